What follows belongs to an exercise in optimizing a design on an open flow for small area and a short achievable clock period; a production flow would make more cautious choices. RTL that was checked went through simulation tests only; none was proved equivalent to the original. Runs are listed by start time; runs that overlapped did not see each other's results, and the first one shown may already differ from the original design. Some runs may be left out. An edit can pass the tests and still lose a function that they never use. Function not checked in runs 2 to 13 and 16: the RTL went through the layout flow alone. Power is estimated from default activity; no workload was simulated.

===== design/flow/design.v =====
module EntryBox(Ai, Bi, Pi, Gi);
  input Ai, Bi;
  output Pi, Gi;
  wire Pi, Gi;
  xor(Pi, Ai, Bi);
  and(Gi, Ai, Bi);
endmodule
module GenerateBox(Pi, Gi, Gki, G);
  input Pi, Gi, Gki;
  output G;
  wire G;
  wire w1, w2;
  and(w1, Pi, Gki);
  or(G, w1, Gi);
endmodule
module PropagateBox(Pi, Gi, Pki, Gki, P, G);
  input Pi, Gi, Pki, Gki;
  output P, G;
  wire P, G;
  and(P, Pi, Pki);  
  GenerateBox gbox(.Pi(Pi), .Gi(Gi), .Gki(Gki), .G(G));
endmodule
module SumBlock(Pi, Gki, Si);
  input Pi, Gki;
  output Si;
  wire Si;
  xor(Si, Pi, Gki);
endmodule
`timescale 1ns / 1ns
module KoggeStoneAdder8bit(A, B, Ci, S, Co);
  input Ci;
  input [7:0] A, B;
  output [7:0] S;
  output Co;
  wire [7:0] S;
  wire Co;
  wire P00, P01, P02, P03, P04, P05, P06, P07;
  wire G00, G01, G02, G03, G04, G05, G06, G07;
  wire P11, P12, P13, P14, P15, P16, P17;
  wire G10, G11, G12, G13, G14, G15, G16, G17;
  wire P23, P24, P25, P26, P27;
  wire G21, G22, G23, G24, G25, G26, G27;
  wire P37;
  wire G33, G34, G35, G36;
  EntryBox E0(.Ai(A[0]), .Bi(B[0]), .Pi(P00), .Gi(G00));
  EntryBox E1(.Ai(A[1]), .Bi(B[1]), .Pi(P01), .Gi(G01));
  EntryBox E2(.Ai(A[2]), .Bi(B[2]), .Pi(P02), .Gi(G02));
  EntryBox E3(.Ai(A[3]), .Bi(B[3]), .Pi(P03), .Gi(G03));
  EntryBox E4(.Ai(A[4]), .Bi(B[4]), .Pi(P04), .Gi(G04));
  EntryBox E5(.Ai(A[5]), .Bi(B[5]), .Pi(P05), .Gi(G05));
  EntryBox E6(.Ai(A[6]), .Bi(B[6]), .Pi(P06), .Gi(G06));
  EntryBox E7(.Ai(A[7]), .Bi(B[7]), .Pi(P07), .Gi(G07));
  GenerateBox  GB10 (.Pi(P00), .Gi(G00), .Gki(Ci),  .G(G10));
  PropagateBox PB11 (.Pi(P01), .Gi(G01), .Pki(P00), .Gki(G00), .P(P11), .G(G11));
  PropagateBox PB12 (.Pi(P02), .Gi(G02), .Pki(P01), .Gki(G01), .P(P12), .G(G12));
  PropagateBox PB13 (.Pi(P03), .Gi(G03), .Pki(P02), .Gki(G02), .P(P13), .G(G13));
  PropagateBox PB14 (.Pi(P04), .Gi(G04), .Pki(P03), .Gki(G03), .P(P14), .G(G14));
  PropagateBox PB15 (.Pi(P05), .Gi(G05), .Pki(P04), .Gki(G04), .P(P15), .G(G15));
  PropagateBox PB16 (.Pi(P06), .Gi(G06), .Pki(P05), .Gki(G05), .P(P16), .G(G16));
  PropagateBox PB17 (.Pi(P07), .Gi(G07), .Pki(P06), .Gki(G06), .P(P17), .G(G17));
  GenerateBox  GB21 (.Pi(P11), .Gi(G11), .Gki(Ci),  .G(G21));
  GenerateBox  GB22 (.Pi(P12), .Gi(G12), .Gki(G10), .G(G22));
  PropagateBox PB23 (.Pi(P13), .Gi(G13), .Pki(P11), .Gki(G11), .P(P23), .G(G23));
  PropagateBox PB24 (.Pi(P14), .Gi(G14), .Pki(P12), .Gki(G12), .P(P24), .G(G24));
  PropagateBox PB25 (.Pi(P15), .Gi(G15), .Pki(P13), .Gki(G13), .P(P25), .G(G25));
  PropagateBox PB26 (.Pi(P16), .Gi(G16), .Pki(P14), .Gki(G14), .P(P26), .G(G26));
  PropagateBox PB27 (.Pi(P17), .Gi(G17), .Pki(P15), .Gki(G15), .P(P27), .G(G27));
  GenerateBox  GB33 (.Pi(P23), .Gi(G23), .Gki(Ci),  .G(G33));
  GenerateBox  GB34 (.Pi(P24), .Gi(G24), .Gki(G10), .G(G34));
  GenerateBox  GB35 (.Pi(P25), .Gi(G25), .Gki(G21), .G(G35));
  GenerateBox  GB36 (.Pi(P26), .Gi(G26), .Gki(G22), .G(G36));
  PropagateBox PB37 (.Pi(P27), .Gi(G27), .Pki(P23), .Gki(G23), .P(P37), .G(G37));
  GenerateBox  GB47 (.Pi(P37), .Gi(G37), .Gki(Ci), .G(Co)); 
  SumBlock S0(.Pi(P00), .Gki(Ci),  .Si(S[0]));
  SumBlock S1(.Pi(P01), .Gki(G10), .Si(S[1]));
  SumBlock S2(.Pi(P02), .Gki(G21), .Si(S[2]));
  SumBlock S3(.Pi(P03), .Gki(G22), .Si(S[3]));
  SumBlock S4(.Pi(P04), .Gki(G33), .Si(S[4]));
  SumBlock S5(.Pi(P05), .Gki(G34), .Si(S[5]));
  SumBlock S6(.Pi(P06), .Gki(G35), .Si(S[6]));
  SumBlock S7(.Pi(P07), .Gki(G36), .Si(S[7]));
endmodule
`timescale 1ns / 1ns
module KSA_24bit(Ci, A, B, S, Co);
	input Ci;						 
	input [23:0] A, B;			 
	output wire [23:0] S;		 
	output wire Co;				 
	wire W1, W2;
	KoggeStoneAdder8bit KSA0(.A(A[7:0]),   .B(B[7:0]),   .Ci(Ci), .S(S[7:0]),   .Co(W1));
	KoggeStoneAdder8bit KSA1(.A(A[15:8]),  .B(B[15:8]),  .Ci(W1), .S(S[15:8]),  .Co(W2));
	KoggeStoneAdder8bit KSA2(.A(A[23:16]), .B(B[23:16]), .Ci(W2), .S(S[23:16]), .Co(Co));
endmodule
`timescale 1ns / 1ps
module FSA(clk, rst, Multiplicand, Multiplier, Result);
	input clk, rst;
	input [11:0] Multiplicand;
	input [11:0] Multiplier;
	output reg [23:0] Result;
	wire [23:0] W0, W1, W2, W3, W4, W5, W6, W7, W8, W9, W10, W11, W12;
	wire [11:0] WAND0, WAND1, WAND2, WAND3, WAND4, WAND5, WAND6, WAND7, WAND8, WAND9, WAND10, WAND11;
	and(WAND0[0], Multiplicand[0], Multiplier[0]);
	and(WAND0[1], Multiplicand[1], Multiplier[0]);
	and(WAND0[2], Multiplicand[2], Multiplier[0]);
	and(WAND0[3], Multiplicand[3], Multiplier[0]);
	and(WAND0[4], Multiplicand[4], Multiplier[0]);
	and(WAND0[5], Multiplicand[5], Multiplier[0]);
	and(WAND0[6], Multiplicand[6], Multiplier[0]);
	and(WAND0[7], Multiplicand[7], Multiplier[0]);
	and(WAND0[8], Multiplicand[8], Multiplier[0]);
	and(WAND0[9], Multiplicand[9], Multiplier[0]);
	and(WAND0[10], Multiplicand[10], Multiplier[0]);
	and(WAND0[11], Multiplicand[11], ~Multiplier[0]);
	and(WAND1[0], Multiplicand[0], Multiplier[1]);
	and(WAND1[1], Multiplicand[1], Multiplier[1]);
	and(WAND1[2], Multiplicand[2], Multiplier[1]);
	and(WAND1[3], Multiplicand[3], Multiplier[1]);
	and(WAND1[4], Multiplicand[4], Multiplier[1]);
	and(WAND1[5], Multiplicand[5], Multiplier[1]);
	and(WAND1[6], Multiplicand[6], Multiplier[1]);
	and(WAND1[7], Multiplicand[7], Multiplier[1]);
	and(WAND1[8], Multiplicand[8], Multiplier[1]);
	and(WAND1[9], Multiplicand[9], Multiplier[1]);
	and(WAND1[10], Multiplicand[10], Multiplier[1]);
	and(WAND1[11], Multiplicand[11], ~Multiplier[1]);
	and(WAND2[0], Multiplicand[0], Multiplier[2]);
	and(WAND2[1], Multiplicand[1], Multiplier[2]);
	and(WAND2[2], Multiplicand[2], Multiplier[2]);
	and(WAND2[3], Multiplicand[3], Multiplier[2]);
	and(WAND2[4], Multiplicand[4], Multiplier[2]);
	and(WAND2[5], Multiplicand[5], Multiplier[2]);
	and(WAND2[6], Multiplicand[6], Multiplier[2]);
	and(WAND2[7], Multiplicand[7], Multiplier[2]);
	and(WAND2[8], Multiplicand[8], Multiplier[2]);
	and(WAND2[9], Multiplicand[9], Multiplier[2]);
	and(WAND2[10], Multiplicand[10], Multiplier[2]);
	and(WAND2[11], Multiplicand[11], ~Multiplier[2]);
	and(WAND3[0], Multiplicand[0], Multiplier[3]);
	and(WAND3[1], Multiplicand[1], Multiplier[3]);
	and(WAND3[2], Multiplicand[2], Multiplier[3]);
	and(WAND3[3], Multiplicand[3], Multiplier[3]);
	and(WAND3[4], Multiplicand[4], Multiplier[3]);
	and(WAND3[5], Multiplicand[5], Multiplier[3]);
	and(WAND3[6], Multiplicand[6], Multiplier[3]);
	and(WAND3[7], Multiplicand[7], Multiplier[3]);
	and(WAND3[8], Multiplicand[8], Multiplier[3]);
	and(WAND3[9], Multiplicand[9], Multiplier[3]);
	and(WAND3[10], Multiplicand[10], Multiplier[3]);
	and(WAND3[11], Multiplicand[11], ~Multiplier[3]);
	and(WAND4[0], Multiplicand[0], Multiplier[4]);
	and(WAND4[1], Multiplicand[1], Multiplier[4]);
	and(WAND4[2], Multiplicand[2], Multiplier[4]);
	and(WAND4[3], Multiplicand[3], Multiplier[4]);
	and(WAND4[4], Multiplicand[4], Multiplier[4]);
	and(WAND4[5], Multiplicand[5], Multiplier[4]);
	and(WAND4[6], Multiplicand[6], Multiplier[4]);
	and(WAND4[7], Multiplicand[7], Multiplier[4]);
	and(WAND4[8], Multiplicand[8], Multiplier[4]);
	and(WAND4[9], Multiplicand[9], Multiplier[4]);
	and(WAND4[10], Multiplicand[10], Multiplier[4]);
	and(WAND4[11], Multiplicand[11], ~Multiplier[4]);
	and(WAND5[0], Multiplicand[0], Multiplier[5]);
	and(WAND5[1], Multiplicand[1], Multiplier[5]);
	and(WAND5[2], Multiplicand[2], Multiplier[5]);
	and(WAND5[3], Multiplicand[3], Multiplier[5]);
	and(WAND5[4], Multiplicand[4], Multiplier[5]);
	and(WAND5[5], Multiplicand[5], Multiplier[5]);
	and(WAND5[6], Multiplicand[6], Multiplier[5]);
	and(WAND5[7], Multiplicand[7], Multiplier[5]);
	and(WAND5[8], Multiplicand[8], Multiplier[5]);
	and(WAND5[9], Multiplicand[9], Multiplier[5]);
	and(WAND5[10], Multiplicand[10], Multiplier[5]);
	and(WAND5[11], Multiplicand[11], ~Multiplier[5]);
	and(WAND6[0], Multiplicand[0], Multiplier[6]);
	and(WAND6[1], Multiplicand[1], Multiplier[6]);
	and(WAND6[2], Multiplicand[2], Multiplier[6]);
	and(WAND6[3], Multiplicand[3], Multiplier[6]);
	and(WAND6[4], Multiplicand[4], Multiplier[6]);
	and(WAND6[5], Multiplicand[5], Multiplier[6]);
	and(WAND6[6], Multiplicand[6], Multiplier[6]);
	and(WAND6[7], Multiplicand[7], Multiplier[6]);
	and(WAND6[8], Multiplicand[8], Multiplier[6]);
	and(WAND6[9], Multiplicand[9], Multiplier[6]);
	and(WAND6[10], Multiplicand[10], Multiplier[6]);
	and(WAND6[11], Multiplicand[11], ~Multiplier[6]);
	and(WAND7[0], Multiplicand[0], Multiplier[7]);
	and(WAND7[1], Multiplicand[1], Multiplier[7]);
	and(WAND7[2], Multiplicand[2], Multiplier[7]);
	and(WAND7[3], Multiplicand[3], Multiplier[7]);
	and(WAND7[4], Multiplicand[4], Multiplier[7]);
	and(WAND7[5], Multiplicand[5], Multiplier[7]);
	and(WAND7[6], Multiplicand[6], Multiplier[7]);
	and(WAND7[7], Multiplicand[7], Multiplier[7]);
	and(WAND7[8], Multiplicand[8], Multiplier[7]);
	and(WAND7[9], Multiplicand[9], Multiplier[7]);
	and(WAND7[10], Multiplicand[10], Multiplier[7]);
	and(WAND7[11], Multiplicand[11], ~Multiplier[7]);
	and(WAND8[0], Multiplicand[0], Multiplier[8]);
	and(WAND8[1], Multiplicand[1], Multiplier[8]);
	and(WAND8[2], Multiplicand[2], Multiplier[8]);
	and(WAND8[3], Multiplicand[3], Multiplier[8]);
	and(WAND8[4], Multiplicand[4], Multiplier[8]);
	and(WAND8[5], Multiplicand[5], Multiplier[8]);
	and(WAND8[6], Multiplicand[6], Multiplier[8]);
	and(WAND8[7], Multiplicand[7], Multiplier[8]);
	and(WAND8[8], Multiplicand[8], Multiplier[8]);
	and(WAND8[9], Multiplicand[9], Multiplier[8]);
	and(WAND8[10], Multiplicand[10], Multiplier[8]);
	and(WAND8[11], Multiplicand[11], ~Multiplier[8]);
	and(WAND9[0], Multiplicand[0], Multiplier[9]);
	and(WAND9[1], Multiplicand[1], Multiplier[9]);
	and(WAND9[2], Multiplicand[2], Multiplier[9]);
	and(WAND9[3], Multiplicand[3], Multiplier[9]);
	and(WAND9[4], Multiplicand[4], Multiplier[9]);
	and(WAND9[5], Multiplicand[5], Multiplier[9]);
	and(WAND9[6], Multiplicand[6], Multiplier[9]);
	and(WAND9[7], Multiplicand[7], Multiplier[9]);
	and(WAND9[8], Multiplicand[8], Multiplier[9]);
	and(WAND9[9], Multiplicand[9], Multiplier[9]);
	and(WAND9[10], Multiplicand[10], Multiplier[9]);
	and(WAND9[11], Multiplicand[11], ~Multiplier[9]);
	and(WAND10[0], Multiplicand[0], Multiplier[10]);
	and(WAND10[1], Multiplicand[1], Multiplier[10]);
	and(WAND10[2], Multiplicand[2], Multiplier[10]);
	and(WAND10[3], Multiplicand[3], Multiplier[10]);
	and(WAND10[4], Multiplicand[4], Multiplier[10]);
	and(WAND10[5], Multiplicand[5], Multiplier[10]);
	and(WAND10[6], Multiplicand[6], Multiplier[10]);
	and(WAND10[7], Multiplicand[7], Multiplier[10]);
	and(WAND10[8], Multiplicand[8], Multiplier[10]);
	and(WAND10[9], Multiplicand[9], Multiplier[10]);
	and(WAND10[10], Multiplicand[10], Multiplier[10]);
	and(WAND10[11], Multiplicand[11], ~Multiplier[10]);
	and(WAND11[0], ~Multiplicand[0], Multiplier[11]);
	and(WAND11[1], ~Multiplicand[1], Multiplier[11]);
	and(WAND11[2], ~Multiplicand[2], Multiplier[11]);
	and(WAND11[3], ~Multiplicand[3], Multiplier[11]);
	and(WAND11[4], ~Multiplicand[4], Multiplier[11]);
	and(WAND11[5], ~Multiplicand[5], Multiplier[11]);
	and(WAND11[6], ~Multiplicand[6], Multiplier[11]);
	and(WAND11[7], ~Multiplicand[7], Multiplier[11]);
	and(WAND11[8], ~Multiplicand[8], Multiplier[11]);
	and(WAND11[9], ~Multiplicand[9], Multiplier[11]);
	and(WAND11[10], ~Multiplicand[10], Multiplier[11]);
	and(WAND11[11], Multiplicand[11], Multiplier[11]);
  KSA_24bit KSA0(.Ci(1'b0), .A({12'b0, WAND0}), .B({11'b0, WAND1, 1'b0}), .S(W0), .Co());
  KSA_24bit KSA1(.Ci(1'b0), .A({10'b0, WAND2, 2'b0}), .B({9'b0, WAND3, 3'b0}), .S(W1), .Co());
  KSA_24bit KSA2(.Ci(1'b0), .A({8'b0, WAND4, 4'b0}), .B({7'b0, WAND5, 5'b0}), .S(W2), .Co());
  KSA_24bit KSA3(.Ci(1'b0), .A({6'b0, WAND6, 6'b0}), .B({5'b0, WAND7, 7'b0}), .S(W3), .Co());
  KSA_24bit KSA4(.Ci(1'b0), .A({4'b0, WAND8, 8'b0}), .B({3'b0, WAND9, 9'b0}), .S(W4), .Co());
  KSA_24bit KSA5(.Ci(1'b0), .A({2'b0, WAND10, 10'b0}), .B({1'b0, WAND11, 11'b0}), .S(W5), .Co());
  KSA_24bit KSA6(.Ci(1'b0), .A({1'b0, ~Multiplier[11], 10'b0, Multiplier[11], 11'b0}), .B({1'b1, ~Multiplicand[11], 10'b0, Multiplicand[11], 11'b0}), .S(W6), .Co());
  KSA_24bit KSA7(.Ci(1'b0), .A(W0), .B(W1), .S(W7), .Co());
  KSA_24bit KSA8(.Ci(1'b0), .A(W2), .B(W3), .S(W8), .Co());
  KSA_24bit KSA9(.Ci(1'b0), .A(W4), .B(W5), .S(W9), .Co());
  KSA_24bit KSA10(.Ci(1'b0), .A(W7), .B(W8), .S(W10), .Co());
  KSA_24bit KSA11(.Ci(1'b0), .A(W6), .B(W9), .S(W11), .Co());
  KSA_24bit KSA12(.Ci(1'b0), .A(W10), .B(W11), .S(W12), .Co());
	always @(posedge clk) begin
		if(rst == 1'b1) begin			
			Result[23:0] <= 1'b0;
		end else begin
			Result[23:0] <= W12[23:0];
		end
	end
endmodule

===== design/flow/run.sh =====
#!/bin/bash
# synth_recipe.tcl (not shown) runs the flow's synth.tcl, then flattens the netlist and writes it again
# the make line also repeats each setting of config.mk as NAME=value (left out here)
make -C /OpenROAD-flow-scripts/flow DESIGN_CONFIG=/design/flow/config.mk WORK_HOME=/design/flow/orfs CLKGATE_MAP_FILE= SYNTH_SCRIPT=/design/flow/synth_recipe.tcl finish

===== design/flow/config.mk =====
export PLATFORM = sky130hd
export DESIGN_NAME = FSA
export DESIGN_NICKNAME = FSA
export VERILOG_FILES = /design/flow/design.v
export SDC_FILE = /design/flow/constraint.sdc
export NUM_CORES = 4
export LEC_CHECK = 0
export CAP_MARGIN = 20
export CORE_MARGIN = 2
export CORE_UTILIZATION = 40
export SLEW_MARGIN = 20

===== design/flow/constraint.sdc =====
create_clock -name core_clock -period 10.0 [get_ports {clk}]
set_input_delay 2.0000 -clock core_clock [delete_from_list [all_inputs] [get_ports {clk}]]
set_output_delay 2.0000 -clock core_clock [all_outputs]
set_load 0.01 [all_outputs]

==> impl_metrics.env, run 1 <==
export IMPL_drt_pass1_iter_count=4
export IMPL_top_register="Result"
export IMPL_ys_ff_latch=24
export IMPL_grt_total_usage=0.176
export IMPL_cts_buffer_depth=2
export IMPL_fmax_mhz=111
export IMPL_routedWlPerCell_um=13.3
export IMPL_core_sq_mm=0.0173
export IMPL_start_util=0.410
export IMPL_worstMarginPinSlew_ps=626
export IMPL_dieArea_sq_mm=0.0188
export IMPL_power_share_switching=0.472
export IMPL_drtAntennaViolNets=0
export IMPL_syn_area_per_cell_sq_um=7.62
export IMPL_crit_type="in2reg"
export IMPL_die_x_um=137
export IMPL_rsz0062_at_grt="no"
export IMPL_reg_top3="Result: 24 flops"
export IMPL_clkTransAtPathRegs_ps=50
export IMPL_clock_tree_root_cell="clkbuf_16"
export IMPL_ys_flop_type="dfxtp_1"
export IMPL_timing_hold_ws_ps=2500
export IMPL_portBuffers=49
export IMPL_vias=5992
export IMPL_peakVddDrop_mv=0.268
export IMPL_grt_use_met3=0.00185
export IMPL_synth_fp_nets=1117
export IMPL_cp_required_ps=10190
export IMPL_diodes=0
export IMPL_yosysWarnings=2
export IMPL_crit_end="Result[23]"
export IMPL_post_cts_buffers=0
export IMPL_cp_arrival_ps=9220
export IMPL_synth_area_sq_mm=0.00709
export IMPL_leakage_nw=3.91
export IMPL_period_minus_slack_ps=9040
export IMPL_grt_max_degree=26
export IMPL_place_congestion=0.855
export IMPL_hold_class="in2reg"
export IMPL_p_seq_frac=0.089
export IMPL_drt_iter0_drc=184
export IMPL_chipHeight_um=137
export IMPL_grt_antenna_before_repair=0
export IMPL_fin_crit_sh=0.904
export IMPL_relSlewSlack=0.578
export IMPL_synth_distinct_cells=56
export IMPL_maxCapViolations=0
export IMPL_rows=48
export IMPL_setup_viol=0
export IMPL_use_met2=0.284
export IMPL_synth_edf_count=0
export IMPL_ios=50
export IMPL_power_density_mw_per_mm2=208
export IMPL_crit_fanout=12
export IMPL_final_layout_size_suffix_gt1_frac=0.0208
export IMPL_grt_first_pass_wirelength_um=26600
export IMPL_async_flop_share=0
export IMPL_ys_seq_area_frac=0.0677
export IMPL_min_from="rst"
export IMPL_critPathMaxStageDelay_ps=610
export IMPL_hold_violations=0
export IMPL_cts_tree="done"
export IMPL_slew_violations=0
export IMPL_cts_htree_levels=1
export IMPL_largest_reg_flops=24
export IMPL_whs_path_depth=3
export IMPL_use_met1=0.260
export IMPL_area_growth_syn_to_layout_pct=11.1
export IMPL_drc=0
export IMPL_final_nets=1148
export IMPL_synth_cells=931
export IMPL_clkPwrFrac=0.050
export IMPL_vias_per_cell=5.06
export IMPL_grt_ovfl_total=0
export IMPL_p_int_mw=0.866
export IMPL_drt_total_wl_um=15800
export IMPL_critPathLaunch="Multiplicand[2]"
export IMPL_cp_slowest_cell="clkdlybuf4s50_1"
export IMPL_outcome="complete, no violations"
export IMPL_combPwrFrac=0.860
export IMPL_totalNegativeSetupSlack_ps=0
export IMPL_crit_top_cell="a21oi_1"
export IMPL_dp_hpwl_um=13700
export IMPL_grt_pass1_vias=5638
export IMPL_busiest_layer="met2"
export IMPL_worstSetupStartpointType="input pin"
export IMPL_worstSetupEndpointType="register"
export IMPL_netSwitchingPower_mw=0.774
export IMPL_cts_buffers=3
export IMPL_clock_sinks=24
[area by class of cell]
class                      count  area, sq um
tap                          225          282
sequential                    24          480
inverter                      79          297
multi-input combinational    800         6220
timing repair buffer          54          528
clock buffer                   3         75.1
fill                        1789         9420
[metal layers]
layer	share of wire	routed length, um	vias to the layer above
met2	0.42	6630	67
met1	0.55	8610	2706
met4	0.014	217	0
met5	0	0	-
met3	0.021	330	10
li1	-	-	3209
[worst min path at each step]
stage / endpoint / slack, ps
2_1_floorplan: Result[1] / 2070
3_3_place_gp: Result[0] / 2730
3_5_place_dp: Result[10] / 2730
4_1_cts: Result[5] / 2490
5_1_grt: Result[5] / 2510
6_report: Result[5] / 2500
[cells in the final DEF, fill, tap and decap left out, types with 5 or more instances in the layout]
cell and count:
or3_1 7, o21ai_0 22, a21oi_1 59, a21o_1 33, xor2_1 32, o21ai_1 10, inv_1 79, ha_1 135
clkdlybuf4s50_1 49, nor3_1 25, nand3_1 13, o21bai_1 18, and3_1 5, nand2b_1 13, and2_1 114, dfxtp_1 24
buf_4 5, nor2_1 96, nand2_1 34, nor2b_1 23, xnor2_1 79, a211oi_1 5, fa_1 25
[timing repair]
action | 4_1_cts | 5_1_grt
hold buffers | 0 | 0
endpoints found under the setup margin | 0 | 1
resized for setup | 0 | 1
[synth_stat cells, types with 3 or more instances]
cell type,number,area (sq um)
inv_1,79,297
or3_1,7,43.8
nand3_1,13,65.1
a211oi_1,5,37.5
xnor2_1,79,692
a21boi_1,3,22.5
o21a_1,4,30.0
xor2_1,32,280
o41a_1,3,33.8
and3_1,5,31.3
nor2b_1,23,144
ha_1,135,1690
o21ai_0,22,110
nand2_1,34,128
clkbuf_1,27,101
a21oi_1,59,295
nor4_1,3,18.8
nand2b_1,13,81.3
o21ai_1,10,50.1
fa_1,25,500
and2_1,114,713
dfxtp_1,24,480
nor3_1,25,125
o21bai_1,18,135
a21o_1,33,248
o41ai_1,3,26.3
nor2_1,96,360
[power groups by stage]
| stage | clock network, mW | registers (mW) | logic [mW] |
|---|---|---|---|
| 5_1_grt | 0.0887 | 0.150 | 1.63 |
| 2_1_floorplan | 0 | 0.168 | 1.11 |
| 6_report | 0.0823 | 0.147 | 1.41 |
| 4_1_cts | 0.0860 | 0.148 | 1.42 |
| 3_5_place_dp | 0 | 0.150 | 1.41 |
| 3_3_place_gp | 0 | 0.149 | 1.41 |
[cell families after synthesis]
family	synth area share
multiplexers	0.00494
other	0.000529
flip-flops	0.0677
buffers and inverters	0.0566
AO/OA/AOI/OAI	0.172
AND/OR/NAND/NOR	0.253
XOR/XNOR	0.137
adder cells (fa/ha/maj)	0.309
[critical path, delay by kind of cell]
kind	cells	cell delay (ps)
muxes	2	370
and+or+nand+nor	7	1250
AOI/OAI and AO/OA	16	2450
xor gates and xnor gates	3	380
adders and majority gates	6	2150
buffers and inverters	1	610
[per-stage QoR]
stage                     instance area [sq um]  setup WS, ps  power, mW  std cells  utilization
after global routing                       7880           207       1.87       1185        0.456
after floorplan                            7090          1720       1.28        931            -
after detailed placement                   7800           519       1.56       1182        0.451
after global placement                     7800           688       1.55       1182        0.451
after CTS                                  7870           746       1.66       1185        0.455
final                                      7880           962       1.64       1185        0.456
==> run 2, diff against run 1 <==
==> design/flow/design.v (replaced) <==
module FSA(clk, rst, Multiplicand, Multiplier, Result);
  input clk, rst;
  input [11:0] Multiplicand;
  input [11:0] Multiplier;
  output reg [23:0] Result;
  wire one1;
  wire two2;
  wire neg3;
  wire pp4;
  wire pp5;
  wire pp6;
  wire pp7;
  wire pp8;
  wire pp9;
  wire pp10;
  wire pp11;
  wire pp12;
  wire pp13;
  wire pp14;
  wire pp15;
  wire pp16;
  wire one17;
  wire two18;
  wire neg19;
  wire pp20;
  wire pp21;
  wire pp22;
  wire pp23;
  wire pp24;
  wire pp25;
  wire pp26;
  wire pp27;
  wire pp28;
  wire pp29;
  wire pp30;
  wire pp31;
  wire pp32;
  wire one33;
  wire two34;
  wire neg35;
  wire pp36;
  wire pp37;
  wire pp38;
  wire pp39;
  wire pp40;
  wire pp41;
  wire pp42;
  wire pp43;
  wire pp44;
  wire pp45;
  wire pp46;
  wire pp47;
  wire pp48;
  wire one49;
  wire two50;
  wire neg51;
  wire pp52;
  wire pp53;
  wire pp54;
  wire pp55;
  wire pp56;
  wire pp57;
  wire pp58;
  wire pp59;
  wire pp60;
  wire pp61;
  wire pp62;
  wire pp63;
  wire pp64;
  wire one65;
  wire two66;
  wire neg67;
  wire pp68;
  wire pp69;
  wire pp70;
  wire pp71;
  wire pp72;
  wire pp73;
  wire pp74;
  wire pp75;
  wire pp76;
  wire pp77;
  wire pp78;
  wire pp79;
  wire pp80;
  wire one81;
  wire two82;
  wire neg83;
  wire pp84;
  wire pp85;
  wire pp86;
  wire pp87;
  wire pp88;
  wire pp89;
  wire pp90;
  wire pp91;
  wire pp92;
  wire pp93;
  wire pp94;
  wire pp95;
  wire pp96;
  wire s97;
  wire c98;
  wire s99;
  wire c100;
  wire s101;
  wire c102;
  wire s103;
  wire c104;
  wire s105;
  wire c106;
  wire s107;
  wire c108;
  wire s109;
  wire c110;
  wire s111;
  wire c112;
  wire s113;
  wire c114;
  wire s115;
  wire c116;
  wire s117;
  wire c118;
  wire s119;
  wire c120;
  wire s121;
  wire c122;
  wire s123;
  wire c124;
  wire s125;
  wire c126;
  wire s127;
  wire c128;
  wire s129;
  wire c130;
  wire s131;
  wire c132;
  wire s133;
  wire c134;
  wire s135;
  wire c136;
  wire s137;
  wire c138;
  wire s139;
  wire c140;
  wire s141;
  wire c142;
  wire s143;
  wire c144;
  wire s145;
  wire c146;
  wire s147;
  wire c148;
  wire s149;
  wire c150;
  wire s151;
  wire c152;
  wire s153;
  wire c154;
  wire s155;
  wire c156;
  wire s157;
  wire c158;
  wire s159;
  wire c160;
  wire s161;
  wire c162;
  wire s163;
  wire c164;
  wire s165;
  wire c166;
  wire s167;
  wire c168;
  wire s169;
  wire c170;
  wire s171;
  wire c172;
  wire s173;
  wire c174;
  wire s175;
  wire c176;
  wire s177;
  wire c178;
  wire s179;
  wire c180;
  wire s181;
  wire c182;
  wire s183;
  wire c184;
  wire s185;
  wire c186;
  wire s187;
  wire c188;
  wire s189;
  wire c190;
  wire s191;
  wire c192;
  wire s193;
  wire c194;
  wire s195;
  wire c196;
  wire s197;
  wire c198;
  wire s199;
  wire c200;
  wire s201;
  wire c202;
  wire s203;
  wire c204;
  wire s205;
  wire c206;
  wire s207;
  wire c208;
  wire s209;
  wire c210;
  wire s211;
  wire c212;
  wire s213;
  wire c214;
  wire s215;
  wire c216;
  wire g217;
  wire p218;
  wire g219;
  wire p220;
  wire g221;
  wire p222;
  wire g223;
  wire p224;
  wire g225;
  wire p226;
  wire g227;
  wire p228;
  wire g229;
  wire p230;
  wire g231;
  wire p232;
  wire g233;
  wire p234;
  wire g235;
  wire p236;
  wire g237;
  wire p238;
  wire g239;
  wire p240;
  wire g241;
  wire p242;
  wire g243;
  wire p244;
  wire g245;
  wire p246;
  wire g247;
  wire p248;
  wire g249;
  wire p250;
  wire g251;
  wire p252;
  wire g253;
  wire p254;
  wire g255;
  wire p256;
  wire g257;
  wire p258;
  wire g259;
  wire p260;
  wire g261;
  wire p262;
  wire g263;
  wire p264;
  wire G265;
  wire P266;
  wire G267;
  wire P268;
  wire G269;
  wire P270;
  wire G271;
  wire P272;
  wire G273;
  wire P274;
  wire G275;
  wire P276;
  wire G277;
  wire P278;
  wire G279;
  wire P280;
  wire G281;
  wire P282;
  wire G283;
  wire P284;
  wire G285;
  wire P286;
  wire G287;
  wire P288;
  wire G289;
  wire P290;
  wire G291;
  wire P292;
  wire G293;
  wire P294;
  wire G295;
  wire P296;
  wire G297;
  wire P298;
  wire G299;
  wire P300;
  wire G301;
  wire P302;
  wire G303;
  wire P304;
  wire G305;
  wire P306;
  wire G307;
  wire P308;
  wire G309;
  wire P310;
  wire G311;
  wire P312;
  wire G313;
  wire P314;
  wire G315;
  wire P316;
  wire G317;
  wire P318;
  wire G319;
  wire P320;
  wire G321;
  wire P322;
  wire G323;
  wire P324;
  wire G325;
  wire P326;
  wire G327;
  wire P328;
  wire G329;
  wire P330;
  wire G331;
  wire P332;
  wire G333;
  wire P334;
  wire G335;
  wire P336;
  wire G337;
  wire P338;
  wire G339;
  wire P340;
  wire G341;
  wire P342;
  wire G343;
  wire P344;
  wire G345;
  wire P346;
  wire G347;
  wire P348;
  wire G349;
  wire P350;
  wire G351;
  wire P352;
  wire G353;
  wire P354;
  wire G355;
  wire P356;
  wire G357;
  wire P358;
  wire G359;
  wire P360;
  wire G361;
  wire P362;
  wire G363;
  wire P364;
  wire G365;
  wire P366;
  wire G367;
  wire P368;
  wire fs369;
  wire fs370;
  wire fs371;
  wire fs372;
  wire fs373;
  wire fs374;
  wire fs375;
  wire fs376;
  wire fs377;
  wire fs378;
  wire fs379;
  wire fs380;
  wire fs381;
  wire fs382;
  wire fs383;
  wire fs384;
  wire fs385;
  wire fs386;
  wire fs387;
  wire fs388;
  wire fs389;
  wire fs390;
  wire fs391;
  wire fs392;
  assign one1 = Multiplier[0] ^ 1'b0;
  assign two2 = (Multiplier[1] & ~Multiplier[0] & ~1'b0) | (~Multiplier[1] & Multiplier[0] & 1'b0);
  assign neg3 = Multiplier[1];
  assign pp4 = ((one1 & Multiplicand[0]) | (two2 & 1'b0)) ^ neg3;
  assign pp5 = ((one1 & Multiplicand[1]) | (two2 & Multiplicand[0])) ^ neg3;
  assign pp6 = ((one1 & Multiplicand[2]) | (two2 & Multiplicand[1])) ^ neg3;
  assign pp7 = ((one1 & Multiplicand[3]) | (two2 & Multiplicand[2])) ^ neg3;
  assign pp8 = ((one1 & Multiplicand[4]) | (two2 & Multiplicand[3])) ^ neg3;
  assign pp9 = ((one1 & Multiplicand[5]) | (two2 & Multiplicand[4])) ^ neg3;
  assign pp10 = ((one1 & Multiplicand[6]) | (two2 & Multiplicand[5])) ^ neg3;
  assign pp11 = ((one1 & Multiplicand[7]) | (two2 & Multiplicand[6])) ^ neg3;
  assign pp12 = ((one1 & Multiplicand[8]) | (two2 & Multiplicand[7])) ^ neg3;
  assign pp13 = ((one1 & Multiplicand[9]) | (two2 & Multiplicand[8])) ^ neg3;
  assign pp14 = ((one1 & Multiplicand[10]) | (two2 & Multiplicand[9])) ^ neg3;
  assign pp15 = ((one1 & Multiplicand[11]) | (two2 & Multiplicand[10])) ^ neg3;
  assign pp16 = ~(((one1 & Multiplicand[11]) | (two2 & Multiplicand[11])) ^ neg3);
  assign one17 = Multiplier[2] ^ Multiplier[1];
  assign two18 = (Multiplier[3] & ~Multiplier[2] & ~Multiplier[1]) | (~Multiplier[3] & Multiplier[2] & Multiplier[1]);
  assign neg19 = Multiplier[3];
  assign pp20 = ((one17 & Multiplicand[0]) | (two18 & 1'b0)) ^ neg19;
  assign pp21 = ((one17 & Multiplicand[1]) | (two18 & Multiplicand[0])) ^ neg19;
  assign pp22 = ((one17 & Multiplicand[2]) | (two18 & Multiplicand[1])) ^ neg19;
  assign pp23 = ((one17 & Multiplicand[3]) | (two18 & Multiplicand[2])) ^ neg19;
  assign pp24 = ((one17 & Multiplicand[4]) | (two18 & Multiplicand[3])) ^ neg19;
  assign pp25 = ((one17 & Multiplicand[5]) | (two18 & Multiplicand[4])) ^ neg19;
  assign pp26 = ((one17 & Multiplicand[6]) | (two18 & Multiplicand[5])) ^ neg19;
  assign pp27 = ((one17 & Multiplicand[7]) | (two18 & Multiplicand[6])) ^ neg19;
  assign pp28 = ((one17 & Multiplicand[8]) | (two18 & Multiplicand[7])) ^ neg19;
  assign pp29 = ((one17 & Multiplicand[9]) | (two18 & Multiplicand[8])) ^ neg19;
  assign pp30 = ((one17 & Multiplicand[10]) | (two18 & Multiplicand[9])) ^ neg19;
  assign pp31 = ((one17 & Multiplicand[11]) | (two18 & Multiplicand[10])) ^ neg19;
  assign pp32 = ~(((one17 & Multiplicand[11]) | (two18 & Multiplicand[11])) ^ neg19);
  assign one33 = Multiplier[4] ^ Multiplier[3];
  assign two34 = (Multiplier[5] & ~Multiplier[4] & ~Multiplier[3]) | (~Multiplier[5] & Multiplier[4] & Multiplier[3]);
  assign neg35 = Multiplier[5];
  assign pp36 = ((one33 & Multiplicand[0]) | (two34 & 1'b0)) ^ neg35;
  assign pp37 = ((one33 & Multiplicand[1]) | (two34 & Multiplicand[0])) ^ neg35;
  assign pp38 = ((one33 & Multiplicand[2]) | (two34 & Multiplicand[1])) ^ neg35;
  assign pp39 = ((one33 & Multiplicand[3]) | (two34 & Multiplicand[2])) ^ neg35;
  assign pp40 = ((one33 & Multiplicand[4]) | (two34 & Multiplicand[3])) ^ neg35;
  assign pp41 = ((one33 & Multiplicand[5]) | (two34 & Multiplicand[4])) ^ neg35;
  assign pp42 = ((one33 & Multiplicand[6]) | (two34 & Multiplicand[5])) ^ neg35;
  assign pp43 = ((one33 & Multiplicand[7]) | (two34 & Multiplicand[6])) ^ neg35;
  assign pp44 = ((one33 & Multiplicand[8]) | (two34 & Multiplicand[7])) ^ neg35;
  assign pp45 = ((one33 & Multiplicand[9]) | (two34 & Multiplicand[8])) ^ neg35;
  assign pp46 = ((one33 & Multiplicand[10]) | (two34 & Multiplicand[9])) ^ neg35;
  assign pp47 = ((one33 & Multiplicand[11]) | (two34 & Multiplicand[10])) ^ neg35;
  assign pp48 = ~(((one33 & Multiplicand[11]) | (two34 & Multiplicand[11])) ^ neg35);
  assign one49 = Multiplier[6] ^ Multiplier[5];
  assign two50 = (Multiplier[7] & ~Multiplier[6] & ~Multiplier[5]) | (~Multiplier[7] & Multiplier[6] & Multiplier[5]);
  assign neg51 = Multiplier[7];
  assign pp52 = ((one49 & Multiplicand[0]) | (two50 & 1'b0)) ^ neg51;
  assign pp53 = ((one49 & Multiplicand[1]) | (two50 & Multiplicand[0])) ^ neg51;
  assign pp54 = ((one49 & Multiplicand[2]) | (two50 & Multiplicand[1])) ^ neg51;
  assign pp55 = ((one49 & Multiplicand[3]) | (two50 & Multiplicand[2])) ^ neg51;
  assign pp56 = ((one49 & Multiplicand[4]) | (two50 & Multiplicand[3])) ^ neg51;
  assign pp57 = ((one49 & Multiplicand[5]) | (two50 & Multiplicand[4])) ^ neg51;
  assign pp58 = ((one49 & Multiplicand[6]) | (two50 & Multiplicand[5])) ^ neg51;
  assign pp59 = ((one49 & Multiplicand[7]) | (two50 & Multiplicand[6])) ^ neg51;
  assign pp60 = ((one49 & Multiplicand[8]) | (two50 & Multiplicand[7])) ^ neg51;
  assign pp61 = ((one49 & Multiplicand[9]) | (two50 & Multiplicand[8])) ^ neg51;
  assign pp62 = ((one49 & Multiplicand[10]) | (two50 & Multiplicand[9])) ^ neg51;
  assign pp63 = ((one49 & Multiplicand[11]) | (two50 & Multiplicand[10])) ^ neg51;
  assign pp64 = ~(((one49 & Multiplicand[11]) | (two50 & Multiplicand[11])) ^ neg51);
  assign one65 = Multiplier[8] ^ Multiplier[7];
  assign two66 = (Multiplier[9] & ~Multiplier[8] & ~Multiplier[7]) | (~Multiplier[9] & Multiplier[8] & Multiplier[7]);
  assign neg67 = Multiplier[9];
  assign pp68 = ((one65 & Multiplicand[0]) | (two66 & 1'b0)) ^ neg67;
  assign pp69 = ((one65 & Multiplicand[1]) | (two66 & Multiplicand[0])) ^ neg67;
  assign pp70 = ((one65 & Multiplicand[2]) | (two66 & Multiplicand[1])) ^ neg67;
  assign pp71 = ((one65 & Multiplicand[3]) | (two66 & Multiplicand[2])) ^ neg67;
  assign pp72 = ((one65 & Multiplicand[4]) | (two66 & Multiplicand[3])) ^ neg67;
  assign pp73 = ((one65 & Multiplicand[5]) | (two66 & Multiplicand[4])) ^ neg67;
  assign pp74 = ((one65 & Multiplicand[6]) | (two66 & Multiplicand[5])) ^ neg67;
  assign pp75 = ((one65 & Multiplicand[7]) | (two66 & Multiplicand[6])) ^ neg67;
  assign pp76 = ((one65 & Multiplicand[8]) | (two66 & Multiplicand[7])) ^ neg67;
  assign pp77 = ((one65 & Multiplicand[9]) | (two66 & Multiplicand[8])) ^ neg67;
  assign pp78 = ((one65 & Multiplicand[10]) | (two66 & Multiplicand[9])) ^ neg67;
  assign pp79 = ((one65 & Multiplicand[11]) | (two66 & Multiplicand[10])) ^ neg67;
  assign pp80 = ~(((one65 & Multiplicand[11]) | (two66 & Multiplicand[11])) ^ neg67);
  assign one81 = Multiplier[10] ^ Multiplier[9];
  assign two82 = (Multiplier[11] & ~Multiplier[10] & ~Multiplier[9]) | (~Multiplier[11] & Multiplier[10] & Multiplier[9]);
  assign neg83 = Multiplier[11];
  assign pp84 = ((one81 & Multiplicand[0]) | (two82 & 1'b0)) ^ neg83;
  assign pp85 = ((one81 & Multiplicand[1]) | (two82 & Multiplicand[0])) ^ neg83;
  assign pp86 = ((one81 & Multiplicand[2]) | (two82 & Multiplicand[1])) ^ neg83;
  assign pp87 = ((one81 & Multiplicand[3]) | (two82 & Multiplicand[2])) ^ neg83;
  assign pp88 = ((one81 & Multiplicand[4]) | (two82 & Multiplicand[3])) ^ neg83;
  assign pp89 = ((one81 & Multiplicand[5]) | (two82 & Multiplicand[4])) ^ neg83;
  assign pp90 = ((one81 & Multiplicand[6]) | (two82 & Multiplicand[5])) ^ neg83;
  assign pp91 = ((one81 & Multiplicand[7]) | (two82 & Multiplicand[6])) ^ neg83;
  assign pp92 = ((one81 & Multiplicand[8]) | (two82 & Multiplicand[7])) ^ neg83;
  assign pp93 = ((one81 & Multiplicand[9]) | (two82 & Multiplicand[8])) ^ neg83;
  assign pp94 = ((one81 & Multiplicand[10]) | (two82 & Multiplicand[9])) ^ neg83;
  assign pp95 = ((one81 & Multiplicand[11]) | (two82 & Multiplicand[10])) ^ neg83;
  assign pp96 = ~(((one81 & Multiplicand[11]) | (two82 & Multiplicand[11])) ^ neg83);
  assign s97 = neg19 ^ pp6;
  assign c98 = neg19 & pp6;
  assign s99 = pp7 ^ pp21;
  assign c100 = pp7 & pp21;
  assign s101 = neg35 ^ pp8 ^ pp22;
  assign c102 = (neg35 & pp8) | (neg35 & pp22) | (pp8 & pp22);
  assign s103 = pp36 ^ c100;
  assign c104 = pp36 & c100;
  assign s105 = pp9 ^ pp23 ^ pp37;
  assign c106 = (pp9 & pp23) | (pp9 & pp37) | (pp23 & pp37);
  assign s107 = c102 ^ c104;
  assign c108 = c102 & c104;
  assign s109 = neg51 ^ pp10 ^ pp24;
  assign c110 = (neg51 & pp10) | (neg51 & pp24) | (pp10 & pp24);
  assign s111 = pp38 ^ pp52 ^ c106;
  assign c112 = (pp38 & pp52) | (pp38 & c106) | (pp52 & c106);
  assign s113 = s109 ^ c108;
  assign c114 = s109 & c108;
  assign s115 = pp11 ^ pp25 ^ pp39;
  assign c116 = (pp11 & pp25) | (pp11 & pp39) | (pp25 & pp39);
  assign s117 = pp53 ^ c110 ^ s115;
  assign c118 = (pp53 & c110) | (pp53 & s115) | (c110 & s115);
  assign s119 = c112 ^ c114;
  assign c120 = c112 & c114;
  assign s121 = neg67 ^ pp12 ^ pp26;
  assign c122 = (neg67 & pp12) | (neg67 & pp26) | (pp12 & pp26);
  assign s123 = pp40 ^ pp54 ^ pp68;
  assign c124 = (pp40 & pp54) | (pp40 & pp68) | (pp54 & pp68);
  assign s125 = c116 ^ s121 ^ s123;
  assign c126 = (c116 & s121) | (c116 & s123) | (s121 & s123);
  assign s127 = c118 ^ s125;
  assign c128 = c118 & s125;
  assign s129 = pp13 ^ pp27 ^ pp41;
  assign c130 = (pp13 & pp27) | (pp13 & pp41) | (pp27 & pp41);
  assign s131 = pp55 ^ pp69 ^ c122;
  assign c132 = (pp55 & pp69) | (pp55 & c122) | (pp69 & c122);
  assign s133 = c124 ^ s129 ^ c126;
  assign c134 = (c124 & s129) | (c124 & c126) | (s129 & c126);
  assign s135 = s131 ^ c128;
  assign c136 = s131 & c128;
  assign s137 = neg83 ^ pp14 ^ pp28;
  assign c138 = (neg83 & pp14) | (neg83 & pp28) | (pp14 & pp28);
  assign s139 = pp42 ^ pp56 ^ pp70;
  assign c140 = (pp42 & pp56) | (pp42 & pp70) | (pp56 & pp70);
  assign s141 = pp84 ^ c130 ^ s137;
  assign c142 = (pp84 & c130) | (pp84 & s137) | (c130 & s137);
  assign s143 = s139 ^ c132 ^ s141;
  assign c144 = (s139 & c132) | (s139 & s141) | (c132 & s141);
  assign s145 = c134 ^ c136;
  assign c146 = c134 & c136;
  assign s147 = pp15 ^ pp29 ^ pp43;
  assign c148 = (pp15 & pp29) | (pp15 & pp43) | (pp29 & pp43);
  assign s149 = pp57 ^ pp71 ^ pp85;
  assign c150 = (pp57 & pp71) | (pp57 & pp85) | (pp71 & pp85);
  assign s151 = c138 ^ c140 ^ s147;
  assign c152 = (c138 & c140) | (c138 & s147) | (c140 & s147);
  assign s153 = s149 ^ c142 ^ s151;
  assign c154 = (s149 & c142) | (s149 & s151) | (c142 & s151);
  assign s155 = c144 ^ s153;
  assign c156 = c144 & s153;
  assign s157 = 1'b1 ^ pp16 ^ pp30;
  assign c158 = (1'b1 & pp16) | (1'b1 & pp30) | (pp16 & pp30);
  assign s159 = pp44 ^ pp58 ^ pp72;
  assign c160 = (pp44 & pp58) | (pp44 & pp72) | (pp58 & pp72);
  assign s161 = pp86 ^ c148 ^ c150;
  assign c162 = (pp86 & c148) | (pp86 & c150) | (c148 & c150);
  assign s163 = s157 ^ s159 ^ c152;
  assign c164 = (s157 & s159) | (s157 & c152) | (s159 & c152);
  assign s165 = s161 ^ c154 ^ s163;
  assign c166 = (s161 & c154) | (s161 & s163) | (c154 & s163);
  assign s167 = 1'b1 ^ pp31 ^ pp45;
  assign c168 = (1'b1 & pp31) | (1'b1 & pp45) | (pp31 & pp45);
  assign s169 = pp59 ^ pp73 ^ pp87;
  assign c170 = (pp59 & pp73) | (pp59 & pp87) | (pp73 & pp87);
  assign s171 = c158 ^ c160 ^ s167;
  assign c172 = (c158 & c160) | (c158 & s167) | (c160 & s167);
  assign s173 = s169 ^ c162 ^ s171;
  assign c174 = (s169 & c162) | (s169 & s171) | (c162 & s171);
  assign s175 = c164 ^ s173;
  assign c176 = c164 & s173;
  assign s177 = pp32 ^ pp46 ^ pp60;
  assign c178 = (pp32 & pp46) | (pp32 & pp60) | (pp46 & pp60);
  assign s179 = pp74 ^ pp88 ^ c168;
  assign c180 = (pp74 & pp88) | (pp74 & c168) | (pp88 & c168);
  assign s181 = c170 ^ s177 ^ c172;
  assign c182 = (c170 & s177) | (c170 & c172) | (s177 & c172);
  assign s183 = s179 ^ c174 ^ s181;
  assign c184 = (s179 & c174) | (s179 & s181) | (c174 & s181);
  assign s185 = 1'b1 ^ pp47 ^ pp61;
  assign c186 = (1'b1 & pp47) | (1'b1 & pp61) | (pp47 & pp61);
  assign s187 = pp75 ^ pp89 ^ c178;
  assign c188 = (pp75 & pp89) | (pp75 & c178) | (pp89 & c178);
  assign s189 = s185 ^ c180 ^ s187;
  assign c190 = (s185 & c180) | (s185 & s187) | (c180 & s187);
  assign s191 = c182 ^ s189;
  assign c192 = c182 & s189;
  assign s193 = pp48 ^ pp62 ^ pp76;
  assign c194 = (pp48 & pp62) | (pp48 & pp76) | (pp62 & pp76);
  assign s195 = pp90 ^ c186 ^ s193;
  assign c196 = (pp90 & c186) | (pp90 & s193) | (c186 & s193);
  assign s197 = c188 ^ s195 ^ c190;
  assign c198 = (c188 & s195) | (c188 & c190) | (s195 & c190);
  assign s199 = 1'b1 ^ pp63 ^ pp77;
  assign c200 = (1'b1 & pp63) | (1'b1 & pp77) | (pp63 & pp77);
  assign s201 = pp91 ^ c194 ^ s199;
  assign c202 = (pp91 & c194) | (pp91 & s199) | (c194 & s199);
  assign s203 = c196 ^ s201;
  assign c204 = c196 & s201;
  assign s205 = pp64 ^ pp78 ^ pp92;
  assign c206 = (pp64 & pp78) | (pp64 & pp92) | (pp78 & pp92);
  assign s207 = c200 ^ s205 ^ c202;
  assign c208 = (c200 & s205) | (c200 & c202) | (s205 & c202);
  assign s209 = 1'b1 ^ pp79 ^ pp93;
  assign c210 = (1'b1 & pp79) | (1'b1 & pp93) | (pp79 & pp93);
  assign s211 = c206 ^ s209;
  assign c212 = c206 & s209;
  assign s213 = pp80 ^ pp94 ^ c210;
  assign c214 = (pp80 & pp94) | (pp80 & c210) | (pp94 & c210);
  assign s215 = 1'b1 ^ pp95;
  assign c216 = 1'b1 & pp95;
  assign g217 = neg3 & pp4;
  assign p218 = neg3 ^ pp4;
  assign g219 = pp5 & 1'b0;
  assign p220 = pp5 ^ 1'b0;
  assign g221 = pp20 & s97;
  assign p222 = pp20 ^ s97;
  assign g223 = c98 & s99;
  assign p224 = c98 ^ s99;
  assign g225 = s101 & s103;
  assign p226 = s101 ^ s103;
  assign g227 = s105 & s107;
  assign p228 = s105 ^ s107;
  assign g229 = s111 & s113;
  assign p230 = s111 ^ s113;
  assign g231 = s117 & s119;
  assign p232 = s117 ^ s119;
  assign g233 = c120 & s127;
  assign p234 = c120 ^ s127;
  assign g235 = s133 & s135;
  assign p236 = s133 ^ s135;
  assign g237 = s143 & s145;
  assign p238 = s143 ^ s145;
  assign g239 = c146 & s155;
  assign p240 = c146 ^ s155;
  assign g241 = c156 & s165;
  assign p242 = c156 ^ s165;
  assign g243 = s175 & c166;
  assign p244 = s175 ^ c166;
  assign g245 = c176 & s183;
  assign p246 = c176 ^ s183;
  assign g247 = s191 & c184;
  assign p248 = s191 ^ c184;
  assign g249 = c192 & s197;
  assign p250 = c192 ^ s197;
  assign g251 = s203 & c198;
  assign p252 = s203 ^ c198;
  assign g253 = c204 & s207;
  assign p254 = c204 ^ s207;
  assign g255 = s211 & c208;
  assign p256 = s211 ^ c208;
  assign g257 = c212 & s213;
  assign p258 = c212 ^ s213;
  assign g259 = s215 & c214;
  assign p260 = s215 ^ c214;
  assign g261 = pp96 & c216;
  assign p262 = pp96 ^ c216;
  assign g263 = 1'b1 & 1'b0;
  assign p264 = 1'b1 ^ 1'b0;
  assign G265 = g219 | (p220 & g217);
  assign P266 = p220 & p218;
  assign G267 = g223 | (p224 & g221);
  assign P268 = p224 & p222;
  assign G269 = g227 | (p228 & g225);
  assign P270 = p228 & p226;
  assign G271 = g231 | (p232 & g229);
  assign P272 = p232 & p230;
  assign G273 = g235 | (p236 & g233);
  assign P274 = p236 & p234;
  assign G275 = g239 | (p240 & g237);
  assign P276 = p240 & p238;
  assign G277 = g243 | (p244 & g241);
  assign P278 = p244 & p242;
  assign G279 = g247 | (p248 & g245);
  assign P280 = p248 & p246;
  assign G281 = g251 | (p252 & g249);
  assign P282 = p252 & p250;
  assign G283 = g255 | (p256 & g253);
  assign P284 = p256 & p254;
  assign G285 = g259 | (p260 & g257);
  assign P286 = p260 & p258;
  assign G287 = g263 | (p264 & g261);
  assign P288 = p264 & p262;
  assign G289 = g221 | (p222 & G265);
  assign P290 = p222 & P266;
  assign G291 = G267 | (P268 & G265);
  assign P292 = P268 & P266;
  assign G293 = g229 | (p230 & G269);
  assign P294 = p230 & P270;
  assign G295 = G271 | (P272 & G269);
  assign P296 = P272 & P270;
  assign G297 = g237 | (p238 & G273);
  assign P298 = p238 & P274;
  assign G299 = G275 | (P276 & G273);
  assign P300 = P276 & P274;
  assign G301 = g245 | (p246 & G277);
  assign P302 = p246 & P278;
  assign G303 = G279 | (P280 & G277);
  assign P304 = P280 & P278;
  assign G305 = g253 | (p254 & G281);
  assign P306 = p254 & P282;
  assign G307 = G283 | (P284 & G281);
  assign P308 = P284 & P282;
  assign G309 = g261 | (p262 & G285);
  assign P310 = p262 & P286;
  assign G311 = G287 | (P288 & G285);
  assign P312 = P288 & P286;
  assign G313 = g225 | (p226 & G291);
  assign P314 = p226 & P292;
  assign G315 = G269 | (P270 & G291);
  assign P316 = P270 & P292;
  assign G317 = G293 | (P294 & G291);
  assign P318 = P294 & P292;
  assign G319 = G295 | (P296 & G291);
  assign P320 = P296 & P292;
  assign G321 = g241 | (p242 & G299);
  assign P322 = p242 & P300;
  assign G323 = G277 | (P278 & G299);
  assign P324 = P278 & P300;
  assign G325 = G301 | (P302 & G299);
  assign P326 = P302 & P300;
  assign G327 = G303 | (P304 & G299);
  assign P328 = P304 & P300;
  assign G329 = g257 | (p258 & G307);
  assign P330 = p258 & P308;
  assign G331 = G285 | (P286 & G307);
  assign P332 = P286 & P308;
  assign G333 = G309 | (P310 & G307);
  assign P334 = P310 & P308;
  assign G335 = G311 | (P312 & G307);
  assign P336 = P312 & P308;
  assign G337 = g233 | (p234 & G319);
  assign P338 = p234 & P320;
  assign G339 = G273 | (P274 & G319);
  assign P340 = P274 & P320;
  assign G341 = G297 | (P298 & G319);
  assign P342 = P298 & P320;
  assign G343 = G299 | (P300 & G319);
  assign P344 = P300 & P320;
  assign G345 = G321 | (P322 & G319);
  assign P346 = P322 & P320;
  assign G347 = G323 | (P324 & G319);
  assign P348 = P324 & P320;
  assign G349 = G325 | (P326 & G319);
  assign P350 = P326 & P320;
  assign G351 = G327 | (P328 & G319);
  assign P352 = P328 & P320;
  assign G353 = g249 | (p250 & G351);
  assign P354 = p250 & P352;
  assign G355 = G281 | (P282 & G351);
  assign P356 = P282 & P352;
  assign G357 = G305 | (P306 & G351);
  assign P358 = P306 & P352;
  assign G359 = G307 | (P308 & G351);
  assign P360 = P308 & P352;
  assign G361 = G329 | (P330 & G351);
  assign P362 = P330 & P352;
  assign G363 = G331 | (P332 & G351);
  assign P364 = P332 & P352;
  assign G365 = G333 | (P334 & G351);
  assign P366 = P334 & P352;
  assign G367 = G335 | (P336 & G351);
  assign P368 = P336 & P352;
  assign fs369 = p218;
  assign fs370 = p220 ^ g217;
  assign fs371 = p222 ^ G265;
  assign fs372 = p224 ^ G289;
  assign fs373 = p226 ^ G291;
  assign fs374 = p228 ^ G313;
  assign fs375 = p230 ^ G315;
  assign fs376 = p232 ^ G317;
  assign fs377 = p234 ^ G319;
  assign fs378 = p236 ^ G337;
  assign fs379 = p238 ^ G339;
  assign fs380 = p240 ^ G341;
  assign fs381 = p242 ^ G343;
  assign fs382 = p244 ^ G345;
  assign fs383 = p246 ^ G347;
  assign fs384 = p248 ^ G349;
  assign fs385 = p250 ^ G351;
  assign fs386 = p252 ^ G353;
  assign fs387 = p254 ^ G355;
  assign fs388 = p256 ^ G357;
  assign fs389 = p258 ^ G359;
  assign fs390 = p260 ^ G361;
  assign fs391 = p262 ^ G363;
  assign fs392 = p264 ^ G365;
  wire [23:0] prod = {fs392, fs391, fs390, fs389, fs388, fs387, fs386, fs385, fs384, fs383, fs382, fs381, fs380, fs379, fs378, fs377, fs376, fs375, fs374, fs373, fs372, fs371, fs370, fs369};
  always @(posedge clk) begin
    if (rst)
      Result <= 24'd0;
    else
      Result <= prod;
  end
endmodule
==> run 2 against run 1 <==
  * Cell area is 23% lower
  * Sequential cell count unchanged
  * Total power fell by 18%
  * Sequential power hardly changed
  * Global-route usage increased by 3.2 points
  * Final cell count down 23%
  * Routed wire length decreased by 4.4%
  * Critical path depth is 16 lower
  * Critical path type unchanged
  * Critical endpoint unchanged
  * Largest cell class unchanged
==> impl_metrics.env, run 2 <==
export IMPL_synth_cells=763
export IMPL_routedWlPerCell_um=16.4
export IMPL_reg_top3="Result: 24 flops"
export IMPL_path_buf_inv=4
export IMPL_final_layout_size_suffix_gt1_frac=0.0270
export IMPL_crit_fanout=20
export IMPL_largest_reg_flops=24
export IMPL_mostFrequentLayoutCells="79 x nand2_1, 69 x inv_1, 66 x a21oi_1, 56 x nor2_1, 48 x clkdlybuf4s50_1"
export IMPL_clock_tree_root_cell="clkbuf_16"
export IMPL_yosysWarnings=1
export IMPL_worstMarginPinSlew_ps=1140
export IMPL_crit_top_cell="fa_1"
export IMPL_grt_pass1_vias=4876
export IMPL_synth_distinct_cells=53
export IMPL_cts_buffer_depth=2
export IMPL_grt_total_usage=0.208
export IMPL_clkTransAtPathRegs_ps=60
export IMPL_vias_per_cell=5.82
export IMPL_start_util=0.414
export IMPL_min_from="Multiplier[1]"
export IMPL_async_flop_share=0
export IMPL_mostFrequentLayoutCell="nand2_1"
export IMPL_ys_ff_latch=24
export IMPL_layout_setup_ws_ps=2040
export IMPL_drc=0
export IMPL_worstSetupEndpointType="register"
export IMPL_core_sq_mm=0.0133
export IMPL_ys_flop_type="dfxtp_1"
export IMPL_dp_hpwl_um=10900
export IMPL_power_density_mw_per_mm2=222
export IMPL_post_cts_buffers=0
export IMPL_crit_chain="clkdlybuf4s50_1 > inv_1 > nor2_1 > a22oi_1 > o22ai_1 > a21oi_1 > fa_1 > fa_1 > inv_1 > fa_1 > fa_1 > inv_1 > ha_1 > and3_4 > and2_4 > a221oi_4 > a21boi_2 > o311a_1 > a2111oi_4"
export IMPL_relSlewSlack=0.236
export IMPL_syn_area_per_cell_sq_um=7.24
export IMPL_leakage_nw=2.50
export IMPL_ctsHoldBuffers=0
export IMPL_whs_endpoint="Result[0]"
export IMPL_totalNegativeSetupSlack_ps=0
export IMPL_synth_top_cell_by_area="fa_1"
export IMPL_cp_slowest_cell="clkdlybuf4s50_1"
export IMPL_vias=5341
export IMPL_final_nets=856
export IMPL_dieArea_sq_mm=0.0148
export IMPL_synth_common_cells="79 x nand2_1, 69 x inv_1, 68 x clkbuf_1"
export IMPL_whs_path_depth=4
export IMPL_portBuffers=49
export IMPL_rows=42
export IMPL_p_total_mw=1.34
export IMPL_drt_iter0_drc=554
export IMPL_netlist_top_cells_area="fa_1 16%, ha_1 9.5%, dfxtp_1 8.7%, a21oi_1 6.0%, nand2_1 5.4%"
export IMPL_ios=50
export IMPL_worstSetupStartpointType="input pin"
export IMPL_drtAntennaViolNets=0
export IMPL_synth_area_sq_mm=0.00552
export IMPL_seq_area_sq_um=480
export IMPL_fin_crit_sh=0.796
export IMPL_critPathMaxStageDelay_ps=960
export IMPL_chipHeight_um=121
export IMPL_cts_htree_levels=1
export IMPL_peakVddDrop_mv=0.140
export IMPL_place_ws_ps=1850
export IMPL_final_core_util=0.454
export IMPL_grt_antenna_before_repair=0
export IMPL_hold_class="in2reg"
export IMPL_drt_pass1_iter_count=5
export IMPL_period_minus_slack_ps=7960
export IMPL_multi_input_area_sq_mm=0.00447
export IMPL_cts_resized_gates=0
export IMPL_nFillCells=1353
export IMPL_timing_hold_ws_ps=2690
export IMPL_fmax_mhz=126
export IMPL_drt_total_wl_um=15100
export IMPL_maxCapViolations=0
export IMPL_setup_viol=0
export IMPL_grt_max_degree=57
export IMPL_rsz0062_at_grt="no"
export IMPL_synth_top_area_frac=0.160
export IMPL_synth_most_common_cell="nand2_1"
export IMPL_cp_required_ps=10150
export IMPL_place_congestion=0.888
export IMPL_cp_arrival_ps=8110
export IMPL_cpLargestDelayFamily="adder cells"
export IMPL_clock_sinks=24
export IMPL_crit_type="in2reg"
export IMPL_die_x_um=121
export IMPL_outcome="complete, no violations"
export IMPL_area_growth_syn_to_layout_pct=9.63
export IMPL_synth_edf_count=0
export IMPL_grt_ovfl_total=0
export IMPL_diodes=0
export IMPL_top_register="Result"
export IMPL_slew_violations=0
export IMPL_cts_buffers=3
export IMPL_cts_tree="done"
export IMPL_synth_fp_nets=875
export IMPL_grt_first_pass_wirelength_um=24700
export IMPL_ys_seq_area_frac=0.0870
export IMPL_hold_violations=0
run 2: power breakdown:
part / total [mW] / internal [mW] / switching (mW)
Clock: 0.0839 / 0.0529 / 0.0310
Sequential: 0.147 / 0.138 / 0.00830
Combinational: 1.11 / 0.501 / 0.609
Total: 1.34 / 0.693 / 0.649
run 2: worst min-delay path: cells and delay by family:
kind,cells,cell delay (ps)
buffers and inverters,2,650
xor gates and xnor gates,1,200
and+or+nand+nor,1,50
run 2: cells by family (layout without fill, tap and decap cells):
family / Yosys count / count (layout) / synth area share
adders and majority gates: 112 / 112 / 0.302
AOI/OAI and AO/OA: 234 / 234 / 0.283
and+or+nand+nor: 209 / 209 / 0.169
muxes: 12 / 12 / 0.0220
buffers and inverters: 151 / 130 / 0.104
xor gates and xnor gates: 21 / 21 / 0.0333
DFF: 24 / 24 / 0.0870
run 2: layout make-up:
| class | count | area share |
|---|---|---|
| Clock buffer | 3 | 0.0124 |
| Tap cell | 176 | 0.0364 |
| Timing Repair Buffer | 57 | 0.0901 |
| Inverter | 70 | 0.0434 |
| Sequential cell | 24 | 0.0794 |
| Multi-Input combinational cell | 588 | 0.738 |
run 2: through the flow:
stage / instances / cell area [sq um]
floorplan: 763 / 5520
global placement: 915 / 5980
detailed placement: 915 / 5980
CTS: 918 / 6050
global route: 918 / 6050
finish: 918 / 6050
run 2: how the worst max path moves through the flow:
stage / from / depth (start not counted) / endpoint / slack (ps)
finish: Multiplier[4] / 19 / Result[23] / 2040
global route: Multiplier[4] / 19 / Result[23] / 1660
CTS: Multiplier[4] / 19 / Result[23] / 2110
detailed placement: Multiplier[4] / 19 / Result[23] / 1850
global placement: Multiplier[4] / 19 / Result[23] / 1960
floorplan: Multiplier[5] / 18 / Result[23] / 3280
run 2: metal layers:
layer  global-route usage  wire [um]  up-vias
li1                     -          -     2630
met1                0.306       7270     2488
met2                0.323       6580      195
met3               0.0127        917       28
met4               0.0682        335        0
met5                    0          0        -
==> run 3, diff against run 2 <==
==> design/flow/design.v (replaced) <==
module FSA(clk, rst, Multiplicand, Multiplier, Result);
  input clk, rst;
  input [11:0] Multiplicand;
  input [11:0] Multiplier;
  output reg [23:0] Result;
  wire pp1;
  wire pp2;
  wire pp3;
  wire pp4;
  wire pp5;
  wire pp6;
  wire pp7;
  wire pp8;
  wire pp9;
  wire pp10;
  wire pp11;
  wire pp12;
  wire pp13;
  wire pp14;
  wire pp15;
  wire pp16;
  wire pp17;
  wire pp18;
  wire pp19;
  wire pp20;
  wire pp21;
  wire pp22;
  wire pp23;
  wire pp24;
  wire pp25;
  wire pp26;
  wire pp27;
  wire pp28;
  wire pp29;
  wire pp30;
  wire pp31;
  wire pp32;
  wire pp33;
  wire pp34;
  wire pp35;
  wire pp36;
  wire pp37;
  wire pp38;
  wire pp39;
  wire pp40;
  wire pp41;
  wire pp42;
  wire pp43;
  wire pp44;
  wire pp45;
  wire pp46;
  wire pp47;
  wire pp48;
  wire pp49;
  wire pp50;
  wire pp51;
  wire pp52;
  wire pp53;
  wire pp54;
  wire pp55;
  wire pp56;
  wire pp57;
  wire pp58;
  wire pp59;
  wire pp60;
  wire pp61;
  wire pp62;
  wire pp63;
  wire pp64;
  wire pp65;
  wire pp66;
  wire pp67;
  wire pp68;
  wire pp69;
  wire pp70;
  wire pp71;
  wire pp72;
  wire pp73;
  wire pp74;
  wire pp75;
  wire pp76;
  wire pp77;
  wire pp78;
  wire pp79;
  wire pp80;
  wire pp81;
  wire pp82;
  wire pp83;
  wire pp84;
  wire pp85;
  wire pp86;
  wire pp87;
  wire pp88;
  wire pp89;
  wire pp90;
  wire pp91;
  wire pp92;
  wire pp93;
  wire pp94;
  wire pp95;
  wire pp96;
  wire pp97;
  wire pp98;
  wire pp99;
  wire pp100;
  wire pp101;
  wire pp102;
  wire pp103;
  wire pp104;
  wire pp105;
  wire pp106;
  wire pp107;
  wire pp108;
  wire pp109;
  wire pp110;
  wire pp111;
  wire pp112;
  wire pp113;
  wire pp114;
  wire pp115;
  wire pp116;
  wire pp117;
  wire pp118;
  wire pp119;
  wire pp120;
  wire pp121;
  wire pp122;
  wire pp123;
  wire pp124;
  wire pp125;
  wire pp126;
  wire pp127;
  wire pp128;
  wire pp129;
  wire pp130;
  wire pp131;
  wire pp132;
  wire pp133;
  wire pp134;
  wire pp135;
  wire pp136;
  wire pp137;
  wire pp138;
  wire pp139;
  wire pp140;
  wire pp141;
  wire pp142;
  wire pp143;
  wire pp144;
  wire s145;
  wire c146;
  wire s147;
  wire c148;
  wire s149;
  wire c150;
  wire s151;
  wire c152;
  wire s153;
  wire c154;
  wire s155;
  wire c156;
  wire s157;
  wire c158;
  wire s159;
  wire c160;
  wire s161;
  wire c162;
  wire s163;
  wire c164;
  wire s165;
  wire c166;
  wire s167;
  wire c168;
  wire s169;
  wire c170;
  wire s171;
  wire c172;
  wire s173;
  wire c174;
  wire s175;
  wire c176;
  wire s177;
  wire c178;
  wire s179;
  wire c180;
  wire s181;
  wire c182;
  wire s183;
  wire c184;
  wire s185;
  wire c186;
  wire s187;
  wire c188;
  wire s189;
  wire c190;
  wire s191;
  wire c192;
  wire s193;
  wire c194;
  wire s195;
  wire c196;
  wire s197;
  wire c198;
  wire s199;
  wire c200;
  wire s201;
  wire c202;
  wire s203;
  wire c204;
  wire s205;
  wire c206;
  wire s207;
  wire c208;
  wire s209;
  wire c210;
  wire s211;
  wire c212;
  wire s213;
  wire c214;
  wire s215;
  wire c216;
  wire s217;
  wire c218;
  wire s219;
  wire c220;
  wire s221;
  wire c222;
  wire s223;
  wire c224;
  wire s225;
  wire c226;
  wire s227;
  wire c228;
  wire s229;
  wire c230;
  wire s231;
  wire c232;
  wire s233;
  wire c234;
  wire s235;
  wire c236;
  wire s237;
  wire c238;
  wire s239;
  wire c240;
  wire s241;
  wire c242;
  wire s243;
  wire c244;
  wire s245;
  wire c246;
  wire s247;
  wire c248;
  wire s249;
  wire c250;
  wire s251;
  wire c252;
  wire s253;
  wire c254;
  wire s255;
  wire c256;
  wire s257;
  wire c258;
  wire s259;
  wire c260;
  wire s261;
  wire c262;
  wire s263;
  wire c264;
  wire s265;
  wire c266;
  wire s267;
  wire c268;
  wire s269;
  wire c270;
  wire s271;
  wire c272;
  wire s273;
  wire c274;
  wire s275;
  wire c276;
  wire s277;
  wire c278;
  wire s279;
  wire c280;
  wire s281;
  wire c282;
  wire s283;
  wire c284;
  wire s285;
  wire c286;
  wire s287;
  wire c288;
  wire s289;
  wire c290;
  wire s291;
  wire c292;
  wire s293;
  wire c294;
  wire s295;
  wire c296;
  wire s297;
  wire c298;
  wire s299;
  wire c300;
  wire s301;
  wire c302;
  wire s303;
  wire c304;
  wire s305;
  wire c306;
  wire s307;
  wire c308;
  wire s309;
  wire c310;
  wire s311;
  wire c312;
  wire s313;
  wire c314;
  wire s315;
  wire c316;
  wire s317;
  wire c318;
  wire s319;
  wire c320;
  wire s321;
  wire c322;
  wire s323;
  wire c324;
  wire s325;
  wire c326;
  wire s327;
  wire c328;
  wire s329;
  wire c330;
  wire s331;
  wire c332;
  wire s333;
  wire c334;
  wire s335;
  wire c336;
  wire s337;
  wire c338;
  wire s339;
  wire c340;
  wire s341;
  wire c342;
  wire s343;
  wire c344;
  wire s345;
  wire c346;
  wire s347;
  wire c348;
  wire s349;
  wire c350;
  wire s351;
  wire c352;
  wire s353;
  wire c354;
  wire s355;
  wire c356;
  wire s357;
  wire c358;
  wire s359;
  wire c360;
  wire s361;
  wire c362;
  wire s363;
  wire c364;
  wire g365;
  wire p366;
  wire g367;
  wire p368;
  wire g369;
  wire p370;
  wire g371;
  wire p372;
  wire g373;
  wire p374;
  wire g375;
  wire p376;
  wire g377;
  wire p378;
  wire g379;
  wire p380;
  wire g381;
  wire p382;
  wire g383;
  wire p384;
  wire g385;
  wire p386;
  wire g387;
  wire p388;
  wire g389;
  wire p390;
  wire g391;
  wire p392;
  wire g393;
  wire p394;
  wire g395;
  wire p396;
  wire g397;
  wire p398;
  wire g399;
  wire p400;
  wire g401;
  wire p402;
  wire g403;
  wire p404;
  wire g405;
  wire p406;
  wire g407;
  wire p408;
  wire g409;
  wire p410;
  wire G411;
  wire P412;
  wire G413;
  wire P414;
  wire G415;
  wire P416;
  wire G417;
  wire P418;
  wire G419;
  wire P420;
  wire G421;
  wire P422;
  wire G423;
  wire P424;
  wire G425;
  wire P426;
  wire G427;
  wire P428;
  wire G429;
  wire P430;
  wire G431;
  wire P432;
  wire G433;
  wire P434;
  wire G435;
  wire P436;
  wire G437;
  wire P438;
  wire G439;
  wire P440;
  wire G441;
  wire P442;
  wire G443;
  wire P444;
  wire G445;
  wire P446;
  wire G447;
  wire P448;
  wire G449;
  wire P450;
  wire G451;
  wire P452;
  wire G453;
  wire P454;
  wire G455;
  wire P456;
  wire G457;
  wire P458;
  wire G459;
  wire P460;
  wire G461;
  wire P462;
  wire G463;
  wire P464;
  wire G465;
  wire P466;
  wire G467;
  wire P468;
  wire G469;
  wire P470;
  wire G471;
  wire P472;
  wire G473;
  wire P474;
  wire G475;
  wire P476;
  wire G477;
  wire P478;
  wire G479;
  wire P480;
  wire G481;
  wire P482;
  wire G483;
  wire P484;
  wire G485;
  wire P486;
  wire G487;
  wire P488;
  wire G489;
  wire P490;
  wire G491;
  wire P492;
  wire G493;
  wire P494;
  wire G495;
  wire P496;
  wire G497;
  wire P498;
  wire G499;
  wire P500;
  wire G501;
  wire P502;
  wire G503;
  wire P504;
  wire G505;
  wire P506;
  wire fs507;
  wire fs508;
  wire fs509;
  wire fs510;
  wire fs511;
  wire fs512;
  wire fs513;
  wire fs514;
  wire fs515;
  wire fs516;
  wire fs517;
  wire fs518;
  wire fs519;
  wire fs520;
  wire fs521;
  wire fs522;
  wire fs523;
  wire fs524;
  wire fs525;
  wire fs526;
  wire fs527;
  wire fs528;
  wire fs529;
  assign pp1 = Multiplicand[0] & Multiplier[0];
  assign pp2 = Multiplicand[0] & Multiplier[1];
  assign pp3 = Multiplicand[0] & Multiplier[2];
  assign pp4 = Multiplicand[0] & Multiplier[3];
  assign pp5 = Multiplicand[0] & Multiplier[4];
  assign pp6 = Multiplicand[0] & Multiplier[5];
  assign pp7 = Multiplicand[0] & Multiplier[6];
  assign pp8 = Multiplicand[0] & Multiplier[7];
  assign pp9 = Multiplicand[0] & Multiplier[8];
  assign pp10 = Multiplicand[0] & Multiplier[9];
  assign pp11 = Multiplicand[0] & Multiplier[10];
  assign pp12 = ~(Multiplicand[0] & Multiplier[11]);
  assign pp13 = Multiplicand[1] & Multiplier[0];
  assign pp14 = Multiplicand[1] & Multiplier[1];
  assign pp15 = Multiplicand[1] & Multiplier[2];
  assign pp16 = Multiplicand[1] & Multiplier[3];
  assign pp17 = Multiplicand[1] & Multiplier[4];
  assign pp18 = Multiplicand[1] & Multiplier[5];
  assign pp19 = Multiplicand[1] & Multiplier[6];
  assign pp20 = Multiplicand[1] & Multiplier[7];
  assign pp21 = Multiplicand[1] & Multiplier[8];
  assign pp22 = Multiplicand[1] & Multiplier[9];
  assign pp23 = Multiplicand[1] & Multiplier[10];
  assign pp24 = ~(Multiplicand[1] & Multiplier[11]);
  assign pp25 = Multiplicand[2] & Multiplier[0];
  assign pp26 = Multiplicand[2] & Multiplier[1];
  assign pp27 = Multiplicand[2] & Multiplier[2];
  assign pp28 = Multiplicand[2] & Multiplier[3];
  assign pp29 = Multiplicand[2] & Multiplier[4];
  assign pp30 = Multiplicand[2] & Multiplier[5];
  assign pp31 = Multiplicand[2] & Multiplier[6];
  assign pp32 = Multiplicand[2] & Multiplier[7];
  assign pp33 = Multiplicand[2] & Multiplier[8];
  assign pp34 = Multiplicand[2] & Multiplier[9];
  assign pp35 = Multiplicand[2] & Multiplier[10];
  assign pp36 = ~(Multiplicand[2] & Multiplier[11]);
  assign pp37 = Multiplicand[3] & Multiplier[0];
  assign pp38 = Multiplicand[3] & Multiplier[1];
  assign pp39 = Multiplicand[3] & Multiplier[2];
  assign pp40 = Multiplicand[3] & Multiplier[3];
  assign pp41 = Multiplicand[3] & Multiplier[4];
  assign pp42 = Multiplicand[3] & Multiplier[5];
  assign pp43 = Multiplicand[3] & Multiplier[6];
  assign pp44 = Multiplicand[3] & Multiplier[7];
  assign pp45 = Multiplicand[3] & Multiplier[8];
  assign pp46 = Multiplicand[3] & Multiplier[9];
  assign pp47 = Multiplicand[3] & Multiplier[10];
  assign pp48 = ~(Multiplicand[3] & Multiplier[11]);
  assign pp49 = Multiplicand[4] & Multiplier[0];
  assign pp50 = Multiplicand[4] & Multiplier[1];
  assign pp51 = Multiplicand[4] & Multiplier[2];
  assign pp52 = Multiplicand[4] & Multiplier[3];
  assign pp53 = Multiplicand[4] & Multiplier[4];
  assign pp54 = Multiplicand[4] & Multiplier[5];
  assign pp55 = Multiplicand[4] & Multiplier[6];
  assign pp56 = Multiplicand[4] & Multiplier[7];
  assign pp57 = Multiplicand[4] & Multiplier[8];
  assign pp58 = Multiplicand[4] & Multiplier[9];
  assign pp59 = Multiplicand[4] & Multiplier[10];
  assign pp60 = ~(Multiplicand[4] & Multiplier[11]);
  assign pp61 = Multiplicand[5] & Multiplier[0];
  assign pp62 = Multiplicand[5] & Multiplier[1];
  assign pp63 = Multiplicand[5] & Multiplier[2];
  assign pp64 = Multiplicand[5] & Multiplier[3];
  assign pp65 = Multiplicand[5] & Multiplier[4];
  assign pp66 = Multiplicand[5] & Multiplier[5];
  assign pp67 = Multiplicand[5] & Multiplier[6];
  assign pp68 = Multiplicand[5] & Multiplier[7];
  assign pp69 = Multiplicand[5] & Multiplier[8];
  assign pp70 = Multiplicand[5] & Multiplier[9];
  assign pp71 = Multiplicand[5] & Multiplier[10];
  assign pp72 = ~(Multiplicand[5] & Multiplier[11]);
  assign pp73 = Multiplicand[6] & Multiplier[0];
  assign pp74 = Multiplicand[6] & Multiplier[1];
  assign pp75 = Multiplicand[6] & Multiplier[2];
  assign pp76 = Multiplicand[6] & Multiplier[3];
  assign pp77 = Multiplicand[6] & Multiplier[4];
  assign pp78 = Multiplicand[6] & Multiplier[5];
  assign pp79 = Multiplicand[6] & Multiplier[6];
  assign pp80 = Multiplicand[6] & Multiplier[7];
  assign pp81 = Multiplicand[6] & Multiplier[8];
  assign pp82 = Multiplicand[6] & Multiplier[9];
  assign pp83 = Multiplicand[6] & Multiplier[10];
  assign pp84 = ~(Multiplicand[6] & Multiplier[11]);
  assign pp85 = Multiplicand[7] & Multiplier[0];
  assign pp86 = Multiplicand[7] & Multiplier[1];
  assign pp87 = Multiplicand[7] & Multiplier[2];
  assign pp88 = Multiplicand[7] & Multiplier[3];
  assign pp89 = Multiplicand[7] & Multiplier[4];
  assign pp90 = Multiplicand[7] & Multiplier[5];
  assign pp91 = Multiplicand[7] & Multiplier[6];
  assign pp92 = Multiplicand[7] & Multiplier[7];
  assign pp93 = Multiplicand[7] & Multiplier[8];
  assign pp94 = Multiplicand[7] & Multiplier[9];
  assign pp95 = Multiplicand[7] & Multiplier[10];
  assign pp96 = ~(Multiplicand[7] & Multiplier[11]);
  assign pp97 = Multiplicand[8] & Multiplier[0];
  assign pp98 = Multiplicand[8] & Multiplier[1];
  assign pp99 = Multiplicand[8] & Multiplier[2];
  assign pp100 = Multiplicand[8] & Multiplier[3];
  assign pp101 = Multiplicand[8] & Multiplier[4];
  assign pp102 = Multiplicand[8] & Multiplier[5];
  assign pp103 = Multiplicand[8] & Multiplier[6];
  assign pp104 = Multiplicand[8] & Multiplier[7];
  assign pp105 = Multiplicand[8] & Multiplier[8];
  assign pp106 = Multiplicand[8] & Multiplier[9];
  assign pp107 = Multiplicand[8] & Multiplier[10];
  assign pp108 = ~(Multiplicand[8] & Multiplier[11]);
  assign pp109 = Multiplicand[9] & Multiplier[0];
  assign pp110 = Multiplicand[9] & Multiplier[1];
  assign pp111 = Multiplicand[9] & Multiplier[2];
  assign pp112 = Multiplicand[9] & Multiplier[3];
  assign pp113 = Multiplicand[9] & Multiplier[4];
  assign pp114 = Multiplicand[9] & Multiplier[5];
  assign pp115 = Multiplicand[9] & Multiplier[6];
  assign pp116 = Multiplicand[9] & Multiplier[7];
  assign pp117 = Multiplicand[9] & Multiplier[8];
  assign pp118 = Multiplicand[9] & Multiplier[9];
  assign pp119 = Multiplicand[9] & Multiplier[10];
  assign pp120 = ~(Multiplicand[9] & Multiplier[11]);
  assign pp121 = Multiplicand[10] & Multiplier[0];
  assign pp122 = Multiplicand[10] & Multiplier[1];
  assign pp123 = Multiplicand[10] & Multiplier[2];
  assign pp124 = Multiplicand[10] & Multiplier[3];
  assign pp125 = Multiplicand[10] & Multiplier[4];
  assign pp126 = Multiplicand[10] & Multiplier[5];
  assign pp127 = Multiplicand[10] & Multiplier[6];
  assign pp128 = Multiplicand[10] & Multiplier[7];
  assign pp129 = Multiplicand[10] & Multiplier[8];
  assign pp130 = Multiplicand[10] & Multiplier[9];
  assign pp131 = Multiplicand[10] & Multiplier[10];
  assign pp132 = ~(Multiplicand[10] & Multiplier[11]);
  assign pp133 = ~(Multiplicand[11] & Multiplier[0]);
  assign pp134 = ~(Multiplicand[11] & Multiplier[1]);
  assign pp135 = ~(Multiplicand[11] & Multiplier[2]);
  assign pp136 = ~(Multiplicand[11] & Multiplier[3]);
  assign pp137 = ~(Multiplicand[11] & Multiplier[4]);
  assign pp138 = ~(Multiplicand[11] & Multiplier[5]);
  assign pp139 = ~(Multiplicand[11] & Multiplier[6]);
  assign pp140 = ~(Multiplicand[11] & Multiplier[7]);
  assign pp141 = ~(Multiplicand[11] & Multiplier[8]);
  assign pp142 = ~(Multiplicand[11] & Multiplier[9]);
  assign pp143 = ~(Multiplicand[11] & Multiplier[10]);
  assign pp144 = Multiplicand[11] & Multiplier[11];
  assign s145 = pp3 ^ pp14;
  assign c146 = pp3 & pp14;
  assign s147 = pp4 ^ pp15 ^ pp26;
  assign c148 = (pp4 & pp15) | (pp4 & pp26) | (pp15 & pp26);
  assign s149 = pp37 ^ c146;
  assign c150 = pp37 & c146;
  assign s151 = pp5 ^ pp16 ^ pp27;
  assign c152 = (pp5 & pp16) | (pp5 & pp27) | (pp16 & pp27);
  assign s153 = pp38 ^ pp49 ^ c148;
  assign c154 = (pp38 & pp49) | (pp38 & c148) | (pp49 & c148);
  assign s155 = c150 ^ s151;
  assign c156 = c150 & s151;
  assign s157 = pp6 ^ pp17 ^ pp28;
  assign c158 = (pp6 & pp17) | (pp6 & pp28) | (pp17 & pp28);
  assign s159 = pp39 ^ pp50 ^ pp61;
  assign c160 = (pp39 & pp50) | (pp39 & pp61) | (pp50 & pp61);
  assign s161 = c152 ^ s157 ^ s159;
  assign c162 = (c152 & s157) | (c152 & s159) | (s157 & s159);
  assign s163 = c156 ^ c154;
  assign c164 = c156 & c154;
  assign s165 = pp7 ^ pp18 ^ pp29;
  assign c166 = (pp7 & pp18) | (pp7 & pp29) | (pp18 & pp29);
  assign s167 = pp40 ^ pp51 ^ pp62;
  assign c168 = (pp40 & pp51) | (pp40 & pp62) | (pp51 & pp62);
  assign s169 = pp73 ^ c158 ^ c160;
  assign c170 = (pp73 & c158) | (pp73 & c160) | (c158 & c160);
  assign s171 = s165 ^ s167 ^ c162;
  assign c172 = (s165 & s167) | (s165 & c162) | (s167 & c162);
  assign s173 = s169 ^ c164;
  assign c174 = s169 & c164;
  assign s175 = pp8 ^ pp19 ^ pp30;
  assign c176 = (pp8 & pp19) | (pp8 & pp30) | (pp19 & pp30);
  assign s177 = pp41 ^ pp52 ^ pp63;
  assign c178 = (pp41 & pp52) | (pp41 & pp63) | (pp52 & pp63);
  assign s179 = pp74 ^ pp85 ^ c166;
  assign c180 = (pp74 & pp85) | (pp74 & c166) | (pp85 & c166);
  assign s181 = c168 ^ s175 ^ s177;
  assign c182 = (c168 & s175) | (c168 & s177) | (s175 & s177);
  assign s183 = c170 ^ s179 ^ s181;
  assign c184 = (c170 & s179) | (c170 & s181) | (s179 & s181);
  assign s185 = c172 ^ c174;
  assign c186 = c172 & c174;
  assign s187 = pp9 ^ pp20 ^ pp31;
  assign c188 = (pp9 & pp20) | (pp9 & pp31) | (pp20 & pp31);
  assign s189 = pp42 ^ pp53 ^ pp64;
  assign c190 = (pp42 & pp53) | (pp42 & pp64) | (pp53 & pp64);
  assign s191 = pp75 ^ pp86 ^ pp97;
  assign c192 = (pp75 & pp86) | (pp75 & pp97) | (pp86 & pp97);
  assign s193 = c176 ^ c178 ^ s187;
  assign c194 = (c176 & c178) | (c176 & s187) | (c178 & s187);
  assign s195 = s189 ^ s191 ^ c180;
  assign c196 = (s189 & s191) | (s189 & c180) | (s191 & c180);
  assign s197 = c182 ^ s193 ^ s195;
  assign c198 = (c182 & s193) | (c182 & s195) | (s193 & s195);
  assign s199 = c184 ^ c186;
  assign c200 = c184 & c186;
  assign s201 = pp10 ^ pp21 ^ pp32;
  assign c202 = (pp10 & pp21) | (pp10 & pp32) | (pp21 & pp32);
  assign s203 = pp43 ^ pp54 ^ pp65;
  assign c204 = (pp43 & pp54) | (pp43 & pp65) | (pp54 & pp65);
  assign s205 = pp76 ^ pp87 ^ pp98;
  assign c206 = (pp76 & pp87) | (pp76 & pp98) | (pp87 & pp98);
  assign s207 = pp109 ^ c188 ^ c190;
  assign c208 = (pp109 & c188) | (pp109 & c190) | (c188 & c190);
  assign s209 = c192 ^ s201 ^ s203;
  assign c210 = (c192 & s201) | (c192 & s203) | (s201 & s203);
  assign s211 = s205 ^ c194 ^ s207;
  assign c212 = (s205 & c194) | (s205 & s207) | (c194 & s207);
  assign s213 = s209 ^ c196 ^ s211;
  assign c214 = (s209 & c196) | (s209 & s211) | (c196 & s211);
  assign s215 = c198 ^ c200;
  assign c216 = c198 & c200;
  assign s217 = pp11 ^ pp22 ^ pp33;
  assign c218 = (pp11 & pp22) | (pp11 & pp33) | (pp22 & pp33);
  assign s219 = pp44 ^ pp55 ^ pp66;
  assign c220 = (pp44 & pp55) | (pp44 & pp66) | (pp55 & pp66);
  assign s221 = pp77 ^ pp88 ^ pp99;
  assign c222 = (pp77 & pp88) | (pp77 & pp99) | (pp88 & pp99);
  assign s223 = pp110 ^ pp121 ^ c202;
  assign c224 = (pp110 & pp121) | (pp110 & c202) | (pp121 & c202);
  assign s225 = c204 ^ c206 ^ s217;
  assign c226 = (c204 & c206) | (c204 & s217) | (c206 & s217);
  assign s227 = s219 ^ s221 ^ c208;
  assign c228 = (s219 & s221) | (s219 & c208) | (s221 & c208);
  assign s229 = c210 ^ s223 ^ s225;
  assign c230 = (c210 & s223) | (c210 & s225) | (s223 & s225);
  assign s231 = c212 ^ s227 ^ s229;
  assign c232 = (c212 & s227) | (c212 & s229) | (s227 & s229);
  assign s233 = c214 ^ s231;
  assign c234 = c214 & s231;
  assign s235 = pp12 ^ pp23 ^ pp34;
  assign c236 = (pp12 & pp23) | (pp12 & pp34) | (pp23 & pp34);
  assign s237 = pp45 ^ pp56 ^ pp67;
  assign c238 = (pp45 & pp56) | (pp45 & pp67) | (pp56 & pp67);
  assign s239 = pp78 ^ pp89 ^ pp100;
  assign c240 = (pp78 & pp89) | (pp78 & pp100) | (pp89 & pp100);
  assign s241 = pp111 ^ pp122 ^ pp133;
  assign c242 = (pp111 & pp122) | (pp111 & pp133) | (pp122 & pp133);
  assign s243 = c218 ^ c220 ^ c222;
  assign c244 = (c218 & c220) | (c218 & c222) | (c220 & c222);
  assign s245 = s235 ^ s237 ^ s239;
  assign c246 = (s235 & s237) | (s235 & s239) | (s237 & s239);
  assign s247 = s241 ^ c224 ^ c226;
  assign c248 = (s241 & c224) | (s241 & c226) | (c224 & c226);
  assign s249 = s243 ^ s245 ^ c228;
  assign c250 = (s243 & s245) | (s243 & c228) | (s245 & c228);
  assign s251 = c230 ^ s247 ^ s249;
  assign c252 = (c230 & s247) | (c230 & s249) | (s247 & s249);
  assign s253 = c232 ^ c234;
  assign c254 = c232 & c234;
  assign s255 = 1'b1 ^ pp24 ^ pp35;
  assign c256 = (1'b1 & pp24) | (1'b1 & pp35) | (pp24 & pp35);
  assign s257 = pp46 ^ pp57 ^ pp68;
  assign c258 = (pp46 & pp57) | (pp46 & pp68) | (pp57 & pp68);
  assign s259 = pp79 ^ pp90 ^ pp101;
  assign c260 = (pp79 & pp90) | (pp79 & pp101) | (pp90 & pp101);
  assign s261 = pp112 ^ pp123 ^ pp134;
  assign c262 = (pp112 & pp123) | (pp112 & pp134) | (pp123 & pp134);
  assign s263 = c236 ^ c238 ^ c240;
  assign c264 = (c236 & c238) | (c236 & c240) | (c238 & c240);
  assign s265 = c242 ^ s255 ^ s257;
  assign c266 = (c242 & s255) | (c242 & s257) | (s255 & s257);
  assign s267 = s259 ^ s261 ^ c244;
  assign c268 = (s259 & s261) | (s259 & c244) | (s261 & c244);
  assign s269 = c246 ^ s263 ^ s265;
  assign c270 = (c246 & s263) | (c246 & s265) | (s263 & s265);
  assign s271 = c248 ^ s267 ^ s269;
  assign c272 = (c248 & s267) | (c248 & s269) | (s267 & s269);
  assign s273 = c250 ^ s271 ^ c252;
  assign c274 = (c250 & s271) | (c250 & c252) | (s271 & c252);
  assign s275 = pp36 ^ pp47 ^ pp58;
  assign c276 = (pp36 & pp47) | (pp36 & pp58) | (pp47 & pp58);
  assign s277 = pp69 ^ pp80 ^ pp91;
  assign c278 = (pp69 & pp80) | (pp69 & pp91) | (pp80 & pp91);
  assign s279 = pp102 ^ pp113 ^ pp124;
  assign c280 = (pp102 & pp113) | (pp102 & pp124) | (pp113 & pp124);
  assign s281 = pp135 ^ c256 ^ c258;
  assign c282 = (pp135 & c256) | (pp135 & c258) | (c256 & c258);
  assign s283 = c260 ^ c262 ^ s275;
  assign c284 = (c260 & c262) | (c260 & s275) | (c262 & s275);
  assign s285 = s277 ^ s279 ^ c264;
  assign c286 = (s277 & s279) | (s277 & c264) | (s279 & c264);
  assign s287 = c266 ^ s281 ^ s283;
  assign c288 = (c266 & s281) | (c266 & s283) | (s281 & s283);
  assign s289 = c268 ^ s285 ^ c270;
  assign c290 = (c268 & s285) | (c268 & c270) | (s285 & c270);
  assign s291 = s287 ^ c272 ^ s289;
  assign c292 = (s287 & c272) | (s287 & s289) | (c272 & s289);
  assign s293 = pp48 ^ pp59 ^ pp70;
  assign c294 = (pp48 & pp59) | (pp48 & pp70) | (pp59 & pp70);
  assign s295 = pp81 ^ pp92 ^ pp103;
  assign c296 = (pp81 & pp92) | (pp81 & pp103) | (pp92 & pp103);
  assign s297 = pp114 ^ pp125 ^ pp136;
  assign c298 = (pp114 & pp125) | (pp114 & pp136) | (pp125 & pp136);
  assign s299 = c276 ^ c278 ^ c280;
  assign c300 = (c276 & c278) | (c276 & c280) | (c278 & c280);
  assign s301 = s293 ^ s295 ^ s297;
  assign c302 = (s293 & s295) | (s293 & s297) | (s295 & s297);
  assign s303 = c282 ^ c284 ^ s299;
  assign c304 = (c282 & c284) | (c282 & s299) | (c284 & s299);
  assign s305 = s301 ^ c286 ^ c288;
  assign c306 = (s301 & c286) | (s301 & c288) | (c286 & c288);
  assign s307 = s303 ^ c290 ^ s305;
  assign c308 = (s303 & c290) | (s303 & s305) | (c290 & s305);
  assign s309 = pp60 ^ pp71 ^ pp82;
  assign c310 = (pp60 & pp71) | (pp60 & pp82) | (pp71 & pp82);
  assign s311 = pp93 ^ pp104 ^ pp115;
  assign c312 = (pp93 & pp104) | (pp93 & pp115) | (pp104 & pp115);
  assign s313 = pp126 ^ pp137 ^ c294;
  assign c314 = (pp126 & pp137) | (pp126 & c294) | (pp137 & c294);
  assign s315 = c296 ^ c298 ^ s309;
  assign c316 = (c296 & c298) | (c296 & s309) | (c298 & s309);
  assign s317 = s311 ^ c300 ^ c302;
  assign c318 = (s311 & c300) | (s311 & c302) | (c300 & c302);
  assign s319 = s313 ^ s315 ^ c304;
  assign c320 = (s313 & s315) | (s313 & c304) | (s315 & c304);
  assign s321 = s317 ^ c306 ^ s319;
  assign c322 = (s317 & c306) | (s317 & s319) | (c306 & s319);
  assign s323 = pp72 ^ pp83 ^ pp94;
  assign c324 = (pp72 & pp83) | (pp72 & pp94) | (pp83 & pp94);
  assign s325 = pp105 ^ pp116 ^ pp127;
  assign c326 = (pp105 & pp116) | (pp105 & pp127) | (pp116 & pp127);
  assign s327 = pp138 ^ c310 ^ c312;
  assign c328 = (pp138 & c310) | (pp138 & c312) | (c310 & c312);
  assign s329 = s323 ^ s325 ^ c314;
  assign c330 = (s323 & s325) | (s323 & c314) | (s325 & c314);
  assign s331 = c316 ^ s327 ^ c318;
  assign c332 = (c316 & s327) | (c316 & c318) | (s327 & c318);
  assign s333 = s329 ^ c320 ^ s331;
  assign c334 = (s329 & c320) | (s329 & s331) | (c320 & s331);
  assign s335 = pp84 ^ pp95 ^ pp106;
  assign c336 = (pp84 & pp95) | (pp84 & pp106) | (pp95 & pp106);
  assign s337 = pp117 ^ pp128 ^ pp139;
  assign c338 = (pp117 & pp128) | (pp117 & pp139) | (pp128 & pp139);
  assign s339 = c324 ^ c326 ^ s335;
  assign c340 = (c324 & c326) | (c324 & s335) | (c326 & s335);
  assign s341 = s337 ^ c328 ^ s339;
  assign c342 = (s337 & c328) | (s337 & s339) | (c328 & s339);
  assign s343 = c330 ^ s341 ^ c332;
  assign c344 = (c330 & s341) | (c330 & c332) | (s341 & c332);
  assign s345 = pp96 ^ pp107 ^ pp118;
  assign c346 = (pp96 & pp107) | (pp96 & pp118) | (pp107 & pp118);
  assign s347 = pp129 ^ pp140 ^ c336;
  assign c348 = (pp129 & pp140) | (pp129 & c336) | (pp140 & c336);
  assign s349 = c338 ^ s345 ^ c340;
  assign c350 = (c338 & s345) | (c338 & c340) | (s345 & c340);
  assign s351 = s347 ^ c342 ^ s349;
  assign c352 = (s347 & c342) | (s347 & s349) | (c342 & s349);
  assign s353 = pp108 ^ pp119 ^ pp130;
  assign c354 = (pp108 & pp119) | (pp108 & pp130) | (pp119 & pp130);
  assign s355 = pp141 ^ c346 ^ s353;
  assign c356 = (pp141 & c346) | (pp141 & s353) | (c346 & s353);
  assign s357 = c348 ^ s355 ^ c350;
  assign c358 = (c348 & s355) | (c348 & c350) | (s355 & c350);
  assign s359 = pp120 ^ pp131 ^ pp142;
  assign c360 = (pp120 & pp131) | (pp120 & pp142) | (pp131 & pp142);
  assign s361 = c354 ^ s359 ^ c356;
  assign c362 = (c354 & s359) | (c354 & c356) | (s359 & c356);
  assign s363 = pp132 ^ pp143 ^ c360;
  assign c364 = (pp132 & pp143) | (pp132 & c360) | (pp143 & c360);
  assign g365 = pp2 & pp13;
  assign p366 = pp2 ^ pp13;
  assign g367 = pp25 & s145;
  assign p368 = pp25 ^ s145;
  assign g369 = s147 & s149;
  assign p370 = s147 ^ s149;
  assign g371 = s155 & s153;
  assign p372 = s155 ^ s153;
  assign g373 = s161 & s163;
  assign p374 = s161 ^ s163;
  assign g375 = s171 & s173;
  assign p376 = s171 ^ s173;
  assign g377 = s183 & s185;
  assign p378 = s183 ^ s185;
  assign g379 = s197 & s199;
  assign p380 = s197 ^ s199;
  assign g381 = s213 & s215;
  assign p382 = s213 ^ s215;
  assign g383 = c216 & s233;
  assign p384 = c216 ^ s233;
  assign g385 = s251 & s253;
  assign p386 = s251 ^ s253;
  assign g387 = c254 & s273;
  assign p388 = c254 ^ s273;
  assign g389 = s291 & c274;
  assign p390 = s291 ^ c274;
  assign g391 = c292 & s307;
  assign p392 = c292 ^ s307;
  assign g393 = s321 & c308;
  assign p394 = s321 ^ c308;
  assign g395 = c322 & s333;
  assign p396 = c322 ^ s333;
  assign g397 = c334 & s343;
  assign p398 = c334 ^ s343;
  assign g399 = s351 & c344;
  assign p400 = s351 ^ c344;
  assign g401 = c352 & s357;
  assign p402 = c352 ^ s357;
  assign g403 = s361 & c358;
  assign p404 = s361 ^ c358;
  assign g405 = s363 & c362;
  assign p406 = s363 ^ c362;
  assign g407 = pp144 & c364;
  assign p408 = pp144 ^ c364;
  assign g409 = 1'b1 & 1'b0;
  assign p410 = 1'b1 ^ 1'b0;
  assign G411 = g367 | (p368 & g365);
  assign P412 = p368 & p366;
  assign G413 = g371 | (p372 & g369);
  assign P414 = p372 & p370;
  assign G415 = g375 | (p376 & g373);
  assign P416 = p376 & p374;
  assign G417 = g379 | (p380 & g377);
  assign P418 = p380 & p378;
  assign G419 = g383 | (p384 & g381);
  assign P420 = p384 & p382;
  assign G421 = g387 | (p388 & g385);
  assign P422 = p388 & p386;
  assign G423 = g391 | (p392 & g389);
  assign P424 = p392 & p390;
  assign G425 = g395 | (p396 & g393);
  assign P426 = p396 & p394;
  assign G427 = g399 | (p400 & g397);
  assign P428 = p400 & p398;
  assign G429 = g403 | (p404 & g401);
  assign P430 = p404 & p402;
  assign G431 = g407 | (p408 & g405);
  assign P432 = p408 & p406;
  assign G433 = g369 | (p370 & G411);
  assign P434 = p370 & P412;
  assign G435 = G413 | (P414 & G411);
  assign P436 = P414 & P412;
  assign G437 = g377 | (p378 & G415);
  assign P438 = p378 & P416;
  assign G439 = G417 | (P418 & G415);
  assign P440 = P418 & P416;
  assign G441 = g385 | (p386 & G419);
  assign P442 = p386 & P420;
  assign G443 = G421 | (P422 & G419);
  assign P444 = P422 & P420;
  assign G445 = g393 | (p394 & G423);
  assign P446 = p394 & P424;
  assign G447 = G425 | (P426 & G423);
  assign P448 = P426 & P424;
  assign G449 = g401 | (p402 & G427);
  assign P450 = p402 & P428;
  assign G451 = G429 | (P430 & G427);
  assign P452 = P430 & P428;
  assign G453 = g409 | (p410 & G431);
  assign P454 = p410 & P432;
  assign G455 = g373 | (p374 & G435);
  assign P456 = p374 & P436;
  assign G457 = G415 | (P416 & G435);
  assign P458 = P416 & P436;
  assign G459 = G437 | (P438 & G435);
  assign P460 = P438 & P436;
  assign G461 = G439 | (P440 & G435);
  assign P462 = P440 & P436;
  assign G463 = g389 | (p390 & G443);
  assign P464 = p390 & P444;
  assign G465 = G423 | (P424 & G443);
  assign P466 = P424 & P444;
  assign G467 = G445 | (P446 & G443);
  assign P468 = P446 & P444;
  assign G469 = G447 | (P448 & G443);
  assign P470 = P448 & P444;
  assign G471 = g405 | (p406 & G451);
  assign P472 = p406 & P452;
  assign G473 = G431 | (P432 & G451);
  assign P474 = P432 & P452;
  assign G475 = G453 | (P454 & G451);
  assign P476 = P454 & P452;
  assign G477 = g381 | (p382 & G461);
  assign P478 = p382 & P462;
  assign G479 = G419 | (P420 & G461);
  assign P480 = P420 & P462;
  assign G481 = G441 | (P442 & G461);
  assign P482 = P442 & P462;
  assign G483 = G443 | (P444 & G461);
  assign P484 = P444 & P462;
  assign G485 = G463 | (P464 & G461);
  assign P486 = P464 & P462;
  assign G487 = G465 | (P466 & G461);
  assign P488 = P466 & P462;
  assign G489 = G467 | (P468 & G461);
  assign P490 = P468 & P462;
  assign G491 = G469 | (P470 & G461);
  assign P492 = P470 & P462;
  assign G493 = g397 | (p398 & G491);
  assign P494 = p398 & P492;
  assign G495 = G427 | (P428 & G491);
  assign P496 = P428 & P492;
  assign G497 = G449 | (P450 & G491);
  assign P498 = P450 & P492;
  assign G499 = G451 | (P452 & G491);
  assign P500 = P452 & P492;
  assign G501 = G471 | (P472 & G491);
  assign P502 = P472 & P492;
  assign G503 = G473 | (P474 & G491);
  assign P504 = P474 & P492;
  assign G505 = G475 | (P476 & G491);
  assign P506 = P476 & P492;
  assign fs507 = p366;
  assign fs508 = p368 ^ g365;
  assign fs509 = p370 ^ G411;
  assign fs510 = p372 ^ G433;
  assign fs511 = p374 ^ G435;
  assign fs512 = p376 ^ G455;
  assign fs513 = p378 ^ G457;
  assign fs514 = p380 ^ G459;
  assign fs515 = p382 ^ G461;
  assign fs516 = p384 ^ G477;
  assign fs517 = p386 ^ G479;
  assign fs518 = p388 ^ G481;
  assign fs519 = p390 ^ G483;
  assign fs520 = p392 ^ G485;
  assign fs521 = p394 ^ G487;
  assign fs522 = p396 ^ G489;
  assign fs523 = p398 ^ G491;
  assign fs524 = p400 ^ G493;
  assign fs525 = p402 ^ G495;
  assign fs526 = p404 ^ G497;
  assign fs527 = p406 ^ G499;
  assign fs528 = p408 ^ G501;
  assign fs529 = p410 ^ G503;
  wire [23:0] prod = {fs529, fs528, fs527, fs526, fs525, fs524, fs523, fs522, fs521, fs520, fs519, fs518, fs517, fs516, fs515, fs514, fs513, fs512, fs511, fs510, fs509, fs508, fs507, pp1};
  always @(posedge clk) begin
    if (rst)
      Result <= 24'd0;
    else
      Result <= prod;
  end
endmodule
==> run 3 against run 2 <==
  * Still clean on timing, DRC and antenna
  * Worst setup slack improved by 490 ps
  * Critical path depth increased by 1
  * Hold slack got worse by 150 ps
  * Clock-buffer cell count increased by 1
  * Non-clock buffer count decreased by 7
  * Largest power group unchanged
  * Highest routed layer unchanged
==> impl_metrics.env, run 3 <==
export IMPL_outcome="complete, no violations"
export IMPL_ys_seq_area_frac=0.0955
export IMPL_crit_fanout=12
export IMPL_grt_ovfl_total=0
export IMPL_hold_violations=0
export IMPL_cts_buffers=3
export IMPL_core_sq_mm=0.0122
export IMPL_drtAntennaViolNets=0
export IMPL_fin_crit_sh=0.747
export IMPL_synth_fp_nets=717
export IMPL_portBuffers=49
export IMPL_chipHeight_um=116
export IMPL_area_growth_syn_to_layout_pct=13.4
export IMPL_final_core_util=0.469
export IMPL_routedWlPerCell_um=15.0
export IMPL_netlist_top_cells_area="fa_1 41%, and2_1 11%, dfxtp_1 9.5%, ha_1 8.0%, inv_1 7.9%"
export IMPL_final_nets=742
export IMPL_syn_area_per_cell_sq_um=9.07
export IMPL_crit_top_cell="fa_1"
export IMPL_drc=0
export IMPL_dp_hpwl_um=9030
export IMPL_clock_sinks=24
export IMPL_worstMarginPinSlew_ps=550
export IMPL_grt_total_usage=0.190
export IMPL_synth_top_area_frac=0.414
export IMPL_synth_distinct_cells=45
export IMPL_cts_buffer_depth=2
export IMPL_relSlewSlack=0.632
export IMPL_worstSetupEndpointType="register"
export IMPL_grt_first_pass_wirelength_um=19900
export IMPL_drt_pass1_iter_count=4
export IMPL_slew_violations=0
export IMPL_yosysWarnings=1
export IMPL_final_cells=747
export IMPL_peakVddDrop_mv=0.204
export IMPL_maxCapViolations=0
export IMPL_mostFrequentLayoutCell="inv_1"
export IMPL_whs_path_depth=3
export IMPL_seq_area_sq_um=480
export IMPL_place_congestion=0.844
export IMPL_final_area_sq_mm=0.00571
export IMPL_totalNegativeSetupSlack_ps=0
export IMPL_clkTransAtPathRegs_ps=60
export IMPL_min_from="rst"
export IMPL_whs_endpoint="Result[6]"
export IMPL_ys_flop_type="dfxtp_1"
export IMPL_hold_class="in2reg"
export IMPL_synth_cells=555
export IMPL_ios=50
export IMPL_synth_top_cell_by_area="fa_1"
export IMPL_largest_reg_flops=24
export IMPL_critPathMaxStageDelay_ps=660
export IMPL_timing_hold_ws_ps=2540
export IMPL_ctsHoldBuffers=0
export IMPL_fmax_mhz=134
export IMPL_start_util=0.414
export IMPL_vias=3746
export IMPL_drt_total_wl_um=11200
export IMPL_ys_ff_latch=24
export IMPL_crit_type="in2reg"
export IMPL_cts_resized_gates=0
export IMPL_synth_most_common_cell="inv_1"
export IMPL_clock_tree_root_cell="clkbuf_16"
export IMPL_vias_per_cell=5.01
export IMPL_rsz0062_at_grt="no"
export IMPL_rows=40
export IMPL_cts_htree_levels=1
export IMPL_diodes=0
export IMPL_grt_antenna_before_repair=0
export IMPL_drt_iter0_drc=190
export IMPL_nFillCells=1190
export IMPL_crit_chain="clkdlybuf4s50_1 > and2_1 > fa_1 > inv_1 > fa_1 > inv_1 > fa_1 > fa_1 > inv_1 > fa_1 > inv_1 > ha_1 > a21oi_4 > o211ai_2 > or2_1 > o21ai_0 > nand2b_1 > fa_1 > xnor2_1 > nor2_1"
export IMPL_multi_input_area_sq_mm=0.00403
export IMPL_worstSetupStartpointType="input pin"
export IMPL_cp_arrival_ps=7610
export IMPL_final_layout_size_suffix_gt1_frac=0.0225
export IMPL_top_register="Result"
export IMPL_period_minus_slack_ps=7470
export IMPL_dp_cells=743
export IMPL_async_flop_share=0
export IMPL_reg_top3="Result: 24 flops"
export IMPL_dieArea_sq_mm=0.0135
export IMPL_grt_pass1_vias=4206
export IMPL_setup_viol=0
export IMPL_synth_edf_count=0
export IMPL_power_density_mw_per_mm2=253
export IMPL_cts_tree="done"
export IMPL_synth_area_sq_mm=0.00503
export IMPL_synth_common_cells="106 x inv_1, 104 x fa_1, 91 x and2_1"
export IMPL_grt_max_degree=35
export IMPL_mostFrequentLayoutCells="106 x inv_1, 104 x fa_1, 91 x and2_1, 58 x nand2_1, 49 x clkdlybuf4s50_1"
export IMPL_cp_required_ps=10130
export IMPL_cp_slowest_cell="clkdlybuf4s50_1"
export IMPL_post_cts_buffers=0
export IMPL_leakage_nw=2.70
export IMPL_dpl_cell_area_sq_mm=0.00562
export IMPL_die_x_um=116
## run 3: cell count changes in the layout (fill, tap and decap cells not counted), sizes merged, moves of 15 or more
cell | before | now
and2 | 6 | 91
fa | 44 | 104
a21oi | 66 | 8
nor2 | 57 | 19
inv | 69 | 106
o21ai | 40 | 3
o22ai | 30 | 1
maj3 | 26 | 0
a22oi | 25 | 0
nand2 | 79 | 58
a221oi | 18 | 0
nand3 | 20 | 5
## run 3: how the worst max path moves through the flow
| stage | start | end | slack (ps) | cells past startpoint |
|---|---|---|---|---|
| global route | Multiplier[7] | Result[18] | 2140 | 20 |
| floorplan | Multiplicand[5] | Result[18] | 3100 | 21 |
| global placement | Multiplier[7] | Result[18] | 2310 | 20 |
| finish | Multiplier[7] | Result[18] | 2530 | 20 |
| CTS | Multiplicand[3] | Result[18] | 2510 | 19 |
| detailed placement | Multiplicand[3] | Result[18] | 2240 | 19 |
## run 3: final cells by class
cell class	instances	share of cell area
multi-input combinational	395	0.706
timing repair buffer	50	0.0872
sequential	24	0.0842
inverter	106	0.0697
tap	168	0.0368
clock buffer	4	0.0156
## run 3: kinds of logic (layout without fill, tap and decap cells)
kind of cell | after synthesis | in the layout | share of synthesized area
xor+xnor | 5 | 5 | 0.00870
compound gates | 40 | 40 | 0.0646
flops | 24 | 24 | 0.0955
fa+ha+maj | 136 | 136 | 0.493
buf+inv | 136 | 160 | 0.103
mux | 6 | 6 | 0.0134
simple gates | 208 | 208 | 0.221
## run 3: report_power, final
group,internal (mW),total (mW),switching (mW)
logic,0.556,1.21,0.652
clock network,0.0610,0.0916,0.0306
registers,0.138,0.146,0.00822
total,0.754,1.45,0.691
## run 3: critical path, delay by kind of cell
kind                       cells  cell delay (ps)
AOI/OAI and AO/OA              3              500
and+or+nand+nor                4              790
buffers and inverters          5              850
xor gates and xnor gates       1              160
adders and majority gates      7             3290
## run 3: metrics by stage
stage	setup WS (ps)	power [mW]
floorplan	3100	1.10
global placement	2310	1.35
detailed placement	2240	1.37
CTS	2510	1.47
global route	2140	1.66
finish	2530	1.45
## run 3: routing by layer
metal,GRT usage,share of wire,wire [um],vias up
li1,-,-,-,1710
met1,0.232,0.40,4470,1909
met2,0.353,0.53,5890,102
met3,0.0208,0.042,471,25
met4,0.0556,0.031,342,0
met5,0,0,0,-
==> run 4, diff against run 3 <==
==> design/flow/design.v (replaced) <==
module FSA(clk, rst, Multiplicand, Multiplier, Result);
  input clk, rst;
  input [11:0] Multiplicand;
  input [11:0] Multiplier;
  output reg [23:0] Result;
  wire pp1;
  wire pp2;
  wire pp3;
  wire pp4;
  wire pp5;
  wire pp6;
  wire pp7;
  wire pp8;
  wire pp9;
  wire pp10;
  wire pp11;
  wire pp12;
  wire pp13;
  wire pp14;
  wire pp15;
  wire pp16;
  wire pp17;
  wire pp18;
  wire pp19;
  wire pp20;
  wire pp21;
  wire pp22;
  wire pp23;
  wire pp24;
  wire pp25;
  wire pp26;
  wire pp27;
  wire pp28;
  wire pp29;
  wire pp30;
  wire pp31;
  wire pp32;
  wire pp33;
  wire pp34;
  wire pp35;
  wire pp36;
  wire pp37;
  wire pp38;
  wire pp39;
  wire pp40;
  wire pp41;
  wire pp42;
  wire pp43;
  wire pp44;
  wire pp45;
  wire pp46;
  wire pp47;
  wire pp48;
  wire pp49;
  wire pp50;
  wire pp51;
  wire pp52;
  wire pp53;
  wire pp54;
  wire pp55;
  wire pp56;
  wire pp57;
  wire pp58;
  wire pp59;
  wire pp60;
  wire pp61;
  wire pp62;
  wire pp63;
  wire pp64;
  wire pp65;
  wire pp66;
  wire pp67;
  wire pp68;
  wire pp69;
  wire pp70;
  wire pp71;
  wire pp72;
  wire pp73;
  wire pp74;
  wire pp75;
  wire pp76;
  wire pp77;
  wire pp78;
  wire pp79;
  wire pp80;
  wire pp81;
  wire pp82;
  wire pp83;
  wire pp84;
  wire pp85;
  wire pp86;
  wire pp87;
  wire pp88;
  wire pp89;
  wire pp90;
  wire pp91;
  wire pp92;
  wire pp93;
  wire pp94;
  wire pp95;
  wire pp96;
  wire pp97;
  wire pp98;
  wire pp99;
  wire pp100;
  wire pp101;
  wire pp102;
  wire pp103;
  wire pp104;
  wire pp105;
  wire pp106;
  wire pp107;
  wire pp108;
  wire pp109;
  wire pp110;
  wire pp111;
  wire pp112;
  wire pp113;
  wire pp114;
  wire pp115;
  wire pp116;
  wire pp117;
  wire pp118;
  wire pp119;
  wire pp120;
  wire pp121;
  wire pp122;
  wire pp123;
  wire pp124;
  wire pp125;
  wire pp126;
  wire pp127;
  wire pp128;
  wire pp129;
  wire pp130;
  wire pp131;
  wire pp132;
  wire pp133;
  wire pp134;
  wire pp135;
  wire pp136;
  wire pp137;
  wire pp138;
  wire pp139;
  wire pp140;
  wire pp141;
  wire pp142;
  wire pp143;
  wire pp144;
  wire s145;
  wire c146;
  wire s147;
  wire c148;
  wire s149;
  wire c150;
  wire s151;
  wire c152;
  wire s153;
  wire c154;
  wire s155;
  wire c156;
  wire s157;
  wire c158;
  wire s159;
  wire c160;
  wire s161;
  wire c162;
  wire s163;
  wire c164;
  wire s165;
  wire c166;
  wire s167;
  wire c168;
  wire s169;
  wire c170;
  wire s171;
  wire c172;
  wire s173;
  wire c174;
  wire s175;
  wire c176;
  wire s177;
  wire c178;
  wire s179;
  wire c180;
  wire s181;
  wire c182;
  wire s183;
  wire c184;
  wire s185;
  wire c186;
  wire s187;
  wire c188;
  wire s189;
  wire c190;
  wire s191;
  wire c192;
  wire s193;
  wire c194;
  wire s195;
  wire c196;
  wire s197;
  wire c198;
  wire s199;
  wire c200;
  wire s201;
  wire c202;
  wire s203;
  wire c204;
  wire s205;
  wire c206;
  wire s207;
  wire c208;
  wire s209;
  wire c210;
  wire s211;
  wire c212;
  wire s213;
  wire c214;
  wire s215;
  wire c216;
  wire s217;
  wire c218;
  wire s219;
  wire c220;
  wire s221;
  wire c222;
  wire s223;
  wire c224;
  wire s225;
  wire c226;
  wire s227;
  wire c228;
  wire s229;
  wire c230;
  wire s231;
  wire c232;
  wire s233;
  wire c234;
  wire s235;
  wire c236;
  wire s237;
  wire c238;
  wire s239;
  wire c240;
  wire s241;
  wire c242;
  wire s243;
  wire c244;
  wire s245;
  wire c246;
  wire s247;
  wire c248;
  wire s249;
  wire c250;
  wire s251;
  wire c252;
  wire s253;
  wire c254;
  wire s255;
  wire c256;
  wire s257;
  wire c258;
  wire s259;
  wire c260;
  wire s261;
  wire c262;
  wire s263;
  wire c264;
  wire s265;
  wire c266;
  wire s267;
  wire c268;
  wire s269;
  wire c270;
  wire s271;
  wire c272;
  wire s273;
  wire c274;
  wire s275;
  wire c276;
  wire s277;
  wire c278;
  wire s279;
  wire c280;
  wire s281;
  wire c282;
  wire s283;
  wire c284;
  wire s285;
  wire c286;
  wire s287;
  wire c288;
  wire s289;
  wire c290;
  wire s291;
  wire c292;
  wire s293;
  wire c294;
  wire s295;
  wire c296;
  wire s297;
  wire c298;
  wire s299;
  wire c300;
  wire s301;
  wire c302;
  wire s303;
  wire c304;
  wire s305;
  wire c306;
  wire s307;
  wire c308;
  wire s309;
  wire c310;
  wire s311;
  wire c312;
  wire s313;
  wire c314;
  wire s315;
  wire c316;
  wire s317;
  wire c318;
  wire s319;
  wire c320;
  wire s321;
  wire c322;
  wire s323;
  wire c324;
  wire s325;
  wire c326;
  wire s327;
  wire c328;
  wire s329;
  wire c330;
  wire s331;
  wire c332;
  wire s333;
  wire c334;
  wire s335;
  wire c336;
  wire s337;
  wire c338;
  wire s339;
  wire c340;
  wire s341;
  wire c342;
  wire s343;
  wire c344;
  wire s345;
  wire c346;
  wire s347;
  wire c348;
  wire s349;
  wire c350;
  wire s351;
  wire c352;
  wire s353;
  wire c354;
  wire s355;
  wire c356;
  wire s357;
  wire c358;
  wire s359;
  wire c360;
  wire s361;
  wire c362;
  wire s363;
  wire c364;
  wire g365;
  wire p366;
  wire g367;
  wire p368;
  wire g369;
  wire p370;
  wire g371;
  wire p372;
  wire g373;
  wire p374;
  wire g375;
  wire p376;
  wire g377;
  wire p378;
  wire g379;
  wire p380;
  wire g381;
  wire p382;
  wire g383;
  wire p384;
  wire g385;
  wire p386;
  wire g387;
  wire p388;
  wire g389;
  wire p390;
  wire g391;
  wire p392;
  wire g393;
  wire p394;
  wire g395;
  wire p396;
  wire g397;
  wire p398;
  wire g399;
  wire p400;
  wire g401;
  wire p402;
  wire g403;
  wire p404;
  wire g405;
  wire p406;
  wire g407;
  wire p408;
  wire g409;
  wire p410;
  wire G411;
  wire P412;
  wire G413;
  wire P414;
  wire G415;
  wire P416;
  wire G417;
  wire P418;
  wire G419;
  wire P420;
  wire G421;
  wire P422;
  wire G423;
  wire P424;
  wire G425;
  wire P426;
  wire G427;
  wire P428;
  wire G429;
  wire P430;
  wire G431;
  wire P432;
  wire G433;
  wire P434;
  wire G435;
  wire P436;
  wire G437;
  wire P438;
  wire G439;
  wire P440;
  wire G441;
  wire P442;
  wire G443;
  wire P444;
  wire G445;
  wire P446;
  wire G447;
  wire P448;
  wire G449;
  wire P450;
  wire G451;
  wire P452;
  wire G453;
  wire P454;
  wire G455;
  wire P456;
  wire G457;
  wire P458;
  wire G459;
  wire P460;
  wire G461;
  wire P462;
  wire G463;
  wire P464;
  wire G465;
  wire P466;
  wire G467;
  wire P468;
  wire G469;
  wire P470;
  wire G471;
  wire P472;
  wire G473;
  wire P474;
  wire G475;
  wire P476;
  wire G477;
  wire P478;
  wire G479;
  wire P480;
  wire G481;
  wire P482;
  wire G483;
  wire P484;
  wire G485;
  wire P486;
  wire G487;
  wire P488;
  wire G489;
  wire P490;
  wire G491;
  wire P492;
  wire G493;
  wire P494;
  wire G495;
  wire P496;
  wire G497;
  wire P498;
  wire G499;
  wire P500;
  wire G501;
  wire P502;
  wire G503;
  wire P504;
  wire G505;
  wire P506;
  wire fs507;
  wire fs508;
  wire fs509;
  wire fs510;
  wire fs511;
  wire fs512;
  wire fs513;
  wire fs514;
  wire fs515;
  wire fs516;
  wire fs517;
  wire fs518;
  wire fs519;
  wire fs520;
  wire fs521;
  wire fs522;
  wire fs523;
  wire fs524;
  wire fs525;
  wire fs526;
  wire fs527;
  wire fs528;
  wire fs529;
  assign pp1 = ~(Multiplicand[0] & Multiplier[0]);
  assign pp2 = ~(Multiplicand[0] & Multiplier[1]);
  assign pp3 = ~(Multiplicand[0] & Multiplier[2]);
  assign pp4 = ~(Multiplicand[0] & Multiplier[3]);
  assign pp5 = ~(Multiplicand[0] & Multiplier[4]);
  assign pp6 = ~(Multiplicand[0] & Multiplier[5]);
  assign pp7 = ~(Multiplicand[0] & Multiplier[6]);
  assign pp8 = ~(Multiplicand[0] & Multiplier[7]);
  assign pp9 = ~(Multiplicand[0] & Multiplier[8]);
  assign pp10 = ~(Multiplicand[0] & Multiplier[9]);
  assign pp11 = ~(Multiplicand[0] & Multiplier[10]);
  assign pp12 = ~(~(Multiplicand[0] & Multiplier[11]));
  assign pp13 = ~(Multiplicand[1] & Multiplier[0]);
  assign pp14 = ~(Multiplicand[1] & Multiplier[1]);
  assign pp15 = ~(Multiplicand[1] & Multiplier[2]);
  assign pp16 = ~(Multiplicand[1] & Multiplier[3]);
  assign pp17 = ~(Multiplicand[1] & Multiplier[4]);
  assign pp18 = ~(Multiplicand[1] & Multiplier[5]);
  assign pp19 = ~(Multiplicand[1] & Multiplier[6]);
  assign pp20 = ~(Multiplicand[1] & Multiplier[7]);
  assign pp21 = ~(Multiplicand[1] & Multiplier[8]);
  assign pp22 = ~(Multiplicand[1] & Multiplier[9]);
  assign pp23 = ~(Multiplicand[1] & Multiplier[10]);
  assign pp24 = ~(~(Multiplicand[1] & Multiplier[11]));
  assign pp25 = ~(Multiplicand[2] & Multiplier[0]);
  assign pp26 = ~(Multiplicand[2] & Multiplier[1]);
  assign pp27 = ~(Multiplicand[2] & Multiplier[2]);
  assign pp28 = ~(Multiplicand[2] & Multiplier[3]);
  assign pp29 = ~(Multiplicand[2] & Multiplier[4]);
  assign pp30 = ~(Multiplicand[2] & Multiplier[5]);
  assign pp31 = ~(Multiplicand[2] & Multiplier[6]);
  assign pp32 = ~(Multiplicand[2] & Multiplier[7]);
  assign pp33 = ~(Multiplicand[2] & Multiplier[8]);
  assign pp34 = ~(Multiplicand[2] & Multiplier[9]);
  assign pp35 = ~(Multiplicand[2] & Multiplier[10]);
  assign pp36 = ~(~(Multiplicand[2] & Multiplier[11]));
  assign pp37 = ~(Multiplicand[3] & Multiplier[0]);
  assign pp38 = ~(Multiplicand[3] & Multiplier[1]);
  assign pp39 = ~(Multiplicand[3] & Multiplier[2]);
  assign pp40 = ~(Multiplicand[3] & Multiplier[3]);
  assign pp41 = ~(Multiplicand[3] & Multiplier[4]);
  assign pp42 = ~(Multiplicand[3] & Multiplier[5]);
  assign pp43 = ~(Multiplicand[3] & Multiplier[6]);
  assign pp44 = ~(Multiplicand[3] & Multiplier[7]);
  assign pp45 = ~(Multiplicand[3] & Multiplier[8]);
  assign pp46 = ~(Multiplicand[3] & Multiplier[9]);
  assign pp47 = ~(Multiplicand[3] & Multiplier[10]);
  assign pp48 = ~(~(Multiplicand[3] & Multiplier[11]));
  assign pp49 = ~(Multiplicand[4] & Multiplier[0]);
  assign pp50 = ~(Multiplicand[4] & Multiplier[1]);
  assign pp51 = ~(Multiplicand[4] & Multiplier[2]);
  assign pp52 = ~(Multiplicand[4] & Multiplier[3]);
  assign pp53 = ~(Multiplicand[4] & Multiplier[4]);
  assign pp54 = ~(Multiplicand[4] & Multiplier[5]);
  assign pp55 = ~(Multiplicand[4] & Multiplier[6]);
  assign pp56 = ~(Multiplicand[4] & Multiplier[7]);
  assign pp57 = ~(Multiplicand[4] & Multiplier[8]);
  assign pp58 = ~(Multiplicand[4] & Multiplier[9]);
  assign pp59 = ~(Multiplicand[4] & Multiplier[10]);
  assign pp60 = ~(~(Multiplicand[4] & Multiplier[11]));
  assign pp61 = ~(Multiplicand[5] & Multiplier[0]);
  assign pp62 = ~(Multiplicand[5] & Multiplier[1]);
  assign pp63 = ~(Multiplicand[5] & Multiplier[2]);
  assign pp64 = ~(Multiplicand[5] & Multiplier[3]);
  assign pp65 = ~(Multiplicand[5] & Multiplier[4]);
  assign pp66 = ~(Multiplicand[5] & Multiplier[5]);
  assign pp67 = ~(Multiplicand[5] & Multiplier[6]);
  assign pp68 = ~(Multiplicand[5] & Multiplier[7]);
  assign pp69 = ~(Multiplicand[5] & Multiplier[8]);
  assign pp70 = ~(Multiplicand[5] & Multiplier[9]);
  assign pp71 = ~(Multiplicand[5] & Multiplier[10]);
  assign pp72 = ~(~(Multiplicand[5] & Multiplier[11]));
  assign pp73 = ~(Multiplicand[6] & Multiplier[0]);
  assign pp74 = ~(Multiplicand[6] & Multiplier[1]);
  assign pp75 = ~(Multiplicand[6] & Multiplier[2]);
  assign pp76 = ~(Multiplicand[6] & Multiplier[3]);
  assign pp77 = ~(Multiplicand[6] & Multiplier[4]);
  assign pp78 = ~(Multiplicand[6] & Multiplier[5]);
  assign pp79 = ~(Multiplicand[6] & Multiplier[6]);
  assign pp80 = ~(Multiplicand[6] & Multiplier[7]);
  assign pp81 = ~(Multiplicand[6] & Multiplier[8]);
  assign pp82 = ~(Multiplicand[6] & Multiplier[9]);
  assign pp83 = ~(Multiplicand[6] & Multiplier[10]);
  assign pp84 = ~(~(Multiplicand[6] & Multiplier[11]));
  assign pp85 = ~(Multiplicand[7] & Multiplier[0]);
  assign pp86 = ~(Multiplicand[7] & Multiplier[1]);
  assign pp87 = ~(Multiplicand[7] & Multiplier[2]);
  assign pp88 = ~(Multiplicand[7] & Multiplier[3]);
  assign pp89 = ~(Multiplicand[7] & Multiplier[4]);
  assign pp90 = ~(Multiplicand[7] & Multiplier[5]);
  assign pp91 = ~(Multiplicand[7] & Multiplier[6]);
  assign pp92 = ~(Multiplicand[7] & Multiplier[7]);
  assign pp93 = ~(Multiplicand[7] & Multiplier[8]);
  assign pp94 = ~(Multiplicand[7] & Multiplier[9]);
  assign pp95 = ~(Multiplicand[7] & Multiplier[10]);
  assign pp96 = ~(~(Multiplicand[7] & Multiplier[11]));
  assign pp97 = ~(Multiplicand[8] & Multiplier[0]);
  assign pp98 = ~(Multiplicand[8] & Multiplier[1]);
  assign pp99 = ~(Multiplicand[8] & Multiplier[2]);
  assign pp100 = ~(Multiplicand[8] & Multiplier[3]);
  assign pp101 = ~(Multiplicand[8] & Multiplier[4]);
  assign pp102 = ~(Multiplicand[8] & Multiplier[5]);
  assign pp103 = ~(Multiplicand[8] & Multiplier[6]);
  assign pp104 = ~(Multiplicand[8] & Multiplier[7]);
  assign pp105 = ~(Multiplicand[8] & Multiplier[8]);
  assign pp106 = ~(Multiplicand[8] & Multiplier[9]);
  assign pp107 = ~(Multiplicand[8] & Multiplier[10]);
  assign pp108 = ~(~(Multiplicand[8] & Multiplier[11]));
  assign pp109 = ~(Multiplicand[9] & Multiplier[0]);
  assign pp110 = ~(Multiplicand[9] & Multiplier[1]);
  assign pp111 = ~(Multiplicand[9] & Multiplier[2]);
  assign pp112 = ~(Multiplicand[9] & Multiplier[3]);
  assign pp113 = ~(Multiplicand[9] & Multiplier[4]);
  assign pp114 = ~(Multiplicand[9] & Multiplier[5]);
  assign pp115 = ~(Multiplicand[9] & Multiplier[6]);
  assign pp116 = ~(Multiplicand[9] & Multiplier[7]);
  assign pp117 = ~(Multiplicand[9] & Multiplier[8]);
  assign pp118 = ~(Multiplicand[9] & Multiplier[9]);
  assign pp119 = ~(Multiplicand[9] & Multiplier[10]);
  assign pp120 = ~(~(Multiplicand[9] & Multiplier[11]));
  assign pp121 = ~(Multiplicand[10] & Multiplier[0]);
  assign pp122 = ~(Multiplicand[10] & Multiplier[1]);
  assign pp123 = ~(Multiplicand[10] & Multiplier[2]);
  assign pp124 = ~(Multiplicand[10] & Multiplier[3]);
  assign pp125 = ~(Multiplicand[10] & Multiplier[4]);
  assign pp126 = ~(Multiplicand[10] & Multiplier[5]);
  assign pp127 = ~(Multiplicand[10] & Multiplier[6]);
  assign pp128 = ~(Multiplicand[10] & Multiplier[7]);
  assign pp129 = ~(Multiplicand[10] & Multiplier[8]);
  assign pp130 = ~(Multiplicand[10] & Multiplier[9]);
  assign pp131 = ~(Multiplicand[10] & Multiplier[10]);
  assign pp132 = ~(~(Multiplicand[10] & Multiplier[11]));
  assign pp133 = ~(~(Multiplicand[11] & Multiplier[0]));
  assign pp134 = ~(~(Multiplicand[11] & Multiplier[1]));
  assign pp135 = ~(~(Multiplicand[11] & Multiplier[2]));
  assign pp136 = ~(~(Multiplicand[11] & Multiplier[3]));
  assign pp137 = ~(~(Multiplicand[11] & Multiplier[4]));
  assign pp138 = ~(~(Multiplicand[11] & Multiplier[5]));
  assign pp139 = ~(~(Multiplicand[11] & Multiplier[6]));
  assign pp140 = ~(~(Multiplicand[11] & Multiplier[7]));
  assign pp141 = ~(~(Multiplicand[11] & Multiplier[8]));
  assign pp142 = ~(~(Multiplicand[11] & Multiplier[9]));
  assign pp143 = ~(~(Multiplicand[11] & Multiplier[10]));
  assign pp144 = ~(Multiplicand[11] & Multiplier[11]);
  IHA us145 (.an(pp3), .bn(pp14), .sn(s145), .con(c146));
  FA us147 (.a(pp4), .b(pp15), .c(pp26), .s(s147), .co(c148));
  IHA us149 (.an(pp37), .bn(c146), .sn(s149), .con(c150));
  FA us151 (.a(pp5), .b(pp16), .c(pp27), .s(s151), .co(c152));
  FA us153 (.a(pp38), .b(pp49), .c(c148), .s(s153), .co(c154));
  IHA us155 (.an(c150), .bn(s151), .sn(s155), .con(c156));
  FA us157 (.a(pp6), .b(pp17), .c(pp28), .s(s157), .co(c158));
  FA us159 (.a(pp39), .b(pp50), .c(pp61), .s(s159), .co(c160));
  FA us161 (.a(c152), .b(s157), .c(s159), .s(s161), .co(c162));
  IHA us163 (.an(c156), .bn(c154), .sn(s163), .con(c164));
  FA us165 (.a(pp7), .b(pp18), .c(pp29), .s(s165), .co(c166));
  FA us167 (.a(pp40), .b(pp51), .c(pp62), .s(s167), .co(c168));
  FA us169 (.a(pp73), .b(c158), .c(c160), .s(s169), .co(c170));
  FA us171 (.a(s165), .b(s167), .c(c162), .s(s171), .co(c172));
  IHA us173 (.an(s169), .bn(c164), .sn(s173), .con(c174));
  FA us175 (.a(pp8), .b(pp19), .c(pp30), .s(s175), .co(c176));
  FA us177 (.a(pp41), .b(pp52), .c(pp63), .s(s177), .co(c178));
  FA us179 (.a(pp74), .b(pp85), .c(c166), .s(s179), .co(c180));
  FA us181 (.a(c168), .b(s175), .c(s177), .s(s181), .co(c182));
  FA us183 (.a(c170), .b(s179), .c(s181), .s(s183), .co(c184));
  IHA us185 (.an(c174), .bn(c172), .sn(s185), .con(c186));
  FA us187 (.a(pp9), .b(pp20), .c(pp31), .s(s187), .co(c188));
  FA us189 (.a(pp42), .b(pp53), .c(pp64), .s(s189), .co(c190));
  FA us191 (.a(pp75), .b(pp86), .c(pp97), .s(s191), .co(c192));
  FA us193 (.a(c176), .b(c178), .c(s187), .s(s193), .co(c194));
  FA us195 (.a(s189), .b(s191), .c(c180), .s(s195), .co(c196));
  FA us197 (.a(c182), .b(s193), .c(s195), .s(s197), .co(c198));
  IHA us199 (.an(c184), .bn(c186), .sn(s199), .con(c200));
  FA us201 (.a(pp10), .b(pp21), .c(pp32), .s(s201), .co(c202));
  FA us203 (.a(pp43), .b(pp54), .c(pp65), .s(s203), .co(c204));
  FA us205 (.a(pp76), .b(pp87), .c(pp98), .s(s205), .co(c206));
  FA us207 (.a(pp109), .b(c188), .c(c190), .s(s207), .co(c208));
  FA us209 (.a(c192), .b(s201), .c(s203), .s(s209), .co(c210));
  FA us211 (.a(s205), .b(c194), .c(s207), .s(s211), .co(c212));
  FA us213 (.a(s209), .b(c196), .c(s211), .s(s213), .co(c214));
  IHA us215 (.an(c200), .bn(c198), .sn(s215), .con(c216));
  FA us217 (.a(pp11), .b(pp22), .c(pp33), .s(s217), .co(c218));
  FA us219 (.a(pp44), .b(pp55), .c(pp66), .s(s219), .co(c220));
  FA us221 (.a(pp77), .b(pp88), .c(pp99), .s(s221), .co(c222));
  FA us223 (.a(pp110), .b(pp121), .c(c202), .s(s223), .co(c224));
  FA us225 (.a(c204), .b(c206), .c(s217), .s(s225), .co(c226));
  FA us227 (.a(s219), .b(s221), .c(c208), .s(s227), .co(c228));
  FA us229 (.a(c210), .b(s223), .c(s225), .s(s229), .co(c230));
  FA us231 (.a(c212), .b(s227), .c(s229), .s(s231), .co(c232));
  IHA us233 (.an(c214), .bn(s231), .sn(s233), .con(c234));
  FA us235 (.a(pp12), .b(pp23), .c(pp34), .s(s235), .co(c236));
  FA us237 (.a(pp45), .b(pp56), .c(pp67), .s(s237), .co(c238));
  FA us239 (.a(pp78), .b(pp89), .c(pp100), .s(s239), .co(c240));
  FA us241 (.a(pp111), .b(pp122), .c(pp133), .s(s241), .co(c242));
  FA us243 (.a(c218), .b(c220), .c(c222), .s(s243), .co(c244));
  FA us245 (.a(s235), .b(s237), .c(s239), .s(s245), .co(c246));
  FA us247 (.a(s241), .b(c224), .c(c226), .s(s247), .co(c248));
  FA us249 (.a(s243), .b(s245), .c(c228), .s(s249), .co(c250));
  FA us251 (.a(s247), .b(c230), .c(s249), .s(s251), .co(c252));
  IHA us253 (.an(c232), .bn(c234), .sn(s253), .con(c254));
  HA us255 (.a(pp24), .b(pp35), .s(s255), .co(c256));
  FA us257 (.a(pp46), .b(pp57), .c(pp68), .s(s257), .co(c258));
  FA us259 (.a(pp79), .b(pp90), .c(pp101), .s(s259), .co(c260));
  FA us261 (.a(pp112), .b(pp123), .c(pp134), .s(s261), .co(c262));
  FA us263 (.a(s255), .b(c236), .c(c238), .s(s263), .co(c264));
  FA us265 (.a(c240), .b(c242), .c(s257), .s(s265), .co(c266));
  FA us267 (.a(s259), .b(s261), .c(c244), .s(s267), .co(c268));
  FA us269 (.a(c246), .b(s263), .c(s265), .s(s269), .co(c270));
  FA us271 (.a(c248), .b(s267), .c(s269), .s(s271), .co(c272));
  FA us273 (.a(c250), .b(s271), .c(c252), .s(s273), .co(c274));
  FA us275 (.a(pp36), .b(pp47), .c(pp58), .s(s275), .co(c276));
  FA us277 (.a(pp69), .b(pp80), .c(pp91), .s(s277), .co(c278));
  FA us279 (.a(pp102), .b(pp113), .c(pp124), .s(s279), .co(c280));
  FA us281 (.a(pp135), .b(c256), .c(c258), .s(s281), .co(c282));
  FA us283 (.a(c260), .b(c262), .c(s275), .s(s283), .co(c284));
  FA us285 (.a(s277), .b(s279), .c(c264), .s(s285), .co(c286));
  FA us287 (.a(c266), .b(s281), .c(s283), .s(s287), .co(c288));
  FA us289 (.a(c268), .b(s285), .c(c270), .s(s289), .co(c290));
  FA us291 (.a(s287), .b(c272), .c(s289), .s(s291), .co(c292));
  FA us293 (.a(pp48), .b(pp59), .c(pp70), .s(s293), .co(c294));
  FA us295 (.a(pp81), .b(pp92), .c(pp103), .s(s295), .co(c296));
  FA us297 (.a(pp114), .b(pp125), .c(pp136), .s(s297), .co(c298));
  FA us299 (.a(c276), .b(c278), .c(c280), .s(s299), .co(c300));
  FA us301 (.a(s293), .b(s295), .c(s297), .s(s301), .co(c302));
  FA us303 (.a(c282), .b(c284), .c(s299), .s(s303), .co(c304));
  FA us305 (.a(s301), .b(c286), .c(s303), .s(s305), .co(c306));
  FA us307 (.a(c288), .b(c290), .c(s305), .s(s307), .co(c308));
  FA us309 (.a(pp60), .b(pp71), .c(pp82), .s(s309), .co(c310));
  FA us311 (.a(pp93), .b(pp104), .c(pp115), .s(s311), .co(c312));
  FA us313 (.a(pp126), .b(pp137), .c(c294), .s(s313), .co(c314));
  FA us315 (.a(c296), .b(c298), .c(s309), .s(s315), .co(c316));
  FA us317 (.a(s311), .b(c300), .c(c302), .s(s317), .co(c318));
  FA us319 (.a(s313), .b(s315), .c(c304), .s(s319), .co(c320));
  FA us321 (.a(s317), .b(s319), .c(c306), .s(s321), .co(c322));
  FA us323 (.a(pp72), .b(pp83), .c(pp94), .s(s323), .co(c324));
  FA us325 (.a(pp105), .b(pp116), .c(pp127), .s(s325), .co(c326));
  FA us327 (.a(pp138), .b(c310), .c(c312), .s(s327), .co(c328));
  FA us329 (.a(s323), .b(s325), .c(c314), .s(s329), .co(c330));
  FA us331 (.a(c316), .b(s327), .c(c318), .s(s331), .co(c332));
  FA us333 (.a(s329), .b(c320), .c(s331), .s(s333), .co(c334));
  FA us335 (.a(pp84), .b(pp95), .c(pp106), .s(s335), .co(c336));
  FA us337 (.a(pp117), .b(pp128), .c(pp139), .s(s337), .co(c338));
  FA us339 (.a(c324), .b(c326), .c(s335), .s(s339), .co(c340));
  FA us341 (.a(s337), .b(c328), .c(s339), .s(s341), .co(c342));
  FA us343 (.a(c330), .b(s341), .c(c332), .s(s343), .co(c344));
  FA us345 (.a(pp96), .b(pp107), .c(pp118), .s(s345), .co(c346));
  FA us347 (.a(pp129), .b(pp140), .c(c336), .s(s347), .co(c348));
  FA us349 (.a(c338), .b(s345), .c(c340), .s(s349), .co(c350));
  FA us351 (.a(s347), .b(s349), .c(c342), .s(s351), .co(c352));
  FA us353 (.a(pp108), .b(pp119), .c(pp130), .s(s353), .co(c354));
  FA us355 (.a(pp141), .b(c346), .c(s353), .s(s355), .co(c356));
  FA us357 (.a(c348), .b(s355), .c(c350), .s(s357), .co(c358));
  FA us359 (.a(pp120), .b(pp131), .c(pp142), .s(s359), .co(c360));
  FA us361 (.a(c354), .b(s359), .c(c356), .s(s361), .co(c362));
  FA us363 (.a(pp132), .b(pp143), .c(c360), .s(s363), .co(c364));
  assign g365 = ~pp2 & ~pp13;
  assign p366 = ~pp2 ^ ~pp13;
  assign g367 = ~pp25 & ~s145;
  assign p368 = ~pp25 ^ ~s145;
  assign g369 = ~s147 & ~s149;
  assign p370 = ~s147 ^ ~s149;
  assign g371 = ~s155 & ~s153;
  assign p372 = ~s155 ^ ~s153;
  assign g373 = ~s161 & ~s163;
  assign p374 = ~s161 ^ ~s163;
  assign g375 = ~s173 & ~s171;
  assign p376 = ~s173 ^ ~s171;
  assign g377 = ~s183 & ~s185;
  assign p378 = ~s183 ^ ~s185;
  assign g379 = ~s199 & ~s197;
  assign p380 = ~s199 ^ ~s197;
  assign g381 = ~s213 & ~s215;
  assign p382 = ~s213 ^ ~s215;
  assign g383 = ~c216 & ~s233;
  assign p384 = ~c216 ^ ~s233;
  assign g385 = ~s251 & ~s253;
  assign p386 = ~s251 ^ ~s253;
  assign g387 = ~c254 & ~s273;
  assign p388 = ~c254 ^ ~s273;
  assign g389 = ~s291 & ~c274;
  assign p390 = ~s291 ^ ~c274;
  assign g391 = ~c292 & ~s307;
  assign p392 = ~c292 ^ ~s307;
  assign g393 = ~c308 & ~s321;
  assign p394 = ~c308 ^ ~s321;
  assign g395 = ~c322 & ~s333;
  assign p396 = ~c322 ^ ~s333;
  assign g397 = ~c334 & ~s343;
  assign p398 = ~c334 ^ ~s343;
  assign g399 = ~s351 & ~c344;
  assign p400 = ~s351 ^ ~c344;
  assign g401 = ~s357 & ~c352;
  assign p402 = ~s357 ^ ~c352;
  assign g403 = ~s361 & ~c358;
  assign p404 = ~s361 ^ ~c358;
  assign g405 = ~s363 & ~c362;
  assign p406 = ~s363 ^ ~c362;
  assign g407 = ~pp144 & ~c364;
  assign p408 = ~pp144 ^ ~c364;
  assign g409 = 1'b1 & 1'b0;
  assign p410 = 1'b1 ^ 1'b0;
  assign G411 = g367 | (p368 & g365);
  assign P412 = p368 & p366;
  assign G413 = g371 | (p372 & g369);
  assign P414 = p372 & p370;
  assign G415 = g375 | (p376 & g373);
  assign P416 = p376 & p374;
  assign G417 = g379 | (p380 & g377);
  assign P418 = p380 & p378;
  assign G419 = g383 | (p384 & g381);
  assign P420 = p384 & p382;
  assign G421 = g387 | (p388 & g385);
  assign P422 = p388 & p386;
  assign G423 = g391 | (p392 & g389);
  assign P424 = p392 & p390;
  assign G425 = g395 | (p396 & g393);
  assign P426 = p396 & p394;
  assign G427 = g399 | (p400 & g397);
  assign P428 = p400 & p398;
  assign G429 = g403 | (p404 & g401);
  assign P430 = p404 & p402;
  assign G431 = g407 | (p408 & g405);
  assign P432 = p408 & p406;
  assign G433 = g369 | (p370 & G411);
  assign P434 = p370 & P412;
  assign G435 = G413 | (P414 & G411);
  assign P436 = P414 & P412;
  assign G437 = g377 | (p378 & G415);
  assign P438 = p378 & P416;
  assign G439 = G417 | (P418 & G415);
  assign P440 = P418 & P416;
  assign G441 = g385 | (p386 & G419);
  assign P442 = p386 & P420;
  assign G443 = G421 | (P422 & G419);
  assign P444 = P422 & P420;
  assign G445 = g393 | (p394 & G423);
  assign P446 = p394 & P424;
  assign G447 = G425 | (P426 & G423);
  assign P448 = P426 & P424;
  assign G449 = g401 | (p402 & G427);
  assign P450 = p402 & P428;
  assign G451 = G429 | (P430 & G427);
  assign P452 = P430 & P428;
  assign G453 = g409 | (p410 & G431);
  assign P454 = p410 & P432;
  assign G455 = g373 | (p374 & G435);
  assign P456 = p374 & P436;
  assign G457 = G415 | (P416 & G435);
  assign P458 = P416 & P436;
  assign G459 = G437 | (P438 & G435);
  assign P460 = P438 & P436;
  assign G461 = G439 | (P440 & G435);
  assign P462 = P440 & P436;
  assign G463 = g389 | (p390 & G443);
  assign P464 = p390 & P444;
  assign G465 = G423 | (P424 & G443);
  assign P466 = P424 & P444;
  assign G467 = G445 | (P446 & G443);
  assign P468 = P446 & P444;
  assign G469 = G447 | (P448 & G443);
  assign P470 = P448 & P444;
  assign G471 = g405 | (p406 & G451);
  assign P472 = p406 & P452;
  assign G473 = G431 | (P432 & G451);
  assign P474 = P432 & P452;
  assign G475 = G453 | (P454 & G451);
  assign P476 = P454 & P452;
  assign G477 = g381 | (p382 & G461);
  assign P478 = p382 & P462;
  assign G479 = G419 | (P420 & G461);
  assign P480 = P420 & P462;
  assign G481 = G441 | (P442 & G461);
  assign P482 = P442 & P462;
  assign G483 = G443 | (P444 & G461);
  assign P484 = P444 & P462;
  assign G485 = G463 | (P464 & G461);
  assign P486 = P464 & P462;
  assign G487 = G465 | (P466 & G461);
  assign P488 = P466 & P462;
  assign G489 = G467 | (P468 & G461);
  assign P490 = P468 & P462;
  assign G491 = G469 | (P470 & G461);
  assign P492 = P470 & P462;
  assign G493 = g397 | (p398 & G491);
  assign P494 = p398 & P492;
  assign G495 = G427 | (P428 & G491);
  assign P496 = P428 & P492;
  assign G497 = G449 | (P450 & G491);
  assign P498 = P450 & P492;
  assign G499 = G451 | (P452 & G491);
  assign P500 = P452 & P492;
  assign G501 = G471 | (P472 & G491);
  assign P502 = P472 & P492;
  assign G503 = G473 | (P474 & G491);
  assign P504 = P474 & P492;
  assign G505 = G475 | (P476 & G491);
  assign P506 = P476 & P492;
  assign fs507 = p366;
  assign fs508 = p368 ^ g365;
  assign fs509 = p370 ^ G411;
  assign fs510 = p372 ^ G433;
  assign fs511 = p374 ^ G435;
  assign fs512 = p376 ^ G455;
  assign fs513 = p378 ^ G457;
  assign fs514 = p380 ^ G459;
  assign fs515 = p382 ^ G461;
  assign fs516 = p384 ^ G477;
  assign fs517 = p386 ^ G479;
  assign fs518 = p388 ^ G481;
  assign fs519 = p390 ^ G483;
  assign fs520 = p392 ^ G485;
  assign fs521 = p394 ^ G487;
  assign fs522 = p396 ^ G489;
  assign fs523 = p398 ^ G491;
  assign fs524 = p400 ^ G493;
  assign fs525 = p402 ^ G495;
  assign fs526 = p404 ^ G497;
  assign fs527 = p406 ^ G499;
  assign fs528 = p408 ^ G501;
  assign fs529 = p410 ^ G503;
  wire [23:0] prod = {fs529, fs528, fs527, fs526, fs525, fs524, fs523, fs522, fs521, fs520, fs519, fs518, fs517, fs516, fs515, fs514, fs513, fs512, fs511, fs510, fs509, fs508, fs507, ~pp1};
  always @(posedge clk) begin
    if (rst)
      Result <= 24'd0;
    else
      Result <= prod;
  end
endmodule
module FA(a, b, c, s, co);
  input a, b, c;
  output s, co;
  assign s = a ^ b ^ c;
  assign co = (a & b) | (a & c) | (b & c);
endmodule
module HA(a, b, s, co);
  input a, b;
  output s, co;
  assign s = a ^ b;
  assign co = a & b;
endmodule
module IHA(an, bn, sn, con);
  input an, bn;
  output sn, con;
  assign sn = ~(an ^ bn);
  assign con = an | bn;
endmodule
--- a/design/flow/config.mk
+++ b/design/flow/config.mk
@@ -10,2 +10,3 @@
 export CORE_UTILIZATION = 40
 export SLEW_MARGIN = 20
+export SYNTH_HIERARCHICAL = 1
==> run 4 against run 3 <==
  * Still clean on timing, DRC and antenna
  * Worst setup slack improved by 250 ps
  * Via count decreased by 6.7%
  * Sequential share of layout area increased by 0.63 points
  * Clock-buffer cell count decreased by 1
  * Total power increased by 3.3%
  * Final cell count decreased by 8.0%
  * Global-route usage increased by 0.20 points
  * Critical endpoint unchanged
  * Largest power group unchanged
==> impl_metrics.env, run 4 <==
export IMPL_final_nets=707
export IMPL_crit_chain="clkdlybuf4s50_1 > nand2_1 > fa_1 > fa_1 > fa_1 > fa_1 > fa_1 > fa_1 > inv_1 > ha_1 > nor2_1 > nor2_1 > nand4_1 > o211ai_2 > inv_2 > fa_1 > xor2_1 > nor2_1"
export IMPL_mostFrequentLayoutCell="nand2_1"
export IMPL_routedWlPerCell_um=16.3
export IMPL_place_congestion=0.887
export IMPL_drtAntennaViolNets=0
export IMPL_clkTransAtPathRegs_ps=60
export IMPL_grt_total_usage=0.192
export IMPL_synth_top_cell_by_area="fa_1"
export IMPL_clock_tree_root_cell="clkbuf_16"
export IMPL_synth_edf_count=0
export IMPL_grt_pass1_vias=3883
export IMPL_cts_buffer_depth=2
export IMPL_crit_top_cell="fa_1"
export IMPL_ys_ff_latch=24
export IMPL_worstMarginPinSlew_ps=1010
export IMPL_syn_area_per_cell_sq_um=8.97
export IMPL_synth_cells=518
export IMPL_power_density_mw_per_mm2=281
export IMPL_yosysWarnings=7
export IMPL_synth_distinct_cells=43
export IMPL_diodes=0
export IMPL_clock_sinks=24
export IMPL_slew_violations=0
export IMPL_synth_most_common_cell="nand2_1"
export IMPL_synth_area_sq_mm=0.00464
export IMPL_final_layout_size_suffix_gt1_frac=0.0239
export IMPL_drt_iter0_drc=170
export IMPL_setup_viol=0
export IMPL_synth_fp_nets=680
export IMPL_cts_resized_gates=0
export IMPL_dp_hpwl_um=9020
export IMPL_largest_reg_flops=24
export IMPL_leakage_nw=2.38
export IMPL_worstSetupEndpointType="register"
export IMPL_outcome="complete, no violations"
export IMPL_fmax_mhz=138
export IMPL_peakVddDrop_mv=0.234
export IMPL_rsz0062_at_grt="no"
export IMPL_critPathMaxStageDelay_ps=880
export IMPL_rows=39
export IMPL_path_buf_inv=3
export IMPL_totalNegativeSetupSlack_ps=0
export IMPL_chipHeight_um=112
export IMPL_core_sq_mm=0.0114
export IMPL_top_register="Result"
export IMPL_reg_top3="Result: 24 flops"
export IMPL_ys_seq_area_frac=0.103
export IMPL_relSlewSlack=0.327
export IMPL_ctsHoldBuffers=0
export IMPL_crit_type="in2reg"
export IMPL_grt_ovfl_total=0
export IMPL_portBuffers=49
export IMPL_cp_arrival_ps=7330
export IMPL_dieArea_sq_mm=0.0125
export IMPL_post_cts_buffers=0
export IMPL_p_total_mw=1.49
export IMPL_hold_class="in2reg"
export IMPL_period_minus_slack_ps=7220
export IMPL_cts_buffers=3
export IMPL_area_growth_syn_to_layout_pct=14.3
export IMPL_async_flop_share=0
export IMPL_synth_common_cells="124 x nand2_1, 104 x fa_1, 84 x inv_1"
export IMPL_timing_hold_ws_ps=2740
export IMPL_cpLargestDelayFamily="adder cells"
export IMPL_cp_slowest_cell="clkdlybuf4s50_1"
export IMPL_ys_flop_type="dfxtp_1"
export IMPL_nFillCells=1091
export IMPL_cp_required_ps=10110
export IMPL_vias=3496
export IMPL_die_x_um=112
export IMPL_place_ws_ps=2580
export IMPL_mostFrequentLayoutCells="124 x nand2_1, 104 x fa_1, 84 x inv_1, 49 x clkdlybuf4s50_1, 32 x ha_1"
export IMPL_cts_htree_levels=1
export IMPL_worstSetupStartpointType="input pin"
export IMPL_drt_total_wl_um=11200
export IMPL_synth_top_area_frac=0.448
export IMPL_grt_antenna_before_repair=0
export IMPL_grt_max_degree=32
export IMPL_cts_tree="done"
export IMPL_hold_violations=0
export IMPL_grt_first_pass_wirelength_um=19100
export IMPL_netlist_top_cells_area="fa_1 45%, dfxtp_1 10%, nand2_1 10%, ha_1 8.6%, inv_1 6.8%"
export IMPL_drc=0
export IMPL_vias_per_cell=5.09
export IMPL_crit_fanout=12
export IMPL_maxCapViolations=0
export IMPL_final_core_util=0.467
export IMPL_ios=50
export IMPL_layout_setup_ws_ps=2780
export IMPL_drt_pass1_iter_count=4
export IMPL_fin_crit_sh=0.722
export IMPL_start_util=0.408
## run 4: tightest hold or removal path: cells and delay by family
family	cells	cell delay, ps
buf+inv	1	680
simple gates	2	260
## run 4: cell families (layout without fill, tap and decap cells)
kind of cell	count (synthesis)	after routing	share of synthesized area
mux	1	1	0.00242
flops	24	24	0.103
buf+inv	112	138	0.0927
xor+xnor	11	11	0.0207
fa+ha+maj	136	136	0.534
compound gates	32	32	0.0482
simple gates	202	202	0.198
## run 4: modules after synthesis, one instance, submodules excluded
module / cells inside / flip-flops and latches
FSA: 368 / 24
IHA: 5 / 0
FA: 1 / 0
HA: 1 / 0
## run 4: cell type report
cell class                 instances  area, sq um  share of cell area
multi-input combinational        382         3730               0.703
clock inverter                     1         30.0             0.00566
tap                              143          179              0.0337
sequential                        24          480              0.0905
clock buffer                       3         75.1              0.0141
timing repair buffer              49          490              0.0924
inverter                          85          319              0.0601
## run 4: routing by layer
| metal | share of wire | routed length [um] | track usage |
|---|---|---|---|
| met3 | 0.054 | 599 | 0.0229 |
| met4 | 0.014 | 153 | 0.0247 |
| met2 | 0.53 | 5960 | 0.362 |
| met1 | 0.40 | 4480 | 0.241 |
| met5 | 0 | 0 | 0 |
## run 4: worst paths after layout
path       startpoint  depth (start not counted)  slack, ps          to
min   Multiplicand[0]                          3       2740   Result[0]
max     Multiplier[8]                         18       2780  Result[18]
## run 4: power by group
group / total, mW / internal, mW / switching [mW]
Sequential: 0.147 / 0.139 / 0.00810
Combinational: 1.24 / 0.568 / 0.669
Clock: 0.110 / 0.0794 / 0.0307
Total: 1.49 / 0.786 / 0.708
## run 4: metrics by stage
stage	cells	area (sq um)
final	687	5310
after global routing	687	5310
after CTS	687	5310
after detailed placement	683	5200
after global placement	683	5200
after floorplan	518	4640
==> run 5, diff against run 4 <==
==> design/flow/design.v (replaced) <==
module FSA(clk, rst, Multiplicand, Multiplier, Result);
  input clk, rst;
  input [11:0] Multiplicand;
  input [11:0] Multiplier;
  output reg [23:0] Result;
  wire pp1;
  wire pp2;
  wire pp3;
  wire pp4;
  wire pp5;
  wire pp6;
  wire pp7;
  wire pp8;
  wire pp9;
  wire pp10;
  wire pp11;
  wire pp12;
  wire pp13;
  wire pp14;
  wire pp15;
  wire pp16;
  wire pp17;
  wire pp18;
  wire pp19;
  wire pp20;
  wire pp21;
  wire pp22;
  wire pp23;
  wire pp24;
  wire pp25;
  wire pp26;
  wire pp27;
  wire pp28;
  wire pp29;
  wire pp30;
  wire pp31;
  wire pp32;
  wire pp33;
  wire pp34;
  wire pp35;
  wire pp36;
  wire pp37;
  wire pp38;
  wire pp39;
  wire pp40;
  wire pp41;
  wire pp42;
  wire pp43;
  wire pp44;
  wire pp45;
  wire pp46;
  wire pp47;
  wire pp48;
  wire pp49;
  wire pp50;
  wire pp51;
  wire pp52;
  wire pp53;
  wire pp54;
  wire pp55;
  wire pp56;
  wire pp57;
  wire pp58;
  wire pp59;
  wire pp60;
  wire pp61;
  wire pp62;
  wire pp63;
  wire pp64;
  wire pp65;
  wire pp66;
  wire pp67;
  wire pp68;
  wire pp69;
  wire pp70;
  wire pp71;
  wire pp72;
  wire pp73;
  wire pp74;
  wire pp75;
  wire pp76;
  wire pp77;
  wire pp78;
  wire pp79;
  wire pp80;
  wire pp81;
  wire pp82;
  wire pp83;
  wire pp84;
  wire pp85;
  wire pp86;
  wire pp87;
  wire pp88;
  wire pp89;
  wire pp90;
  wire pp91;
  wire pp92;
  wire pp93;
  wire pp94;
  wire pp95;
  wire pp96;
  wire pp97;
  wire pp98;
  wire pp99;
  wire pp100;
  wire pp101;
  wire pp102;
  wire pp103;
  wire pp104;
  wire pp105;
  wire pp106;
  wire pp107;
  wire pp108;
  wire pp109;
  wire pp110;
  wire pp111;
  wire pp112;
  wire pp113;
  wire pp114;
  wire pp115;
  wire pp116;
  wire pp117;
  wire pp118;
  wire pp119;
  wire pp120;
  wire pp121;
  wire pp122;
  wire pp123;
  wire pp124;
  wire pp125;
  wire pp126;
  wire pp127;
  wire pp128;
  wire pp129;
  wire pp130;
  wire pp131;
  wire pp132;
  wire pp133;
  wire pp134;
  wire pp135;
  wire pp136;
  wire pp137;
  wire pp138;
  wire pp139;
  wire pp140;
  wire pp141;
  wire pp142;
  wire pp143;
  wire pp144;
  wire s145;
  wire c146;
  wire s147;
  wire c148;
  wire s149;
  wire c150;
  wire s151;
  wire c152;
  wire s153;
  wire c154;
  wire s155;
  wire c156;
  wire s157;
  wire c158;
  wire s159;
  wire c160;
  wire s161;
  wire c162;
  wire s163;
  wire c164;
  wire s165;
  wire c166;
  wire s167;
  wire c168;
  wire s169;
  wire c170;
  wire s171;
  wire c172;
  wire s173;
  wire c174;
  wire s175;
  wire c176;
  wire s177;
  wire c178;
  wire s179;
  wire c180;
  wire s181;
  wire c182;
  wire s183;
  wire c184;
  wire s185;
  wire c186;
  wire s187;
  wire c188;
  wire s189;
  wire c190;
  wire s191;
  wire c192;
  wire s193;
  wire c194;
  wire s195;
  wire c196;
  wire s197;
  wire c198;
  wire s199;
  wire c200;
  wire s201;
  wire c202;
  wire s203;
  wire c204;
  wire s205;
  wire c206;
  wire s207;
  wire c208;
  wire s209;
  wire c210;
  wire s211;
  wire c212;
  wire s213;
  wire c214;
  wire s215;
  wire c216;
  wire s217;
  wire c218;
  wire s219;
  wire c220;
  wire s221;
  wire c222;
  wire s223;
  wire c224;
  wire s225;
  wire c226;
  wire s227;
  wire c228;
  wire s229;
  wire c230;
  wire s231;
  wire c232;
  wire s233;
  wire c234;
  wire s235;
  wire c236;
  wire s237;
  wire c238;
  wire s239;
  wire c240;
  wire s241;
  wire c242;
  wire s243;
  wire c244;
  wire s245;
  wire c246;
  wire s247;
  wire c248;
  wire s249;
  wire c250;
  wire s251;
  wire c252;
  wire s253;
  wire c254;
  wire n255;
  wire n256;
  wire s257;
  wire c258;
  wire s259;
  wire c260;
  wire s261;
  wire c262;
  wire s263;
  wire c264;
  wire n265;
  wire s266;
  wire c267;
  wire s268;
  wire c269;
  wire s270;
  wire c271;
  wire s272;
  wire c273;
  wire s274;
  wire c275;
  wire s276;
  wire c277;
  wire s278;
  wire c279;
  wire s280;
  wire c281;
  wire s282;
  wire c283;
  wire n284;
  wire s285;
  wire c286;
  wire s287;
  wire c288;
  wire s289;
  wire c290;
  wire s291;
  wire c292;
  wire s293;
  wire c294;
  wire s295;
  wire c296;
  wire s297;
  wire c298;
  wire s299;
  wire c300;
  wire s301;
  wire c302;
  wire s303;
  wire c304;
  wire s305;
  wire c306;
  wire s307;
  wire c308;
  wire s309;
  wire c310;
  wire s311;
  wire c312;
  wire s313;
  wire c314;
  wire s315;
  wire c316;
  wire s317;
  wire c318;
  wire s319;
  wire c320;
  wire s321;
  wire c322;
  wire s323;
  wire c324;
  wire s325;
  wire c326;
  wire s327;
  wire c328;
  wire s329;
  wire c330;
  wire s331;
  wire c332;
  wire s333;
  wire c334;
  wire s335;
  wire c336;
  wire s337;
  wire c338;
  wire s339;
  wire c340;
  wire s341;
  wire c342;
  wire s343;
  wire c344;
  wire s345;
  wire c346;
  wire s347;
  wire c348;
  wire s349;
  wire c350;
  wire s351;
  wire c352;
  wire s353;
  wire c354;
  wire s355;
  wire c356;
  wire s357;
  wire c358;
  wire s359;
  wire c360;
  wire s361;
  wire c362;
  wire s363;
  wire c364;
  wire s365;
  wire c366;
  wire s367;
  wire c368;
  wire g369;
  wire p370;
  wire g371;
  wire p372;
  wire g373;
  wire p374;
  wire g375;
  wire p376;
  wire g377;
  wire p378;
  wire g379;
  wire p380;
  wire g381;
  wire p382;
  wire g383;
  wire p384;
  wire g385;
  wire p386;
  wire g387;
  wire p388;
  wire g389;
  wire p390;
  wire g391;
  wire p392;
  wire g393;
  wire p394;
  wire g395;
  wire p396;
  wire g397;
  wire p398;
  wire g399;
  wire p400;
  wire g401;
  wire p402;
  wire g403;
  wire p404;
  wire g405;
  wire p406;
  wire g407;
  wire p408;
  wire g409;
  wire p410;
  wire g411;
  wire p412;
  wire g413;
  wire p414;
  wire G415;
  wire P416;
  wire G417;
  wire P418;
  wire G419;
  wire P420;
  wire G421;
  wire P422;
  wire G423;
  wire P424;
  wire G425;
  wire P426;
  wire G427;
  wire P428;
  wire G429;
  wire P430;
  wire G431;
  wire P432;
  wire G433;
  wire P434;
  wire G435;
  wire P436;
  wire G437;
  wire P438;
  wire G439;
  wire P440;
  wire G441;
  wire P442;
  wire G443;
  wire P444;
  wire G445;
  wire P446;
  wire G447;
  wire P448;
  wire G449;
  wire P450;
  wire G451;
  wire P452;
  wire G453;
  wire P454;
  wire G455;
  wire P456;
  wire G457;
  wire P458;
  wire G459;
  wire P460;
  wire G461;
  wire P462;
  wire G463;
  wire P464;
  wire G465;
  wire P466;
  wire G467;
  wire P468;
  wire G469;
  wire P470;
  wire G471;
  wire P472;
  wire G473;
  wire P474;
  wire G475;
  wire P476;
  wire G477;
  wire P478;
  wire G479;
  wire P480;
  wire G481;
  wire P482;
  wire G483;
  wire P484;
  wire G485;
  wire P486;
  wire G487;
  wire P488;
  wire G489;
  wire P490;
  wire G491;
  wire P492;
  wire G493;
  wire P494;
  wire G495;
  wire P496;
  wire G497;
  wire P498;
  wire G499;
  wire P500;
  wire G501;
  wire P502;
  wire G503;
  wire P504;
  wire G505;
  wire P506;
  wire G507;
  wire P508;
  wire G509;
  wire P510;
  wire fs511;
  wire fs512;
  wire fs513;
  wire fs514;
  wire fs515;
  wire fs516;
  wire fs517;
  wire fs518;
  wire fs519;
  wire fs520;
  wire fs521;
  wire fs522;
  wire fs523;
  wire fs524;
  wire fs525;
  wire fs526;
  wire fs527;
  wire fs528;
  wire fs529;
  wire fs530;
  wire fs531;
  wire fs532;
  wire fs533;
  assign pp1 = Multiplicand[0] & Multiplier[0];
  assign pp2 = Multiplicand[0] & Multiplier[1];
  assign pp3 = Multiplicand[0] & Multiplier[2];
  assign pp4 = Multiplicand[0] & Multiplier[3];
  assign pp5 = Multiplicand[0] & Multiplier[4];
  assign pp6 = Multiplicand[0] & Multiplier[5];
  assign pp7 = Multiplicand[0] & Multiplier[6];
  assign pp8 = Multiplicand[0] & Multiplier[7];
  assign pp9 = Multiplicand[0] & Multiplier[8];
  assign pp10 = Multiplicand[0] & Multiplier[9];
  assign pp11 = Multiplicand[0] & Multiplier[10];
  assign pp12 = ~(Multiplicand[0] & Multiplier[11]);
  assign pp13 = Multiplicand[1] & Multiplier[0];
  assign pp14 = Multiplicand[1] & Multiplier[1];
  assign pp15 = Multiplicand[1] & Multiplier[2];
  assign pp16 = Multiplicand[1] & Multiplier[3];
  assign pp17 = Multiplicand[1] & Multiplier[4];
  assign pp18 = Multiplicand[1] & Multiplier[5];
  assign pp19 = Multiplicand[1] & Multiplier[6];
  assign pp20 = Multiplicand[1] & Multiplier[7];
  assign pp21 = Multiplicand[1] & Multiplier[8];
  assign pp22 = Multiplicand[1] & Multiplier[9];
  assign pp23 = Multiplicand[1] & Multiplier[10];
  assign pp24 = ~(Multiplicand[1] & Multiplier[11]);
  assign pp25 = Multiplicand[2] & Multiplier[0];
  assign pp26 = Multiplicand[2] & Multiplier[1];
  assign pp27 = Multiplicand[2] & Multiplier[2];
  assign pp28 = Multiplicand[2] & Multiplier[3];
  assign pp29 = Multiplicand[2] & Multiplier[4];
  assign pp30 = Multiplicand[2] & Multiplier[5];
  assign pp31 = Multiplicand[2] & Multiplier[6];
  assign pp32 = Multiplicand[2] & Multiplier[7];
  assign pp33 = Multiplicand[2] & Multiplier[8];
  assign pp34 = Multiplicand[2] & Multiplier[9];
  assign pp35 = Multiplicand[2] & Multiplier[10];
  assign pp36 = ~(Multiplicand[2] & Multiplier[11]);
  assign pp37 = Multiplicand[3] & Multiplier[0];
  assign pp38 = Multiplicand[3] & Multiplier[1];
  assign pp39 = Multiplicand[3] & Multiplier[2];
  assign pp40 = Multiplicand[3] & Multiplier[3];
  assign pp41 = Multiplicand[3] & Multiplier[4];
  assign pp42 = Multiplicand[3] & Multiplier[5];
  assign pp43 = Multiplicand[3] & Multiplier[6];
  assign pp44 = Multiplicand[3] & Multiplier[7];
  assign pp45 = Multiplicand[3] & Multiplier[8];
  assign pp46 = Multiplicand[3] & Multiplier[9];
  assign pp47 = Multiplicand[3] & Multiplier[10];
  assign pp48 = ~(Multiplicand[3] & Multiplier[11]);
  assign pp49 = Multiplicand[4] & Multiplier[0];
  assign pp50 = Multiplicand[4] & Multiplier[1];
  assign pp51 = Multiplicand[4] & Multiplier[2];
  assign pp52 = Multiplicand[4] & Multiplier[3];
  assign pp53 = Multiplicand[4] & Multiplier[4];
  assign pp54 = Multiplicand[4] & Multiplier[5];
  assign pp55 = Multiplicand[4] & Multiplier[6];
  assign pp56 = Multiplicand[4] & Multiplier[7];
  assign pp57 = Multiplicand[4] & Multiplier[8];
  assign pp58 = Multiplicand[4] & Multiplier[9];
  assign pp59 = Multiplicand[4] & Multiplier[10];
  assign pp60 = ~(Multiplicand[4] & Multiplier[11]);
  assign pp61 = Multiplicand[5] & Multiplier[0];
  assign pp62 = Multiplicand[5] & Multiplier[1];
  assign pp63 = Multiplicand[5] & Multiplier[2];
  assign pp64 = Multiplicand[5] & Multiplier[3];
  assign pp65 = Multiplicand[5] & Multiplier[4];
  assign pp66 = Multiplicand[5] & Multiplier[5];
  assign pp67 = Multiplicand[5] & Multiplier[6];
  assign pp68 = Multiplicand[5] & Multiplier[7];
  assign pp69 = Multiplicand[5] & Multiplier[8];
  assign pp70 = Multiplicand[5] & Multiplier[9];
  assign pp71 = Multiplicand[5] & Multiplier[10];
  assign pp72 = ~(Multiplicand[5] & Multiplier[11]);
  assign pp73 = Multiplicand[6] & Multiplier[0];
  assign pp74 = Multiplicand[6] & Multiplier[1];
  assign pp75 = Multiplicand[6] & Multiplier[2];
  assign pp76 = Multiplicand[6] & Multiplier[3];
  assign pp77 = Multiplicand[6] & Multiplier[4];
  assign pp78 = Multiplicand[6] & Multiplier[5];
  assign pp79 = Multiplicand[6] & Multiplier[6];
  assign pp80 = Multiplicand[6] & Multiplier[7];
  assign pp81 = Multiplicand[6] & Multiplier[8];
  assign pp82 = Multiplicand[6] & Multiplier[9];
  assign pp83 = Multiplicand[6] & Multiplier[10];
  assign pp84 = ~(Multiplicand[6] & Multiplier[11]);
  assign pp85 = Multiplicand[7] & Multiplier[0];
  assign pp86 = Multiplicand[7] & Multiplier[1];
  assign pp87 = Multiplicand[7] & Multiplier[2];
  assign pp88 = Multiplicand[7] & Multiplier[3];
  assign pp89 = Multiplicand[7] & Multiplier[4];
  assign pp90 = Multiplicand[7] & Multiplier[5];
  assign pp91 = Multiplicand[7] & Multiplier[6];
  assign pp92 = Multiplicand[7] & Multiplier[7];
  assign pp93 = Multiplicand[7] & Multiplier[8];
  assign pp94 = Multiplicand[7] & Multiplier[9];
  assign pp95 = Multiplicand[7] & Multiplier[10];
  assign pp96 = ~(Multiplicand[7] & Multiplier[11]);
  assign pp97 = Multiplicand[8] & Multiplier[0];
  assign pp98 = Multiplicand[8] & Multiplier[1];
  assign pp99 = Multiplicand[8] & Multiplier[2];
  assign pp100 = Multiplicand[8] & Multiplier[3];
  assign pp101 = Multiplicand[8] & Multiplier[4];
  assign pp102 = Multiplicand[8] & Multiplier[5];
  assign pp103 = Multiplicand[8] & Multiplier[6];
  assign pp104 = Multiplicand[8] & Multiplier[7];
  assign pp105 = Multiplicand[8] & Multiplier[8];
  assign pp106 = Multiplicand[8] & Multiplier[9];
  assign pp107 = Multiplicand[8] & Multiplier[10];
  assign pp108 = ~(Multiplicand[8] & Multiplier[11]);
  assign pp109 = Multiplicand[9] & Multiplier[0];
  assign pp110 = Multiplicand[9] & Multiplier[1];
  assign pp111 = Multiplicand[9] & Multiplier[2];
  assign pp112 = Multiplicand[9] & Multiplier[3];
  assign pp113 = Multiplicand[9] & Multiplier[4];
  assign pp114 = Multiplicand[9] & Multiplier[5];
  assign pp115 = Multiplicand[9] & Multiplier[6];
  assign pp116 = Multiplicand[9] & Multiplier[7];
  assign pp117 = Multiplicand[9] & Multiplier[8];
  assign pp118 = Multiplicand[9] & Multiplier[9];
  assign pp119 = Multiplicand[9] & Multiplier[10];
  assign pp120 = ~(Multiplicand[9] & Multiplier[11]);
  assign pp121 = Multiplicand[10] & Multiplier[0];
  assign pp122 = Multiplicand[10] & Multiplier[1];
  assign pp123 = Multiplicand[10] & Multiplier[2];
  assign pp124 = Multiplicand[10] & Multiplier[3];
  assign pp125 = Multiplicand[10] & Multiplier[4];
  assign pp126 = Multiplicand[10] & Multiplier[5];
  assign pp127 = Multiplicand[10] & Multiplier[6];
  assign pp128 = Multiplicand[10] & Multiplier[7];
  assign pp129 = Multiplicand[10] & Multiplier[8];
  assign pp130 = Multiplicand[10] & Multiplier[9];
  assign pp131 = Multiplicand[10] & Multiplier[10];
  assign pp132 = ~(Multiplicand[10] & Multiplier[11]);
  assign pp133 = ~(Multiplicand[11] & Multiplier[0]);
  assign pp134 = ~(Multiplicand[11] & Multiplier[1]);
  assign pp135 = ~(Multiplicand[11] & Multiplier[2]);
  assign pp136 = ~(Multiplicand[11] & Multiplier[3]);
  assign pp137 = ~(Multiplicand[11] & Multiplier[4]);
  assign pp138 = ~(Multiplicand[11] & Multiplier[5]);
  assign pp139 = ~(Multiplicand[11] & Multiplier[6]);
  assign pp140 = ~(Multiplicand[11] & Multiplier[7]);
  assign pp141 = ~(Multiplicand[11] & Multiplier[8]);
  assign pp142 = ~(Multiplicand[11] & Multiplier[9]);
  assign pp143 = ~(Multiplicand[11] & Multiplier[10]);
  assign pp144 = Multiplicand[11] & Multiplier[11];
  HA us145 (.a(pp3), .b(pp14), .s(s145), .co(c146));
  FA us147 (.a(pp4), .b(pp15), .c(pp26), .s(s147), .co(c148));
  HA us149 (.a(pp37), .b(c146), .s(s149), .co(c150));
  FA us151 (.a(pp5), .b(pp16), .c(pp27), .s(s151), .co(c152));
  FA us153 (.a(pp38), .b(pp49), .c(c148), .s(s153), .co(c154));
  HA us155 (.a(c150), .b(s151), .s(s155), .co(c156));
  FA us157 (.a(pp6), .b(pp17), .c(pp28), .s(s157), .co(c158));
  FA us159 (.a(pp39), .b(pp50), .c(pp61), .s(s159), .co(c160));
  FA us161 (.a(c152), .b(s157), .c(s159), .s(s161), .co(c162));
  HA us163 (.a(c156), .b(c154), .s(s163), .co(c164));
  FA us165 (.a(pp7), .b(pp18), .c(pp29), .s(s165), .co(c166));
  FA us167 (.a(pp40), .b(pp51), .c(pp62), .s(s167), .co(c168));
  FA us169 (.a(pp73), .b(c158), .c(c160), .s(s169), .co(c170));
  FA us171 (.a(s165), .b(s167), .c(c162), .s(s171), .co(c172));
  HA us173 (.a(s169), .b(c164), .s(s173), .co(c174));
  FA us175 (.a(pp8), .b(pp19), .c(pp30), .s(s175), .co(c176));
  FA us177 (.a(pp41), .b(pp52), .c(pp63), .s(s177), .co(c178));
  FA us179 (.a(pp74), .b(pp85), .c(c166), .s(s179), .co(c180));
  FA us181 (.a(c168), .b(s175), .c(s177), .s(s181), .co(c182));
  FA us183 (.a(c170), .b(s179), .c(s181), .s(s183), .co(c184));
  HA us185 (.a(c174), .b(c172), .s(s185), .co(c186));
  FA us187 (.a(pp9), .b(pp20), .c(pp31), .s(s187), .co(c188));
  FA us189 (.a(pp42), .b(pp53), .c(pp64), .s(s189), .co(c190));
  FA us191 (.a(pp75), .b(pp86), .c(pp97), .s(s191), .co(c192));
  FA us193 (.a(c176), .b(c178), .c(s187), .s(s193), .co(c194));
  FA us195 (.a(s189), .b(s191), .c(c180), .s(s195), .co(c196));
  FA us197 (.a(c182), .b(s193), .c(s195), .s(s197), .co(c198));
  HA us199 (.a(c184), .b(c186), .s(s199), .co(c200));
  FA us201 (.a(pp10), .b(pp21), .c(pp32), .s(s201), .co(c202));
  FA us203 (.a(pp43), .b(pp54), .c(pp65), .s(s203), .co(c204));
  FA us205 (.a(pp76), .b(pp87), .c(pp98), .s(s205), .co(c206));
  FA us207 (.a(pp109), .b(c188), .c(c190), .s(s207), .co(c208));
  FA us209 (.a(c192), .b(s201), .c(s203), .s(s209), .co(c210));
  FA us211 (.a(s205), .b(c194), .c(s207), .s(s211), .co(c212));
  FA us213 (.a(s209), .b(c196), .c(s211), .s(s213), .co(c214));
  HA us215 (.a(c200), .b(c198), .s(s215), .co(c216));
  FA us217 (.a(pp11), .b(pp22), .c(pp33), .s(s217), .co(c218));
  FA us219 (.a(pp44), .b(pp55), .c(pp66), .s(s219), .co(c220));
  FA us221 (.a(pp77), .b(pp88), .c(pp99), .s(s221), .co(c222));
  FA us223 (.a(pp110), .b(pp121), .c(c202), .s(s223), .co(c224));
  FA us225 (.a(c204), .b(c206), .c(s217), .s(s225), .co(c226));
  FA us227 (.a(s219), .b(s221), .c(c208), .s(s227), .co(c228));
  FA us229 (.a(c210), .b(s223), .c(s225), .s(s229), .co(c230));
  FA us231 (.a(c212), .b(s227), .c(s229), .s(s231), .co(c232));
  HA us233 (.a(c214), .b(s231), .s(s233), .co(c234));
  FA us235 (.a(pp12), .b(pp23), .c(pp34), .s(s235), .co(c236));
  FA us237 (.a(pp45), .b(pp56), .c(pp67), .s(s237), .co(c238));
  FA us239 (.a(pp78), .b(pp89), .c(pp100), .s(s239), .co(c240));
  FA us241 (.a(pp111), .b(pp122), .c(pp133), .s(s241), .co(c242));
  FA us243 (.a(c218), .b(c220), .c(c222), .s(s243), .co(c244));
  FA us245 (.a(s235), .b(s237), .c(s239), .s(s245), .co(c246));
  FA us247 (.a(s241), .b(c224), .c(c226), .s(s247), .co(c248));
  FA us249 (.a(s243), .b(s245), .c(c228), .s(s249), .co(c250));
  FA us251 (.a(s247), .b(c230), .c(s249), .s(s251), .co(c252));
  HA us253 (.a(c232), .b(c234), .s(s253), .co(c254));
  assign n255 = ~pp24;
  assign n256 = ~pp35;
  HA us257 (.a(n255), .b(n256), .s(s257), .co(c258));
  FA us259 (.a(pp46), .b(pp57), .c(pp68), .s(s259), .co(c260));
  FA us261 (.a(pp79), .b(pp90), .c(pp101), .s(s261), .co(c262));
  FA us263 (.a(pp112), .b(pp123), .c(pp134), .s(s263), .co(c264));
  assign n265 = ~s257;
  FA us266 (.a(n265), .b(c236), .c(c238), .s(s266), .co(c267));
  FA us268 (.a(c240), .b(c242), .c(s259), .s(s268), .co(c269));
  FA us270 (.a(s261), .b(s263), .c(c244), .s(s270), .co(c271));
  FA us272 (.a(c246), .b(s266), .c(s268), .s(s272), .co(c273));
  FA us274 (.a(c248), .b(s270), .c(s272), .s(s274), .co(c275));
  FA us276 (.a(c250), .b(s274), .c(c252), .s(s276), .co(c277));
  FA us278 (.a(pp36), .b(pp47), .c(pp58), .s(s278), .co(c279));
  FA us280 (.a(pp69), .b(pp80), .c(pp91), .s(s280), .co(c281));
  FA us282 (.a(pp102), .b(pp113), .c(pp124), .s(s282), .co(c283));
  assign n284 = ~c258;
  FA us285 (.a(pp135), .b(n284), .c(c260), .s(s285), .co(c286));
  FA us287 (.a(c262), .b(c264), .c(s278), .s(s287), .co(c288));
  FA us289 (.a(s280), .b(s282), .c(c267), .s(s289), .co(c290));
  FA us291 (.a(c269), .b(s285), .c(s287), .s(s291), .co(c292));
  FA us293 (.a(c271), .b(s289), .c(c273), .s(s293), .co(c294));
  FA us295 (.a(s291), .b(c275), .c(s293), .s(s295), .co(c296));
  FA us297 (.a(pp48), .b(pp59), .c(pp70), .s(s297), .co(c298));
  FA us299 (.a(pp81), .b(pp92), .c(pp103), .s(s299), .co(c300));
  FA us301 (.a(pp114), .b(pp125), .c(pp136), .s(s301), .co(c302));
  FA us303 (.a(c279), .b(c281), .c(c283), .s(s303), .co(c304));
  FA us305 (.a(s297), .b(s299), .c(s301), .s(s305), .co(c306));
  FA us307 (.a(c286), .b(c288), .c(s303), .s(s307), .co(c308));
  FA us309 (.a(s305), .b(c290), .c(s307), .s(s309), .co(c310));
  FA us311 (.a(c292), .b(c294), .c(s309), .s(s311), .co(c312));
  FA us313 (.a(pp60), .b(pp71), .c(pp82), .s(s313), .co(c314));
  FA us315 (.a(pp93), .b(pp104), .c(pp115), .s(s315), .co(c316));
  FA us317 (.a(pp126), .b(pp137), .c(c298), .s(s317), .co(c318));
  FA us319 (.a(c300), .b(c302), .c(s313), .s(s319), .co(c320));
  FA us321 (.a(s315), .b(c304), .c(c306), .s(s321), .co(c322));
  FA us323 (.a(s317), .b(s319), .c(c308), .s(s323), .co(c324));
  FA us325 (.a(s321), .b(s323), .c(c310), .s(s325), .co(c326));
  FA us327 (.a(pp72), .b(pp83), .c(pp94), .s(s327), .co(c328));
  FA us329 (.a(pp105), .b(pp116), .c(pp127), .s(s329), .co(c330));
  FA us331 (.a(pp138), .b(c314), .c(c316), .s(s331), .co(c332));
  FA us333 (.a(s327), .b(s329), .c(c318), .s(s333), .co(c334));
  FA us335 (.a(c320), .b(s331), .c(c322), .s(s335), .co(c336));
  FA us337 (.a(s333), .b(c324), .c(s335), .s(s337), .co(c338));
  FA us339 (.a(pp84), .b(pp95), .c(pp106), .s(s339), .co(c340));
  FA us341 (.a(pp117), .b(pp128), .c(pp139), .s(s341), .co(c342));
  FA us343 (.a(c328), .b(c330), .c(s339), .s(s343), .co(c344));
  FA us345 (.a(s341), .b(c332), .c(s343), .s(s345), .co(c346));
  FA us347 (.a(c334), .b(s345), .c(c336), .s(s347), .co(c348));
  FA us349 (.a(pp96), .b(pp107), .c(pp118), .s(s349), .co(c350));
  FA us351 (.a(pp129), .b(pp140), .c(c340), .s(s351), .co(c352));
  FA us353 (.a(c342), .b(s349), .c(c344), .s(s353), .co(c354));
  FA us355 (.a(s351), .b(s353), .c(c346), .s(s355), .co(c356));
  FA us357 (.a(pp108), .b(pp119), .c(pp130), .s(s357), .co(c358));
  FA us359 (.a(pp141), .b(c350), .c(s357), .s(s359), .co(c360));
  FA us361 (.a(c352), .b(s359), .c(c354), .s(s361), .co(c362));
  FA us363 (.a(pp120), .b(pp131), .c(pp142), .s(s363), .co(c364));
  FA us365 (.a(c358), .b(s363), .c(c360), .s(s365), .co(c366));
  FA us367 (.a(pp132), .b(pp143), .c(c364), .s(s367), .co(c368));
  assign g369 = pp2 & pp13;
  assign p370 = pp2 ^ pp13;
  assign g371 = pp25 & s145;
  assign p372 = pp25 ^ s145;
  assign g373 = s147 & s149;
  assign p374 = s147 ^ s149;
  assign g375 = s155 & s153;
  assign p376 = s155 ^ s153;
  assign g377 = s161 & s163;
  assign p378 = s161 ^ s163;
  assign g379 = s173 & s171;
  assign p380 = s173 ^ s171;
  assign g381 = s183 & s185;
  assign p382 = s183 ^ s185;
  assign g383 = s199 & s197;
  assign p384 = s199 ^ s197;
  assign g385 = s213 & s215;
  assign p386 = s213 ^ s215;
  assign g387 = c216 & s233;
  assign p388 = c216 ^ s233;
  assign g389 = s251 & s253;
  assign p390 = s251 ^ s253;
  assign g391 = c254 & s276;
  assign p392 = c254 ^ s276;
  assign g393 = s295 & c277;
  assign p394 = s295 ^ c277;
  assign g395 = c296 & s311;
  assign p396 = c296 ^ s311;
  assign g397 = c312 & s325;
  assign p398 = c312 ^ s325;
  assign g399 = c326 & s337;
  assign p400 = c326 ^ s337;
  assign g401 = c338 & s347;
  assign p402 = c338 ^ s347;
  assign g403 = s355 & c348;
  assign p404 = s355 ^ c348;
  assign g405 = s361 & c356;
  assign p406 = s361 ^ c356;
  assign g407 = s365 & c362;
  assign p408 = s365 ^ c362;
  assign g409 = s367 & c366;
  assign p410 = s367 ^ c366;
  assign g411 = pp144 & c368;
  assign p412 = pp144 ^ c368;
  assign g413 = 1'b1 & 1'b0;
  assign p414 = 1'b1 ^ 1'b0;
  assign G415 = g371 | (p372 & g369);
  assign P416 = p372 & p370;
  assign G417 = g375 | (p376 & g373);
  assign P418 = p376 & p374;
  assign G419 = g379 | (p380 & g377);
  assign P420 = p380 & p378;
  assign G421 = g383 | (p384 & g381);
  assign P422 = p384 & p382;
  assign G423 = g387 | (p388 & g385);
  assign P424 = p388 & p386;
  assign G425 = g391 | (p392 & g389);
  assign P426 = p392 & p390;
  assign G427 = g395 | (p396 & g393);
  assign P428 = p396 & p394;
  assign G429 = g399 | (p400 & g397);
  assign P430 = p400 & p398;
  assign G431 = g403 | (p404 & g401);
  assign P432 = p404 & p402;
  assign G433 = g407 | (p408 & g405);
  assign P434 = p408 & p406;
  assign G435 = g411 | (p412 & g409);
  assign P436 = p412 & p410;
  assign G437 = g373 | (p374 & G415);
  assign P438 = p374 & P416;
  assign G439 = G417 | (P418 & G415);
  assign P440 = P418 & P416;
  assign G441 = g381 | (p382 & G419);
  assign P442 = p382 & P420;
  assign G443 = G421 | (P422 & G419);
  assign P444 = P422 & P420;
  assign G445 = g389 | (p390 & G423);
  assign P446 = p390 & P424;
  assign G447 = G425 | (P426 & G423);
  assign P448 = P426 & P424;
  assign G449 = g397 | (p398 & G427);
  assign P450 = p398 & P428;
  assign G451 = G429 | (P430 & G427);
  assign P452 = P430 & P428;
  assign G453 = g405 | (p406 & G431);
  assign P454 = p406 & P432;
  assign G455 = G433 | (P434 & G431);
  assign P456 = P434 & P432;
  assign G457 = g413 | (p414 & G435);
  assign P458 = p414 & P436;
  assign G459 = g377 | (p378 & G439);
  assign P460 = p378 & P440;
  assign G461 = G419 | (P420 & G439);
  assign P462 = P420 & P440;
  assign G463 = G441 | (P442 & G439);
  assign P464 = P442 & P440;
  assign G465 = G443 | (P444 & G439);
  assign P466 = P444 & P440;
  assign G467 = g393 | (p394 & G447);
  assign P468 = p394 & P448;
  assign G469 = G427 | (P428 & G447);
  assign P470 = P428 & P448;
  assign G471 = G449 | (P450 & G447);
  assign P472 = P450 & P448;
  assign G473 = G451 | (P452 & G447);
  assign P474 = P452 & P448;
  assign G475 = g409 | (p410 & G455);
  assign P476 = p410 & P456;
  assign G477 = G435 | (P436 & G455);
  assign P478 = P436 & P456;
  assign G479 = G457 | (P458 & G455);
  assign P480 = P458 & P456;
  assign G481 = g385 | (p386 & G465);
  assign P482 = p386 & P466;
  assign G483 = G423 | (P424 & G465);
  assign P484 = P424 & P466;
  assign G485 = G445 | (P446 & G465);
  assign P486 = P446 & P466;
  assign G487 = G447 | (P448 & G465);
  assign P488 = P448 & P466;
  assign G489 = G467 | (P468 & G465);
  assign P490 = P468 & P466;
  assign G491 = G469 | (P470 & G465);
  assign P492 = P470 & P466;
  assign G493 = G471 | (P472 & G465);
  assign P494 = P472 & P466;
  assign G495 = G473 | (P474 & G465);
  assign P496 = P474 & P466;
  assign G497 = g401 | (p402 & G495);
  assign P498 = p402 & P496;
  assign G499 = G431 | (P432 & G495);
  assign P500 = P432 & P496;
  assign G501 = G453 | (P454 & G495);
  assign P502 = P454 & P496;
  assign G503 = G455 | (P456 & G495);
  assign P504 = P456 & P496;
  assign G505 = G475 | (P476 & G495);
  assign P506 = P476 & P496;
  assign G507 = G477 | (P478 & G495);
  assign P508 = P478 & P496;
  assign G509 = G479 | (P480 & G495);
  assign P510 = P480 & P496;
  assign fs511 = p370;
  assign fs512 = p372 ^ g369;
  assign fs513 = p374 ^ G415;
  assign fs514 = p376 ^ G437;
  assign fs515 = p378 ^ G439;
  assign fs516 = p380 ^ G459;
  assign fs517 = p382 ^ G461;
  assign fs518 = p384 ^ G463;
  assign fs519 = p386 ^ G465;
  assign fs520 = p388 ^ G481;
  assign fs521 = p390 ^ G483;
  assign fs522 = p392 ^ G485;
  assign fs523 = p394 ^ G487;
  assign fs524 = p396 ^ G489;
  assign fs525 = p398 ^ G491;
  assign fs526 = p400 ^ G493;
  assign fs527 = p402 ^ G495;
  assign fs528 = p404 ^ G497;
  assign fs529 = p406 ^ G499;
  assign fs530 = p408 ^ G501;
  assign fs531 = p410 ^ G503;
  assign fs532 = p412 ^ G505;
  assign fs533 = p414 ^ G507;
  wire [23:0] prod = {fs533, fs532, fs531, fs530, fs529, fs528, fs527, fs526, fs525, fs524, fs523, fs522, fs521, fs520, fs519, fs518, fs517, fs516, fs515, fs514, fs513, fs512, fs511, pp1};
  always @(posedge clk) begin
    if (rst)
      Result <= 24'd0;
    else
      Result <= prod;
  end
endmodule
module FA(a, b, c, s, co);
  input a, b, c;
  output s, co;
  assign s = a ^ b ^ c;
  assign co = (a & b) | (a & c) | (b & c);
endmodule
module HA(a, b, s, co);
  input a, b;
  output s, co;
  assign s = a ^ b;
  assign co = a & b;
endmodule
module IHA(an, bn, sn, con);
  input an, bn;
  output sn, con;
  assign sn = ~(an ^ bn);
  assign con = an | bn;
endmodule
==> run 5 against run 4 <==
  * Still clean
  * Critical path depth shrank 3
  * Maximum frequency is 1.8% higher
  * Final cell count down 11%
  * Synthesized cell count is 15% lower
  * Clock power about the same
  * Die area down 0.91%
  * Worst setup slack gained 130 ps
==> impl_metrics.env, run 5 <==
export IMPL_cts_buffers=3
export IMPL_synth_most_common_cell="and2_1"
export IMPL_cts_buffer_depth=2
export IMPL_clkTransAtPathRegs_ps=60
export IMPL_cp_required_ps=10170
export IMPL_netlist_top_cells_area="fa_1 45%, and2_1 17%, dfxtp_1 10%, ha_1 8.7%, nand2_1 2.3%"
export IMPL_synth_common_cells="122 x and2_1, 104 x fa_1, 32 x ha_1"
export IMPL_largest_reg_flops=24
export IMPL_setup_viol=0
export IMPL_final_nets=628
export IMPL_synth_top_cell_by_area="fa_1"
export IMPL_nFillCells=1094
export IMPL_area_growth_syn_to_layout_pct=14.5
export IMPL_drt_pass1_iter_count=4
export IMPL_wl_met3_um=335
export IMPL_grt_first_pass_wirelength_um=18000
export IMPL_period_minus_slack_ps=7090
export IMPL_worstMarginPinSlew_ps=959
export IMPL_chipHeight_um=111
export IMPL_crit_fanout=12
export IMPL_wl_met2_um=5520
export IMPL_ios=50
export IMPL_synth_top_area_frac=0.453
export IMPL_dp_hpwl_um=8760
export IMPL_fmax_mhz=141
export IMPL_start_util=0.406
export IMPL_clock_sinks=24
export IMPL_drt_total_wl_um=10400
export IMPL_vias=3157
export IMPL_m1WireLength_um=4440
export IMPL_reg_top3="Result: 24 flops"
export IMPL_portBuffers=49
export IMPL_grt_antenna_before_repair=0
export IMPL_ys_ff_latch=24
export IMPL_mostFrequentLayoutCell="and2_1"
export IMPL_crit_type="in2reg"
export IMPL_synth_edf_count=0
export IMPL_ys_flop_type="dfxtp_1"
export IMPL_leakage_nw=2.24
export IMPL_die_x_um=111
export IMPL_synth_fp_nets=602
export IMPL_slew_violations=0
export IMPL_grt_max_degree=29
export IMPL_relSlewSlack=0.359
export IMPL_power_density_mw_per_mm2=272
export IMPL_cp_arrival_ps=7260
export IMPL_p_total_mw=1.43
export IMPL_hold_class="in2reg"
export IMPL_cts_resized_gates=0
export IMPL_syn_area_per_cell_sq_um=10.5
export IMPL_post_cts_buffers=0
export IMPL_rows=39
export IMPL_highest_layer="met4"
export IMPL_top_register="Result"
export IMPL_final_layout_size_suffix_gt1_frac=0.0237
export IMPL_grt_ovfl_total=0
export IMPL_totalNegativeSetupSlack_ps=0
export IMPL_synth_cells=440
export IMPL_grt_pass1_vias=3590
export IMPL_worstSetupStartpointType="input pin"
export IMPL_ys_seq_area_frac=0.104
export IMPL_synth_area_sq_mm=0.00460
export IMPL_vias_per_cell=5.19
export IMPL_place_congestion=0.868
export IMPL_drc=0
export IMPL_async_flop_share=0
export IMPL_routedWlPerCell_um=17.1
export IMPL_yosysWarnings=7
export IMPL_diodes=0
export IMPL_cts_tree="done"
export IMPL_drtAntennaViolNets=0
export IMPL_hold_violations=0
export IMPL_worstSetupEndpointType="register"
export IMPL_fin_crit_sh=0.709
export IMPL_dieArea_sq_mm=0.0124
export IMPL_maxCapViolations=0
export IMPL_mostFrequentLayoutCells="122 x and2_1, 104 x fa_1, 49 x clkdlybuf4s50_1, 32 x ha_1, 28 x nand2_1"
export IMPL_synth_distinct_cells=41
export IMPL_drt_iter0_drc=95
export IMPL_rsz0062_at_grt="no"
export IMPL_cts_htree_levels=1
export IMPL_ctsHoldBuffers=0
export IMPL_grt_total_usage=0.182
export IMPL_outcome="complete, no violations"
export IMPL_clock_tree_root_cell="clkbuf_16"
export IMPL_peakVddDrop_mv=0.213
export IMPL_core_sq_mm=0.0113
==> run 5: cell count changes after synthesis, moves of 2 or more <==
cell,previous run,this run
a31oi_1,0,2
and2_1,26,122
and2_2,2,0
inv_1,84,10
nand2_1,124,28
nor2_1,19,21
nor3_1,7,0
nor3b_1,0,3
nor4b_1,4,1
o21a_1,2,0
o21ai_1,1,3
or4_1,2,0
==> run 5: cell type report <==
type | instances | area, sq um | share of cell area
sequential | 24 | 480 | 0.0912
inverter | 10 | 37.5 | 0.00712
clock inverter | 1 | 30.0 | 0.00570
timing repair buffer | 49 | 490 | 0.0931
multi-input combinational | 378 | 3980 | 0.755
clock buffer | 3 | 75.1 | 0.0142
tap | 143 | 179 | 0.0340
==> run 5: per-stage QoR <==
stage | setup slack (ps) | hold WS [ps] | utilization | instance area [sq um] | instances
final | 2910 | 2620 | 0.466 | 5270 | 608
after global routing | 2700 | 2690 | 0.466 | 5270 | 608
after CTS | 2910 | 2640 | 0.466 | 5270 | 608
after detailed placement | 2670 | 2740 | 0.456 | 5160 | 604
after global placement | 2720 | 2740 | 0.456 | 5160 | 604
after floorplan | 3500 | 2280 | - | 4600 | 440
==> run 5: per-module statistics from Yosys, one instance, submodules excluded <==
module  cells inside  cell area [sq um]
FA                 1               20.0
FSA              330               2480
HA                 1               12.5
==> run 5: cells by family (layout without fill, tap and decap cells) <==
family          after synthesis  after routing  share of synthesized area
flops                        24             24                      0.104
compound gates               38             38                     0.0639
buf+inv                      38             63                     0.0310
xor+xnor                     12             12                     0.0228
mux                           2              2                    0.00544
simple gates                190            190                      0.233
fa+ha+maj                   136            136                      0.540
==> run 5: worst max-delay path: stages <==
cell and delay, ps:
clkdlybuf4s50_1 710, and2_1 310, fa_1 420, fa_1 410
fa_1 380, fa_1 470, fa_1 390, fa_1 440
ha_1 340, a21o_1 200, a311oi_2 310, o31ai_4 160
a21oi_1 200, fa_1 430, nor2_1 100
==> run 5: final timing paths <==
kind                        start          to  slack [ps]  cells past startpoint
setup / recovery    Multiplier[7]  Result[17]        2910                     15
hold / removal    Multiplicand[0]   Result[0]        2620                      3
==> run 5: metal layers <==
| layer | global-route usage | vias to the layer above |
|---|---|---|
| li1 | - | 1442 |
| met2 | 0.340 | 71 |
| met5 | 0 | - |
| met1 | 0.232 | 1636 |
| met3 | 0.0213 | 8 |
| met4 | 0.0247 | 0 |
==> run 5: where the power goes <==
| group | total [mW] | leakage (nW) | internal (mW) | switching (mW) |
|---|---|---|---|---|
| Combinational | 1.17 | 1.99 | 0.554 | 0.620 |
| Clock | 0.112 | 0.0511 | 0.0795 | 0.0324 |
| Sequential | 0.147 | 0.200 | 0.138 | 0.00877 |
==> run 6, diff against run 5 <==
--- a/design/flow/config.mk
+++ b/design/flow/config.mk
@@ -9,4 +9,5 @@
 export CORE_MARGIN = 2
 export CORE_UTILIZATION = 40
+export SETUP_SLACK_MARGIN = 3
 export SLEW_MARGIN = 20
 export SYNTH_HIERARCHICAL = 1
==> run 6 against run 5 <==
  * Global-route usage did not move
  * Clock power barely moved
  * Clock-buffer cell count did not move
  * Still clean
  * Critical path type unchanged
  * Total power rose by 0.13%
  * Highest routed layer unchanged
  * Sequential share of layout area fell by 0.060 points
  * Worst setup slack improved by 370 ps
  * Largest power group unchanged
  * Critical endpoint unchanged
==> impl_metrics.env, run 6 <==
export IMPL_crit_fanout=12
export IMPL_worstSetupStartpointType="input pin"
export IMPL_rsz0062_at_grt="no"
export IMPL_largest_reg_flops=24
export IMPL_mostFrequentLayoutCells="122 x and2_1, 104 x fa_1, 32 x ha_1, 28 x nand2_1, 25 x clkdlybuf4s50_1"
export IMPL_ys_flop_type="dfxtp_1"
export IMPL_clkTransAtPathRegs_ps=60
export IMPL_synth_adder_area_share=0.540
export IMPL_outcome="complete, no violations"
export IMPL_crit_type="in2reg"
export IMPL_async_flop_share=0
export IMPL_wl_met3_um=352
export IMPL_hold_violations=0
export IMPL_period_minus_slack_ps=6730
export IMPL_maxCapViolations=0
export IMPL_drt_pass1_iter_count=4
export IMPL_syn_area_per_cell_sq_um=10.5
export IMPL_die_x_um=111
export IMPL_ys_ff_latch=24
export IMPL_min_from="Multiplicand[0]"
export IMPL_final_area_sq_mm=0.00531
export IMPL_grt_antenna_before_repair=0
export IMPL_synth_xor_area_frac=0.0228
export IMPL_vias_per_cell=5.18
export IMPL_grt_pass1_vias=3590
export IMPL_synth_compound_area_frac=0.0639
export IMPL_drtAntennaViolNets=0
export IMPL_synth_distinct_cells=41
export IMPL_fin_crit_sh=0.673
export IMPL_vias=3149
export IMPL_synth_top_cell_by_area="fa_1"
export IMPL_totalNegativeSetupSlack_ps=0
export IMPL_peakVddDrop_mv=0.214
export IMPL_cts_buffers=3
export IMPL_ctsHoldBuffers=0
export IMPL_routedWlPerCell_um=17.2
export IMPL_synth_simple_area_share=0.233
export IMPL_mostFrequentLayoutCell="and2_1"
export IMPL_final_layout_size_suffix_gt1_frac=0.0280
export IMPL_chipHeight_um=111
export IMPL_fmax_mhz=149
export IMPL_synth_common_cells="122 x and2_1, 104 x fa_1, 32 x ha_1"
export IMPL_start_util=0.406
export IMPL_clock_tree_root_cell="clkbuf_16"
export IMPL_rows=39
export IMPL_cts_tree="done"
export IMPL_cts_buffer_depth=2
export IMPL_grt_ovfl_total=0
export IMPL_cp_required_ps=10170
export IMPL_leakage_nw=2.40
export IMPL_drt_total_wl_um=10500
export IMPL_yosysWarnings=7
export IMPL_grt_total_usage=0.182
export IMPL_dpl_cell_area_sq_mm=0.00516
export IMPL_grt_max_degree=29
export IMPL_whs_path_depth=3
export IMPL_ios=50
export IMPL_synth_top_area_frac=0.453
export IMPL_final_nets=628
export IMPL_diodes=0
export IMPL_core_sq_mm=0.0113
export IMPL_post_cts_buffers=0
export IMPL_whs_endpoint="Result[0]"
export IMPL_worstMarginPinSlew_ps=963
export IMPL_setup_viol=0
export IMPL_synth_area_sq_mm=0.00460
export IMPL_slew_violations=0
export IMPL_highest_layer="met4"
export IMPL_grt_first_pass_wirelength_um=18000
export IMPL_synth_fp_nets=602
export IMPL_wl_met2_um=5550
export IMPL_synth_cells=440
export IMPL_ys_seq_area_frac=0.104
export IMPL_synth_edf_count=0
export IMPL_portBuffers=49
export IMPL_dp_hpwl_um=8760
export IMPL_hold_class="in2reg"
export IMPL_relSlewSlack=0.356
export IMPL_synthMuxAreaShare=0.00544
export IMPL_clock_sinks=24
export IMPL_area_growth_syn_to_layout_pct=15.3
export IMPL_top_register="Result"
export IMPL_cts_htree_levels=1
export IMPL_worstSetupEndpointType="register"
export IMPL_dieArea_sq_mm=0.0124
export IMPL_place_congestion=0.868
export IMPL_drc=0
export IMPL_synth_top_family_by_area="adder cells"
export IMPL_cp_arrival_ps=6900
export IMPL_netlist_top_cells_area="fa_1 45%, and2_1 17%, dfxtp_1 10%, ha_1 8.7%, nand2_1 2.3%"
export IMPL_reg_top3="Result: 24 flops"
export IMPL_power_density_mw_per_mm2=270
export IMPL_m1WireLength_um=4450
export IMPL_drt_iter0_drc=98
export IMPL_synth_most_common_cell="and2_1"
run 6: cell counts after synthesis:
No cell type changed its count.
run 6: worst max-delay path by stage:
stage	startpoint	end	slack (ps)	cells after the start
floorplan	Multiplicand[0]	Result[17]	3500	15
global placement	Multiplicand[3]	Result[17]	2720	15
detailed placement	Multiplier[7]	Result[17]	2670	15
CTS	Multiplier[4]	Result[17]	3000	15
global route	Multiplicand[2]	Result[17]	3020	15
finish	Multiplicand[2]	Result[17]	3280	15
run 6: cell type report:
type / count / area [sq um]
Tap cell: 143 / 179
Inverter: 10 / 37.5
Fill cell: 1090 / 6020
Sequential cell: 24 / 480
Clock inverter: 1 / 30.0
Clock buffer: 3 / 75.1
Multi-Input combinational cell: 378 / 3980
Timing Repair Buffer: 49 / 522
run 6: modules after synthesis, one instance, submodules excluded:
module	cells	copies in the design	flops+latches	area, sq um
FSA	330	1	24	2480
FA	1	99	0	20.0
HA	1	11	0	12.5
run 6: critical path: stages:
cell and delay (ps):
clkdlybuf4s15_1 390, and2_1 290, fa_1 390, fa_1 410, fa_1 380, fa_1 470
fa_1 390, fa_1 440, ha_1 340, a21o_1 200, a311oi_2 310, o31ai_4 160
a21oi_1 200, fa_1 430, nor2_1 100
run 6: cell families after synthesis:
family,Yosys count
AND/OR/NAND/NOR,190
adder cells (fa/ha/maj),136
AO/OA/AOI/OAI,38
buffers and inverters,38
flip-flops,24
XOR/XNOR,12
multiplexers,2
run 6: repair_timing:
item,in CTS,in global routing
endpoints found under the setup margin,4,9
gates cloned,0,0
hold endpoints to repair,0,0
gates resized for setup,7,21
run 6: through the flow:
step | setup WS, ps | power, mW | std cells | hold slack, ps | utilization
2_1_floorplan | 3500 | 1.05 | 440 | 2280 | -
3_3_place_gp | 2720 | 1.32 | 604 | 2740 | 0.456
3_5_place_dp | 2670 | 1.34 | 604 | 2740 | 0.456
4_1_cts | 3000 | 1.46 | 608 | 2640 | 0.465
5_1_grt | 3020 | 1.61 | 608 | 2270 | 0.469
6_report | 3280 | 1.43 | 608 | 2220 | 0.469
run 6: per-layer routing:
layer  vias to the layer above  track usage
met5                         -            0
met4                         0       0.0247
met3                         8       0.0213
met2                        71        0.340
met1                      1628        0.232
li1                       1442            -
run 6: report_power, final:
group,total [mW],internal (mW),switching (mW)
Sequential,0.147,0.138,0.00877
Clock,0.112,0.0795,0.0323
Combinational,1.18,0.554,0.621
Total,1.43,0.772,0.662
==> run 7, diff against run 6 <==
--- a/design/flow/config.mk
+++ b/design/flow/config.mk
@@ -9,5 +9,5 @@
 export CORE_MARGIN = 2
 export CORE_UTILIZATION = 40
-export SETUP_SLACK_MARGIN = 3
+export SETUP_SLACK_MARGIN = 4.5
 export SLEW_MARGIN = 20
 export SYNTH_HIERARCHICAL = 1
==> run 7 against run 6 <==
  * Still clean on timing, DRC and antenna
  * Sequential share of layout area fell by 0.90 points
  * Core utilization rose by 5.2 points
  * Worst setup slack improved by 590 ps
  * Final cell count rose by 3.1%
  * Global-route usage rose by 1.5 points
  * Total power rose by 43%
  * Non-clock buffer count rose by 20
  * Clock-buffer cell count did not move
  * Highest routed layer unchanged
==> impl_metrics.env, run 7 <==
export IMPL_hold_class="in2reg"
export IMPL_whs_path_depth=3
export IMPL_synth_area_sq_mm=0.00460
export IMPL_critPathMaxStageDelay_ps=560
export IMPL_grt_first_pass_wirelength_um=19300
export IMPL_crit_type="in2reg"
export IMPL_cp_arrival_ps=6310
export IMPL_peakVddDrop_mv=0.230
export IMPL_routedWlPerCell_um=18.4
export IMPL_ios=50
export IMPL_cts_htree_levels=1
export IMPL_largest_reg_flops=24
export IMPL_vias_per_cell=5.21
export IMPL_final_core_util=0.520
export IMPL_diodes=0
export IMPL_final_nets=648
export IMPL_clkPwrFrac=0.041
export IMPL_leakage_nw=2.44
export IMPL_crit_chain="buf_12 > buf_6 > and2_4 > fa_2 > fa_2 > fa_1 > fa_2 > fa_1 > ha_4 > a21o_1 > a311oi_4 > o31ai_4 > a21oi_2 > fa_2 > nor2_1"
export IMPL_vias=3265
export IMPL_totalNegativeSetupSlack_ps=0
export IMPL_dieArea_sq_mm=0.0124
export IMPL_slew_violations=0
export IMPL_portBuffers=49
export IMPL_core_sq_mm=0.0113
export IMPL_cp_slowest_cell="fa_1"
export IMPL_grt_ovfl_total=0
export IMPL_reg_top3="Result: 24 flops"
export IMPL_grt_antenna_before_repair=0
export IMPL_cpLargestDelayFamily="adder cells"
export IMPL_synth_fp_nets=602
export IMPL_drc=0
export IMPL_die_x_um=111
export IMPL_chipHeight_um=111
export IMPL_maxCapViolations=0
export IMPL_relSlewSlack=0.363
export IMPL_clock_tree_root_cell="clkbuf_16"
export IMPL_path_buf_inv=2
export IMPL_rsz0062_at_grt="yes"
export IMPL_grt_max_degree=29
export IMPL_outcome="complete, no violations"
export IMPL_dpl_cell_area_sq_mm=0.00529
export IMPL_synth_edf_count=0
export IMPL_drtAntennaViolNets=0
export IMPL_crit_top_cell="fa_2"
export IMPL_drt_pass1_iter_count=4
export IMPL_syn_area_per_cell_sq_um=10.5
export IMPL_worstSetupEndpointType="register"
export IMPL_cts_buffers=3
export IMPL_drt_iter0_drc=97
export IMPL_synth_cells=440
export IMPL_worstMarginPinSlew_ps=952
export IMPL_final_cells=627
export IMPL_synth_top_area_frac=0.453
export IMPL_grt_total_usage=0.197
export IMPL_drt_total_wl_um=11500
export IMPL_ys_ff_latch=24
export IMPL_netlist_top_cells_area="fa_1 45%, and2_1 17%, dfxtp_1 10%, ha_1 8.7%, nand2_1 2.3%"
export IMPL_mostFrequentLayoutCell="and2_1"
export IMPL_setup_viol=0
export IMPL_ys_seq_area_frac=0.104
export IMPL_fin_crit_sh=0.613
export IMPL_p_seq_frac=0.071
export IMPL_fmax_mhz=163
export IMPL_clock_sinks=24
export IMPL_netSwitchingPower_mw=0.921
export IMPL_start_util=0.406
export IMPL_ys_flop_type="dfxtp_1"
export IMPL_combPwrFrac=0.888
export IMPL_grt_pass1_vias=3748
export IMPL_synth_distinct_cells=41
export IMPL_cp_depth=15
export IMPL_yosysWarnings=7
export IMPL_cts_buffer_depth=2
export IMPL_top_register="Result"
export IMPL_cts_tree="done"
export IMPL_period_minus_slack_ps=6130
export IMPL_dp_cells=604
export IMPL_crit_fanout=5
export IMPL_worstSetupStartpointType="input pin"
export IMPL_power_share_switching=0.448
export IMPL_final_area_sq_mm=0.00589
export IMPL_area_growth_syn_to_layout_pct=28.1
export IMPL_mostFrequentLayoutCells="102 x and2_1, 79 x fa_1, 27 x nand2_1, 25 x fa_2, 25 x clkdlybuf4s50_1"
export IMPL_dp_hpwl_um=8840
export IMPL_synth_most_common_cell="and2_1"
export IMPL_async_flop_share=0
export IMPL_cp_required_ps=10170
export IMPL_timing_hold_ws_ps=2020
export IMPL_synth_common_cells="122 x and2_1, 104 x fa_1, 32 x ha_1"
export IMPL_place_congestion=0.858
export IMPL_ctsHoldBuffers=0
export IMPL_rows=39
export IMPL_p_int_mw=1.14
export IMPL_synth_top_cell_by_area="fa_1"
export IMPL_hold_violations=0
export IMPL_clkTransAtPathRegs_ps=60
export IMPL_power_density_mw_per_mm2=349
export IMPL_final_layout_size_suffix_gt1_frac=0.273
run 7: cell types whose count changed in the layout (fill, tap and decap cells not counted), moves of 10 or more:
cell	delta
ha_1	-11
dlymetal6s2s_1	-17
buf_6	+16
fa_1	-25
buf_4	+18
and2_1	-20
fa_2	+25
ha_4	+10
and2_4	+20
run 7: modules after synthesis, one instance, submodules excluded:
module  cell area, sq um  cells inside
FSA                 2480           330
FA                  20.0             1
HA                  12.5             1
run 7: power by group through the flow:
stage | logic (mW) | registers (mW) | clock network, mW
after floorplan | 0.992 | 0.166 | 0
after global placement | 1.29 | 0.149 | 0
after detailed placement | 1.31 | 0.150 | 0
after CTS | 1.56 | 0.148 | 0.0865
after global routing | 1.99 | 0.150 | 0.0899
final | 1.83 | 0.147 | 0.0833
run 7: final timing paths:
| kind | end | start | slack [ps] |
|---|---|---|---|
| setup / recovery | Result[17] | Multiplier[4] | 3870 |
| hold / removal | Result[0] | Multiplicand[0] | 2020 |
run 7: layout make-up:
type	instances	area, sq um
clock buffers	3	75.1
fillers	1034	5430
inverters	10	37.5
multi-input cells	378	4410
flip-flops and latches	24	480
well taps	143	179
repair buffers	69	706
run 7: worst min-delay path: stages:
cell,delay (ps)
buf_6,130
nand2_1,70
nor2_1,30
run 7: cell families (layout without fill, tap and decap cells):
family,Yosys count,count (layout),share of synthesized area
XOR/XNOR,12,12,0.0228
multiplexers,2,2,0.00544
adder cells (fa/ha/maj),136,136,0.540
AO/OA/AOI/OAI,38,38,0.0639
buffers and inverters,38,82,0.0310
flip-flops,24,24,0.104
AND/OR/NAND/NOR,190,190,0.233
run 7: timing repair:
item	in CTS	in global routing
setup buffers	8	11
gates cloned	0	1
pin swaps	26	28
setup endpoints to repair	15	15
resized for setup	179	59
run 7: metrics by stage:
stage	total power [mW]	worst slack [ps]
floorplan	1.16	3730
global placement	1.44	2850
detailed placement	1.46	2840
CTS	1.79	3800
global route	2.23	3730
finish	2.06	3870
run 7: layer usage:
layer / vias up / routed length (um) / GRT usage
li1: 1484 / - / -
met1: 1714 / 4650 / 0.243
met2: 57 / 6460 / 0.381
met3: 10 / 280 / 0.0186
met4: 0 / 125 / 0.0239
met5: - / 0 / 0
==> run 8, diff against run 7 <==
==> design/flow/design.v (replaced) <==
module FSA(clk, rst, Multiplicand, Multiplier, Result);
  input clk, rst;
  input [11:0] Multiplicand;
  input [11:0] Multiplier;
  output reg [23:0] Result;
  wire w1;
  wire w2;
  wire w3;
  wire w4;
  wire w5;
  wire w6;
  wire w7;
  wire w8;
  wire w9;
  wire w10;
  wire w11;
  wire w12;
  wire w13;
  wire w14;
  wire w15;
  wire w16;
  wire w17;
  wire w18;
  wire w19;
  wire w20;
  wire w21;
  wire w22;
  wire w23;
  wire w24;
  wire w25;
  wire w26;
  wire w27;
  wire w28;
  wire w29;
  wire w30;
  wire w31;
  wire w32;
  wire w33;
  wire w34;
  wire w35;
  wire w36;
  wire w37;
  wire w38;
  wire w39;
  wire w40;
  wire w41;
  wire w42;
  wire w43;
  wire w44;
  wire w45;
  wire w46;
  wire w47;
  wire w48;
  wire w49;
  wire w50;
  wire w51;
  wire w52;
  wire w53;
  wire w54;
  wire w55;
  wire w56;
  wire w57;
  wire w58;
  wire w59;
  wire w60;
  wire w61;
  wire w62;
  wire w63;
  wire w64;
  wire w65;
  wire w66;
  wire w67;
  wire w68;
  wire w69;
  wire w70;
  wire w71;
  wire w72;
  wire w73;
  wire w74;
  wire w75;
  wire w76;
  wire w77;
  wire w78;
  wire w79;
  wire w80;
  wire w81;
  wire w82;
  wire w83;
  wire w84;
  wire w85;
  wire w86;
  wire w87;
  wire w88;
  wire w89;
  wire w90;
  wire w91;
  wire w92;
  wire w93;
  wire w94;
  wire w95;
  wire w96;
  wire w97;
  wire w98;
  wire w99;
  wire w100;
  wire w101;
  wire w102;
  wire w103;
  wire w104;
  wire w105;
  wire w106;
  wire w107;
  wire w108;
  wire w109;
  wire w110;
  wire w111;
  wire w112;
  wire w113;
  wire w114;
  wire w115;
  wire w116;
  wire w117;
  wire w118;
  wire w119;
  wire w120;
  wire w121;
  wire w122;
  wire w123;
  wire w124;
  wire w125;
  wire w126;
  wire w127;
  wire w128;
  wire w129;
  wire w130;
  wire w131;
  wire w132;
  wire w133;
  wire w134;
  wire w135;
  wire w136;
  wire w137;
  wire w138;
  wire w139;
  wire w140;
  wire w141;
  wire w142;
  wire w143;
  wire w144;
  wire w145;
  wire w146;
  wire w147;
  wire w148;
  wire w149;
  wire w150;
  wire w151;
  wire w152;
  wire w153;
  wire w154;
  wire w155;
  wire w156;
  wire w157;
  wire w158;
  wire w159;
  wire w160;
  wire w161;
  wire w162;
  wire w163;
  wire w164;
  wire w165;
  wire w166;
  wire w167;
  wire w168;
  wire w169;
  wire w170;
  wire w171;
  wire w172;
  wire w173;
  wire w174;
  wire w175;
  wire w176;
  wire w177;
  wire w178;
  wire w179;
  wire w180;
  wire w181;
  wire w182;
  wire w183;
  wire w184;
  wire w185;
  wire w186;
  wire w187;
  wire w188;
  wire w189;
  wire w190;
  wire w191;
  wire w192;
  wire w193;
  wire w194;
  wire w195;
  wire w196;
  wire w197;
  wire w198;
  wire w199;
  wire w200;
  wire w201;
  wire w202;
  wire w203;
  wire w204;
  wire w205;
  wire w206;
  wire w207;
  wire w208;
  wire w209;
  wire w210;
  wire w211;
  wire w212;
  wire w213;
  wire w214;
  wire w215;
  wire w216;
  wire w217;
  wire w218;
  wire w219;
  wire w220;
  wire w221;
  wire w222;
  wire w223;
  wire w224;
  wire w225;
  wire w226;
  wire w227;
  wire w228;
  wire w229;
  wire w230;
  wire w231;
  wire w232;
  wire w233;
  wire w234;
  wire w235;
  wire w236;
  wire w237;
  wire w238;
  wire w239;
  wire w240;
  wire w241;
  wire w242;
  wire w243;
  wire w244;
  wire w245;
  wire w246;
  wire w247;
  wire w248;
  wire w249;
  wire w250;
  wire w251;
  wire w252;
  wire w253;
  wire w254;
  wire w255;
  wire w256;
  wire w257;
  wire w258;
  wire w259;
  wire w260;
  wire w261;
  wire w262;
  wire w263;
  wire w264;
  wire w265;
  wire w266;
  wire w267;
  wire w268;
  wire w269;
  wire w270;
  wire w271;
  wire w272;
  wire w273;
  wire w274;
  wire w275;
  wire w276;
  wire w277;
  wire w278;
  wire w279;
  wire w280;
  wire w281;
  wire w282;
  wire w283;
  wire w284;
  wire w285;
  wire w286;
  wire w287;
  wire w288;
  wire w289;
  wire w290;
  wire w291;
  wire w292;
  wire w293;
  wire w294;
  wire w295;
  wire w296;
  wire w297;
  wire w298;
  wire w299;
  wire w300;
  wire w301;
  wire w302;
  wire w303;
  wire w304;
  wire w305;
  wire w306;
  wire w307;
  wire w308;
  wire w309;
  wire w310;
  wire w311;
  wire w312;
  wire w313;
  wire w314;
  wire w315;
  wire w316;
  wire w317;
  wire w318;
  wire w319;
  wire w320;
  wire w321;
  wire w322;
  wire w323;
  wire w324;
  wire w325;
  wire w326;
  wire w327;
  wire w328;
  wire w329;
  wire w330;
  wire w331;
  wire w332;
  wire w333;
  wire w334;
  wire w335;
  wire w336;
  wire w337;
  wire w338;
  wire w339;
  wire w340;
  wire w341;
  wire w342;
  wire w343;
  wire w344;
  wire w345;
  wire w346;
  wire w347;
  wire w348;
  wire w349;
  wire w350;
  wire w351;
  wire w352;
  wire w353;
  wire w354;
  wire w355;
  wire w356;
  wire w357;
  wire w358;
  wire w359;
  wire w360;
  wire w361;
  wire w362;
  wire w363;
  wire w364;
  wire w365;
  wire w366;
  wire w367;
  wire w368;
  wire w369;
  wire w370;
  wire w371;
  wire w372;
  wire w373;
  wire w374;
  wire w375;
  wire w376;
  wire w377;
  wire w378;
  wire w379;
  wire w380;
  wire w381;
  wire w382;
  wire w383;
  wire w384;
  wire w385;
  wire w386;
  wire w387;
  wire w388;
  wire w389;
  wire w390;
  wire w391;
  wire w392;
  wire w393;
  wire w394;
  wire w395;
  wire w396;
  wire w397;
  wire w398;
  wire w399;
  wire w400;
  wire w401;
  wire w402;
  wire w403;
  wire w404;
  wire w405;
  wire w406;
  wire w407;
  wire w408;
  wire w409;
  wire w410;
  wire w411;
  wire w412;
  wire w413;
  wire w414;
  wire w415;
  wire w416;
  wire w417;
  wire w418;
  wire w419;
  wire w420;
  wire w421;
  wire w422;
  wire w423;
  wire w424;
  wire w425;
  wire w426;
  wire w427;
  wire w428;
  wire w429;
  wire w430;
  wire w431;
  wire w432;
  wire w433;
  wire w434;
  wire w435;
  wire w436;
  wire w437;
  wire w438;
  wire w439;
  wire w440;
  wire w441;
  wire w442;
  wire w443;
  wire w444;
  wire w445;
  wire w446;
  wire w447;
  wire w448;
  wire w449;
  wire w450;
  wire w451;
  wire w452;
  wire w453;
  wire w454;
  wire w455;
  wire w456;
  wire w457;
  wire w458;
  wire w459;
  wire w460;
  wire w461;
  wire w462;
  wire w463;
  wire w464;
  wire w465;
  wire w466;
  wire w467;
  wire w468;
  wire w469;
  wire w470;
  wire w471;
  wire w472;
  wire w473;
  wire w474;
  wire w475;
  wire w476;
  wire w477;
  wire w478;
  wire w479;
  wire w480;
  wire w481;
  wire w482;
  wire w483;
  wire w484;
  wire w485;
  wire w486;
  wire w487;
  wire w488;
  wire w489;
  wire w490;
  wire w491;
  wire w492;
  wire w493;
  wire w494;
  wire w495;
  wire w496;
  wire w497;
  wire w498;
  wire w499;
  wire w500;
  wire w501;
  wire w502;
  wire w503;
  wire w504;
  wire w505;
  wire w506;
  wire w507;
  wire w508;
  wire w509;
  wire w510;
  wire w511;
  wire w512;
  wire w513;
  wire w514;
  wire w515;
  ND2 u1 (Multiplicand[0], Multiplier[0], w1);
  ND2 u2 (Multiplicand[0], Multiplier[1], w2);
  ND2 u3 (Multiplicand[0], Multiplier[2], w3);
  ND2 u4 (Multiplicand[0], Multiplier[3], w4);
  ND2 u5 (Multiplicand[0], Multiplier[4], w5);
  ND2 u6 (Multiplicand[0], Multiplier[5], w6);
  ND2 u7 (Multiplicand[0], Multiplier[6], w7);
  ND2 u8 (Multiplicand[0], Multiplier[7], w8);
  ND2 u9 (Multiplicand[0], Multiplier[8], w9);
  ND2 u10 (Multiplicand[0], Multiplier[9], w10);
  ND2 u11 (Multiplicand[0], Multiplier[10], w11);
  AN2 u12 (Multiplicand[0], Multiplier[11], w12);
  ND2 u13 (Multiplicand[1], Multiplier[0], w13);
  ND2 u14 (Multiplicand[1], Multiplier[1], w14);
  ND2 u15 (Multiplicand[1], Multiplier[2], w15);
  ND2 u16 (Multiplicand[1], Multiplier[3], w16);
  ND2 u17 (Multiplicand[1], Multiplier[4], w17);
  ND2 u18 (Multiplicand[1], Multiplier[5], w18);
  ND2 u19 (Multiplicand[1], Multiplier[6], w19);
  ND2 u20 (Multiplicand[1], Multiplier[7], w20);
  ND2 u21 (Multiplicand[1], Multiplier[8], w21);
  ND2 u22 (Multiplicand[1], Multiplier[9], w22);
  ND2 u23 (Multiplicand[1], Multiplier[10], w23);
  AN2 u24 (Multiplicand[1], Multiplier[11], w24);
  ND2 u25 (Multiplicand[2], Multiplier[0], w25);
  ND2 u26 (Multiplicand[2], Multiplier[1], w26);
  ND2 u27 (Multiplicand[2], Multiplier[2], w27);
  ND2 u28 (Multiplicand[2], Multiplier[3], w28);
  ND2 u29 (Multiplicand[2], Multiplier[4], w29);
  ND2 u30 (Multiplicand[2], Multiplier[5], w30);
  ND2 u31 (Multiplicand[2], Multiplier[6], w31);
  ND2 u32 (Multiplicand[2], Multiplier[7], w32);
  ND2 u33 (Multiplicand[2], Multiplier[8], w33);
  ND2 u34 (Multiplicand[2], Multiplier[9], w34);
  ND2 u35 (Multiplicand[2], Multiplier[10], w35);
  AN2 u36 (Multiplicand[2], Multiplier[11], w36);
  ND2 u37 (Multiplicand[3], Multiplier[0], w37);
  ND2 u38 (Multiplicand[3], Multiplier[1], w38);
  ND2 u39 (Multiplicand[3], Multiplier[2], w39);
  ND2 u40 (Multiplicand[3], Multiplier[3], w40);
  ND2 u41 (Multiplicand[3], Multiplier[4], w41);
  ND2 u42 (Multiplicand[3], Multiplier[5], w42);
  ND2 u43 (Multiplicand[3], Multiplier[6], w43);
  ND2 u44 (Multiplicand[3], Multiplier[7], w44);
  ND2 u45 (Multiplicand[3], Multiplier[8], w45);
  ND2 u46 (Multiplicand[3], Multiplier[9], w46);
  ND2 u47 (Multiplicand[3], Multiplier[10], w47);
  AN2 u48 (Multiplicand[3], Multiplier[11], w48);
  ND2 u49 (Multiplicand[4], Multiplier[0], w49);
  ND2 u50 (Multiplicand[4], Multiplier[1], w50);
  ND2 u51 (Multiplicand[4], Multiplier[2], w51);
  ND2 u52 (Multiplicand[4], Multiplier[3], w52);
  ND2 u53 (Multiplicand[4], Multiplier[4], w53);
  ND2 u54 (Multiplicand[4], Multiplier[5], w54);
  ND2 u55 (Multiplicand[4], Multiplier[6], w55);
  ND2 u56 (Multiplicand[4], Multiplier[7], w56);
  ND2 u57 (Multiplicand[4], Multiplier[8], w57);
  ND2 u58 (Multiplicand[4], Multiplier[9], w58);
  ND2 u59 (Multiplicand[4], Multiplier[10], w59);
  AN2 u60 (Multiplicand[4], Multiplier[11], w60);
  ND2 u61 (Multiplicand[5], Multiplier[0], w61);
  ND2 u62 (Multiplicand[5], Multiplier[1], w62);
  ND2 u63 (Multiplicand[5], Multiplier[2], w63);
  ND2 u64 (Multiplicand[5], Multiplier[3], w64);
  ND2 u65 (Multiplicand[5], Multiplier[4], w65);
  ND2 u66 (Multiplicand[5], Multiplier[5], w66);
  ND2 u67 (Multiplicand[5], Multiplier[6], w67);
  ND2 u68 (Multiplicand[5], Multiplier[7], w68);
  ND2 u69 (Multiplicand[5], Multiplier[8], w69);
  ND2 u70 (Multiplicand[5], Multiplier[9], w70);
  ND2 u71 (Multiplicand[5], Multiplier[10], w71);
  AN2 u72 (Multiplicand[5], Multiplier[11], w72);
  ND2 u73 (Multiplicand[6], Multiplier[0], w73);
  ND2 u74 (Multiplicand[6], Multiplier[1], w74);
  ND2 u75 (Multiplicand[6], Multiplier[2], w75);
  ND2 u76 (Multiplicand[6], Multiplier[3], w76);
  ND2 u77 (Multiplicand[6], Multiplier[4], w77);
  ND2 u78 (Multiplicand[6], Multiplier[5], w78);
  ND2 u79 (Multiplicand[6], Multiplier[6], w79);
  ND2 u80 (Multiplicand[6], Multiplier[7], w80);
  ND2 u81 (Multiplicand[6], Multiplier[8], w81);
  ND2 u82 (Multiplicand[6], Multiplier[9], w82);
  ND2 u83 (Multiplicand[6], Multiplier[10], w83);
  AN2 u84 (Multiplicand[6], Multiplier[11], w84);
  ND2 u85 (Multiplicand[7], Multiplier[0], w85);
  ND2 u86 (Multiplicand[7], Multiplier[1], w86);
  ND2 u87 (Multiplicand[7], Multiplier[2], w87);
  ND2 u88 (Multiplicand[7], Multiplier[3], w88);
  ND2 u89 (Multiplicand[7], Multiplier[4], w89);
  ND2 u90 (Multiplicand[7], Multiplier[5], w90);
  ND2 u91 (Multiplicand[7], Multiplier[6], w91);
  ND2 u92 (Multiplicand[7], Multiplier[7], w92);
  ND2 u93 (Multiplicand[7], Multiplier[8], w93);
  ND2 u94 (Multiplicand[7], Multiplier[9], w94);
  ND2 u95 (Multiplicand[7], Multiplier[10], w95);
  AN2 u96 (Multiplicand[7], Multiplier[11], w96);
  ND2 u97 (Multiplicand[8], Multiplier[0], w97);
  ND2 u98 (Multiplicand[8], Multiplier[1], w98);
  ND2 u99 (Multiplicand[8], Multiplier[2], w99);
  ND2 u100 (Multiplicand[8], Multiplier[3], w100);
  ND2 u101 (Multiplicand[8], Multiplier[4], w101);
  ND2 u102 (Multiplicand[8], Multiplier[5], w102);
  ND2 u103 (Multiplicand[8], Multiplier[6], w103);
  ND2 u104 (Multiplicand[8], Multiplier[7], w104);
  ND2 u105 (Multiplicand[8], Multiplier[8], w105);
  ND2 u106 (Multiplicand[8], Multiplier[9], w106);
  ND2 u107 (Multiplicand[8], Multiplier[10], w107);
  AN2 u108 (Multiplicand[8], Multiplier[11], w108);
  ND2 u109 (Multiplicand[9], Multiplier[0], w109);
  ND2 u110 (Multiplicand[9], Multiplier[1], w110);
  ND2 u111 (Multiplicand[9], Multiplier[2], w111);
  ND2 u112 (Multiplicand[9], Multiplier[3], w112);
  ND2 u113 (Multiplicand[9], Multiplier[4], w113);
  ND2 u114 (Multiplicand[9], Multiplier[5], w114);
  ND2 u115 (Multiplicand[9], Multiplier[6], w115);
  ND2 u116 (Multiplicand[9], Multiplier[7], w116);
  ND2 u117 (Multiplicand[9], Multiplier[8], w117);
  ND2 u118 (Multiplicand[9], Multiplier[9], w118);
  ND2 u119 (Multiplicand[9], Multiplier[10], w119);
  AN2 u120 (Multiplicand[9], Multiplier[11], w120);
  ND2 u121 (Multiplicand[10], Multiplier[0], w121);
  ND2 u122 (Multiplicand[10], Multiplier[1], w122);
  ND2 u123 (Multiplicand[10], Multiplier[2], w123);
  ND2 u124 (Multiplicand[10], Multiplier[3], w124);
  ND2 u125 (Multiplicand[10], Multiplier[4], w125);
  ND2 u126 (Multiplicand[10], Multiplier[5], w126);
  ND2 u127 (Multiplicand[10], Multiplier[6], w127);
  ND2 u128 (Multiplicand[10], Multiplier[7], w128);
  ND2 u129 (Multiplicand[10], Multiplier[8], w129);
  ND2 u130 (Multiplicand[10], Multiplier[9], w130);
  ND2 u131 (Multiplicand[10], Multiplier[10], w131);
  AN2 u132 (Multiplicand[10], Multiplier[11], w132);
  AN2 u133 (Multiplicand[11], Multiplier[0], w133);
  AN2 u134 (Multiplicand[11], Multiplier[1], w134);
  AN2 u135 (Multiplicand[11], Multiplier[2], w135);
  AN2 u136 (Multiplicand[11], Multiplier[3], w136);
  AN2 u137 (Multiplicand[11], Multiplier[4], w137);
  AN2 u138 (Multiplicand[11], Multiplier[5], w138);
  AN2 u139 (Multiplicand[11], Multiplier[6], w139);
  AN2 u140 (Multiplicand[11], Multiplier[7], w140);
  AN2 u141 (Multiplicand[11], Multiplier[8], w141);
  AN2 u142 (Multiplicand[11], Multiplier[9], w142);
  AN2 u143 (Multiplicand[11], Multiplier[10], w143);
  ND2 u144 (Multiplicand[11], Multiplier[11], w144);
  XNOR2 u145 (w3, w14, w145);
  OR2 u146 (w3, w14, w146);
  FA u148 (w4, w15, w26, w147, w148);
  XNOR2 u149 (w37, w146, w149);
  OR2 u150 (w37, w146, w150);
  FA u152 (w5, w16, w27, w151, w152);
  FA u154 (w38, w49, w148, w153, w154);
  XNOR2 u155 (w150, w151, w155);
  OR2 u156 (w150, w151, w156);
  FA u158 (w6, w17, w28, w157, w158);
  FA u160 (w39, w50, w61, w159, w160);
  FA u162 (w152, w157, w159, w161, w162);
  XNOR2 u163 (w156, w154, w163);
  OR2 u164 (w156, w154, w164);
  FA u166 (w7, w18, w29, w165, w166);
  FA u168 (w40, w51, w62, w167, w168);
  FA u170 (w73, w158, w160, w169, w170);
  FA u172 (w165, w167, w162, w171, w172);
  XNOR2 u173 (w169, w164, w173);
  OR2 u174 (w169, w164, w174);
  FA u176 (w8, w19, w30, w175, w176);
  FA u178 (w41, w52, w63, w177, w178);
  FA u180 (w74, w85, w166, w179, w180);
  FA u182 (w168, w175, w177, w181, w182);
  FA u184 (w170, w179, w181, w183, w184);
  XNOR2 u185 (w174, w172, w185);
  OR2 u186 (w174, w172, w186);
  FA u188 (w9, w20, w31, w187, w188);
  FA u190 (w42, w53, w64, w189, w190);
  FA u192 (w75, w86, w97, w191, w192);
  FA u194 (w176, w178, w187, w193, w194);
  FA u196 (w189, w191, w180, w195, w196);
  FA u198 (w182, w193, w195, w197, w198);
  XNOR2 u199 (w184, w186, w199);
  OR2 u200 (w184, w186, w200);
  FA u202 (w10, w21, w32, w201, w202);
  FA u204 (w43, w54, w65, w203, w204);
  FA u206 (w76, w87, w98, w205, w206);
  FA u208 (w109, w188, w190, w207, w208);
  FA u210 (w192, w201, w203, w209, w210);
  FA u212 (w205, w194, w207, w211, w212);
  FA u214 (w209, w196, w211, w213, w214);
  XNOR2 u215 (w200, w198, w215);
  OR2 u216 (w200, w198, w216);
  FA u218 (w11, w22, w33, w217, w218);
  FA u220 (w44, w55, w66, w219, w220);
  FA u222 (w77, w88, w99, w221, w222);
  FA u224 (w110, w121, w202, w223, w224);
  FA u226 (w204, w206, w217, w225, w226);
  FA u228 (w219, w221, w208, w227, w228);
  FA u230 (w210, w223, w225, w229, w230);
  FA u232 (w212, w227, w229, w231, w232);
  XNOR2 u233 (w214, w231, w233);
  OR2 u234 (w214, w231, w234);
  FA u236 (w23, w34, w45, w235, w236);
  FA u238 (w56, w67, w78, w237, w238);
  FA u240 (w89, w100, w111, w239, w240);
  FA u242 (w122, w12, w133, w241, w242);
  FA u244 (w218, w220, w222, w243, w244);
  FA u246 (w235, w237, w239, w245, w246);
  FA u248 (w241, w224, w226, w247, w248);
  FA u250 (w243, w245, w228, w249, w250);
  FA u252 (w247, w230, w249, w251, w252);
  XNOR2 u253 (w232, w234, w253);
  OR2 u254 (w232, w234, w254);
  HA u256 (w35, w46, w255, w256);
  FA u258 (w57, w68, w79, w257, w258);
  FA u260 (w90, w101, w112, w259, w260);
  FA u262 (w123, w24, w134, w261, w262);
  FA u264 (w255, w236, w238, w263, w264);
  FA u266 (w240, w257, w259, w265, w266);
  FA u268 (w242, w261, w244, w267, w268);
  FA u270 (w246, w263, w265, w269, w270);
  FA u272 (w248, w267, w269, w271, w272);
  FA u274 (w250, w271, w252, w273, w274);
  FA u276 (w47, w58, w69, w275, w276);
  FA u278 (w80, w91, w102, w277, w278);
  FA u280 (w113, w124, w36, w279, w280);
  FA u282 (w135, w256, w258, w281, w282);
  FA u284 (w260, w275, w277, w283, w284);
  FA u286 (w262, w279, w264, w285, w286);
  FA u288 (w266, w281, w283, w287, w288);
  FA u290 (w268, w285, w270, w289, w290);
  FA u292 (w287, w272, w289, w291, w292);
  FA u294 (w59, w70, w81, w293, w294);
  FA u296 (w92, w103, w114, w295, w296);
  FA u298 (w125, w48, w136, w297, w298);
  FA u300 (w276, w278, w293, w299, w300);
  FA u302 (w295, w280, w297, w301, w302);
  FA u304 (w282, w284, w299, w303, w304);
  FA u306 (w301, w286, w288, w305, w306);
  FA u308 (w303, w290, w305, w307, w308);
  FA u310 (w71, w82, w93, w309, w310);
  FA u312 (w104, w115, w126, w311, w312);
  FA u314 (w60, w137, w294, w313, w314);
  FA u316 (w296, w309, w311, w315, w316);
  FA u318 (w298, w300, w313, w317, w318);
  FA u320 (w315, w302, w317, w319, w320);
  FA u322 (w304, w306, w319, w321, w322);
  FA u324 (w83, w94, w105, w323, w324);
  FA u326 (w116, w127, w72, w325, w326);
  FA u328 (w138, w310, w312, w327, w328);
  FA u330 (w323, w325, w314, w329, w330);
  FA u332 (w316, w327, w318, w331, w332);
  FA u334 (w329, w331, w320, w333, w334);
  FA u336 (w95, w106, w117, w335, w336);
  FA u338 (w128, w84, w139, w337, w338);
  FA u340 (w324, w335, w326, w339, w340);
  FA u342 (w337, w328, w339, w341, w342);
  FA u344 (w330, w341, w332, w343, w344);
  FA u346 (w107, w118, w129, w345, w346);
  FA u348 (w96, w140, w336, w347, w348);
  FA u350 (w345, w338, w347, w349, w350);
  FA u352 (w340, w349, w342, w351, w352);
  FA u354 (w119, w130, w108, w353, w354);
  FA u356 (w141, w346, w353, w355, w356);
  FA u358 (w348, w355, w350, w357, w358);
  FA u360 (w131, w120, w142, w359, w360);
  FA u362 (w354, w359, w356, w361, w362);
  FA u364 (w132, w143, w360, w363, w364);
  NR2 u365 (w2, w13, w365);
  XOR2 u366 (w2, w13, w366);
  NR2 u367 (w25, w145, w367);
  XOR2 u368 (w25, w145, w368);
  NR2 u369 (w147, w149, w369);
  XOR2 u370 (w147, w149, w370);
  NR2 u371 (w153, w155, w371);
  XOR2 u372 (w153, w155, w372);
  NR2 u373 (w161, w163, w373);
  XOR2 u374 (w161, w163, w374);
  NR2 u375 (w171, w173, w375);
  XOR2 u376 (w171, w173, w376);
  NR2 u377 (w183, w185, w377);
  XOR2 u378 (w183, w185, w378);
  NR2 u379 (w197, w199, w379);
  XOR2 u380 (w197, w199, w380);
  NR2 u381 (w213, w215, w381);
  XOR2 u382 (w213, w215, w382);
  NR2 u383 (w216, w233, w383);
  XOR2 u384 (w216, w233, w384);
  NR2 u385 (w251, w253, w385);
  XOR2 u386 (w251, w253, w386);
  NR2 u387 (w254, w273, w387);
  XOR2 u388 (w254, w273, w388);
  NR2 u389 (w274, w291, w389);
  XOR2 u390 (w274, w291, w390);
  NR2 u391 (w292, w307, w391);
  XOR2 u392 (w292, w307, w392);
  NR2 u393 (w308, w321, w393);
  XOR2 u394 (w308, w321, w394);
  NR2 u395 (w322, w333, w395);
  XOR2 u396 (w322, w333, w396);
  NR2 u397 (w334, w343, w397);
  XOR2 u398 (w334, w343, w398);
  NR2 u399 (w344, w351, w399);
  XOR2 u400 (w344, w351, w400);
  NR2 u401 (w352, w357, w401);
  XOR2 u402 (w352, w357, w402);
  NR2 u403 (w358, w361, w403);
  XOR2 u404 (w358, w361, w404);
  NR2 u405 (w362, w363, w405);
  XOR2 u406 (w362, w363, w406);
  NR2 u407 (w144, w364, w407);
  XOR2 u408 (w144, w364, w408);
  AOI21 u409 (w368, w365, w367, w409);
  AOI21 u410 (w372, w369, w371, w410);
  ND2 u411 (w372, w370, w411);
  AOI21 u412 (w376, w373, w375, w412);
  ND2 u413 (w376, w374, w413);
  AOI21 u414 (w380, w377, w379, w414);
  ND2 u415 (w380, w378, w415);
  AOI21 u416 (w384, w381, w383, w416);
  ND2 u417 (w384, w382, w417);
  AOI21 u418 (w388, w385, w387, w418);
  ND2 u419 (w388, w386, w419);
  AOI21 u420 (w392, w389, w391, w420);
  ND2 u421 (w392, w390, w421);
  AOI21 u422 (w396, w393, w395, w422);
  ND2 u423 (w396, w394, w423);
  AOI21 u424 (w400, w397, w399, w424);
  ND2 u425 (w400, w398, w425);
  AOI21 u426 (w404, w401, w403, w426);
  ND2 u427 (w404, w402, w427);
  AOI21 u428 (w408, w405, w407, w428);
  ND2 u429 (w408, w406, w429);
  INV u430 (w409, w430);
  AOI21 u431 (w370, w430, w369, w431);
  OAI21 u432 (w411, w409, w410, w432);
  INV u433 (w412, w433);
  AOI21 u434 (w378, w433, w377, w434);
  INV u435 (w413, w435);
  ND2 u436 (w378, w435, w436);
  OAI21 u437 (w415, w412, w414, w437);
  NR2 u438 (w415, w413, w438);
  INV u439 (w416, w439);
  AOI21 u440 (w386, w439, w385, w440);
  INV u441 (w417, w441);
  ND2 u442 (w386, w441, w442);
  OAI21 u443 (w419, w416, w418, w443);
  NR2 u444 (w419, w417, w444);
  INV u445 (w420, w445);
  AOI21 u446 (w394, w445, w393, w446);
  INV u447 (w421, w447);
  ND2 u448 (w394, w447, w448);
  OAI21 u449 (w423, w420, w422, w449);
  NR2 u450 (w423, w421, w450);
  INV u451 (w424, w451);
  AOI21 u452 (w402, w451, w401, w452);
  INV u453 (w425, w453);
  ND2 u454 (w402, w453, w454);
  OAI21 u455 (w427, w424, w426, w455);
  NR2 u456 (w427, w425, w456);
  AOI21 u457 (w374, w432, w373, w457);
  INV u458 (w432, w458);
  OAI21 u459 (w413, w458, w412, w459);
  OAI21 u460 (w436, w458, w434, w460);
  AOI21 u461 (w438, w432, w437, w461);
  AOI21 u462 (w390, w443, w389, w462);
  ND2 u463 (w390, w444, w463);
  INV u464 (w443, w464);
  OAI21 u465 (w421, w464, w420, w465);
  INV u466 (w444, w466);
  NR2 u467 (w421, w466, w467);
  OAI21 u468 (w448, w464, w446, w468);
  NR2 u469 (w448, w466, w469);
  AOI21 u470 (w450, w443, w449, w470);
  ND2 u471 (w450, w444, w471);
  AOI21 u472 (w406, w455, w405, w472);
  ND2 u473 (w406, w456, w473);
  INV u474 (w455, w474);
  OAI21 u475 (w429, w474, w428, w475);
  INV u476 (w456, w476);
  NR2 u477 (w429, w476, w477);
  INV u478 (w461, w478);
  AOI21 u479 (w382, w478, w381, w479);
  OAI21 u480 (w417, w461, w416, w480);
  OAI21 u481 (w442, w461, w440, w481);
  AOI21 u482 (w444, w478, w443, w482);
  OAI21 u483 (w463, w461, w462, w483);
  AOI21 u484 (w467, w478, w465, w484);
  AOI21 u485 (w469, w478, w468, w485);
  OAI21 u486 (w471, w461, w470, w486);
  AOI21 u487 (w398, w486, w397, w487);
  INV u488 (w486, w488);
  OAI21 u489 (w425, w488, w424, w489);
  OAI21 u490 (w454, w488, w452, w490);
  AOI21 u491 (w456, w486, w455, w491);
  OAI21 u492 (w473, w488, w472, w492);
  AOI21 u493 (w477, w486, w475, w493);
  XNOR2 u494 (w368, w365, w494);
  XOR2 u495 (w370, w409, w495);
  XOR2 u496 (w372, w431, w496);
  XNOR2 u497 (w374, w432, w497);
  XOR2 u498 (w376, w457, w498);
  XNOR2 u499 (w378, w459, w499);
  XNOR2 u500 (w380, w460, w500);
  XOR2 u501 (w382, w461, w501);
  XOR2 u502 (w384, w479, w502);
  XNOR2 u503 (w386, w480, w503);
  XNOR2 u504 (w388, w481, w504);
  XOR2 u505 (w390, w482, w505);
  XNOR2 u506 (w392, w483, w506);
  XOR2 u507 (w394, w484, w507);
  XOR2 u508 (w396, w485, w508);
  XNOR2 u509 (w398, w486, w509);
  XOR2 u510 (w400, w487, w510);
  XNOR2 u511 (w402, w489, w511);
  XNOR2 u512 (w404, w490, w512);
  XOR2 u513 (w406, w491, w513);
  XNOR2 u514 (w408, w492, w514);
  INV u515 (w493, w515);
  wire [23:0] prodn = {w515, w514, w513, w512, w511, w510, w509, w508, w507, w506, w505, w504, w503, w502, w501, w500, w499, w498, w497, w496, w495, w494, ~w366, w1};
  always @(posedge clk) begin
    if (rst)
      Result <= 24'd0;
    else
      Result <= ~prodn;
  end
endmodule
module AN2(a, b, y);
  input a, b;
  output y;
  assign y = a & b;
endmodule
module AOI21(a1, a2, b, y);
  input a1, a2, b;
  output y;
  assign y = ~((a1 & a2) | b);
endmodule
module INV(a, y);
  input a;
  output y;
  assign y = ~a;
endmodule
module ND2(a, b, y);
  input a, b;
  output y;
  assign y = ~(a & b);
endmodule
module NR2(a, b, y);
  input a, b;
  output y;
  assign y = ~(a | b);
endmodule
module OAI21(a1, a2, b, y);
  input a1, a2, b;
  output y;
  assign y = ~((a1 | a2) & b);
endmodule
module OR2(a, b, y);
  input a, b;
  output y;
  assign y = a | b;
endmodule
module XNOR2(a, b, y);
  input a, b;
  output y;
  assign y = ~(a ^ b);
endmodule
module XOR2(a, b, y);
  input a, b;
  output y;
  assign y = a ^ b;
endmodule
module FA(a, b, c, s, co);
  input a, b, c;
  output s, co;
  assign s = a ^ b ^ c;
  assign co = (a & b) | (a & c) | (b & c);
endmodule
module HA(a, b, s, co);
  input a, b;
  output s, co;
  assign s = a ^ b;
  assign co = a & b;
endmodule
--- a/design/flow/config.mk
+++ b/design/flow/config.mk
@@ -9,5 +9,5 @@
 export CORE_MARGIN = 2
 export CORE_UTILIZATION = 40
-export SETUP_SLACK_MARGIN = 4.5
+export SETUP_SLACK_MARGIN = 3
 export SLEW_MARGIN = 20
 export SYNTH_HIERARCHICAL = 1
==> run 8 against run 7 <==
  * Clock-buffer cell count is the same
  * Hold slack gained 140 ps
  * Non-clock buffer count shrank 20
==> impl_metrics.env, run 8 <==
export IMPL_dp_cells=648
export IMPL_start_util=0.413
export IMPL_final_cells=652
export IMPL_rows=37
export IMPL_crit_fanout=12
export IMPL_top_register="Result"
export IMPL_synth_common_cells="139 x nand2_1, 99 x fa_1, 52 x nor2_1"
export IMPL_worstMarginPinSlew_ps=795
export IMPL_synth_most_common_cell="nand2_1"
export IMPL_grt_pass1_vias=3778
export IMPL_die_x_um=107
export IMPL_drtAntennaViolNets=0
export IMPL_ios=50
export IMPL_synth_top_cell_by_area="fa_1"
export IMPL_critPathMaxStageDelay_ps=530
export IMPL_netSwitchingPower_mw=0.768
export IMPL_netlist_top_cells_area="fa_1 46%, nand2_1 12%, dfxtp_1 11%, xor2_1 6.5%, a21oi_2 5.7%"
export IMPL_hold_class="in2reg"
export IMPL_seq_area_sq_um=480
export IMPL_vias=3303
export IMPL_p_int_mw=0.726
export IMPL_nFillCells=1011
export IMPL_largest_reg_flops=24
export IMPL_core_sq_mm=0.0104
export IMPL_crit_type="in2reg"
export IMPL_path_buf_inv=2
export IMPL_rsz0062_at_grt="no"
export IMPL_leakage_nw=1.87
export IMPL_worstSetupEndpointType="register"
export IMPL_ys_ff_latch=24
export IMPL_maxCapViolations=0
export IMPL_clkTransAtPathRegs_ps=80
export IMPL_final_nets=643
export IMPL_chipHeight_um=107
export IMPL_synth_top_area_frac=0.463
export IMPL_cpLargestDelayFamily="adder cells"
export IMPL_synth_distinct_cells=14
export IMPL_relSlewSlack=0.469
export IMPL_diodes=0
export IMPL_final_area_sq_mm=0.00493
export IMPL_clkPwrFrac=0.056
export IMPL_cts_htree_levels=1
export IMPL_drt_pass1_iter_count=6
export IMPL_clock_sinks=24
export IMPL_cp_required_ps=10130
export IMPL_drt_iter0_drc=79
export IMPL_mostFrequentLayoutCells="139 x nand2_1, 99 x fa_1, 52 x nor2_1, 32 x xor2_1"
export IMPL_peakVddDrop_mv=0.212
export IMPL_yosysWarnings=7
export IMPL_dpl_cell_area_sq_mm=0.00492
export IMPL_area_growth_syn_to_layout_pct=15.3
export IMPL_worstSetupStartpointType="input pin"
export IMPL_routedWlPerCell_um=15.4
export IMPL_outcome="complete, no violations"
export IMPL_power_density_mw_per_mm2=303
export IMPL_dieArea_sq_mm=0.0115
export IMPL_final_core_util=0.476
export IMPL_grt_antenna_before_repair=0
export IMPL_crit_chain="dlymetal6s2s_1 > nand2_1 > fa_1 > fa_1 > fa_1 > fa_1 > fa_1 > fa_1 > xor2_1 > nand2_1 > nor2_1 > nand2_1 > o21ai_2 > inv_1 > o21ai_1 > xnor2_1 > nor2_1"
export IMPL_place_congestion=0.828
export IMPL_grt_total_usage=0.190
export IMPL_period_minus_slack_ps=6560
export IMPL_p_seq_frac=0.097
export IMPL_ctsHoldBuffers=0
export IMPL_hold_violations=0
export IMPL_dp_hpwl_um=8090
export IMPL_combPwrFrac=0.847
export IMPL_synth_cells=465
export IMPL_vias_per_cell=5.07
export IMPL_grt_ovfl_total=0
export IMPL_grt_max_degree=25
export IMPL_clock_tree_root_cell="clkbuf_8"
export IMPL_grt_first_pass_wirelength_um=17100
export IMPL_crit_top_cell="fa_1"
export IMPL_cts_tree="done"
export IMPL_power_share_switching=0.514
export IMPL_fmax_mhz=152
export IMPL_final_layout_size_suffix_gt1_frac=0.0930
export IMPL_synth_area_sq_mm=0.00428
export IMPL_syn_area_per_cell_sq_um=9.20
export IMPL_setup_viol=0
export IMPL_synth_edf_count=0
export IMPL_ys_seq_area_frac=0.112
export IMPL_fin_crit_sh=0.656
export IMPL_cp_arrival_ps=6690
export IMPL_drc=0
export IMPL_totalNegativeSetupSlack_ps=0
export IMPL_multi_input_area_sq_mm=0.00372
export IMPL_slew_violations=0
export IMPL_cp_slowest_cell="fa_1"
export IMPL_cts_buffer_depth=2
export IMPL_reg_top3="Result: 24 flops"
export IMPL_ys_flop_type="dfxtp_1"
export IMPL_portBuffers=49
export IMPL_mostFrequentLayoutCell="nand2_1"
export IMPL_layout_setup_ws_ps=3440
export IMPL_async_flop_share=0
export IMPL_drt_total_wl_um=10000
export IMPL_synth_fp_nets=591
export IMPL_place_ws_ps=2440
export IMPL_cts_buffers=3
[run 8: cell types whose count changed in the layout (fill, tap and decap cells not counted), moves of 25 or more]
cell     previous run  this run
fa_2               25         0
xor2_1              3        32
and2_1            102        22
a21oi_2             3        28
nand2_1            27       139
nor2_1             19        52
[run 8: cell type report]
cell class / instances / area share
multi-input combinational: 422 / 0.753
sequential: 24 / 0.0974
timing repair buffer: 49 / 0.0873
tap: 136 / 0.0345
inverter: 17 / 0.0129
clock buffer: 3 / 0.00837
clock inverter: 1 / 0.00609
[run 8: logic make-up (layout without fill, tap and decap cells)]
group / count (synthesis) / in the layout / share of synthesized area
adder cells (fa/ha/maj): 100 / 100 / 0.466
XOR/XNOR: 53 / 53 / 0.108
AND/OR/NAND/NOR: 224 / 224 / 0.216
buffers and inverters: 19 / 70 / 0.0202
AO/OA/AOI/OAI: 45 / 45 / 0.0772
flip-flops: 24 / 24 / 0.112
[run 8: what timing repair did]
item                                    4_1_cts  5_1_grt
gates cloned                                  0        0
endpoints found under the setup margin        5        9
setup buffers                                 0        0
gates resized for setup                      16       36
[run 8: path summary, 6_finish.rpt]
| check | to | slack, ps | startpoint | depth (start not counted) |
|---|---|---|---|---|
| setup / recovery | Result[22] | 3440 | Multiplier[3] | 17 |
| hold / removal | Result[0] | 2160 | Multiplicand[0] | 3 |
[run 8: modules after synthesis (local to each module, per instance), a selection]
module | area, sq um | flip-flops and latches | copies in the design
INV | 3.75 | 0 | 17
ND2 | 3.75 | 0 | 139
XNOR2 | 8.76 | 0 | 21
FSA | 596 | 24 | 1
HA | 12.5 | 0 | 1
NR2 | 3.75 | 0 | 29
AN2 | 6.26 | 0 | 22
OAI21 | 5.00 | 0 | 17
OR2 | 6.26 | 0 | 10
AOI21 | 8.76 | 0 | 28
FA | 20.0 | 0 | 99
[run 8: metrics by stage]
stage / power (mW) / hold slack (ps)
after floorplan: 1.14 / 2070
after global placement: 1.40 / 2740
after detailed placement: 1.42 / 2740
after CTS: 1.51 / 2380
after global routing: 1.68 / 2180
final: 1.49 / 2160
[run 8: power by group through the flow]
| stage | clock (mW) | sequential, mW | combinational [mW] |
|---|---|---|---|
| detailed placement | 0 | 0.149 | 1.27 |
| CTS | 0.0862 | 0.146 | 1.28 |
| global route | 0.0904 | 0.148 | 1.44 |
| floorplan | 0 | 0.167 | 0.970 |
| finish | 0.0831 | 0.145 | 1.27 |
| global placement | 0 | 0.149 | 1.26 |
[run 8: metal layers]
| metal | track usage | vias up | wire length (um) |
|---|---|---|---|
| li1 | - | 1529 | - |
| met4 | 0.0522 | 0 | 285 |
| met3 | 0.0248 | 18 | 370 |
| met2 | 0.366 | 77 | 5460 |
| met1 | 0.218 | 1679 | 3920 |
| met5 | 0 | - | 0 |
==> run 9, diff against run 8 <==
--- a/design/flow/design.v
+++ b/design/flow/design.v
@@ -490,33 +490,4 @@
   wire w485;
   wire w486;
-  wire w487;
-  wire w488;
-  wire w489;
-  wire w490;
-  wire w491;
-  wire w492;
-  wire w493;
-  wire w494;
-  wire w495;
-  wire w496;
-  wire w497;
-  wire w498;
-  wire w499;
-  wire w500;
-  wire w501;
-  wire w502;
-  wire w503;
-  wire w504;
-  wire w505;
-  wire w506;
-  wire w507;
-  wire w508;
-  wire w509;
-  wire w510;
-  wire w511;
-  wire w512;
-  wire w513;
-  wire w514;
-  wire w515;
   ND2 u1 (Multiplicand[0], Multiplier[0], w1);
   ND2 u2 (Multiplicand[0], Multiplier[1], w2);
@@ -848,91 +819,62 @@
   AOI21 u428 (w408, w405, w407, w428);
   ND2 u429 (w408, w406, w429);
-  INV u430 (w409, w430);
-  AOI21 u431 (w370, w430, w369, w431);
-  OAI21 u432 (w411, w409, w410, w432);
-  INV u433 (w412, w433);
-  AOI21 u434 (w378, w433, w377, w434);
-  INV u435 (w413, w435);
-  ND2 u436 (w378, w435, w436);
-  OAI21 u437 (w415, w412, w414, w437);
-  NR2 u438 (w415, w413, w438);
-  INV u439 (w416, w439);
-  AOI21 u440 (w386, w439, w385, w440);
-  INV u441 (w417, w441);
-  ND2 u442 (w386, w441, w442);
-  OAI21 u443 (w419, w416, w418, w443);
-  NR2 u444 (w419, w417, w444);
-  INV u445 (w420, w445);
-  AOI21 u446 (w394, w445, w393, w446);
-  INV u447 (w421, w447);
-  ND2 u448 (w394, w447, w448);
-  OAI21 u449 (w423, w420, w422, w449);
-  NR2 u450 (w423, w421, w450);
-  INV u451 (w424, w451);
-  AOI21 u452 (w402, w451, w401, w452);
-  INV u453 (w425, w453);
-  ND2 u454 (w402, w453, w454);
-  OAI21 u455 (w427, w424, w426, w455);
-  NR2 u456 (w427, w425, w456);
-  AOI21 u457 (w374, w432, w373, w457);
-  INV u458 (w432, w458);
-  OAI21 u459 (w413, w458, w412, w459);
-  OAI21 u460 (w436, w458, w434, w460);
-  AOI21 u461 (w438, w432, w437, w461);
-  AOI21 u462 (w390, w443, w389, w462);
-  ND2 u463 (w390, w444, w463);
-  INV u464 (w443, w464);
-  OAI21 u465 (w421, w464, w420, w465);
-  INV u466 (w444, w466);
-  NR2 u467 (w421, w466, w467);
-  OAI21 u468 (w448, w464, w446, w468);
-  NR2 u469 (w448, w466, w469);
-  AOI21 u470 (w450, w443, w449, w470);
-  ND2 u471 (w450, w444, w471);
-  AOI21 u472 (w406, w455, w405, w472);
-  ND2 u473 (w406, w456, w473);
-  INV u474 (w455, w474);
-  OAI21 u475 (w429, w474, w428, w475);
-  INV u476 (w456, w476);
-  NR2 u477 (w429, w476, w477);
-  INV u478 (w461, w478);
-  AOI21 u479 (w382, w478, w381, w479);
-  OAI21 u480 (w417, w461, w416, w480);
-  OAI21 u481 (w442, w461, w440, w481);
-  AOI21 u482 (w444, w478, w443, w482);
-  OAI21 u483 (w463, w461, w462, w483);
-  AOI21 u484 (w467, w478, w465, w484);
-  AOI21 u485 (w469, w478, w468, w485);
-  OAI21 u486 (w471, w461, w470, w486);
-  AOI21 u487 (w398, w486, w397, w487);
-  INV u488 (w486, w488);
-  OAI21 u489 (w425, w488, w424, w489);
-  OAI21 u490 (w454, w488, w452, w490);
-  AOI21 u491 (w456, w486, w455, w491);
-  OAI21 u492 (w473, w488, w472, w492);
-  AOI21 u493 (w477, w486, w475, w493);
-  XNOR2 u494 (w368, w365, w494);
-  XOR2 u495 (w370, w409, w495);
-  XOR2 u496 (w372, w431, w496);
-  XNOR2 u497 (w374, w432, w497);
-  XOR2 u498 (w376, w457, w498);
-  XNOR2 u499 (w378, w459, w499);
-  XNOR2 u500 (w380, w460, w500);
-  XOR2 u501 (w382, w461, w501);
-  XOR2 u502 (w384, w479, w502);
-  XNOR2 u503 (w386, w480, w503);
-  XNOR2 u504 (w388, w481, w504);
-  XOR2 u505 (w390, w482, w505);
-  XNOR2 u506 (w392, w483, w506);
-  XOR2 u507 (w394, w484, w507);
-  XOR2 u508 (w396, w485, w508);
-  XNOR2 u509 (w398, w486, w509);
-  XOR2 u510 (w400, w487, w510);
-  XNOR2 u511 (w402, w489, w511);
-  XNOR2 u512 (w404, w490, w512);
-  XOR2 u513 (w406, w491, w513);
-  XNOR2 u514 (w408, w492, w514);
-  INV u515 (w493, w515);
-  wire [23:0] prodn = {w515, w514, w513, w512, w511, w510, w509, w508, w507, w506, w505, w504, w503, w502, w501, w500, w499, w498, w497, w496, w495, w494, ~w366, w1};
+  OAI21 u430 (w411, w409, w410, w430);
+  OAI21 u431 (w415, w412, w414, w431);
+  NR2 u432 (w415, w413, w432);
+  OAI21 u433 (w419, w416, w418, w433);
+  NR2 u434 (w419, w417, w434);
+  OAI21 u435 (w423, w420, w422, w435);
+  NR2 u436 (w423, w421, w436);
+  OAI21 u437 (w427, w424, w426, w437);
+  NR2 u438 (w427, w425, w438);
+  AOI21 u439 (w432, w430, w431, w439);
+  AOI21 u440 (w436, w433, w435, w440);
+  ND2 u441 (w436, w434, w441);
+  OAI21 u442 (w441, w439, w440, w442);
+  INV u443 (w439, w443);
+  AOI21 u444 (w434, w443, w433, w444);
+  AOI21 u445 (w438, w442, w437, w445);
+  INV u446 (w430, w446);
+  OAI21 u447 (w413, w446, w412, w447);
+  OAI21 u448 (w417, w439, w416, w448);
+  OAI21 u449 (w421, w444, w420, w449);
+  INV u450 (w442, w450);
+  OAI21 u451 (w425, w450, w424, w451);
+  OAI21 u452 (w429, w445, w428, w452);
+  INV u453 (w409, w453);
+  AOI21 u454 (w370, w453, w369, w454);
+  AOI21 u455 (w374, w430, w373, w455);
+  AOI21 u456 (w378, w447, w377, w456);
+  AOI21 u457 (w382, w443, w381, w457);
+  AOI21 u458 (w386, w448, w385, w458);
+  INV u459 (w444, w459);
+  AOI21 u460 (w390, w459, w389, w460);
+  AOI21 u461 (w394, w449, w393, w461);
+  AOI21 u462 (w398, w442, w397, w462);
+  AOI21 u463 (w402, w451, w401, w463);
+  INV u464 (w445, w464);
+  AOI21 u465 (w406, w464, w405, w465);
+  XNOR2 u466 (w368, w365, w466);
+  XOR2 u467 (w370, w409, w467);
+  XOR2 u468 (w372, w454, w468);
+  XNOR2 u469 (w374, w430, w469);
+  XOR2 u470 (w376, w455, w470);
+  XNOR2 u471 (w378, w447, w471);
+  XOR2 u472 (w380, w456, w472);
+  XOR2 u473 (w382, w439, w473);
+  XOR2 u474 (w384, w457, w474);
+  XNOR2 u475 (w386, w448, w475);
+  XOR2 u476 (w388, w458, w476);
+  XOR2 u477 (w390, w444, w477);
+  XOR2 u478 (w392, w460, w478);
+  XNOR2 u479 (w394, w449, w479);
+  XOR2 u480 (w396, w461, w480);
+  XNOR2 u481 (w398, w442, w481);
+  XOR2 u482 (w400, w462, w482);
+  XNOR2 u483 (w402, w451, w483);
+  XOR2 u484 (w404, w463, w484);
+  XOR2 u485 (w406, w445, w485);
+  XOR2 u486 (w408, w465, w486);
+  wire [23:0] prodn = {w452, w486, w485, w484, w483, w482, w481, w480, w479, w478, w477, w476, w475, w474, w473, w472, w471, w470, w469, w468, w467, w466, ~w366, w1};
   always @(posedge clk) begin
     if (rst)
==> run 9 against run 8 <==
  * Total power decreased by 9.0%
  * Worst setup slack worse by 130 ps
  * Routed wire length fell by 1.2%
  * Largest cell class unchanged
  * Maximum frequency decreased by 1.9%
  * Sequential power about the same
  * Critical endpoint is now Result[20]
  * Cell area is 2.6% lower
  * Hold slack improved by 4.6 ps
==> impl_metrics.env, run 9 <==
export IMPL_ios=50
export IMPL_grt_total_usage=0.193
export IMPL_reg_top3="Result: 24 flops"
export IMPL_crit_chain="clkdlybuf4s15_1 > nand2_1 > fa_1 > fa_1 > fa_1 > fa_1 > fa_1 > xor2_1 > nand2_1 > nor2_1 > nand2_1 > o21ai_2 > inv_1 > o21ai_1 > a21oi_2 > xor2_1 > nor2_1"
export IMPL_final_area_sq_mm=0.00480
export IMPL_synth_most_common_cell="nand2_1"
export IMPL_yosysWarnings=7
export IMPL_area_growth_syn_to_layout_pct=15.8
export IMPL_final_nets=614
export IMPL_vias_per_cell=5.10
export IMPL_core_sq_mm=0.0102
export IMPL_clkTransAtPathRegs_ps=80
export IMPL_ys_seq_area_frac=0.116
export IMPL_layout_setup_ws_ps=3310
export IMPL_rows=37
export IMPL_worstSetupEndpointType="register"
export IMPL_dieArea_sq_mm=0.0112
export IMPL_grt_max_degree=25
export IMPL_totalNegativeSetupSlack_ps=0
export IMPL_leakage_nw=1.80
export IMPL_cp_slowest_cell="fa_1"
export IMPL_crit_top_cell="fa_1"
export IMPL_drt_iter0_drc=119
export IMPL_synth_area_sq_mm=0.00415
export IMPL_relSlewSlack=0.466
export IMPL_dp_hpwl_um=8110
export IMPL_ctsHoldBuffers=0
export IMPL_synth_top_cell_by_area="fa_1"
export IMPL_crit_type="in2reg"
export IMPL_cp_required_ps=10120
export IMPL_hold_violations=0
export IMPL_synth_cells=436
export IMPL_power_density_mw_per_mm2=283
export IMPL_drc=0
export IMPL_cts_htree_levels=1
export IMPL_cp_arrival_ps=6810
export IMPL_grt_antenna_before_repair=0
export IMPL_period_minus_slack_ps=6690
export IMPL_crit_fanout=12
export IMPL_syn_area_per_cell_sq_um=9.51
export IMPL_top_register="Result"
export IMPL_cpLargestDelayFamily="adder cells"
export IMPL_drt_total_wl_um=9920
export IMPL_outcome="complete, no violations"
export IMPL_fmax_mhz=150
export IMPL_synth_top_area_frac=0.478
export IMPL_final_core_util=0.472
export IMPL_seq_area_sq_um=480
export IMPL_portBuffers=49
export IMPL_cts_buffer_depth=2
export IMPL_drt_pass1_iter_count=8
export IMPL_cts_tree="done"
export IMPL_async_flop_share=0
export IMPL_vias=3177
export IMPL_dp_cells=619
export IMPL_clock_sinks=24
export IMPL_nFillCells=1006
export IMPL_worstSetupStartpointType="input pin"
export IMPL_maxCapViolations=0
export IMPL_mostFrequentLayoutCell="nand2_1"
export IMPL_cp_depth=17
export IMPL_diodes=0
export IMPL_timing_hold_ws_ps=2160
export IMPL_grt_first_pass_wirelength_um=17000
export IMPL_path_buf_inv=2
export IMPL_slew_violations=0
export IMPL_final_layout_size_suffix_gt1_frac=0.0862
export IMPL_ys_flop_type="dfxtp_1"
export IMPL_fin_crit_sh=0.669
export IMPL_routedWlPerCell_um=15.9
export IMPL_critPathLaunch="Multiplicand[6]"
export IMPL_multi_input_area_sq_mm=0.00363
export IMPL_final_cells=623
export IMPL_drtAntennaViolNets=0
export IMPL_synth_common_cells="133 x nand2_1, 99 x fa_1, 49 x nor2_1"
export IMPL_die_x_um=106
export IMPL_synth_edf_count=0
export IMPL_clock_tree_root_cell="clkbuf_8"
export IMPL_chipHeight_um=106
export IMPL_p_total_mw=1.36
export IMPL_hold_class="in2reg"
export IMPL_critPathMaxStageDelay_ps=550
export IMPL_place_ws_ps=2530
export IMPL_synth_fp_nets=562
export IMPL_crit_end="Result[20]"
export IMPL_netlist_top_cells_area="fa_1 48%, nand2_1 12%, dfxtp_1 12%, xor2_1 7.6%, a21oi_2 5.3%"
export IMPL_dpl_cell_area_sq_mm=0.00479
export IMPL_peakVddDrop_mv=0.223
export IMPL_synth_distinct_cells=14
export IMPL_largest_reg_flops=24
export IMPL_worstMarginPinSlew_ps=799
export IMPL_mostFrequentLayoutCells="133 x nand2_1, 99 x fa_1, 49 x nor2_1, 36 x xor2_1, 28 x clkdlybuf4s50_1"
export IMPL_place_congestion=0.815
export IMPL_start_util=0.407
export IMPL_ys_ff_latch=24
export IMPL_setup_viol=0
export IMPL_grt_pass1_vias=3662
export IMPL_rsz0062_at_grt="no"
export IMPL_grt_ovfl_total=0
export IMPL_cts_buffers=3
export IMPL_post_cts_buffers=0
[run 9: where the power goes]
group | total [mW] | internal [mW] | switching (mW)
Sequential | 0.146 | 0.138 | 0.00748
Clock | 0.0631 | 0.0350 | 0.0281
Combinational | 1.15 | 0.496 | 0.656
[run 9: Yosys stat by module, one instance, submodules excluded]
module  copies in the design  cell area (sq um)
AN2                       22               6.26
NR2                       26               3.75
HA                         1               12.5
XOR2                      36               8.76
OAI21                     11               5.00
ND2                      133               3.75
OR2                       10               6.26
FA                        99               20.0
INV                        6               3.75
XNOR2                     17               8.76
AOI21                     25               8.76
FSA                        1                596
[run 9: final cells by class]
type | count | share of cell area
Timing Repair Buffer | 49 | 0.0937
Multi-Input combinational cell | 404 | 0.755
Sequential cell | 24 | 0.100
Clock buffer | 4 | 0.0115
Tap cell | 136 | 0.0354
Inverter | 6 | 0.00469
[run 9: repair_timing]
item,in CTS,in global routing
pin swaps,0,0
endpoints found under the setup margin,3,5
gates resized for setup,14,33
[run 9: cell families after synthesis]
kind of cell,count (synthesis),synth area share
adders and majority gates,100,0.481
buffers and inverters,8,0.0109
xor gates and xnor gates,53,0.112
and+or+nand+nor,215,0.214
DFF,24,0.116
AOI/OAI and AO/OA,36,0.0661
[run 9: how the worst min path moves through the flow]
stage                 end  cells past startpoint            start
6_report        Result[0]                      3  Multiplicand[0]
5_1_grt         Result[0]                      3  Multiplicand[0]
4_1_cts         Result[0]                      3  Multiplicand[0]
3_5_place_dp   Result[15]                      1       Result[15]
3_3_place_gp    Result[8]                      1        Result[8]
2_1_floorplan  Result[21]                      1              rst
[run 9: per-layer routing]
metal	GRT usage	share of wire	vias to the layer above
met2	0.376	0.55	89
met4	0.0667	0.037	0
met1	0.215	0.38	1623
li1	-	-	1443
met3	0.0204	0.033	22
met5	0	0	-
==> run 10, diff against run 9 <==
==> design/flow/design.v: back to that of run 8 <==
==> design/flow/flow/run.sh (new file) <==
#!/bin/bash
# Own layout flow: the standard layout (standard.sh), except that the
# port buffers are small buffers instead of the resizer's default choice.
# Each tool's output goes to a log of its own here (make.log holds the ORFS
# make run, with its per-step logs under orfs/logs).
set -euo pipefail
BUF=${PORT_BUF:-sky130_fd_sc_hd__buf_1}
bash standard.sh "BUFFER_PORTS_ARGS=-buffer_cell $BUF" finish > make.log 2>&1
==> design/flow/standard.sh (new file) <==
#!/bin/bash
# synth_recipe.tcl (not shown) runs the flow's synth.tcl, then flattens the netlist and writes it again
# the make line also repeats each setting of config.mk as NAME=value (left out here)
make -C /OpenROAD-flow-scripts/flow DESIGN_CONFIG=/design/flow/config.mk WORK_HOME=/design/flow/orfs CLKGATE_MAP_FILE= SYNTH_SCRIPT=/design/flow/synth_recipe.tcl "${@:-finish}"
removed: design/flow/run.sh
==> run 10 against run 9 <==
  * Sequential power hardly changed
  * Clock-buffer cell count stayed put
  * Critical path depth is 1 lower
  * Critical path type unchanged
  * Critical endpoint unchanged
==> impl_metrics.env, run 10 <==
export IMPL_netlist_top_cells_area="fa_1 46%, nand2_1 12%, dfxtp_1 11%, xor2_1 6.5%, a21oi_2 5.7%"
export IMPL_p_int_mw=0.665
export IMPL_diodes=0
export IMPL_clock_tree_root_cell="clkbuf_8"
export IMPL_power_share_switching=0.532
export IMPL_critPathMaxStageDelay_ps=560
export IMPL_post_cts_buffers=0
export IMPL_area_growth_syn_to_layout_pct=9.65
export IMPL_synth_fp_nets=591
export IMPL_slew_violations=0
export IMPL_rows=37
export IMPL_relSlewSlack=0.374
export IMPL_cts_buffers=3
export IMPL_synth_cells=465
export IMPL_ys_flop_type="dfxtp_1"
export IMPL_ios=50
export IMPL_synth_top_cell_by_area="fa_1"
export IMPL_vias=3309
export IMPL_yosysWarnings=7
export IMPL_netSwitchingPower_mw=0.755
export IMPL_layout_setup_ws_ps=3330
export IMPL_drtAntennaViolNets=0
export IMPL_cts_resized_gates=1
export IMPL_hold_violations=0
export IMPL_dp_cells=648
export IMPL_chipHeight_um=107
export IMPL_synth_distinct_cells=14
export IMPL_synth_common_cells="139 x nand2_1, 99 x fa_1, 52 x nor2_1"
export IMPL_synth_area_sq_mm=0.00428
export IMPL_hold_class="in2reg"
export IMPL_cts_buffer_depth=2
export IMPL_path_buf_inv=2
export IMPL_vias_per_cell=5.08
export IMPL_cp_arrival_ps=6780
export IMPL_drc=0
export IMPL_reg_top3="Result: 24 flops"
export IMPL_worstSetupEndpointType="register"
export IMPL_final_nets=643
export IMPL_grt_total_usage=0.188
export IMPL_clkTransAtPathRegs_ps=80
export IMPL_cts_tree="done"
export IMPL_grt_ovfl_total=0
export IMPL_start_util=0.413
export IMPL_fin_crit_sh=0.667
export IMPL_outcome="complete, no violations"
export IMPL_final_layout_size_suffix_gt1_frac=0.0988
export IMPL_ys_seq_area_frac=0.112
export IMPL_ctsHoldBuffers=0
export IMPL_async_flop_share=0
export IMPL_place_ws_ps=2720
export IMPL_rsz0062_at_grt="no"
export IMPL_clock_sinks=24
export IMPL_worstSetupStartpointType="input pin"
export IMPL_mostFrequentLayoutCell="nand2_1"
export IMPL_ys_ff_latch=24
export IMPL_dieArea_sq_mm=0.0115
export IMPL_totalNegativeSetupSlack_ps=0
export IMPL_clkPwrFrac=0.045
export IMPL_drt_iter0_drc=156
export IMPL_crit_fanout=12
export IMPL_routedWlPerCell_um=15.2
export IMPL_worstMarginPinSlew_ps=938
export IMPL_crit_chain="buf_1 > nand2_1 > fa_1 > fa_1 > fa_1 > fa_1 > fa_1 > xor2_1 > nand2_1 > nor2_1 > nand2_1 > o21ai_2 > inv_1 > o21ai_1 > xnor2_1 > nor2_1"
export IMPL_combPwrFrac=0.852
export IMPL_peakVddDrop_mv=0.225
export IMPL_top_register="Result"
export IMPL_grt_max_degree=25
export IMPL_final_cells=652
export IMPL_drt_pass1_iter_count=4
export IMPL_crit_type="in2reg"
export IMPL_syn_area_per_cell_sq_um=9.20
export IMPL_nFillCells=1040
export IMPL_power_density_mw_per_mm2=303
export IMPL_grt_pass1_vias=3698
export IMPL_portBuffers=49
export IMPL_fmax_mhz=150
export IMPL_dp_hpwl_um=8120
export IMPL_cts_htree_levels=1
export IMPL_die_x_um=107
export IMPL_maxCapViolations=0
export IMPL_cp_slowest_cell="fa_1"
export IMPL_largest_reg_flops=24
export IMPL_place_congestion=0.860
export IMPL_cpLargestDelayFamily="adder cells"
export IMPL_core_sq_mm=0.0104
export IMPL_timing_hold_ws_ps=2130
export IMPL_synth_edf_count=0
export IMPL_leakage_nw=1.73
export IMPL_mostFrequentLayoutCells="139 x nand2_1, 99 x fa_1, 52 x nor2_1, 32 x xor2_1, 31 x buf_1"
export IMPL_period_minus_slack_ps=6670
export IMPL_drt_total_wl_um=9940
export IMPL_p_seq_frac=0.103
export IMPL_setup_viol=0
export IMPL_crit_top_cell="fa_1"
export IMPL_synth_top_area_frac=0.463
export IMPL_grt_first_pass_wirelength_um=17000
export IMPL_cp_required_ps=10120
export IMPL_synth_most_common_cell="nand2_1"
export IMPL_grt_antenna_before_repair=0
## run 10: cell types whose count changed after synthesis, sizes merged, moves of 4 or more
cell   change
xor2       -4
xnor2      +4
nand2      +6
inv       +11
o21ai      +6
## run 10: layout make-up
class,instances,area (sq um),area share
multi-input combinational,422,3720,0.792
sequential,24,480,0.102
timing repair buffer,49,206,0.0440
tap,136,170,0.0363
inverter,17,63.8,0.0136
clock buffer,4,55.1,0.0117
## run 10: cell families (layout without fill, tap and decap cells)
family	count (synthesis)	in the layout	share of synthesized area
adders and majority gates	100	100	0.466
buffers and inverters	19	70	0.0202
DFF	24	24	0.112
xor gates and xnor gates	53	53	0.108
and+or+nand+nor	224	224	0.216
AOI/OAI and AO/OA	45	45	0.0772
## run 10: modules after synthesis (local to each module, per instance), excerpt
module,flops+latches,copies in the design,cells,area [sq um]
OAI21,0,17,1,5.00
FSA,24,1,50,596
NR2,0,29,1,3.75
FA,0,99,1,20.0
XNOR2,0,21,1,8.76
ND2,0,139,1,3.75
## run 10: per-layer routing
metal	track usage	up-vias	wire length, um
li1	-	1527	-
met1	0.208	1665	3810
met2	0.369	97	5500
met3	0.0254	20	369
met4	0.0531	0	263
met5	0	-	0
## run 10: metrics by stage
| stage | util | power, mW | instance area, sq um |
|---|---|---|---|
| 2_1_floorplan | - | 1.14 | 4280 |
| 3_3_place_gp | 0.445 | 1.36 | 4610 |
| 3_5_place_dp | 0.445 | 1.37 | 4610 |
| 4_1_cts | 0.450 | 1.44 | 4670 |
| 5_1_grt | 0.452 | 1.60 | 4690 |
| 6_report | 0.452 | 1.42 | 4690 |
## run 10: power groups by stage
stage	Clock [mW]	Combinational, mW	Sequential [mW]
floorplan	0	0.970	0.167
global placement	0	1.21	0.149
detailed placement	0	1.22	0.150
CTS	0.0666	1.23	0.148
global route	0.0698	1.38	0.150
finish	0.0633	1.21	0.147
## run 10: worst min-delay path, stage by stage
cell and delay [ps]:
buf_2 190, nand2_1 110, nor2_1 40
## run 10: worst paths after layout
path | startpoint | to | slack, ps | depth (start not counted)
max | Multiplicand[9] | Result[20] | 3330 | 16
min | Multiplicand[0] | Result[0] | 2130 | 3
==> run 11, diff against run 10 <==
--- a/design/flow/config.mk
+++ b/design/flow/config.mk
@@ -9,5 +9,5 @@
 export CORE_MARGIN = 2
 export CORE_UTILIZATION = 40
-export SETUP_SLACK_MARGIN = 3
+export SETUP_SLACK_MARGIN = 4
 export SLEW_MARGIN = 20
 export SYNTH_HIERARCHICAL = 1
==> run 11 against run 10 <==
  * Still clean
  * Core utilization increased by 6.2 points
  * Global-route usage increased by 0.97 points
  * Hold slack got worse by 110 ps
  * Routed wire length increased by 7.4%
  * First-iteration DRC count decreased by 17%
  * Synthesized area unchanged
  * Critical path type unchanged
  * Highest routed layer unchanged
==> impl_metrics.env, run 11 <==
export IMPL_power_density_mw_per_mm2=337
export IMPL_relSlewSlack=0.361
export IMPL_drt_total_wl_um=10700
export IMPL_place_congestion=0.829
export IMPL_leakage_nw=2.00
export IMPL_cp_required_ps=10120
export IMPL_grt_total_usage=0.197
export IMPL_async_flop_share=0
export IMPL_core_sq_mm=0.0104
export IMPL_cp_slowest_cell="fa_1"
export IMPL_setup_viol=0
export IMPL_crit_fanout=10
export IMPL_final_layout_size_suffix_gt1_frac=0.214
export IMPL_drt_iter0_drc=130
export IMPL_crit_chain="buf_12 > nand2_2 > fa_1 > fa_1 > fa_1 > fa_1 > fa_2 > xor2_2 > a21oi_2 > o21ai_4 > a21oi_4 > o21ai_4 > buf_6 > a21oi_2 > xor2_1 > nor2_1"
export IMPL_grt_ovfl_total=0
export IMPL_cpLargestDelayFamily="adder cells"
export IMPL_mostFrequentLayoutCell="nand2_1"
export IMPL_wl_met2_um=6000
export IMPL_grt_antenna_before_repair=0
export IMPL_drc=0
export IMPL_final_nets=670
export IMPL_crit_top_cell="fa_1"
export IMPL_rows=37
export IMPL_synth_distinct_cells=14
export IMPL_synth_top_area_frac=0.463
export IMPL_place_ws_ps=3010
export IMPL_ctsHoldBuffers=0
export IMPL_dp_cells=648
export IMPL_synth_fp_nets=591
export IMPL_nFillCells=960
export IMPL_vias_per_cell=5.07
export IMPL_path_buf_inv=2
export IMPL_fmax_mhz=170
export IMPL_ys_ff_latch=24
export IMPL_drtAntennaViolNets=0
export IMPL_cts_buffer_depth=2
export IMPL_dp_hpwl_um=8170
export IMPL_ys_flop_type="dfxtp_1"
export IMPL_cts_tree="done"
export IMPL_top_register="Result"
export IMPL_outcome="complete, no violations"
export IMPL_worstMarginPinSlew_ps=958
export IMPL_fin_crit_sh=0.590
export IMPL_crit_type="in2reg"
export IMPL_critPathMaxStageDelay_ps=580
export IMPL_grt_first_pass_wirelength_um=17800
export IMPL_synth_edf_count=0
export IMPL_period_minus_slack_ps=5900
export IMPL_drt_pass1_iter_count=4
export IMPL_seq_area_sq_um=480
export IMPL_rsz0062_at_grt="yes"
export IMPL_multi_input_area_sq_mm=0.00389
export IMPL_routedWlPerCell_um=15.7
export IMPL_ios=50
export IMPL_layout_setup_ws_ps=4100
export IMPL_synth_area_sq_mm=0.00428
export IMPL_netlist_top_cells_area="fa_1 46%, nand2_1 12%, dfxtp_1 11%, xor2_1 6.5%, a21oi_2 5.7%"
export IMPL_largest_reg_flops=24
export IMPL_final_cells=679
export IMPL_clock_tree_root_cell="clkbuf_8"
export IMPL_synth_most_common_cell="nand2_1"
export IMPL_slew_violations=0
export IMPL_hold_class="in2reg"
export IMPL_highest_layer="met4"
export IMPL_worstSetupEndpointType="register"
export IMPL_die_x_um=107
export IMPL_synth_common_cells="139 x nand2_1, 99 x fa_1, 52 x nor2_1"
export IMPL_reg_top3="Result: 24 flops"
export IMPL_chipHeight_um=107
export IMPL_start_util=0.413
export IMPL_peakVddDrop_mv=0.240
export IMPL_clkTransAtPathRegs_ps=80
export IMPL_syn_area_per_cell_sq_um=9.20
export IMPL_cp_arrival_ps=6020
export IMPL_hold_violations=0
export IMPL_yosysWarnings=7
export IMPL_m1WireLength_um=3960
export IMPL_diodes=0
export IMPL_grt_pass1_vias=3848
export IMPL_cts_htree_levels=1
export IMPL_grt_max_degree=25
export IMPL_clock_sinks=24
export IMPL_worstSetupStartpointType="input pin"
export IMPL_synth_cells=465
export IMPL_area_growth_syn_to_layout_pct=24.7
export IMPL_ys_seq_area_frac=0.112
export IMPL_wl_met3_um=473
export IMPL_mostFrequentLayoutCells="131 x nand2_1, 90 x fa_1, 50 x nor2_1, 27 x buf_1"
export IMPL_synth_top_cell_by_area="fa_1"
export IMPL_maxCapViolations=0
export IMPL_totalNegativeSetupSlack_ps=0
export IMPL_vias=3445
export IMPL_portBuffers=49
export IMPL_cts_buffers=3
export IMPL_dieArea_sq_mm=0.0115
run 11: cell counts after synthesis:
Identical to the previous run, type by type.
run 11: tightest hold or removal path, cell delays in order:
cell	delay, ps
buf_6	130
nand2_1	70
nor2_1	40
run 11: cell families (layout without fill, tap and decap cells):
kind of cell               after synthesis  count (layout)  share of synthesized area
xor gates and xnor gates                53              53                      0.108
adders and majority gates              100             100                      0.466
buffers and inverters                   19              97                     0.0202
and+or+nand+nor                        224             224                      0.216
AOI/OAI and AO/OA                       45              45                     0.0772
DFF                                     24              24                      0.112
run 11: final cells by class:
| type | count | area share |
|---|---|---|
| tap | 136 | 0.0319 |
| inverter | 17 | 0.0120 |
| timing repair buffer | 76 | 0.127 |
| clock buffer | 4 | 0.0103 |
| multi-input combinational | 422 | 0.729 |
| sequential | 24 | 0.0900 |
run 11: report_power, final:
group	internal (mW)	total, mW	switching [mW]
clock	0.0351	0.0641	0.0290
sequential	0.138	0.146	0.00759
combinational	0.703	1.59	0.885
total	0.876	1.80	0.922
run 11: worst paths after layout:
path                        start  cells past startpoint          to  slack [ps]
setup / recovery  Multiplicand[8]                     16  Result[18]        4100
hold / removal    Multiplicand[0]                      3   Result[0]        2020
run 11: metrics by stage:
stage	hold WS [ps]	total power, mW	utilization	instance area [sq um]
after CTS	2020	1.63	0.470	4880
final	2020	1.80	0.515	5340
after detailed placement	2390	1.41	0.447	4640
after global placement	2390	1.39	0.447	4640
after floorplan	2070	1.17	-	4300
after global routing	2020	1.98	0.515	5340
run 11: timing repair:
item / in CTS / in global routing
resized for setup: 54 / 73
endpoints found under the setup margin: 11 / 9
gates cloned: 0 / 1
buffers inserted: 5 / 21
pin swaps: 9 / 22
run 11: metal layers:
layer	vias to the layer above	global-route usage
met2	100	0.390
met1	1748	0.222
met3	20	0.0260
li1	1577	-
met4	0	0.0458
met5	-	0
run 11: per-module statistics from Yosys, one instance, submodules excluded:
module,times used,flops+latches
FA,99,0
AOI21,28,0
OR2,10,0
NR2,29,0
HA,1,0
XOR2,32,0
AN2,22,0
ND2,139,0
XNOR2,21,0
OAI21,17,0
INV,17,0
FSA,1,24
==> run 12, diff against run 11 <==
--- a/design/flow/config.mk
+++ b/design/flow/config.mk
@@ -9,5 +9,5 @@
 export CORE_MARGIN = 2
 export CORE_UTILIZATION = 40
-export SETUP_SLACK_MARGIN = 4
+export SETUP_SLACK_MARGIN = 5
 export SLEW_MARGIN = 20
 export SYNTH_HIERARCHICAL = 1
==> run 12 against run 11 <==
  * Core utilization up 4.9 points
  * Non-clock buffer count is 22 higher
  * Cell area is 9.4% higher
  * Sequential share of layout area decreased by 0.78 points
  * Sequential power hardly changed
  * Synthesized area unchanged
  * Clock-buffer cell count unchanged
  * Sequential cell count stayed put
  * Worst setup slack improved by 41 ps
  * Clock power is 0.9% higher
  * Hold slack got worse by 10 ps
  * Highest routed layer unchanged
==> impl_metrics.env, run 12 <==
export IMPL_synth_distinct_cells=14
export IMPL_drt_iter0_drc=139
export IMPL_synth_area_sq_mm=0.00428
export IMPL_syn_area_per_cell_sq_um=9.20
export IMPL_grt_antenna_before_repair=0
export IMPL_drt_total_wl_um=11700
export IMPL_final_area_sq_mm=0.00584
export IMPL_cp_slowest_cell="fa_1"
export IMPL_mostFrequentLayoutCells="115 x nand2_1, 77 x fa_1, 47 x nor2_1, 35 x buf_4, 26 x buf_1"
export IMPL_synth_common_cells="139 x nand2_1, 99 x fa_1, 52 x nor2_1"
export IMPL_start_util=0.413
export IMPL_portBuffers=49
export IMPL_grt_pass1_vias=3925
export IMPL_cp_required_ps=10120
export IMPL_cp_arrival_ps=5980
export IMPL_cts_buffers=3
export IMPL_worstSetupEndpointType="register"
export IMPL_nFillCells=919
export IMPL_dp_cells=648
export IMPL_crit_top_cell="fa_1"
export IMPL_hold_violations=0
export IMPL_cts_htree_levels=1
export IMPL_cts_tree="done"
export IMPL_die_x_um=107
export IMPL_place_congestion=0.817
export IMPL_worstSetupStartpointType="input pin"
export IMPL_multi_input_area_sq_mm=0.00411
export IMPL_vias=3502
export IMPL_area_growth_syn_to_layout_pct=36.5
export IMPL_ys_flop_type="dfxtp_1"
export IMPL_synth_cells=465
export IMPL_ctsHoldBuffers=0
export IMPL_ys_seq_area_frac=0.112
export IMPL_slew_violations=0
export IMPL_relSlewSlack=0.331
export IMPL_worstMarginPinSlew_ps=1000
export IMPL_yosysWarnings=7
export IMPL_critPathMaxStageDelay_ps=570
export IMPL_largest_reg_flops=24
export IMPL_final_nets=692
export IMPL_crit_chain="buf_12 > nand2_2 > fa_1 > fa_1 > fa_1 > fa_1 > or2_4 > or2_4 > xor2_4 > a21oi_2 > o21ai_4 > a21oi_2 > o21ai_4 > buf_6 > a21oi_4 > xor2_1 > nor2_1"
export IMPL_outcome="complete, no violations"
export IMPL_top_register="Result"
export IMPL_diodes=0
export IMPL_seq_area_sq_um=480
export IMPL_core_sq_mm=0.0104
export IMPL_dpl_cell_area_sq_mm=0.00471
export IMPL_rsz0062_at_grt="yes"
export IMPL_chipHeight_um=107
export IMPL_synth_top_area_frac=0.463
export IMPL_reg_top3="Result: 24 flops"
export IMPL_ios=50
export IMPL_period_minus_slack_ps=5860
export IMPL_peakVddDrop_mv=0.261
export IMPL_leakage_nw=2.20
export IMPL_totalNegativeSetupSlack_ps=0
export IMPL_synth_edf_count=0
export IMPL_grt_total_usage=0.210
export IMPL_ys_ff_latch=24
export IMPL_crit_type="in2reg"
export IMPL_async_flop_share=0
export IMPL_clkTransAtPathRegs_ps=80
export IMPL_drc=0
export IMPL_clock_sinks=24
export IMPL_power_density_mw_per_mm2=368
export IMPL_rows=37
export IMPL_synth_most_common_cell="nand2_1"
export IMPL_crit_fanout=6
export IMPL_fin_crit_sh=0.586
export IMPL_grt_ovfl_total=0
export IMPL_netlist_top_cells_area="fa_1 46%, nand2_1 12%, dfxtp_1 11%, xor2_1 6.5%, a21oi_2 5.7%"
export IMPL_synth_top_cell_by_area="fa_1"
export IMPL_final_cells=701
export IMPL_routedWlPerCell_um=16.6
export IMPL_grt_max_degree=25
export IMPL_mostFrequentLayoutCell="nand2_1"
export IMPL_vias_per_cell=5.00
export IMPL_setup_viol=0
export IMPL_clock_tree_root_cell="clkbuf_8"
export IMPL_drtAntennaViolNets=0
export IMPL_hold_class="in2reg"
export IMPL_cts_buffer_depth=2
export IMPL_dieArea_sq_mm=0.0115
export IMPL_drt_pass1_iter_count=4
export IMPL_final_layout_size_suffix_gt1_frac=0.320
export IMPL_synth_fp_nets=591
export IMPL_dp_hpwl_um=8110
export IMPL_grt_first_pass_wirelength_um=18800
export IMPL_maxCapViolations=0
export IMPL_fmax_mhz=171
run 12: cell counts after synthesis:
No cell type changed its count.
run 12: layout make-up:
cell class | count | area share
Inverter | 17 | 0.0114
Sequential cell | 24 | 0.0823
Tap cell | 136 | 0.0291
Timing Repair Buffer | 98 | 0.164
Multi-Input combinational cell | 422 | 0.704
Clock buffer | 4 | 0.00943
run 12: path summary, 6_finish.rpt:
check,startpoint,cells past startpoint,end
setup / recovery,Multiplicand[2],17,Result[21]
hold / removal,Multiplicand[0],3,Result[0]
run 12: metal layers:
| layer | share of wire | global-route usage | vias up |
|---|---|---|---|
| met5 | 0 | 0 | - |
| met4 | 0.016 | 0.0339 | 0 |
| met3 | 0.034 | 0.0236 | 16 |
| met2 | 0.56 | 0.410 | 75 |
| met1 | 0.39 | 0.249 | 1780 |
| li1 | - | - | 1631 |
run 12: worst max-delay path: cells and delay by family:
| family | cells | cell delay (ps) |
|---|---|---|
| XOR/XNOR | 2 | 370 |
| AO/OA/AOI/OAI | 5 | 760 |
| buffers and inverters | 2 | 230 |
| adder cells (fa/ha/maj) | 4 | 1950 |
| AND/OR/NAND/NOR | 4 | 650 |
run 12: what timing repair did:
| action | in CTS | in global routing |
|---|---|---|
| gates cloned | 2 | 1 |
| setup buffers | 24 | 22 |
| endpoints found under the setup margin | 17 | 15 |
| hold endpoints to repair | 0 | 0 |
| gates resized for setup | 117 | 63 |
| pin swaps | 35 | 66 |
run 12: stage by stage:
| stage | util | worst slack (ps) | power (mW) | hold slack [ps] |
|---|---|---|---|---|
| CTS | 0.523 | 4120 | 1.77 | 2010 |
| finish | 0.563 | 4140 | 2.15 | 2010 |
| global route | 0.563 | 4000 | 2.35 | 2020 |
| global placement | 0.455 | 3230 | 1.43 | 2390 |
| detailed placement | 0.455 | 3120 | 1.45 | 2390 |
| floorplan | - | 4090 | 1.21 | 2070 |
run 12: cell families after synthesis:
family                     after synthesis  synth area share
buffers and inverters                   19            0.0202
and+or+nand+nor                        224             0.216
adders and majority gates              100             0.466
AOI/OAI and AO/OA                       45            0.0772
xor gates and xnor gates                53             0.108
DFF                                     24             0.112
run 12: report_power, final:
| part | switching [mW] | internal, mW | total [mW] |
|---|---|---|---|
| Sequential | 0.00810 | 0.138 | 0.146 |
| Clock | 0.0296 | 0.0351 | 0.0647 |
| Combinational | 1.01 | 0.929 | 1.94 |
run 12: modules after synthesis, one instance, submodules excluded, a selection:
module / copies in the design / cells / flops+latches
FSA: 1 / 50 / 24
HA: 1 / 1 / 0
XNOR2: 21 / 1 / 0
AOI21: 28 / 1 / 0
XOR2: 32 / 1 / 0
AN2: 22 / 1 / 0
OR2: 10 / 1 / 0
OAI21: 17 / 1 / 0
NR2: 29 / 1 / 0
INV: 17 / 1 / 0
==> run 13, diff against run 12 <==
--- a/design/flow/design.v
+++ b/design/flow/design.v
@@ -519,4 +519,26 @@
   wire w514;
   wire w515;
+  wire w516;
+  wire w517;
+  wire w518;
+  wire w519;
+  wire w520;
+  wire w521;
+  wire w522;
+  wire w523;
+  wire w524;
+  wire w525;
+  wire w526;
+  wire w527;
+  wire w528;
+  wire w529;
+  wire w530;
+  wire w531;
+  wire w532;
+  wire w533;
+  wire w534;
+  wire w535;
+  wire w536;
+  wire w537;
   ND2 u1 (Multiplicand[0], Multiplier[0], w1);
   ND2 u2 (Multiplicand[0], Multiplier[1], w2);
@@ -785,154 +807,176 @@
   NR2 u365 (w2, w13, w365);
   XOR2 u366 (w2, w13, w366);
-  NR2 u367 (w25, w145, w367);
-  XOR2 u368 (w25, w145, w368);
-  NR2 u369 (w147, w149, w369);
-  XOR2 u370 (w147, w149, w370);
-  NR2 u371 (w153, w155, w371);
-  XOR2 u372 (w153, w155, w372);
-  NR2 u373 (w161, w163, w373);
-  XOR2 u374 (w161, w163, w374);
-  NR2 u375 (w171, w173, w375);
-  XOR2 u376 (w171, w173, w376);
-  NR2 u377 (w183, w185, w377);
-  XOR2 u378 (w183, w185, w378);
-  NR2 u379 (w197, w199, w379);
-  XOR2 u380 (w197, w199, w380);
-  NR2 u381 (w213, w215, w381);
-  XOR2 u382 (w213, w215, w382);
-  NR2 u383 (w216, w233, w383);
-  XOR2 u384 (w216, w233, w384);
-  NR2 u385 (w251, w253, w385);
-  XOR2 u386 (w251, w253, w386);
-  NR2 u387 (w254, w273, w387);
-  XOR2 u388 (w254, w273, w388);
-  NR2 u389 (w274, w291, w389);
-  XOR2 u390 (w274, w291, w390);
-  NR2 u391 (w292, w307, w391);
-  XOR2 u392 (w292, w307, w392);
-  NR2 u393 (w308, w321, w393);
-  XOR2 u394 (w308, w321, w394);
-  NR2 u395 (w322, w333, w395);
-  XOR2 u396 (w322, w333, w396);
-  NR2 u397 (w334, w343, w397);
-  XOR2 u398 (w334, w343, w398);
-  NR2 u399 (w344, w351, w399);
-  XOR2 u400 (w344, w351, w400);
-  NR2 u401 (w352, w357, w401);
-  XOR2 u402 (w352, w357, w402);
-  NR2 u403 (w358, w361, w403);
-  XOR2 u404 (w358, w361, w404);
-  NR2 u405 (w362, w363, w405);
-  XOR2 u406 (w362, w363, w406);
-  NR2 u407 (w144, w364, w407);
-  XOR2 u408 (w144, w364, w408);
-  AOI21 u409 (w368, w365, w367, w409);
-  AOI21 u410 (w372, w369, w371, w410);
-  ND2 u411 (w372, w370, w411);
-  AOI21 u412 (w376, w373, w375, w412);
-  ND2 u413 (w376, w374, w413);
-  AOI21 u414 (w380, w377, w379, w414);
-  ND2 u415 (w380, w378, w415);
-  AOI21 u416 (w384, w381, w383, w416);
-  ND2 u417 (w384, w382, w417);
-  AOI21 u418 (w388, w385, w387, w418);
-  ND2 u419 (w388, w386, w419);
-  AOI21 u420 (w392, w389, w391, w420);
-  ND2 u421 (w392, w390, w421);
-  AOI21 u422 (w396, w393, w395, w422);
-  ND2 u423 (w396, w394, w423);
-  AOI21 u424 (w400, w397, w399, w424);
-  ND2 u425 (w400, w398, w425);
-  AOI21 u426 (w404, w401, w403, w426);
-  ND2 u427 (w404, w402, w427);
-  AOI21 u428 (w408, w405, w407, w428);
-  ND2 u429 (w408, w406, w429);
-  INV u430 (w409, w430);
-  AOI21 u431 (w370, w430, w369, w431);
-  OAI21 u432 (w411, w409, w410, w432);
-  INV u433 (w412, w433);
-  AOI21 u434 (w378, w433, w377, w434);
-  INV u435 (w413, w435);
-  ND2 u436 (w378, w435, w436);
-  OAI21 u437 (w415, w412, w414, w437);
-  NR2 u438 (w415, w413, w438);
-  INV u439 (w416, w439);
-  AOI21 u440 (w386, w439, w385, w440);
-  INV u441 (w417, w441);
-  ND2 u442 (w386, w441, w442);
-  OAI21 u443 (w419, w416, w418, w443);
-  NR2 u444 (w419, w417, w444);
-  INV u445 (w420, w445);
-  AOI21 u446 (w394, w445, w393, w446);
-  INV u447 (w421, w447);
-  ND2 u448 (w394, w447, w448);
-  OAI21 u449 (w423, w420, w422, w449);
-  NR2 u450 (w423, w421, w450);
-  INV u451 (w424, w451);
-  AOI21 u452 (w402, w451, w401, w452);
-  INV u453 (w425, w453);
-  ND2 u454 (w402, w453, w454);
-  OAI21 u455 (w427, w424, w426, w455);
-  NR2 u456 (w427, w425, w456);
-  AOI21 u457 (w374, w432, w373, w457);
-  INV u458 (w432, w458);
-  OAI21 u459 (w413, w458, w412, w459);
-  OAI21 u460 (w436, w458, w434, w460);
-  AOI21 u461 (w438, w432, w437, w461);
-  AOI21 u462 (w390, w443, w389, w462);
-  ND2 u463 (w390, w444, w463);
-  INV u464 (w443, w464);
-  OAI21 u465 (w421, w464, w420, w465);
-  INV u466 (w444, w466);
-  NR2 u467 (w421, w466, w467);
-  OAI21 u468 (w448, w464, w446, w468);
-  NR2 u469 (w448, w466, w469);
-  AOI21 u470 (w450, w443, w449, w470);
-  ND2 u471 (w450, w444, w471);
-  AOI21 u472 (w406, w455, w405, w472);
-  ND2 u473 (w406, w456, w473);
-  INV u474 (w455, w474);
-  OAI21 u475 (w429, w474, w428, w475);
-  INV u476 (w456, w476);
-  NR2 u477 (w429, w476, w477);
-  INV u478 (w461, w478);
-  AOI21 u479 (w382, w478, w381, w479);
-  OAI21 u480 (w417, w461, w416, w480);
-  OAI21 u481 (w442, w461, w440, w481);
-  AOI21 u482 (w444, w478, w443, w482);
-  OAI21 u483 (w463, w461, w462, w483);
-  AOI21 u484 (w467, w478, w465, w484);
-  AOI21 u485 (w469, w478, w468, w485);
-  OAI21 u486 (w471, w461, w470, w486);
-  AOI21 u487 (w398, w486, w397, w487);
-  INV u488 (w486, w488);
-  OAI21 u489 (w425, w488, w424, w489);
-  OAI21 u490 (w454, w488, w452, w490);
-  AOI21 u491 (w456, w486, w455, w491);
-  OAI21 u492 (w473, w488, w472, w492);
-  AOI21 u493 (w477, w486, w475, w493);
-  XNOR2 u494 (w368, w365, w494);
-  XOR2 u495 (w370, w409, w495);
-  XOR2 u496 (w372, w431, w496);
-  XNOR2 u497 (w374, w432, w497);
-  XOR2 u498 (w376, w457, w498);
-  XNOR2 u499 (w378, w459, w499);
-  XNOR2 u500 (w380, w460, w500);
-  XOR2 u501 (w382, w461, w501);
-  XOR2 u502 (w384, w479, w502);
-  XNOR2 u503 (w386, w480, w503);
-  XNOR2 u504 (w388, w481, w504);
-  XOR2 u505 (w390, w482, w505);
-  XNOR2 u506 (w392, w483, w506);
-  XOR2 u507 (w394, w484, w507);
-  XOR2 u508 (w396, w485, w508);
-  XNOR2 u509 (w398, w486, w509);
-  XOR2 u510 (w400, w487, w510);
-  XNOR2 u511 (w402, w489, w511);
-  XNOR2 u512 (w404, w490, w512);
-  XOR2 u513 (w406, w491, w513);
-  XNOR2 u514 (w408, w492, w514);
-  INV u515 (w493, w515);
-  wire [23:0] prodn = {w515, w514, w513, w512, w511, w510, w509, w508, w507, w506, w505, w504, w503, w502, w501, w500, w499, w498, w497, w496, w495, w494, ~w366, w1};
+  ND2 u367 (w2, w13, w367);
+  NR2 u368 (w25, w145, w368);
+  XOR2 u369 (w25, w145, w369);
+  ND2 u370 (w25, w145, w370);
+  NR2 u371 (w147, w149, w371);
+  XOR2 u372 (w147, w149, w372);
+  ND2 u373 (w147, w149, w373);
+  NR2 u374 (w153, w155, w374);
+  XOR2 u375 (w153, w155, w375);
+  ND2 u376 (w153, w155, w376);
+  NR2 u377 (w161, w163, w377);
+  XOR2 u378 (w161, w163, w378);
+  ND2 u379 (w161, w163, w379);
+  NR2 u380 (w171, w173, w380);
+  XOR2 u381 (w171, w173, w381);
+  ND2 u382 (w171, w173, w382);
+  NR2 u383 (w183, w185, w383);
+  XOR2 u384 (w183, w185, w384);
+  ND2 u385 (w183, w185, w385);
+  NR2 u386 (w197, w199, w386);
+  XOR2 u387 (w197, w199, w387);
+  ND2 u388 (w197, w199, w388);
+  NR2 u389 (w213, w215, w389);
+  XOR2 u390 (w213, w215, w390);
+  ND2 u391 (w213, w215, w391);
+  NR2 u392 (w216, w233, w392);
+  XOR2 u393 (w216, w233, w393);
+  ND2 u394 (w216, w233, w394);
+  NR2 u395 (w251, w253, w395);
+  XOR2 u396 (w251, w253, w396);
+  ND2 u397 (w251, w253, w397);
+  NR2 u398 (w254, w273, w398);
+  XOR2 u399 (w254, w273, w399);
+  ND2 u400 (w254, w273, w400);
+  NR2 u401 (w274, w291, w401);
+  XOR2 u402 (w274, w291, w402);
+  ND2 u403 (w274, w291, w403);
+  NR2 u404 (w292, w307, w404);
+  XOR2 u405 (w292, w307, w405);
+  ND2 u406 (w292, w307, w406);
+  NR2 u407 (w308, w321, w407);
+  XOR2 u408 (w308, w321, w408);
+  ND2 u409 (w308, w321, w409);
+  NR2 u410 (w322, w333, w410);
+  XOR2 u411 (w322, w333, w411);
+  ND2 u412 (w322, w333, w412);
+  NR2 u413 (w334, w343, w413);
+  XOR2 u414 (w334, w343, w414);
+  ND2 u415 (w334, w343, w415);
+  NR2 u416 (w344, w351, w416);
+  XOR2 u417 (w344, w351, w417);
+  ND2 u418 (w344, w351, w418);
+  NR2 u419 (w352, w357, w419);
+  XOR2 u420 (w352, w357, w420);
+  ND2 u421 (w352, w357, w421);
+  NR2 u422 (w358, w361, w422);
+  XOR2 u423 (w358, w361, w423);
+  ND2 u424 (w358, w361, w424);
+  NR2 u425 (w362, w363, w425);
+  XOR2 u426 (w362, w363, w426);
+  ND2 u427 (w362, w363, w427);
+  NR2 u428 (w144, w364, w428);
+  XOR2 u429 (w144, w364, w429);
+  ND2 u430 (w144, w364, w430);
+  AOI21 u431 (w370, w365, w368, w431);
+  AOI21 u432 (w376, w371, w374, w432);
+  ND2 u433 (w376, w373, w433);
+  AOI21 u434 (w382, w377, w380, w434);
+  ND2 u435 (w382, w379, w435);
+  AOI21 u436 (w388, w383, w386, w436);
+  ND2 u437 (w388, w385, w437);
+  AOI21 u438 (w394, w389, w392, w438);
+  ND2 u439 (w394, w391, w439);
+  AOI21 u440 (w400, w395, w398, w440);
+  ND2 u441 (w400, w397, w441);
+  AOI21 u442 (w406, w401, w404, w442);
+  ND2 u443 (w406, w403, w443);
+  AOI21 u444 (w412, w407, w410, w444);
+  ND2 u445 (w412, w409, w445);
+  AOI21 u446 (w418, w413, w416, w446);
+  ND2 u447 (w418, w415, w447);
+  AOI21 u448 (w424, w419, w422, w448);
+  ND2 u449 (w424, w421, w449);
+  AOI21 u450 (w430, w425, w428, w450);
+  ND2 u451 (w430, w427, w451);
+  INV u452 (w431, w452);
+  AOI21 u453 (w373, w452, w371, w453);
+  OAI21 u454 (w433, w431, w432, w454);
+  INV u455 (w434, w455);
+  AOI21 u456 (w385, w455, w383, w456);
+  INV u457 (w435, w457);
+  ND2 u458 (w385, w457, w458);
+  OAI21 u459 (w437, w434, w436, w459);
+  NR2 u460 (w437, w435, w460);
+  INV u461 (w438, w461);
+  AOI21 u462 (w397, w461, w395, w462);
+  INV u463 (w439, w463);
+  ND2 u464 (w397, w463, w464);
+  OAI21 u465 (w441, w438, w440, w465);
+  NR2 u466 (w441, w439, w466);
+  INV u467 (w442, w467);
+  AOI21 u468 (w409, w467, w407, w468);
+  INV u469 (w443, w469);
+  ND2 u470 (w409, w469, w470);
+  OAI21 u471 (w445, w442, w444, w471);
+  NR2 u472 (w445, w443, w472);
+  INV u473 (w446, w473);
+  AOI21 u474 (w421, w473, w419, w474);
+  INV u475 (w447, w475);
+  ND2 u476 (w421, w475, w476);
+  OAI21 u477 (w449, w446, w448, w477);
+  NR2 u478 (w449, w447, w478);
+  AOI21 u479 (w379, w454, w377, w479);
+  INV u480 (w454, w480);
+  OAI21 u481 (w435, w480, w434, w481);
+  OAI21 u482 (w458, w480, w456, w482);
+  AOI21 u483 (w460, w454, w459, w483);
+  AOI21 u484 (w403, w465, w401, w484);
+  ND2 u485 (w403, w466, w485);
+  INV u486 (w465, w486);
+  OAI21 u487 (w443, w486, w442, w487);
+  INV u488 (w466, w488);
+  NR2 u489 (w443, w488, w489);
+  OAI21 u490 (w470, w486, w468, w490);
+  NR2 u491 (w470, w488, w491);
+  AOI21 u492 (w472, w465, w471, w492);
+  ND2 u493 (w472, w466, w493);
+  AOI21 u494 (w427, w477, w425, w494);
+  ND2 u495 (w427, w478, w495);
+  INV u496 (w477, w496);
+  OAI21 u497 (w451, w496, w450, w497);
+  INV u498 (w478, w498);
+  NR2 u499 (w451, w498, w499);
+  INV u500 (w483, w500);
+  AOI21 u501 (w391, w500, w389, w501);
+  OAI21 u502 (w439, w483, w438, w502);
+  OAI21 u503 (w464, w483, w462, w503);
+  AOI21 u504 (w466, w500, w465, w504);
+  OAI21 u505 (w485, w483, w484, w505);
+  AOI21 u506 (w489, w500, w487, w506);
+  AOI21 u507 (w491, w500, w490, w507);
+  OAI21 u508 (w493, w483, w492, w508);
+  AOI21 u509 (w415, w508, w413, w509);
+  INV u510 (w508, w510);
+  OAI21 u511 (w447, w510, w446, w511);
+  OAI21 u512 (w476, w510, w474, w512);
+  AOI21 u513 (w478, w508, w477, w513);
+  OAI21 u514 (w495, w510, w494, w514);
+  AOI21 u515 (w499, w508, w497, w515);
+  XNOR2 u516 (w369, w365, w516);
+  XOR2 u517 (w372, w431, w517);
+  XOR2 u518 (w375, w453, w518);
+  XNOR2 u519 (w378, w454, w519);
+  XOR2 u520 (w381, w479, w520);
+  XNOR2 u521 (w384, w481, w521);
+  XNOR2 u522 (w387, w482, w522);
+  XOR2 u523 (w390, w483, w523);
+  XOR2 u524 (w393, w501, w524);
+  XNOR2 u525 (w396, w502, w525);
+  XNOR2 u526 (w399, w503, w526);
+  XOR2 u527 (w402, w504, w527);
+  XNOR2 u528 (w405, w505, w528);
+  XOR2 u529 (w408, w506, w529);
+  XOR2 u530 (w411, w507, w530);
+  XNOR2 u531 (w414, w508, w531);
+  XOR2 u532 (w417, w509, w532);
+  XNOR2 u533 (w420, w511, w533);
+  XNOR2 u534 (w423, w512, w534);
+  XOR2 u535 (w426, w513, w535);
+  XNOR2 u536 (w429, w514, w536);
+  INV u537 (w515, w537);
+  wire [23:0] prodn = {w537, w536, w535, w534, w533, w532, w531, w530, w529, w528, w527, w526, w525, w524, w523, w522, w521, w520, w519, w518, w517, w516, ~w366, w1};
   always @(posedge clk) begin
     if (rst)
--- a/design/flow/config.mk
+++ b/design/flow/config.mk
@@ -9,5 +9,5 @@
 export CORE_MARGIN = 2
 export CORE_UTILIZATION = 40
-export SETUP_SLACK_MARGIN = 5
+export SETUP_SLACK_MARGIN = 3
 export SLEW_MARGIN = 20
 export SYNTH_HIERARCHICAL = 1
==> run 13 against run 12 <==
  * Still clean
  * Synthesized cell count up 4.5%
  * Synthesized area is 1.8% higher
  * Maximum frequency fell by 10%
  * Core utilization decreased by 12 points
  * Cell area down 18%
==> impl_metrics.env, run 13 <==
export IMPL_timing_hold_ws_ps=2150
export IMPL_worstMarginPinSlew_ps=712
export IMPL_grt_antenna_before_repair=0
export IMPL_slew_violations=0
export IMPL_synth_cells=486
export IMPL_rsz0062_at_grt="no"
export IMPL_yosysWarnings=7
export IMPL_ys_seq_area_frac=0.110
export IMPL_cts_htree_levels=1
export IMPL_synth_top_cell_by_area="fa_1"
export IMPL_final_area_sq_mm=0.00477
export IMPL_synth_distinct_cells=14
export IMPL_cp_arrival_ps=6670
export IMPL_dp_cells=673
export IMPL_async_flop_share=0
export IMPL_synth_area_sq_mm=0.00436
export IMPL_ys_ff_latch=24
export IMPL_ys_flop_type="dfxtp_1"
export IMPL_hold_class="in2reg"
export IMPL_worstSetupEndpointType="register"
export IMPL_synth_most_common_cell="nand2_1"
export IMPL_leakage_nw=1.78
export IMPL_dieArea_sq_mm=0.0117
export IMPL_reg_top3="Result: 24 flops"
export IMPL_crit_fanout=12
export IMPL_final_layout_size_suffix_gt1_frac=0.0670
export IMPL_grt_max_degree=25
export IMPL_power_density_mw_per_mm2=317
export IMPL_relSlewSlack=0.525
export IMPL_dp_hpwl_um=8390
export IMPL_routedWlPerCell_um=15.4
export IMPL_portBuffers=49
export IMPL_fin_crit_sh=0.652
export IMPL_clock_sinks=24
export IMPL_final_nets=664
export IMPL_outcome="complete, no violations"
export IMPL_synth_top_area_frac=0.455
export IMPL_final_core_util=0.444
export IMPL_drc=0
export IMPL_cp_required_ps=10150
export IMPL_period_minus_slack_ps=6520
export IMPL_maxCapViolations=0
export IMPL_post_cts_buffers=0
export IMPL_cts_buffer_depth=2
export IMPL_drtAntennaViolNets=0
export IMPL_cts_buffers=3
export IMPL_vias_per_cell=5.03
export IMPL_drt_pass1_iter_count=4
export IMPL_ios=50
export IMPL_dpl_cell_area_sq_mm=0.00469
export IMPL_synth_common_cells="160 x nand2_1, 99 x fa_1, 52 x nor2_1"
export IMPL_grt_first_pass_wirelength_um=18000
export IMPL_peakVddDrop_mv=0.289
export IMPL_hold_violations=0
export IMPL_area_growth_syn_to_layout_pct=9.53
export IMPL_top_register="Result"
export IMPL_syn_area_per_cell_sq_um=8.97
export IMPL_final_cells=677
export IMPL_grt_pass1_vias=3761
export IMPL_crit_type="in2reg"
export IMPL_worstSetupStartpointType="input pin"
export IMPL_start_util=0.406
export IMPL_synth_fp_nets=612
export IMPL_fmax_mhz=153
export IMPL_clkTransAtPathRegs_ps=90
export IMPL_place_congestion=0.843
export IMPL_rows=38
export IMPL_grt_total_usage=0.199
export IMPL_synth_edf_count=0
export IMPL_setup_viol=0
export IMPL_cts_tree="done"
export IMPL_totalNegativeSetupSlack_ps=0
export IMPL_mostFrequentLayoutCells="160 x nand2_1, 99 x fa_1, 52 x nor2_1, 46 x buf_1, 32 x xor2_1"
export IMPL_vias=3403
export IMPL_grt_ovfl_total=0
export IMPL_chipHeight_um=108
export IMPL_die_x_um=108
export IMPL_clock_tree_root_cell="clkbuf_8"
export IMPL_drt_iter0_drc=143
export IMPL_netlist_top_cells_area="fa_1 45%, nand2_1 14%, dfxtp_1 11%, xor2_1 6.4%, a21oi_2 5.6%"
export IMPL_whs_path_depth=3
export IMPL_mostFrequentLayoutCell="nand2_1"
export IMPL_diodes=0
export IMPL_nFillCells=1081
export IMPL_drt_total_wl_um=10400
export IMPL_largest_reg_flops=24
export IMPL_core_sq_mm=0.0107
## run 13: changes by cell type in the layout (fill, tap and decap cells not counted), sizes merged
cell	previous run	this run
buf	94	46
bufbuf	1	0
bufinv	0	1
clkbuf	7	6
nand2	139	160
## run 13: routing by layer
layer  track usage  wire length, um
met5             0                0
met4        0.0394              155
met3        0.0259              598
met2         0.393             5730
met1         0.228             3930
## run 13: critical path, stage by stage
cell     delay, ps
buf_1          450
nand2_1        160
fa_1           480
fa_1           420
fa_1           390
fa_1           470
fa_1           390
fa_1           500
nand2_1        120
nand2_1         70
nor2_1         270
nand2_1        110
o21ai_2        310
inv_1          130
o21ai_1        200
xnor2_1        140
nor2_1          50
## run 13: final timing paths
kind,startpoint,to,slack [ps]
setup / recovery,Multiplier[8],Result[19],3480
hold / removal,Multiplicand[0],Result[0],2150
## run 13: metrics by stage
| stage | total power, mW | worst slack (ps) |
|---|---|---|
| global route | 1.71 | 3160 |
| CTS | 1.53 | 3290 |
| detailed placement | 1.43 | 3000 |
| finish | 1.51 | 3480 |
| floorplan | 1.19 | 4020 |
| global placement | 1.42 | 3110 |
## run 13: timing repair
item | 4_1_cts | 5_1_grt
hold buffers | 0 | 0
endpoints found under the setup margin | 0 | 3
resized for setup | 0 | 3
## run 13: area by class of cell
type	count	area [sq um]	share of cell area
Multi-Input combinational cell	443	3790	0.795
Sequential cell	24	480	0.101
Timing Repair Buffer	49	188	0.0393
Tap cell	140	175	0.0367
Inverter	17	63.8	0.0134
Clock buffer	3	41.3	0.00865
Clock inverter	1	30.0	0.00629
## run 13: per-module statistics from Yosys, one instance, submodules excluded
| module | copies in the design | flip-flops and latches |
|---|---|---|
| XNOR2 | 21 | 0 |
| FSA | 1 | 24 |
| XOR2 | 32 | 0 |
| AN2 | 22 | 0 |
| NR2 | 29 | 0 |
| FA | 99 | 0 |
| OAI21 | 17 | 0 |
| HA | 1 | 0 |
| ND2 | 160 | 0 |
| OR2 | 10 | 0 |
| AOI21 | 28 | 0 |
| INV | 17 | 0 |
## run 13: power by group
part	leakage, nW	total (mW)	internal [mW]	switching, mW
combinational	1.54	1.28	0.532	0.748
clock	0.0357	0.0852	0.0536	0.0317
sequential	0.200	0.148	0.139	0.00825
## run 13: cell families after synthesis
kind of cell    Yosys count  synth area share
flops                    24             0.110
buf+inv                  19            0.0198
xor+xnor                 53             0.107
compound gates           45            0.0758
simple gates            245             0.230
fa+ha+maj               100             0.458
==> run 14, diff against run 13 <==
--- a/design/flow/design.v
+++ b/design/flow/design.v
@@ -512,33 +512,4 @@
   wire w507;
   wire w508;
-  wire w509;
-  wire w510;
-  wire w511;
-  wire w512;
-  wire w513;
-  wire w514;
-  wire w515;
-  wire w516;
-  wire w517;
-  wire w518;
-  wire w519;
-  wire w520;
-  wire w521;
-  wire w522;
-  wire w523;
-  wire w524;
-  wire w525;
-  wire w526;
-  wire w527;
-  wire w528;
-  wire w529;
-  wire w530;
-  wire w531;
-  wire w532;
-  wire w533;
-  wire w534;
-  wire w535;
-  wire w536;
-  wire w537;
   ND2 u1 (Multiplicand[0], Multiplier[0], w1);
   ND2 u2 (Multiplicand[0], Multiplier[1], w2);
@@ -892,91 +863,62 @@
   AOI21 u450 (w430, w425, w428, w450);
   ND2 u451 (w430, w427, w451);
-  INV u452 (w431, w452);
-  AOI21 u453 (w373, w452, w371, w453);
-  OAI21 u454 (w433, w431, w432, w454);
-  INV u455 (w434, w455);
-  AOI21 u456 (w385, w455, w383, w456);
-  INV u457 (w435, w457);
-  ND2 u458 (w385, w457, w458);
-  OAI21 u459 (w437, w434, w436, w459);
-  NR2 u460 (w437, w435, w460);
-  INV u461 (w438, w461);
-  AOI21 u462 (w397, w461, w395, w462);
-  INV u463 (w439, w463);
-  ND2 u464 (w397, w463, w464);
-  OAI21 u465 (w441, w438, w440, w465);
-  NR2 u466 (w441, w439, w466);
-  INV u467 (w442, w467);
-  AOI21 u468 (w409, w467, w407, w468);
-  INV u469 (w443, w469);
-  ND2 u470 (w409, w469, w470);
-  OAI21 u471 (w445, w442, w444, w471);
-  NR2 u472 (w445, w443, w472);
-  INV u473 (w446, w473);
-  AOI21 u474 (w421, w473, w419, w474);
-  INV u475 (w447, w475);
-  ND2 u476 (w421, w475, w476);
-  OAI21 u477 (w449, w446, w448, w477);
-  NR2 u478 (w449, w447, w478);
-  AOI21 u479 (w379, w454, w377, w479);
-  INV u480 (w454, w480);
-  OAI21 u481 (w435, w480, w434, w481);
-  OAI21 u482 (w458, w480, w456, w482);
-  AOI21 u483 (w460, w454, w459, w483);
-  AOI21 u484 (w403, w465, w401, w484);
-  ND2 u485 (w403, w466, w485);
-  INV u486 (w465, w486);
-  OAI21 u487 (w443, w486, w442, w487);
-  INV u488 (w466, w488);
-  NR2 u489 (w443, w488, w489);
-  OAI21 u490 (w470, w486, w468, w490);
-  NR2 u491 (w470, w488, w491);
-  AOI21 u492 (w472, w465, w471, w492);
-  ND2 u493 (w472, w466, w493);
-  AOI21 u494 (w427, w477, w425, w494);
-  ND2 u495 (w427, w478, w495);
-  INV u496 (w477, w496);
-  OAI21 u497 (w451, w496, w450, w497);
-  INV u498 (w478, w498);
-  NR2 u499 (w451, w498, w499);
-  INV u500 (w483, w500);
-  AOI21 u501 (w391, w500, w389, w501);
-  OAI21 u502 (w439, w483, w438, w502);
-  OAI21 u503 (w464, w483, w462, w503);
-  AOI21 u504 (w466, w500, w465, w504);
-  OAI21 u505 (w485, w483, w484, w505);
-  AOI21 u506 (w489, w500, w487, w506);
-  AOI21 u507 (w491, w500, w490, w507);
-  OAI21 u508 (w493, w483, w492, w508);
-  AOI21 u509 (w415, w508, w413, w509);
-  INV u510 (w508, w510);
-  OAI21 u511 (w447, w510, w446, w511);
-  OAI21 u512 (w476, w510, w474, w512);
-  AOI21 u513 (w478, w508, w477, w513);
-  OAI21 u514 (w495, w510, w494, w514);
-  AOI21 u515 (w499, w508, w497, w515);
-  XNOR2 u516 (w369, w365, w516);
-  XOR2 u517 (w372, w431, w517);
-  XOR2 u518 (w375, w453, w518);
-  XNOR2 u519 (w378, w454, w519);
-  XOR2 u520 (w381, w479, w520);
-  XNOR2 u521 (w384, w481, w521);
-  XNOR2 u522 (w387, w482, w522);
-  XOR2 u523 (w390, w483, w523);
-  XOR2 u524 (w393, w501, w524);
-  XNOR2 u525 (w396, w502, w525);
-  XNOR2 u526 (w399, w503, w526);
-  XOR2 u527 (w402, w504, w527);
-  XNOR2 u528 (w405, w505, w528);
-  XOR2 u529 (w408, w506, w529);
-  XOR2 u530 (w411, w507, w530);
-  XNOR2 u531 (w414, w508, w531);
-  XOR2 u532 (w417, w509, w532);
-  XNOR2 u533 (w420, w511, w533);
-  XNOR2 u534 (w423, w512, w534);
-  XOR2 u535 (w426, w513, w535);
-  XNOR2 u536 (w429, w514, w536);
-  INV u537 (w515, w537);
-  wire [23:0] prodn = {w537, w536, w535, w534, w533, w532, w531, w530, w529, w528, w527, w526, w525, w524, w523, w522, w521, w520, w519, w518, w517, w516, ~w366, w1};
+  OAI21 u452 (w433, w431, w432, w452);
+  OAI21 u453 (w437, w434, w436, w453);
+  NR2 u454 (w437, w435, w454);
+  OAI21 u455 (w441, w438, w440, w455);
+  NR2 u456 (w441, w439, w456);
+  OAI21 u457 (w445, w442, w444, w457);
+  NR2 u458 (w445, w443, w458);
+  OAI21 u459 (w449, w446, w448, w459);
+  NR2 u460 (w449, w447, w460);
+  AOI21 u461 (w454, w452, w453, w461);
+  AOI21 u462 (w458, w455, w457, w462);
+  ND2 u463 (w458, w456, w463);
+  OAI21 u464 (w463, w461, w462, w464);
+  INV u465 (w461, w465);
+  AOI21 u466 (w456, w465, w455, w466);
+  AOI21 u467 (w460, w464, w459, w467);
+  INV u468 (w452, w468);
+  OAI21 u469 (w435, w468, w434, w469);
+  OAI21 u470 (w439, w461, w438, w470);
+  OAI21 u471 (w443, w466, w442, w471);
+  INV u472 (w464, w472);
+  OAI21 u473 (w447, w472, w446, w473);
+  OAI21 u474 (w451, w467, w450, w474);
+  INV u475 (w431, w475);
+  AOI21 u476 (w373, w475, w371, w476);
+  AOI21 u477 (w379, w452, w377, w477);
+  AOI21 u478 (w385, w469, w383, w478);
+  AOI21 u479 (w391, w465, w389, w479);
+  AOI21 u480 (w397, w470, w395, w480);
+  INV u481 (w466, w481);
+  AOI21 u482 (w403, w481, w401, w482);
+  AOI21 u483 (w409, w471, w407, w483);
+  AOI21 u484 (w415, w464, w413, w484);
+  AOI21 u485 (w421, w473, w419, w485);
+  INV u486 (w467, w486);
+  AOI21 u487 (w427, w486, w425, w487);
+  XNOR2 u488 (w369, w365, w488);
+  XOR2 u489 (w372, w431, w489);
+  XOR2 u490 (w375, w476, w490);
+  XNOR2 u491 (w378, w452, w491);
+  XOR2 u492 (w381, w477, w492);
+  XNOR2 u493 (w384, w469, w493);
+  XOR2 u494 (w387, w478, w494);
+  XOR2 u495 (w390, w461, w495);
+  XOR2 u496 (w393, w479, w496);
+  XNOR2 u497 (w396, w470, w497);
+  XOR2 u498 (w399, w480, w498);
+  XOR2 u499 (w402, w466, w499);
+  XOR2 u500 (w405, w482, w500);
+  XNOR2 u501 (w408, w471, w501);
+  XOR2 u502 (w411, w483, w502);
+  XNOR2 u503 (w414, w464, w503);
+  XOR2 u504 (w417, w484, w504);
+  XNOR2 u505 (w420, w473, w505);
+  XOR2 u506 (w423, w485, w506);
+  XOR2 u507 (w426, w467, w507);
+  XOR2 u508 (w429, w487, w508);
+  wire [23:0] prodn = {w474, w508, w507, w506, w505, w504, w503, w502, w501, w500, w499, w498, w497, w496, w495, w494, w493, w492, w491, w490, w489, w488, ~w366, w1};
   always @(posedge clk) begin
     if (rst)
==> run 14 against run 13 <==
  * Critical path depth is 1 higher
  * Largest cell class unchanged
  * Sequential power barely moved
  * Total power fell by 9.9%
  * Clock power decreased by 27%
  * Combinational power is about 10% lower
==> impl_metrics.env, run 14 <==
export IMPL_power_density_mw_per_mm2=295
export IMPL_diodes=0
export IMPL_crit_fanout=12
export IMPL_yosysWarnings=7
export IMPL_routedWlPerCell_um=15.9
export IMPL_worstSetupEndpointType="register"
export IMPL_vias_per_cell=5.05
export IMPL_synth_fp_nets=583
export IMPL_synth_area_sq_mm=0.00423
export IMPL_cp_slowest_cell="buf_1"
export IMPL_core_sq_mm=0.0103
export IMPL_critPathMaxStageDelay_ps=510
export IMPL_synth_top_cell_by_area="fa_1"
export IMPL_drt_iter0_drc=94
export IMPL_netlist_top_cells_area="fa_1 47%, nand2_1 14%, dfxtp_1 11%, xor2_1 7.5%, a21oi_2 5.2%"
export IMPL_dieArea_sq_mm=0.0114
export IMPL_async_flop_share=0
export IMPL_dp_hpwl_um=8160
export IMPL_vias=3251
export IMPL_combPwrFrac=0.846
export IMPL_timing_hold_ws_ps=2220
export IMPL_ys_ff_latch=24
export IMPL_worstMarginPinSlew_ps=992
export IMPL_crit_end="Result[20]"
export IMPL_start_util=0.411
export IMPL_mostFrequentLayoutCells="154 x nand2_1, 99 x fa_1, 49 x nor2_1, 46 x buf_1, 36 x xor2_1"
export IMPL_cts_buffer_depth=2
export IMPL_ctsHoldBuffers=0
export IMPL_setup_viol=0
export IMPL_critPathLaunch="Multiplicand[1]"
export IMPL_grt_antenna_before_repair=0
export IMPL_rsz0062_at_grt="no"
export IMPL_synth_common_cells="154 x nand2_1, 99 x fa_1, 49 x nor2_1"
export IMPL_relSlewSlack=0.339
export IMPL_final_core_util=0.449
export IMPL_crit_type="in2reg"
export IMPL_clock_tree_root_cell="clkbuf_8"
export IMPL_grt_total_usage=0.197
export IMPL_post_cts_buffers=0
export IMPL_cts_htree_levels=1
export IMPL_hold_class="in2reg"
export IMPL_cp_depth=18
export IMPL_maxCapViolations=0
export IMPL_synth_distinct_cells=14
export IMPL_grt_ovfl_total=0
export IMPL_grt_max_degree=25
export IMPL_crit_chain="buf_1 > nand2_1 > fa_1 > fa_1 > fa_1 > fa_1 > fa_1 > fa_1 > nand2_1 > nand2_1 > nor2_1 > nand2_1 > o21ai_1 > inv_1 > o21ai_1 > a21oi_2 > xor2_1 > nor2_1"
export IMPL_cp_arrival_ps=6740
export IMPL_drt_total_wl_um=10200
export IMPL_nFillCells=1061
export IMPL_drt_pass1_iter_count=4
export IMPL_peakVddDrop_mv=0.172
export IMPL_fmax_mhz=151
export IMPL_fin_crit_sh=0.664
export IMPL_clkTransAtPathRegs_ps=80
export IMPL_drtAntennaViolNets=0
export IMPL_slew_violations=0
export IMPL_netSwitchingPower_mw=0.704
export IMPL_drc=0
export IMPL_grt_pass1_vias=3757
export IMPL_final_nets=635
export IMPL_chipHeight_um=107
export IMPL_clock_sinks=24
export IMPL_portBuffers=49
export IMPL_largest_reg_flops=24
export IMPL_synth_cells=457
export IMPL_leakage_nw=1.68
export IMPL_period_minus_slack_ps=6640
export IMPL_p_seq_frac=0.108
export IMPL_power_share_switching=0.516
export IMPL_path_buf_inv=2
export IMPL_worstSetupStartpointType="input pin"
export IMPL_outcome="complete, no violations"
export IMPL_synth_most_common_cell="nand2_1"
export IMPL_ios=50
export IMPL_rows=37
export IMPL_cp_required_ps=10110
export IMPL_die_x_um=107
export IMPL_totalNegativeSetupSlack_ps=0
export IMPL_top_register="Result"
export IMPL_cts_buffers=3
export IMPL_hold_violations=0
export IMPL_p_int_mw=0.659
export IMPL_synth_top_area_frac=0.469
export IMPL_ys_flop_type="dfxtp_1"
export IMPL_crit_top_cell="fa_1"
export IMPL_min_from="Multiplicand[0]"
export IMPL_synth_edf_count=0
export IMPL_place_congestion=0.839
export IMPL_area_growth_syn_to_layout_pct=9.24
export IMPL_grt_first_pass_wirelength_um=17700
export IMPL_p_total_mw=1.36
export IMPL_mostFrequentLayoutCell="nand2_1"
export IMPL_cpLargestDelayFamily="adder cells"
export IMPL_ys_seq_area_frac=0.114
export IMPL_syn_area_per_cell_sq_um=9.25
export IMPL_reg_top3="Result: 24 flops"
export IMPL_cts_tree="done"
export IMPL_final_layout_size_suffix_gt1_frac=0.0630
export IMPL_clkPwrFrac=0.046
## run 14: timing repair
action                                 4_1_cts  5_1_grt
endpoints found under the hold margin        0        0
setup endpoints to repair                    0        1
resized for setup                            0        3
## run 14: stage by stage
stage / instance area (sq um) / instances / worst slack [ps]
floorplan: 4230 / 457 / 4060
global placement: 4560 / 640 / 3160
detailed placement: 4560 / 640 / 3020
CTS: 4610 / 644 / 3290
global route: 4620 / 644 / 3000
finish: 4620 / 644 / 3360
## run 14: how the worst min path moves through the flow
stage | endpoint | slack, ps | cells past startpoint
after detailed placement | Result[2] | 2390 | 1
after CTS | Result[0] | 2280 | 3
final | Result[0] | 2220 | 3
after global placement | Result[0] | 2390 | 1
after floorplan | Result[21] | 2070 | 1
after global routing | Result[0] | 2220 | 3
## run 14: final cells by class
class / count / area [sq um] / share of cell area
Sequential cell: 24 / 480 / 0.104
Timing Repair Buffer: 49 / 188 / 0.0407
Clock buffer: 4 / 55.1 / 0.0119
Inverter: 6 / 22.5 / 0.00488
Tap cell: 136 / 170 / 0.0369
Multi-Input combinational cell: 425 / 3700 / 0.802
## run 14: cells by family (layout without fill, tap and decap cells)
group                      count (synthesis)  in the layout  synth area share
and+or+nand+nor                          236            236             0.229
adders and majority gates                100            100             0.472
xor gates and xnor gates                  53             53             0.110
AOI/OAI and AO/OA                         36             36            0.0648
DFF                                       24             24             0.114
buffers and inverters                      8             59            0.0107
## run 14: modules after synthesis, one instance, submodules excluded, a selection
module / times used / cell area [sq um]
AN2: 22 / 6.26
AOI21: 25 / 8.76
FA: 99 / 20.0
FSA: 1 / 596
HA: 1 / 12.5
NR2: 26 / 3.75
OAI21: 11 / 5.00
XNOR2: 17 / 8.76
XOR2: 36 / 8.76
## run 14: metal layers
layer  wire length [um]  global-route usage  vias to the layer above
met2               5840               0.395                       56
met5                  0                   0                        -
met4                 81              0.0269                        0
met3                273              0.0195                        8
li1                   -                   -                     1510
met1               4040               0.230                     1677
## run 14: power groups by stage
stage	registers (mW)	logic, mW	clock network (mW)
3_5_place_dp	0.151	1.17	0
3_3_place_gp	0.150	1.15	0
6_report	0.148	1.15	0.0626
4_1_cts	0.149	1.18	0.0658
5_1_grt	0.151	1.32	0.0686
2_1_floorplan	0.168	0.918	0
==> run 15, diff against run 14 <==
==> design/flow/flow/run.sh (replaced) <==
#!/bin/bash
set -euo pipefail
here=$(pwd)
export IN_BUF=${IN_BUF:-sky130_fd_sc_hd__buf_4}
bash standard.sh "BUFFER_PORTS_ARGS=-buffer_cell sky130_fd_sc_hd__buf_1" \
  "POST_GLOBAL_PLACE_TCL=$here/flow/inbuf.tcl" finish > make.log 2>&1
==> design/flow/flow/inbuf.tcl (new file) <==
# Resize the buffers that buffer_ports put on the input ports (not the clock,
# which buffer_ports leaves alone) to $::env(IN_BUF).
set n 0
foreach inst [[ord::get_db_block] getInsts] {
  set name [$inst getName]
  if { [string match "input*" $name] && [[$inst getMaster] getName] eq "sky130_fd_sc_hd__buf_1" } {
    replace_cell $name $::env(IN_BUF)
    incr n
  }
}
puts "inbuf.tcl: resized $n input buffers to $::env(IN_BUF)"
==> run 15 against run 14 <==
  * Via count grew 0.92%
  * Die area did not move
  * Global-route usage about the same
  * Clock power about the same
  * Critical path depth is the same
  * Maximum frequency is 6.5% higher
  * Sequential power about the same
  * Routed wire length about the same
  * Synthesized cell count unchanged
  * Critical path type unchanged
  * Largest power group unchanged
==> impl_metrics.env, run 15 <==
export IMPL_ys_flop_type="dfxtp_1"
export IMPL_grt_total_usage=0.198
export IMPL_clock_sinks=24
export IMPL_worstMarginPinSlew_ps=444
export IMPL_portBuffers=49
export IMPL_drtAntennaViolNets=0
export IMPL_mostFrequentLayoutCell="nand2_1"
export IMPL_crit_end="Result[20]"
export IMPL_cp_required_ps=10140
export IMPL_peakVddDrop_mv=0.188
export IMPL_grt_ovfl_total=0
export IMPL_synth_edf_count=0
export IMPL_async_flop_share=0
export IMPL_syn_area_per_cell_sq_um=9.25
export IMPL_critPathLaunch="Multiplicand[0]"
export IMPL_totalNegativeSetupSlack_ps=0
export IMPL_hold_violations=0
export IMPL_diodes=0
export IMPL_setup_viol=0
export IMPL_worstSetupEndpointType="register"
export IMPL_relSlewSlack=0.702
export IMPL_grt_antenna_before_repair=0
export IMPL_cts_buffer_depth=2
export IMPL_ios=50
export IMPL_grt_pass1_vias=3785
export IMPL_cts_buffers=3
export IMPL_synth_area_sq_mm=0.00423
export IMPL_crit_fanout=12
export IMPL_synth_cells=457
export IMPL_rows=37
export IMPL_drt_total_wl_um=10200
export IMPL_dp_hpwl_um=8190
export IMPL_start_util=0.411
export IMPL_ys_seq_area_frac=0.114
export IMPL_reg_top3="Result: 24 flops"
export IMPL_routedWlPerCell_um=15.9
export IMPL_dieArea_sq_mm=0.0114
export IMPL_mostFrequentLayoutCells="154 x nand2_1, 99 x fa_1, 49 x nor2_1, 36 x xor2_1"
export IMPL_yosysWarnings=7
export IMPL_ys_ff_latch=24
export IMPL_place_ws_ps=3490
export IMPL_synth_top_cell_by_area="fa_1"
export IMPL_cts_resized_gates=0
export IMPL_outcome="complete, no violations"
export IMPL_maxCapViolations=0
export IMPL_synth_common_cells="154 x nand2_1, 99 x fa_1, 49 x nor2_1"
export IMPL_core_sq_mm=0.0103
export IMPL_leakage_nw=1.77
export IMPL_worstSetupStartpointType="input pin"
export IMPL_synth_top_area_frac=0.469
export IMPL_vias_per_cell=5.09
export IMPL_period_minus_slack_ps=6230
export IMPL_post_cts_buffers=0
export IMPL_layout_setup_ws_ps=3770
export IMPL_drt_pass1_iter_count=4
export IMPL_clkTransAtPathRegs_ps=80
export IMPL_drt_iter0_drc=135
export IMPL_area_growth_syn_to_layout_pct=11.4
export IMPL_crit_type="in2reg"
export IMPL_die_x_um=107
export IMPL_rsz0062_at_grt="no"
export IMPL_vias=3281
export IMPL_power_density_mw_per_mm2=291
export IMPL_clock_tree_root_cell="clkbuf_8"
export IMPL_synth_distinct_cells=14
export IMPL_largest_reg_flops=24
export IMPL_hold_class="in2reg"
export IMPL_synth_most_common_cell="nand2_1"
export IMPL_fmax_mhz=160
export IMPL_ctsHoldBuffers=0
export IMPL_grt_first_pass_wirelength_um=17700
export IMPL_drc=0
export IMPL_netlist_top_cells_area="fa_1 47%, nand2_1 14%, dfxtp_1 11%, xor2_1 7.5%, a21oi_2 5.2%"
export IMPL_grt_max_degree=25
export IMPL_final_layout_size_suffix_gt1_frac=0.106
export IMPL_chipHeight_um=107
export IMPL_top_register="Result"
export IMPL_final_nets=635
export IMPL_synth_fp_nets=583
export IMPL_cp_arrival_ps=6380
export IMPL_slew_violations=0
export IMPL_fin_crit_sh=0.623
export IMPL_cts_htree_levels=1
export IMPL_cts_tree="done"
-- run 15: cell counts after synthesis --
Identical to the previous run, type by type.
-- run 15: logic make-up after synthesis --
logic type | count (synthesis) | synth area share
AOI/OAI and AO/OA | 36 | 0.0648
xor gates and xnor gates | 53 | 0.110
adders and majority gates | 100 | 0.472
buffers and inverters | 8 | 0.0107
DFF | 24 | 0.114
and+or+nand+nor | 236 | 0.229
-- run 15: worst min path at each step --
stage / start / endpoint / slack [ps] / cells after the start
6_report: rst / Result[2] / 2070 / 2
4_1_cts: rst / Result[2] / 2070 / 2
2_1_floorplan: rst / Result[21] / 2070 / 1
5_1_grt: rst / Result[6] / 2080 / 2
3_5_place_dp: rst / Result[14] / 2340 / 2
3_3_place_gp: Result[0] / Result[0] / 2390 / 1
-- run 15: per-layer routing --
metal / wire length, um / GRT usage
met1: 4040 / 0.232
met2: 5760 / 0.392
met3: 300 / 0.0182
met4: 141 / 0.0334
met5: 0 / 0
-- run 15: where the power goes --
| part | switching [mW] | leakage (nW) | internal, mW |
|---|---|---|---|
| registers | 0.00790 | 0.200 | 0.139 |
| clock network | 0.0275 | 0.0288 | 0.0350 |
| logic | 0.670 | 1.54 | 0.489 |
-- run 15: area by class of cell --
class / instances / area (sq um)
Tap cell: 136 / 170
Inverter: 6 / 22.5
Clock buffer: 4 / 55.1
Fill cell: 1031 / 5570
Multi-Input combinational cell: 425 / 3700
Sequential cell: 24 / 480
Timing Repair Buffer: 49 / 278
-- run 15: critical path: stages --
cell and delay (ps):
buf_4 180, nand2_1 100, fa_1 450, fa_1 420
fa_1 380, fa_1 470, fa_1 390, fa_1 490
nand2_1 120, nand2_1 80, nor2_1 160, nand2_1 70
o21ai_1 370, inv_1 110, o21ai_1 250, a21oi_2 90
xor2_1 180, nor2_1 70
-- run 15: metrics by stage --
step                      cell area, sq um  total power [mW]  cells  utilization  hold WS [ps]
after detailed placement              4650              1.33    640        0.453          2340
after floorplan                       4230              1.09    457            -          2070
after CTS                             4710              1.40    644        0.458          2070
after global placement                4560              1.30    640        0.444          2390
final                                 4710              1.37    644        0.458          2070
after global routing                  4710              1.54    644        0.458          2080
-- run 15: per-module statistics from Yosys (local to each module, per instance), a selection --
module	copies in the design	flip-flops and latches
INV	6	0
XOR2	36	0
XNOR2	17	0
AN2	22	0
OR2	10	0
NR2	26	0
==> run 16, diff against run 15 <==
==> design/flow/design.v: back to that of run 13 <==
==> run 16 against run 15 <==
  * Sequential cell count is the same
  * Final cell count grew 5.1%
  * Critical path depth shrank 1
  * Routed wire length grew 1.6%
  * Total power grew 11%
  * Worst setup slack lost 130 ps
  * Die area grew 3.0%
  * Largest cell class unchanged
  * Sequential share of layout area shrank 0.32 points
==> impl_metrics.env, run 16 <==
export IMPL_critPathMaxStageDelay_ps=500
export IMPL_grt_total_usage=0.197
export IMPL_post_cts_buffers=0
export IMPL_crit_chain="buf_4 > nand2_1 > fa_1 > fa_1 > fa_1 > fa_1 > fa_1 > fa_1 > nand2_1 > nand2_1 > nor2_1 > nand2_1 > o21ai_1 > inv_1 > o21ai_1 > xnor2_1 > nor2_1"
export IMPL_cp_required_ps=10160
export IMPL_maxCapViolations=0
export IMPL_grt_first_pass_wirelength_um=17800
export IMPL_reg_top3="Result: 24 flops"
export IMPL_top_register="Result"
export IMPL_drt_total_wl_um=10400
export IMPL_largest_reg_flops=24
export IMPL_drt_iter0_drc=124
export IMPL_hold_class="in2reg"
export IMPL_grt_pass1_vias=3814
export IMPL_outcome="complete, no violations"
export IMPL_portBuffers=49
export IMPL_vias=3431
export IMPL_chipHeight_um=108
export IMPL_synth_edf_count=0
export IMPL_nFillCells=1066
export IMPL_netlist_top_cells_area="fa_1 45%, nand2_1 14%, dfxtp_1 11%, xor2_1 6.4%, a21oi_2 5.6%"
export IMPL_syn_area_per_cell_sq_um=8.97
export IMPL_dp_hpwl_um=8380
export IMPL_totalNegativeSetupSlack_ps=0
export IMPL_worstSetupStartpointType="input pin"
export IMPL_cp_slowest_cell="fa_1"
export IMPL_crit_fanout=12
export IMPL_drt_pass1_iter_count=6
export IMPL_dieArea_sq_mm=0.0117
export IMPL_fin_crit_sh=0.636
export IMPL_final_layout_size_suffix_gt1_frac=0.106
export IMPL_yosysWarnings=7
export IMPL_die_x_um=108
export IMPL_vias_per_cell=5.07
export IMPL_ios=50
export IMPL_async_flop_share=0
export IMPL_power_density_mw_per_mm2=312
export IMPL_final_nets=664
export IMPL_grt_ovfl_total=0
export IMPL_cts_buffers=3
export IMPL_clkTransAtPathRegs_ps=90
export IMPL_drtAntennaViolNets=0
export IMPL_period_minus_slack_ps=6360
export IMPL_cts_htree_levels=1
export IMPL_worstMarginPinSlew_ps=557
export IMPL_whs_path_depth=3
export IMPL_leakage_nw=1.86
export IMPL_ctsHoldBuffers=0
export IMPL_final_core_util=0.452
export IMPL_cts_resized_gates=0
export IMPL_cpLargestDelayFamily="adder cells"
export IMPL_synth_fp_nets=612
export IMPL_fmax_mhz=157
export IMPL_crit_type="in2reg"
export IMPL_synth_cells=486
export IMPL_synth_top_area_frac=0.455
export IMPL_synth_area_sq_mm=0.00436
export IMPL_drc=0
export IMPL_mostFrequentLayoutCell="nand2_1"
export IMPL_cts_buffer_depth=2
export IMPL_diodes=0
export IMPL_cp_depth=17
export IMPL_mostFrequentLayoutCells="160 x nand2_1, 99 x fa_1, 52 x nor2_1, 32 x xor2_1, 28 x a21oi_2"
export IMPL_setup_viol=0
export IMPL_area_growth_syn_to_layout_pct=11.5
export IMPL_synth_common_cells="160 x nand2_1, 99 x fa_1, 52 x nor2_1"
export IMPL_slew_violations=0
export IMPL_synth_top_cell_by_area="fa_1"
export IMPL_relSlewSlack=0.626
export IMPL_path_buf_inv=2
export IMPL_crit_top_cell="fa_1"
export IMPL_clock_sinks=24
export IMPL_worstSetupEndpointType="register"
export IMPL_rows=38
export IMPL_dpl_cell_area_sq_mm=0.00479
export IMPL_clock_tree_root_cell="clkbuf_8"
export IMPL_grt_max_degree=25
export IMPL_start_util=0.406
export IMPL_synth_most_common_cell="nand2_1"
export IMPL_synth_distinct_cells=14
export IMPL_routedWlPerCell_um=15.4
export IMPL_peakVddDrop_mv=0.248
export IMPL_cp_arrival_ps=6520
export IMPL_ys_seq_area_frac=0.110
export IMPL_cts_tree="done"
export IMPL_ys_ff_latch=24
export IMPL_hold_violations=0
export IMPL_final_area_sq_mm=0.00486
export IMPL_grt_antenna_before_repair=0
export IMPL_rsz0062_at_grt="no"
export IMPL_core_sq_mm=0.0107
export IMPL_ys_flop_type="dfxtp_1"
[run 16: final timing paths]
| path | from | endpoint |
|---|---|---|
| hold / removal | Multiplier[0] | Result[0] |
| setup / recovery | Multiplicand[0] | Result[19] |
[run 16: cell families after synthesis]
kind of cell	share of synthesized area
fa+ha+maj	0.458
compound gates	0.0758
buf+inv	0.0198
flops	0.110
simple gates	0.230
xor+xnor	0.107
[run 16: routing by layer]
layer	share of wire	routed length, um	GRT usage	vias to the layer above
met5	0	0	0	-
met4	0.026	268	0.0549	0
met3	0.040	412	0.0217	21
met2	0.54	5620	0.385	86
met1	0.39	4100	0.225	1731
li1	-	-	-	1593
[run 16: worst min-delay path, stage by stage]
cell and delay (ps):
buf_4 170, nand2_1 70, nor2_1 40
[run 16: where the power goes]
part | switching, mW | total (mW) | internal (mW)
clock network | 0.0315 | 0.0851 | 0.0536
registers | 0.00825 | 0.148 | 0.139
logic | 0.748 | 1.28 | 0.534
[run 16: area by class of cell]
class | instances | area, sq um | share of cell area
inverter | 17 | 63.8 | 0.0131
timing repair buffer | 49 | 278 | 0.0572
multi-input combinational | 443 | 3790 | 0.780
tap | 140 | 175 | 0.0360
clock buffer | 3 | 41.3 | 0.00850
sequential | 24 | 480 | 0.0989
clock inverter | 1 | 30.0 | 0.00618
[run 16: through the flow]
stage	std cells	power, mW	hold WS [ps]	setup WS, ps
floorplan	486	1.19	2070	4020
global placement	673	1.42	2390	3110
detailed placement	673	1.44	2330	3440
CTS	677	1.53	2040	3720
global route	677	1.71	2050	3400
finish	677	1.51	2040	3640
[run 16: Yosys stat by module (local to each module, per instance)]
module | cell area (sq um) | flops+latches | cells | times used
AN2 | 6.26 | 0 | 1 | 22
AOI21 | 8.76 | 0 | 1 | 28
FA | 20.0 | 0 | 1 | 99
FSA | 596 | 24 | 50 | 1
HA | 12.5 | 0 | 1 | 1
INV | 3.75 | 0 | 1 | 17
ND2 | 3.75 | 0 | 1 | 160
NR2 | 3.75 | 0 | 1 | 29
OAI21 | 5.00 | 0 | 1 | 17
OR2 | 6.26 | 0 | 1 | 10
XNOR2 | 8.76 | 0 | 1 | 21
XOR2 | 8.76 | 0 | 1 | 32

afterwards: timing with drivers on the ports:
Ports are ideal in the flow. The routed layouts listed here were re-timed in OpenROAD. Step 1, drivers: a clkbuf_16 drives clk and a buf_2 each remaining input, both assumed. Step 2, shift: input delay + t, output delay - t, t = (earliest + latest rising clock arrival at the registers) / 2. This alone moves slack from input paths to output paths. Slacks: ideal ports / drivers / drivers and shift; pairs: ideal ports / drivers.
run | shift t [ns] | setup slack, ns | worst setup path after step 2
run 1 | 0.286 | 0.962 / 0.973 / 0.687 | input to register
run 2 | 0.287 | 2.039 / 2.047 / 1.759 | input to register
run 3 | 0.282 | 2.527 / 2.538 / 2.255 | input to register
run 4 | 0.278 | 2.779 / 2.786 / 2.508 | input to register
run 5 | 0.284 | 2.909 / 2.914 / 2.630 | input to register
run 6 | 0.284 | 3.275 / 3.280 / 2.996 | input to register
run 7 | 0.282 | 3.866 / 3.834 / 3.551 | input to register
run 8 | 0.290 | 3.438 / 3.447 / 3.156 | input to register
run 9 | 0.281 | 3.311 / 3.313 / 3.031 | input to register
run 10 | 0.284 | 3.333 / 3.335 / 3.051 | input to register
run 11 | 0.286 | 4.102 / 4.061 / 3.775 | input to register
run 12 | 0.287 | 4.143 / 4.041 / 3.754 | input to register
run 13 | 0.298 | 3.480 / 3.488 / 3.190 | input to register
run 14 | 0.281 | 3.363 / 3.364 / 3.082 | input to register
run 15 | 0.281 | 3.768 / 3.770 / 3.490 | input to register
run 16 | 0.300 | 3.638 / 3.646 / 3.346 | input to register
After both steps setup and hold are still met in every run listed. For run 12, which loses most, drivers alone change the setup slack by -0.102 ns; drivers and shift together by -0.389 ns.
